Source: an optimization exercise on an open RTL-to-GDS flow (aim: small area). Production flows keep margins and buffers that such runs may drop. At most, simulation tests tie the RTL to the original design; equivalence was not proved. The runs stand in the order in which they began. Some may have run side by side, so a run need not build on the results above it, and the first need not be the original design. Some runs may be left out. An edit can pass the tests and still lose a function that they never use. The RTL of runs 5, 7 to 9, 13 and 15 was laid out without a check of its function.

## flow/run.sh

```bash
#!/bin/bash
# synth_recipe.tcl (not shown) runs the flow's synth.tcl, then flattens the netlist and writes it again
# the make line also repeats each setting of config.mk as NAME=value (left out here)
make -C /OpenROAD-flow-scripts/flow DESIGN_CONFIG=/design/flow/config.mk WORK_HOME=/design/flow/orfs CLKGATE_MAP_FILE= SYNTH_SCRIPT=/design/flow/synth_recipe.tcl finish
```

## flow/config.mk

```make
export PLATFORM = sky130hd
export DESIGN_NAME = h_lcd
export DESIGN_NICKNAME = h_lcd
export VERILOG_FILES = /design/flow/design.v
export SDC_FILE = /design/flow/constraint.sdc
export NUM_CORES = 4
export LEC_CHECK = 0
export CAP_MARGIN = 20
export CORE_MARGIN = 2
export CORE_UTILIZATION = 40
export SLEW_MARGIN = 20
```

## flow/constraint.sdc

```tcl
create_clock -name core_clock -period 5.0 [get_ports {clk_in}]
set_input_delay 1.0000 -clock core_clock [delete_from_list [all_inputs] [get_ports {clk_in}]]
set_output_delay 1.0000 -clock core_clock [all_outputs]
set_load 0.01 [all_outputs]
```

## flow/design.v

```verilog
`timescale 1ns / 1ps
module h_gandata(
input [2:0] state,
input eval,
input success,
output reg [127:0] lcd_h0,
output reg [127:0] lcd_h1
    );
localparam IDLE = 3'b000;
localparam WAIT = 3'b001;
localparam OPEN = 3'b010;
localparam CLOSE = 3'b011;
localparam NEW = 3'b100;
localparam EXIT = 3'b101;
localparam WRONG = 3'b110;
localparam WARNING = 3'b111;
always @(*) begin
    if (state == IDLE) begin
        lcd_h0="Enter password  ";
        lcd_h1="    to open     ";
    end
    else if (state == WAIT) begin
        lcd_h0="Correct, press #";
        lcd_h1="open or 3* new  ";
    end
    else if (state == NEW) begin
        lcd_h0="Enter new pass  ";
        lcd_h1="Save press # 3s ";
    end
    else if (state == EXIT && success == 1) begin
        lcd_h0="Successfully sav";
        lcd_h1="e new pass, EXIT";
    end
    else if (state == EXIT && success == 0) begin
        lcd_h0="Fail to save new";
        lcd_h1="pass, EXIT      ";
    end
    else if (state == OPEN && eval == 0) begin
        lcd_h0="Door opening    ";
        lcd_h1="To close press #";
    end
    else if (state == OPEN && eval == 1) begin
        lcd_h0="Open over 30s   ";
        lcd_h1="Please press #,*";
    end
    else if (state == CLOSE) begin
        lcd_h0="Door close in 10";
        lcd_h1="To open press # ";
    end
    else if (state == WARNING) begin
        lcd_h0="Wrong pass!     ";
        lcd_h1="Try again       ";
    end
    else if (state == WRONG) begin
        lcd_h0="Wrong pass!     ";
        lcd_h1="Wait after:     ";
    end
    else begin
        lcd_h0="                ";
        lcd_h1="      ^.^       ";
    end
end
endmodule
`timescale 1ns / 1ps
module h_khoitao_ht(
input clk,
input rst,
input [127:0] lcd_h0,
input [127:0] lcd_h1,
output rs,
output e,
output [7:0] data
    );
     parameter [3:0] 
        LCD_INIT = 4'b0000,
        LCD_ADDR_L0 = 4'b0001,
        LCD_DATA_L0 = 4'b0010,
        LCD_ADDR_L1 = 4'b0011,
        LCD_DATA_L1 = 4'b0100,
        LCD_IDLE = 4'b1001,
        LCD_PRE = 4'b1010;
     wire[7:0] lcd_h0b[0:15];
     wire[7:0] lcd_h1b[0:15];
     reg [3:0] state;
     reg [15:0] slx;
     reg [3:0] ptr;
     reg rsr;
     reg er;
     reg [7:0] datar;
     wire [7:0] cmd [0:6];
     assign e = er;
     assign rs = rsr;
     assign data= datar;
     assign cmd[0]=8'h30;  
     assign cmd[1]=8'h38;  
     assign cmd[2]=8'h0C;  
     assign cmd[3]=8'h01;  
     assign cmd[4]=8'h06;  
     assign cmd[5]=8'h0F;  
     generate
     genvar i;
     for(i=1;i<17;i=i+1)
     begin:for_name
        assign lcd_h0b[16-i] = lcd_h0[i*8-1: i*8-8];
        assign lcd_h1b[16-i] = lcd_h1[i*8-1: i*8-8];
    end
    endgenerate
    always@(posedge clk) begin
    if (rst) begin
        state <= LCD_INIT;
        slx <= 16'd0;
        ptr <= 4'd0;
        rsr <= 1'b0;
        er <= 1'b0;
        datar <= 8'd0;
    end
    else
    case(state)
      LCD_PRE:
      begin  
        slx <= slx + 15'd1;
        if(slx == 15'd2000) begin
        slx <= 15'd0;
        state <= LCD_INIT;
        end
      end
      LCD_INIT:
        begin  
        slx <= slx + 15'd1;
        case (slx)
        15'd16: begin
            rsr <= 1'b0;  
            datar <= cmd[0];  
        end
        15'd20: er <= 1'b1;  
        15'd40: er <= 1'b0;  
        15'd46: begin
            rsr <= 1'b0;
            datar <= cmd[0];  
        end
        15'd50: er <= 1'b1;  
        15'd70: er <= 1'b0;  
        15'd96: begin
            rsr <= 1'b0;
            datar <= cmd[1];  
        end
        15'd100: er <= 1'b1;
        15'd120: er <= 1'b0;
        15'd140: begin
            rsr <= 1'b0;
            datar <= cmd[2];  
        end
        15'd145: er <= 1'b1;
        15'd165: er <= 1'b0;
        15'd185: begin
            rsr <= 1'b0;
            datar <= cmd[3];  
        end
        15'd190: er <= 1'b1;
        15'd195: er <= 1'b0;
        15'd510: begin
            rsr <= 1'b0;
            datar <= cmd[4];  
        end
        15'd515: er <= 1'b1;
        15'd535: er <= 1'b0;
        15'd600: begin
            slx <= 15'd0;
            state <= LCD_ADDR_L0;  
          end
          endcase
          end
        LCD_ADDR_L0:
        begin
            slx <= slx+15'd1;
            datar <= 8'h80;  
            rsr <= 1'b0;
            if(slx==15'd10) er <= 1'b1;  
            else if(slx==15'd11) er <= 1'b0;  
            else if(slx==15'd12) begin
                slx <= 15'd0;
                ptr <= 4'd0;
                state <= LCD_DATA_L0;
            end
        end
        LCD_DATA_L0:
        begin
            slx <= slx+15'd1;
            datar <= lcd_h0b[ptr];
            rsr <= 1'b1;
            if(slx==15'd10) er <= 1'b1;  
            else if(slx==15'd11) er <= 1'b0;  
            else if(slx==15'd12) begin
                slx <= 15'd0;
                if(ptr==4'd15) state <= LCD_ADDR_L1;
                else ptr <= ptr+4'd1;
                end
        end
        LCD_ADDR_L1:
        begin
            slx <= slx+15'd1;
            datar <= 8'hc0;  
            rsr <= 1'b0;
            if(slx==15'd10) er <= 1'b1;  
            else if(slx==15'd11) er <= 1'b0;  
            else if(slx==15'd12) begin
                slx <= 15'd0;
                ptr <= 4'd0;
                state <= LCD_DATA_L1;
            end
        end
        LCD_DATA_L1:
        begin
            slx <= slx+15'd1;
            datar <= lcd_h1b[ptr];
            rsr <= 1'b1;
            if(slx==15'd10) er <= 1'b1;  
            else if(slx==15'd11) er <= 1'b0;  
            else if(slx==15'd12) begin
                slx <= 15'd0;
                if(ptr==4'd15) state <= LCD_IDLE;
                else ptr <= ptr+4'd1;
                end
        end
        LCD_IDLE:
        begin
        slx <= slx+15'd1;
        if(slx == 15'd5) begin
            slx <= 15'd0;
            state <= LCD_ADDR_L0;
            end
        end  
        endcase
    end
endmodule
`timescale 1ns / 1ps
module h_lcd(
input [2:0] state,
input eval,
input success,
input clk_in,
input rst,
output rs,
output e,
output [7:0] data
    );
wire [127:0] lcd_h0;
wire [127:0] lcd_h1;
h_gandata IC1 (
        .state(state),
        .eval(eval),
        .success(success),
        .lcd_h0(lcd_h0),
        .lcd_h1(lcd_h1)
        );
h_khoitao_ht IC2(
        .clk(clk_in),
        .rst(rst),
        .lcd_h0(lcd_h0),
        .lcd_h1(lcd_h1),
        .rs(rs),
        .e(e),
        .data(data)
        );
endmodule
```

==> results of run 1 <==
## synth_stat cells, types with 4 or more instances
| library cell | count |
|---|---|
| or2_2 | 5 |
| and2_1 | 7 |
| o2111ai_1 | 6 |
| inv_1 | 15 |
| a21oi_1 | 74 |
| or3b_2 | 4 |
| nand2_1 | 53 |
| a31oi_1 | 12 |
| nand3_1 | 20 |
| o21ai_0 | 52 |
| o22ai_1 | 18 |
| buf_1 | 10 |
| nor2b_1 | 16 |
| o31ai_1 | 4 |
| clkbuf_1 | 48 |
| nor3_1 | 25 |
| or4_1 | 5 |
| and3b_1 | 10 |
| dfxtp_1 | 34 |
| nand2b_1 | 13 |
| a22oi_1 | 7 |
| ha_1 | 8 |
| o32ai_1 | 4 |
| a32oi_1 | 7 |
| a221oi_1 | 10 |
| xnor2_1 | 9 |
| nor3b_1 | 4 |
| a211oi_1 | 10 |
| nor4_1 | 8 |
| xor2_1 | 11 |
| o221ai_1 | 6 |
| nor2_1 | 85 |
| buf_2 | 13 |
| and3_1 | 11 |
| o211ai_1 | 10 |
| mux2i_1 | 4 |
| nand3b_1 | 13 |
| nand4_1 | 17 |
## registers in the layout, indices dropped and copies added (netlist names)
name,count
IC2.datar,8
IC2.ptr,4
IC2.slx,16
IC2.rsr,1
IC2.er,1
IC2.state,4
## per-layer routing
metal	global-route usage	vias to the layer above
li1	-	2713
met1	0.474	2982
met2	0.620	552
met3	0.0616	149
met4	0.249	0
met5	0	-
## how the worst min path moves through the flow
stage	to	slack, ns	cells past startpoint
2_1_floorplan	IC2.datar[5]	0.49	2
3_3_place_gp	IC2.datar[7]	0.48	2
3_5_place_dp	IC2.datar[7]	0.48	2
4_1_cts	IC2.datar[7]	0.50	2
5_1_grt	IC2.datar[5]	0.54	2
6_report	IC2.datar[7]	0.49	2
## through the flow
| step | hold WS (ns) | cell area, um^2 | std cells | setup WS (ns) | util |
|---|---|---|---|---|---|
| final | 0.492 | 5160 | 850 | 1.00 | 0.446 |
| after global routing | 0.541 | 5160 | 850 | 1.03 | 0.446 |
| after CTS | 0.501 | 5160 | 850 | 1.20 | 0.446 |
| after detailed placement | 0.483 | 5010 | 842 | 0.869 | 0.433 |
| after global placement | 0.478 | 5000 | 842 | 1.03 | 0.432 |
| after floorplan | 0.490 | 4780 | 731 | 2.16 | - |
## final cells by class
type / count / area, um^2
clock buffers: 6 / 139
clock inverters: 2 / 12.5
fillers: 1190 / 6410
inverters: 15 / 56.3
multi-input cells: 609 / 3760
flip-flops and latches: 34 / 681
well taps: 143 / 179
repair buffers: 41 / 333
## worst max-delay path, cell delays in order
cell and delay (ns):
clkdlybuf4s50_1 0.88, and2_1 0.43, o21ai_0 0.54, o22ai_1 0.25, or4b_1 0.56, a221oi_1 0.35
o41ai_1 0.12
## cells by family after synthesis
| kind of cell | Yosys count | share of synthesized area |
|---|---|---|
| xor gates and xnor gates | 20 | 0.0366 |
| adders and majority gates | 9 | 0.0230 |
| and+or+nand+nor | 314 | 0.355 |
| muxes | 6 | 0.0131 |
| AOI/OAI and AO/OA | 260 | 0.356 |
| DFF | 34 | 0.142 |
| buffers and inverters | 88 | 0.0743 |
==> flow_metrics.py, run 1 <==
metrics = {
    "placement": {
        "dp_hpwl_mm": 17.7,
        "gp_congestion": 1.13,
        "port_buffers": 16,
    },
    "worst_setup_path": {
        "cp-start-kind": "input pin",
        "r2r_end": "IC2.datar[3]",
        "r2r_start": "IC2.ptr[2]",
        "worstPathRequired_ns": 5.15,
        "r2r_cells": 8,
        "arrival_ns": 4.15,
        "rrSetupSlack_ns": 1.55,
        "path_class": "in -> reg",
        "cp-startpoint": "success",
        "crit_fanout": 19,
        "crit_end": "IC2.datar[3]",
        "crit_path_end_kind": "register",
    },
    "timing": {
        "finClkSkew_ns": 0.00869,
        "report.final.slew_viol_count": 0,
        "timing_hold_violations_final": 0,
        "setup_viol_count_final": 0,
        "min_period_ns": 4.00,
        "rsz0062_at_grt": "false",
        "setup_tns_ns": 0,
        "fin_crit_sh": 0.799,
        "relSlewSlack": 0.346,
        "worst_pin_slew_ns": 0.980,
        "max_freq_mhz": 250,
    },
    "detailed_routing": {
        "wl_met2_mm": 11.0,
        "drc": 0,
        "ant_nets": 0,
        "routed_via_density": 7.52,
        "drt-wirelength-per-cell_um": 29.3,
        "routed.top_layer": "met4",
        "drtIter0Drc": 1071,
        "dr_wl_met3_mm": 2.73,
        "wl_met1_mm": 9.18,
        "postRouteWirelength_mm": 24.9,
        "vias": 6396,
        "dr.pass1.iters": 6,
    },
    "cts": {
        "clock-sinks": 34,
        "clock-root-buffer": "clkbuf_16",
        "post_cts_buffers": 0,
        "clkLatencyLatePin_ns": 0.29,
        "cts_tree": "yes",
        "htree_levels": 2,
        "cts_resized": 0,
        "path_clk_slew_ns": 0.06,
        "clockBufferDepth": 2,
        "holdBufCountCts": 0,
        "numCtsBuffers": 5,
    },
    "die": {
        "boundaryPins": 17,
        "chipWidth_um": 113,
        "coreArea_um2": 11600,
        "dieArea_um2": 12800,
        "fp-row-count": 39,
        "start_util": 0.414,
        "dieHeight_um": 113,
    },
    "synthesis": {
        "synth_area_leader_cell": "dfxtp_1",
        "yosysWarnings": 2,
        "async_flop_share": 0,
        "synth_top_area_share": 0.142,
        "avgSynthCellArea_um2": 6.54,
        "syn-instance-count": 731,
        "netlist_top_cells_area": "dfxtp_1 (14%), a21oi_1 (7.7%), nor2_1 (6.7%)",
        "ys_types": 77,
        "synth-main-ff-cell": "dfxtp_1",
        "syn-num-nets": 746,
        "synth_edf_count": 0,
        "ys_ff_latch": 34,
        "synth_area_um2": 4780,
        "synth_seq_area_share": 0.142,
    },
    "status": {
        "status": "complete, no violations",
    },
    "layout": {
        "layout_common_cells": "nor2_1 (85), a21oi_1 (74), nand2_1 (53), o21ai_0 (52), dfxtp_1 (34)",
        "syn2layout_area_growth_pct": 7.85,
        "antenna_cells": 0,
        "drive_above_1_share": 0.0806,
        "fin_nets": 721,
        "layout.cells.most_common": "nor2_1",
    },
    "global_route": {
        "grt_pass1_vias": 6066,
        "grt_usage": 0.384,
        "grt_pass1_wl_mm": 37.4,
        "antenna_found_initial": 0,
        "grt_overflow": 0,
        "grt_max_degree": 40,
    },
    "min_path": {
        "hold_class": "reg -> reg",
        "min_from": "IC2.datar[7]",
    },
    "run": {
        "cap_violations": 0,
    },
}
Power of run 1 is not shown: the default activity estimate is doubtful for this run.
==> run 2: changes to the inputs <==
==> flow/design.v (replaced) <==
module h_lcd(state, eval, success, clk_in, rst, rs, e, data);
  input [2:0] state;
  wire [2:0] state;
  input eval;
  wire eval;
  input success;
  wire success;
  input clk_in;
  wire clk_in;
  input rst;
  wire rst;
  output rs;
  wire rs;
  output e;
  wire e;
  output [7:0] data;
  wire [7:0] data;
  wire _0000_;
  wire _0001_;
  wire _0002_;
  wire _0003_;
  wire _0004_;
  wire _0005_;
  wire _0006_;
  wire _0007_;
  wire _0008_;
  wire _0009_;
  wire _0010_;
  wire _0011_;
  wire _0012_;
  wire _0013_;
  wire _0014_;
  wire _0015_;
  wire _0016_;
  wire _0017_;
  wire _0018_;
  wire _0019_;
  wire _0020_;
  wire _0021_;
  wire _0022_;
  wire _0023_;
  wire _0024_;
  wire _0025_;
  wire _0026_;
  wire _0027_;
  wire _0028_;
  wire _0029_;
  wire _0030_;
  wire _0031_;
  wire _0032_;
  wire _0033_;
  wire _0034_;
  wire _0035_;
  wire _0036_;
  wire _0037_;
  wire _0038_;
  wire _0039_;
  wire _0040_;
  wire _0041_;
  wire _0042_;
  wire _0043_;
  wire _0044_;
  wire _0045_;
  wire _0046_;
  wire _0047_;
  wire _0048_;
  wire _0049_;
  wire _0050_;
  wire _0051_;
  wire _0052_;
  wire _0053_;
  wire _0054_;
  wire _0055_;
  wire _0056_;
  wire _0057_;
  wire _0058_;
  wire _0059_;
  wire _0060_;
  wire _0061_;
  wire _0062_;
  wire _0063_;
  wire _0064_;
  wire _0065_;
  wire _0066_;
  wire _0067_;
  wire _0068_;
  wire _0069_;
  wire _0070_;
  wire _0071_;
  wire _0072_;
  wire _0073_;
  wire _0074_;
  wire _0075_;
  wire _0076_;
  wire _0077_;
  wire _0078_;
  wire _0079_;
  wire _0080_;
  wire _0081_;
  wire _0082_;
  wire _0083_;
  wire _0084_;
  wire _0085_;
  wire _0086_;
  wire _0087_;
  wire _0088_;
  wire _0089_;
  wire _0090_;
  wire _0091_;
  wire _0092_;
  wire _0093_;
  wire _0094_;
  wire _0095_;
  wire _0096_;
  wire _0097_;
  wire _0098_;
  wire _0099_;
  wire _0100_;
  wire _0101_;
  wire _0102_;
  wire _0103_;
  wire _0104_;
  wire _0105_;
  wire _0106_;
  wire _0107_;
  wire _0108_;
  wire _0109_;
  wire _0110_;
  wire _0111_;
  wire _0112_;
  wire _0113_;
  wire _0114_;
  wire _0115_;
  wire _0116_;
  wire _0117_;
  wire _0118_;
  wire _0119_;
  wire _0120_;
  wire _0121_;
  wire _0122_;
  wire _0123_;
  wire _0124_;
  wire _0125_;
  wire _0126_;
  wire _0127_;
  wire _0128_;
  wire _0129_;
  wire _0130_;
  wire _0131_;
  wire _0132_;
  wire _0133_;
  wire _0134_;
  wire _0135_;
  wire _0136_;
  wire _0137_;
  wire _0138_;
  wire _0139_;
  wire _0140_;
  wire _0141_;
  wire _0142_;
  wire _0143_;
  wire _0144_;
  wire _0145_;
  wire _0146_;
  wire _0147_;
  wire _0148_;
  wire _0149_;
  wire _0150_;
  wire _0151_;
  wire _0152_;
  wire _0153_;
  wire _0154_;
  wire _0155_;
  wire _0156_;
  wire _0157_;
  wire _0158_;
  wire _0159_;
  wire _0160_;
  wire _0161_;
  wire _0162_;
  wire _0163_;
  wire _0164_;
  wire _0165_;
  wire _0166_;
  wire _0167_;
  wire _0168_;
  wire _0169_;
  wire _0170_;
  wire _0171_;
  wire _0172_;
  wire _0173_;
  wire _0174_;
  wire _0175_;
  wire _0176_;
  wire _0177_;
  wire _0178_;
  wire _0179_;
  wire _0180_;
  wire _0181_;
  wire _0182_;
  wire _0183_;
  wire _0184_;
  wire _0185_;
  wire _0186_;
  wire _0187_;
  wire _0188_;
  wire _0189_;
  wire _0190_;
  wire _0191_;
  wire _0192_;
  wire _0193_;
  wire _0194_;
  wire _0195_;
  wire _0196_;
  wire _0197_;
  wire _0198_;
  wire _0199_;
  wire _0200_;
  wire _0201_;
  wire _0202_;
  wire _0203_;
  wire _0204_;
  wire _0205_;
  wire _0206_;
  wire _0207_;
  wire _0208_;
  wire _0209_;
  wire _0210_;
  wire _0211_;
  wire _0212_;
  wire _0213_;
  wire _0214_;
  wire _0215_;
  wire _0216_;
  wire _0217_;
  wire _0218_;
  wire _0219_;
  wire _0220_;
  wire _0221_;
  wire _0222_;
  wire _0223_;
  wire _0224_;
  wire _0225_;
  wire _0226_;
  wire _0227_;
  wire _0228_;
  wire _0229_;
  wire _0230_;
  wire _0231_;
  wire _0232_;
  wire _0233_;
  wire _0234_;
  wire _0235_;
  wire _0236_;
  wire _0237_;
  wire _0238_;
  wire _0239_;
  wire _0240_;
  wire _0241_;
  wire _0242_;
  wire _0243_;
  wire _0244_;
  wire _0245_;
  wire _0246_;
  wire _0247_;
  wire _0248_;
  wire _0249_;
  wire _0250_;
  wire _0251_;
  wire _0252_;
  wire _0253_;
  wire _0254_;
  wire _0255_;
  wire _0256_;
  wire _0257_;
  wire _0258_;
  wire _0259_;
  wire _0260_;
  wire _0261_;
  wire _0262_;
  wire _0263_;
  wire _0264_;
  wire _0265_;
  wire _0266_;
  wire _0267_;
  wire _0268_;
  wire _0269_;
  wire _0270_;
  wire _0271_;
  wire _0272_;
  wire _0273_;
  wire _0274_;
  wire _0275_;
  wire _0276_;
  wire _0277_;
  wire _0278_;
  wire _0279_;
  wire _0280_;
  wire _0281_;
  wire _0282_;
  wire _0283_;
  wire _0284_;
  wire _0285_;
  wire _0286_;
  wire _0287_;
  wire _0288_;
  wire _0289_;
  wire _0290_;
  wire _0291_;
  wire _0292_;
  wire _0293_;
  wire _0294_;
  wire _0295_;
  wire _0296_;
  wire _0297_;
  wire _0298_;
  wire _0299_;
  wire _0300_;
  wire _0301_;
  wire _0302_;
  wire _0303_;
  wire _0304_;
  wire _0305_;
  wire _0306_;
  wire _0307_;
  wire _0308_;
  wire _0309_;
  wire _0310_;
  wire _0311_;
  wire _0312_;
  wire _0313_;
  wire _0314_;
  wire _0315_;
  wire _0316_;
  wire _0317_;
  wire _0318_;
  wire _0319_;
  wire _0320_;
  wire _0321_;
  wire _0322_;
  wire _0323_;
  wire _0324_;
  wire _0325_;
  wire _0326_;
  wire _0327_;
  wire _0328_;
  wire _0329_;
  wire _0330_;
  wire _0331_;
  wire _0332_;
  wire _0333_;
  wire _0334_;
  wire _0335_;
  wire _0336_;
  wire _0337_;
  wire _0338_;
  wire _0339_;
  wire _0340_;
  wire _0341_;
  wire _0342_;
  wire _0343_;
  wire _0344_;
  wire _0345_;
  wire _0346_;
  wire _0347_;
  wire _0348_;
  wire _0349_;
  wire _0350_;
  wire _0351_;
  wire _0352_;
  wire _0353_;
  wire _0354_;
  wire _0355_;
  wire _0356_;
  wire _0357_;
  wire _0358_;
  wire _0359_;
  wire _0360_;
  wire _0361_;
  wire _0362_;
  wire _0363_;
  wire _0364_;
  wire _0365_;
  wire _0366_;
  wire _0367_;
  wire _0368_;
  wire _0369_;
  wire _0370_;
  wire _0371_;
  wire _0372_;
  wire _0373_;
  wire _0374_;
  wire _0375_;
  wire _0376_;
  wire _0377_;
  wire _0378_;
  wire _0379_;
  wire _0380_;
  wire _0381_;
  wire _0382_;
  wire _0383_;
  wire _0384_;
  wire _0385_;
  wire _0386_;
  wire _0387_;
  wire _0388_;
  wire _0389_;
  wire _0390_;
  wire _0391_;
  wire _0392_;
  wire _0393_;
  wire _0394_;
  wire _0395_;
  wire _0396_;
  wire _0397_;
  wire _0398_;
  wire _0399_;
  wire _0400_;
  wire _0401_;
  wire _0402_;
  wire _0403_;
  wire _0404_;
  wire _0405_;
  wire _0406_;
  wire _0407_;
  wire _0408_;
  wire _0409_;
  wire _0410_;
  wire _0411_;
  wire _0412_;
  wire _0413_;
  wire _0414_;
  wire _0415_;
  wire _0416_;
  wire _0417_;
  wire _0418_;
  wire _0419_;
  wire _0420_;
  wire _0421_;
  wire _0422_;
  wire _0423_;
  wire _0424_;
  wire _0425_;
  wire _0426_;
  wire _0427_;
  wire _0428_;
  wire _0429_;
  wire _0430_;
  wire _0431_;
  wire _0432_;
  wire _0433_;
  wire _0434_;
  wire _0435_;
  wire _0436_;
  wire _0437_;
  wire _0438_;
  wire _0439_;
  wire _0440_;
  wire _0441_;
  wire _0442_;
  wire _0443_;
  wire _0444_;
  wire _0445_;
  wire _0446_;
  wire _0447_;
  wire _0448_;
  wire _0449_;
  wire _0450_;
  wire _0451_;
  wire _0452_;
  wire _0453_;
  wire _0454_;
  wire _0455_;
  wire _0456_;
  wire _0457_;
  wire _0458_;
  wire _0459_;
  wire _0460_;
  wire _0461_;
  wire _0462_;
  wire _0463_;
  wire _0464_;
  wire _0465_;
  wire _0466_;
  wire _0467_;
  wire _0468_;
  wire _0469_;
  wire _0470_;
  wire _0471_;
  wire _0472_;
  wire _0473_;
  wire _0474_;
  wire _0475_;
  wire _0476_;
  wire _0477_;
  wire _0478_;
  wire _0479_;
  wire _0480_;
  wire _0481_;
  wire _0482_;
  wire _0483_;
  wire _0484_;
  wire _0485_;
  wire _0486_;
  wire _0487_;
  wire _0488_;
  wire _0489_;
  wire _0490_;
  wire _0491_;
  wire _0492_;
  wire _0493_;
  wire _0494_;
  wire _0495_;
  wire _0496_;
  wire _0497_;
  wire _0498_;
  wire _0499_;
  wire _0500_;
  wire _0501_;
  wire _0502_;
  wire _0503_;
  wire _0504_;
  wire _0505_;
  wire _0506_;
  wire _0507_;
  wire _0508_;
  wire _0509_;
  wire _0510_;
  wire _0511_;
  wire _0512_;
  wire _0513_;
  wire _0514_;
  wire _0515_;
  wire _0516_;
  wire _0517_;
  wire _0518_;
  wire _0519_;
  wire _0520_;
  wire _0521_;
  wire _0522_;
  wire _0523_;
  wire _0524_;
  wire _0525_;
  wire _0526_;
  wire _0527_;
  wire _0528_;
  wire _0529_;
  wire _0530_;
  wire _0531_;
  wire _0532_;
  wire _0533_;
  wire _0534_;
  wire _0535_;
  wire _0536_;
  wire _0537_;
  wire _0538_;
  wire _0539_;
  wire _0540_;
  wire _0541_;
  wire _0542_;
  wire _0543_;
  wire _0544_;
  wire _0545_;
  wire _0546_;
  wire _0547_;
  wire _0548_;
  wire _0549_;
  wire _0550_;
  wire _0551_;
  wire _0552_;
  wire _0553_;
  wire _0554_;
  wire _0555_;
  wire _0556_;
  wire _0557_;
  wire _0558_;
  wire _0559_;
  wire _0560_;
  wire _0561_;
  wire _0562_;
  wire _0563_;
  wire _0564_;
  wire _0565_;
  wire _0566_;
  wire _0567_;
  wire _0568_;
  wire _0569_;
  wire _0570_;
  wire _0571_;
  wire _0572_;
  wire _0573_;
  wire _0574_;
  wire _0575_;
  wire _0576_;
  wire _0577_;
  wire _0578_;
  wire _0579_;
  wire _0580_;
  wire _0581_;
  wire _0582_;
  wire _0583_;
  wire _0584_;
  wire _0585_;
  wire _0586_;
  wire _0587_;
  wire _0588_;
  wire _0589_;
  wire _0590_;
  wire _0591_;
  wire _0592_;
  wire _0593_;
  wire _0594_;
  wire _0595_;
  wire _0596_;
  wire _0597_;
  wire _0598_;
  wire _0599_;
  wire _0600_;
  wire _0601_;
  wire _0602_;
  wire _0603_;
  wire _0604_;
  wire _0605_;
  wire _0606_;
  wire _0607_;
  wire _0608_;
  wire _0609_;
  wire _0610_;
  wire _0611_;
  wire _0612_;
  wire _0613_;
  wire _0614_;
  wire _0615_;
  wire _0616_;
  wire _0617_;
  wire _0618_;
  wire _0619_;
  wire _0620_;
  wire _0621_;
  wire _0622_;
  wire _0623_;
  wire _0624_;
  wire _0625_;
  wire _0626_;
  wire _0627_;
  wire _0628_;
  wire _0629_;
  wire _0630_;
  wire _0631_;
  wire _0632_;
  wire _0633_;
  wire _0634_;
  wire _0635_;
  wire _0636_;
  wire _0637_;
  wire _0638_;
  wire _0639_;
  wire _0640_;
  wire _0641_;
  wire _0642_;
  wire _0643_;
  wire _0644_;
  wire _0645_;
  wire _0646_;
  wire _0647_;
  wire _0648_;
  wire _0649_;
  wire _0650_;
  wire _0651_;
  wire _0652_;
  wire _0653_;
  wire _0654_;
  wire _0655_;
  wire _0656_;
  wire _0657_;
  wire _0658_;
  wire _0659_;
  wire _0660_;
  wire _0661_;
  wire _0662_;
  wire _0663_;
  wire _0664_;
  wire _0665_;
  wire _0666_;
  wire _0667_;
  wire _0668_;
  wire _0669_;
  wire _0670_;
  wire _0671_;
  wire _0672_;
  wire _0673_;
  wire _0674_;
  wire _0675_;
  wire _0676_;
  wire _0677_;
  wire _0678_;
  wire _0679_;
  wire _0680_;
  wire _0681_;
  wire _0682_;
  wire _0683_;
  wire _0684_;
  wire _0685_;
  wire _0686_;
  wire _0687_;
  wire _0688_;
  wire _0689_;
  wire _0690_;
  wire _0691_;
  wire _0692_;
  wire _0693_;
  wire _0694_;
  wire _0695_;
  wire _0696_;
  wire _0697_;
  wire _0698_;
  wire _0699_;
  wire _0700_;
  wire _0701_;
  wire _0702_;
  wire _0703_;
  wire _0704_;
  wire _0705_;
  wire _0706_;
  wire _0707_;
  wire _0708_;
  wire _0709_;
  wire _0710_;
  wire _0711_;
  wire _0712_;
  wire _0713_;
  wire _0714_;
  wire _0715_;
  wire _0716_;
  wire _0717_;
  wire _0718_;
  wire _0719_;
  wire _0720_;
  wire _0721_;
  wire _0722_;
  wire _0723_;
  wire _0724_;
  wire _0725_;
  wire _0726_;
  wire _0727_;
  wire _0728_;
  wire _0729_;
  wire _0730_;
  wire _0731_;
  wire _0732_;
  wire _0733_;
  wire _0734_;
  wire _0735_;
  wire _0736_;
  wire _0737_;
  wire _0738_;
  wire _0739_;
  wire _0740_;
  wire _0741_;
  wire _0742_;
  wire _0743_;
  wire _0744_;
  wire _0745_;
  wire _0746_;
  wire _0747_;
  wire _0748_;
  wire _0749_;
  wire _0750_;
  wire _0751_;
  wire _0752_;
  wire _0753_;
  wire _0754_;
  wire _0755_;
  wire _0756_;
  wire _0757_;
  wire _0758_;
  wire _0759_;
  wire _0760_;
  wire _0761_;
  wire _0762_;
  wire _0763_;
  wire _0764_;
  wire _0765_;
  wire _0766_;
  wire _0767_;
  wire _0768_;
  wire _0769_;
  wire _0770_;
  wire _0771_;
  wire _0772_;
  wire _0773_;
  wire _0774_;
  wire _0775_;
  wire _0776_;
  wire _0777_;
  wire _0778_;
  wire _0779_;
  wire _0780_;
  wire _0781_;
  wire _0782_;
  wire _0783_;
  wire _0784_;
  wire _0785_;
  wire _0786_;
  wire _0787_;
  wire _0788_;
  wire _0789_;
  wire _0790_;
  wire _0791_;
  wire _0792_;
  wire _0793_;
  wire _0794_;
  wire _0795_;
  wire _0796_;
  wire _0797_;
  wire _0798_;
  wire _0799_;
  wire _0800_;
  wire _0801_;
  wire _0802_;
  wire _0803_;
  wire _0804_;
  wire _0805_;
  wire _0806_;
  wire _0807_;
  wire _0808_;
  wire _0809_;
  wire _0810_;
  wire _0811_;
  wire _0812_;
  wire _0813_;
  wire _0814_;
  wire _0815_;
  wire _0816_;
  wire _0817_;
  wire _0818_;
  wire _0819_;
  wire _0820_;
  wire _0821_;
  wire _0822_;
  wire _0823_;
  wire _0824_;
  wire _0825_;
  wire _0826_;
  wire _0827_;
  wire _0828_;
  wire _0829_;
  wire _0830_;
  wire _0831_;
  wire _0832_;
  wire _0833_;
  wire _0834_;
  wire _0835_;
  wire _0836_;
  wire _0837_;
  wire _0838_;
  wire _0839_;
  wire _0840_;
  wire _0841_;
  wire _0842_;
  wire _0843_;
  wire _0844_;
  wire _0845_;
  wire _0846_;
  wire _0847_;
  wire _0848_;
  wire _0849_;
  wire _0850_;
  wire _0851_;
  wire _0852_;
  wire _0853_;
  wire _0854_;
  wire _0855_;
  wire _0856_;
  wire _0857_;
  wire _0858_;
  wire _0859_;
  wire _0860_;
  wire _0861_;
  wire _0862_;
  wire _0863_;
  wire _0864_;
  wire _0865_;
  wire _0866_;
  wire _0867_;
  wire _0868_;
  wire _0869_;
  wire _0870_;
  wire _0871_;
  wire _0872_;
  wire _0873_;
  wire _0874_;
  wire _0875_;
  wire _0876_;
  wire _0877_;
  wire _0878_;
  wire _0879_;
  wire _0880_;
  wire _0881_;
  wire _0882_;
  wire _0883_;
  wire _0884_;
  wire _0885_;
  wire _0886_;
  wire _0887_;
  wire _0888_;
  wire _0889_;
  wire _0890_;
  wire _0891_;
  wire _0892_;
  wire _0893_;
  wire _0894_;
  wire _0895_;
  wire _0896_;
  wire _0897_;
  wire _0898_;
  wire _0899_;
  wire _0900_;
  wire _0901_;
  wire _0902_;
  wire _0903_;
  wire _0904_;
  wire _0905_;
  wire _0906_;
  wire _0907_;
  wire _0908_;
  wire _0909_;
  wire _0910_;
  wire _0911_;
  wire _0912_;
  wire _0913_;
  wire _0914_;
  wire _0915_;
  wire _0916_;
  wire _0917_;
  wire _0918_;
  wire _0919_;
  wire _0920_;
  wire _0921_;
  wire _0922_;
  wire _0923_;
  wire _0924_;
  wire _0925_;
  wire _0926_;
  wire _0927_;
  wire _0928_;
  wire _0929_;
  wire _0930_;
  wire _0931_;
  wire _0932_;
  wire _0933_;
  wire _0934_;
  wire _0935_;
  wire _0936_;
  wire _0937_;
  wire _0938_;
  wire _0939_;
  wire _0940_;
  wire _0941_;
  wire _0942_;
  wire _0943_;
  wire _0944_;
  wire _0945_;
  wire _0946_;
  wire _0947_;
  wire _0948_;
  wire _0949_;
  wire _0950_;
  wire _0951_;
  wire _0952_;
  wire _0953_;
  wire _0954_;
  wire _0955_;
  wire _0956_;
  wire _0957_;
  wire _0958_;
  wire _0959_;
  wire _0960_;
  wire _0961_;
  wire _0962_;
  wire _0963_;
  wire _0964_;
  wire _0965_;
  wire _0966_;
  wire _0967_;
  wire _0968_;
  wire _0969_;
  wire _0970_;
  wire _0971_;
  wire _0972_;
  wire _0973_;
  wire _0974_;
  wire _0975_;
  wire _0976_;
  wire _0977_;
  wire _0978_;
  wire _0979_;
  wire _0980_;
  wire _0981_;
  wire _0982_;
  wire _0983_;
  wire _0984_;
  wire _0985_;
  wire _0986_;
  wire _0987_;
  wire _0988_;
  wire _0989_;
  wire _0990_;
  wire _0991_;
  wire _0992_;
  wire _0993_;
  wire _0994_;
  wire _0995_;
  wire _0996_;
  wire _0997_;
  wire _0998_;
  wire _0999_;
  wire _1000_;
  wire _1001_;
  wire _1002_;
  wire _1003_;
  wire _1004_;
  wire _1005_;
  wire _1006_;
  wire _1007_;
  wire _1008_;
  wire _1009_;
  wire _1010_;
  wire _1011_;
  wire _1012_;
  wire _1013_;
  wire _1014_;
  wire _1015_;
  wire _1016_;
  wire _1017_;
  wire _1018_;
  wire _1019_;
  wire _1020_;
  wire _1021_;
  wire _1022_;
  wire _1023_;
  wire _1024_;
  wire _1025_;
  wire _1026_;
  wire _1027_;
  wire _1028_;
  wire _1029_;
  wire _1030_;
  wire _1031_;
  wire _1032_;
  wire _1033_;
  wire _1034_;
  wire _1035_;
  wire _1036_;
  wire _1037_;
  wire _1038_;
  wire _1039_;
  wire _1040_;
  wire _1041_;
  wire _1042_;
  wire _1043_;
  wire _1044_;
  wire _1045_;
  wire _1046_;
  wire _1047_;
  wire _1048_;
  wire _1049_;
  wire _1050_;
  wire _1051_;
  wire _1052_;
  wire _1053_;
  wire _1054_;
  wire _1055_;
  wire _1056_;
  wire _1057_;
  wire _1058_;
  wire _1059_;
  wire _1060_;
  wire _1061_;
  wire _1062_;
  wire _1063_;
  wire _1064_;
  wire _1065_;
  wire _1066_;
  wire _1067_;
  wire _1068_;
  wire _1069_;
  wire _1070_;
  wire _1071_;
  wire _1072_;
  wire _1073_;
  wire _1074_;
  wire _1075_;
  wire _1076_;
  wire _1077_;
  wire _1078_;
  wire _1079_;
  wire _1080_;
  wire _1081_;
  wire _1082_;
  wire _1083_;
  wire _1084_;
  wire _1085_;
  wire _1086_;
  wire _1087_;
  wire _1088_;
  wire _1089_;
  wire _1090_;
  wire _1091_;
  wire _1092_;
  wire _1093_;
  wire _1094_;
  wire _1095_;
  wire _1096_;
  wire _1097_;
  wire _1098_;
  wire _1099_;
  wire _1100_;
  wire _1101_;
  wire _1102_;
  wire _1103_;
  wire _1104_;
  wire _1105_;
  wire _1106_;
  wire _1107_;
  wire _1108_;
  wire _1109_;
  wire _1110_;
  wire _1111_;
  wire _1112_;
  wire _1113_;
  wire _1114_;
  wire _1115_;
  wire _1116_;
  wire _1117_;
  reg \IC2.c ;
  wire \IC2.c_n ;
  wire \IC2.idle_n ;
  reg [3:0] \IC2.k ;
  wire [3:0] \IC2.k_n ;
  reg \IC2.line ;
  reg [3:0] \IC2.m ;
  reg \IC2.mode ;
  wire \IC2.mode_n ;
  reg [3:0] \IC2.p ;
  wire [3:0] \IC2.p_n ;
  assign _0511_ = ~\IC2.p [0];
  assign _0522_ = \IC2.p [2] & _0511_;
  assign _0533_ = ~_0522_;
  assign _0544_ = ~\IC2.p [1];
  assign _0555_ = _0544_ & \IC2.p [2];
  assign _0566_ = ~_0555_;
  assign _0577_ = ~\IC2.p [2];
  assign _0588_ = \IC2.p [1] & \IC2.p [0];
  assign _0599_ = _0588_ & _0577_;
  assign _0610_ = ~_0599_;
  assign _0621_ = _0610_ & _0566_;
  assign _0631_ = _0621_ & _0533_;
  assign _0642_ = ~_0631_;
  assign _0653_ = ~\IC2.c ;
  assign _0664_ = \IC2.mode  & _0653_;
  assign _0675_ = ~_0664_;
  assign _0004_ = _0675_ & _0642_;
  assign _0696_ = ~_0588_;
  assign _0707_ = _0544_ & _0511_;
  assign _0718_ = ~_0707_;
  assign _0729_ = _0718_ & _0696_;
  assign _0003_ = _0729_ & _0675_;
  assign _0750_ = \IC2.k [2] & \IC2.k [3];
  assign _0761_ = ~\IC2.k [1];
  assign _0772_ = ~\IC2.k [0];
  assign _0782_ = _0772_ & _0761_;
  assign _0793_ = _0782_ & _0750_;
  assign _0804_ = \IC2.p [3] & \IC2.p [2];
  assign _0815_ = _0804_ & _0588_;
  assign _0826_ = _0815_ & \IC2.line ;
  assign _0837_ = _0793_ & \IC2.c ;
  assign _0848_ = _0837_ & _0826_;
  assign _0859_ = _0848_ & \IC2.mode ;
  assign _0870_ = ~_0859_;
  assign _0881_ = _0870_ & _0793_;
  assign _0892_ = ~_0881_;
  assign _0903_ = \IC2.k [0] & \IC2.k [2];
  assign _0914_ = _0903_ & \IC2.k [1];
  assign _0925_ = ~_0914_;
  assign _0934_ = ~\IC2.k [2];
  assign _0945_ = \IC2.k [0] & \IC2.k [1];
  assign _0956_ = ~_0945_;
  assign _0967_ = _0956_ & _0934_;
  assign _0978_ = ~_0967_;
  assign _0989_ = _0978_ & _0925_;
  assign \IC2.k_n [2] = _0989_ & _0892_;
  assign data[7] = _0664_ & _0511_;
  assign _1020_ = data[7] & \IC2.line ;
  assign _1031_ = ~_1020_;
  assign _1042_ = ~\IC2.m [2];
  assign _1052_ = ~\IC2.m [1];
  assign _1063_ = ~\IC2.line ;
  assign _1074_ = _0804_ & \IC2.p [1];
  assign _1085_ = ~_1074_;
  assign _1096_ = _1085_ & _1063_;
  assign _1107_ = _0544_ & \IC2.p [0];
  assign _0007_ = ~_0804_;
  assign _0018_ = ~\IC2.p [3];
  assign _0029_ = _0018_ & _0577_;
  assign _0040_ = ~_0029_;
  assign _0051_ = _0040_ & _0007_;
  assign _0062_ = _0051_ & _1107_;
  assign _0073_ = ~_0062_;
  assign _0082_ = _0073_ & _1096_;
  assign _0091_ = _0082_ & _1052_;
  assign _0100_ = ~_0091_;
  assign _0108_ = _0533_ & _0018_;
  assign _0119_ = ~_0108_;
  assign _0130_ = _0544_ & _0577_;
  assign _0141_ = ~_0130_;
  assign _0152_ = \IC2.p [1] & \IC2.p [2];
  assign _0163_ = _0152_ & _0511_;
  assign _0174_ = ~_0163_;
  assign _0184_ = _0174_ & _0141_;
  assign _0193_ = _0184_ & _0119_;
  assign _0194_ = ~_0193_;
  assign _0195_ = _1052_ & \IC2.line ;
  assign _0196_ = _0195_ & _0194_;
  assign _0197_ = ~_0196_;
  assign _0198_ = _0197_ & _0100_;
  assign _0199_ = ~_0729_;
  assign _0200_ = _0199_ & \IC2.p [2];
  assign _0201_ = ~_0815_;
  assign _0202_ = _0201_ & _1063_;
  assign _0203_ = _0202_ & _0200_;
  assign _0204_ = ~_0203_;
  assign _0205_ = \IC2.p [3] & _0577_;
  assign _0206_ = _0205_ & _0544_;
  assign _0207_ = ~_0206_;
  assign _0208_ = _0207_ & \IC2.line ;
  assign _0209_ = \IC2.p [1] & _0018_;
  assign _0210_ = ~_0209_;
  assign _0211_ = _0210_ & _0040_;
  assign _0212_ = _0211_ & _0208_;
  assign _0213_ = ~_0212_;
  assign _0214_ = ~\IC2.m [0];
  assign _0215_ = _0214_ & \IC2.m [1];
  assign _0216_ = _0215_ & _0213_;
  assign _0217_ = _0216_ & _0204_;
  assign _0218_ = ~_0217_;
  assign _0219_ = \IC2.m [0] & \IC2.m [1];
  assign _0220_ = _1107_ & _0018_;
  assign _0221_ = ~_0220_;
  assign _0222_ = \IC2.p [1] & \IC2.p [3];
  assign _0223_ = _0222_ & _0577_;
  assign _0224_ = ~_0223_;
  assign _0225_ = _0224_ & \IC2.line ;
  assign _0226_ = _0225_ & _0221_;
  assign _0227_ = ~_0226_;
  assign _0228_ = _0804_ & _0707_;
  assign _0229_ = ~_0228_;
  assign _0230_ = _0229_ & _1063_;
  assign _0231_ = ~_0230_;
  assign _0232_ = _0231_ & _0227_;
  assign _0233_ = ~_0232_;
  assign _0234_ = _0233_ & _0219_;
  assign _0235_ = ~_0234_;
  assign _0236_ = _0235_ & _0218_;
  assign _0237_ = _0236_ & _0198_;
  assign _0238_ = ~_0237_;
  assign _0239_ = _0238_ & _1042_;
  assign _0240_ = ~_0239_;
  assign _0241_ = _0210_ & _0119_;
  assign _0242_ = _0207_ & _0195_;
  assign _0243_ = _0242_ & _0241_;
  assign _0244_ = ~_0243_;
  assign _0245_ = _0610_ & _0018_;
  assign _0246_ = ~_0245_;
  assign _0247_ = _0205_ & _0707_;
  assign _0248_ = ~_0247_;
  assign _0249_ = \IC2.m [1] & \IC2.line ;
  assign _0250_ = _0249_ & _0248_;
  assign _0251_ = _0250_ & _0246_;
  assign _0252_ = ~_0251_;
  assign _0253_ = _0207_ & _1063_;
  assign _0254_ = \IC2.p [2] & \IC2.p [0];
  assign _0255_ = _0254_ & _0544_;
  assign _0256_ = ~_0255_;
  assign _0257_ = _0256_ & _0018_;
  assign _0258_ = ~_0257_;
  assign _0259_ = _0258_ & _0253_;
  assign _0260_ = ~_0259_;
  assign _0261_ = _0260_ & _0252_;
  assign _0262_ = _0261_ & _0244_;
  assign _0263_ = _0262_ & \IC2.m [2];
  assign _0264_ = ~_0263_;
  assign _0265_ = _0264_ & \IC2.m [3];
  assign _0266_ = _0265_ & _0240_;
  assign _0267_ = ~_0266_;
  assign _0268_ = ~\IC2.m [3];
  assign _0269_ = _0200_ & _0018_;
  assign _0270_ = ~_0269_;
  assign _0271_ = _0621_ & \IC2.p [3];
  assign _0272_ = ~_0271_;
  assign _0273_ = _0272_ & _0270_;
  assign _0274_ = _0273_ & _0249_;
  assign _0275_ = ~_0274_;
  assign _0276_ = _0209_ & _0254_;
  assign _0277_ = ~_0276_;
  assign _0278_ = _0277_ & _0248_;
  assign _0279_ = ~_0278_;
  assign _0280_ = _0279_ & \IC2.m [1];
  assign _0281_ = ~_0280_;
  assign _0282_ = _0577_ & _0511_;
  assign _0283_ = ~_0282_;
  assign _0284_ = _0283_ & _1052_;
  assign _0285_ = _0696_ & _0018_;
  assign _0286_ = _0577_ & \IC2.p [0];
  assign _0287_ = ~_0286_;
  assign _0288_ = _0287_ & _0533_;
  assign _0289_ = _0288_ & _0285_;
  assign _0290_ = _0289_ & _0284_;
  assign _0291_ = ~_0290_;
  assign _0292_ = _0291_ & _1096_;
  assign _0293_ = _0292_ & _0281_;
  assign _0294_ = ~_0293_;
  assign _0295_ = _0174_ & _0007_;
  assign _0296_ = _0295_ & _0195_;
  assign _0297_ = _0040_ & _0610_;
  assign _0298_ = _0297_ & _0296_;
  assign _0299_ = ~_0298_;
  assign _0300_ = _0299_ & _1042_;
  assign _0301_ = _0300_ & _0294_;
  assign _0302_ = _0301_ & _0275_;
  assign _0303_ = ~_0302_;
  assign _0304_ = ~_0051_;
  assign _0305_ = \IC2.p [1] & _0511_;
  assign _0306_ = _0305_ & _0304_;
  assign _0307_ = ~_0306_;
  assign _0308_ = _0248_ & \IC2.line ;
  assign _0309_ = _0308_ & _1085_;
  assign _0310_ = _0309_ & _0307_;
  assign _0311_ = ~_0310_;
  assign _0312_ = _0205_ & _1063_;
  assign _0313_ = ~_0312_;
  assign _0314_ = _0313_ & _0214_;
  assign _0315_ = _0314_ & _0311_;
  assign _0316_ = ~_0315_;
  assign _0317_ = ~_0296_;
  assign _0318_ = _0544_ & \IC2.p [3];
  assign _0319_ = _0318_ & _0511_;
  assign _0320_ = _1052_ & _1063_;
  assign _0321_ = _0320_ & _0319_;
  assign _0322_ = ~_0321_;
  assign _0323_ = _0214_ & _1052_;
  assign _0324_ = ~_0323_;
  assign _0325_ = _0324_ & _0322_;
  assign _0326_ = _0325_ & _0317_;
  assign _0327_ = ~_0326_;
  assign _0328_ = _0327_ & _0316_;
  assign _0329_ = ~_0328_;
  assign _0330_ = ~_0305_;
  assign _0331_ = _0330_ & \IC2.p [3];
  assign _0332_ = \IC2.m [1] & _1063_;
  assign _0333_ = _0332_ & _0331_;
  assign _0334_ = ~_0333_;
  assign _0335_ = _0209_ & _0511_;
  assign _0336_ = _0335_ & _0577_;
  assign _0337_ = ~_0336_;
  assign _0338_ = _0337_ & _0249_;
  assign _0339_ = ~_0338_;
  assign _0340_ = _0339_ & _0334_;
  assign _0341_ = ~_0340_;
  assign _0342_ = ~_0285_;
  assign _0343_ = _0342_ & _0718_;
  assign _0344_ = _0343_ & \IC2.p [2];
  assign _0345_ = ~_0344_;
  assign _0346_ = _0345_ & _0341_;
  assign _0347_ = ~_0346_;
  assign _0348_ = ~_0241_;
  assign _0349_ = _0348_ & _1063_;
  assign _0350_ = ~_0349_;
  assign _0351_ = _0350_ & \IC2.m [2];
  assign _0352_ = _0351_ & _0347_;
  assign _0353_ = _0352_ & _0329_;
  assign _0354_ = ~_0353_;
  assign _0355_ = _0354_ & _0303_;
  assign _0356_ = ~_0355_;
  assign _0357_ = _0356_ & _0268_;
  assign _0358_ = ~_0357_;
  assign _0359_ = ~data[7];
  assign rs = _0359_ & \IC2.mode ;
  assign _0360_ = rs & _0358_;
  assign _0361_ = _0360_ & _0267_;
  assign _0362_ = ~_0361_;
  assign _0363_ = _0362_ & _1031_;
  assign data[6] = ~_0363_;
  assign _0364_ = ~\IC2.mode ;
  assign _0365_ = _0653_ & \IC2.line ;
  assign _0366_ = _0365_ & _0364_;
  assign _0367_ = _0029_ & _0696_;
  assign _0368_ = ~_0367_;
  assign _0369_ = _0368_ & _0366_;
  assign _0370_ = ~_0750_;
  assign _0371_ = _0370_ & _0707_;
  assign _0372_ = ~\IC2.k [3];
  assign _0373_ = _0925_ & _0372_;
  assign _0374_ = ~_0373_;
  assign _0375_ = ~_0903_;
  assign _0376_ = _0375_ & _0761_;
  assign _0377_ = ~_0376_;
  assign _0378_ = _0377_ & _0925_;
  assign _0379_ = ~_0378_;
  assign _0380_ = _0379_ & _0750_;
  assign _0381_ = ~_0380_;
  assign \IC2.k_n [3] = _0381_ & _0374_;
  assign _0382_ = ~\IC2.k_n [3];
  assign _0383_ = _0382_ & _0371_;
  assign _0384_ = ~_0383_;
  assign _0385_ = _0384_ & _0804_;
  assign _0386_ = ~_0385_;
  assign _0387_ = _0386_ & _0369_;
  assign _0388_ = ~_0387_;
  assign _0389_ = _0029_ & _0707_;
  assign _0390_ = ~_0389_;
  assign _0391_ = _0249_ & _1042_;
  assign _0392_ = ~_0391_;
  assign _0393_ = _0392_ & _0390_;
  assign _0394_ = ~_0393_;
  assign _0395_ = _0152_ & _0018_;
  assign _0396_ = ~_0395_;
  assign _0397_ = _0396_ & _0215_;
  assign _0398_ = _0397_ & _0207_;
  assign _0399_ = ~_0398_;
  assign _0400_ = _0219_ & _0007_;
  assign _0401_ = ~_0400_;
  assign _0402_ = _0401_ & \IC2.m [3];
  assign _0403_ = _0402_ & _0399_;
  assign _0404_ = ~_0403_;
  assign _0405_ = _1042_ & \IC2.line ;
  assign _0406_ = _0405_ & _0404_;
  assign _0407_ = ~_0406_;
  assign _0408_ = _0407_ & _0394_;
  assign _0409_ = ~_0408_;
  assign _0410_ = _0409_ & rs;
  assign _0411_ = ~_0410_;
  assign _0412_ = _0411_ & _0388_;
  assign data[5] = ~_0412_;
  assign _0413_ = ~_0331_;
  assign _0414_ = _0413_ & _0288_;
  assign _0415_ = ~_0414_;
  assign _0416_ = _0029_ & _0588_;
  assign _0417_ = ~_0416_;
  assign _0418_ = _0417_ & _1085_;
  assign _0419_ = _0205_ & \IC2.p [0];
  assign _0420_ = ~_0419_;
  assign _0421_ = _0420_ & _0418_;
  assign _0422_ = _0421_ & _0415_;
  assign _0423_ = ~_0200_;
  assign _0424_ = _0249_ & _0423_;
  assign _0425_ = _0424_ & _0422_;
  assign _0426_ = ~_0425_;
  assign _0427_ = ~_0152_;
  assign _0428_ = _0141_ & _0427_;
  assign _0429_ = _0428_ & _0511_;
  assign _0430_ = ~_0429_;
  assign _0431_ = _0522_ & _0018_;
  assign _0432_ = ~_0431_;
  assign _0433_ = _0253_ & _0432_;
  assign _0434_ = _0433_ & _0430_;
  assign _0435_ = ~_0434_;
  assign _0436_ = _0544_ & _0018_;
  assign _0437_ = _0436_ & _0522_;
  assign _0438_ = ~_0437_;
  assign _0439_ = _0438_ & _0308_;
  assign _0440_ = ~_0439_;
  assign _0441_ = _0440_ & _1052_;
  assign _0442_ = _0441_ & _0435_;
  assign _0443_ = ~_0442_;
  assign _0444_ = _0029_ & \IC2.p [0];
  assign _0445_ = ~_0444_;
  assign _0446_ = _0445_ & _0007_;
  assign _0447_ = ~_0436_;
  assign _0448_ = _0447_ & _0729_;
  assign _0449_ = ~_0448_;
  assign _0450_ = _0449_ & _0446_;
  assign _0451_ = ~_0450_;
  assign _0452_ = _0029_ & _1107_;
  assign _0453_ = ~_0452_;
  assign _0454_ = _0453_ & _1085_;
  assign _0455_ = _0454_ & _0332_;
  assign _0456_ = _0455_ & _0451_;
  assign _0457_ = ~_0456_;
  assign _0458_ = _0457_ & _0443_;
  assign _0459_ = _0458_ & _1042_;
  assign _0460_ = _0459_ & _0426_;
  assign _0461_ = ~_0460_;
  assign _0462_ = _1107_ & \IC2.p [3];
  assign _0463_ = ~_0462_;
  assign _0464_ = _0463_ & \IC2.line ;
  assign _0465_ = _0436_ & \IC2.p [2];
  assign _0466_ = ~_0465_;
  assign _0467_ = _0207_ & _0511_;
  assign _0468_ = _0467_ & _0307_;
  assign _0469_ = _0468_ & _0466_;
  assign _0470_ = ~_0469_;
  assign _0471_ = _0470_ & _0464_;
  assign _0472_ = ~_0471_;
  assign _0473_ = ~_0288_;
  assign _0474_ = _0473_ & _0209_;
  assign _0475_ = ~_0474_;
  assign _0476_ = _0475_ & _1063_;
  assign _0477_ = ~_0476_;
  assign _0478_ = _0477_ & _0214_;
  assign _0479_ = _0478_ & _0472_;
  assign _0480_ = ~_0479_;
  assign _0481_ = _0473_ & _0544_;
  assign _0482_ = ~_0481_;
  assign _0483_ = _0482_ & _0427_;
  assign _0484_ = ~_0483_;
  assign _0485_ = ~_0335_;
  assign _0486_ = _0445_ & _0485_;
  assign _0487_ = ~_0486_;
  assign _0488_ = _0487_ & _0484_;
  assign _0489_ = ~_0488_;
  assign _0490_ = \IC2.p [3] & _0511_;
  assign _0491_ = _0490_ & _0427_;
  assign _0492_ = ~_0491_;
  assign _0493_ = _0248_ & _1063_;
  assign _0494_ = _0493_ & _0224_;
  assign _0495_ = _0494_ & _0492_;
  assign _0496_ = _0495_ & _0489_;
  assign _0497_ = ~_0496_;
  assign _0498_ = _0277_ & \IC2.line ;
  assign _0499_ = ~_1107_;
  assign _0500_ = _0499_ & _0007_;
  assign _0501_ = _0500_ & _0210_;
  assign _0502_ = ~_0501_;
  assign _0503_ = _0502_ & _0498_;
  assign _0504_ = ~_0503_;
  assign _0505_ = _0504_ & \IC2.m [0];
  assign _0506_ = _0505_ & _0497_;
  assign _0507_ = ~_0506_;
  assign _0508_ = _0507_ & _0480_;
  assign _0509_ = ~_0508_;
  assign _0510_ = _0509_ & _1052_;
  assign _0512_ = ~_0510_;
  assign _0513_ = _0418_ & _0493_;
  assign _0514_ = ~_0513_;
  assign _0515_ = _0420_ & \IC2.line ;
  assign _0516_ = _0515_ & _0718_;
  assign _0517_ = ~_0516_;
  assign _0518_ = _0517_ & \IC2.m [1];
  assign _0519_ = _0518_ & _0514_;
  assign _0520_ = ~_0519_;
  assign _0521_ = _0520_ & \IC2.m [2];
  assign _0523_ = _0521_ & _0512_;
  assign _0524_ = ~_0523_;
  assign _0525_ = _0524_ & _0461_;
  assign _0526_ = ~_0525_;
  assign _0527_ = _0526_ & _0268_;
  assign _0528_ = ~_0527_;
  assign _0529_ = _0108_ & _0499_;
  assign _0530_ = ~_0529_;
  assign _0531_ = _0205_ & _1107_;
  assign _0532_ = ~_0531_;
  assign _0534_ = _0532_ & \IC2.line ;
  assign _0535_ = _0534_ & _0530_;
  assign _0536_ = ~_0535_;
  assign _0537_ = ~_0318_;
  assign _0538_ = _0210_ & _0537_;
  assign _0539_ = _0538_ & _0254_;
  assign _0540_ = ~_0539_;
  assign _0541_ = _0288_ & \IC2.p [3];
  assign _0542_ = ~_0541_;
  assign _0543_ = _0542_ & _1063_;
  assign _0545_ = ~_0543_;
  assign _0546_ = ~_0205_;
  assign _0547_ = _0546_ & _1063_;
  assign _0548_ = ~_0547_;
  assign _0549_ = _0548_ & _0545_;
  assign _0550_ = ~_0549_;
  assign _0551_ = _0550_ & _0540_;
  assign _0552_ = ~_0551_;
  assign _0553_ = _0552_ & _0536_;
  assign _0554_ = ~_0553_;
  assign _0556_ = _0554_ & _0215_;
  assign _0557_ = ~_0556_;
  assign _0558_ = _0432_ & _0208_;
  assign _0559_ = ~_0558_;
  assign _0560_ = _0205_ & _0588_;
  assign _0561_ = ~_0560_;
  assign _0562_ = _0561_ & _1063_;
  assign _0563_ = ~_0343_;
  assign _0564_ = _0430_ & _0563_;
  assign _0565_ = ~_0564_;
  assign _0567_ = _0565_ & _0562_;
  assign _0568_ = ~_0567_;
  assign _0569_ = _0568_ & _0559_;
  assign _0570_ = ~_0569_;
  assign _0571_ = _0804_ & \IC2.p [0];
  assign _0572_ = ~_0571_;
  assign _0573_ = _0572_ & _0219_;
  assign _0574_ = _0573_ & _0570_;
  assign _0575_ = ~_0574_;
  assign _0576_ = _0467_ & _0194_;
  assign _0578_ = ~_0576_;
  assign _0579_ = _0256_ & _0242_;
  assign _0580_ = _0579_ & _0578_;
  assign _0581_ = ~_0580_;
  assign _0582_ = _0318_ & _0287_;
  assign _0583_ = ~_0582_;
  assign _0584_ = _0583_ & _0320_;
  assign _0585_ = _0584_ & _0430_;
  assign _0586_ = ~_0585_;
  assign _0587_ = _0586_ & _1042_;
  assign _0589_ = _0587_ & _0581_;
  assign _0590_ = _0589_ & _0575_;
  assign _0591_ = _0590_ & _0557_;
  assign _0592_ = ~_0591_;
  assign _0593_ = ~_0184_;
  assign _0594_ = _0593_ & _0018_;
  assign _0595_ = ~_0594_;
  assign _0596_ = _0595_ & _0253_;
  assign _0597_ = ~_0596_;
  assign _0598_ = _0108_ & _0199_;
  assign _0600_ = ~_0598_;
  assign _0601_ = _0205_ & _0696_;
  assign _0602_ = _0601_ & _0718_;
  assign _0603_ = ~_0602_;
  assign _0604_ = _0603_ & _0195_;
  assign _0605_ = _0604_ & _0600_;
  assign _0606_ = ~_0605_;
  assign _0607_ = _0368_ & _0249_;
  assign _0608_ = ~_0607_;
  assign _0609_ = _0608_ & \IC2.m [2];
  assign _0611_ = _0609_ & _0606_;
  assign _0612_ = _0611_ & _0597_;
  assign _0613_ = ~_0612_;
  assign _0614_ = _0613_ & \IC2.m [3];
  assign _0615_ = _0614_ & _0592_;
  assign _0616_ = ~_0615_;
  assign _0617_ = _0616_ & rs;
  assign _0618_ = _0617_ & _0528_;
  assign _0619_ = ~_0618_;
  assign _0620_ = _0619_ & _0388_;
  assign data[4] = ~_0620_;
  assign _0622_ = _0488_ & _0320_;
  assign _0623_ = ~_0622_;
  assign _0624_ = _0312_ & _0718_;
  assign _0625_ = ~_0624_;
  assign _0626_ = _0558_ & _0448_;
  assign _0627_ = ~_0626_;
  assign _0628_ = _0627_ & _0625_;
  assign _0629_ = ~_0628_;
  assign _0630_ = _0629_ & _0219_;
  assign _0632_ = ~_0630_;
  assign _0633_ = _0632_ & _0623_;
  assign _0634_ = _0029_ & \IC2.p [1];
  assign _0635_ = ~_0634_;
  assign _0636_ = _0635_ & _1063_;
  assign _0637_ = ~_0538_;
  assign _0638_ = _0330_ & _0205_;
  assign _0639_ = ~_0638_;
  assign _0640_ = _0639_ & _1085_;
  assign _0641_ = _0640_ & _0729_;
  assign _0643_ = _0641_ & _0637_;
  assign _0644_ = ~_0643_;
  assign _0645_ = _0644_ & _0636_;
  assign _0646_ = ~_0645_;
  assign _0647_ = _0270_ & _0308_;
  assign _0648_ = ~_0647_;
  assign _0649_ = _0648_ & _0215_;
  assign _0650_ = _0649_ & _0646_;
  assign _0651_ = ~_0650_;
  assign _0652_ = _0651_ & _0633_;
  assign _0654_ = ~_0652_;
  assign _0655_ = _0654_ & _1042_;
  assign _0656_ = ~_0655_;
  assign _0657_ = _0338_ & _0278_;
  assign _0658_ = ~_0657_;
  assign _0659_ = _0305_ & _0577_;
  assign _0660_ = ~_0659_;
  assign _0661_ = _0660_ & _0195_;
  assign _0662_ = ~_0661_;
  assign _0663_ = ~_0636_;
  assign _0665_ = _0663_ & \IC2.m [2];
  assign _0666_ = _0665_ & _0662_;
  assign _0667_ = _0666_ & _0658_;
  assign _0668_ = ~_0667_;
  assign _0669_ = _0668_ & _0656_;
  assign _0670_ = ~_0669_;
  assign _0671_ = _0670_ & \IC2.m [3];
  assign _0672_ = ~_0671_;
  assign _0673_ = _0430_ & _0423_;
  assign _0674_ = _0673_ & _0454_;
  assign _0676_ = _0427_ & _0018_;
  assign _0677_ = _0676_ & _0674_;
  assign _0678_ = _0677_ & \IC2.m [0];
  assign _0679_ = ~_0678_;
  assign _0680_ = ~_0601_;
  assign _0681_ = _0676_ & _0729_;
  assign _0682_ = ~_0681_;
  assign _0683_ = _0682_ & _0680_;
  assign _0684_ = ~_0683_;
  assign _0685_ = _0684_ & _0214_;
  assign _0686_ = ~_0685_;
  assign _0687_ = _0686_ & _1063_;
  assign _0688_ = _0687_ & _0679_;
  assign _0689_ = ~_0688_;
  assign _0690_ = ~_0454_;
  assign _0691_ = _0690_ & \IC2.m [0];
  assign _0692_ = ~_0691_;
  assign _0693_ = _0436_ & _0214_;
  assign _0694_ = _0693_ & _0283_;
  assign _0695_ = ~_0694_;
  assign _0697_ = _0695_ & \IC2.line ;
  assign _0698_ = _0697_ & _0692_;
  assign _0699_ = ~_0698_;
  assign _0700_ = _0699_ & _0689_;
  assign _0701_ = ~_0700_;
  assign _0702_ = _0701_ & _1052_;
  assign _0703_ = ~_0702_;
  assign _0704_ = _0330_ & _0577_;
  assign _0705_ = ~_0704_;
  assign _0706_ = _0705_ & _0637_;
  assign _0708_ = ~_0706_;
  assign _0709_ = _0538_ & _0286_;
  assign _0710_ = ~_0709_;
  assign _0711_ = _0710_ & _0708_;
  assign _0712_ = ~_0711_;
  assign _0713_ = _0542_ & _0440_;
  assign _0714_ = _0713_ & _0712_;
  assign _0715_ = ~_0714_;
  assign _0716_ = _0466_ & _0473_;
  assign _0717_ = _0018_ & \IC2.line ;
  assign _0719_ = _0717_ & _0716_;
  assign _0720_ = ~_0719_;
  assign _0721_ = _0720_ & \IC2.m [1];
  assign _0722_ = _0721_ & _0715_;
  assign _0723_ = ~_0722_;
  assign _0724_ = _0723_ & _0703_;
  assign _0725_ = ~_0724_;
  assign _0726_ = _0725_ & \IC2.m [2];
  assign _0727_ = ~_0726_;
  assign _0728_ = ~_0677_;
  assign _0730_ = _0728_ & _0515_;
  assign _0731_ = ~_0730_;
  assign _0732_ = _0453_ & _1063_;
  assign _0733_ = _0732_ & _0277_;
  assign _0734_ = ~_0733_;
  assign _0735_ = _0734_ & \IC2.m [1];
  assign _0736_ = _0735_ & _0731_;
  assign _0737_ = ~_0736_;
  assign _0738_ = _0709_ & _0320_;
  assign _0739_ = ~_0738_;
  assign _0740_ = _0254_ & _0018_;
  assign _0741_ = ~_0740_;
  assign _0742_ = _0305_ & _0205_;
  assign _0743_ = ~_0742_;
  assign _0744_ = _0743_ & _0741_;
  assign _0745_ = ~_0744_;
  assign _0746_ = _0745_ & _0195_;
  assign _0747_ = ~_0746_;
  assign _0748_ = _0747_ & _1042_;
  assign _0749_ = _0748_ & _0739_;
  assign _0751_ = _0749_ & _0737_;
  assign _0752_ = ~_0751_;
  assign _0753_ = _0752_ & _0268_;
  assign _0754_ = _0753_ & _0727_;
  assign _0755_ = ~_0754_;
  assign _0756_ = _0755_ & _0672_;
  assign _0757_ = ~_0756_;
  assign _0758_ = _0757_ & rs;
  assign _0759_ = ~_0758_;
  assign _0760_ = _0707_ & _0577_;
  assign _0762_ = ~_0760_;
  assign _0763_ = _0762_ & \IC2.p [3];
  assign _0764_ = _0763_ & \IC2.line ;
  assign _0765_ = _0934_ & _0372_;
  assign _0766_ = _0765_ & _0761_;
  assign _0767_ = _0766_ & _0531_;
  assign _0768_ = ~_0767_;
  assign _0769_ = _0768_ & _0369_;
  assign _0770_ = _0769_ & _0764_;
  assign _0771_ = ~_0770_;
  assign _0773_ = _0771_ & _0759_;
  assign data[3] = ~_0773_;
  assign _0774_ = _0673_ & _0018_;
  assign _0775_ = _0774_ & _0453_;
  assign _0776_ = ~_0775_;
  assign _0777_ = _0776_ & _1063_;
  assign _0778_ = ~_0222_;
  assign _0779_ = _0572_ & _0778_;
  assign _0780_ = _0779_ & _0777_;
  assign _0781_ = ~_0780_;
  assign _0783_ = _0534_ & _0432_;
  assign _0784_ = ~_0783_;
  assign _0785_ = _0784_ & _0215_;
  assign _0786_ = _0785_ & _0781_;
  assign _0787_ = ~_0786_;
  assign _0788_ = ~_0273_;
  assign _0789_ = _0307_ & _0788_;
  assign _0790_ = ~_0789_;
  assign _0791_ = _0790_ & _0732_;
  assign _0792_ = ~_0791_;
  assign _0794_ = _0304_ & _0199_;
  assign _0795_ = ~_0794_;
  assign _0796_ = _0430_ & \IC2.line ;
  assign _0797_ = _0796_ & _0795_;
  assign _0798_ = ~_0797_;
  assign _0799_ = _0798_ & _0219_;
  assign _0800_ = _0799_ & _0792_;
  assign _0801_ = ~_0800_;
  assign _0802_ = ~_0763_;
  assign _0803_ = _0466_ & _0320_;
  assign _0805_ = _0803_ & _0802_;
  assign _0806_ = ~_0805_;
  assign _0807_ = _0195_ & _0533_;
  assign _0808_ = _0807_ & _0209_;
  assign _0809_ = ~_0808_;
  assign _0810_ = _0809_ & \IC2.m [3];
  assign _0811_ = _0810_ & _0806_;
  assign _0812_ = _0811_ & _0801_;
  assign _0813_ = _0812_ & _0787_;
  assign _0814_ = ~_0813_;
  assign _0816_ = _0484_ & _0018_;
  assign _0817_ = ~_0816_;
  assign _0818_ = _0817_ & _0272_;
  assign _0819_ = ~_0818_;
  assign _0820_ = _0819_ & \IC2.line ;
  assign _0821_ = ~_0820_;
  assign _0822_ = _0817_ & _0562_;
  assign _0823_ = ~_0822_;
  assign _0824_ = _0823_ & \IC2.m [1];
  assign _0825_ = _0824_ & _0821_;
  assign _0827_ = ~_0825_;
  assign _0828_ = _0762_ & _0298_;
  assign _0829_ = ~_0828_;
  assign _0830_ = _0463_ & \IC2.p [2];
  assign _0831_ = ~_0830_;
  assign _0832_ = _0320_ & _0207_;
  assign _0833_ = _0832_ & _0831_;
  assign _0834_ = ~_0833_;
  assign _0835_ = _0834_ & _0268_;
  assign _0836_ = _0835_ & _0829_;
  assign _0838_ = _0836_ & _0827_;
  assign _0839_ = ~_0838_;
  assign _0840_ = _0839_ & _0814_;
  assign _0841_ = ~_0840_;
  assign _0842_ = _0841_ & _1042_;
  assign _0843_ = ~_0842_;
  assign _0844_ = _0108_ & _0610_;
  assign _0845_ = ~_0844_;
  assign _0846_ = _0845_ & _0494_;
  assign _0847_ = ~_0846_;
  assign _0849_ = _0561_ & _0447_;
  assign _0850_ = _0849_ & _0498_;
  assign _0851_ = ~_0850_;
  assign _0852_ = _0851_ & _0847_;
  assign _0853_ = ~_0852_;
  assign _0854_ = _0853_ & _0323_;
  assign _0855_ = ~_0854_;
  assign _0856_ = ~_0774_;
  assign _0857_ = _0743_ & _0249_;
  assign _0858_ = _0857_ & _0856_;
  assign _0860_ = ~_0858_;
  assign _0861_ = _0621_ & _0018_;
  assign _0862_ = ~_0861_;
  assign _0863_ = _0473_ & _0318_;
  assign _0864_ = ~_0863_;
  assign _0865_ = _0864_ & _0332_;
  assign _0866_ = _0865_ & _0862_;
  assign _0867_ = ~_0866_;
  assign _0868_ = _0305_ & _0051_;
  assign _0869_ = ~_0868_;
  assign _0871_ = _0869_ & \IC2.line ;
  assign _0872_ = _0572_ & _0729_;
  assign _0873_ = _0872_ & _0871_;
  assign _0874_ = ~_0873_;
  assign _0875_ = _0732_ & _0348_;
  assign _0876_ = ~_0875_;
  assign _0877_ = \IC2.m [0] & _1052_;
  assign _0878_ = _0877_ & _0876_;
  assign _0879_ = _0878_ & _0874_;
  assign _0880_ = ~_0879_;
  assign _0882_ = _0880_ & _0867_;
  assign _0883_ = _0882_ & _0860_;
  assign _0884_ = _0883_ & _0855_;
  assign _0885_ = ~_0884_;
  assign _0886_ = _0885_ & _0268_;
  assign _0887_ = ~_0886_;
  assign _0888_ = ~_0284_;
  assign _0889_ = _0888_ & _0544_;
  assign _0890_ = ~_0889_;
  assign _0891_ = _0284_ & \IC2.p [1];
  assign _0893_ = ~_0891_;
  assign _0894_ = _0893_ & _0890_;
  assign _0895_ = ~_0894_;
  assign _0896_ = _0482_ & _0018_;
  assign _0897_ = _0896_ & _0895_;
  assign _0898_ = ~_0897_;
  assign _0899_ = _0898_ & _0308_;
  assign _0900_ = ~_0899_;
  assign _0901_ = _0676_ & _0499_;
  assign _0902_ = ~_0901_;
  assign _0904_ = _0902_ & _1063_;
  assign _0905_ = ~_0904_;
  assign _0906_ = _0905_ & _0900_;
  assign _0907_ = ~_0906_;
  assign _0908_ = _0907_ & \IC2.m [3];
  assign _0909_ = ~_0908_;
  assign _0910_ = _0909_ & _0887_;
  assign _0911_ = ~_0910_;
  assign _0912_ = _0911_ & \IC2.m [2];
  assign _0913_ = ~_0912_;
  assign _0915_ = _0913_ & rs;
  assign _0916_ = _0915_ & _0843_;
  assign _0917_ = ~_0916_;
  assign _0918_ = _0364_ & \IC2.c ;
  assign _0919_ = _0918_ & _0764_;
  assign _0920_ = ~_0919_;
  assign _0921_ = _0385_ & _0366_;
  assign _0922_ = ~_0921_;
  assign _0923_ = _0922_ & _0920_;
  assign _0924_ = _0923_ & _0917_;
  assign data[2] = ~_0924_;
  assign _0926_ = ~_0782_;
  assign _0927_ = _0956_ & _0926_;
  assign _0928_ = ~_0927_;
  assign _0929_ = _0928_ & _0870_;
  assign \IC2.k_n [1] = ~_0929_;
  assign _0930_ = _0777_ & _0492_;
  assign _0931_ = ~_0930_;
  assign _0932_ = _0438_ & _0225_;
  assign _0933_ = _0932_ & _0542_;
  assign _0935_ = ~_0933_;
  assign _0936_ = _0935_ & _0877_;
  assign _0937_ = _0936_ & _0931_;
  assign _0938_ = ~_0937_;
  assign _0939_ = ~_0716_;
  assign _0940_ = _0939_ & \IC2.line ;
  assign _0941_ = ~_0940_;
  assign _0942_ = _0018_ & \IC2.p [0];
  assign _0943_ = ~_0942_;
  assign _0944_ = ~_0319_;
  assign _0946_ = _0944_ & _0943_;
  assign _0947_ = _0946_ & _0636_;
  assign _0948_ = ~_0947_;
  assign _0949_ = _0948_ & \IC2.m [1];
  assign _0950_ = _0949_ & _0941_;
  assign _0951_ = ~_0950_;
  assign _0952_ = _0951_ & \IC2.m [2];
  assign _0953_ = ~_0500_;
  assign _0954_ = _0953_ & _0184_;
  assign _0955_ = ~_0954_;
  assign _0957_ = _0871_ & _0445_;
  assign _0958_ = _0957_ & _0955_;
  assign _0959_ = ~_0958_;
  assign _0960_ = _0676_ & _0718_;
  assign _0961_ = ~_0960_;
  assign _0962_ = _0961_ & _0494_;
  assign _0963_ = ~_0962_;
  assign _0964_ = _0963_ & _0323_;
  assign _0965_ = _0964_ & _0959_;
  assign _0966_ = ~_0965_;
  assign _0968_ = _0966_ & _0952_;
  assign _0969_ = _0968_ & _0938_;
  assign _0970_ = ~_0969_;
  assign _0971_ = _0413_ & _0577_;
  assign _0972_ = ~_0971_;
  assign _0973_ = _0972_ & _0955_;
  assign _0974_ = ~_0973_;
  assign _0975_ = _0974_ & _0332_;
  assign _0976_ = ~_0975_;
  assign _0977_ = _0674_ & _0249_;
  assign _0979_ = ~_0977_;
  assign _0980_ = _0482_ & _0546_;
  assign _0981_ = ~_0980_;
  assign _0982_ = _0981_ & _0320_;
  assign _0983_ = ~_0982_;
  assign _0984_ = _0983_ & _0748_;
  assign _0985_ = _0984_ & _0979_;
  assign _0986_ = _0985_ & _0976_;
  assign _0987_ = ~_0986_;
  assign _0988_ = _0987_ & _0970_;
  assign _0990_ = ~_0988_;
  assign _0991_ = _0990_ & _0268_;
  assign _0992_ = ~_0991_;
  assign _0993_ = ~_0673_;
  assign _0994_ = _0993_ & \IC2.p [3];
  assign _0995_ = ~_0994_;
  assign _0996_ = _0466_ & _0195_;
  assign _0997_ = _0996_ & _0995_;
  assign _0998_ = _0997_ & _0943_;
  assign _0999_ = ~_0998_;
  assign _1000_ = _0422_ & _0320_;
  assign _1001_ = ~_1000_;
  assign _1002_ = _1001_ & _0999_;
  assign _1003_ = _0594_ & _0511_;
  assign _1004_ = ~_1003_;
  assign _1005_ = _1004_ & _0543_;
  assign _1006_ = ~_1005_;
  assign _1007_ = _0635_ & \IC2.line ;
  assign _1008_ = ~_1007_;
  assign _1009_ = _1008_ & _0215_;
  assign _1010_ = _1009_ & _1006_;
  assign _1011_ = ~_1010_;
  assign _1012_ = ~_0490_;
  assign _1013_ = _0980_ & _1012_;
  assign _1014_ = ~_1013_;
  assign _1015_ = _1014_ & _1063_;
  assign _1016_ = ~_1015_;
  assign _1017_ = _0429_ & _0018_;
  assign _1018_ = ~_1017_;
  assign _1019_ = _1018_ & _0208_;
  assign _1021_ = ~_1019_;
  assign _1022_ = _1021_ & _0219_;
  assign _1023_ = _1022_ & _1016_;
  assign _1024_ = ~_1023_;
  assign _1025_ = _1024_ & _1011_;
  assign _1026_ = _1025_ & _1002_;
  assign _1027_ = ~_1026_;
  assign _1028_ = _1027_ & _1042_;
  assign _1029_ = ~_1028_;
  assign _1030_ = _1004_ & _0604_;
  assign _1032_ = ~_1030_;
  assign _1033_ = _0250_ & _0221_;
  assign _1034_ = ~_1033_;
  assign _1035_ = _0904_ & _0141_;
  assign _1036_ = ~_1035_;
  assign _1037_ = _1036_ & \IC2.m [2];
  assign _1038_ = _1037_ & _1034_;
  assign _1039_ = _1038_ & _1032_;
  assign _1040_ = ~_1039_;
  assign _1041_ = _1040_ & \IC2.m [3];
  assign _1043_ = _1041_ & _1029_;
  assign _1044_ = ~_1043_;
  assign _1045_ = _1044_ & rs;
  assign _1046_ = _1045_ & _0992_;
  assign _1047_ = ~_1046_;
  assign _1048_ = _1047_ & _0920_;
  assign data[1] = ~_1048_;
  assign _1049_ = ~_0764_;
  assign _1050_ = _0918_ & _1049_;
  assign _1051_ = ~_1050_;
  assign _1053_ = _0997_ & _0485_;
  assign _1054_ = ~_1053_;
  assign _1055_ = ~_0641_;
  assign _1056_ = _0572_ & _0225_;
  assign _1057_ = _1056_ & _1055_;
  assign _1058_ = ~_1057_;
  assign _1059_ = _0588_ & \IC2.p [2];
  assign _1060_ = ~_1059_;
  assign _1061_ = _1060_ & _0230_;
  assign _1062_ = _1061_ & _0603_;
  assign _1064_ = ~_1062_;
  assign _1065_ = _1064_ & _1058_;
  assign _1066_ = ~_1065_;
  assign _1067_ = _1066_ & _0219_;
  assign _1068_ = ~_1067_;
  assign _1069_ = ~_0211_;
  assign _1070_ = _1069_ & _0729_;
  assign _1071_ = ~_1070_;
  assign _1072_ = _0639_ & _1096_;
  assign _1073_ = _1072_ & _1071_;
  assign _1075_ = ~_1073_;
  assign _1076_ = _0486_ & _0308_;
  assign _1077_ = ~_1076_;
  assign _1078_ = _1077_ & _0215_;
  assign _1079_ = _1078_ & _1075_;
  assign _1080_ = ~_1079_;
  assign _1081_ = ~_0872_;
  assign _1082_ = _0803_ & _1081_;
  assign _1083_ = _1082_ & _0082_;
  assign _1084_ = ~_1083_;
  assign _1086_ = _1084_ & _1042_;
  assign _1087_ = _1086_ & _1080_;
  assign _1088_ = _1087_ & _1068_;
  assign _1089_ = _1088_ & _1054_;
  assign _1090_ = ~_1089_;
  assign _1091_ = _0610_ & _1063_;
  assign _1092_ = _1091_ & _0221_;
  assign _1093_ = _1092_ & _0295_;
  assign _1094_ = ~_1093_;
  assign _1095_ = _0704_ & \IC2.m [1];
  assign _1097_ = ~_1095_;
  assign _1098_ = _0284_ & _0499_;
  assign _1099_ = ~_1098_;
  assign _1100_ = _1099_ & _0717_;
  assign _1101_ = _1100_ & _1097_;
  assign _1102_ = ~_1101_;
  assign _1103_ = _0247_ & _0195_;
  assign _1104_ = ~_1103_;
  assign _1105_ = _1104_ & \IC2.m [2];
  assign _1106_ = _1105_ & _1102_;
  assign _1108_ = _1106_ & _1094_;
  assign _1109_ = ~_1108_;
  assign _1110_ = _1109_ & \IC2.m [3];
  assign _1111_ = _1110_ & _1090_;
  assign _1112_ = ~_1111_;
  assign _1113_ = _0415_ & _0230_;
  assign _1114_ = ~_1113_;
  assign _1115_ = _0537_ & _0428_;
  assign _1116_ = ~_1115_;
  assign _1117_ = _1116_ & _0464_;
  assign _0008_ = ~_1117_;
  assign _0009_ = _0008_ & _0877_;
  assign _0010_ = _0009_ & _1114_;
  assign _0011_ = ~_0010_;
  assign _0012_ = _0420_ & _1063_;
  assign _0013_ = _0012_ & _0741_;
  assign _0014_ = _0013_ & _0682_;
  assign _0015_ = ~_0014_;
  assign _0016_ = _0331_ & _0141_;
  assign _0017_ = ~_0016_;
  assign _0019_ = _0943_ & \IC2.line ;
  assign _0020_ = _0019_ & _0396_;
  assign _0021_ = _0020_ & _0017_;
  assign _0022_ = ~_0021_;
  assign _0023_ = _0022_ & _0323_;
  assign _0024_ = _0023_ & _0015_;
  assign _0025_ = ~_0024_;
  assign _0026_ = _0025_ & _0011_;
  assign _0027_ = _0245_ & _0499_;
  assign _0028_ = ~_0027_;
  assign _0030_ = _0572_ & \IC2.m [1];
  assign _0031_ = _0030_ & _0208_;
  assign _0032_ = _0031_ & _0028_;
  assign _0033_ = ~_0032_;
  assign _0034_ = ~_0468_;
  assign _0035_ = _0417_ & _1063_;
  assign _0036_ = _0035_ & _0030_;
  assign _0037_ = _0036_ & _0034_;
  assign _0038_ = ~_0037_;
  assign _0039_ = _0038_ & \IC2.m [2];
  assign _0041_ = _0039_ & _0033_;
  assign _0042_ = _0041_ & _0026_;
  assign _0043_ = ~_0042_;
  assign _0044_ = _0547_ & _0600_;
  assign _0045_ = ~_0044_;
  assign _0046_ = _0741_ & _0534_;
  assign _0047_ = ~_0046_;
  assign _0048_ = _0047_ & _1052_;
  assign _0049_ = _0048_ & _0045_;
  assign _0050_ = ~_0049_;
  assign _0052_ = ~_0289_;
  assign _0053_ = _0583_ & _0052_;
  assign _0054_ = ~_0053_;
  assign _0055_ = _0054_ & _0249_;
  assign _0056_ = ~_0055_;
  assign _0057_ = _0017_ & _0447_;
  assign _0058_ = ~_0057_;
  assign _0059_ = _0058_ & _0332_;
  assign _0060_ = ~_0059_;
  assign _0061_ = _0060_ & _1042_;
  assign _0063_ = _0061_ & _0056_;
  assign _0064_ = _0063_ & _0050_;
  assign _0065_ = ~_0064_;
  assign _0066_ = _0065_ & _0268_;
  assign _0067_ = _0066_ & _0043_;
  assign _0068_ = ~_0067_;
  assign _0069_ = _0068_ & _1112_;
  assign _0070_ = ~_0069_;
  assign _0071_ = _0070_ & rs;
  assign _0072_ = ~_0071_;
  assign _0074_ = _0072_ & _1051_;
  assign data[0] = ~_0074_;
  assign \IC2.k_n [0] = _0892_ & _0772_;
  assign _0075_ = ~eval;
  assign _0076_ = ~state[0];
  assign _0077_ = _0076_ & _0075_;
  assign _0078_ = ~_0077_;
  assign _0079_ = ~success;
  assign _0080_ = state[0] & _0079_;
  assign _0081_ = ~_0080_;
  assign _0006_ = _0081_ & _0078_;
  assign _0083_ = _0201_ & _0664_;
  assign _0084_ = ~_0083_;
  assign _0000_ = _0084_ & _0881_;
  assign _0085_ = ~_0000_;
  assign _0086_ = _0085_ & \IC2.p [0];
  assign _0087_ = ~_0086_;
  assign _0088_ = _0000_ & _0511_;
  assign _0089_ = ~_0088_;
  assign _0090_ = _0089_ & _0087_;
  assign \IC2.p_n [0] = ~_0090_;
  assign _0092_ = ~_0848_;
  assign _0093_ = _0092_ & _0364_;
  assign \IC2.mode_n  = ~_0093_;
  assign _0094_ = ~_0826_;
  assign _0095_ = _0201_ & \IC2.mode ;
  assign _0096_ = ~_0095_;
  assign _0097_ = _0096_ & _0094_;
  assign _0098_ = ~_0097_;
  assign _0099_ = _0098_ & _0793_;
  assign _0101_ = ~_0099_;
  assign _0102_ = _0101_ & _0653_;
  assign _0103_ = ~_0102_;
  assign _0001_ = _0096_ & _0793_;
  assign _0104_ = _0001_ & \IC2.mode_n ;
  assign _0105_ = ~_0104_;
  assign \IC2.c_n  = _0105_ & _0103_;
  assign _0106_ = ~\IC2.c_n ;
  assign _0107_ = _0106_ & \IC2.mode_n ;
  assign \IC2.idle_n  = _0107_ & \IC2.p_n [0];
  assign _0109_ = ~_0765_;
  assign _0110_ = _0761_ & _0372_;
  assign _0111_ = ~_0110_;
  assign _0112_ = _0111_ & _0109_;
  assign _0113_ = ~_0112_;
  assign _0114_ = _0113_ & _0544_;
  assign _0115_ = ~_0114_;
  assign _0116_ = _0115_ & _0602_;
  assign _0117_ = ~_0116_;
  assign _0118_ = _0109_ & _0416_;
  assign _0120_ = ~_0118_;
  assign _0121_ = _0978_ & \IC2.k [3];
  assign _0122_ = ~_0121_;
  assign _0123_ = _0122_ & _0437_;
  assign _0124_ = ~_0123_;
  assign _0125_ = _0124_ & _0120_;
  assign _0126_ = _0125_ & _0117_;
  assign _0127_ = ~_0766_;
  assign _0128_ = _1059_ & _0127_;
  assign _0129_ = ~_0128_;
  assign _0131_ = _0740_ & \IC2.k [3];
  assign _0132_ = ~_0131_;
  assign _0133_ = _0132_ & _0396_;
  assign _0134_ = ~_0133_;
  assign _0135_ = _0134_ & _0129_;
  assign _0136_ = ~_0135_;
  assign _0137_ = _0112_ & \IC2.p [1];
  assign _0138_ = ~_0137_;
  assign _0139_ = ~_0371_;
  assign _0140_ = _0804_ & _0696_;
  assign _0142_ = _0140_ & _0139_;
  assign _0143_ = _0142_ & _0138_;
  assign _0144_ = ~_0143_;
  assign _0145_ = _0144_ & _0136_;
  assign _0146_ = _0145_ & _0126_;
  assign _0147_ = ~_0146_;
  assign _0148_ = _0147_ & _0366_;
  assign _0149_ = ~_0148_;
  assign _0150_ = _0750_ & _0511_;
  assign _0151_ = ~_0150_;
  assign _0153_ = _0151_ & \IC2.line ;
  assign _0154_ = _0153_ & _0602_;
  assign _0155_ = ~_0154_;
  assign _0156_ = \IC2.k [1] & \IC2.k [3];
  assign _0157_ = ~_0156_;
  assign _0158_ = _0370_ & _1063_;
  assign _0159_ = _0158_ & _0157_;
  assign _0160_ = _0159_ & _0389_;
  assign _0161_ = ~_0160_;
  assign _0162_ = _0161_ & _0155_;
  assign _0164_ = ~_0162_;
  assign _0165_ = ~_0534_;
  assign _0166_ = _0113_ & _0375_;
  assign _0167_ = _0166_ & _0165_;
  assign _0168_ = ~_0167_;
  assign _0169_ = _0168_ & _0918_;
  assign _0170_ = _0169_ & _0164_;
  assign _0171_ = ~_0170_;
  assign _0172_ = _0653_ & \IC2.p [0];
  assign _0173_ = ~_0172_;
  assign _0175_ = _0156_ & \IC2.mode ;
  assign _0176_ = _0175_ & _0173_;
  assign _0177_ = _0176_ & _0967_;
  assign _0178_ = ~_0177_;
  assign _0179_ = _0178_ & _0171_;
  assign _0180_ = _0179_ & _0149_;
  assign e = ~_0180_;
  assign _0181_ = \IC2.mode  & \IC2.c ;
  assign _0182_ = ~_0181_;
  assign _0183_ = ~_0202_;
  assign _0185_ = _0094_ & _0364_;
  assign _0186_ = _0185_ & _0183_;
  assign _0187_ = ~_0186_;
  assign _0188_ = _0187_ & _0182_;
  assign _0002_ = ~_0188_;
  assign _0189_ = _1060_ & \IC2.p [3];
  assign _0190_ = ~_0189_;
  assign _0191_ = _0190_ & _0277_;
  assign _0192_ = ~_0191_;
  assign _0005_ = _0192_ & _0675_;
  always @(posedge clk_in)
    if (rst) \IC2.c  <= 1'h0;
    else \IC2.c  <= \IC2.c_n ;
  always @(posedge clk_in)
    if (!\IC2.idle_n ) \IC2.m [0] <= _0006_;
  always @(posedge clk_in)
    if (!\IC2.idle_n ) \IC2.m [1] <= state[0];
  always @(posedge clk_in)
    if (!\IC2.idle_n ) \IC2.m [2] <= state[1];
  always @(posedge clk_in)
    if (!\IC2.idle_n ) \IC2.m [3] <= state[2];
  always @(posedge clk_in)
    if (rst) \IC2.line  <= 1'h1;
    else if (_0001_) \IC2.line  <= _0002_;
  always @(posedge clk_in)
    if (rst) \IC2.p [0] <= 1'h1;
    else \IC2.p [0] <= \IC2.p_n [0];
  always @(posedge clk_in)
    if (rst) \IC2.p [1] <= 1'h0;
    else if (_0000_) \IC2.p [1] <= _0003_;
  always @(posedge clk_in)
    if (rst) \IC2.p [2] <= 1'h0;
    else if (_0000_) \IC2.p [2] <= _0004_;
  always @(posedge clk_in)
    if (rst) \IC2.p [3] <= 1'h0;
    else if (_0000_) \IC2.p [3] <= _0005_;
  always @(posedge clk_in)
    if (rst) \IC2.mode  <= 1'h0;
    else \IC2.mode  <= \IC2.mode_n ;
  always @(posedge clk_in)
    if (rst) \IC2.k [0] <= 1'h1;
    else \IC2.k [0] <= \IC2.k_n [0];
  always @(posedge clk_in)
    if (rst) \IC2.k [1] <= 1'h0;
    else \IC2.k [1] <= \IC2.k_n [1];
  always @(posedge clk_in)
    if (rst) \IC2.k [2] <= 1'h0;
    else \IC2.k [2] <= \IC2.k_n [2];
  always @(posedge clk_in)
    if (rst) \IC2.k [3] <= 1'h1;
    else \IC2.k [3] <= \IC2.k_n [3];
  assign \IC2.p_n [3:1] = 3'hx;
endmodule
--- a/flow/config.mk
+++ b/flow/config.mk
@@ -5,6 +5,7 @@
 export SDC_FILE = /design/flow/constraint.sdc
 export NUM_CORES = 4
 export LEC_CHECK = 0
+export ABC_AREA = 1
 export CAP_MARGIN = 20
 export CORE_MARGIN = 2
 export CORE_UTILIZATION = 40
==> flow_metrics.py, run 2 <==
metrics = {
    "detailed_routing": {
        "routed_via_density": 6.48,
        "dr.pass1.iters": 7,
        "ant_nets": 0,
        "postRouteWirelength_mm": 16.2,
        "drtIter0Drc": 956,
        "drt-wirelength-per-cell_um": 22.8,
        "vias": 4590,
        "drc": 0,
    },
    "worst_setup_path": {
        "rrSetupSlack_ns": 2.38,
        "crit_path_end_kind": "output port",
        "cp-start-kind": "register",
        "path_class": "reg -> out",
        "worstPathRequired_ns": 4.00,
        "crit_fanout": 13,
        "arrival_ns": 3.49,
    },
    "synthesis": {
        "synth_area_leader_cell": "nand2_1",
        "ys_ff_latch": 15,
        "synth_top_area_share": 0.230,
        "syn-instance-count": 596,
        "netlist_top_cells_area": "nand2_1 (23%), nand3_1 (9.6%), ha_1 (9.1%)",
        "ys_types": 35,
        "post-synth-top-count-cell": "nand2_1",
        "synth-main-ff-cell": "dfxtp_1",
        "synth_seq_area_share": 0.107,
        "synthTopCellsByCount": "nand2_1 (194), nand3_1 (61), inv_1 (57), nor2_1 (57), a21oi_1 (51)",
        "yosysWarnings": 1,
        "avgSynthCellArea_um2": 5.32,
        "async_flop_share": 0,
        "synth_edf_count": 4,
        "synth_area_um2": 3170,
        "syn-num-nets": 626,
    },
    "timing": {
        "finClkSkew_ns": 0.00170,
        "max_freq_mhz": 223,
        "worst_pin_slew_ns": 0.775,
        "relSlewSlack": 0.483,
        "min_period_ns": 4.49,
        "setup_viol_count_final": 0,
        "timing_hold_violations_final": 0,
        "rsz0062_at_grt": "false",
        "setup_tns_ns": 0,
        "fin_crit_sh": 0.898,
        "report.final.slew_viol_count": 0,
    },
    "die": {
        "chipWidth_um": 93.0,
        "fp-row-count": 32,
        "start_util": 0.413,
        "dieArea_um2": 8660,
        "boundaryPins": 17,
        "coreArea_um2": 7690,
        "dieHeight_um": 93.0,
    },
    "cts": {
        "htree_levels": 1,
        "post_cts_buffers": 0,
        "clkLatencyLatePin_ns": 0.25,
        "clock-root-buffer": "clkbuf_8",
        "clock-sinks": 15,
        "numCtsBuffers": 3,
        "cts_resized": 0,
        "path_clk_slew_ns": 0.06,
        "cts_tree": "yes",
        "clockBufferDepth": 2,
        "holdBufCountCts": 0,
    },
    "layout": {
        "antenna_cells": 0,
        "layout.cells.most_common": "nand2_1",
        "fin_nets": 637,
        "syn2layout_area_growth_pct": 8.76,
        "layout_common_cells": "nand2_1 (194), nand3_1 (61), inv_1 (57), nor2_1 (57), a21oi_1 (51)",
        "reg_top3": "IC2.k (4), IC2.m (4), IC2.p (4)",
        "drive_above_1_share": 0.0743,
    },
    "status": {
        "status": "complete, no violations",
    },
    "placement": {
        "port_buffers": 16,
        "gp_congestion": 1.15,
        "dp_hpwl_mm": 12.1,
    },
    "global_route": {
        "grt_pass1_vias": 4357,
        "grt_max_degree": 35,
        "grt_usage": 0.377,
        "antenna_found_initial": 0,
        "grt_pass1_wl_mm": 24.8,
        "grt_overflow": 0,
    },
    "min_path": {
        "hold_class": "reg -> reg",
    },
    "run": {
        "cap_violations": 0,
    },
}
==> run 2: worst max-delay path, cell delays in order, from the launching register on <==
cell             delay, ns
edfxtp_1              0.76
inv_1                 0.50
nor2_2                0.35
nand2_1               0.12
o21ai_0               0.58
nor2_1                0.14
nand3_1               0.11
a21oi_1               0.06
nand2_1               0.09
nand2_1               0.05
clkdlybuf4s50_1       0.47
==> run 2: area by class of cell <==
type | count | area, um^2
multi-input cells | 493 | 2450
fillers | 851 | 4240
clock buffers | 4 | 45.0
well taps | 102 | 128
inverters | 69 | 259
flip-flops and latches | 15 | 340
repair buffers | 25 | 228
==> run 2: layer usage <==
layer	share of wire	track usage
met2	0.42	0.583
met3	0.14	0.0878
met1	0.35	0.459
met5	0	0
met4	0.086	0.270
==> run 2: path summary, 6_finish.rpt <==
path	endpoint	cells after the start	startpoint
worst max-delay path	data[2]	10	IC2.m[1]
worst min register to register	IC2.k[0]	1	IC2.k[0]
worst min-delay path	IC2.k[0]	1	IC2.k[0]
worst max register to register	IC2.m[2]	10	IC2.p[1]
==> run 2: cells by family (layout without fill, tap and decap cells) <==
| kind of cell | count (synthesis) | in the layout | share of synthesized area |
|---|---|---|---|
| compound gates | 125 | 125 | 0.216 |
| fa+ha+maj | 23 | 23 | 0.0907 |
| mux | 1 | 1 | 0.00355 |
| flops | 15 | 15 | 0.107 |
| buf+inv | 88 | 98 | 0.120 |
| simple gates | 344 | 344 | 0.462 |
==> run 2: per-stage QoR <==
step                utilization  hold WS (ns)  area (um^2)  cells  setup WS, ns
global placement          0.443         0.501         3400    704          1.02
global route              0.449         0.582         3450    708         0.436
floorplan                     -         0.472         3170    596          2.08
finish                    0.449         0.517         3450    708         0.511
detailed placement        0.443         0.504         3400    704          1.08
CTS                       0.449         0.521         3450    708         0.797
Power of run 2 is not shown: the default activity estimate is doubtful for this run.
==> run 3: changes to the inputs <==
==> flow/flow/run.sh (new file) <==
#!/bin/bash
# Layout flow: the standard ORFS flow, except that synthesis maps the
# logic with an area-only ABC script (flow/abc_area.script) in place of
# ORFS's abc_area.script, which maps for delay and then buffers and upsizes.
# Every other script is ORFS's own, copied unchanged.
set -euo pipefail
W=$(pwd)
rm -rf "$W/scripts"
cp -r "$FLOW_HOME/scripts" "$W/scripts"
cp "$W/flow/abc_area.script" "$W/scripts/abc_area.script"
bash "$W/standard.sh" SCRIPTS_DIR="$W/scripts" finish > "$W/make.log" 2>&1
==> flow/flow/abc_area.script (new file) <==
strash
dch -f
map -a
topo
==> flow/standard.sh (new file) <==
#!/bin/bash
# synth_recipe.tcl (not shown) runs the flow's synth.tcl, then flattens the netlist and writes it again
# the make line also repeats each setting of config.mk as NAME=value (left out here)
make -C /OpenROAD-flow-scripts/flow DESIGN_CONFIG=/design/flow/config.mk WORK_HOME=/design/flow/orfs CLKGATE_MAP_FILE= SYNTH_SCRIPT=/design/flow/synth_recipe.tcl "${@:-finish}"
removed: flow/run.sh
==> flow_metrics.py, run 3 <==
metrics = {
    "cts": {
        "path_clk_slew_ns": 0.07,
        "numCtsBuffers": 3,
        "holdBufCountCts": 0,
        "htree_levels": 1,
        "clock-root-buffer": "clkbuf_8",
        "clkLatencyLatePin_ns": 0.26,
        "clock-sinks": 15,
        "cts_tree": "yes",
        "clockBufferDepth": 2,
    },
    "layout": {
        "drive_above_1_share": 0.0617,
        "antenna_cells": 0,
        "layout.cells.most_common": "nor2_1",
        "fin_nets": 550,
        "layout_common_cells": "nor2_1 (75), nand2_1 (71), clkinv_1 (69), a21oi_1 (46), o21ai_0 (40)",
        "syn2layout_area_growth_pct": 18.2,
        "reg_top3": "IC2.k (4), IC2.m (4), IC2.p (4)",
    },
    "global_route": {
        "grt_max_degree": 26,
        "grt_usage": 0.424,
        "grt_pass1_vias": 4160,
        "antenna_found_initial": 0,
        "grt_use_met2": 0.609,
        "top_usage_layer": "met2",
        "use_met3": 0.157,
        "grt_pass1_wl_mm": 23.9,
        "grtUsageMet1": 0.526,
        "grt_overflow": 0,
    },
    "die": {
        "coreArea_um2": 6720,
        "boundaryPins": 17,
        "dieHeight_um": 87.0,
        "chipWidth_um": 87.0,
        "fp-row-count": 30,
        "dieArea_um2": 7570,
        "start_util": 0.410,
    },
    "timing": {
        "max_freq_mhz": 205,
        "min_period_ns": 4.88,
        "relSlewSlack": 0.573,
        "rsz0062_at_grt": "false",
        "finClkSkew_ns": 0.00204,
        "timing_hold_violations_final": 0,
        "setup_viol_count_final": 0,
        "report.final.slew_viol_count": 0,
        "worst_pin_slew_ns": 0.641,
        "setup_tns_ns": 0,
        "fin_crit_sh": 0.976,
    },
    "detailed_routing": {
        "postRouteWirelength_mm": 15.9,
        "drt-wirelength-per-cell_um": 26.6,
        "drc": 0,
        "routed_via_density": 7.34,
        "drtIter0Drc": 1094,
        "vias": 4394,
        "ant_nets": 0,
        "dr.pass1.iters": 10,
    },
    "worst_setup_path": {
        "cp-startpoint": "IC2.p[1]",
        "rrSetupSlack_ns": 1.50,
        "crit_fanout": 6,
        "crit_path_end_kind": "output port",
        "cp-start-kind": "register",
        "r2r_cells": 12,
        "r2r_start": "IC2.p[3]",
        "arrival_ns": 3.88,
        "r2r_end": "IC2.m[1]",
        "worstPathRequired_ns": 4.00,
        "path_class": "reg -> out",
    },
    "synthesis": {
        "netlist_top_cells_area": "ha_1 (10%), nor2_1 (10%), nand2_1 (9.7%)",
        "synth_edf_count": 4,
        "yosysWarnings": 1,
        "synth-main-ff-cell": "dfxtp_1",
        "synth_area_leader_cell": "ha_1",
        "ys_ff_latch": 15,
        "avgSynthCellArea_um2": 5.82,
        "syn-num-nets": 504,
        "synth_area_um2": 2760,
        "synth_seq_area_share": 0.123,
        "synthTopCellsByCount": "nor2_1 (75), nand2_1 (71), clkinv_1 (69)",
        "syn-instance-count": 474,
        "post-synth-top-count-cell": "nor2_1",
        "synth_top_area_share": 0.104,
        "ys_types": 33,
        "async_flop_share": 0,
    },
    "placement": {
        "port_buffers": 16,
        "dp_hpwl_mm": 12.0,
        "gp_congestion": 1.29,
    },
    "run": {
        "cap_violations": 0,
    },
    "min_path": {
        "hold_class": "reg -> reg",
        "hold_end": "IC2.k[0]",
        "worstHoldPathCells": 3,
        "min_from": "IC2.k[0]",
    },
    "status": {
        "status": "complete, no violations",
    },
}
## run 3: area by class of cell
class / count / area, um^2
Clock inverter: 1 / 6.26
Clock buffer: 3 / 41.3
Inverter: 69 / 259
Tap cell: 80 / 100
Fill cell: 697 / 3460
Sequential cell: 15 / 340
Multi-Input combinational cell: 390 / 2160
Timing Repair Buffer: 41 / 348
## run 3: per-layer routing
| layer | up-vias | share of wire |
|---|---|---|
| li1 | 1801 | - |
| met1 | 1870 | 0.34 |
| met4 | 0 | 0.10 |
| met3 | 203 | 0.17 |
| met5 | - | 0 |
| met2 | 520 | 0.39 |
## run 3: timing repair
item | in CTS | in global routing
setup buffers | 0 | 0
setup endpoints to repair | 0 | 1
resized for setup | 0 | 1
## run 3: through the flow
step	cell area [um^2]	setup slack, ns	util	hold slack (ns)	instances
global placement	3210	0.399	0.477	0.496	595
global route	3260	0.0173	0.485	0.548	599
detailed placement	3210	0.513	0.477	0.501	595
floorplan	2760	1.22	-	0.468	474
CTS	3250	0.209	0.484	0.519	599
finish	3260	0.121	0.485	0.517	599
## run 3: logic make-up (layout without fill, tap and decap cells)
kind of cell             Yosys count  count (layout)  share of synthesized area
AO/OA/AOI/OAI                    154             154                      0.348
XOR/XNOR                           1               1                    0.00318
adder cells (fa/ha/maj)           23              23                      0.104
buffers and inverters             69             114                     0.0939
flip-flops                        15              15                      0.123
multiplexers                       1               1                    0.00408
AND/OR/NAND/NOR                  211             211                      0.324
## run 3: worst max path at each step
stage	end	cells past startpoint	slack [ns]
after floorplan	data[6]	9	1.22
after CTS	data[2]	12	0.21
final	data[2]	12	0.12
after global routing	data[2]	11	0.02
after detailed placement	data[2]	12	0.51
after global placement	data[2]	12	0.40
## run 3: critical path: stages, from the launching register on
cell	delay, ns
dfxtp_1	0.45
ha_1	0.35
clkinv_1	0.27
nor2_1	0.49
clkinv_1	0.22
nand4_1	0.11
nand2_1	0.10
a2111oi_2	0.54
nand2_1	0.13
nand2_1	0.09
o21ai_0	0.09
o211ai_1	0.20
clkdlybuf4s50_1	0.57
Power of run 3 is not shown: the default activity estimate is doubtful for this run.
==> run 4: changes to the inputs <==
==> flow/flow/run.sh (replaced) <==
#!/bin/bash
# Layout flow: the standard ORFS flow (standard.sh) with these changes,
# all aimed at cell area:
#  - synthesis maps the logic with an area-only ABC script
#    (flow/abc_area.script: strash; dch -f; map -a) in place of ORFS's
#    abc_area.script, which maps for delay and then buffers and upsizes;
#    Yosys's own early ABC run and the half/full-adder extraction are skipped
#    (SYNTH_ARGS=-noabc, ADDER_MAP_FILE empty), so ABC sees the design's
#    logic as written;
#  - the port buffers are sky130_fd_sc_hd__buf_1.
# Every script is ORFS's own, copied unchanged apart from abc_area.script.
# All tool output goes to make.log and to ORFS's logs under orfs/logs.
set -euo pipefail
W=$(pwd)
rm -rf "$W/scripts"
cp -r "$FLOW_HOME/scripts" "$W/scripts"
cp "$W/flow/abc_area.script" "$W/scripts/abc_area.script"
bash "$W/standard.sh" SCRIPTS_DIR="$W/scripts" SYNTH_ARGS=-noabc ADDER_MAP_FILE= \
  BUFFER_PORTS_ARGS="-buffer_cell sky130_fd_sc_hd__buf_1" finish > "$W/make.log" 2>&1
--- a/flow/config.mk
+++ b/flow/config.mk
@@ -9,4 +9,5 @@
 export CAP_MARGIN = 20
 export CORE_MARGIN = 2
 export CORE_UTILIZATION = 40
+export GPL_TIMING_DRIVEN = 0
 export SLEW_MARGIN = 20
==> flow_metrics.py, run 4 <==
metrics = {
    "status": {
        "status": "complete, but fails checks",
        "so_faults": "setup timing",
    },
    "placement": {
        "gp_congestion": 1.16,
        "dpl-instance-area_um2": 2730,
        "dp_hpwl_mm": 10.8,
        "port_buffers": 16,
    },
    "worst_setup_path": {
        "crit_path_top_delay_cell": "dfxtp_2",
        "slowest_delay_ns": 0.78,
        "crit_family": "buffers and inverters",
        "crit_fanout": 32,
        "rrSetupSlack_ns": 1.86,
        "worstPathRequired_ns": 4.00,
        "r2r_cells": 9,
        "cp-start-kind": "register",
        "r2r_end": "IC2.m[2]",
        "r2r_start": "IC2.p[0]",
        "crit_buf_inv": 3,
        "crit_chain": "clkinvlp_4 -> nor2_1 -> clkinv_1 -> nor3_1 -> a2111oi_0 -> o311ai_0 -> nand2_1 -> buf_1",
        "crit_path_end_kind": "output port",
        "arrival_ns": 4.03,
        "path_class": "reg -> out",
    },
    "die": {
        "dieHeight_um": 84.2,
        "start_util": 0.410,
        "coreArea_um2": 6280,
        "fp-row-count": 29,
        "chipWidth_um": 84.2,
        "boundaryPins": 17,
        "dieArea_um2": 7100,
    },
    "layout": {
        "reg_top3": "IC2.k (4), IC2.m (4), IC2.p (4)",
        "area.sequential_um2": 345,
        "layout_common_cells": "nor2_1 (109), nand2_1 (77), clkinv_1 (67), o21ai_0 (46), a21oi_1 (40)",
        "fin_nets": 513,
        "drive_above_1_share": 0.0436,
        "antenna_cells": 0,
        "multi_input_area_um2": 1990,
        "fill_cells": 718,
        "layout.cells.most_common": "nor2_1",
        "fin_area_um2": 2820,
        "syn2layout_area_growth_pct": 9.52,
    },
    "detailed_routing": {
        "drt-wirelength-per-cell_um": 25.1,
        "ant_nets": 0,
        "drc": 0,
        "routed_via_density": 7.21,
        "dr.pass1.iters": 7,
        "vias": 4196,
        "postRouteWirelength_mm": 14.6,
        "drtIter0Drc": 1007,
    },
    "timing": {
        "setup_viol_count_final": 1,
        "rsz0062_at_grt": "false",
        "relSlewSlack": 0.493,
        "report.final.slew_viol_count": 0,
        "setup_tns_ns": -0.0343,
        "fin_crit_sh": 1.01,
        "timing_hold_violations_final": 0,
        "worst_pin_slew_ns": 0.757,
        "max_freq_mhz": 199,
        "finClkSkew_ns": 0.00268,
        "min_period_ns": 5.03,
        "final.setup.worst_slack_ns": -0.0343,
    },
    "global_route": {
        "grt_usage": 0.401,
        "grt_overflow": 0,
        "grt_max_degree": 33,
        "grt_pass1_vias": 3757,
        "antenna_found_initial": 0,
        "grt_pass1_wl_mm": 21.8,
    },
    "cts": {
        "holdBufCountCts": 0,
        "clock-sinks": 15,
        "htree_levels": 1,
        "path_clk_slew_ns": 0.06,
        "clkLatencyLatePin_ns": 0.25,
        "numCtsBuffers": 3,
        "clock-root-buffer": "clkbuf_8",
        "clockBufferDepth": 2,
        "cts_tree": "yes",
    },
    "synthesis": {
        "async_flop_share": 0,
        "netlist_top_cells_area": "nor2_1 (17%), nand2_1 (11%), clkinv_1 (10%)",
        "ys_types": 31,
        "synth_seq_area_share": 0.132,
        "syn-instance-count": 485,
        "yosysWarnings": 1,
        "ys_ff_latch": 15,
        "synth-main-ff-cell": "dfxtp_1",
        "synth_edf_count": 4,
        "synth_top_area_share": 0.166,
        "syn-num-nets": 492,
        "synth_area_um2": 2570,
        "post-synth-top-count-cell": "nor2_1",
        "synth_area_leader_cell": "nor2_1",
        "synthTopCellsByCount": "nor2_1 (114), nand2_1 (77), clkinv_1 (72)",
        "avgSynthCellArea_um2": 5.31,
    },
    "min_path": {
        "min_from": "IC2.k[0]",
        "hold_end": "IC2.k[0]",
        "worstHoldPathCells": 1,
        "hold_class": "reg -> reg",
    },
    "run": {
        "cap_violations": 0,
    },
}
==> run 4: worst max path at each step <==
stage / from / to / slack (ns) / depth (start not counted)
after floorplan: IC2.line / data[2] / 1.25 / 8
after global placement: IC2.p[3] / data[3] / -0.58 / 12
after detailed placement: IC2.p[3] / data[3] / -0.26 / 12
after CTS: IC2.line / data[6] / 0.08 / 9
after global routing: IC2.line / data[1] / 0.007 / 8
final: IC2.line / data[1] / -0.03 / 8
==> run 4: metal layers <==
metal | up-vias | GRT usage | part of all wire
met5 | - | 0 | 0
met2 | 468 | 0.583 | 0.38
met3 | 166 | 0.102 | 0.14
met1 | 1803 | 0.513 | 0.36
li1 | 1759 | - | -
met4 | 0 | 0.286 | 0.12
==> run 4: worst register-to-register path, stage by stage (launching register included) <==
cell	delay [ns]
dfxtp_1	0.79
nand2_1	0.40
nor2_1	0.35
clkinv_1	0.18
nor2_1	0.25
nand4_1	0.17
nand2_1	0.16
a21oi_1	0.12
xor2_1	0.19
nand3b_1	0.22
==> run 4: cell families (layout without fill, tap and decap cells) <==
| kind of cell | count (synthesis) | in the layout | share of synthesized area |
|---|---|---|---|
| buffers and inverters | 72 | 92 | 0.105 |
| AND/OR/NAND/NOR | 246 | 246 | 0.395 |
| multiplexers | 1 | 1 | 0.00437 |
| AO/OA/AOI/OAI | 149 | 149 | 0.357 |
| XOR/XNOR | 2 | 2 | 0.00680 |
| flip-flops | 15 | 15 | 0.132 |
==> run 4: metrics by stage <==
step | cells | setup WS, ns | hold WS, ns | utilization
final | 582 | -0.0343 | 0.535 | 0.449
after global routing | 582 | 0.00655 | 0.561 | 0.449
after CTS | 582 | 0.0847 | 0.538 | 0.443
after detailed placement | 578 | -0.258 | 0.524 | 0.435
after global placement | 578 | -0.584 | 0.505 | 0.435
after floorplan | 485 | 1.25 | 0.471 | -
==> run 4: repair_timing <==
item / CTS / global route
setup buffers: 0 / 0
cloned: 0 / 0
resized for setup: 4 / 11
endpoints found under the setup margin: 7 / 6
==> run 4: cell type report <==
type	instances	share of cell area
multi-input cells	398	0.705
flip-flops and latches	15	0.122
inverters	72	0.101
well taps	77	0.0342
repair buffers	16	0.0213
clock buffers	4	0.0160
Power of run 4 is not shown: the default activity estimate is doubtful for this run.
--- run 5: outline of the changes from run 4 ---
flow/design.v: 2325 -> 2264 lines; modules unchanged: 0
  h_lcd: edited, 2325 -> 2264 lines, shown in part
==> module h_lcd as of run 5, first 116 of 2264 lines <==
module h_lcd(state, eval, success, clk_in, rst, rs, e, data);
  input [2:0] state;
  wire [2:0] state;
  input eval;
  wire eval;
  input success;
  wire success;
  input clk_in;
  wire clk_in;
  input rst;
  wire rst;
  output rs;
  wire rs;
  output e;
  wire e;
  output [7:0] data;
  wire [7:0] data;
  wire _0000_;
  wire [3:0] _0001_;
  wire _0002_;
  wire _0003_;
  wire _0004_;
  wire _0005_;
  wire _0006_;
  wire _0007_;
  wire _0008_;
  wire _0009_;
  wire _0010_;
  wire _0011_;
  wire _0012_;
  wire _0013_;
  wire _0014_;
  wire _0015_;
  wire _0016_;
  wire _0017_;
  wire _0018_;
  wire _0019_;
  wire _0020_;
  wire _0021_;
  wire _0022_;
  wire _0023_;
  wire _0024_;
  wire _0025_;
  wire _0026_;
  wire _0027_;
  wire _0028_;
  wire _0029_;
  wire _0030_;
  wire _0031_;
  wire _0032_;
  wire _0033_;
  wire _0034_;
  wire _0035_;
  wire _0036_;
  wire _0037_;
  wire _0038_;
  wire _0039_;
  wire _0040_;
  wire _0041_;
  wire _0042_;
  wire _0043_;
  wire _0044_;
  wire _0045_;
  wire _0046_;
  wire _0047_;
  wire _0048_;
  wire _0049_;
  wire _0050_;
  wire _0051_;
  wire _0052_;
  wire _0053_;
  wire _0054_;
  wire _0055_;
  wire _0056_;
  wire _0057_;
  wire _0058_;
  wire _0059_;
  wire _0060_;
  wire _0061_;
  wire _0062_;
  wire _0063_;
  wire _0064_;
  wire _0065_;
  wire _0066_;
  wire _0067_;
  wire _0068_;
  wire _0069_;
  wire _0070_;
  wire _0071_;
  wire _0072_;
  wire _0073_;
  wire _0074_;
  wire _0075_;
  wire _0076_;
  wire _0077_;
  wire _0078_;
  wire _0079_;
  wire _0080_;
  wire _0081_;
  wire _0082_;
  wire _0083_;
  wire _0084_;
  wire _0085_;
  wire _0086_;
  wire _0087_;
  wire _0088_;
  wire _0089_;
  wire _0090_;
  wire _0091_;
  wire _0092_;
  wire _0093_;
  wire _0094_;
  wire _0095_;
  wire _0096_;
  wire _0097_;
  wire _0098_;
--- a/flow/config.mk
+++ b/flow/config.mk
@@ -8,6 +8,8 @@
 export ABC_AREA = 1
 export CAP_MARGIN = 20
 export CORE_MARGIN = 2
-export CORE_UTILIZATION = 40
+export CORE_UTILIZATION = 30
 export GPL_TIMING_DRIVEN = 0
+export PLACE_DENSITY = 0.45
+export SETUP_SLACK_MARGIN = 0.4
 export SLEW_MARGIN = 20
==> flow_metrics.py, run 5 <==
metrics = {
    "synthesis": {
        "synth_area_um2": 2560,
        "post-synth-top-count-cell": "nor2_1",
        "synthTopCellsByCount": "nor2_1 (108), clkinv_1 (82), nand2_1 (45)",
        "netlist_top_cells_area": "nor2_1 (16%), clkinv_1 (12%), dfxtp_1 (8.6%)",
        "ys_types": 29,
        "synth-main-ff-cell": "dfxtp_1",
        "avgSynthCellArea_um2": 5.43,
        "synth_edf_count": 4,
        "ys_ff_latch": 15,
        "yosysWarnings": 1,
        "synth_top_area_share": 0.159,
        "synth_seq_area_share": 0.133,
        "synth_area_leader_cell": "nor2_1",
        "syn-num-nets": 478,
        "async_flop_share": 0,
        "syn-instance-count": 471,
    },
    "timing": {
        "timing_hold_violations_final": 0,
        "setup_viol_count_final": 0,
        "fin_crit_sh": 0.942,
        "report.final.slew_viol_count": 0,
        "max_freq_mhz": 212,
        "setup_tns_ns": 0,
        "finClkSkew_ns": 0.00222,
        "final.setup.worst_slack_ns": 0.289,
        "rsz0062_at_grt": "true",
        "relSlewSlack": 0.226,
        "min_period_ns": 4.71,
        "worst_pin_slew_ns": 1.13,
    },
    "global_route": {
        "antenna_found_initial": 0,
        "grt_pass1_wl_mm": 23.3,
        "grt_overflow": 0,
        "grt_max_degree": 23,
        "grt_pass1_vias": 3881,
        "grt_usage": 0.345,
    },
    "cts": {
        "clock-sinks": 15,
        "clock-root-buffer": "clkbuf_8",
        "numCtsBuffers": 3,
        "cts_tree": "yes",
        "htree_levels": 1,
        "clkLatencyLatePin_ns": 0.24,
        "path_clk_slew_ns": 0.06,
        "clockBufferDepth": 2,
    },
    "layout": {
        "syn2layout_area_growth_pct": 15.0,
        "fin_nets": 503,
        "reg_top3": "k (4), m (4), p (4)",
        "multi_input_area_um2": 1990,
        "fin_cells": 600,
        "layout.cells.most_common": "nor2_1",
        "drive_above_1_share": 0.0808,
        "area.sequential_um2": 352,
        "antenna_cells": 0,
        "layout_common_cells": "nor2_1 (93), clkinv_1 (75), nand2_1 (45), o21ai_0 (39), a21oi_1 (37)",
        "fin_area_um2": 2940,
        "fill_cells": 987,
    },
    "worst_setup_path": {
        "cp-start-kind": "register",
        "crit_fanout": 14,
        "r2r_end": "m[1]",
        "worstPathRequired_ns": 4.00,
        "crit_path_end_kind": "output port",
        "path_class": "reg -> out",
        "r2r_start": "p[2]",
        "arrival_ns": 3.71,
        "rrSetupSlack_ns": 2.03,
        "r2r_cells": 7,
    },
    "die": {
        "start_util": 0.310,
        "coreArea_um2": 8260,
        "chipWidth_um": 96.3,
        "dieHeight_um": 96.3,
        "fp-row-count": 33,
        "boundaryPins": 17,
        "dieArea_um2": 9280,
    },
    "placement": {
        "dpl-instance-area_um2": 2750,
        "dp_hpwl_mm": 11.8,
        "dp_slack_ns": -0.528,
        "gp_congestion": 1.08,
        "port_buffers": 16,
        "dp_cells": 592,
    },
    "detailed_routing": {
        "drt-wirelength-per-cell_um": 26.1,
        "routed_via_density": 6.88,
        "drtIter0Drc": 729,
        "ant_nets": 0,
        "postRouteWirelength_mm": 15.7,
        "vias": 4128,
        "drc": 0,
        "dr.pass1.iters": 8,
    },
    "min_path": {
        "min_from": "k[0]",
        "hold_class": "reg -> reg",
        "hold_end": "k[0]",
        "worstHoldPathCells": 1,
    },
    "run": {
        "cap_violations": 0,
    },
    "status": {
        "status": "complete, no violations",
    },
}
-- run 5: changes by cell type after synthesis, sizes merged, moves of 7 or more --
| cell | previous run | this run |
|---|---|---|
| a211oi | 1 | 8 |
| clkinv | 72 | 82 |
| nand2 | 77 | 45 |
| nand3 | 23 | 30 |
| nor3 | 15 | 25 |
| o21ai | 46 | 39 |
-- run 5: critical path: stages, from the launching register on --
cell and delay [ns]:
dfxtp_2 0.46, nor2_1 0.41, clkinv_1 0.38, nor2_2 0.48, o21ai_0 0.34, a2111oi_0 0.54, o2111ai_1 0.16, a22oi_1 0.37
o22ai_1 0.17, buf_1 0.16
-- run 5: cell families (layout without fill, tap and decap cells) --
family,Yosys count,count (layout),synth area share
mux,1,1,0.00440
buf+inv,82,106,0.120
simple gates,223,223,0.370
flops,15,15,0.133
compound gates,150,150,0.372
-- run 5: layout make-up --
class	instances	share of cell area
multi-input cells	374	0.678
flip-flops and latches	15	0.120
inverters	82	0.112
clock buffers	4	0.0153
repair buffers	20	0.0306
well taps	105	0.0447
-- run 5: worst max-delay path by stage --
stage	from	endpoint	cells after the start
floorplan	line	data[3]	10
global placement	line	data[3]	11
detailed placement	p[3]	data[0]	10
CTS	p[3]	data[1]	9
global route	p[1]	data[4]	11
finish	p[1]	data[1]	9
-- run 5: layer usage --
| metal | up-vias | part of all wire | routed length [um] | global-route usage |
|---|---|---|---|---|
| li1 | 1761 | - | - | - |
| met1 | 1822 | 0.36 | 5650 | 0.428 |
| met2 | 411 | 0.41 | 6500 | 0.521 |
| met3 | 134 | 0.13 | 2050 | 0.0838 |
| met4 | 0 | 0.094 | 1470 | 0.242 |
| met5 | - | 0 | 0 | 0 |
-- run 5: repair_timing --
item / in CTS / in global routing
pin swaps: 0 / 1
buffers inserted: 1 / 3
resized for setup: 24 / 18
endpoints found under the setup margin: 7 / 6
hold buffers: 0 / 0
-- run 5: stage by stage --
step                      hold WS (ns)  utilization
final                            0.508        0.356
after global routing             0.552        0.356
after CTS                        0.512        0.346
after detailed placement         0.504        0.333
after global placement           0.499        0.333
after floorplan                  0.468            -
Power of run 5 is not shown: the default activity estimate is doubtful for this run.
==> run 6: changes to the inputs <==
==> flow/design.v: back to that of run 2 <==
--- a/flow/config.mk
+++ b/flow/config.mk
@@ -8,8 +8,7 @@
 export ABC_AREA = 1
 export CAP_MARGIN = 20
 export CORE_MARGIN = 2
-export CORE_UTILIZATION = 30
+export CORE_UTILIZATION = 40
 export GPL_TIMING_DRIVEN = 0
-export PLACE_DENSITY = 0.45
 export SETUP_SLACK_MARGIN = 0.4
 export SLEW_MARGIN = 20
==> flow_metrics.py, run 6 <==
metrics = {
    "timing": {
        "timing_hold_violations_final": 0,
        "relSlewSlack": 0.534,
        "max_freq_mhz": 214,
        "finClkSkew_ns": 0.00319,
        "fin_crit_sh": 0.933,
        "report.final.slew_viol_count": 0,
        "rsz0062_at_grt": "false",
        "setup_viol_count_final": 0,
        "worst_pin_slew_ns": 0.699,
        "min_period_ns": 4.67,
    },
    "layout": {
        "fin_util": 0.450,
        "drive_above_1_share": 0.0554,
        "fill_cells": 717,
        "layout_common_cells": "nor2_1 (105), nand2_1 (77), clkinv_1 (66), o21ai_0 (46), a21oi_1 (40)",
        "fin_nets": 513,
        "area.sequential_um2": 347,
        "antenna_cells": 0,
        "reg_top3": "IC2.k (4), IC2.m (4), IC2.p (4)",
        "fin_area_um2": 2820,
        "layout.cells.most_common": "nor2_1",
        "syn2layout_area_growth_pct": 9.67,
        "multi_input_area_um2": 2000,
    },
    "detailed_routing": {
        "drt-wirelength-per-cell_um": 25.1,
        "dr.pass1.iters": 8,
        "vias": 4208,
        "ant_nets": 0,
        "drc": 0,
        "routed_via_density": 7.23,
        "drtIter0Drc": 1073,
        "postRouteWirelength_mm": 14.6,
    },
    "synthesis": {
        "ys_types": 31,
        "synth_area_leader_cell": "nor2_1",
        "synth_seq_area_share": 0.132,
        "async_flop_share": 0,
        "synthTopCellsByCount": "nor2_1 (114), nand2_1 (77), clkinv_1 (72)",
        "netlist_top_cells_area": "nor2_1 (17%), nand2_1 (11%), clkinv_1 (10%)",
        "syn-instance-count": 485,
        "synth_top_area_share": 0.166,
        "yosysWarnings": 1,
        "syn-num-nets": 492,
        "avgSynthCellArea_um2": 5.31,
        "synth_area_um2": 2570,
        "synth-main-ff-cell": "dfxtp_1",
        "ys_ff_latch": 15,
        "synth_edf_count": 4,
        "post-synth-top-count-cell": "nor2_1",
    },
    "die": {
        "chipWidth_um": 84.2,
        "boundaryPins": 17,
        "dieHeight_um": 84.2,
        "start_util": 0.410,
        "coreArea_um2": 6280,
        "fp-row-count": 29,
        "dieArea_um2": 7100,
    },
    "cts": {
        "clkLatencyLatePin_ns": 0.25,
        "path_clk_slew_ns": 0.06,
        "clock-root-buffer": "clkbuf_8",
        "numCtsBuffers": 3,
        "htree_levels": 1,
        "holdBufCountCts": 0,
        "cts_tree": "yes",
        "clockBufferDepth": 2,
        "clock-sinks": 15,
    },
    "placement": {
        "gp_congestion": 1.16,
        "dp_hpwl_mm": 10.8,
        "port_buffers": 16,
        "dpl-instance-area_um2": 2730,
    },
    "worst_setup_path": {
        "cp-start-kind": "register",
        "crit_chain": "clkinv_2 -> nor2_1 -> nor2_1 -> nor2_2 -> nor2_1 -> clkinv_1 -> nor3_1 -> nand2_1 -> o21ai_0 -> a21oi_1 -> o21ai_0 -> a21oi_1 -> o32ai_1 -> buf_1",
        "crit_path_top_delay_cell": "dfxtp_2",
        "worstPathRequired_ns": 4.00,
        "crit_fanout": 14,
        "cpMostUsedCell": "nor2_1",
        "rrSetupSlack_ns": 2.08,
        "crit_buf_inv": 3,
        "arrival_ns": 3.67,
        "crit_family": "simple AND/OR/NAND/NOR gates",
        "crit_path_end_kind": "output port",
        "slowest_delay_ns": 0.58,
        "path_class": "reg -> out",
    },
    "run": {
        "cap_violations": 0,
    },
    "global_route": {
        "grt_pass1_vias": 3773,
        "grt_usage": 0.401,
        "grt_overflow": 0,
        "grt_max_degree": 33,
        "grt_pass1_wl_mm": 21.9,
        "antenna_found_initial": 0,
    },
    "min_path": {
        "hold_class": "reg -> reg",
    },
    "status": {
        "status": "complete, no violations",
    },
}
## run 6: changes by cell type after synthesis, moves of 6 or more
| cell | delta |
|---|---|
| a211oi_1 | -7 |
| clkinv_1 | -10 |
| nand2_1 | +32 |
| nand3_1 | -7 |
| nor2_1 | +6 |
| nor3_1 | -10 |
| o21ai_0 | +7 |
| o31ai_1 | +6 |
## run 6: routing by layer
layer,vias to the layer above,global-route usage,wire [um]
li1,1758,-,-
met1,1852,0.504,5120
met5,-,0,0
met4,0,0.274,1510
met3,141,0.114,2180
met2,457,0.589,5810
## run 6: path summary, 6_finish.rpt
check,from,cells past startpoint,end
worst max-delay path,IC2.p[0],14,data[3]
worst min-delay path,IC2.k[0],1,IC2.k[0]
worst max register to register,IC2.p[2],9,IC2.m[2]
worst min register to register,IC2.k[0],1,IC2.k[0]
## run 6: final cells by class
cell class                      instances  area share
Sequential cell                        15       0.123
Tap cell                               77      0.0341
Inverter                               72      0.0979
Clock buffer                            4      0.0160
Multi-Input combinational cell        398       0.708
Timing Repair Buffer                   16      0.0213
## run 6: worst reg2reg max path, cell delays in order, from the launching register on
cell and delay (ns):
dfxtp_2 0.61, nand2_1 0.35, nor2_1 0.36, clkinv_1 0.18
nor2_1 0.25, nand4_1 0.18, nand2_1 0.16, a21oi_1 0.12
xor2_1 0.19, nand3b_1 0.21
## run 6: cells by family (layout without fill, tap and decap cells)
logic type / count (synthesis) / after routing / share of synthesized area
buf+inv: 72 / 92 / 0.105
xor+xnor: 2 / 2 / 0.00680
compound gates: 149 / 149 / 0.357
flops: 15 / 15 / 0.132
simple gates: 246 / 246 / 0.395
mux: 1 / 1 / 0.00437
## run 6: repair_timing
item | in CTS | in global routing
setup endpoints to repair | 7 | 6
buffers inserted | 0 | 0
gates resized for setup | 13 | 8
## run 6: per-stage QoR
step	setup slack, ns	TNS (ns)	std cells	hold WS [ns]
2_1_floorplan	1.25	0	485	0.471
3_3_place_gp	-0.584	-2.73	578	0.505
3_5_place_dp	-0.258	-0.520	578	0.524
4_1_cts	0.455	0	582	0.538
5_1_grt	0.410	0	582	0.561
6_report	0.334	0	582	0.535
Power of run 6 is not shown: the default activity estimate is doubtful for this run.
## Run 7: large edit since run 6, in outline
flow/design.v: 2325 -> 2235 lines; modules unchanged: 0
  h_lcd: edited, 2325 -> 2235 lines, shown in part
==> module h_lcd as of run 7, first 116 of 2235 lines <==
module h_lcd(state, eval, success, clk_in, rst, rs, e, data);
  input [2:0] state;
  wire [2:0] state;
  input eval;
  wire eval;
  input success;
  wire success;
  input clk_in;
  wire clk_in;
  input rst;
  wire rst;
  output rs;
  wire rs;
  output e;
  wire e;
  output [7:0] data;
  wire [7:0] data;
  wire _0000_;
  wire [3:0] _0001_;
  wire _0002_;
  wire _0003_;
  wire _0004_;
  wire _0005_;
  wire _0006_;
  wire _0007_;
  wire _0008_;
  wire _0009_;
  wire _0010_;
  wire _0011_;
  wire _0012_;
  wire _0013_;
  wire _0014_;
  wire _0015_;
  wire _0016_;
  wire _0017_;
  wire _0018_;
  wire _0019_;
  wire _0020_;
  wire _0021_;
  wire _0022_;
  wire _0023_;
  wire _0024_;
  wire _0025_;
  wire _0026_;
  wire _0027_;
  wire _0028_;
  wire _0029_;
  wire _0030_;
  wire _0031_;
  wire _0032_;
  wire _0033_;
  wire _0034_;
  wire _0035_;
  wire _0036_;
  wire _0037_;
  wire _0038_;
  wire _0039_;
  wire _0040_;
  wire _0041_;
  wire _0042_;
  wire _0043_;
  wire _0044_;
  wire _0045_;
  wire _0046_;
  wire _0047_;
  wire _0048_;
  wire _0049_;
  wire _0050_;
  wire _0051_;
  wire _0052_;
  wire _0053_;
  wire _0054_;
  wire _0055_;
  wire _0056_;
  wire _0057_;
  wire _0058_;
  wire _0059_;
  wire _0060_;
  wire _0061_;
  wire _0062_;
  wire _0063_;
  wire _0064_;
  wire _0065_;
  wire _0066_;
  wire _0067_;
  wire _0068_;
  wire _0069_;
  wire _0070_;
  wire _0071_;
  wire _0072_;
  wire _0073_;
  wire _0074_;
  wire _0075_;
  wire _0076_;
  wire _0077_;
  wire _0078_;
  wire _0079_;
  wire _0080_;
  wire _0081_;
  wire _0082_;
  wire _0083_;
  wire _0084_;
  wire _0085_;
  wire _0086_;
  wire _0087_;
  wire _0088_;
  wire _0089_;
  wire _0090_;
  wire _0091_;
  wire _0092_;
  wire _0093_;
  wire _0094_;
  wire _0095_;
  wire _0096_;
  wire _0097_;
  wire _0098_;
--- a/flow/config.mk
+++ b/flow/config.mk
@@ -9,6 +9,9 @@
 export CAP_MARGIN = 20
 export CORE_MARGIN = 2
 export CORE_UTILIZATION = 40
+export CTS_BUF_LIST = sky130_fd_sc_hd__clkbuf_4
+export CTS_CLUSTER_DIAMETER = 200
+export CTS_CLUSTER_SIZE = 30
 export GPL_TIMING_DRIVEN = 0
 export SETUP_SLACK_MARGIN = 0.4
 export SLEW_MARGIN = 20
==> flow_metrics.py, run 7 <==
metrics = {
    "status": {
        "status": "complete, no violations",
    },
    "die": {
        "start_util": 0.420,
        "boundaryPins": 17,
        "coreArea_um2": 5990,
        "fp-row-count": 28,
        "dieArea_um2": 6950,
        "chipWidth_um": 83.4,
        "dieHeight_um": 83.4,
    },
    "layout": {
        "fill_cells": 672,
        "drive_above_1_share": 0.0704,
        "fin_nets": 491,
        "layout.cells.most_common": "nor2_1",
        "antenna_cells": 0,
        "reg_top3": "k (4), m (4), p (4)",
        "layout_common_cells": "nor2_1 (110), clkinv_1 (64), nand2_1 (57), o21ai_0 (34), a21oi_1 (33)",
        "fin_util": 0.470,
        "syn2layout_area_growth_pct": 11.8,
    },
    "global_route": {
        "antenna_found_initial": 0,
        "grt_pass1_wl_mm": 20.7,
        "use_met3": 0.127,
        "grt_usage": 0.380,
        "grt_use_met2": 0.552,
        "grt_max_degree": 19,
        "top_usage_layer": "met2",
        "grtUsageMet1": 0.471,
        "grt_pass1_vias": 3762,
        "grt_overflow": 0,
    },
    "synthesis": {
        "ys_ff_latch": 15,
        "synthTopCellsByCount": "nor2_1 (120), clkinv_1 (71), nand2_1 (57)",
        "synth-main-ff-cell": "dfxtp_1",
        "ys_types": 36,
        "synth_seq_area_share": 0.135,
        "synth_top_area_share": 0.179,
        "post-synth-top-count-cell": "nor2_1",
        "netlist_top_cells_area": "nor2_1 (18%), clkinv_1 (11%), dfxtp_1 (8.7%)",
        "synth_edf_count": 4,
        "synth_area_leader_cell": "nor2_1",
        "avgSynthCellArea_um2": 5.48,
        "syn-num-nets": 467,
        "synth_area_um2": 2520,
        "yosysWarnings": 1,
        "async_flop_share": 0,
        "syn-instance-count": 460,
    },
    "timing": {
        "timing_hold_violations_final": 0,
        "setup_viol_count_final": 0,
        "max_freq_mhz": 219,
        "rsz0062_at_grt": "false",
        "min_period_ns": 4.56,
        "report.final.slew_viol_count": 0,
        "worst_pin_slew_ns": 0.966,
        "finClkSkew_ns": 0.0107,
        "hold_ws_ns": 0.506,
        "relSlewSlack": 0.353,
        "fin_crit_sh": 0.913,
    },
    "detailed_routing": {
        "drtIter0Drc": 881,
        "dr.pass1.iters": 9,
        "vias": 4038,
        "drc": 0,
        "ant_nets": 0,
        "routed_via_density": 7.24,
        "drt-wirelength-per-cell_um": 24.3,
        "postRouteWirelength_mm": 13.6,
    },
    "cts": {
        "clock-sinks": 15,
        "cts_tree": "yes",
        "clock-root-buffer": "clkbuf_4",
        "path_clk_slew_ns": 0.10,
        "clkLatencyLatePin_ns": 0.30,
        "numCtsBuffers": 3,
        "htree_levels": 1,
        "clockBufferDepth": 2,
    },
    "worst_setup_path": {
        "crit_buf_inv": 4,
        "crit_fanout": 18,
        "slowest_delay_ns": 0.55,
        "crit_path_top_delay_cell": "a2111oi_2",
        "worstPathRequired_ns": 4.00,
        "cp-start-kind": "register",
        "path_class": "reg -> out",
        "arrival_ns": 3.56,
        "crit_chain": "clkinv_2 -> nor2_1 -> clkinv_1 -> nand2_1 -> nand2_1 -> clkinv_1 -> a21oi_1 -> nor2_1 -> a2111oi_1 -> a2111oi_2 -> a22o_2 -> buf_1",
        "crit_family": "compound AO/OA/AOI/OAI gates",
        "crit_path_end_kind": "output port",
    },
    "placement": {
        "port_buffers": 16,
        "gp_congestion": 1.18,
        "dp_hpwl_mm": 10.1,
    },
    "run": {
        "cap_violations": 0,
    },
    "min_path": {
        "hold_class": "reg -> reg",
    },
}
[run 7: cell count changes after synthesis, sizes merged, moves of 4 or more]
| cell | delta |
|---|---|
| a2111oi | +4 |
| a211oi | +7 |
| a21oi | -7 |
| a31oi | -4 |
| nand2 | -20 |
| nand3 | -7 |
| nor2 | +6 |
| nor3 | +4 |
| o2111ai | +6 |
| o21ai | -12 |
| o22ai | +4 |
| o311ai | -5 |
| o31ai | -5 |
[run 7: cell type report]
cell class / count / area, um^2 / share of cell area
clock buffer: 3 / 22.5 / 0.00800
clock inverter: 1 / 6.26 / 0.00222
inverter: 71 / 284 / 0.101
tap: 75 / 93.8 / 0.0333
sequential: 15 / 354 / 0.126
timing repair buffer: 19 / 82.6 / 0.0293
multi-input combinational: 374 / 1970 / 0.700
[run 7: per-stage QoR]
step,instances,setup TNS [ns],cell area [um^2],worst slack [ns]
2_1_floorplan,460,0,2520,1.31
3_3_place_gp,551,-2.27,2670,-0.906
3_5_place_dp,551,-0.879,2670,-0.584
4_1_cts,555,0,2740,0.278
5_1_grt,558,0,2820,0.433
6_report,558,0,2820,0.435
[run 7: what timing repair did]
item,in CTS,in global routing
resized for setup,19,19
buffers inserted,0,3
hold buffers,0,0
endpoints found under the setup margin,7,5
pin swaps,1,1
[run 7: cell families after synthesis]
logic type             share of synthesized area
AND/OR/NAND/NOR                            0.372
multiplexers                             0.00447
flip-flops                                 0.135
AO/OA/AOI/OAI                              0.373
XOR/XNOR                                  0.0104
buffers and inverters                      0.106
[run 7: worst paths after layout]
kind / start / endpoint / slack [ns] / cells after the start
max: p[3] / data[3] / 0.44 / 12
min reg2reg: k[0] / k[0] / 0.51 / 1
max reg2reg: p[3] / m[0] / 1.25 / 8
min: k[0] / k[0] / 0.51 / 1
[run 7: layer usage]
metal	vias to the layer above	part of all wire
met5	-	0
met4	0	0.095
met3	143	0.17
met2	414	0.39
met1	1769	0.35
li1	1712	-
Power of run 7 is not shown: the default activity estimate is doubtful for this run.
==> run 8: changes to the inputs <==
==> flow/design.v (replaced) <==
module h_lcd(state, eval, success, clk_in, rst, rs, e, data);
  input [2:0] state;
  wire [2:0] state;
  input eval;
  wire eval;
  input success;
  wire success;
  input clk_in;
  wire clk_in;
  input rst;
  wire rst;
  output rs;
  wire rs;
  output e;
  wire e;
  output [7:0] data;
  wire [7:0] data;
  wire _0000_;
  wire [3:0] _0001_;
  wire _0002_;
  wire _0003_;
  wire _0004_;
  wire _0005_;
  wire _0006_;
  wire _0007_;
  wire _0008_;
  wire _0009_;
  wire _0010_;
  wire _0011_;
  wire _0012_;
  wire _0013_;
  wire _0014_;
  wire _0015_;
  wire _0016_;
  wire _0017_;
  wire _0018_;
  wire _0019_;
  wire _0020_;
  wire _0021_;
  wire _0022_;
  wire _0023_;
  wire _0024_;
  wire _0025_;
  wire _0026_;
  wire _0027_;
  wire _0028_;
  wire _0029_;
  wire _0030_;
  wire _0031_;
  wire _0032_;
  wire _0033_;
  wire _0034_;
  wire _0035_;
  wire _0036_;
  wire _0037_;
  wire _0038_;
  wire _0039_;
  wire _0040_;
  wire _0041_;
  wire _0042_;
  wire _0043_;
  wire _0044_;
  wire _0045_;
  wire _0046_;
  wire _0047_;
  wire _0048_;
  wire _0049_;
  wire _0050_;
  wire _0051_;
  wire _0052_;
  wire _0053_;
  wire _0054_;
  wire _0055_;
  wire _0056_;
  wire _0057_;
  wire _0058_;
  wire _0059_;
  wire _0060_;
  wire _0061_;
  wire _0062_;
  wire _0063_;
  wire _0064_;
  wire _0065_;
  wire _0066_;
  wire _0067_;
  wire _0068_;
  wire _0069_;
  wire _0070_;
  wire _0071_;
  wire _0072_;
  wire _0073_;
  wire _0074_;
  wire _0075_;
  wire _0076_;
  wire _0077_;
  wire _0078_;
  wire _0079_;
  wire _0080_;
  wire _0081_;
  wire _0082_;
  wire _0083_;
  wire _0084_;
  wire _0085_;
  wire _0086_;
  wire _0087_;
  wire _0088_;
  wire _0089_;
  wire _0090_;
  wire _0091_;
  wire _0092_;
  wire _0093_;
  wire _0094_;
  wire _0095_;
  wire _0096_;
  wire _0097_;
  wire _0098_;
  wire _0099_;
  wire _0100_;
  wire _0101_;
  wire _0102_;
  wire _0103_;
  wire _0104_;
  wire _0105_;
  wire _0106_;
  wire _0107_;
  wire _0108_;
  wire _0109_;
  wire _0110_;
  wire _0111_;
  wire _0112_;
  wire _0113_;
  wire _0114_;
  wire _0115_;
  wire _0116_;
  wire _0117_;
  wire _0118_;
  wire _0119_;
  wire _0120_;
  wire _0121_;
  wire _0122_;
  wire _0123_;
  wire _0124_;
  wire _0125_;
  wire _0126_;
  wire _0127_;
  wire _0128_;
  wire _0129_;
  wire _0130_;
  wire _0131_;
  wire _0132_;
  wire _0133_;
  wire _0134_;
  wire _0135_;
  wire _0136_;
  wire _0137_;
  wire _0138_;
  wire _0139_;
  wire _0140_;
  wire _0141_;
  wire _0142_;
  wire _0143_;
  wire _0144_;
  wire _0145_;
  wire _0146_;
  wire _0147_;
  wire _0148_;
  wire _0149_;
  wire _0150_;
  wire _0151_;
  wire _0152_;
  wire _0153_;
  wire _0154_;
  wire _0155_;
  wire _0156_;
  wire _0157_;
  wire _0158_;
  wire _0159_;
  wire _0160_;
  wire _0161_;
  wire _0162_;
  wire _0163_;
  wire _0164_;
  wire _0165_;
  wire _0166_;
  wire _0167_;
  wire _0168_;
  wire _0169_;
  wire _0170_;
  wire _0171_;
  wire _0172_;
  wire _0173_;
  wire _0174_;
  wire _0175_;
  wire _0176_;
  wire _0177_;
  wire _0178_;
  wire _0179_;
  wire _0180_;
  wire _0181_;
  wire _0182_;
  wire _0183_;
  wire _0184_;
  wire _0185_;
  wire _0186_;
  wire _0187_;
  wire _0188_;
  wire _0189_;
  wire _0190_;
  wire _0191_;
  wire _0192_;
  wire _0193_;
  wire _0194_;
  wire _0195_;
  wire _0196_;
  wire _0197_;
  wire _0198_;
  wire _0199_;
  wire _0200_;
  wire _0201_;
  wire _0202_;
  wire _0203_;
  wire _0204_;
  wire _0205_;
  wire _0206_;
  wire _0207_;
  wire _0208_;
  wire _0209_;
  wire _0210_;
  wire _0211_;
  wire _0212_;
  wire _0213_;
  wire _0214_;
  wire _0215_;
  wire _0216_;
  wire _0217_;
  wire _0218_;
  wire _0219_;
  wire _0220_;
  wire _0221_;
  wire _0222_;
  wire _0223_;
  wire _0224_;
  wire _0225_;
  wire _0226_;
  wire _0227_;
  wire _0228_;
  wire _0229_;
  wire _0230_;
  wire _0231_;
  wire _0232_;
  wire _0233_;
  wire _0234_;
  wire _0235_;
  wire _0236_;
  wire _0237_;
  wire _0238_;
  wire _0239_;
  wire _0240_;
  wire _0241_;
  wire _0242_;
  wire _0243_;
  wire _0244_;
  wire _0245_;
  wire _0246_;
  wire _0247_;
  wire _0248_;
  wire _0249_;
  wire _0250_;
  wire _0251_;
  wire _0252_;
  wire _0253_;
  wire _0254_;
  wire _0255_;
  wire _0256_;
  wire _0257_;
  wire _0258_;
  wire _0259_;
  wire _0260_;
  wire _0261_;
  wire _0262_;
  wire _0263_;
  wire _0264_;
  wire _0265_;
  wire _0266_;
  wire _0267_;
  wire _0268_;
  wire _0269_;
  wire _0270_;
  wire _0271_;
  wire _0272_;
  wire _0273_;
  wire _0274_;
  wire _0275_;
  wire _0276_;
  wire _0277_;
  wire _0278_;
  wire _0279_;
  wire _0280_;
  wire _0281_;
  wire _0282_;
  wire _0283_;
  wire _0284_;
  wire _0285_;
  wire _0286_;
  wire _0287_;
  wire _0288_;
  wire _0289_;
  wire _0290_;
  wire _0291_;
  wire _0292_;
  wire _0293_;
  wire _0294_;
  wire _0295_;
  wire _0296_;
  wire _0297_;
  wire _0298_;
  wire _0299_;
  wire _0300_;
  wire _0301_;
  wire _0302_;
  wire _0303_;
  wire _0304_;
  wire _0305_;
  wire _0306_;
  wire _0307_;
  wire _0308_;
  wire _0309_;
  wire _0310_;
  wire _0311_;
  wire _0312_;
  wire _0313_;
  wire _0314_;
  wire _0315_;
  wire _0316_;
  wire _0317_;
  wire _0318_;
  wire _0319_;
  wire _0320_;
  wire _0321_;
  wire _0322_;
  wire _0323_;
  wire _0324_;
  wire _0325_;
  wire _0326_;
  wire _0327_;
  wire _0328_;
  wire _0329_;
  wire _0330_;
  wire _0331_;
  wire _0332_;
  wire _0333_;
  wire _0334_;
  wire _0335_;
  wire _0336_;
  wire _0337_;
  wire _0338_;
  wire _0339_;
  wire _0340_;
  wire _0341_;
  wire _0342_;
  wire _0343_;
  wire _0344_;
  wire _0345_;
  wire _0346_;
  wire _0347_;
  wire _0348_;
  wire _0349_;
  wire _0350_;
  wire _0351_;
  wire _0352_;
  wire _0353_;
  wire _0354_;
  wire _0355_;
  wire _0356_;
  wire _0357_;
  wire _0358_;
  wire _0359_;
  wire _0360_;
  wire _0361_;
  wire _0362_;
  wire _0363_;
  wire _0364_;
  wire _0365_;
  wire _0366_;
  wire _0367_;
  wire _0368_;
  wire _0369_;
  wire _0370_;
  wire _0371_;
  wire _0372_;
  wire _0373_;
  wire _0374_;
  wire _0375_;
  wire _0376_;
  wire _0377_;
  wire _0378_;
  wire _0379_;
  wire _0380_;
  wire _0381_;
  wire _0382_;
  wire _0383_;
  wire _0384_;
  wire _0385_;
  wire _0386_;
  wire _0387_;
  wire _0388_;
  wire _0389_;
  wire _0390_;
  wire _0391_;
  wire _0392_;
  wire _0393_;
  wire _0394_;
  wire _0395_;
  wire _0396_;
  wire _0397_;
  wire _0398_;
  wire _0399_;
  wire _0400_;
  wire _0401_;
  wire _0402_;
  wire _0403_;
  wire _0404_;
  wire _0405_;
  wire _0406_;
  wire _0407_;
  wire _0408_;
  wire _0409_;
  wire _0410_;
  wire _0411_;
  wire _0412_;
  wire _0413_;
  wire _0414_;
  wire _0415_;
  wire _0416_;
  wire _0417_;
  wire _0418_;
  wire _0419_;
  wire _0420_;
  wire _0421_;
  wire _0422_;
  wire _0423_;
  wire _0424_;
  wire _0425_;
  wire _0426_;
  wire _0427_;
  wire _0428_;
  wire _0429_;
  wire _0430_;
  wire _0431_;
  wire _0432_;
  wire _0433_;
  wire _0434_;
  wire _0435_;
  wire _0436_;
  wire _0437_;
  wire _0438_;
  wire _0439_;
  wire _0440_;
  wire _0441_;
  wire _0442_;
  wire _0443_;
  wire _0444_;
  wire _0445_;
  wire _0446_;
  wire _0447_;
  wire _0448_;
  wire _0449_;
  wire _0450_;
  wire _0451_;
  wire _0452_;
  wire _0453_;
  wire _0454_;
  wire _0455_;
  wire _0456_;
  wire _0457_;
  wire _0458_;
  wire _0459_;
  wire _0460_;
  wire _0461_;
  wire _0462_;
  wire _0463_;
  wire _0464_;
  wire _0465_;
  wire _0466_;
  wire _0467_;
  wire _0468_;
  wire _0469_;
  wire _0470_;
  wire _0471_;
  wire _0472_;
  wire _0473_;
  wire _0474_;
  wire _0475_;
  wire _0476_;
  wire _0477_;
  wire _0478_;
  wire _0479_;
  wire _0480_;
  wire _0481_;
  wire _0482_;
  wire _0483_;
  wire _0484_;
  wire _0485_;
  wire _0486_;
  wire _0487_;
  wire _0488_;
  wire _0489_;
  wire _0490_;
  wire _0491_;
  wire _0492_;
  wire _0493_;
  wire _0494_;
  wire _0495_;
  wire _0496_;
  wire _0497_;
  wire _0498_;
  wire _0499_;
  wire _0500_;
  wire _0501_;
  wire _0502_;
  wire _0503_;
  wire _0504_;
  wire _0505_;
  wire _0506_;
  wire _0507_;
  wire _0508_;
  wire _0509_;
  wire _0510_;
  wire _0511_;
  wire _0512_;
  wire _0513_;
  wire _0514_;
  wire _0515_;
  wire _0516_;
  wire _0517_;
  wire _0518_;
  wire _0519_;
  wire _0520_;
  wire _0521_;
  wire _0522_;
  wire _0523_;
  wire _0524_;
  wire _0525_;
  wire _0526_;
  wire _0527_;
  wire _0528_;
  wire _0529_;
  wire _0530_;
  wire _0531_;
  wire _0532_;
  wire _0533_;
  wire _0534_;
  wire _0535_;
  wire _0536_;
  wire _0537_;
  wire _0538_;
  wire _0539_;
  wire _0540_;
  wire _0541_;
  wire _0542_;
  wire _0543_;
  wire _0544_;
  wire _0545_;
  wire _0546_;
  wire _0547_;
  wire _0548_;
  wire _0549_;
  wire _0550_;
  wire _0551_;
  wire _0552_;
  wire _0553_;
  wire _0554_;
  wire _0555_;
  wire _0556_;
  wire _0557_;
  wire _0558_;
  wire _0559_;
  wire _0560_;
  wire _0561_;
  wire _0562_;
  wire _0563_;
  wire _0564_;
  wire _0565_;
  wire _0566_;
  wire _0567_;
  wire _0568_;
  wire _0569_;
  wire _0570_;
  wire _0571_;
  wire _0572_;
  wire _0573_;
  wire _0574_;
  wire _0575_;
  wire _0576_;
  wire _0577_;
  wire _0578_;
  wire _0579_;
  wire _0580_;
  wire _0581_;
  wire _0582_;
  wire _0583_;
  wire _0584_;
  wire _0585_;
  wire _0586_;
  wire _0587_;
  wire _0588_;
  wire _0589_;
  wire _0590_;
  wire _0591_;
  wire _0592_;
  wire _0593_;
  wire _0594_;
  wire _0595_;
  wire _0596_;
  wire _0597_;
  wire _0598_;
  wire _0599_;
  wire _0600_;
  wire _0601_;
  wire _0602_;
  wire _0603_;
  wire _0604_;
  wire _0605_;
  wire _0606_;
  wire _0607_;
  wire _0608_;
  wire _0609_;
  wire _0610_;
  wire _0611_;
  wire _0612_;
  wire _0613_;
  wire _0614_;
  wire _0615_;
  wire _0616_;
  wire _0617_;
  wire _0618_;
  wire _0619_;
  wire _0620_;
  wire _0621_;
  wire _0622_;
  wire _0623_;
  wire _0624_;
  wire _0625_;
  wire _0626_;
  wire _0627_;
  wire _0628_;
  wire _0629_;
  wire _0630_;
  wire _0631_;
  wire _0632_;
  wire _0633_;
  wire _0634_;
  wire _0635_;
  wire _0636_;
  wire _0637_;
  wire _0638_;
  wire _0639_;
  wire _0640_;
  wire _0641_;
  wire _0642_;
  wire _0643_;
  wire _0644_;
  wire _0645_;
  wire _0646_;
  wire _0647_;
  wire _0648_;
  wire _0649_;
  wire _0650_;
  wire _0651_;
  wire _0652_;
  wire _0653_;
  wire _0654_;
  wire _0655_;
  wire _0656_;
  wire _0657_;
  wire _0658_;
  wire _0659_;
  wire _0660_;
  wire _0661_;
  wire _0662_;
  wire _0663_;
  wire _0664_;
  wire _0665_;
  wire _0666_;
  wire _0667_;
  wire _0668_;
  wire _0669_;
  wire _0670_;
  wire _0671_;
  wire _0672_;
  wire _0673_;
  wire _0674_;
  wire _0675_;
  wire _0676_;
  wire _0677_;
  wire _0678_;
  wire _0679_;
  wire _0680_;
  wire _0681_;
  wire _0682_;
  wire _0683_;
  wire _0684_;
  wire _0685_;
  wire _0686_;
  wire _0687_;
  wire _0688_;
  wire _0689_;
  wire _0690_;
  wire _0691_;
  wire _0692_;
  wire _0693_;
  wire _0694_;
  wire _0695_;
  wire _0696_;
  wire _0697_;
  wire _0698_;
  wire _0699_;
  wire _0700_;
  wire _0701_;
  wire _0702_;
  wire _0703_;
  wire _0704_;
  wire _0705_;
  wire _0706_;
  wire _0707_;
  wire _0708_;
  wire _0709_;
  wire _0710_;
  wire _0711_;
  wire _0712_;
  wire _0713_;
  wire _0714_;
  wire _0715_;
  wire _0716_;
  wire _0717_;
  wire _0718_;
  wire _0719_;
  wire _0720_;
  wire _0721_;
  wire _0722_;
  wire _0723_;
  wire _0724_;
  wire _0725_;
  wire _0726_;
  wire _0727_;
  wire _0728_;
  wire _0729_;
  wire _0730_;
  wire _0731_;
  wire _0732_;
  wire _0733_;
  wire _0734_;
  wire _0735_;
  wire _0736_;
  wire _0737_;
  wire _0738_;
  wire _0739_;
  wire _0740_;
  wire _0741_;
  wire _0742_;
  wire _0743_;
  wire _0744_;
  wire _0745_;
  wire _0746_;
  wire _0747_;
  wire _0748_;
  wire _0749_;
  wire _0750_;
  wire _0751_;
  wire _0752_;
  wire _0753_;
  wire _0754_;
  wire _0755_;
  wire _0756_;
  wire _0757_;
  wire _0758_;
  wire _0759_;
  wire _0760_;
  wire _0761_;
  wire _0762_;
  wire _0763_;
  wire _0764_;
  wire _0765_;
  wire _0766_;
  wire _0767_;
  wire _0768_;
  wire _0769_;
  wire _0770_;
  wire _0771_;
  wire _0772_;
  wire _0773_;
  wire _0774_;
  wire _0775_;
  wire _0776_;
  wire _0777_;
  wire _0778_;
  wire _0779_;
  wire _0780_;
  wire _0781_;
  wire _0782_;
  wire _0783_;
  wire _0784_;
  wire _0785_;
  wire _0786_;
  wire _0787_;
  wire _0788_;
  wire _0789_;
  wire _0790_;
  wire _0791_;
  wire _0792_;
  wire _0793_;
  wire _0794_;
  wire _0795_;
  wire _0796_;
  wire _0797_;
  wire _0798_;
  wire _0799_;
  wire _0800_;
  wire _0801_;
  wire _0802_;
  wire _0803_;
  wire _0804_;
  wire _0805_;
  wire _0806_;
  wire _0807_;
  wire _0808_;
  wire _0809_;
  wire _0810_;
  wire _0811_;
  wire _0812_;
  wire _0813_;
  wire _0814_;
  wire _0815_;
  wire _0816_;
  wire _0817_;
  wire _0818_;
  wire _0819_;
  wire _0820_;
  wire _0821_;
  wire _0822_;
  wire _0823_;
  wire _0824_;
  wire _0825_;
  wire _0826_;
  wire _0827_;
  wire _0828_;
  wire _0829_;
  wire _0830_;
  wire _0831_;
  wire _0832_;
  wire _0833_;
  wire _0834_;
  wire _0835_;
  wire _0836_;
  wire _0837_;
  wire _0838_;
  wire _0839_;
  wire _0840_;
  wire _0841_;
  wire _0842_;
  wire _0843_;
  wire _0844_;
  wire _0845_;
  wire _0846_;
  wire _0847_;
  wire _0848_;
  wire _0849_;
  wire _0850_;
  wire _0851_;
  wire _0852_;
  wire _0853_;
  wire _0854_;
  wire _0855_;
  wire _0856_;
  wire _0857_;
  wire _0858_;
  wire _0859_;
  wire _0860_;
  wire _0861_;
  wire _0862_;
  wire _0863_;
  wire _0864_;
  wire _0865_;
  wire _0866_;
  wire _0867_;
  wire _0868_;
  wire _0869_;
  wire _0870_;
  wire _0871_;
  wire _0872_;
  wire _0873_;
  wire _0874_;
  wire _0875_;
  wire _0876_;
  wire _0877_;
  wire _0878_;
  wire _0879_;
  wire _0880_;
  wire _0881_;
  wire _0882_;
  wire _0883_;
  wire _0884_;
  wire _0885_;
  wire _0886_;
  wire _0887_;
  wire _0888_;
  wire _0889_;
  wire _0890_;
  wire _0891_;
  wire _0892_;
  wire _0893_;
  wire _0894_;
  wire _0895_;
  wire _0896_;
  wire _0897_;
  wire _0898_;
  wire _0899_;
  wire _0900_;
  wire _0901_;
  wire _0902_;
  wire _0903_;
  wire _0904_;
  wire _0905_;
  wire _0906_;
  wire _0907_;
  wire _0908_;
  wire _0909_;
  wire _0910_;
  wire _0911_;
  wire _0912_;
  wire _0913_;
  wire _0914_;
  wire _0915_;
  wire _0916_;
  wire _0917_;
  wire _0918_;
  wire _0919_;
  wire _0920_;
  wire _0921_;
  wire _0922_;
  wire _0923_;
  wire _0924_;
  wire _0925_;
  wire _0926_;
  wire _0927_;
  wire _0928_;
  wire _0929_;
  wire _0930_;
  wire _0931_;
  wire _0932_;
  wire _0933_;
  wire _0934_;
  wire _0935_;
  wire _0936_;
  wire _0937_;
  wire _0938_;
  wire _0939_;
  wire _0940_;
  wire _0941_;
  wire _0942_;
  wire _0943_;
  wire _0944_;
  wire _0945_;
  wire _0946_;
  wire _0947_;
  wire _0948_;
  wire _0949_;
  wire _0950_;
  wire _0951_;
  wire _0952_;
  wire _0953_;
  wire _0954_;
  wire _0955_;
  wire _0956_;
  wire _0957_;
  wire _0958_;
  wire _0959_;
  wire _0960_;
  wire _0961_;
  wire _0962_;
  wire _0963_;
  wire _0964_;
  wire _0965_;
  wire _0966_;
  wire _0967_;
  wire _0968_;
  wire _0969_;
  wire _0970_;
  wire _0971_;
  wire _0972_;
  wire _0973_;
  wire _0974_;
  wire _0975_;
  wire _0976_;
  wire _0977_;
  wire _0978_;
  wire _0979_;
  wire _0980_;
  wire _0981_;
  wire _0982_;
  wire _0983_;
  wire _0984_;
  wire _0985_;
  wire _0986_;
  wire _0987_;
  wire _0988_;
  wire _0989_;
  wire _0990_;
  wire _0991_;
  wire _0992_;
  wire _0993_;
  wire _0994_;
  wire _0995_;
  wire _0996_;
  wire _0997_;
  wire _0998_;
  wire _0999_;
  wire _1000_;
  wire _1001_;
  wire _1002_;
  wire _1003_;
  wire _1004_;
  wire _1005_;
  wire _1006_;
  wire _1007_;
  wire _1008_;
  wire _1009_;
  wire _1010_;
  wire _1011_;
  wire _1012_;
  wire _1013_;
  wire _1014_;
  wire _1015_;
  wire _1016_;
  wire _1017_;
  wire _1018_;
  wire _1019_;
  wire _1020_;
  wire _1021_;
  wire _1022_;
  wire _1023_;
  wire _1024_;
  wire _1025_;
  wire _1026_;
  wire _1027_;
  wire _1028_;
  wire _1029_;
  wire _1030_;
  wire _1031_;
  wire _1032_;
  wire _1033_;
  wire _1034_;
  wire _1035_;
  wire _1036_;
  wire _1037_;
  wire _1038_;
  wire [3:0] _1039_;
  reg c;
  wire c_n;
  wire idle_n;
  reg [3:0] k;
  wire [3:0] k_n;
  reg line;
  reg [3:0] m;
  reg mode;
  wire mode_n;
  reg [3:0] p;
  wire p_n;
  assign _0495_ = ~p[2];
  assign _0505_ = ~p[1];
  assign _0516_ = _0505_ & _0495_;
  assign _0527_ = ~p[3];
  assign _0538_ = ~line;
  assign _0549_ = p[0] & _0538_;
  assign _0560_ = _0549_ & _0527_;
  assign _0571_ = _0560_ & _0516_;
  assign _0582_ = ~_0571_;
  assign _0593_ = p[1] & _0495_;
  assign _0604_ = ~p[0];
  assign _0615_ = p[3] & _0604_;
  assign _0625_ = ~_0615_;
  assign _0636_ = _0625_ & line;
  assign _0647_ = ~_0636_;
  assign _0658_ = _0647_ & _0593_;
  assign _0669_ = _0658_ & line;
  assign _0680_ = ~_0669_;
  assign _0691_ = ~m[2];
  assign _0702_ = p[2] & line;
  assign _0713_ = _0527_ & p[0];
  assign _0724_ = _0713_ & _0702_;
  assign _0735_ = ~_0724_;
  assign _0746_ = _0735_ & _0691_;
  assign _0756_ = ~m[1];
  assign _0767_ = _0495_ & _0538_;
  assign _0778_ = p[3] & p[0];
  assign _0789_ = _0778_ & p[1];
  assign _0800_ = _0789_ & _0767_;
  assign _0811_ = ~_0800_;
  assign _0822_ = _0811_ & _0756_;
  assign _0833_ = _0822_ & _0746_;
  assign _0844_ = _0833_ & _0680_;
  assign _0855_ = ~_0844_;
  assign _0866_ = _0691_ & m[1];
  assign _0877_ = p[2] & _0538_;
  assign _0887_ = _0604_ & p[1];
  assign _0898_ = _0887_ & _0527_;
  assign _0909_ = _0898_ & _0877_;
  assign _0920_ = ~_0909_;
  assign _0931_ = _0920_ & _0866_;
  assign _0942_ = ~_0931_;
  assign _0953_ = _0713_ & p[2];
  assign _0964_ = p[1] & p[2];
  assign _0975_ = _0964_ & _0549_;
  assign _0986_ = ~_0975_;
  assign _0995_ = _0713_ & line;
  assign _1005_ = _0995_ & _0505_;
  assign _1014_ = ~_1005_;
  assign _1025_ = _1014_ & _0986_;
  assign _0005_ = ~_1025_;
  assign _0016_ = _0005_ & _0953_;
  assign _0027_ = ~_0016_;
  assign _0038_ = _0527_ & _0505_;
  assign _0049_ = ~_0038_;
  assign _0059_ = _0495_ & line;
  assign _0069_ = _0059_ & p[0];
  assign _0078_ = _0069_ & _0049_;
  assign _0087_ = ~_0078_;
  assign _0097_ = m[2] & _0756_;
  assign _0106_ = _0527_ & _0604_;
  assign _0113_ = _0106_ & _0059_;
  assign _0114_ = m[2] & p[1];
  assign _0115_ = ~_0114_;
  assign _0116_ = _0115_ & _0113_;
  assign _0117_ = ~_0116_;
  assign _0118_ = _0117_ & _0097_;
  assign _0119_ = _0118_ & _0087_;
  assign _0120_ = _0119_ & _0027_;
  assign _0121_ = ~_0120_;
  assign _0122_ = _0121_ & _0942_;
  assign _0123_ = _0122_ & _0855_;
  assign _0124_ = ~_0123_;
  assign _0125_ = _0124_ & _0582_;
  assign _0126_ = ~_0125_;
  assign _0127_ = _0995_ & _0964_;
  assign _0128_ = ~_0127_;
  assign _0129_ = _0615_ & _0516_;
  assign _0130_ = _0129_ & line;
  assign _0131_ = ~_0130_;
  assign _0132_ = _0131_ & _0128_;
  assign _0133_ = _0505_ & p[2];
  assign _0134_ = _0133_ & _0106_;
  assign _0135_ = _0134_ & line;
  assign _0136_ = ~_0135_;
  assign _0137_ = ~m[0];
  assign _0138_ = m[2] & m[1];
  assign _0139_ = _0138_ & _0137_;
  assign _0140_ = _0527_ & p[1];
  assign _0141_ = _0140_ & _0767_;
  assign _0142_ = ~_0141_;
  assign _0143_ = _0142_ & _0139_;
  assign _0144_ = _0143_ & _0136_;
  assign _0145_ = _0898_ & _0538_;
  assign _0146_ = ~_0145_;
  assign _0147_ = p[3] & p[2];
  assign _0148_ = _0549_ & _0505_;
  assign _0149_ = _0148_ & _0147_;
  assign _0150_ = ~_0149_;
  assign _0151_ = _0150_ & _0146_;
  assign _0152_ = _0151_ & _0144_;
  assign _0153_ = _0152_ & _0132_;
  assign _0154_ = ~_0153_;
  assign _0155_ = ~m[3];
  assign _0156_ = ~c;
  assign _0157_ = mode & _0156_;
  assign data[7] = _0157_ & _0604_;
  assign _0158_ = ~data[7];
  assign rs = _0158_ & mode;
  assign _0159_ = rs & _0155_;
  assign _0160_ = _0138_ & m[0];
  assign _0161_ = _0964_ & p[0];
  assign _0162_ = ~_0161_;
  assign _0163_ = ~_0877_;
  assign _0164_ = _0604_ & _0505_;
  assign _0165_ = ~_0164_;
  assign _0166_ = _0165_ & _0163_;
  assign _0167_ = _0166_ & _0162_;
  assign _0168_ = ~_0069_;
  assign _0169_ = ~_0059_;
  assign _0170_ = _0169_ & _0527_;
  assign _0171_ = ~_0170_;
  assign _0172_ = _0171_ & _0168_;
  assign _0173_ = _0172_ & _0167_;
  assign _0174_ = ~_0173_;
  assign _0175_ = _0174_ & _0160_;
  assign _0176_ = ~_0175_;
  assign _0177_ = _0176_ & _0159_;
  assign _0178_ = _0177_ & _0154_;
  assign _0179_ = _0178_ & _0126_;
  assign _0180_ = ~_0179_;
  assign _0181_ = _0669_ & m[2];
  assign _0182_ = ~_0181_;
  assign _0183_ = ~_0132_;
  assign _0184_ = _0183_ & _0691_;
  assign _0185_ = ~_0184_;
  assign _0186_ = _0106_ & _0593_;
  assign _0187_ = ~_0186_;
  assign _0188_ = _0187_ & _0756_;
  assign _0189_ = _0188_ & _0142_;
  assign _0190_ = _0189_ & _0185_;
  assign _0191_ = _0190_ & _0182_;
  assign _0192_ = ~_0191_;
  assign _0193_ = rs & m[3];
  assign _0194_ = ~_0593_;
  assign _0195_ = ~_0133_;
  assign _0196_ = _0195_ & _0194_;
  assign _0197_ = ~_0196_;
  assign _0198_ = _0197_ & _0549_;
  assign _0199_ = ~_0198_;
  assign _0200_ = _0604_ & _0538_;
  assign _0201_ = _0516_ & _0527_;
  assign _0202_ = _0201_ & _0200_;
  assign _0203_ = ~_0202_;
  assign _0204_ = _0203_ & _0199_;
  assign _0205_ = ~_0204_;
  assign _0206_ = _0205_ & _0527_;
  assign _0207_ = ~_0206_;
  assign _0208_ = p[3] & p[1];
  assign _0209_ = _0208_ & _0702_;
  assign _0210_ = ~_0209_;
  assign _0211_ = _0069_ & _0038_;
  assign _0212_ = ~_0211_;
  assign _0213_ = _0212_ & _0210_;
  assign _0214_ = _0213_ & _0160_;
  assign _0215_ = _0214_ & _0207_;
  assign _0216_ = ~_0215_;
  assign _0217_ = _0216_ & _0193_;
  assign _0218_ = _0767_ & p[3];
  assign _0219_ = _0218_ & _0505_;
  assign _0220_ = ~_0219_;
  assign _0221_ = _0049_ & p[2];
  assign _0222_ = ~_0221_;
  assign _0223_ = _0222_ & _0200_;
  assign _0224_ = ~_0223_;
  assign _0225_ = _0224_ & _0220_;
  assign _0226_ = ~_0225_;
  assign _0227_ = _0226_ & _0049_;
  assign _0228_ = ~_0227_;
  assign _0229_ = _0038_ & p[0];
  assign _0230_ = ~_0229_;
  assign _0231_ = _0230_ & _0139_;
  assign _0232_ = _0038_ & _0702_;
  assign _0233_ = ~_0232_;
  assign _0234_ = _0233_ & _0231_;
  assign _0235_ = _0234_ & _0228_;
  assign _0236_ = ~_0235_;
  assign _0237_ = ~_0887_;
  assign _0238_ = _0986_ & _0237_;
  assign _0239_ = ~_0238_;
  assign _0240_ = _0239_ & _0170_;
  assign _0241_ = ~_0240_;
  assign _0242_ = _0200_ & _0133_;
  assign _0243_ = _0242_ & p[3];
  assign _0244_ = ~_0243_;
  assign _0245_ = _0244_ & _0866_;
  assign _0246_ = _0245_ & _0241_;
  assign _0247_ = ~_0516_;
  assign _0248_ = _0168_ & _0247_;
  assign _0249_ = ~_0248_;
  assign _0250_ = _0249_ & _0713_;
  assign _0251_ = ~_0250_;
  assign _0252_ = _0251_ & _0811_;
  assign _0253_ = _0252_ & _0246_;
  assign _0254_ = ~_0253_;
  assign _0255_ = _0254_ & _0236_;
  assign _0256_ = _0255_ & _0217_;
  assign _0257_ = _0256_ & _0192_;
  assign _0258_ = ~_0257_;
  assign _0259_ = ~k[2];
  assign _0260_ = ~k[1];
  assign _0261_ = _0260_ & _0259_;
  assign _0262_ = ~k[3];
  assign _0263_ = _0516_ & _0262_;
  assign _0264_ = _0263_ & _0261_;
  assign _0265_ = ~_0264_;
  assign _0266_ = ~_0129_;
  assign _0267_ = ~mode;
  assign _0268_ = _0267_ & line;
  assign _0269_ = _0268_ & p[3];
  assign _0270_ = _0269_ & _0266_;
  assign _0271_ = _0270_ & _0156_;
  assign _0272_ = _0271_ & _0265_;
  assign _0273_ = ~_0272_;
  assign _0274_ = _0273_ & _0258_;
  assign _0275_ = _0274_ & _0180_;
  assign data[3] = ~_0275_;
  assign _0276_ = ~k[0];
  assign _0277_ = k[3] & k[2];
  assign _0278_ = ~_0277_;
  assign k_n[0] = _0278_ & _0276_;
  assign _0279_ = ~_0157_;
  assign _0280_ = p[0] & p[1];
  assign _0281_ = ~_0280_;
  assign _0282_ = _0281_ & p[2];
  assign _0283_ = ~_0282_;
  assign _0284_ = _0280_ & _0495_;
  assign _0285_ = ~_0284_;
  assign _0286_ = _0285_ & _0283_;
  assign _0287_ = ~_0286_;
  assign _0001_[2] = _0287_ & _0279_;
  assign _0288_ = _0281_ & _0165_;
  assign _0001_[1] = _0288_ & _0279_;
  assign _0289_ = _0778_ & _0593_;
  assign _0290_ = ~_0289_;
  assign _0291_ = _0290_ & _0582_;
  assign _0292_ = _0160_ & _0128_;
  assign _0293_ = ~_0702_;
  assign _0294_ = ~_0964_;
  assign _0295_ = _0294_ & _0293_;
  assign _0296_ = _0295_ & _0615_;
  assign _0297_ = ~_0296_;
  assign _0298_ = _0297_ & _0136_;
  assign _0299_ = _0298_ & _0292_;
  assign _0300_ = _0299_ & _0291_;
  assign _0301_ = ~_0300_;
  assign _0302_ = _0059_ & _0778_;
  assign _0303_ = _0302_ & _0505_;
  assign _0304_ = ~_0303_;
  assign _0305_ = _0304_ & _0139_;
  assign _0306_ = _0593_ & _0560_;
  assign _0307_ = ~_0306_;
  assign _0308_ = _0898_ & p[2];
  assign _0309_ = ~_0308_;
  assign _0310_ = _0505_ & line;
  assign _0311_ = _0310_ & _0147_;
  assign _0312_ = ~_0311_;
  assign _0313_ = _0312_ & _0309_;
  assign _0314_ = _0313_ & _0307_;
  assign _0315_ = _0314_ & _0305_;
  assign _0316_ = ~_0315_;
  assign _0317_ = ~_0713_;
  assign _0318_ = _0317_ & _0625_;
  assign _0319_ = _0318_ & m[2];
  assign _0320_ = ~_0319_;
  assign _0321_ = _0320_ & line;
  assign _0322_ = ~_0321_;
  assign _0323_ = _0322_ & _0516_;
  assign _0324_ = ~_0323_;
  assign _0325_ = _0201_ & _0691_;
  assign _0326_ = ~_0325_;
  assign _0327_ = _0114_ & _0995_;
  assign _0328_ = ~_0327_;
  assign _0329_ = _0328_ & _0756_;
  assign _0330_ = _0329_ & _0326_;
  assign _0331_ = _0330_ & _0324_;
  assign _0332_ = ~_0331_;
  assign _0333_ = _0332_ & _0316_;
  assign _0334_ = _0333_ & _0301_;
  assign _0335_ = ~_0334_;
  assign _0336_ = _0117_ & _0920_;
  assign _0337_ = _0336_ & _0182_;
  assign _0338_ = _0337_ & _0335_;
  assign _0339_ = ~_0338_;
  assign _0340_ = _0164_ & line;
  assign _0341_ = ~_0340_;
  assign _0342_ = _0341_ & m[1];
  assign _0343_ = _0342_ & _0307_;
  assign _0344_ = ~_0302_;
  assign _0345_ = _0344_ & _0266_;
  assign _0346_ = _0208_ & _0877_;
  assign _0347_ = ~_0346_;
  assign _0348_ = _0347_ & _0691_;
  assign _0349_ = _0348_ & _0345_;
  assign _0350_ = _0349_ & _0343_;
  assign _0351_ = ~_0350_;
  assign _0352_ = _0351_ & _0193_;
  assign _0353_ = _0352_ & _0339_;
  assign _0354_ = ~_0353_;
  assign _0355_ = ~_0789_;
  assign _0356_ = _0049_ & _0355_;
  assign _0357_ = _0165_ & _0767_;
  assign _0358_ = _0357_ & _0356_;
  assign _0359_ = ~_0358_;
  assign _0360_ = ~_0318_;
  assign _0361_ = _0516_ & line;
  assign _0362_ = _0361_ & _0360_;
  assign _0363_ = ~_0362_;
  assign _0364_ = _0309_ & _0097_;
  assign _0365_ = _0364_ & _0363_;
  assign _0366_ = _0365_ & _0359_;
  assign _0367_ = ~_0366_;
  assign _0368_ = _0140_ & line;
  assign _0369_ = _0368_ & p[0];
  assign _0370_ = ~_0369_;
  assign _0371_ = ~_0113_;
  assign _0372_ = _0371_ & _0137_;
  assign _0373_ = _0372_ & _0370_;
  assign _0374_ = ~_0373_;
  assign _0375_ = ~_0295_;
  assign _0376_ = _0375_ & _0106_;
  assign _0377_ = ~_0376_;
  assign _0378_ = _0266_ & m[0];
  assign _0379_ = _0378_ & _0377_;
  assign _0380_ = ~_0379_;
  assign _0381_ = _0380_ & _0374_;
  assign _0382_ = ~_0381_;
  assign _0383_ = _0304_ & _0138_;
  assign _0384_ = m[0] & _0538_;
  assign _0385_ = _0384_ & _0201_;
  assign _0386_ = ~_0385_;
  assign _0387_ = _0133_ & _0560_;
  assign _0388_ = ~_0387_;
  assign _0389_ = _0388_ & _0386_;
  assign _0390_ = _0877_ & _0789_;
  assign _0391_ = ~_0390_;
  assign _0392_ = _0767_ & _0137_;
  assign _0393_ = _0392_ & _0615_;
  assign _0394_ = ~_0393_;
  assign _0395_ = _0394_ & _0391_;
  assign _0396_ = _0395_ & _0389_;
  assign _0397_ = _0396_ & _0383_;
  assign _0398_ = _0397_ & _0382_;
  assign _0399_ = ~_0398_;
  assign _0400_ = _0399_ & _0367_;
  assign _0401_ = ~_0400_;
  assign _0402_ = _0615_ & _0505_;
  assign _0403_ = ~_0402_;
  assign _0404_ = _0887_ & line;
  assign _0405_ = ~_0404_;
  assign _0406_ = _0405_ & _0403_;
  assign _0407_ = ~_0406_;
  assign _0408_ = _0407_ & _0702_;
  assign _0409_ = ~_0408_;
  assign _0410_ = _0409_ & _0756_;
  assign _0411_ = ~_0410_;
  assign _0412_ = _0778_ & _0767_;
  assign _0413_ = _0412_ & _0505_;
  assign _0414_ = ~_0413_;
  assign _0415_ = _0164_ & _0702_;
  assign _0416_ = ~_0415_;
  assign _0417_ = _0416_ & m[1];
  assign _0418_ = _0417_ & _0414_;
  assign _0419_ = ~_0418_;
  assign _0420_ = _0419_ & _0411_;
  assign _0421_ = ~_0420_;
  assign _0422_ = _0133_ & _0756_;
  assign _0423_ = ~_0422_;
  assign _0424_ = m[0] & p[0];
  assign _0425_ = _0169_ & m[1];
  assign _0426_ = _0425_ & _0424_;
  assign _0427_ = ~_0426_;
  assign _0428_ = _0427_ & _0423_;
  assign _0429_ = ~_0428_;
  assign _0430_ = _0429_ & p[3];
  assign _0431_ = _0430_ & _0421_;
  assign _0432_ = ~_0431_;
  assign _0433_ = _0432_ & _0401_;
  assign _0434_ = ~_0433_;
  assign _0435_ = ~_0134_;
  assign _0436_ = _0220_ & _0435_;
  assign _0437_ = _0436_ & _0146_;
  assign _0438_ = ~_0437_;
  assign _0439_ = _0438_ & _0756_;
  assign _0440_ = ~_0439_;
  assign _0441_ = _0304_ & _0150_;
  assign _0442_ = _0288_ & _0702_;
  assign _0443_ = ~_0442_;
  assign _0444_ = _0443_ & _0371_;
  assign _0445_ = _0444_ & _0441_;
  assign _0446_ = ~_0445_;
  assign _0447_ = _0446_ & m[1];
  assign _0448_ = ~_0447_;
  assign _0449_ = _0200_ & _0197_;
  assign _0450_ = ~_0449_;
  assign _0451_ = _0266_ & _0691_;
  assign _0452_ = _0451_ & _0450_;
  assign _0453_ = _0452_ & _0448_;
  assign _0454_ = _0453_ & _0440_;
  assign _0455_ = ~_0454_;
  assign _0456_ = _0455_ & _0159_;
  assign _0457_ = _0456_ & _0434_;
  assign _0458_ = ~_0457_;
  assign _0459_ = k[1] & k[2];
  assign _0460_ = _0459_ & k[0];
  assign _0461_ = ~_0460_;
  assign _0462_ = _0461_ & _0262_;
  assign _0463_ = _0462_ & _0402_;
  assign _0464_ = ~_0463_;
  assign _0465_ = ~_0147_;
  assign _0466_ = _0527_ & _0495_;
  assign _0467_ = ~_0466_;
  assign _0468_ = _0467_ & _0465_;
  assign _0469_ = ~_0468_;
  assign _0470_ = _0469_ & _0285_;
  assign _0471_ = _0470_ & _0464_;
  assign _0472_ = ~_0471_;
  assign _0473_ = _0472_ & _0156_;
  assign _0474_ = _0473_ & _0268_;
  assign _0475_ = ~_0474_;
  assign _0476_ = _0475_ & _0458_;
  assign _0477_ = _0476_ & _0354_;
  assign data[4] = ~_0477_;
  assign _0478_ = _0468_ & _0196_;
  assign _0479_ = ~_0478_;
  assign _0480_ = _0479_ & _0137_;
  assign _0481_ = ~_0480_;
  assign _0482_ = _0465_ & m[0];
  assign _0483_ = ~_0482_;
  assign _0484_ = _0155_ & line;
  assign _0485_ = _0484_ & _0138_;
  assign _0486_ = _0485_ & _0483_;
  assign _0487_ = _0486_ & _0481_;
  assign _0488_ = ~_0487_;
  assign _0489_ = ~_0866_;
  assign _0490_ = _0484_ & _0489_;
  assign _0491_ = ~_0490_;
  assign _0492_ = _0106_ & _0516_;
  assign _0493_ = _0492_ & _0491_;
  assign _0494_ = ~_0493_;
  assign _0496_ = _0494_ & rs;
  assign _0497_ = _0496_ & _0488_;
  assign _0498_ = ~_0497_;
  assign _0499_ = _0498_ & _0475_;
  assign data[5] = ~_0499_;
  assign _0500_ = ~_0767_;
  assign _0501_ = m[1] & p[3];
  assign _0502_ = _0501_ & _0500_;
  assign _0503_ = _0502_ & _0593_;
  assign _0504_ = ~_0503_;
  assign _0506_ = _0527_ & line;
  assign _0507_ = _0756_ & _0495_;
  assign _0508_ = _0507_ & _0506_;
  assign _0509_ = ~_0508_;
  assign _0510_ = _0509_ & _0388_;
  assign _0511_ = _0247_ & line;
  assign _0512_ = _0511_ & _0778_;
  assign _0513_ = ~_0512_;
  assign _0514_ = _0513_ & _0348_;
  assign _0515_ = _0514_ & _0510_;
  assign _0517_ = _0515_ & _0421_;
  assign _0518_ = ~_0517_;
  assign _0519_ = _0964_ & _0560_;
  assign _0520_ = ~_0519_;
  assign _0521_ = ~_0140_;
  assign _0522_ = _0521_ & _0702_;
  assign _0523_ = ~_0522_;
  assign _0524_ = ~_0242_;
  assign _0525_ = _0524_ & _0139_;
  assign _0526_ = _0525_ & _0523_;
  assign _0528_ = _0526_ & _0520_;
  assign _0529_ = ~_0528_;
  assign _0530_ = _0244_ & _0160_;
  assign _0531_ = _0530_ & _1014_;
  assign _0532_ = ~_0531_;
  assign _0533_ = _0532_ & _0529_;
  assign _0534_ = _0533_ & _0518_;
  assign _0535_ = ~_0534_;
  assign _0536_ = _0535_ & _0504_;
  assign _0537_ = ~_0536_;
  assign _0539_ = _0361_ & p[3];
  assign _0540_ = ~_0539_;
  assign _0541_ = _0540_ & _0136_;
  assign _0542_ = ~_0106_;
  assign _0543_ = _0542_ & _0964_;
  assign _0544_ = ~_0543_;
  assign _0545_ = _0266_ & _0097_;
  assign _0546_ = _0545_ & _0544_;
  assign _0547_ = _0546_ & _0680_;
  assign _0548_ = _0547_ & _0541_;
  assign _0550_ = ~_0548_;
  assign _0551_ = _0550_ & _0537_;
  assign _0552_ = ~_0551_;
  assign _0553_ = _0552_ & _0159_;
  assign _0554_ = ~_0553_;
  assign _0555_ = data[7] & line;
  assign _0556_ = ~_0555_;
  assign _0557_ = ~_0200_;
  assign _0558_ = _0557_ & _0049_;
  assign _0559_ = ~_0558_;
  assign _0561_ = _0559_ & _0163_;
  assign _0562_ = ~_0561_;
  assign _0563_ = _0470_ & _0312_;
  assign _0564_ = _0563_ & _0562_;
  assign _0565_ = ~_0564_;
  assign _0566_ = _0524_ & _0131_;
  assign _0567_ = _0566_ & _0565_;
  assign _0568_ = ~_0567_;
  assign _0569_ = _0568_ & _0139_;
  assign _0570_ = ~_0569_;
  assign _0572_ = _0570_ & _0193_;
  assign _0573_ = _0078_ & _0691_;
  assign _0574_ = ~_0573_;
  assign _0575_ = _0415_ & m[2];
  assign _0576_ = ~_0575_;
  assign _0577_ = ~_0208_;
  assign _0578_ = _0577_ & _0465_;
  assign _0579_ = _0578_ & _0388_;
  assign _0580_ = _0579_ & _0576_;
  assign _0581_ = _0580_ & _0574_;
  assign _0583_ = ~_0581_;
  assign _0584_ = _0583_ & _0756_;
  assign _0585_ = ~_0584_;
  assign _0586_ = _0557_ & _0187_;
  assign _0587_ = _0778_ & p[2];
  assign _0588_ = ~_0587_;
  assign _0589_ = _0588_ & _0544_;
  assign _0590_ = _0589_ & _0586_;
  assign _0591_ = ~_0590_;
  assign _0592_ = _0591_ & _0866_;
  assign _0594_ = ~_0592_;
  assign _0595_ = _0506_ & _0237_;
  assign _0596_ = ~_0595_;
  assign _0597_ = _0160_ & _0169_;
  assign _0598_ = _0597_ & _0596_;
  assign _0599_ = ~_0598_;
  assign _0600_ = _0599_ & _0594_;
  assign _0601_ = ~_0600_;
  assign _0602_ = ~_0778_;
  assign _0603_ = _0577_ & _0538_;
  assign _0605_ = _0603_ & _0602_;
  assign _0606_ = _0605_ & _0435_;
  assign _0607_ = ~_0606_;
  assign _0608_ = _0607_ & _0601_;
  assign _0609_ = ~_0608_;
  assign _0610_ = _0609_ & _0585_;
  assign _0611_ = _0610_ & _0572_;
  assign _0612_ = ~_0611_;
  assign _0613_ = _0612_ & _0556_;
  assign _0614_ = _0613_ & _0554_;
  assign data[6] = ~_0614_;
  assign _0616_ = ~_0412_;
  assign _0617_ = _0402_ & _0169_;
  assign _0618_ = ~_0617_;
  assign _0619_ = _0618_ & _0521_;
  assign _0620_ = _0619_ & _0604_;
  assign _0621_ = ~_0620_;
  assign _0622_ = _0621_ & _0702_;
  assign _0623_ = ~_0622_;
  assign _0624_ = _0623_ & _0231_;
  assign _0626_ = ~_0624_;
  assign _0627_ = _0375_ & _0615_;
  assign _0628_ = ~_0627_;
  assign _0629_ = _0059_ & _0887_;
  assign _0630_ = ~_0629_;
  assign _0631_ = _0630_ & _0628_;
  assign _0632_ = ~_0631_;
  assign _0633_ = _0632_ & _0615_;
  assign _0634_ = ~_0633_;
  assign _0635_ = _0230_ & _0866_;
  assign _0637_ = _0635_ & _0220_;
  assign _0638_ = _0637_ & _0634_;
  assign _0639_ = ~_0638_;
  assign _0640_ = _0639_ & _0626_;
  assign _0641_ = ~_0640_;
  assign _0642_ = _0641_ & _0616_;
  assign _0643_ = ~_0642_;
  assign _0644_ = _0296_ & _0247_;
  assign _0645_ = ~_0644_;
  assign _0646_ = _0187_ & m[0];
  assign _0648_ = _0233_ & _0138_;
  assign _0649_ = _0310_ & _0778_;
  assign _0650_ = ~_0649_;
  assign _0651_ = _0106_ & _0767_;
  assign _0652_ = ~_0651_;
  assign _0653_ = _0652_ & _0650_;
  assign _0654_ = _0653_ & _0648_;
  assign _0655_ = _0654_ & _0646_;
  assign _0656_ = _0655_ & _0645_;
  assign _0657_ = ~_0656_;
  assign _0659_ = _0657_ & _0643_;
  assign _0660_ = ~_0659_;
  assign _0661_ = ~_0560_;
  assign _0662_ = _0142_ & _0168_;
  assign _0663_ = _0662_ & _0661_;
  assign _0664_ = ~_0663_;
  assign _0665_ = _0307_ & _0247_;
  assign _0666_ = _0665_ & _0664_;
  assign _0667_ = ~_0666_;
  assign _0668_ = _0667_ & _0660_;
  assign _0670_ = ~_0668_;
  assign _0671_ = _0778_ & _0505_;
  assign _0672_ = ~_0671_;
  assign _0673_ = _0672_ & _0171_;
  assign _0674_ = _0516_ & m[2];
  assign _0675_ = _0674_ & _0673_;
  assign _0676_ = ~_0675_;
  assign _0677_ = _0691_ & _0527_;
  assign _0678_ = _0677_ & _0702_;
  assign _0679_ = ~_0678_;
  assign _0681_ = _0679_ & _0188_;
  assign _0682_ = _0681_ & _0225_;
  assign _0683_ = _0682_ & _0676_;
  assign _0684_ = _0683_ & _0027_;
  assign _0685_ = ~_0684_;
  assign _0686_ = _0685_ & _0193_;
  assign _0687_ = _0686_ & _0670_;
  assign _0688_ = ~_0687_;
  assign _0689_ = ~_0453_;
  assign _0690_ = ~_0502_;
  assign _0692_ = _0690_ & _0691_;
  assign _0693_ = ~_0692_;
  assign _0694_ = _0693_ & _0689_;
  assign _0695_ = ~_0694_;
  assign _0696_ = ~_0218_;
  assign _0697_ = _0696_ & _0735_;
  assign _0698_ = ~_0697_;
  assign _0699_ = _0698_ & _0489_;
  assign _0700_ = ~_0699_;
  assign _0701_ = _0700_ & _0695_;
  assign _0703_ = _0673_ & _0756_;
  assign _0704_ = ~_0703_;
  assign _0705_ = ~_0148_;
  assign _0706_ = _0195_ & _0237_;
  assign _0707_ = _0706_ & _0465_;
  assign _0708_ = _0707_ & _0705_;
  assign _0709_ = _0708_ & _0704_;
  assign _0710_ = ~_0709_;
  assign _0711_ = _0710_ & _0701_;
  assign _0712_ = ~_0711_;
  assign _0714_ = _0898_ & line;
  assign _0715_ = ~_0714_;
  assign _0716_ = _0513_ & _0414_;
  assign _0717_ = _0716_ & _0715_;
  assign _0718_ = _0645_ & _1025_;
  assign _0719_ = _0718_ & _0717_;
  assign _0720_ = ~_0719_;
  assign _0721_ = _0720_ & _0160_;
  assign _0722_ = ~_0721_;
  assign _0723_ = _0341_ & _0195_;
  assign _0725_ = ~_0723_;
  assign _0726_ = _0725_ & _0542_;
  assign _0727_ = ~_0726_;
  assign _0728_ = ~_0356_;
  assign _0729_ = _0728_ & _0538_;
  assign _0730_ = ~_0729_;
  assign _0731_ = _0371_ & _0097_;
  assign _0732_ = _0731_ & _0730_;
  assign _0733_ = _0732_ & _0727_;
  assign _0734_ = ~_0733_;
  assign _0736_ = _0360_ & _0249_;
  assign _0737_ = ~_0736_;
  assign _0738_ = ~_0898_;
  assign _0739_ = _0139_ & _0738_;
  assign _0740_ = _0616_ & _0347_;
  assign _0741_ = _0740_ & _0739_;
  assign _0742_ = _0741_ & _0737_;
  assign _0743_ = ~_0742_;
  assign _0744_ = _0743_ & _0159_;
  assign _0745_ = _0744_ & _0734_;
  assign _0747_ = _0745_ & _0722_;
  assign _0748_ = _0747_ & _0712_;
  assign _0749_ = ~_0748_;
  assign _0750_ = ~_0270_;
  assign _0751_ = _0267_ & c;
  assign _0752_ = _0751_ & _0750_;
  assign _0753_ = ~_0752_;
  assign _0754_ = _0753_ & _0749_;
  assign _0755_ = _0754_ & _0688_;
  assign data[0] = ~_0755_;
  assign _0757_ = _0887_ & _0702_;
  assign _0758_ = ~_0757_;
  assign _0759_ = _0758_ & _0371_;
  assign _0760_ = _0759_ & _0345_;
  assign _0761_ = ~_0760_;
  assign _0762_ = _0761_ & m[1];
  assign _0763_ = ~_0762_;
  assign _0764_ = _0763_ & _0524_;
  assign _0765_ = _0764_ & _0125_;
  assign _0766_ = _0765_ & _0701_;
  assign _0768_ = ~_0766_;
  assign _0769_ = _0616_ & _0213_;
  assign _0770_ = ~_0167_;
  assign _0771_ = _0770_ & _0140_;
  assign _0772_ = ~_0771_;
  assign _0773_ = _0631_ & _0436_;
  assign _0774_ = _0773_ & _0772_;
  assign _0775_ = _0774_ & _0769_;
  assign _0776_ = ~_0775_;
  assign _0777_ = _0776_ & _0097_;
  assign _0779_ = ~_0777_;
  assign _0780_ = _0087_ & _0293_;
  assign _0781_ = _0140_ & m[0];
  assign _0782_ = _0781_ & _0780_;
  assign _0783_ = ~_0782_;
  assign _0784_ = _0203_ & _0138_;
  assign _0785_ = _0784_ & _0783_;
  assign _0786_ = _0480_ & _0368_;
  assign _0787_ = ~_0786_;
  assign _0788_ = ~_0541_;
  assign _0790_ = _0788_ & m[0];
  assign _0791_ = ~_0790_;
  assign _0792_ = ~_0424_;
  assign _0793_ = _0792_ & _0602_;
  assign _0794_ = ~_0793_;
  assign _0795_ = _0794_ & _0877_;
  assign _0796_ = ~_0795_;
  assign _0797_ = _0394_ & _0920_;
  assign _0798_ = _0797_ & _0796_;
  assign _0799_ = _0798_ & _0791_;
  assign _0801_ = _0799_ & _0787_;
  assign _0802_ = _0801_ & _0785_;
  assign _0803_ = ~_0802_;
  assign _0804_ = _0803_ & _0159_;
  assign _0805_ = _0804_ & _0779_;
  assign _0806_ = _0805_ & _0768_;
  assign _0807_ = ~_0806_;
  assign _0808_ = _0270_ & c;
  assign _0809_ = ~_0808_;
  assign _0810_ = _0266_ & _1014_;
  assign _0812_ = ~_0810_;
  assign _0813_ = _0812_ & _0691_;
  assign _0814_ = ~_0813_;
  assign _0815_ = _0468_ & _0114_;
  assign _0816_ = _0815_ & _0407_;
  assign _0817_ = ~_0816_;
  assign _0818_ = ~_0995_;
  assign _0819_ = _0705_ & _0818_;
  assign _0820_ = _0295_ & _0170_;
  assign _0821_ = _0820_ & _0819_;
  assign _0823_ = ~_0821_;
  assign _0824_ = _0823_ & _0817_;
  assign _0825_ = _0824_ & _0814_;
  assign _0826_ = _0825_ & _0324_;
  assign _0827_ = ~_0826_;
  assign _0828_ = _0827_ & _0756_;
  assign _0829_ = ~_0828_;
  assign _0830_ = _0407_ & _0169_;
  assign _0831_ = ~_0830_;
  assign _0832_ = _0831_ & _0663_;
  assign _0834_ = ~_0832_;
  assign _0835_ = _0834_ & _0866_;
  assign _0836_ = ~_0835_;
  assign _0837_ = _0344_ & _0137_;
  assign _0838_ = _0837_ & _0540_;
  assign _0839_ = ~_0838_;
  assign _0840_ = _0646_ & _0818_;
  assign _0841_ = _0840_ & _0409_;
  assign _0842_ = ~_0841_;
  assign _0843_ = _0842_ & _0839_;
  assign _0845_ = ~_0843_;
  assign _0846_ = m[0] & _0604_;
  assign _0847_ = ~_0846_;
  assign _0848_ = _0847_ & _0317_;
  assign _0849_ = ~_0848_;
  assign _0850_ = _0849_ & _0435_;
  assign _0851_ = ~_0850_;
  assign _0852_ = _0851_ & _0877_;
  assign _0853_ = ~_0852_;
  assign _0854_ = _0360_ & _0964_;
  assign _0856_ = ~_0854_;
  assign _0857_ = _0138_ & _0371_;
  assign _0858_ = _0857_ & _0856_;
  assign _0859_ = _0794_ & _0516_;
  assign _0860_ = ~_0859_;
  assign _0861_ = ~_0384_;
  assign _0862_ = _0861_ & _0049_;
  assign _0863_ = ~_0862_;
  assign _0864_ = _0863_ & _0848_;
  assign _0865_ = ~_0864_;
  assign _0867_ = _0865_ & _0860_;
  assign _0868_ = _0867_ & _0858_;
  assign _0869_ = _0868_ & _0853_;
  assign _0870_ = _0869_ & _0845_;
  assign _0871_ = ~_0870_;
  assign _0872_ = _0871_ & _0836_;
  assign _0873_ = _0872_ & _0829_;
  assign _0874_ = ~_0873_;
  assign _0875_ = _0874_ & _0193_;
  assign _0876_ = ~_0875_;
  assign _0878_ = _0876_ & _0809_;
  assign _0879_ = _0878_ & _0807_;
  assign data[1] = ~_0879_;
  assign _0880_ = ~_0825_;
  assign _0881_ = _0165_ & _0169_;
  assign _0882_ = _0881_ & _0880_;
  assign _0883_ = ~_0882_;
  assign _0884_ = _0340_ & _0495_;
  assign _0885_ = ~_0884_;
  assign _0886_ = _0885_ & _0329_;
  assign _0888_ = _0886_ & _0823_;
  assign _0889_ = _0888_ & _0883_;
  assign _0890_ = ~_0889_;
  assign _0891_ = ~_0819_;
  assign _0892_ = _0891_ & _0167_;
  assign _0893_ = ~_0892_;
  assign _0894_ = ~_0201_;
  assign _0895_ = _0894_ & _0680_;
  assign _0896_ = _0895_ & _0893_;
  assign _0897_ = _0896_ & _0246_;
  assign _0899_ = ~_0897_;
  assign _0900_ = _0953_ & _0505_;
  assign _0901_ = ~_0900_;
  assign _0902_ = _0901_ & m[0];
  assign _0903_ = ~_0902_;
  assign _0904_ = ~_0953_;
  assign _0905_ = _0290_ & _0904_;
  assign _0906_ = _0905_ & _0562_;
  assign _0907_ = ~_0906_;
  assign _0908_ = _0907_ & _0903_;
  assign _0910_ = ~_0908_;
  assign _0911_ = _0846_ & _0209_;
  assign _0912_ = ~_0911_;
  assign _0913_ = _0424_ & _0361_;
  assign _0914_ = ~_0913_;
  assign _0915_ = _0914_ & _0912_;
  assign _0916_ = _0915_ & _0910_;
  assign _0917_ = _0916_ & _0785_;
  assign _0918_ = ~_0917_;
  assign _0919_ = _0918_ & _0193_;
  assign _0921_ = _0919_ & _0899_;
  assign _0922_ = _0921_ & _0890_;
  assign _0923_ = ~_0922_;
  assign _0924_ = ~_0473_;
  assign _0925_ = _0924_ & _0270_;
  assign _0926_ = ~_0925_;
  assign _0927_ = ~_0288_;
  assign _0928_ = _0927_ & _0132_;
  assign _0929_ = ~_0928_;
  assign _0930_ = ~_0310_;
  assign _0932_ = _0930_ & _0294_;
  assign _0933_ = ~_0932_;
  assign _0934_ = _0933_ & _0929_;
  assign _0935_ = ~_0934_;
  assign _0936_ = _0652_ & _0290_;
  assign _0937_ = _0936_ & _0204_;
  assign _0938_ = _0937_ & _0935_;
  assign _0939_ = ~_0938_;
  assign _0940_ = _0939_ & _0160_;
  assign _0941_ = ~_0940_;
  assign _0943_ = ~_0658_;
  assign _0944_ = _0233_ & _0943_;
  assign _0945_ = _0944_ & _0746_;
  assign _0946_ = _0945_ & _0441_;
  assign _0947_ = ~_0946_;
  assign _0948_ = _0947_ & _0489_;
  assign _0949_ = ~_0948_;
  assign _0950_ = _0767_ & _0527_;
  assign _0951_ = ~_0950_;
  assign _0952_ = ~_0619_;
  assign _0954_ = _0409_ & m[1];
  assign _0955_ = _0954_ & _0952_;
  assign _0956_ = ~_0955_;
  assign _0957_ = _0956_ & _0951_;
  assign _0958_ = _0957_ & _0949_;
  assign _0959_ = ~_0958_;
  assign _0960_ = _0208_ & _0538_;
  assign _0961_ = ~_0960_;
  assign _0962_ = _0961_ & _0377_;
  assign _0963_ = _0962_ & _0204_;
  assign _0965_ = _0963_ & _0305_;
  assign _0966_ = ~_0965_;
  assign _0967_ = _0106_ & line;
  assign _0968_ = ~_0967_;
  assign _0969_ = _0930_ & _0542_;
  assign _0970_ = ~_0969_;
  assign _0971_ = _0970_ & p[2];
  assign _0972_ = _0971_ & _0968_;
  assign _0973_ = ~_0972_;
  assign _0974_ = _0500_ & _0293_;
  assign _0976_ = _0974_ & _0140_;
  assign _0977_ = ~_0976_;
  assign _0978_ = _0977_ & _0731_;
  assign _0979_ = _0978_ & _0291_;
  assign _0980_ = _0979_ & _0973_;
  assign _0981_ = ~_0980_;
  assign _0982_ = _0244_ & _0159_;
  assign _0983_ = _0982_ & _0981_;
  assign _0984_ = _0983_ & _0966_;
  assign _0985_ = _0984_ & _0959_;
  assign _0987_ = _0985_ & _0941_;
  assign _0988_ = ~_0987_;
  assign _0989_ = _0988_ & _0926_;
  assign _0990_ = _0989_ & _0923_;
  assign data[2] = ~_0990_;
  assign _0991_ = k[1] & k[0];
  assign _0992_ = ~_0991_;
  assign _0993_ = _0992_ & _0259_;
  assign _0994_ = ~_0993_;
  assign _1039_[2] = _0994_ & _0461_;
  assign _0996_ = _0260_ & _0276_;
  assign _0997_ = ~_0996_;
  assign _1039_[1] = _0997_ & _0992_;
  assign _0998_ = mode & c;
  assign _0999_ = ~_0998_;
  assign _1000_ = _0964_ & _0778_;
  assign _1001_ = ~_1000_;
  assign _1002_ = _1001_ & _0538_;
  assign _1003_ = ~_1002_;
  assign _1004_ = _0209_ & p[0];
  assign _1006_ = ~_1004_;
  assign _1007_ = _1006_ & _0267_;
  assign _1008_ = _1007_ & _1003_;
  assign _1009_ = ~_1008_;
  assign _1010_ = _1009_ & _0999_;
  assign _0000_ = ~_1010_;
  assign _1011_ = _0162_ & _0527_;
  assign _1012_ = ~_1011_;
  assign _1013_ = _1001_ & _0279_;
  assign _0001_[3] = _1013_ & _1012_;
  assign _1015_ = ~k_n[0];
  assign _1016_ = _0294_ & k[3];
  assign _1017_ = _1016_ & _0106_;
  assign _1018_ = _1017_ & _1015_;
  assign _1019_ = ~_1018_;
  assign _1020_ = _1019_ & _0544_;
  assign _1021_ = ~_1020_;
  assign _1022_ = ~_0261_;
  assign _1023_ = ~_0459_;
  assign _1024_ = _1023_ & p[3];
  assign _1026_ = ~_1024_;
  assign _1027_ = _1026_ & _1022_;
  assign _1028_ = _1027_ & _1021_;
  assign _1029_ = ~_1028_;
  assign _1030_ = _0360_ & _0505_;
  assign _1031_ = ~_1030_;
  assign _1032_ = _0260_ & _0505_;
  assign _1033_ = ~_1032_;
  assign _1034_ = _1033_ & k[2];
  assign _1035_ = ~_1034_;
  assign _0006_ = _1035_ & _0495_;
  assign _0007_ = ~_0006_;
  assign _0008_ = _0007_ & _1031_;
  assign _0009_ = ~_0008_;
  assign _0010_ = _0009_ & _0262_;
  assign _0011_ = ~_0010_;
  assign _0012_ = _0615_ & _0259_;
  assign _0013_ = ~_0012_;
  assign _0014_ = _0013_ & _0544_;
  assign _0015_ = ~_0014_;
  assign _0017_ = _0015_ & k[3];
  assign _0018_ = ~_0017_;
  assign _0019_ = ~_0780_;
  assign _0020_ = _0355_ & _0156_;
  assign _0021_ = _0020_ & _0019_;
  assign _0022_ = _0021_ & _0018_;
  assign _0023_ = _0022_ & _0011_;
  assign _0024_ = _0023_ & _1029_;
  assign _0025_ = ~_0024_;
  assign _0026_ = _0277_ & c;
  assign _0028_ = ~_0026_;
  assign _0029_ = _0028_ & _0669_;
  assign _0030_ = ~_0029_;
  assign _0031_ = _1022_ & k[3];
  assign _0032_ = ~_0031_;
  assign _0033_ = _0032_ & _0202_;
  assign _0034_ = ~_0033_;
  assign _0035_ = _0034_ & _0304_;
  assign _0036_ = ~_0035_;
  assign _0037_ = _0997_ & k[2];
  assign _0039_ = ~_0037_;
  assign _0040_ = _0039_ & _0262_;
  assign _0041_ = ~_0040_;
  assign _0042_ = _0041_ & c;
  assign _0043_ = _0042_ & _0036_;
  assign _0044_ = ~_0043_;
  assign _0045_ = _0044_ & _0030_;
  assign _0046_ = _0045_ & _0025_;
  assign _0047_ = ~_0046_;
  assign _0048_ = _0047_ & _0267_;
  assign _0050_ = ~_0048_;
  assign _0051_ = k_n[0] & mode;
  assign _0052_ = _0051_ & _0031_;
  assign _0053_ = ~_0052_;
  assign _0054_ = _0053_ & _0050_;
  assign e = ~_0054_;
  assign _0055_ = _1004_ & _0998_;
  assign _0056_ = ~_0055_;
  assign _0057_ = _0157_ & p[0];
  assign _0058_ = ~_0057_;
  assign _0060_ = _0058_ & _0278_;
  assign _0061_ = ~_0060_;
  assign _0062_ = _1015_ & k[2];
  assign _0063_ = _0062_ & _0061_;
  assign _0064_ = _0063_ & _0056_;
  assign _0002_ = _0064_ & _0158_;
  assign _0065_ = _0999_ & _0158_;
  assign _0066_ = ~_0065_;
  assign _0067_ = _0066_ & _1001_;
  assign _0068_ = ~_0067_;
  assign _0003_ = _0068_ & _0063_;
  assign _0070_ = _0026_ & _1004_;
  assign _0071_ = ~_0070_;
  assign _0072_ = _0071_ & _0267_;
  assign mode_n = ~_0072_;
  assign _0073_ = ~_0064_;
  assign _0074_ = _0073_ & p[0];
  assign _0075_ = ~_0074_;
  assign _0076_ = _0002_ & _0604_;
  assign _0077_ = ~_0076_;
  assign _0079_ = _0077_ & _0075_;
  assign p_n = ~_0079_;
  assign _0080_ = ~state[0];
  assign _0081_ = _0080_ & state[1];
  assign _0082_ = ~_0081_;
  assign _0083_ = ~state[1];
  assign _0084_ = state[0] & _0083_;
  assign _0085_ = ~_0084_;
  assign _0086_ = _0085_ & _0082_;
  assign _1038_ = ~_0086_;
  assign _0088_ = ~state[2];
  assign _0089_ = _0088_ & state[1];
  assign _0090_ = ~_0089_;
  assign _0091_ = state[2] & _0083_;
  assign _0092_ = ~_0091_;
  assign _0093_ = _0092_ & _0090_;
  assign _1037_ = ~_0093_;
  assign _0094_ = ~success;
  assign _0095_ = _0094_ & state[0];
  assign _0096_ = ~_0095_;
  assign _0098_ = ~eval;
  assign _0099_ = _0098_ & _0080_;
  assign _0100_ = ~_0099_;
  assign _1036_ = _0100_ & _0096_;
  assign idle_n = _0073_ & _0061_;
  assign _0101_ = mode_n & _0003_;
  assign _0102_ = ~_0101_;
  assign _0103_ = ~_1007_;
  assign _0104_ = _0103_ & _0277_;
  assign _0105_ = ~_0104_;
  assign _0107_ = _0105_ & _0156_;
  assign _0108_ = ~_0107_;
  assign c_n = _0108_ & _0102_;
  assign _0109_ = ~_0462_;
  assign _0110_ = ~_0063_;
  assign k_n[3] = _0110_ & _0109_;
  assign _0111_ = ~rst;
  assign _0112_ = _0110_ & _0111_;
  assign _0004_ = ~_0112_;
  always @(posedge clk_in)
    if (rst) c <= 1'h0;
    else c <= c_n;
  always @(posedge clk_in)
    if (rst) mode <= 1'h0;
    else mode <= mode_n;
  always @(posedge clk_in)
    if (rst) line <= 1'h1;
    else if (_0003_) line <= _0000_;
  always @(posedge clk_in)
    if (rst) p[0] <= 1'h1;
    else p[0] <= p_n;
  always @(posedge clk_in)
    if (rst) p[1] <= 1'h0;
    else if (_0002_) p[1] <= _0001_[1];
  always @(posedge clk_in)
    if (rst) p[2] <= 1'h0;
    else if (_0002_) p[2] <= _0001_[2];
  always @(posedge clk_in)
    if (rst) p[3] <= 1'h0;
    else if (_0002_) p[3] <= _0001_[3];
  always @(posedge clk_in)
    if (_0004_) k[1] <= 1'h0;
    else k[1] <= _1039_[1];
  always @(posedge clk_in)
    if (_0004_) k[2] <= 1'h0;
    else k[2] <= _1039_[2];
  always @(posedge clk_in)
    if (rst) k[0] <= 1'h1;
    else k[0] <= k_n[0];
  always @(posedge clk_in)
    if (rst) k[3] <= 1'h1;
    else k[3] <= k_n[3];
  always @(posedge clk_in)
    if (!idle_n) m[0] <= _1036_;
  always @(posedge clk_in)
    if (!idle_n) m[1] <= _1037_;
  always @(posedge clk_in)
    if (!idle_n) m[2] <= _1038_;
  always @(posedge clk_in)
    if (!idle_n) m[3] <= state[1];
endmodule
==> flow_metrics.py, run 8 <==
metrics = {
    "placement": {
        "dp_cells": 554,
        "port_buffers": 16,
        "dp_slack_ns": -0.323,
        "gp_congestion": 1.22,
        "dp_hpwl_mm": 10.2,
    },
    "layout": {
        "syn2layout_area_growth_pct": 13.5,
        "multi_input_area_um2": 1920,
        "reg_top3": "k (4), m (4), p (4)",
        "area.sequential_um2": 352,
        "fill_cells": 665,
        "fin_nets": 497,
        "drive_above_1_share": 0.0859,
        "fin_cells": 564,
        "antenna_cells": 0,
        "layout.cells.most_common": "nor2_1",
        "layout_common_cells": "nor2_1 (117), clkinv_1 (73), a21oi_1 (39), nand2_1 (39), o21ai_0 (34)",
    },
    "detailed_routing": {
        "routed_via_density": 7.34,
        "wl_met1_mm": 4.68,
        "routed.top_layer": "met4",
        "drt-wirelength-per-cell_um": 25.3,
        "vias": 4137,
        "dr_wl_met3_mm": 2.38,
        "postRouteWirelength_mm": 14.3,
        "wl_met2_mm": 5.69,
        "ant_nets": 0,
        "drc": 0,
        "dr.pass1.iters": 12,
        "drtIter0Drc": 1010,
    },
    "die": {
        "boundaryPins": 17,
        "start_util": 0.418,
        "fp-row-count": 28,
        "dieArea_um2": 6900,
        "chipWidth_um": 83.1,
        "coreArea_um2": 5990,
        "dieHeight_um": 83.1,
    },
    "timing": {
        "final.setup.worst_slack_ns": 0.409,
        "timing_hold_violations_final": 0,
        "max_freq_mhz": 218,
        "setup_viol_count_final": 0,
        "relSlewSlack": 0.474,
        "report.final.slew_viol_count": 0,
        "min_period_ns": 4.59,
        "rsz0062_at_grt": "false",
        "worst_pin_slew_ns": 0.783,
        "finClkSkew_ns": 0.00455,
        "fin_crit_sh": 0.918,
    },
    "cts": {
        "numCtsBuffers": 3,
        "clkLatencyLatePin_ns": 0.29,
        "clock-root-buffer": "clkbuf_4",
        "clock-sinks": 15,
        "htree_levels": 1,
        "clockBufferDepth": 2,
        "cts_tree": "yes",
        "path_clk_slew_ns": 0.08,
        "holdBufCountCts": 0,
    },
    "global_route": {
        "grt_pass1_wl_mm": 21.3,
        "grt_usage": 0.398,
        "grt_max_degree": 18,
        "grt_overflow": 0,
        "grt_pass1_vias": 3659,
        "antenna_found_initial": 0,
    },
    "worst_setup_path": {
        "crit_chain": "clkinv_1 -> nor2_1 -> clkinv_1 -> nor2_1 -> clkinv_1 -> o311ai_2 -> a32oi_1 -> o21ai_1 -> buf_1",
        "cp-startpoint": "m[1]",
        "crit_path_top_delay_cell": "edfxtp_1",
        "path_class": "reg -> out",
        "crit_buf_inv": 4,
        "crit_family": "buffers and inverters",
        "r2r_end": "m[0]",
        "r2r_start": "p[3]",
        "crit_fanout": 11,
        "crit_path_end_kind": "output port",
        "rrSetupSlack_ns": 2.16,
        "cpMostUsedCell": "clkinv_1",
        "slowest_delay_ns": 0.60,
        "worstPathRequired_ns": 4.00,
        "arrival_ns": 3.59,
        "r2r_cells": 10,
        "cp-start-kind": "register",
    },
    "min_path": {
        "worstHoldPathCells": 1,
        "hold_end": "k[0]",
        "min_from": "k[0]",
        "hold_class": "reg -> reg",
    },
    "synthesis": {
        "synth_top_area_share": 0.194,
        "syn-instance-count": 463,
        "synth_area_leader_cell": "nor2_1",
        "avgSynthCellArea_um2": 5.40,
        "syn-num-nets": 470,
        "async_flop_share": 0,
        "yosysWarnings": 1,
        "post-synth-top-count-cell": "nor2_1",
        "synth_edf_count": 4,
        "synth-main-ff-cell": "dfxtp_1",
        "ys_types": 32,
        "synth_area_um2": 2500,
        "synth_seq_area_share": 0.136,
        "synthTopCellsByCount": "nor2_1 (129), clkinv_1 (83), a21oi_1 (39), nand2_1 (39), o21ai_0 (35)",
        "netlist_top_cells_area": "nor2_1 (19%), clkinv_1 (12%), dfxtp_1 (8.8%)",
        "ys_ff_latch": 15,
    },
    "run": {
        "cap_violations": 0,
    },
    "status": {
        "status": "complete, no violations",
    },
}
-- run 8: cell type report --
class	count	share of cell area
multi-input cells	365	0.676
clock buffers	4	0.0106
flip-flops and latches	15	0.124
inverters	83	0.119
well taps	75	0.0330
repair buffers	22	0.0370
-- run 8: per-stage QoR --
stage	setup TNS (ns)	util	area (um^2)	hold WS (ns)
floorplan	0	-	2500	0.474
global placement	-2.70	0.443	2660	0.515
detailed placement	-1.19	0.443	2660	0.510
CTS	0	0.454	2720	0.532
global route	0	0.474	2840	0.566
finish	0	0.474	2840	0.537
-- run 8: cells by family (layout without fill, tap and decap cells) --
logic type | after synthesis | in the layout | synth area share
AO/OA/AOI/OAI | 142 | 142 | 0.366
XOR/XNOR | 2 | 2 | 0.00700
buffers and inverters | 83 | 109 | 0.125
flip-flops | 15 | 15 | 0.136
multiplexers | 1 | 1 | 0.00450
AND/OR/NAND/NOR | 220 | 220 | 0.362
-- run 8: worst max path at each step --
stage | cells past startpoint | end
after global placement | 10 | data[6]
final | 9 | data[6]
after global routing | 9 | data[6]
after floorplan | 10 | data[3]
after CTS | 9 | data[6]
after detailed placement | 10 | data[6]
-- run 8: what timing repair did --
action	CTS	global route
buffers inserted	0	6
resized for setup	13	27
endpoints found under the setup margin	7	6
endpoints found under the hold margin	0	0
-- run 8: per-layer routing --
metal / vias up / global-route usage
li1: 1715 / -
met4: 0 / 0.243
met2: 442 / 0.593
met5: - / 0
met3: 197 / 0.160
met1: 1783 / 0.475
Power of run 8 is not shown: the default activity estimate is doubtful for this run.
==> run 9: changes to the inputs <==
--- a/flow/config.mk
+++ b/flow/config.mk
@@ -13,5 +13,5 @@
 export CTS_CLUSTER_DIAMETER = 200
 export CTS_CLUSTER_SIZE = 30
 export GPL_TIMING_DRIVEN = 0
-export SETUP_SLACK_MARGIN = 0.4
+export SETUP_SLACK_MARGIN = 0.3
 export SLEW_MARGIN = 20
==> flow_metrics.py, run 9 <==
metrics = {
    "placement": {
        "gp_congestion": 1.22,
        "dp_hpwl_mm": 10.2,
        "dp_slack_ns": -0.323,
        "port_buffers": 16,
    },
    "die": {
        "coreArea_um2": 5990,
        "fp-row-count": 28,
        "boundaryPins": 17,
        "dieArea_um2": 6900,
        "chipWidth_um": 83.1,
        "dieHeight_um": 83.1,
        "start_util": 0.418,
    },
    "cts": {
        "cts_tree": "yes",
        "clock-root-buffer": "clkbuf_4",
        "numCtsBuffers": 3,
        "clock-sinks": 15,
        "clkLatencyLatePin_ns": 0.28,
        "clockBufferDepth": 2,
        "path_clk_slew_ns": 0.08,
        "htree_levels": 1,
    },
    "synthesis": {
        "synth_area_um2": 2500,
        "yosysWarnings": 1,
        "ys_ff_latch": 15,
        "syn-instance-count": 463,
        "synthTopCellsByCount": "nor2_1 (129), clkinv_1 (83), a21oi_1 (39), nand2_1 (39), o21ai_0 (35)",
        "synth_edf_count": 4,
        "ys_types": 32,
        "netlist_top_cells_area": "nor2_1 (19%), clkinv_1 (12%), dfxtp_1 (8.8%)",
        "syn-num-nets": 470,
        "synth_area_leader_cell": "nor2_1",
        "avgSynthCellArea_um2": 5.40,
        "synth-main-ff-cell": "dfxtp_1",
        "post-synth-top-count-cell": "nor2_1",
        "async_flop_share": 0,
        "synth_top_area_share": 0.194,
        "synth_seq_area_share": 0.136,
    },
    "worst_setup_path": {
        "rrSetupSlack_ns": 1.95,
        "arrival_ns": 3.80,
        "crit_fanout": 13,
        "crit_path_end_kind": "output port",
        "cp-start-kind": "register",
        "path_class": "reg -> out",
        "worstPathRequired_ns": 4.00,
        "r2r_cells": 6,
    },
    "timing": {
        "fin_crit_sh": 0.961,
        "worst_pin_slew_ns": 0.787,
        "setup_viol_count_final": 0,
        "min_period_ns": 4.80,
        "max_freq_mhz": 208,
        "rsz0062_at_grt": "true",
        "relSlewSlack": 0.471,
        "report.final.slew_viol_count": 0,
        "timing_hold_violations_final": 0,
        "final.setup.worst_slack_ns": 0.196,
        "finClkSkew_ns": 0.000937,
    },
    "run": {
        "cap_violations": 0,
    },
    "detailed_routing": {
        "ant_nets": 0,
        "routed_via_density": 7.27,
        "drt-wirelength-per-cell_um": 25.1,
        "drc": 0,
        "vias": 4079,
        "drtIter0Drc": 1013,
        "postRouteWirelength_mm": 14.1,
        "dr.pass1.iters": 9,
    },
    "layout": {
        "syn2layout_area_growth_pct": 11.9,
        "antenna_cells": 0,
        "fin_nets": 494,
        "layout_common_cells": "nor2_1 (118), clkinv_1 (74), a21oi_1 (39), nand2_1 (39), o21ai_0 (34)",
        "drive_above_1_share": 0.0720,
        "layout.cells.most_common": "nor2_1",
        "reg_top3": "k (4), m (4), p (4)",
    },
    "global_route": {
        "grt_usage": 0.395,
        "top_usage_layer": "met2",
        "use_met3": 0.162,
        "grt_pass1_vias": 3670,
        "grt_overflow": 0,
        "grt_pass1_wl_mm": 21.1,
        "grt_use_met2": 0.588,
        "antenna_found_initial": 0,
        "grt_max_degree": 18,
        "grtUsageMet1": 0.468,
    },
    "status": {
        "status": "complete, no violations",
    },
    "min_path": {
        "worstHoldPathCells": 1,
        "hold_class": "reg -> reg",
    },
}
-- run 9: layout make-up --
cell class / instances / area [um^2]
clock buffers: 4 / 30.0
fillers: 653 / 3190
inverters: 83 / 335
multi-input cells: 365 / 1910
flip-flops and latches: 15 / 347
well taps: 75 / 93.8
repair buffers: 19 / 82.6
-- run 9: final timing paths --
| kind | start | end |
|---|---|---|
| setup / recovery | m[2] | data[6] |
| setup reg to reg | p[2] | m[0] |
| hold / removal | k[0] | k[0] |
| hold reg to reg | k[0] | k[0] |
-- run 9: through the flow --
step / cells / hold slack [ns] / setup TNS, ns / util / instance area, um^2
4_1_cts: 558 / 0.532 / 0 / 0.453 / 2720
3_5_place_dp: 554 / 0.510 / -1.19 / 0.443 / 2660
2_1_floorplan: 463 / 0.474 / 0 / - / 2500
3_3_place_gp: 554 / 0.515 / -2.70 / 0.443 / 2660
5_1_grt: 561 / 0.566 / 0 / 0.467 / 2800
6_report: 561 / 0.538 / 0 / 0.467 / 2800
-- run 9: critical path, stage by stage, from the launching register on --
cell	delay (ns)
edfxtp_1	0.78
clkinv_1	0.51
nor2_1	0.21
clkinv_1	0.31
nor2_1	0.23
clkinv_1	0.24
o311ai_2	0.51
a32oi_1	0.13
o21ai_1	0.38
buf_1	0.20
-- run 9: cell families after synthesis --
logic type / after synthesis / share of synthesized area
buf+inv: 83 / 0.125
mux: 1 / 0.00450
flops: 15 / 0.136
xor+xnor: 2 / 0.00700
simple gates: 220 / 0.362
compound gates: 142 / 0.366
-- run 9: layer usage --
metal | up-vias | part of all wire
li1 | 1703 | -
met1 | 1747 | 0.33
met2 | 457 | 0.39
met3 | 172 | 0.17
met4 | 0 | 0.11
met5 | - | 0
-- run 9: what timing repair did --
item | 4_1_cts | 5_1_grt
setup buffers | 0 | 3
gates resized for setup | 12 | 21
setup endpoints to repair | 7 | 5
hold buffers | 0 | 0
Power of run 9 is not shown: the default activity estimate is doubtful for this run.
==> run 10: too many edits to list; what changed since run 9 <==
flow/design.v: 2169 -> 2206 lines; modules unchanged: 0
  h_lcd: edited, 2169 -> 2206 lines, shown in part
==> module h_lcd, changes in run 10, first 84 of 2161 lines <==
@@ -16,7 +16,7 @@
   output [7:0] data;
   wire [7:0] data;
   wire _0000_;
-  wire [3:0] _0001_;
+  wire _0001_;
   wire _0002_;
   wire _0003_;
   wire _0004_;
@@ -1054,1116 +1054,1153 @@
   wire _1036_;
   wire _1037_;
   wire _1038_;
-  wire [3:0] _1039_;
+  wire _1039_;
+  wire _1040_;
+  wire _1041_;
+  wire _1042_;
+  wire _1043_;
+  wire _1044_;
+  wire _1045_;
+  wire _1046_;
+  wire _1047_;
+  wire _1048_;
+  wire _1049_;
+  wire _1050_;
+  wire _1051_;
+  wire _1052_;
+  wire _1053_;
+  wire _1054_;
+  wire _1055_;
+  wire _1056_;
+  wire _1057_;
+  wire _1058_;
+  wire _1059_;
+  wire _1060_;
+  wire _1061_;
+  wire _1062_;
+  wire _1063_;
+  wire _1064_;
+  wire _1065_;
+  wire _1066_;
+  wire _1067_;
+  wire _1068_;
+  wire _1069_;
+  wire _1070_;
   reg c;
-  wire c_n;
-  wire idle_n;
   reg [3:0] k;
-  wire [3:0] k_n;
   reg line;
   reg [3:0] m;
   reg mode;
-  wire mode_n;
   reg [3:0] p;
-  wire p_n;
-  assign _0495_ = ~p[2];
-  assign _0505_ = ~p[1];
-  assign _0516_ = _0505_ & _0495_;
-  assign _0527_ = ~p[3];
-  assign _0538_ = ~line;
-  assign _0549_ = p[0] & _0538_;
-  assign _0560_ = _0549_ & _0527_;
-  assign _0571_ = _0560_ & _0516_;
-  assign _0582_ = ~_0571_;
-  assign _0593_ = p[1] & _0495_;
-  assign _0604_ = ~p[0];
-  assign _0615_ = p[3] & _0604_;
-  assign _0625_ = ~_0615_;
-  assign _0636_ = _0625_ & line;
-  assign _0647_ = ~_0636_;
-  assign _0658_ = _0647_ & _0593_;
-  assign _0669_ = _0658_ & line;
-  assign _0680_ = ~_0669_;
-  assign _0691_ = ~m[2];
-  assign _0702_ = p[2] & line;
-  assign _0713_ = _0527_ & p[0];
-  assign _0724_ = _0713_ & _0702_;
-  assign _0735_ = ~_0724_;
-  assign _0746_ = _0735_ & _0691_;
-  assign _0756_ = ~m[1];
-  assign _0767_ = _0495_ & _0538_;
-  assign _0778_ = p[3] & p[0];
==> flow_metrics.py, run 10 <==
metrics = {
    "synthesis": {
        "synth_top_area_share": 0.195,
        "netlist_top_cells_area": "nor2_1 (19%), clkinv_1 (11%), dfxtp_1 (9.1%)",
        "synthTopCellsByCount": "nor2_1 (126), clkinv_1 (73), nand2_1 (44)",
        "synth_area_um2": 2430,
        "ys_types": 34,
        "yosysWarnings": 1,
        "synth-main-ff-cell": "dfxtp_1",
        "synth_top_family_by_area": "simple AND/OR/NAND/NOR gates",
        "synth_seq_area_share": 0.140,
        "synth_edf_count": 4,
        "syn-num-nets": 455,
        "async_flop_share": 0,
        "synth_xor_area_frac": 0.00722,
        "synth_area_leader_cell": "nor2_1",
        "avgSynthCellArea_um2": 5.42,
        "yosys.area_share.simple": 0.386,
        "syn-instance-count": 448,
        "synth_fa_ha_area_frac": 0,
        "ys_ff_latch": 15,
        "synth_compound_area_frac": 0.349,
        "post-synth-top-count-cell": "nor2_1",
        "muxShareOfSynthArea": 0.00464,
    },
    "worst_setup_path": {
        "cp-start-kind": "register",
        "crit_chain": "clkinv_2 -> nor2_1 -> clkinv_1 -> nor2_1 -> a211oi_1 -> a21oi_1 -> o22ai_1 -> nand2_1 -> o22ai_1 -> a22o_2 -> buf_1",
        "slowest_delay_ns": 0.71,
        "crit_path_top_delay_cell": "nor2_1",
        "r2r_cells": 10,
        "crit_family": "simple AND/OR/NAND/NOR gates",
        "arrival_ns": 3.64,
        "cp.depth": 11,
        "worstPathRequired_ns": 4.00,
        "crit_fanout": 11,
        "crit_buf_inv": 3,
        "path_class": "reg -> out",
        "crit_path_end_kind": "output port",
    },
    "run": {
        "cap_violations": 0,
    },
    "layout": {
        "layout_common_cells": "nor2_1 (118), clkinv_1 (64), nand2_1 (44), a21oi_1 (38), o21ai_0 (32)",
        "syn2layout_area_growth_pct": 11.7,
        "layout.cells.most_common": "nor2_1",
        "fin_cells": 546,
        "fin_nets": 479,
        "drive_above_1_share": 0.0743,
        "reg_top3": "k (4), m (4), p (4)",
        "antenna_cells": 0,
    },
    "global_route": {
        "grt_pass1_vias": 3535,
        "grtUsageMet1": 0.510,
        "antenna_found_initial": 0,
        "grt_overflow": 0,
        "use_met3": 0.0824,
        "grt_usage": 0.402,
        "grt_pass1_wl_mm": 20.0,
        "grt_max_degree": 21,
        "grt_use_met2": 0.620,
        "top_usage_layer": "met2",
    },
    "timing": {
        "report.final.slew_viol_count": 0,
        "worst_pin_slew_ns": 0.990,
        "finClkSkew_ns": 0.0109,
        "final.setup.worst_slack_ns": 0.356,
        "fin_crit_sh": 0.929,
        "timing_hold_violations_final": 0,
        "rsz0062_at_grt": "true",
        "setup_viol_count_final": 0,
        "relSlewSlack": 0.334,
        "max_freq_mhz": 215,
        "min_period_ns": 4.64,
    },
    "cts": {
        "path_clk_slew_ns": 0.10,
        "htree_levels": 1,
        "clock-sinks": 15,
        "clkLatencyLatePin_ns": 0.29,
        "clockBufferDepth": 2,
        "cts_tree": "yes",
        "holdBufCountCts": 0,
        "clock-root-buffer": "clkbuf_4",
        "numCtsBuffers": 3,
    },
    "placement": {
        "dp_cells": 539,
        "dp_hpwl_mm": 9.75,
        "port_buffers": 16,
        "dp_slack_ns": -0.642,
        "gp_congestion": 1.11,
    },
    "detailed_routing": {
        "dr.pass1.iters": 7,
        "routed_via_density": 7.14,
        "ant_nets": 0,
        "drc": 0,
        "drt-wirelength-per-cell_um": 23.8,
        "postRouteWirelength_mm": 13.0,
        "drtIter0Drc": 682,
        "vias": 3896,
    },
    "status": {
        "status": "complete, no violations",
    },
    "die": {
        "boundaryPins": 17,
        "chipWidth_um": 81.9,
        "start_util": 0.412,
        "dieArea_um2": 6710,
        "dieHeight_um": 81.9,
        "fp-row-count": 28,
        "coreArea_um2": 5890,
    },
    "min_path": {
        "hold_class": "reg -> reg",
        "worstHoldPathCells": 1,
    },
}
## run 10: changes by cell type after synthesis, moves of 3 or more
cell / change
clkinv_1: -10
a221oi_1: +3
o211ai_1: -3
nand2_1: +5
nand4_1: +7
a41oi_1: -3
nor2_1: -3
o311ai_0: -5
o2111ai_1: +4
nor3_1: -5
## run 10: cells by family after synthesis
family          Yosys count
compound gates          133
mux                       1
flops                    15
simple gates            224
xor+xnor                  2
buf+inv                  73
## run 10: path summary, 6_finish.rpt
check | startpoint | endpoint | slack [ns]
setup / recovery | p[2] | data[1] | 0.36
hold reg to reg | k[0] | k[0] | 0.50
hold / removal | k[0] | k[0] | 0.50
setup reg to reg | p[2] | c | 2.07
## run 10: cell type report
cell class / instances / area (um^2)
fill: 658 / 3170
multi-input combinational: 360 / 1860
sequential: 15 / 352
inverter: 73 / 299
tap: 75 / 93.8
timing repair buffer: 19 / 82.6
clock buffer: 3 / 22.5
clock inverter: 1 / 6.26
## run 10: per-stage QoR
step	hold slack, ns	setup TNS (ns)	cell area [um^2]	util
final	0.495	0	2710	0.461
after global routing	0.553	0	2710	0.461
after CTS	0.497	0	2640	0.449
after detailed placement	0.478	-2.11	2580	0.439
after global placement	0.484	-2.85	2580	0.439
after floorplan	0.457	0	2430	-
## run 10: metal layers
metal | vias to the layer above | share of wire
li1 | 1647 | -
met1 | 1730 | 0.35
met2 | 420 | 0.41
met3 | 99 | 0.16
met4 | 0 | 0.085
met5 | - | 0
## run 10: what timing repair did
| item | 4_1_cts | 5_1_grt |
|---|---|---|
| pin swaps | 0 | 0 |
| endpoints found under the setup margin | 7 | 5 |
| setup buffers | 0 | 3 |
| resized for setup | 16 | 17 |
Power of run 10 is not shown: the default activity estimate is doubtful for this run.
==> run 11: changes to the inputs <==
--- a/flow/config.mk
+++ b/flow/config.mk
@@ -13,5 +13,5 @@
 export CTS_CLUSTER_DIAMETER = 200
 export CTS_CLUSTER_SIZE = 30
 export GPL_TIMING_DRIVEN = 0
-export SETUP_SLACK_MARGIN = 0.3
+export SETUP_SLACK_MARGIN = 0.2
 export SLEW_MARGIN = 20
==> flow_metrics.py, run 11 <==
metrics = {
    "cts": {
        "clock-root-buffer": "clkbuf_4",
        "clock-sinks": 15,
        "numCtsBuffers": 3,
        "cts_tree": "yes",
        "clkLatencyLatePin_ns": 0.30,
        "path_clk_slew_ns": 0.10,
        "htree_levels": 1,
        "clockBufferDepth": 2,
    },
    "die": {
        "fp-row-count": 28,
        "dieHeight_um": 81.9,
        "chipWidth_um": 81.9,
        "start_util": 0.412,
        "dieArea_um2": 6710,
        "coreArea_um2": 5890,
        "boundaryPins": 17,
    },
    "synthesis": {
        "synth-main-ff-cell": "dfxtp_1",
        "synth_area_um2": 2430,
        "ys_types": 34,
        "syn-num-nets": 455,
        "async_flop_share": 0,
        "synth_seq_area_share": 0.140,
        "syn-instance-count": 448,
        "synth_area_leader_cell": "nor2_1",
        "synth_top_area_share": 0.195,
        "synthTopCellsByCount": "nor2_1 (126), clkinv_1 (73), nand2_1 (44)",
        "yosysWarnings": 1,
        "post-synth-top-count-cell": "nor2_1",
        "netlist_top_cells_area": "nor2_1 (19%), clkinv_1 (11%), dfxtp_1 (9.1%)",
        "ys_ff_latch": 15,
        "synth_edf_count": 4,
        "avgSynthCellArea_um2": 5.42,
    },
    "timing": {
        "min_period_ns": 4.66,
        "worst_pin_slew_ns": 1.02,
        "finClkSkew_ns": 0.0147,
        "fin_crit_sh": 0.932,
        "setup_viol_count_final": 0,
        "relSlewSlack": 0.316,
        "timing_hold_violations_final": 0,
        "report.final.slew_viol_count": 0,
        "rsz0062_at_grt": "false",
        "max_freq_mhz": 215,
    },
    "global_route": {
        "grt_pass1_wl_mm": 19.9,
        "grt_max_degree": 21,
        "grt_overflow": 0,
        "grt_usage": 0.401,
        "antenna_found_initial": 0,
        "grt_pass1_vias": 3550,
    },
    "run": {
        "cap_violations": 0,
    },
    "layout": {
        "fin_util": 0.460,
        "fin_nets": 480,
        "reg_top3": "k (4), m (4), p (4)",
        "layout.cells.most_common": "nor2_1",
        "syn2layout_area_growth_pct": 11.6,
        "layout_common_cells": "nor2_1 (118), clkinv_1 (65), nand2_1 (44), a21oi_1 (38), o21ai_0 (32)",
        "drive_above_1_share": 0.0720,
        "antenna_cells": 0,
    },
    "worst_setup_path": {
        "slowest_delay_ns": 0.72,
        "r2r_end": "c",
        "crit_fanout": 11,
        "rrSetupSlack_ns": 2.05,
        "crit_path_top_delay_cell": "nor2_1",
        "worstPathRequired_ns": 4.00,
        "path_class": "reg -> out",
        "crit_path_end_kind": "output port",
        "crit_family": "simple AND/OR/NAND/NOR gates",
        "cp-start-kind": "register",
        "crit_buf_inv": 3,
        "r2r_cells": 10,
        "r2r_start": "p[2]",
        "crit_chain": "clkinv_2 -> nor2_1 -> clkinv_1 -> nor2_1 -> a211oi_1 -> a21oi_1 -> o22ai_1 -> nand2_1 -> o22ai_1 -> a22o_2 -> buf_1",
        "arrival_ns": 3.66,
    },
    "detailed_routing": {
        "vias": 3902,
        "postRouteWirelength_mm": 13.0,
        "dr.pass1.iters": 6,
        "drt-wirelength-per-cell_um": 23.8,
        "drtIter0Drc": 670,
        "ant_nets": 0,
        "drc": 0,
        "routed_via_density": 7.13,
    },
    "min_path": {
        "min_from": "k[0]",
        "worstHoldPathCells": 1,
        "hold_class": "reg -> reg",
        "hold_end": "k[0]",
    },
    "placement": {
        "port_buffers": 16,
        "dp_hpwl_mm": 9.75,
        "gp_congestion": 1.11,
    },
    "status": {
        "status": "complete, no violations",
    },
}
==> run 11: cell counts after synthesis <==
Identical to the previous run, type by type.
==> run 11: through the flow <==
stage               std cells  TNS (ns)  cell area, um^2  hold slack [ns]  worst slack [ns]
finish                    547         0             2710            0.497             0.340
global route              547         0             2710            0.553             0.214
CTS                       543         0             2630            0.497             0.157
detailed placement        539     -2.11             2580            0.478            -0.642
global placement          539     -2.85             2580            0.484            -0.796
floorplan                 448         0             2430            0.457             0.921
==> run 11: logic make-up (layout without fill, tap and decap cells) <==
logic type | Yosys count | in the layout | synth area share
buffers and inverters | 73 | 97 | 0.113
muxes | 1 | 1 | 0.00464
DFF | 15 | 15 | 0.140
and+or+nand+nor | 224 | 224 | 0.386
AOI/OAI and AO/OA | 133 | 133 | 0.349
xor gates and xnor gates | 2 | 2 | 0.00722
==> run 11: cell type report <==
class | instances | area [um^2]
Fill cell | 658 | 3180
Multi-Input combinational cell | 360 | 1850
Sequential cell | 15 | 352
Inverter | 73 | 295
Tap cell | 75 | 93.8
Timing Repair Buffer | 20 | 90.1
Clock buffer | 3 | 22.5
Clock inverter | 1 | 6.26
==> run 11: how the worst max path moves through the flow <==
stage / slack, ns / startpoint / endpoint / cells past startpoint
after floorplan: 0.92 / line / data[4] / 12
after global placement: -0.80 / line / data[1] / 12
after detailed placement: -0.64 / line / data[1] / 12
after CTS: 0.16 / line / data[1] / 12
after global routing: 0.21 / p[2] / data[1] / 12
final: 0.34 / p[2] / data[1] / 11
==> run 11: per-layer routing <==
layer | share of wire | GRT usage | vias up | routed length (um)
met1 | 0.35 | 0.509 | 1702 | 4560
met5 | 0 | 0 | - | 0
li1 | - | - | 1654 | -
met3 | 0.15 | 0.0791 | 129 | 1970
met4 | 0.095 | 0.252 | 0 | 1240
met2 | 0.40 | 0.620 | 417 | 5250
==> run 11: timing repair <==
item	CTS	global route
gates resized for setup	11	19
endpoints found under the setup margin	6	5
hold buffers	0	0
buffers inserted	0	4
Power of run 11 is not shown: the default activity estimate is doubtful for this run.
==> run 12: changes to the inputs <==
--- a/flow/flow/run.sh
+++ b/flow/flow/run.sh
@@ -7,13 +7,19 @@
 #    Yosys's own early ABC run and the half/full-adder extraction are skipped
 #    (SYNTH_ARGS=-noabc, ADDER_MAP_FILE empty), so ABC sees the design's
 #    logic as written;
-#  - the port buffers are sky130_fd_sc_hd__buf_1.
+#  - the port buffers are sky130_fd_sc_hd__buf_1;
+#  - the larger flip-flop sizes (dfxtp_2, dfxtp_4) are added to the
+#    platform's don't-use list, so that timing repair buffers the loads of a
+#    flip-flop instead of upsizing it.
 # Every script is ORFS's own, copied unchanged apart from abc_area.script.
 # All tool output goes to make.log and to ORFS's logs under orfs/logs.
 set -euo pipefail
 W=$(pwd)
+# the platform's don't-use cells (platforms/sky130hd/config.mk) and two more
+DONT_USE="sky130_fd_sc_hd__probe_p_8 sky130_fd_sc_hd__probec_p_8 sky130_fd_sc_hd__lpflow_bleeder_1 sky130_fd_sc_hd__lpflow_clkbufkapwr_1 sky130_fd_sc_hd__lpflow_clkbufkapwr_16 sky130_fd_sc_hd__lpflow_clkbufkapwr_2 sky130_fd_sc_hd__lpflow_clkbufkapwr_4 sky130_fd_sc_hd__lpflow_clkbufkapwr_8 sky130_fd_sc_hd__lpflow_clkinvkapwr_1 sky130_fd_sc_hd__lpflow_clkinvkapwr_16 sky130_fd_sc_hd__lpflow_clkinvkapwr_2 sky130_fd_sc_hd__lpflow_clkinvkapwr_4 sky130_fd_sc_hd__lpflow_clkinvkapwr_8 sky130_fd_sc_hd__lpflow_decapkapwr_12 sky130_fd_sc_hd__lpflow_decapkapwr_3 sky130_fd_sc_hd__lpflow_decapkapwr_4 sky130_fd_sc_hd__lpflow_decapkapwr_6 sky130_fd_sc_hd__lpflow_decapkapwr_8 sky130_fd_sc_hd__lpflow_inputiso0n_1 sky130_fd_sc_hd__lpflow_inputiso0p_1 sky130_fd_sc_hd__lpflow_inputiso1n_1 sky130_fd_sc_hd__lpflow_inputiso1p_1 sky130_fd_sc_hd__lpflow_inputisolatch_1 sky130_fd_sc_hd__lpflow_isobufsrc_1 sky130_fd_sc_hd__lpflow_isobufsrc_16 sky130_fd_sc_hd__lpflow_isobufsrc_2 sky130_fd_sc_hd__lpflow_isobufsrc_4 sky130_fd_sc_hd__lpflow_isobufsrc_8 sky130_fd_sc_hd__lpflow_isobufsrckapwr_16 sky130_fd_sc_hd__lpflow_lsbuf_lh_hl_isowell_tap_1 sky130_fd_sc_hd__lpflow_lsbuf_lh_hl_isowell_tap_2 sky130_fd_sc_hd__lpflow_lsbuf_lh_hl_isowell_tap_4 sky130_fd_sc_hd__lpflow_lsbuf_lh_isowell_4 sky130_fd_sc_hd__lpflow_lsbuf_lh_isowell_tap_1 sky130_fd_sc_hd__lpflow_lsbuf_lh_isowell_tap_2 sky130_fd_sc_hd__lpflow_lsbuf_lh_isowell_tap_4 sky130_fd_sc_hd__dfxtp_2 sky130_fd_sc_hd__dfxtp_4"
 rm -rf "$W/scripts"
 cp -r "$FLOW_HOME/scripts" "$W/scripts"
 cp "$W/flow/abc_area.script" "$W/scripts/abc_area.script"
 bash "$W/standard.sh" SCRIPTS_DIR="$W/scripts" SYNTH_ARGS=-noabc ADDER_MAP_FILE= \
-  BUFFER_PORTS_ARGS="-buffer_cell sky130_fd_sc_hd__buf_1" finish > "$W/make.log" 2>&1
+  BUFFER_PORTS_ARGS="-buffer_cell sky130_fd_sc_hd__buf_1" \
+  DONT_USE_CELLS="$DONT_USE" finish > "$W/make.log" 2>&1
--- a/flow/config.mk
+++ b/flow/config.mk
@@ -13,5 +13,5 @@
 export CTS_CLUSTER_DIAMETER = 200
 export CTS_CLUSTER_SIZE = 30
 export GPL_TIMING_DRIVEN = 0
-export SETUP_SLACK_MARGIN = 0.2
+export SETUP_SLACK_MARGIN = 0.3
 export SLEW_MARGIN = 20
==> flow_metrics.py, run 12 <==
metrics = {
    "status": {
        "status": "complete, no violations",
    },
    "cts": {
        "path_clk_slew_ns": 0.10,
        "htree_levels": 1,
        "clockBufferDepth": 2,
        "clock-root-buffer": "clkbuf_4",
        "clock-sinks": 15,
        "clkLatencyLatePin_ns": 0.30,
        "cts_tree": "yes",
        "holdBufCountCts": 0,
        "numCtsBuffers": 3,
    },
    "synthesis": {
        "synth_area_leader_cell": "nor2_1",
        "synth_area_um2": 2430,
        "synth-main-ff-cell": "dfxtp_1",
        "syn-instance-count": 448,
        "synth_seq_area_share": 0.140,
        "ys_ff_latch": 15,
        "post-synth-top-count-cell": "nor2_1",
        "async_flop_share": 0,
        "synthTopCellsByCount": "nor2_1 (126), clkinv_1 (73), nand2_1 (44)",
        "syn-num-nets": 455,
        "synth_edf_count": 4,
        "synth_top_area_share": 0.195,
        "netlist_top_cells_area": "nor2_1 (19%), clkinv_1 (11%), dfxtp_1 (9.1%)",
        "avgSynthCellArea_um2": 5.42,
        "yosysWarnings": 1,
        "ys_types": 34,
    },
    "layout": {
        "syn2layout_area_growth_pct": 13.5,
        "fin_nets": 489,
        "reg_top3": "k (4), m (4), p (4)",
        "antenna_cells": 0,
        "layout.cells.most_common": "nor2_1",
        "layout_common_cells": "nor2_1 (119), clkinv_1 (66), nand2_1 (44), a21oi_1 (38), o21ai_0 (32)",
        "drive_above_1_share": 0.0769,
        "fill_cells": 658,
    },
    "timing": {
        "fin_crit_sh": 0.928,
        "min_period_ns": 4.64,
        "max_freq_mhz": 215,
        "report.final.slew_viol_count": 0,
        "setup_tns_ns": 0,
        "relSlewSlack": 0.297,
        "worst_pin_slew_ns": 1.05,
        "rsz0062_at_grt": "false",
        "final.setup.worst_slack_ns": 0.359,
        "timing_hold_violations_final": 0,
        "setup_viol_count_final": 0,
        "hold_ws_ns": 0.493,
        "finClkSkew_ns": 0.0126,
    },
    "detailed_routing": {
        "routed_via_density": 7.20,
        "vias": 4004,
        "postRouteWirelength_mm": 13.2,
        "ant_nets": 0,
        "drtIter0Drc": 739,
        "drt-wirelength-per-cell_um": 23.8,
        "dr.pass1.iters": 7,
        "drc": 0,
    },
    "worst_setup_path": {
        "cp-startpoint": "line",
        "crit_family": "simple AND/OR/NAND/NOR gates",
        "crit_chain": "buf_4 -> nor2_2 -> clkinv_1 -> nor2_1 -> a32oi_1 -> nand2_1 -> nor2_1 -> clkinv_1 -> nand2_1 -> a21oi_1 -> a211o_2 -> a221oi_1 -> o221ai_1 -> buf_1",
        "slowest_delay_ns": 0.51,
        "path_class": "reg -> out",
        "worstPathRequired_ns": 4.00,
        "crit_path_top_delay_cell": "nor2_1",
        "r2r_start": "p[2]",
        "crit_buf_inv": 4,
        "arrival_ns": 3.64,
        "cp-start-kind": "register",
        "crit_path_end_kind": "output port",
        "crit_fanout": 10,
    },
    "min_path": {
        "min_from": "k[0]",
        "hold_class": "reg -> reg",
    },
    "global_route": {
        "grt_pass1_wl_mm": 20.1,
        "antenna_found_initial": 0,
        "grt_pass1_vias": 3561,
        "grt_usage": 0.407,
        "grt_overflow": 0,
        "grt_max_degree": 20,
    },
    "placement": {
        "dp_slack_ns": -0.642,
        "dp_hpwl_mm": 9.75,
        "port_buffers": 16,
        "gp_congestion": 1.11,
    },
    "die": {
        "fp-row-count": 28,
        "dieHeight_um": 81.9,
        "dieArea_um2": 6710,
        "chipWidth_um": 81.9,
        "start_util": 0.412,
        "boundaryPins": 17,
        "coreArea_um2": 5890,
    },
    "run": {
        "cap_violations": 0,
    },
}
-- run 12: cell counts after synthesis --
No cell type changed its count.
-- run 12: cells by family after synthesis --
kind of cell,Yosys count,share of synthesized area
AO/OA/AOI/OAI,133,0.349
AND/OR/NAND/NOR,224,0.386
buffers and inverters,73,0.113
multiplexers,1,0.00464
XOR/XNOR,2,0.00722
flip-flops,15,0.140
-- run 12: timing repair --
item / 4_1_cts / 5_1_grt
endpoints found under the setup margin: 7 / 5
gates resized for setup: 10 / 10
buffers inserted: 5 / 8
-- run 12: layer usage --
layer  track usage  up-vias  share of wire
met4         0.268        0           0.10
met3        0.0912      145           0.15
met2         0.622      448           0.40
met5             0        -              0
met1         0.510     1741           0.35
li1              -     1670              -
-- run 12: final cells by class --
| type | instances | area (um^2) | share of cell area |
|---|---|---|---|
| multi-input cells | 360 | 1850 | 0.671 |
| flip-flops and latches | 15 | 340 | 0.124 |
| well taps | 75 | 93.8 | 0.0341 |
| inverters | 73 | 287 | 0.104 |
| clock buffers | 3 | 22.5 | 0.00817 |
| clock inverters | 1 | 6.26 | 0.00227 |
| repair buffers | 29 | 158 | 0.0572 |
-- run 12: path summary, 6_finish.rpt --
| kind | end | slack, ns | cells past startpoint |
|---|---|---|---|
| hold / removal | k[0] | 0.49 | 1 |
| setup reg to reg | c | 2.18 | 10 |
| hold reg to reg | k[0] | 0.49 | 1 |
| setup / recovery | data[4] | 0.36 | 14 |
-- run 12: per-stage QoR --
| step | util | area (um^2) | instances |
|---|---|---|---|
| 6_report | 0.468 | 2760 | 556 |
| 2_1_floorplan | - | 2430 | 448 |
| 3_5_place_dp | 0.439 | 2580 | 539 |
| 5_1_grt | 0.468 | 2760 | 556 |
| 4_1_cts | 0.453 | 2670 | 548 |
| 3_3_place_gp | 0.439 | 2580 | 539 |
Power of run 12 is not shown: the default activity estimate is doubtful for this run.
==> run 13: too many edits to list; what changed since run 12 <==
flow/design.v: 2206 -> 2190 lines; modules unchanged: 0
  h_lcd: edited, 2206 -> 2190 lines, shown in part
==> module h_lcd as of run 13, first 116 of 2190 lines <==
module h_lcd(state, eval, success, clk_in, rst, rs, e, data);
  input [2:0] state;
  wire [2:0] state;
  input eval;
  wire eval;
  input success;
  wire success;
  input clk_in;
  wire clk_in;
  input rst;
  wire rst;
  output rs;
  wire rs;
  output e;
  wire e;
  output [7:0] data;
  wire [7:0] data;
  wire _0000_;
  wire _0001_;
  wire _0002_;
  wire _0003_;
  wire _0004_;
  wire _0005_;
  wire _0006_;
  wire _0007_;
  wire _0008_;
  wire _0009_;
  wire _0010_;
  wire _0011_;
  wire _0012_;
  wire _0013_;
  wire _0014_;
  wire _0015_;
  wire _0016_;
  wire _0017_;
  wire _0018_;
  wire _0019_;
  wire _0020_;
  wire _0021_;
  wire _0022_;
  wire _0023_;
  wire _0024_;
  wire _0025_;
  wire _0026_;
  wire _0027_;
  wire _0028_;
  wire _0029_;
  wire _0030_;
  wire _0031_;
  wire _0032_;
  wire _0033_;
  wire _0034_;
  wire _0035_;
  wire _0036_;
  wire _0037_;
  wire _0038_;
  wire _0039_;
  wire _0040_;
  wire _0041_;
  wire _0042_;
  wire _0043_;
  wire _0044_;
  wire _0045_;
  wire _0046_;
  wire _0047_;
  wire _0048_;
  wire _0049_;
  wire _0050_;
  wire _0051_;
  wire _0052_;
  wire _0053_;
  wire _0054_;
  wire _0055_;
  wire _0056_;
  wire _0057_;
  wire _0058_;
  wire _0059_;
  wire _0060_;
  wire _0061_;
  wire _0062_;
  wire _0063_;
  wire _0064_;
  wire _0065_;
  wire _0066_;
  wire _0067_;
  wire _0068_;
  wire _0069_;
  wire _0070_;
  wire _0071_;
  wire _0072_;
  wire _0073_;
  wire _0074_;
  wire _0075_;
  wire _0076_;
  wire _0077_;
  wire _0078_;
  wire _0079_;
  wire _0080_;
  wire _0081_;
  wire _0082_;
  wire _0083_;
  wire _0084_;
  wire _0085_;
  wire _0086_;
  wire _0087_;
  wire _0088_;
  wire _0089_;
  wire _0090_;
  wire _0091_;
  wire _0092_;
  wire _0093_;
  wire _0094_;
  wire _0095_;
  wire _0096_;
  wire _0097_;
  wire _0098_;
==> flow/flow/run.sh (replaced) <==
#!/bin/bash
# Layout flow: the standard ORFS flow (standard.sh) with these changes,
# all aimed at cell area:
#  - synthesis maps the logic with an area-only ABC script
#    (flow/abc_area.script: strash; dch -f; map -a) in place of ORFS's
#    abc_area.script, which maps for delay and then buffers and upsizes;
#    Yosys's own early ABC run and the half/full-adder extraction are skipped
#    (SYNTH_ARGS=-noabc, ADDER_MAP_FILE empty), so ABC sees the design's
#    logic as written;
#  - the port buffers are sky130_fd_sc_hd__buf_1.
# Every script is ORFS's own, copied unchanged apart from abc_area.script.
# All tool output goes to make.log and to ORFS's logs under orfs/logs.
set -euo pipefail
W=$(pwd)
rm -rf "$W/scripts"
cp -r "$FLOW_HOME/scripts" "$W/scripts"
cp "$W/flow/abc_area.script" "$W/scripts/abc_area.script"
bash "$W/standard.sh" SCRIPTS_DIR="$W/scripts" SYNTH_ARGS=-noabc ADDER_MAP_FILE= \
  BUFFER_PORTS_ARGS="-buffer_cell sky130_fd_sc_hd__buf_1" finish > "$W/make.log" 2>&1
==> flow_metrics.py, run 13 <==
metrics = {
    "status": {
        "status": "complete, no violations",
    },
    "die": {
        "boundaryPins": 17,
        "fp-row-count": 28,
        "chipWidth_um": 81.8,
        "dieArea_um2": 6700,
        "dieHeight_um": 81.8,
        "coreArea_um2": 5890,
        "start_util": 0.412,
    },
    "cts": {
        "htree_levels": 1,
        "clkLatencyLatePin_ns": 0.30,
        "clock-root-buffer": "clkbuf_4",
        "clock-sinks": 15,
        "numCtsBuffers": 3,
        "path_clk_slew_ns": 0.10,
        "cts_tree": "yes",
        "clockBufferDepth": 2,
    },
    "synthesis": {
        "synth_area_leader_cell": "nor2_1",
        "async_flop_share": 0,
        "netlist_top_cells_area": "nor2_1 (17%), clkinv_1 (12%), dfxtp_1 (9.1%)",
        "synth_edf_count": 4,
        "yosysWarnings": 1,
        "ys_ff_latch": 15,
        "syn-instance-count": 448,
        "syn-num-nets": 455,
        "ys_types": 33,
        "synth_seq_area_share": 0.140,
        "synth_top_area_share": 0.169,
        "synth_area_um2": 2420,
        "synthTopCellsByCount": "nor2_1 (109), clkinv_1 (76), nand2_1 (54)",
        "post-synth-top-count-cell": "nor2_1",
        "synth-main-ff-cell": "dfxtp_1",
        "avgSynthCellArea_um2": 5.41,
    },
    "placement": {
        "dp_hpwl_mm": 9.55,
        "gp_congestion": 1.11,
        "port_buffers": 16,
    },
    "timing": {
        "max_freq_mhz": 214,
        "relSlewSlack": 0.528,
        "finClkSkew_ns": 0.00189,
        "timing_hold_violations_final": 0,
        "report.final.slew_viol_count": 0,
        "min_period_ns": 4.68,
        "rsz0062_at_grt": "true",
        "setup_tns_ns": 0,
        "worst_pin_slew_ns": 0.690,
        "fin_crit_sh": 0.937,
        "setup_viol_count_final": 0,
    },
    "global_route": {
        "grt_max_degree": 24,
        "grtUsageMet1": 0.500,
        "antenna_found_initial": 0,
        "grt_pass1_wl_mm": 20.3,
        "use_met3": 0.126,
        "grt_overflow": 0,
        "grt_pass1_vias": 3507,
        "top_usage_layer": "met2",
        "grt_usage": 0.412,
        "grt_use_met2": 0.607,
    },
    "worst_setup_path": {
        "path_class": "reg -> out",
        "slowest_delay_ns": 0.56,
        "crit_fanout": 15,
        "crit_path_end_kind": "output port",
        "crit_path_top_delay_cell": "dfxtp_2",
        "arrival_ns": 3.68,
        "worstPathRequired_ns": 4.00,
        "rrSetupSlack_ns": 2.28,
        "crit_chain": "clkinv_2 -> nor2_4 -> clkinvlp_4 -> nor2_1 -> clkinv_1 -> o21ai_0 -> clkinv_1 -> a31oi_1 -> o21ai_0 -> nand3_1 -> a31oi_1 -> o22ai_1 -> buf_1",
        "cp-start-kind": "register",
    },
    "detailed_routing": {
        "drtIter0Drc": 951,
        "vias": 3957,
        "postRouteWirelength_mm": 13.4,
        "ant_nets": 0,
        "dr.pass1.iters": 12,
        "drc": 0,
        "drt-wirelength-per-cell_um": 24.3,
        "routed_via_density": 7.17,
    },
    "layout": {
        "reg_top3": "k (4), m (4), p (4)",
        "antenna_cells": 0,
        "fin_nets": 485,
        "syn2layout_area_growth_pct": 14.1,
        "drive_above_1_share": 0.0839,
        "layout.cells.most_common": "nor2_1",
        "layout_common_cells": "nor2_1 (100), clkinv_1 (67), nand2_1 (54), o21ai_0 (40), a21oi_1 (39)",
    },
    "min_path": {
        "hold_class": "reg -> reg",
    },
    "run": {
        "cap_violations": 0,
    },
}
-- run 13: changes by cell type after synthesis, sizes merged, moves of 3 or more --
cell    change
clkinv      +3
o21ai       +7
nor2       -17
nand2      +10
a31oi       +6
a22oi       +3
o32ai       +3
nand4       -8
nor4        -3
-- run 13: metrics by stage --
stage               hold WS (ns)  area (um^2)  instances  setup WS [ns]  utilization
floorplan                  0.458         2420        448           1.03            -
global placement           0.487         2580        539         -0.809        0.438
detailed placement         0.489         2580        539         -0.596        0.438
CTS                        0.507         2640        543          0.307        0.448
global route               0.548         2770        552          0.268        0.470
finish                     0.506         2770        552          0.316        0.470
-- run 13: cells by family (layout without fill, tap and decap cells) --
logic type | after synthesis | after routing | synth area share
simple gates | 205 | 205 | 0.344
xor+xnor | 2 | 2 | 0.00723
compound gates | 149 | 149 | 0.386
mux | 1 | 1 | 0.00465
buf+inv | 76 | 105 | 0.118
flops | 15 | 15 | 0.140
-- run 13: worst paths after layout --
check | cells after the start | startpoint | endpoint
max reg2reg | 11 | p[2] | c
min reg2reg | 1 | k[0] | k[0]
max | 13 | p[2] | data[1]
min | 1 | k[0] | k[0]
-- run 13: area by class of cell --
cell class	instances	area [um^2]
fillers	632	3120
multi-input cells	357	1850
flip-flops and latches	15	352
inverters	76	313
repair buffers	25	131
well taps	75	93.8
clock buffers	3	22.5
clock inverters	1	5.00
-- run 13: what timing repair did --
item                       4_1_cts  5_1_grt
hold buffers                     0        0
pin swaps                        0        1
buffers inserted                 0        9
setup endpoints to repair        8        4
gates resized for setup         16       16
-- run 13: critical path: cells and delay by family (launching register included) --
family                 cells  cell delay, ns
AND/OR/NAND/NOR            3            0.78
flip-flops                 1            0.56
AO/OA/AOI/OAI              5            0.95
buffers and inverters      5            1.09
-- run 13: metal layers --
layer | wire length (um) | vias to the layer above
li1 | - | 1669
met1 | 4500 | 1694
met2 | 5450 | 460
met3 | 2040 | 134
met4 | 1420 | 0
met5 | 0 | -
Power of run 13 is not shown: the default activity estimate is doubtful for this run.
==> run 14: changes to the inputs <==
==> flow/design.v: back to that of run 10 <==
--- a/flow/config.mk
+++ b/flow/config.mk
@@ -6,7 +6,7 @@
 export NUM_CORES = 4
 export LEC_CHECK = 0
 export ABC_AREA = 1
-export CAP_MARGIN = 20
+export CAP_MARGIN = 0
 export CORE_MARGIN = 2
 export CORE_UTILIZATION = 40
 export CTS_BUF_LIST = sky130_fd_sc_hd__clkbuf_4
@@ -14,4 +14,4 @@
 export CTS_CLUSTER_SIZE = 30
 export GPL_TIMING_DRIVEN = 0
 export SETUP_SLACK_MARGIN = 0.3
-export SLEW_MARGIN = 20
+export SLEW_MARGIN = 0
==> flow_metrics.py, run 14 <==
metrics = {
    "status": {
        "status": "complete, no violations",
    },
    "synthesis": {
        "synth_area_leader_cell": "nor2_1",
        "synthTopCellsByCount": "nor2_1 (126), clkinv_1 (73), nand2_1 (44)",
        "synth-main-ff-cell": "dfxtp_1",
        "post-synth-top-count-cell": "nor2_1",
        "synth_seq_area_share": 0.140,
        "syn-instance-count": 448,
        "async_flop_share": 0,
        "synth_top_area_share": 0.195,
        "avgSynthCellArea_um2": 5.42,
        "yosysWarnings": 1,
        "netlist_top_cells_area": "nor2_1 (19%), clkinv_1 (11%), dfxtp_1 (9.1%)",
        "ys_ff_latch": 15,
        "synth_area_um2": 2430,
        "synth_edf_count": 4,
        "ys_types": 34,
        "syn-num-nets": 455,
    },
    "global_route": {
        "grt_overflow": 0,
        "grt_pass1_wl_mm": 20.0,
        "grt_max_degree": 21,
        "grt_pass1_vias": 3535,
        "antenna_found_initial": 0,
        "grt_usage": 0.402,
    },
    "cts": {
        "htree_levels": 1,
        "clkLatencyLatePin_ns": 0.29,
        "holdBufCountCts": 0,
        "path_clk_slew_ns": 0.10,
        "numCtsBuffers": 3,
        "cts_tree": "yes",
        "clockBufferDepth": 2,
        "clock-sinks": 15,
        "clock-root-buffer": "clkbuf_4",
    },
    "detailed_routing": {
        "postRouteWirelength_mm": 13.0,
        "ant_nets": 0,
        "drc": 0,
        "routed_via_density": 7.14,
        "drtIter0Drc": 682,
        "vias": 3896,
        "drt-wirelength-per-cell_um": 23.8,
        "dr.pass1.iters": 7,
    },
    "timing": {
        "timing_hold_violations_final": 0,
        "min_period_ns": 4.64,
        "relSlewSlack": 0.334,
        "final.setup.worst_slack_ns": 0.356,
        "worst_pin_slew_ns": 0.990,
        "max_freq_mhz": 215,
        "setup_viol_count_final": 0,
        "fin_crit_sh": 0.929,
        "setup_tns_ns": 0,
        "report.final.slew_viol_count": 0,
        "rsz0062_at_grt": "true",
        "hold_ws_ns": 0.495,
        "finClkSkew_ns": 0.0109,
    },
    "layout": {
        "drive_above_1_share": 0.0743,
        "layout.cells.most_common": "nor2_1",
        "reg_top3": "k (4), m (4), p (4)",
        "fin_nets": 479,
        "layout_common_cells": "nor2_1 (118), clkinv_1 (64), nand2_1 (44), a21oi_1 (38), o21ai_0 (32)",
        "fill_cells": 658,
        "syn2layout_area_growth_pct": 11.7,
        "antenna_cells": 0,
        "fin_util": 0.461,
    },
    "placement": {
        "dp_hpwl_mm": 9.75,
        "dp_slack_ns": -0.642,
        "port_buffers": 16,
        "gp_congestion": 1.11,
    },
    "die": {
        "chipWidth_um": 81.9,
        "dieHeight_um": 81.9,
        "fp-row-count": 28,
        "boundaryPins": 17,
        "dieArea_um2": 6710,
        "coreArea_um2": 5890,
        "start_util": 0.412,
    },
    "run": {
        "cap_violations": 0,
    },
    "worst_setup_path": {
        "crit_fanout": 11,
        "worstPathRequired_ns": 4.00,
        "path_class": "reg -> out",
        "arrival_ns": 3.64,
        "crit_path_end_kind": "output port",
        "cp-start-kind": "register",
    },
    "min_path": {
        "hold_class": "reg -> reg",
    },
}
-- run 14: logic make-up after synthesis --
| kind of cell | count (synthesis) | synth area share |
|---|---|---|
| and+or+nand+nor | 224 | 0.386 |
| AOI/OAI and AO/OA | 133 | 0.349 |
| buffers and inverters | 73 | 0.113 |
| DFF | 15 | 0.140 |
| xor gates and xnor gates | 2 | 0.00722 |
| muxes | 1 | 0.00464 |
-- run 14: final cells by class --
| type | count | area (um^2) | share of cell area |
|---|---|---|---|
| multi-input cells | 360 | 1860 | 0.684 |
| flip-flops and latches | 15 | 352 | 0.130 |
| inverters | 73 | 299 | 0.110 |
| well taps | 75 | 93.8 | 0.0346 |
| repair buffers | 19 | 82.6 | 0.0305 |
| clock buffers | 3 | 22.5 | 0.00831 |
| clock inverters | 1 | 6.26 | 0.00231 |
-- run 14: worst paths after layout --
| check | start | to | slack, ns | cells after the start |
|---|---|---|---|---|
| hold / removal | k[0] | k[0] | 0.50 | 1 |
| setup / recovery | p[2] | data[1] | 0.36 | 11 |
| hold reg to reg | k[0] | k[0] | 0.50 | 1 |
| setup reg to reg | p[2] | c | 2.07 | 10 |
-- run 14: layer usage --
layer | track usage | share of wire | up-vias
li1 | - | - | 1647
met1 | 0.510 | 0.35 | 1730
met2 | 0.620 | 0.41 | 420
met3 | 0.0824 | 0.16 | 99
met4 | 0.252 | 0.085 | 0
met5 | 0 | 0 | -
-- run 14: critical path, cell delays in order, from the launching register on --
cell and delay [ns]:
dfxtp_2 0.52, clkinv_2 0.30, nor2_1 0.71, clkinv_1 0.38, nor2_1 0.44, a211oi_1 0.11
a21oi_1 0.17, o22ai_1 0.08, nand2_1 0.07, o22ai_1 0.15, a22o_2 0.28, buf_1 0.13
-- run 14: stage by stage --
stage                     area, um^2  std cells
final                           2710        546
after global routing            2710        546
after CTS                       2640        543
after detailed placement        2580        539
after global placement          2580        539
after floorplan                 2430        448
-- run 14: repair_timing --
item | in CTS | in global routing
setup endpoints to repair | 7 | 5
buffers inserted | 0 | 3
gates resized for setup | 16 | 17
Power of run 14 is not shown: the default activity estimate is doubtful for this run.
==> run 15: changes to the inputs <==
==> flow/design.v (replaced) <==
module h_lcd(state, eval, success, clk_in, rst, rs, e, data);
  input [2:0] state;
  wire [2:0] state;
  input eval;
  wire eval;
  input success;
  wire success;
  input clk_in;
  wire clk_in;
  input rst;
  wire rst;
  output rs;
  wire rs;
  output e;
  wire e;
  output [7:0] data;
  wire [7:0] data;
  wire _0000_;
  wire _0001_;
  wire _0002_;
  wire _0003_;
  wire _0004_;
  wire _0005_;
  wire _0006_;
  wire _0007_;
  wire _0008_;
  wire _0009_;
  wire _0010_;
  wire _0011_;
  wire _0012_;
  wire _0013_;
  wire _0014_;
  wire _0015_;
  wire _0016_;
  wire _0017_;
  wire _0018_;
  wire _0019_;
  wire _0020_;
  wire _0021_;
  wire _0022_;
  wire _0023_;
  wire _0024_;
  wire _0025_;
  wire _0026_;
  wire _0027_;
  wire _0028_;
  wire _0029_;
  wire _0030_;
  wire _0031_;
  wire _0032_;
  wire _0033_;
  wire _0034_;
  wire _0035_;
  wire _0036_;
  wire _0037_;
  wire _0038_;
  wire _0039_;
  wire _0040_;
  wire _0041_;
  wire _0042_;
  wire _0043_;
  wire _0044_;
  wire _0045_;
  wire _0046_;
  wire _0047_;
  wire _0048_;
  wire _0049_;
  wire _0050_;
  wire _0051_;
  wire _0052_;
  wire _0053_;
  wire _0054_;
  wire _0055_;
  wire _0056_;
  wire _0057_;
  wire _0058_;
  wire _0059_;
  wire _0060_;
  wire _0061_;
  wire _0062_;
  wire _0063_;
  wire _0064_;
  wire _0065_;
  wire _0066_;
  wire _0067_;
  wire _0068_;
  wire _0069_;
  wire _0070_;
  wire _0071_;
  wire _0072_;
  wire _0073_;
  wire _0074_;
  wire _0075_;
  wire _0076_;
  wire _0077_;
  wire _0078_;
  wire _0079_;
  wire _0080_;
  wire _0081_;
  wire _0082_;
  wire _0083_;
  wire _0084_;
  wire _0085_;
  wire _0086_;
  wire _0087_;
  wire _0088_;
  wire _0089_;
  wire _0090_;
  wire _0091_;
  wire _0092_;
  wire _0093_;
  wire _0094_;
  wire _0095_;
  wire _0096_;
  wire _0097_;
  wire _0098_;
  wire _0099_;
  wire _0100_;
  wire _0101_;
  wire _0102_;
  wire _0103_;
  wire _0104_;
  wire _0105_;
  wire _0106_;
  wire _0107_;
  wire _0108_;
  wire _0109_;
  wire _0110_;
  wire _0111_;
  wire _0112_;
  wire _0113_;
  wire _0114_;
  wire _0115_;
  wire _0116_;
  wire _0117_;
  wire _0118_;
  wire _0119_;
  wire _0120_;
  wire _0121_;
  wire _0122_;
  wire _0123_;
  wire _0124_;
  wire _0125_;
  wire _0126_;
  wire _0127_;
  wire _0128_;
  wire _0129_;
  wire _0130_;
  wire _0131_;
  wire _0132_;
  wire _0133_;
  wire _0134_;
  wire _0135_;
  wire _0136_;
  wire _0137_;
  wire _0138_;
  wire _0139_;
  wire _0140_;
  wire _0141_;
  wire _0142_;
  wire _0143_;
  wire _0144_;
  wire _0145_;
  wire _0146_;
  wire _0147_;
  wire _0148_;
  wire _0149_;
  wire _0150_;
  wire _0151_;
  wire _0152_;
  wire _0153_;
  wire _0154_;
  wire _0155_;
  wire _0156_;
  wire _0157_;
  wire _0158_;
  wire _0159_;
  wire _0160_;
  wire _0161_;
  wire _0162_;
  wire _0163_;
  wire _0164_;
  wire _0165_;
  wire _0166_;
  wire _0167_;
  wire _0168_;
  wire _0169_;
  wire _0170_;
  wire _0171_;
  wire _0172_;
  wire _0173_;
  wire _0174_;
  wire _0175_;
  wire _0176_;
  wire _0177_;
  wire _0178_;
  wire _0179_;
  wire _0180_;
  wire _0181_;
  wire _0182_;
  wire _0183_;
  wire _0184_;
  wire _0185_;
  wire _0186_;
  wire _0187_;
  wire _0188_;
  wire _0189_;
  wire _0190_;
  wire _0191_;
  wire _0192_;
  wire _0193_;
  wire _0194_;
  wire _0195_;
  wire _0196_;
  wire _0197_;
  wire _0198_;
  wire _0199_;
  wire _0200_;
  wire _0201_;
  wire _0202_;
  wire _0203_;
  wire _0204_;
  wire _0205_;
  wire _0206_;
  wire _0207_;
  wire _0208_;
  wire _0209_;
  wire _0210_;
  wire _0211_;
  wire _0212_;
  wire _0213_;
  wire _0214_;
  wire _0215_;
  wire _0216_;
  wire _0217_;
  wire _0218_;
  wire _0219_;
  wire _0220_;
  wire _0221_;
  wire _0222_;
  wire _0223_;
  wire _0224_;
  wire _0225_;
  wire _0226_;
  wire _0227_;
  wire _0228_;
  wire _0229_;
  wire _0230_;
  wire _0231_;
  wire _0232_;
  wire _0233_;
  wire _0234_;
  wire _0235_;
  wire _0236_;
  wire _0237_;
  wire _0238_;
  wire _0239_;
  wire _0240_;
  wire _0241_;
  wire _0242_;
  wire _0243_;
  wire _0244_;
  wire _0245_;
  wire _0246_;
  wire _0247_;
  wire _0248_;
  wire _0249_;
  wire _0250_;
  wire _0251_;
  wire _0252_;
  wire _0253_;
  wire _0254_;
  wire _0255_;
  wire _0256_;
  wire _0257_;
  wire _0258_;
  wire _0259_;
  wire _0260_;
  wire _0261_;
  wire _0262_;
  wire _0263_;
  wire _0264_;
  wire _0265_;
  wire _0266_;
  wire _0267_;
  wire _0268_;
  wire _0269_;
  wire _0270_;
  wire _0271_;
  wire _0272_;
  wire _0273_;
  wire _0274_;
  wire _0275_;
  wire _0276_;
  wire _0277_;
  wire _0278_;
  wire _0279_;
  wire _0280_;
  wire _0281_;
  wire _0282_;
  wire _0283_;
  wire _0284_;
  wire _0285_;
  wire _0286_;
  wire _0287_;
  wire _0288_;
  wire _0289_;
  wire _0290_;
  wire _0291_;
  wire _0292_;
  wire _0293_;
  wire _0294_;
  wire _0295_;
  wire _0296_;
  wire _0297_;
  wire _0298_;
  wire _0299_;
  wire _0300_;
  wire _0301_;
  wire _0302_;
  wire _0303_;
  wire _0304_;
  wire _0305_;
  wire _0306_;
  wire _0307_;
  wire _0308_;
  wire _0309_;
  wire _0310_;
  wire _0311_;
  wire _0312_;
  wire _0313_;
  wire _0314_;
  wire _0315_;
  wire _0316_;
  wire _0317_;
  wire _0318_;
  wire _0319_;
  wire _0320_;
  wire _0321_;
  wire _0322_;
  wire _0323_;
  wire _0324_;
  wire _0325_;
  wire _0326_;
  wire _0327_;
  wire _0328_;
  wire _0329_;
  wire _0330_;
  wire _0331_;
  wire _0332_;
  wire _0333_;
  wire _0334_;
  wire _0335_;
  wire _0336_;
  wire _0337_;
  wire _0338_;
  wire _0339_;
  wire _0340_;
  wire _0341_;
  wire _0342_;
  wire _0343_;
  wire _0344_;
  wire _0345_;
  wire _0346_;
  wire _0347_;
  wire _0348_;
  wire _0349_;
  wire _0350_;
  wire _0351_;
  wire _0352_;
  wire _0353_;
  wire _0354_;
  wire _0355_;
  wire _0356_;
  wire _0357_;
  wire _0358_;
  wire _0359_;
  wire _0360_;
  wire _0361_;
  wire _0362_;
  wire _0363_;
  wire _0364_;
  wire _0365_;
  wire _0366_;
  wire _0367_;
  wire _0368_;
  wire _0369_;
  wire _0370_;
  wire _0371_;
  wire _0372_;
  wire _0373_;
  wire _0374_;
  wire _0375_;
  wire _0376_;
  wire _0377_;
  wire _0378_;
  wire _0379_;
  wire _0380_;
  wire _0381_;
  wire _0382_;
  wire _0383_;
  wire _0384_;
  wire _0385_;
  wire _0386_;
  wire _0387_;
  wire _0388_;
  wire _0389_;
  wire _0390_;
  wire _0391_;
  wire _0392_;
  wire _0393_;
  wire _0394_;
  wire _0395_;
  wire _0396_;
  wire _0397_;
  wire _0398_;
  wire _0399_;
  wire _0400_;
  wire _0401_;
  wire _0402_;
  wire _0403_;
  wire _0404_;
  wire _0405_;
  wire _0406_;
  wire _0407_;
  wire _0408_;
  wire _0409_;
  wire _0410_;
  wire _0411_;
  wire _0412_;
  wire _0413_;
  wire _0414_;
  wire _0415_;
  wire _0416_;
  wire _0417_;
  wire _0418_;
  wire _0419_;
  wire _0420_;
  wire _0421_;
  wire _0422_;
  wire _0423_;
  wire _0424_;
  wire _0425_;
  wire _0426_;
  wire _0427_;
  wire _0428_;
  wire _0429_;
  wire _0430_;
  wire _0431_;
  wire _0432_;
  wire _0433_;
  wire _0434_;
  wire _0435_;
  wire _0436_;
  wire _0437_;
  wire _0438_;
  wire _0439_;
  wire _0440_;
  wire _0441_;
  wire _0442_;
  wire _0443_;
  wire _0444_;
  wire _0445_;
  wire _0446_;
  wire _0447_;
  wire _0448_;
  wire _0449_;
  wire _0450_;
  wire _0451_;
  wire _0452_;
  wire _0453_;
  wire _0454_;
  wire _0455_;
  wire _0456_;
  wire _0457_;
  wire _0458_;
  wire _0459_;
  wire _0460_;
  wire _0461_;
  wire _0462_;
  wire _0463_;
  wire _0464_;
  wire _0465_;
  wire _0466_;
  wire _0467_;
  wire _0468_;
  wire _0469_;
  wire _0470_;
  wire _0471_;
  wire _0472_;
  wire _0473_;
  wire _0474_;
  wire _0475_;
  wire _0476_;
  wire _0477_;
  wire _0478_;
  wire _0479_;
  wire _0480_;
  wire _0481_;
  wire _0482_;
  wire _0483_;
  wire _0484_;
  wire _0485_;
  wire _0486_;
  wire _0487_;
  wire _0488_;
  wire _0489_;
  wire _0490_;
  wire _0491_;
  wire _0492_;
  wire _0493_;
  wire _0494_;
  wire _0495_;
  wire _0496_;
  wire _0497_;
  wire _0498_;
  wire _0499_;
  wire _0500_;
  wire _0501_;
  wire _0502_;
  wire _0503_;
  wire _0504_;
  wire _0505_;
  wire _0506_;
  wire _0507_;
  wire _0508_;
  wire _0509_;
  wire _0510_;
  wire _0511_;
  wire _0512_;
  wire _0513_;
  wire _0514_;
  wire _0515_;
  wire _0516_;
  wire _0517_;
  wire _0518_;
  wire _0519_;
  wire _0520_;
  wire _0521_;
  wire _0522_;
  wire _0523_;
  wire _0524_;
  wire _0525_;
  wire _0526_;
  wire _0527_;
  wire _0528_;
  wire _0529_;
  wire _0530_;
  wire _0531_;
  wire _0532_;
  wire _0533_;
  wire _0534_;
  wire _0535_;
  wire _0536_;
  wire _0537_;
  wire _0538_;
  wire _0539_;
  wire _0540_;
  wire _0541_;
  wire _0542_;
  wire _0543_;
  wire _0544_;
  wire _0545_;
  wire _0546_;
  wire _0547_;
  wire _0548_;
  wire _0549_;
  wire _0550_;
  wire _0551_;
  wire _0552_;
  wire _0553_;
  wire _0554_;
  wire _0555_;
  wire _0556_;
  wire _0557_;
  wire _0558_;
  wire _0559_;
  wire _0560_;
  wire _0561_;
  wire _0562_;
  wire _0563_;
  wire _0564_;
  wire _0565_;
  wire _0566_;
  wire _0567_;
  wire _0568_;
  wire _0569_;
  wire _0570_;
  wire _0571_;
  wire _0572_;
  wire _0573_;
  wire _0574_;
  wire _0575_;
  wire _0576_;
  wire _0577_;
  wire _0578_;
  wire _0579_;
  wire _0580_;
  wire _0581_;
  wire _0582_;
  wire _0583_;
  wire _0584_;
  wire _0585_;
  wire _0586_;
  wire _0587_;
  wire _0588_;
  wire _0589_;
  wire _0590_;
  wire _0591_;
  wire _0592_;
  wire _0593_;
  wire _0594_;
  wire _0595_;
  wire _0596_;
  wire _0597_;
  wire _0598_;
  wire _0599_;
  wire _0600_;
  wire _0601_;
  wire _0602_;
  wire _0603_;
  wire _0604_;
  wire _0605_;
  wire _0606_;
  wire _0607_;
  wire _0608_;
  wire _0609_;
  wire _0610_;
  wire _0611_;
  wire _0612_;
  wire _0613_;
  wire _0614_;
  wire _0615_;
  wire _0616_;
  wire _0617_;
  wire _0618_;
  wire _0619_;
  wire _0620_;
  wire _0621_;
  wire _0622_;
  wire _0623_;
  wire _0624_;
  wire _0625_;
  wire _0626_;
  wire _0627_;
  wire _0628_;
  wire _0629_;
  wire _0630_;
  wire _0631_;
  wire _0632_;
  wire _0633_;
  wire _0634_;
  wire _0635_;
  wire _0636_;
  wire _0637_;
  wire _0638_;
  wire _0639_;
  wire _0640_;
  wire _0641_;
  wire _0642_;
  wire _0643_;
  wire _0644_;
  wire _0645_;
  wire _0646_;
  wire _0647_;
  wire _0648_;
  wire _0649_;
  wire _0650_;
  wire _0651_;
  wire _0652_;
  wire _0653_;
  wire _0654_;
  wire _0655_;
  wire _0656_;
  wire _0657_;
  wire _0658_;
  wire _0659_;
  wire _0660_;
  wire _0661_;
  wire _0662_;
  wire _0663_;
  wire _0664_;
  wire _0665_;
  wire _0666_;
  wire _0667_;
  wire _0668_;
  wire _0669_;
  wire _0670_;
  wire _0671_;
  wire _0672_;
  wire _0673_;
  wire _0674_;
  wire _0675_;
  wire _0676_;
  wire _0677_;
  wire _0678_;
  wire _0679_;
  wire _0680_;
  wire _0681_;
  wire _0682_;
  wire _0683_;
  wire _0684_;
  wire _0685_;
  wire _0686_;
  wire _0687_;
  wire _0688_;
  wire _0689_;
  wire _0690_;
  wire _0691_;
  wire _0692_;
  wire _0693_;
  wire _0694_;
  wire _0695_;
  wire _0696_;
  wire _0697_;
  wire _0698_;
  wire _0699_;
  wire _0700_;
  wire _0701_;
  wire _0702_;
  wire _0703_;
  wire _0704_;
  wire _0705_;
  wire _0706_;
  wire _0707_;
  wire _0708_;
  wire _0709_;
  wire _0710_;
  wire _0711_;
  wire _0712_;
  wire _0713_;
  wire _0714_;
  wire _0715_;
  wire _0716_;
  wire _0717_;
  wire _0718_;
  wire _0719_;
  wire _0720_;
  wire _0721_;
  wire _0722_;
  wire _0723_;
  wire _0724_;
  wire _0725_;
  wire _0726_;
  wire _0727_;
  wire _0728_;
  wire _0729_;
  wire _0730_;
  wire _0731_;
  wire _0732_;
  wire _0733_;
  wire _0734_;
  wire _0735_;
  wire _0736_;
  wire _0737_;
  wire _0738_;
  wire _0739_;
  wire _0740_;
  wire _0741_;
  wire _0742_;
  wire _0743_;
  wire _0744_;
  wire _0745_;
  wire _0746_;
  wire _0747_;
  wire _0748_;
  wire _0749_;
  wire _0750_;
  wire _0751_;
  wire _0752_;
  wire _0753_;
  wire _0754_;
  wire _0755_;
  wire _0756_;
  wire _0757_;
  wire _0758_;
  wire _0759_;
  wire _0760_;
  wire _0761_;
  wire _0762_;
  wire _0763_;
  wire _0764_;
  wire _0765_;
  wire _0766_;
  wire _0767_;
  wire _0768_;
  wire _0769_;
  wire _0770_;
  wire _0771_;
  wire _0772_;
  wire _0773_;
  wire _0774_;
  wire _0775_;
  wire _0776_;
  wire _0777_;
  wire _0778_;
  wire _0779_;
  wire _0780_;
  wire _0781_;
  wire _0782_;
  wire _0783_;
  wire _0784_;
  wire _0785_;
  wire _0786_;
  wire _0787_;
  wire _0788_;
  wire _0789_;
  wire _0790_;
  wire _0791_;
  wire _0792_;
  wire _0793_;
  wire _0794_;
  wire _0795_;
  wire _0796_;
  wire _0797_;
  wire _0798_;
  wire _0799_;
  wire _0800_;
  wire _0801_;
  wire _0802_;
  wire _0803_;
  wire _0804_;
  wire _0805_;
  wire _0806_;
  wire _0807_;
  wire _0808_;
  wire _0809_;
  wire _0810_;
  wire _0811_;
  wire _0812_;
  wire _0813_;
  wire _0814_;
  wire _0815_;
  wire _0816_;
  wire _0817_;
  wire _0818_;
  wire _0819_;
  wire _0820_;
  wire _0821_;
  wire _0822_;
  wire _0823_;
  wire _0824_;
  wire _0825_;
  wire _0826_;
  wire _0827_;
  wire _0828_;
  wire _0829_;
  wire _0830_;
  wire _0831_;
  wire _0832_;
  wire _0833_;
  wire _0834_;
  wire _0835_;
  wire _0836_;
  wire _0837_;
  wire _0838_;
  wire _0839_;
  wire _0840_;
  wire _0841_;
  wire _0842_;
  wire _0843_;
  wire _0844_;
  wire _0845_;
  wire _0846_;
  wire _0847_;
  wire _0848_;
  wire _0849_;
  wire _0850_;
  wire _0851_;
  wire _0852_;
  wire _0853_;
  wire _0854_;
  wire _0855_;
  wire _0856_;
  wire _0857_;
  wire _0858_;
  wire _0859_;
  wire _0860_;
  wire _0861_;
  wire _0862_;
  wire _0863_;
  wire _0864_;
  wire _0865_;
  wire _0866_;
  wire _0867_;
  wire _0868_;
  wire _0869_;
  wire _0870_;
  wire _0871_;
  wire _0872_;
  wire _0873_;
  wire _0874_;
  wire _0875_;
  wire _0876_;
  wire _0877_;
  wire _0878_;
  wire _0879_;
  wire _0880_;
  wire _0881_;
  wire _0882_;
  wire _0883_;
  wire _0884_;
  wire _0885_;
  wire _0886_;
  wire _0887_;
  wire _0888_;
  wire _0889_;
  wire _0890_;
  wire _0891_;
  wire _0892_;
  wire _0893_;
  wire _0894_;
  wire _0895_;
  wire _0896_;
  wire _0897_;
  wire _0898_;
  wire _0899_;
  wire _0900_;
  wire _0901_;
  wire _0902_;
  wire _0903_;
  wire _0904_;
  wire _0905_;
  wire _0906_;
  wire _0907_;
  wire _0908_;
  wire _0909_;
  wire _0910_;
  wire _0911_;
  wire _0912_;
  wire _0913_;
  wire _0914_;
  wire _0915_;
  wire _0916_;
  wire _0917_;
  wire _0918_;
  wire _0919_;
  wire _0920_;
  wire _0921_;
  wire _0922_;
  wire _0923_;
  wire _0924_;
  wire _0925_;
  wire _0926_;
  wire _0927_;
  wire _0928_;
  wire _0929_;
  wire _0930_;
  wire _0931_;
  wire _0932_;
  wire _0933_;
  wire _0934_;
  wire _0935_;
  wire _0936_;
  wire _0937_;
  wire _0938_;
  wire _0939_;
  wire _0940_;
  wire _0941_;
  wire _0942_;
  wire _0943_;
  wire _0944_;
  wire _0945_;
  wire _0946_;
  wire _0947_;
  wire _0948_;
  wire _0949_;
  wire _0950_;
  wire _0951_;
  wire _0952_;
  wire _0953_;
  wire _0954_;
  wire _0955_;
  wire _0956_;
  wire _0957_;
  wire _0958_;
  wire _0959_;
  wire _0960_;
  wire _0961_;
  wire _0962_;
  wire _0963_;
  wire _0964_;
  wire _0965_;
  wire _0966_;
  wire _0967_;
  wire _0968_;
  wire _0969_;
  wire _0970_;
  wire _0971_;
  wire _0972_;
  wire _0973_;
  wire _0974_;
  wire _0975_;
  wire _0976_;
  wire _0977_;
  wire _0978_;
  wire _0979_;
  wire _0980_;
  wire _0981_;
  wire _0982_;
  wire _0983_;
  wire _0984_;
  wire _0985_;
  wire _0986_;
  wire _0987_;
  wire _0988_;
  wire _0989_;
  wire _0990_;
  wire _0991_;
  wire _0992_;
  wire _0993_;
  wire _0994_;
  wire _0995_;
  wire _0996_;
  wire _0997_;
  wire _0998_;
  wire _0999_;
  wire _1000_;
  wire _1001_;
  wire _1002_;
  wire _1003_;
  wire _1004_;
  wire _1005_;
  wire _1006_;
  wire _1007_;
  wire _1008_;
  wire _1009_;
  wire _1010_;
  wire _1011_;
  wire _1012_;
  wire _1013_;
  wire _1014_;
  wire _1015_;
  wire _1016_;
  wire _1017_;
  wire _1018_;
  wire _1019_;
  wire _1020_;
  wire _1021_;
  wire _1022_;
  wire _1023_;
  wire _1024_;
  wire _1025_;
  wire _1026_;
  wire _1027_;
  wire _1028_;
  wire _1029_;
  wire _1030_;
  wire _1031_;
  wire _1032_;
  wire _1033_;
  wire _1034_;
  wire _1035_;
  wire _1036_;
  wire _1037_;
  wire _1038_;
  wire _1039_;
  wire _1040_;
  wire _1041_;
  wire _1042_;
  wire _1043_;
  wire _1044_;
  wire _1045_;
  wire _1046_;
  wire _1047_;
  wire _1048_;
  wire _1049_;
  wire _1050_;
  wire _1051_;
  wire _1052_;
  wire _1053_;
  wire _1054_;
  wire _1055_;
  wire _1056_;
  wire _1057_;
  reg c;
  reg [3:0] k;
  reg line;
  reg [3:0] m;
  reg mode;
  reg [3:0] p;
  assign _0512_ = m[2] & m[1];
  assign _0523_ = ~line;
  assign _0534_ = ~m[0];
  assign _0545_ = _0534_ & _0523_;
  assign _0556_ = ~p[0];
  assign _0566_ = ~p[2];
  assign _0577_ = _0566_ & p[3];
  assign _0587_ = _0577_ & _0556_;
  assign _0598_ = _0587_ & _0545_;
  assign _0609_ = ~_0598_;
  assign _0620_ = _0609_ & _0512_;
  assign _0631_ = p[2] & _0523_;
  assign _0642_ = ~_0631_;
  assign _0653_ = m[0] & _0556_;
  assign _0664_ = _0653_ & _0642_;
  assign _0675_ = _0556_ & p[1];
  assign _0686_ = ~_0675_;
  assign _0697_ = ~p[1];
  assign _0707_ = p[0] & _0697_;
  assign _0718_ = ~_0707_;
  assign _0729_ = _0718_ & _0686_;
  assign _0740_ = m[0] & _0523_;
  assign _0751_ = _0740_ & _0729_;
  assign _0762_ = ~_0751_;
  assign _0773_ = _0556_ & _0697_;
  assign _0784_ = ~_0577_;
  assign _0795_ = ~p[3];
  assign _0806_ = line & _0795_;
  assign _0817_ = _0806_ & p[2];
  assign _0828_ = ~_0817_;
  assign _0838_ = _0828_ & _0784_;
  assign _0849_ = ~_0838_;
  assign _0860_ = _0849_ & _0773_;
  assign _0871_ = ~_0860_;
  assign _0882_ = _0871_ & _0762_;
  assign _0893_ = ~_0882_;
  assign _0904_ = _0893_ & _0664_;
  assign _0915_ = ~_0904_;
  assign _0926_ = _0915_ & _0620_;
  assign _0937_ = _0773_ & _0577_;
  assign _0947_ = _0937_ & _0926_;
  assign _0958_ = ~_0947_;
  assign _0969_ = p[2] & line;
  assign _0980_ = _0534_ & _0795_;
  assign _0991_ = _0980_ & _0729_;
  assign _1002_ = ~_0991_;
  assign _1013_ = _0697_ & p[3];
  assign _1024_ = _1013_ & p[0];
  assign _1035_ = _1024_ & m[0];
  assign _1045_ = ~_1035_;
  assign _0015_ = _1045_ & _1002_;
  assign _0024_ = ~_0015_;
  assign _0035_ = _0024_ & _0969_;
  assign _0046_ = ~_0035_;
  assign _0057_ = ~_0773_;
  assign _0068_ = _0057_ & p[3];
  assign _0079_ = _0068_ & _0664_;
  assign _0090_ = ~_0079_;
  assign _0099_ = p[1] & _0795_;
  assign _0108_ = _0545_ & _0566_;
  assign _0118_ = _0108_ & _0099_;
  assign _0128_ = ~_0118_;
  assign _0132_ = p[0] & p[3];
  assign _0133_ = _0132_ & _0523_;
  assign _0134_ = m[0] & _0566_;
  assign _0135_ = _0134_ & _0133_;
  assign _0136_ = ~_0135_;
  assign _0137_ = _0136_ & _0128_;
  assign _0138_ = _0137_ & _0090_;
  assign _0139_ = ~_0729_;
  assign _0140_ = ~_1013_;
  assign _0141_ = ~_0099_;
  assign _0142_ = _0141_ & _0140_;
  assign _0143_ = ~_0142_;
  assign _0144_ = _0143_ & _0139_;
  assign _0145_ = _0631_ & _0534_;
  assign _0146_ = _0145_ & _0144_;
  assign _0147_ = ~_0146_;
  assign _0148_ = _0566_ & line;
  assign _0149_ = _0148_ & _0675_;
  assign _0150_ = _0149_ & m[0];
  assign _0151_ = ~_0150_;
  assign _0152_ = _0151_ & _0512_;
  assign _0153_ = _0152_ & _0147_;
  assign _0154_ = _0153_ & _0138_;
  assign _0155_ = _0154_ & _0046_;
  assign _0156_ = _0155_ & _0958_;
  assign _0157_ = ~_0156_;
  assign _0158_ = ~m[2];
  assign _0159_ = ~m[1];
  assign _0160_ = p[0] & p[2];
  assign _0161_ = _0806_ & _0158_;
  assign _0162_ = _0161_ & _0160_;
  assign _0163_ = _0162_ & _0159_;
  assign _0164_ = ~_0163_;
  assign _0165_ = _0164_ & _0158_;
  assign _0166_ = p[0] & p[1];
  assign _0167_ = _0166_ & _0577_;
  assign _0168_ = _0167_ & _0523_;
  assign _0169_ = ~_0168_;
  assign _0170_ = _0149_ & p[3];
  assign _0171_ = ~_0170_;
  assign _0172_ = _0171_ & _0169_;
  assign _0173_ = ~_0172_;
  assign _0174_ = _0173_ & _0159_;
  assign _0175_ = ~_0174_;
  assign _0176_ = _0556_ & _0795_;
  assign _0177_ = _0176_ & _0631_;
  assign _0178_ = _0177_ & p[1];
  assign _0179_ = _0178_ & m[1];
  assign _0180_ = ~_0179_;
  assign _0181_ = _0566_ & _0523_;
  assign _0182_ = _0181_ & _0707_;
  assign _0183_ = _0182_ & _0795_;
  assign _0184_ = ~_0183_;
  assign _0185_ = _0184_ & _0180_;
  assign _0186_ = _0185_ & _0175_;
  assign _0187_ = _0186_ & _0165_;
  assign _0188_ = ~_0187_;
  assign _0189_ = m[2] & _0159_;
  assign _0190_ = _0189_ & _0184_;
  assign _0191_ = _0697_ & _0795_;
  assign _0192_ = ~_0160_;
  assign _0193_ = _0556_ & _0566_;
  assign _0194_ = ~_0193_;
  assign _0195_ = _0194_ & _0192_;
  assign _0196_ = ~_0195_;
  assign _0197_ = _0196_ & line;
  assign _0198_ = _0197_ & _0191_;
  assign _0199_ = ~_0198_;
  assign _0200_ = ~_0191_;
  assign _0201_ = _0148_ & p[0];
  assign _0202_ = _0201_ & _0200_;
  assign _0203_ = ~_0202_;
  assign _0204_ = _0099_ & p[0];
  assign _0205_ = _0204_ & _0631_;
  assign _0206_ = ~_0205_;
  assign _0207_ = _0206_ & _0203_;
  assign _0208_ = _0207_ & _0199_;
  assign _0209_ = _0208_ & _0190_;
  assign _0210_ = ~_0209_;
  assign _0211_ = _0210_ & _0188_;
  assign _0212_ = ~m[3];
  assign _0213_ = ~c;
  assign _0214_ = mode & _0213_;
  assign data[7] = _0214_ & _0556_;
  assign _0215_ = ~data[7];
  assign rs = _0215_ & mode;
  assign _0216_ = rs & _0212_;
  assign _0217_ = _0216_ & _0211_;
  assign _0218_ = _0217_ & _0157_;
  assign _0219_ = ~_0218_;
  assign _0220_ = ~_0162_;
  assign _0221_ = _0176_ & _0148_;
  assign _0222_ = ~_0221_;
  assign _0223_ = _0222_ & _0220_;
  assign _0224_ = ~_0223_;
  assign _0225_ = _0224_ & p[1];
  assign _0226_ = ~_0225_;
  assign _0227_ = _0170_ & m[2];
  assign _0228_ = ~_0227_;
  assign _0229_ = _0099_ & _0523_;
  assign _0230_ = _0229_ & _0566_;
  assign _0231_ = ~_0230_;
  assign _0232_ = _0231_ & _0159_;
  assign _0233_ = _0577_ & line;
  assign _0234_ = _0233_ & _0773_;
  assign _0235_ = _0234_ & _0158_;
  assign _0236_ = ~_0235_;
  assign _0237_ = _0236_ & _0232_;
  assign _0238_ = _0237_ & _0228_;
  assign _0239_ = _0238_ & _0226_;
  assign _0240_ = ~_0239_;
  assign _0241_ = _0566_ & _0697_;
  assign _0242_ = _0241_ & line;
  assign _0243_ = _0242_ & _0556_;
  assign _0244_ = ~_0243_;
  assign _0245_ = ~_0176_;
  assign _0246_ = p[2] & _0697_;
  assign _0247_ = _0246_ & _0245_;
  assign _0248_ = ~_0247_;
  assign _0249_ = _0248_ & _0222_;
  assign _0250_ = _0249_ & _0244_;
  assign _0251_ = _0139_ & _0795_;
  assign _0252_ = _0251_ & _0250_;
  assign _0253_ = ~_0252_;
  assign _0254_ = _0773_ & _0631_;
  assign _0255_ = _0254_ & p[3];
  assign _0256_ = ~_0255_;
  assign _0257_ = _0201_ & _0795_;
  assign _0258_ = ~_0257_;
  assign _0259_ = _0099_ & _0631_;
  assign _0260_ = ~_0259_;
  assign _0261_ = _0158_ & m[1];
  assign _0262_ = _0261_ & _0260_;
  assign _0263_ = _0262_ & _0258_;
  assign _0264_ = _0263_ & _0256_;
  assign _0265_ = _0264_ & _0169_;
  assign _0266_ = _0265_ & _0253_;
  assign _0267_ = ~_0266_;
  assign _0268_ = _0806_ & m[0];
  assign _0269_ = ~_0268_;
  assign _0270_ = p[2] & p[1];
  assign _0271_ = m[0] & line;
  assign _0272_ = _0271_ & _0270_;
  assign _0273_ = ~_0272_;
  assign _0274_ = _0191_ & _0969_;
  assign _0275_ = ~_0274_;
  assign _0276_ = _0275_ & _0273_;
  assign _0277_ = ~_0276_;
  assign _0278_ = _0277_ & _0269_;
  assign _0279_ = ~_0278_;
  assign _0280_ = p[0] & _0795_;
  assign _0281_ = _0280_ & _0697_;
  assign _0282_ = ~_0969_;
  assign _0283_ = ~_0181_;
  assign _0284_ = _0283_ & _0282_;
  assign _0285_ = _0284_ & _0281_;
  assign _0286_ = ~_0285_;
  assign _0287_ = _0108_ & _0139_;
  assign _0288_ = ~_0287_;
  assign _0289_ = _0288_ & _0286_;
  assign _0290_ = _0289_ & _0279_;
  assign _0291_ = _0642_ & _0784_;
  assign _0292_ = _0291_ & _0751_;
  assign _0293_ = ~_0292_;
  assign _0294_ = _0293_ & _0620_;
  assign _0295_ = _0294_ & _0290_;
  assign _0296_ = ~_0295_;
  assign _0297_ = rs & m[3];
  assign _0298_ = _0297_ & _0296_;
  assign _0299_ = _0298_ & _0267_;
  assign _0300_ = _0299_ & _0240_;
  assign _0301_ = ~_0300_;
  assign _0302_ = ~mode;
  assign _0303_ = line & p[3];
  assign _0304_ = _0303_ & _0244_;
  assign _0305_ = _0304_ & _0302_;
  assign _0306_ = ~k[1];
  assign _0307_ = ~k[2];
  assign _0308_ = ~k[3];
  assign _0309_ = _0308_ & _0307_;
  assign _0310_ = _0309_ & _0306_;
  assign _0311_ = _0310_ & _0241_;
  assign _0312_ = ~_0311_;
  assign _0313_ = _0312_ & _0213_;
  assign _0314_ = _0313_ & _0305_;
  assign _0315_ = ~_0314_;
  assign _0316_ = _0315_ & _0301_;
  assign _0317_ = _0316_ & _0219_;
  assign data[3] = ~_0317_;
  assign _0318_ = ~_0214_;
  assign _0319_ = k[3] & k[2];
  assign _0320_ = _0319_ & p[0];
  assign _0321_ = ~_0320_;
  assign _0322_ = _0321_ & _0318_;
  assign _0323_ = ~_0322_;
  assign _0324_ = ~k[0];
  assign _0325_ = ~_0319_;
  assign _0326_ = _0325_ & _0324_;
  assign _0327_ = ~_0326_;
  assign _0328_ = _0327_ & k[2];
  assign _0329_ = _0328_ & _0214_;
  assign _0330_ = ~_0329_;
  assign _0331_ = _0270_ & p[3];
  assign _0332_ = mode & line;
  assign _0333_ = _0332_ & _0331_;
  assign _0334_ = ~_0333_;
  assign _0335_ = _0334_ & _0320_;
  assign _0336_ = ~_0335_;
  assign _0337_ = _0325_ & _0556_;
  assign _0338_ = ~_0337_;
  assign _0339_ = _0338_ & _0336_;
  assign _0340_ = _0339_ & _0330_;
  assign _0341_ = _0340_ & _0323_;
  assign _0000_ = ~_0341_;
  assign _0342_ = ~rst;
  assign _0343_ = _0327_ & _0342_;
  assign _0004_ = ~_0343_;
  assign _0344_ = _0329_ & p[0];
  assign _0345_ = ~_0344_;
  assign _0346_ = _0345_ & _0342_;
  assign _0347_ = _0346_ & _0325_;
  assign _0348_ = k[1] & k[0];
  assign _0349_ = ~_0348_;
  assign _0350_ = _0306_ & _0324_;
  assign _0351_ = ~_0350_;
  assign _0352_ = _0351_ & _0349_;
  assign _0005_ = _0352_ & _0347_;
  assign _0353_ = _0335_ & p[1];
  assign _0354_ = _0353_ & p[2];
  assign _0355_ = ~_0354_;
  assign _0356_ = ~_0353_;
  assign _0357_ = _0356_ & _0566_;
  assign _0358_ = ~_0357_;
  assign _0359_ = _0358_ & _0346_;
  assign _0006_ = _0359_ & _0355_;
  assign _0360_ = _0321_ & _0697_;
  assign _0361_ = ~_0360_;
  assign _0362_ = _0361_ & _0356_;
  assign _0007_ = _0362_ & _0346_;
  assign _0363_ = _0534_ & p[2];
  assign _0364_ = ~_0280_;
  assign _0365_ = _0364_ & line;
  assign _0366_ = _0365_ & _0363_;
  assign _0367_ = ~_0366_;
  assign _0368_ = _0653_ & _0631_;
  assign _0369_ = ~_0368_;
  assign _0370_ = _0369_ & _0367_;
  assign _0371_ = ~_0370_;
  assign _0372_ = _0371_ & _0143_;
  assign _0373_ = ~_0372_;
  assign _0374_ = _0373_ & _0512_;
  assign _0375_ = ~_0363_;
  assign _0376_ = _0176_ & _0697_;
  assign _0377_ = _0376_ & line;
  assign _0378_ = ~_0377_;
  assign _0379_ = ~_0740_;
  assign _0380_ = ~_0148_;
  assign _0381_ = _0380_ & _0379_;
  assign _0382_ = _0381_ & _0204_;
  assign _0383_ = ~_0382_;
  assign _0384_ = _0383_ & _0378_;
  assign _0385_ = ~_0384_;
  assign _0386_ = _0385_ & _0375_;
  assign _0387_ = ~_0386_;
  assign _0388_ = ~_0182_;
  assign _0389_ = _0201_ & _1013_;
  assign _0390_ = ~_0389_;
  assign _0391_ = _0390_ & _0388_;
  assign _0392_ = ~_0391_;
  assign _0393_ = ~_0545_;
  assign _0394_ = ~_0271_;
  assign _0395_ = _0394_ & _0393_;
  assign _0396_ = _0395_ & _0392_;
  assign _0397_ = ~_0396_;
  assign _0398_ = _0718_ & p[3];
  assign _0399_ = _0398_ & _0134_;
  assign _0400_ = ~_0399_;
  assign _0401_ = _0400_ & _0397_;
  assign _0402_ = _0401_ & _0387_;
  assign _0403_ = _0402_ & _0374_;
  assign _0404_ = ~_0403_;
  assign _0405_ = ~_0211_;
  assign _0406_ = _0405_ & line;
  assign _0407_ = ~_0406_;
  assign _0408_ = _0407_ & _0241_;
  assign _0409_ = ~_0408_;
  assign _0410_ = ~_0166_;
  assign _0411_ = _0410_ & _0566_;
  assign _0412_ = _0411_ & _0161_;
  assign _0413_ = ~_0412_;
  assign _0414_ = m[2] & line;
  assign _0415_ = _0414_ & _0204_;
  assign _0416_ = ~_0415_;
  assign _0417_ = _0416_ & _0159_;
  assign _0418_ = _0417_ & _0413_;
  assign _0419_ = _0418_ & _0409_;
  assign _0420_ = ~_0419_;
  assign _0421_ = _0420_ & _0404_;
  assign _0422_ = ~_0421_;
  assign _0423_ = ~_0178_;
  assign _0424_ = _0228_ & _0423_;
  assign _0425_ = _0424_ & _0422_;
  assign _0426_ = ~_0425_;
  assign _0427_ = ~_0204_;
  assign _0428_ = ~_0254_;
  assign _0429_ = _0969_ & _0675_;
  assign _0430_ = ~_0429_;
  assign _0431_ = _0430_ & _0222_;
  assign _0432_ = ~_0431_;
  assign _0433_ = _0432_ & m[1];
  assign _0434_ = ~_0433_;
  assign _0435_ = _0434_ & _0428_;
  assign _0436_ = _0196_ & _0697_;
  assign _0437_ = ~_0436_;
  assign _0438_ = _0437_ & m[1];
  assign _0439_ = _0438_ & _0435_;
  assign _0440_ = ~_0439_;
  assign _0441_ = _0440_ & p[3];
  assign _0442_ = ~_0441_;
  assign _0443_ = _0442_ & _0427_;
  assign _0444_ = ~_0443_;
  assign _0445_ = _0444_ & _0181_;
  assign _0446_ = ~_0445_;
  assign _0447_ = _0192_ & _0686_;
  assign _0448_ = _0447_ & _0365_;
  assign _0449_ = ~_0448_;
  assign _0450_ = _0331_ & _0523_;
  assign _0451_ = ~_0450_;
  assign _0452_ = ~_0261_;
  assign _0453_ = _0577_ & _0697_;
  assign _0454_ = ~_0453_;
  assign _0455_ = _0454_ & _0452_;
  assign _0456_ = ~_0455_;
  assign _0457_ = _0456_ & _0451_;
  assign _0458_ = _0457_ & _0449_;
  assign _0459_ = _0458_ & _0446_;
  assign _0460_ = ~_0459_;
  assign _0461_ = _0460_ & _0297_;
  assign _0462_ = _0461_ & _0426_;
  assign _0463_ = ~_0462_;
  assign _0464_ = _0181_ & _0675_;
  assign _0465_ = ~_0464_;
  assign _0466_ = m[1] & p[0];
  assign _0467_ = _0284_ & _1024_;
  assign _0468_ = ~_0467_;
  assign _0469_ = _0247_ & line;
  assign _0470_ = ~_0469_;
  assign _0471_ = _0470_ & _0468_;
  assign _0472_ = ~_0471_;
  assign _0473_ = _0472_ & _0466_;
  assign _0474_ = ~_0473_;
  assign _0475_ = ~_0177_;
  assign _0476_ = _0181_ & _1013_;
  assign _0477_ = ~_0476_;
  assign _0478_ = _0376_ & p[2];
  assign _0479_ = ~_0478_;
  assign _0480_ = _0479_ & _0477_;
  assign _0481_ = _0480_ & _0475_;
  assign _0482_ = ~_0481_;
  assign _0483_ = _0482_ & _0159_;
  assign _0484_ = ~_0483_;
  assign _0485_ = ~_0937_;
  assign _0486_ = _0485_ & _0158_;
  assign _0487_ = _0486_ & _0435_;
  assign _0488_ = _0487_ & _0484_;
  assign _0489_ = _0488_ & _0474_;
  assign _0490_ = ~_0489_;
  assign _0491_ = ~_0234_;
  assign _0492_ = _0256_ & m[2];
  assign _0493_ = _0492_ & _0491_;
  assign _0494_ = _0380_ & _0144_;
  assign _0495_ = ~_0494_;
  assign _0496_ = _0257_ & _0697_;
  assign _0497_ = ~_0496_;
  assign _0498_ = _0497_ & _0232_;
  assign _0499_ = _0498_ & _0495_;
  assign _0500_ = _0499_ & _0493_;
  assign _0501_ = ~_0500_;
  assign _0502_ = _0501_ & _0490_;
  assign _0503_ = ~_0502_;
  assign _0504_ = _0503_ & _0465_;
  assign _0505_ = ~_0504_;
  assign _0506_ = _0270_ & _0176_;
  assign _0507_ = ~_0506_;
  assign _0508_ = p[2] & p[3];
  assign _0509_ = ~_0508_;
  assign _0510_ = _0509_ & _0507_;
  assign _0511_ = _0142_ & _0523_;
  assign _0513_ = ~_0511_;
  assign _0514_ = _0513_ & m[0];
  assign _0515_ = _0514_ & _0510_;
  assign _0516_ = ~_0515_;
  assign _0517_ = _0507_ & _0653_;
  assign _0518_ = ~_0517_;
  assign _0519_ = _0511_ & _0160_;
  assign _0520_ = ~_0519_;
  assign _0521_ = _0166_ & _0806_;
  assign _0522_ = ~_0521_;
  assign _0524_ = _0222_ & _0534_;
  assign _0525_ = _0524_ & _0522_;
  assign _0526_ = _0525_ & _0520_;
  assign _0527_ = ~_0526_;
  assign _0528_ = _0527_ & _0518_;
  assign _0529_ = _0528_ & _0516_;
  assign _0530_ = ~_0529_;
  assign _0531_ = _0390_ & _0926_;
  assign _0532_ = _0531_ & _0530_;
  assign _0533_ = ~_0532_;
  assign _0535_ = _0533_ & _0216_;
  assign _0536_ = _0535_ & _0505_;
  assign _0537_ = ~_0536_;
  assign _0538_ = _0191_ & _0566_;
  assign _0539_ = ~_0538_;
  assign _0540_ = _0539_ & _0509_;
  assign _0541_ = ~_0540_;
  assign _0542_ = _0348_ & k[2];
  assign _0543_ = ~_0542_;
  assign _0544_ = _0543_ & _0308_;
  assign _0546_ = _0544_ & _0773_;
  assign _0547_ = ~_0546_;
  assign _0548_ = _0547_ & _0541_;
  assign _0549_ = ~_0548_;
  assign _0550_ = _0213_ & line;
  assign _0551_ = _0550_ & _0549_;
  assign _0552_ = _0222_ & _0302_;
  assign _0553_ = _0552_ & _0551_;
  assign _0554_ = ~_0553_;
  assign _0555_ = _0554_ & _0537_;
  assign _0557_ = _0555_ & _0463_;
  assign data[4] = ~_0557_;
  assign _0558_ = _0363_ & _0099_;
  assign _0559_ = ~_0558_;
  assign _0560_ = ~_0241_;
  assign _0561_ = m[0] & p[2];
  assign _0562_ = ~_0561_;
  assign _0563_ = _0562_ & _0560_;
  assign _0564_ = ~_0563_;
  assign _0565_ = ~_0134_;
  assign _0567_ = _0565_ & p[3];
  assign _0568_ = _0567_ & _0564_;
  assign _0569_ = ~_0568_;
  assign _0570_ = _0569_ & _0559_;
  assign _0571_ = ~_0570_;
  assign _0572_ = _0212_ & line;
  assign _0573_ = _0572_ & _0512_;
  assign _0574_ = _0573_ & _0571_;
  assign _0575_ = ~_0574_;
  assign _0576_ = _0572_ & _0452_;
  assign _0578_ = ~_0576_;
  assign _0579_ = _0241_ & _0176_;
  assign _0580_ = _0579_ & _0578_;
  assign _0581_ = ~_0580_;
  assign _0582_ = _0581_ & rs;
  assign _0583_ = _0582_ & _0575_;
  assign _0584_ = ~_0583_;
  assign _0585_ = _0584_ & _0554_;
  assign data[5] = ~_0585_;
  assign _0586_ = ~_0488_;
  assign _0588_ = _0586_ & _0241_;
  assign _0589_ = ~_0588_;
  assign _0590_ = _0589_ & p[3];
  assign _0591_ = ~_0590_;
  assign _0592_ = ~_0414_;
  assign _0593_ = _0592_ & _0773_;
  assign _0594_ = ~_0593_;
  assign _0595_ = _0969_ & _0773_;
  assign _0596_ = ~_0595_;
  assign _0597_ = _0596_ & _0642_;
  assign _0599_ = ~_0597_;
  assign _0600_ = _0599_ & _0594_;
  assign _0601_ = ~_0600_;
  assign _0602_ = _0158_ & _0566_;
  assign _0603_ = _0602_ & _0166_;
  assign _0604_ = ~_0603_;
  assign _0605_ = _0604_ & _0159_;
  assign _0606_ = _0605_ & _0601_;
  assign _0607_ = _0606_ & _0591_;
  assign _0608_ = ~_0607_;
  assign _0610_ = ~_0395_;
  assign _0611_ = ~_0510_;
  assign _0612_ = _0611_ & _0610_;
  assign _0613_ = ~_0612_;
  assign _0614_ = _0068_ & _0740_;
  assign _0615_ = ~_0614_;
  assign _0616_ = _0615_ & _0512_;
  assign _0617_ = _0616_ & _0613_;
  assign _0618_ = _0617_ & _0958_;
  assign _0619_ = ~_0618_;
  assign _0621_ = ~_0229_;
  assign _0622_ = _0233_ & _0410_;
  assign _0623_ = ~_0622_;
  assign _0624_ = _0623_ & _0871_;
  assign _0625_ = _0196_ & _0200_;
  assign _0626_ = _0625_ & _0624_;
  assign _0627_ = ~_0626_;
  assign _0628_ = _0627_ & _0261_;
  assign _0629_ = ~_0628_;
  assign _0630_ = _0629_ & _0621_;
  assign _0632_ = _0630_ & _0619_;
  assign _0633_ = ~_0632_;
  assign _0634_ = _0376_ & _0631_;
  assign _0635_ = ~_0634_;
  assign _0636_ = _0149_ & _0980_;
  assign _0637_ = ~_0636_;
  assign _0638_ = _0637_ & _0635_;
  assign _0639_ = _0638_ & _0633_;
  assign _0640_ = ~_0639_;
  assign _0641_ = _0640_ & _0608_;
  assign _0643_ = ~_0641_;
  assign _0644_ = ~_0331_;
  assign _0645_ = _0644_ & _0297_;
  assign _0646_ = _0645_ & _0643_;
  assign _0647_ = ~_0646_;
  assign _0648_ = data[7] & line;
  assign _0649_ = ~_0648_;
  assign _0650_ = _0466_ & _0806_;
  assign _0651_ = ~_0650_;
  assign _0652_ = _0651_ & _0621_;
  assign _0654_ = _0181_ & _0140_;
  assign _0655_ = ~_0654_;
  assign _0656_ = _0655_ & _0468_;
  assign _0657_ = _0656_ & _0652_;
  assign _0658_ = _0657_ & _0187_;
  assign _0659_ = _0658_ & _0488_;
  assign _0660_ = ~_0659_;
  assign _0661_ = _0270_ & _0245_;
  assign _0662_ = ~_0661_;
  assign _0663_ = _0662_ & _0624_;
  assign _0665_ = ~_0663_;
  assign _0666_ = _0665_ & _0189_;
  assign _0667_ = ~_0666_;
  assign _0668_ = ~_0411_;
  assign _0669_ = _0394_ & _0057_;
  assign _0670_ = ~_0669_;
  assign _0671_ = _0670_ & _0668_;
  assign _0672_ = ~_0671_;
  assign _0673_ = _0672_ & _0206_;
  assign _0674_ = ~_0673_;
  assign _0676_ = _0674_ & _0534_;
  assign _0677_ = ~_0676_;
  assign _0678_ = _0141_ & line;
  assign _0679_ = _0678_ & _0563_;
  assign _0680_ = ~_0679_;
  assign _0681_ = p[0] & line;
  assign _0682_ = _0681_ & _0191_;
  assign _0683_ = _0682_ & m[0];
  assign _0684_ = ~_0683_;
  assign _0685_ = _0684_ & _0256_;
  assign _0687_ = _0685_ & _0680_;
  assign _0688_ = _0687_ & _0677_;
  assign _0689_ = ~_0688_;
  assign _0690_ = _0689_ & _0512_;
  assign _0691_ = ~_0690_;
  assign _0692_ = _0691_ & _0216_;
  assign _0693_ = _0692_ & _0667_;
  assign _0694_ = _0693_ & _0660_;
  assign _0695_ = ~_0694_;
  assign _0696_ = _0695_ & _0649_;
  assign _0698_ = _0696_ & _0647_;
  assign data[6] = ~_0698_;
  assign _0699_ = ~_0602_;
  assign _0700_ = ~_0161_;
  assign _0701_ = ~_0682_;
  assign _0702_ = _0701_ & _0700_;
  assign _0703_ = ~_0702_;
  assign _0704_ = _0703_ & _0699_;
  assign _0705_ = ~_0704_;
  assign _0706_ = ~_0149_;
  assign _0708_ = _0193_ & _0706_;
  assign _0709_ = ~_0708_;
  assign _0710_ = _0176_ & _0282_;
  assign _0711_ = ~_0710_;
  assign _0712_ = _0711_ & _0159_;
  assign _0713_ = _0712_ & _0709_;
  assign _0714_ = _0713_ & _0705_;
  assign _0715_ = ~_0714_;
  assign _0716_ = ~_0242_;
  assign _0717_ = ~_0270_;
  assign _0719_ = _0556_ & _0523_;
  assign _0720_ = _0719_ & _0717_;
  assign _0721_ = ~_0720_;
  assign _0722_ = _0245_ & _0192_;
  assign _0723_ = _0722_ & _0721_;
  assign _0724_ = ~_0723_;
  assign _0725_ = _0724_ & m[1];
  assign _0726_ = ~_0725_;
  assign _0727_ = _0726_ & _0716_;
  assign _0728_ = ~_0727_;
  assign _0730_ = ~_0281_;
  assign _0731_ = _0730_ & _0158_;
  assign _0732_ = _0731_ & _0728_;
  assign _0733_ = ~_0732_;
  assign _0734_ = _0733_ & _0715_;
  assign _0735_ = ~_0734_;
  assign _0736_ = _0735_ & _0477_;
  assign _0737_ = ~_0736_;
  assign _0738_ = _0397_ & _0642_;
  assign _0739_ = ~_0738_;
  assign _0741_ = _0739_ & _0364_;
  assign _0742_ = ~_0741_;
  assign _0743_ = _0140_ & _0653_;
  assign _0744_ = ~_0743_;
  assign _0745_ = _0565_ & p[0];
  assign _0746_ = ~_0745_;
  assign _0747_ = _0746_ & _0744_;
  assign _0748_ = _0747_ & _0203_;
  assign _0749_ = ~_0748_;
  assign _0750_ = _0273_ & _0244_;
  assign _0752_ = _0750_ & _0749_;
  assign _0753_ = _0752_ & _0742_;
  assign _0754_ = ~_0753_;
  assign _0755_ = _0754_ & _0374_;
  assign _0756_ = ~_0755_;
  assign _0757_ = _0756_ & _0737_;
  assign _0758_ = ~_0757_;
  assign _0759_ = _0758_ & _0621_;
  assign _0760_ = ~_0759_;
  assign _0761_ = _0229_ & _0195_;
  assign _0763_ = ~_0761_;
  assign _0764_ = _0763_ & _0297_;
  assign _0765_ = _0764_ & _0760_;
  assign _0766_ = ~_0765_;
  assign _0767_ = _0283_ & _0159_;
  assign _0768_ = ~_0767_;
  assign _0769_ = _0768_ & _0441_;
  assign _0770_ = ~_0769_;
  assign _0771_ = ~_0652_;
  assign _0772_ = _0771_ & _0204_;
  assign _0774_ = ~_0772_;
  assign _0775_ = ~_0681_;
  assign _0776_ = _0775_ & _0139_;
  assign _0777_ = ~_0776_;
  assign _0778_ = m[1] & _0566_;
  assign _0779_ = _0778_ & _0777_;
  assign _0780_ = ~_0779_;
  assign _0781_ = _0719_ & _0241_;
  assign _0782_ = ~_0781_;
  assign _0783_ = _0782_ & _0390_;
  assign _0785_ = _0783_ & _0780_;
  assign _0786_ = _0785_ & _0774_;
  assign _0787_ = _0786_ & _0165_;
  assign _0788_ = _0787_ & _0770_;
  assign _0789_ = ~_0788_;
  assign _0790_ = ~_0246_;
  assign _0791_ = ~_0304_;
  assign _0792_ = _0791_ & _0790_;
  assign _0793_ = ~_0792_;
  assign _0794_ = _0793_ & _0534_;
  assign _0796_ = ~_0794_;
  assign _0797_ = _0283_ & m[0];
  assign _0798_ = _0797_ & _0166_;
  assign _0799_ = ~_0798_;
  assign _0800_ = _0269_ & _0256_;
  assign _0801_ = _0800_ & _0799_;
  assign _0802_ = _0801_ & _0384_;
  assign _0803_ = ~_0291_;
  assign _0804_ = _0803_ & _0675_;
  assign _0805_ = ~_0804_;
  assign _0807_ = _0805_ & _0192_;
  assign _0808_ = ~_0807_;
  assign _0809_ = _0808_ & _0642_;
  assign _0810_ = ~_0809_;
  assign _0811_ = _0181_ & _0024_;
  assign _0812_ = ~_0811_;
  assign _0813_ = _0812_ & _0810_;
  assign _0814_ = _0813_ & _0802_;
  assign _0815_ = _0814_ & _0796_;
  assign _0816_ = ~_0815_;
  assign _0818_ = _0268_ & _0729_;
  assign _0819_ = ~_0818_;
  assign _0820_ = _0819_ & _0512_;
  assign _0821_ = _0820_ & _0816_;
  assign _0822_ = ~_0821_;
  assign _0823_ = _0511_ & _0686_;
  assign _0824_ = ~_0823_;
  assign _0825_ = _0250_ & _0189_;
  assign _0826_ = _0825_ & _0824_;
  assign _0827_ = ~_0826_;
  assign _0829_ = _0827_ & _0216_;
  assign _0830_ = _0829_ & _0822_;
  assign _0831_ = _0830_ & _0789_;
  assign _0832_ = ~_0831_;
  assign _0833_ = _0302_ & c;
  assign _0834_ = _0833_ & _0791_;
  assign _0835_ = ~_0834_;
  assign _0836_ = _0835_ & _0832_;
  assign _0837_ = _0836_ & _0766_;
  assign data[0] = ~_0837_;
  assign _0839_ = _0305_ & c;
  assign _0840_ = ~_0839_;
  assign _0841_ = _0682_ & _0158_;
  assign _0842_ = ~_0841_;
  assign _0843_ = _0376_ & _0523_;
  assign _0844_ = ~_0843_;
  assign _0845_ = _0506_ & _0414_;
  assign _0846_ = ~_0845_;
  assign _0847_ = _0846_ & _0844_;
  assign _0848_ = _0847_ & _0842_;
  assign _0850_ = _0848_ & _0238_;
  assign _0851_ = _0850_ & _0409_;
  assign _0852_ = ~_0851_;
  assign _0853_ = ~_0197_;
  assign _0854_ = ~_0133_;
  assign _0855_ = ~_0376_;
  assign _0856_ = _0855_ & _0854_;
  assign _0857_ = _0856_ & _0853_;
  assign _0858_ = _0857_ & _0805_;
  assign _0859_ = ~_0858_;
  assign _0861_ = _0859_ & _0261_;
  assign _0862_ = ~_0861_;
  assign _0863_ = _0862_ & _0297_;
  assign _0864_ = _0863_ & _0852_;
  assign _0865_ = ~_0864_;
  assign _0866_ = _0260_ & _0706_;
  assign _0867_ = _0662_ & _0854_;
  assign _0868_ = _0867_ & _0596_;
  assign _0869_ = _0868_ & _0866_;
  assign _0870_ = _0869_ & _0480_;
  assign _0872_ = ~_0870_;
  assign _0873_ = _0872_ & _0189_;
  assign _0874_ = ~_0873_;
  assign _0875_ = _0716_ & p[3];
  assign _0876_ = ~_0875_;
  assign _0877_ = _0876_ & m[0];
  assign _0878_ = ~_0877_;
  assign _0879_ = _0878_ & _0620_;
  assign _0880_ = ~_0879_;
  assign _0881_ = _0880_ & _0258_;
  assign _0883_ = ~_0881_;
  assign _0884_ = _0148_ & _0099_;
  assign _0885_ = ~_0884_;
  assign _0886_ = _0885_ & _0475_;
  assign _0887_ = _0886_ & _0844_;
  assign _0888_ = _0887_ & _0883_;
  assign _0889_ = ~_0888_;
  assign _0890_ = _0889_ & _0874_;
  assign _0891_ = ~_0890_;
  assign _0892_ = _0132_ & _0631_;
  assign _0894_ = ~_0892_;
  assign _0895_ = _0894_ & _0891_;
  assign _0896_ = ~_0895_;
  assign _0897_ = _0466_ & _0233_;
  assign _0898_ = ~_0897_;
  assign _0899_ = _0898_ & _0435_;
  assign _0900_ = _0899_ & _0187_;
  assign _0901_ = _0900_ & _0770_;
  assign _0902_ = ~_0901_;
  assign _0903_ = _0902_ & _0216_;
  assign _0905_ = _0903_ & _0896_;
  assign _0906_ = ~_0905_;
  assign _0907_ = _0906_ & _0865_;
  assign _0908_ = ~_0907_;
  assign _0909_ = _0809_ & p[3];
  assign _0910_ = ~_0909_;
  assign _0911_ = _0280_ & _0717_;
  assign _0912_ = ~_0911_;
  assign _0913_ = _0912_ & m[3];
  assign _0914_ = ~_0913_;
  assign _0916_ = _0538_ & m[0];
  assign _0917_ = ~_0916_;
  assign _0918_ = _0917_ & _0672_;
  assign _0919_ = _0918_ & _0914_;
  assign _0920_ = ~_0919_;
  assign _0921_ = ~_0108_;
  assign _0922_ = _0271_ & _0132_;
  assign _0923_ = ~_0922_;
  assign _0924_ = _0923_ & _0921_;
  assign _0925_ = ~_0924_;
  assign _0927_ = _0925_ & p[1];
  assign _0928_ = ~_0927_;
  assign _0929_ = _0928_ & _0373_;
  assign _0930_ = _0929_ & _0920_;
  assign _0931_ = _0930_ & _0910_;
  assign _0932_ = _0931_ & _0926_;
  assign _0933_ = ~_0932_;
  assign _0934_ = _0933_ & _0908_;
  assign _0935_ = ~_0934_;
  assign _0936_ = _0935_ & _0840_;
  assign data[1] = ~_0936_;
  assign _0938_ = _0166_ & _0838_;
  assign _0939_ = ~_0938_;
  assign _0940_ = _0596_ & _0855_;
  assign _0941_ = _0940_ & _0939_;
  assign _0942_ = ~_0941_;
  assign _0943_ = _0942_ & _0797_;
  assign _0944_ = ~_0943_;
  assign _0945_ = _0740_ & _0587_;
  assign _0946_ = ~_0945_;
  assign _0948_ = _0946_ & _0152_;
  assign _0949_ = _0366_ & _0795_;
  assign _0950_ = ~_0949_;
  assign _0951_ = _0507_ & _0099_;
  assign _0952_ = ~_0951_;
  assign _0953_ = _0192_ & _0697_;
  assign _0954_ = ~_0953_;
  assign _0955_ = _0954_ & _0545_;
  assign _0956_ = _0955_ & _0952_;
  assign _0957_ = ~_0956_;
  assign _0959_ = _0957_ & _0950_;
  assign _0960_ = _0959_ & _0948_;
  assign _0961_ = _0812_ & _0397_;
  assign _0962_ = _0961_ & _0960_;
  assign _0963_ = _0962_ & _0944_;
  assign _0964_ = ~_0963_;
  assign _0965_ = _0275_ & _0159_;
  assign _0966_ = _0965_ & _0656_;
  assign _0967_ = ~_0966_;
  assign _0968_ = _0782_ & m[1];
  assign _0970_ = _0968_ & _0952_;
  assign _0971_ = ~_0970_;
  assign _0972_ = _0971_ & _0967_;
  assign _0973_ = ~_0972_;
  assign _0974_ = _0973_ & _0187_;
  assign _0975_ = ~_0974_;
  assign _0976_ = ~_0167_;
  assign _0977_ = _0260_ & _0976_;
  assign _0978_ = _0977_ & _0222_;
  assign _0979_ = _0886_ & _0470_;
  assign _0981_ = _0979_ & _0978_;
  assign _0982_ = _0981_ & _0190_;
  assign _0983_ = ~_0982_;
  assign _0984_ = _0983_ & _0216_;
  assign _0985_ = _0984_ & _0975_;
  assign _0986_ = _0985_ & _0964_;
  assign _0987_ = ~_0986_;
  assign _0988_ = ~_0551_;
  assign _0989_ = _0988_ & _0305_;
  assign _0990_ = ~_0989_;
  assign _0992_ = _0291_ & _0675_;
  assign _0993_ = _0992_ & _0828_;
  assign _0994_ = ~_0993_;
  assign _0995_ = _0621_ & m[0];
  assign _0996_ = _0995_ & _0390_;
  assign _0997_ = _0996_ & _0994_;
  assign _0998_ = ~_0997_;
  assign _0999_ = ~_0719_;
  assign _1000_ = _0999_ & _0191_;
  assign _1001_ = ~_1000_;
  assign _1003_ = _0976_ & _0534_;
  assign _1004_ = _1003_ & _1001_;
  assign _1005_ = ~_1004_;
  assign _1006_ = _1005_ & _0998_;
  assign _1007_ = ~_1006_;
  assign _1008_ = _0375_ & _0790_;
  assign _1009_ = ~_1008_;
  assign _1010_ = _1009_ & _0280_;
  assign _1011_ = ~_1010_;
  assign _1012_ = _1011_ & _0620_;
  assign _1014_ = _1012_ & _1007_;
  assign _1015_ = ~_1014_;
  assign _1016_ = _0507_ & _0388_;
  assign _1017_ = _1016_ & _0539_;
  assign _1018_ = _1017_ & _0171_;
  assign _1019_ = _1018_ & _0264_;
  assign _1020_ = ~_1019_;
  assign _1021_ = _1020_ & _1015_;
  assign _1022_ = ~_1021_;
  assign _1023_ = _0181_ & _0176_;
  assign _1025_ = ~_1023_;
  assign _1026_ = _1025_ & _0701_;
  assign _1027_ = _1026_ & _1022_;
  assign _1028_ = ~_1027_;
  assign _1029_ = ~_0848_;
  assign _1030_ = _1029_ & _0380_;
  assign _1031_ = ~_1030_;
  assign _1032_ = _0416_ & _0244_;
  assign _1033_ = _1032_ & _0232_;
  assign _1034_ = _1033_ & _1031_;
  assign _1036_ = ~_1034_;
  assign _1037_ = _1036_ & _0297_;
  assign _1038_ = _1037_ & _1028_;
  assign _1039_ = ~_1038_;
  assign _1040_ = _1039_ & _0990_;
  assign _1041_ = _1040_ & _0987_;
  assign data[2] = ~_1041_;
  assign _1042_ = ~_0544_;
  assign _1043_ = _1042_ & _0347_;
  assign _1044_ = ~_1043_;
  assign _1046_ = _1044_ & _0342_;
  assign _0008_ = ~_1046_;
  assign _1047_ = _0331_ & _0320_;
  assign _1048_ = _1047_ & line;
  assign _1049_ = _1048_ & c;
  assign _1050_ = ~_1049_;
  assign _1051_ = _1050_ & _0302_;
  assign _1052_ = ~_1051_;
  assign _1053_ = _1052_ & _1047_;
  assign _1054_ = ~_1053_;
  assign _0016_ = ~_1048_;
  assign _0017_ = _0319_ & data[7];
  assign _0018_ = ~_0017_;
  assign _0019_ = _0018_ & _0213_;
  assign _0020_ = _0019_ & _0016_;
  assign _0021_ = ~_0020_;
  assign _0022_ = _0021_ & _0342_;
  assign _0009_ = _0022_ & _1054_;
  assign _0010_ = _1052_ & _0342_;
  assign _0023_ = _0556_ & c;
  assign _0025_ = _0023_ & _0319_;
  assign _0026_ = ~_0025_;
  assign _0027_ = _0026_ & _0302_;
  assign _0028_ = ~_0027_;
  assign _0029_ = k[1] & _0307_;
  assign _0030_ = k[3] & _0324_;
  assign _0031_ = _0030_ & _0029_;
  assign _0032_ = ~_0031_;
  assign _0033_ = _0032_ & _0028_;
  assign _0034_ = ~_0033_;
  assign _0036_ = _0508_ & _0338_;
  assign _0037_ = ~_0036_;
  assign _0038_ = _0160_ & k[3];
  assign _0039_ = ~_0038_;
  assign _0040_ = _0039_ & _0037_;
  assign _0041_ = ~_0040_;
  assign _0042_ = _0041_ & _0697_;
  assign _0043_ = ~_0042_;
  assign _0044_ = ~_0310_;
  assign _0045_ = _0044_ & _0160_;
  assign _0047_ = ~_0045_;
  assign _0048_ = _0047_ & _0099_;
  assign _0049_ = ~_0048_;
  assign _0050_ = k[1] & k[2];
  assign _0051_ = ~_0050_;
  assign _0052_ = _0051_ & _0308_;
  assign _0053_ = _0052_ & _0675_;
  assign _0054_ = ~_0053_;
  assign _0055_ = _0349_ & _0307_;
  assign _0056_ = ~_0055_;
  assign _0058_ = _0056_ & k[3];
  assign _0059_ = ~_0058_;
  assign _0060_ = _0059_ & _0176_;
  assign _0061_ = ~_0060_;
  assign _0062_ = _0061_ & _0054_;
  assign _0063_ = _0062_ & _0049_;
  assign _0064_ = _0063_ & _0043_;
  assign _0065_ = ~_0064_;
  assign _0066_ = ~_0309_;
  assign _0067_ = _0681_ & _0066_;
  assign _0069_ = ~_0067_;
  assign _0070_ = _0069_ & _0282_;
  assign _0071_ = ~_0070_;
  assign _0072_ = _0071_ & _0213_;
  assign _0073_ = _0072_ & _0065_;
  assign _0074_ = ~_0073_;
  assign _0075_ = _0328_ & c;
  assign _0076_ = ~_0075_;
  assign _0077_ = _0076_ & _0052_;
  assign _0078_ = ~_0077_;
  assign _0080_ = ~_0029_;
  assign _0081_ = _0719_ & c;
  assign _0082_ = _0081_ & _0080_;
  assign _0083_ = _0082_ & _0538_;
  assign _0084_ = ~_0083_;
  assign _0085_ = _0390_ & _0302_;
  assign _0086_ = _0085_ & _0084_;
  assign _0087_ = ~_0086_;
  assign _0088_ = _0087_ & _0078_;
  assign _0089_ = ~_0088_;
  assign _0091_ = _0089_ & _0171_;
  assign _0092_ = _0091_ & _0074_;
  assign _0093_ = ~_0092_;
  assign e = _0093_ & _0034_;
  assign _0094_ = ~_0340_;
  assign _0095_ = _0094_ & _0342_;
  assign _0011_ = ~_0095_;
  assign _0096_ = ~state[1];
  assign _0097_ = ~state[0];
  assign _0098_ = _0097_ & _0096_;
  assign _0100_ = ~_0098_;
  assign _0101_ = state[0] & state[1];
  assign _0102_ = ~_0101_;
  assign _1057_ = _0102_ & _0100_;
  assign _0103_ = ~state[2];
  assign _0104_ = _0103_ & _0096_;
  assign _0105_ = ~_0104_;
  assign _0106_ = state[2] & state[1];
  assign _0107_ = ~_0106_;
  assign _1056_ = _0107_ & _0105_;
  assign _0109_ = ~success;
  assign _0110_ = _0109_ & state[0];
  assign _0111_ = ~_0110_;
  assign _0112_ = ~eval;
  assign _0113_ = _0112_ & _0097_;
  assign _0114_ = ~_0113_;
  assign _1055_ = _0114_ & _0111_;
  assign _0115_ = _1048_ & _0302_;
  assign _0116_ = ~_0115_;
  assign _0117_ = ~_1047_;
  assign _0119_ = _0117_ & _0523_;
  assign _0120_ = ~_0119_;
  assign _0121_ = _0120_ & _0345_;
  assign _0122_ = _0121_ & _0116_;
  assign _0123_ = ~_0122_;
  assign _0124_ = _0123_ & _0342_;
  assign _0012_ = ~_0124_;
  assign _0125_ = _0354_ & p[3];
  assign _0126_ = ~_0125_;
  assign _0127_ = _0355_ & _0795_;
  assign _0129_ = ~_0127_;
  assign _0130_ = _0129_ & _0346_;
  assign _0013_ = _0130_ & _0126_;
  assign _0131_ = _0056_ & _0543_;
  assign _0014_ = _0131_ & _0347_;
  assign _0001_ = ~_0341_;
  assign _0002_ = ~_0341_;
  assign _0003_ = ~_0341_;
  always @(posedge clk_in)
    c <= _0009_;
  always @(posedge clk_in)
    mode <= _0010_;
  always @(posedge clk_in)
    line <= _0012_;
  always @(posedge clk_in)
    p[0] <= _0011_;
  always @(posedge clk_in)
    p[1] <= _0007_;
  always @(posedge clk_in)
    p[2] <= _0006_;
  always @(posedge clk_in)
    p[3] <= _0013_;
  always @(posedge clk_in)
    k[1] <= _0005_;
  always @(posedge clk_in)
    k[2] <= _0014_;
  always @(posedge clk_in)
    k[0] <= _0004_;
  always @(posedge clk_in)
    k[3] <= _0008_;
  always @(posedge clk_in)
    if (_0002_) m[0] <= _1055_;
  always @(posedge clk_in)
    if (_0001_) m[1] <= _1056_;
  always @(posedge clk_in)
    if (_0000_) m[2] <= _1057_;
  always @(posedge clk_in)
    if (_0003_) m[3] <= state[1];
endmodule
--- a/flow/config.mk
+++ b/flow/config.mk
@@ -6,7 +6,7 @@
 export NUM_CORES = 4
 export LEC_CHECK = 0
 export ABC_AREA = 1
-export CAP_MARGIN = 0
+export CAP_MARGIN = 20
 export CORE_MARGIN = 2
 export CORE_UTILIZATION = 40
 export CTS_BUF_LIST = sky130_fd_sc_hd__clkbuf_4
@@ -14,4 +14,4 @@
 export CTS_CLUSTER_SIZE = 30
 export GPL_TIMING_DRIVEN = 0
 export SETUP_SLACK_MARGIN = 0.3
-export SLEW_MARGIN = 0
+export SLEW_MARGIN = 20
==> flow_metrics.py, run 15 <==
metrics = {
    "status": {
        "status": "complete, no violations",
    },
    "synthesis": {
        "avgSynthCellArea_um2": 5.44,
        "synth_edf_count": 4,
        "synth_seq_area_share": 0.141,
        "syn-instance-count": 444,
        "netlist_top_cells_area": "nor2_1 (18%), clkinv_1 (11%), dfxtp_1 (9.1%)",
        "synth_area_um2": 2420,
        "yosysWarnings": 1,
        "ys_ff_latch": 15,
        "async_flop_share": 0,
        "synth-main-ff-cell": "dfxtp_1",
        "synth_top_area_share": 0.180,
        "post-synth-top-count-cell": "nor2_1",
        "synth_area_leader_cell": "nor2_1",
        "synthTopCellsByCount": "nor2_1 (116), clkinv_1 (74), nand2_1 (49)",
        "ys_types": 35,
        "syn-num-nets": 451,
    },
    "global_route": {
        "grt_overflow": 0,
        "antenna_found_initial": 0,
        "grt_pass1_wl_mm": 19.8,
        "grt_pass1_vias": 3538,
        "grt_usage": 0.401,
        "grt_max_degree": 22,
    },
    "die": {
        "chipWidth_um": 81.7,
        "coreArea_um2": 5890,
        "boundaryPins": 17,
        "fp-row-count": 28,
        "dieArea_um2": 6680,
        "dieHeight_um": 81.7,
        "start_util": 0.411,
    },
    "timing": {
        "finClkSkew_ns": 0.00117,
        "rsz0062_at_grt": "false",
        "report.final.slew_viol_count": 0,
        "setup_viol_count_final": 0,
        "relSlewSlack": 0.475,
        "min_period_ns": 4.62,
        "fin_crit_sh": 0.924,
        "max_freq_mhz": 216,
        "timing_hold_violations_final": 0,
        "hold_ws_ns": 0.512,
        "worst_pin_slew_ns": 0.785,
    },
    "layout": {
        "reg_top3": "k (4), m (4), p (4)",
        "layout.cells.most_common": "nor2_1",
        "fin_util": 0.463,
        "fill_cells": 661,
        "fin_nets": 480,
        "syn2layout_area_growth_pct": 12.7,
        "antenna_cells": 0,
        "drive_above_1_share": 0.0678,
        "layout_common_cells": "nor2_1 (110), clkinv_1 (68), nand2_1 (49), o21ai_0 (39), a21oi_1 (37)",
    },
    "worst_setup_path": {
        "slowest_delay_ns": 0.50,
        "cp-start-kind": "register",
        "cpMostUsedCell": "clkinv_1",
        "worstPathRequired_ns": 4.00,
        "crit_buf_inv": 6,
        "crit_family": "buffers and inverters",
        "rrSetupSlack_ns": 2.48,
        "crit_path_end_kind": "output port",
        "crit_path_top_delay_cell": "dfxtp_4",
        "r2r_start": "p[2]",
        "r2r_end": "m[3]",
        "path_class": "reg -> out",
        "r2r_cells": 8,
        "crit_chain": "clkinv_2 -> nor2_4 -> clkinv_1 -> nor2_1 -> clkinv_1 -> nor2_1 -> a211oi_1 -> a21oi_1 -> clkinv_1 -> a21oi_1 -> clkinv_1 -> nand3_1 -> nand3_1 -> o21ai_0 -> a22o_2 -> buf_1",
        "crit_fanout": 14,
        "arrival_ns": 3.62,
    },
    "placement": {
        "dp_hpwl_mm": 9.75,
        "port_buffers": 16,
        "gp_congestion": 1.19,
    },
    "cts": {
        "holdBufCountCts": 0,
        "clock-root-buffer": "clkbuf_4",
        "clkLatencyLatePin_ns": 0.27,
        "path_clk_slew_ns": 0.08,
        "clockBufferDepth": 2,
        "clock-sinks": 15,
        "numCtsBuffers": 3,
        "htree_levels": 1,
        "cts_tree": "yes",
    },
    "detailed_routing": {
        "ant_nets": 0,
        "routed_via_density": 7.13,
        "dr.pass1.iters": 9,
        "drc": 0,
        "drtIter0Drc": 686,
        "postRouteWirelength_mm": 13.1,
        "drt-wirelength-per-cell_um": 24.0,
        "vias": 3900,
    },
    "min_path": {
        "hold_end": "k[0]",
        "min_from": "k[0]",
        "worstHoldPathCells": 1,
        "hold_class": "reg -> reg",
    },
    "run": {
        "cap_violations": 0,
    },
}
run 15: cell families (layout without fill, tap and decap cells):
logic type      count (synthesis)  after routing  synth area share
compound gates                145            145             0.383
xor+xnor                        2              2           0.00725
buf+inv                        74            102             0.115
flops                          15             15             0.141
mux                             1              1           0.00466
simple gates                  207            207             0.350
run 15: metrics by stage:
| stage | instances | setup WS, ns | TNS [ns] | area (um^2) |
|---|---|---|---|---|
| finish | 547 | 0.378 | 0 | 2720 |
| global placement | 535 | -0.624 | -1.62 | 2570 |
| detailed placement | 535 | -0.405 | -0.847 | 2570 |
| global route | 547 | 0.308 | 0 | 2720 |
| floorplan | 444 | 1.11 | 0 | 2420 |
| CTS | 539 | 0.450 | 0 | 2640 |
run 15: area by class of cell:
type | count | area [um^2] | area share
Sequential cell | 15 | 354 | 0.130
Inverter | 74 | 292 | 0.107
Timing Repair Buffer | 24 | 120 | 0.0441
Multi-Input combinational cell | 355 | 1830 | 0.673
Tap cell | 75 | 93.8 | 0.0345
Clock buffer | 4 | 30.0 | 0.0110
run 15: worst reg2reg max path, cell delays in order (launching register included):
cell,delay (ns)
dfxtp_2,0.55
inv_4,0.19
nor2_1,0.30
clkinv_1,0.11
nor2_1,0.15
clkinv_1,0.15
o31ai_1,0.36
nand3_1,0.16
o21bai_1,0.28
run 15: per-layer routing:
layer,GRT usage,wire length (um)
met1,0.511,4510
met3,0.0890,2060
met2,0.607,5380
met5,0,0
met4,0.255,1180
run 15: timing repair:
| item | 4_1_cts | 5_1_grt |
|---|---|---|
| endpoints found under the hold margin | 0 | 0 |
| endpoints found under the setup margin | 7 | 4 |
| buffers inserted | 0 | 8 |
| resized for setup | 19 | 9 |
run 15: worst max path at each step:
stage	start	to	slack [ns]	cells past startpoint
2_1_floorplan	line	data[4]	1.11	15
3_3_place_gp	line	data[1]	-0.62	17
3_5_place_dp	line	data[1]	-0.40	17
4_1_cts	p[0]	data[1]	0.45	15
5_1_grt	p[1]	data[1]	0.31	16
6_report	p[1]	data[1]	0.38	16
Power of run 15 is not shown: the default activity estimate is doubtful for this run.
==> run 16: changes to the inputs <==
==> flow/design.v: back to that of run 10 <==
--- a/flow/config.mk
+++ b/flow/config.mk
@@ -12,6 +12,5 @@
 export CTS_BUF_LIST = sky130_fd_sc_hd__clkbuf_4
 export CTS_CLUSTER_DIAMETER = 200
 export CTS_CLUSTER_SIZE = 30
-export GPL_TIMING_DRIVEN = 0
 export SETUP_SLACK_MARGIN = 0.3
 export SLEW_MARGIN = 20
==> flow_metrics.py, run 16 <==
metrics = {
    "status": {
        "status": "complete, no violations",
    },
    "min_path": {
        "worstHoldPathCells": 1,
        "hold_class": "reg -> reg",
    },
    "placement": {
        "dp_hpwl_mm": 10.0,
        "gp_congestion": 1.12,
        "dpl-instance-area_um2": 2750,
        "port_buffers": 16,
    },
    "synthesis": {
        "synth_edf_count": 4,
        "avgSynthCellArea_um2": 5.42,
        "synth_seq_area_share": 0.140,
        "ys_types": 34,
        "post-synth-top-count-cell": "nor2_1",
        "syn-instance-count": 448,
        "synth-main-ff-cell": "dfxtp_1",
        "ys_ff_latch": 15,
        "netlist_top_cells_area": "nor2_1 (19%), clkinv_1 (11%), dfxtp_1 (9.1%)",
        "synth_area_leader_cell": "nor2_1",
        "synth_area_um2": 2430,
        "async_flop_share": 0,
        "synthTopCellsByCount": "nor2_1 (126), clkinv_1 (73), nand2_1 (44)",
        "synth_top_area_share": 0.195,
        "yosysWarnings": 1,
        "syn-num-nets": 455,
    },
    "detailed_routing": {
        "routed_via_density": 7.02,
        "drc": 0,
        "drt-wirelength-per-cell_um": 23.2,
        "vias": 3972,
        "ant_nets": 0,
        "dr.pass1.iters": 9,
        "drtIter0Drc": 991,
        "postRouteWirelength_mm": 13.1,
    },
    "cts": {
        "clkLatencyLatePin_ns": 0.30,
        "numCtsBuffers": 3,
        "clock-root-buffer": "clkbuf_4",
        "cts_resized": 1,
        "post_cts_buffers": 0,
        "path_clk_slew_ns": 0.11,
        "cts_tree": "yes",
        "holdBufCountCts": 0,
        "clockBufferDepth": 2,
        "htree_levels": 1,
        "clock-sinks": 15,
    },
    "layout": {
        "area.sequential_um2": 343,
        "fin_area_um2": 2790,
        "reg_top3": "k (4), m (4), p (4)",
        "layout.cells.most_common": "nor2_1",
        "layout_common_cells": "nor2_1 (124), clkinv_1 (70), nand2_1 (44), a21oi_1 (38), o21ai_0 (33)",
        "antenna_cells": 0,
        "multi_input_area_um2": 1820,
        "fill_cells": 671,
        "syn2layout_area_growth_pct": 15.0,
        "fin_nets": 499,
        "drive_above_1_share": 0.0794,
    },
    "timing": {
        "rsz0062_at_grt": "false",
        "setup_viol_count_final": 0,
        "max_freq_mhz": 221,
        "setup_tns_ns": 0,
        "timing_hold_violations_final": 0,
        "report.final.slew_viol_count": 0,
        "fin_crit_sh": 0.903,
        "min_period_ns": 4.52,
        "finClkSkew_ns": 0.00880,
        "worst_pin_slew_ns": 0.735,
        "relSlewSlack": 0.497,
    },
    "worst_setup_path": {
        "r2r_end": "c",
        "crit_end": "data[2]",
        "cp-startpoint": "p[1]",
        "worstPathRequired_ns": 4.00,
        "path_class": "reg -> out",
        "cp-start-kind": "register",
        "crit_fanout": 11,
        "r2r_start": "p[1]",
        "arrival_ns": 3.52,
        "r2r_cells": 10,
        "rrSetupSlack_ns": 2.20,
        "crit_path_end_kind": "output port",
    },
    "die": {
        "boundaryPins": 17,
        "dieArea_um2": 6710,
        "chipWidth_um": 81.9,
        "dieHeight_um": 81.9,
        "fp-row-count": 28,
        "coreArea_um2": 5890,
        "start_util": 0.412,
    },
    "global_route": {
        "grt_overflow": 0,
        "grt_usage": 0.411,
        "grt_pass1_wl_mm": 20.4,
        "grt_pass1_vias": 3694,
        "antenna_found_initial": 0,
        "grt_max_degree": 20,
    },
    "run": {
        "cap_violations": 0,
    },
}
## run 16: per-stage QoR
step                      cells  hold WS [ns]  setup WS, ns  utilization
after floorplan             448         0.457         0.921            -
after global placement      562         0.479         0.453        0.468
after detailed placement    562         0.483         0.529        0.468
after CTS                   566         0.504         0.362        0.473
after global routing        566         0.549         0.316        0.474
final                       566         0.504         0.484        0.474
## run 16: cell families (layout without fill, tap and decap cells)
group,Yosys count,in the layout,synth area share
AOI/OAI and AO/OA,133,133,0.349
and+or+nand+nor,224,224,0.386
muxes,1,1,0.00464
buffers and inverters,73,116,0.113
xor gates and xnor gates,2,2,0.00722
DFF,15,15,0.140
## run 16: cell type report
class	instances	share of cell area
Multi-Input combinational cell	360	0.651
Sequential cell	15	0.123
Inverter	73	0.0986
Timing Repair Buffer	39	0.0834
Tap cell	75	0.0336
Clock buffer	3	0.00807
Clock inverter	1	0.00224
## run 16: routing by layer
metal | routed length [um] | GRT usage | part of all wire | vias to the layer above
met5 | 0 | 0 | 0 | -
met1 | 4530 | 0.512 | 0.35 | 1716
li1 | - | - | - | 1696
met4 | 1020 | 0.225 | 0.078 | 0
met3 | 2240 | 0.149 | 0.17 | 119
met2 | 5320 | 0.612 | 0.41 | 441
## run 16: worst min path at each step
stage	startpoint	endpoint	slack, ns
3_3_place_gp	k[0]	k[0]	0.48
2_1_floorplan	k[0]	k[0]	0.46
6_report	k[0]	k[0]	0.50
5_1_grt	k[0]	k[1]	0.55
3_5_place_dp	k[0]	k[0]	0.48
4_1_cts	k[0]	k[0]	0.50
## run 16: worst max-delay path: stages, from the launching register on
cell and delay (ns):
dfxtp_1 0.48, buf_4 0.27, nor2_1 0.15, clkinv_1 0.25, nor2_1 0.23, clkinv_1 0.11
nor2_1 0.44, clkinv_1 0.20, nand4_1 0.11, o31ai_1 0.09, a32oi_1 0.44, o221ai_1 0.16
nand3_1 0.11, buf_1 0.15
Power of run 16 is not shown: the default activity estimate is doubtful for this run.
==> run 17: changes to the inputs <==
--- a/flow/config.mk
+++ b/flow/config.mk
@@ -8,9 +8,11 @@
 export ABC_AREA = 1
 export CAP_MARGIN = 20
 export CORE_MARGIN = 2
-export CORE_UTILIZATION = 40
+export CORE_UTILIZATION = 55
 export CTS_BUF_LIST = sky130_fd_sc_hd__clkbuf_4
 export CTS_CLUSTER_DIAMETER = 200
 export CTS_CLUSTER_SIZE = 30
+export GPL_TIMING_DRIVEN = 0
+export PLACE_DENSITY = 0.75
 export SETUP_SLACK_MARGIN = 0.3
 export SLEW_MARGIN = 20
==> flow_metrics.py, run 17 <==
metrics = {
    "status": {
        "status": "complete, no violations",
    },
    "die": {
        "boundaryPins": 17,
        "coreArea_um2": 4290,
        "chipWidth_um": 70.4,
        "dieArea_um2": 4960,
        "start_util": 0.565,
        "dieHeight_um": 70.4,
        "fp-row-count": 24,
    },
    "synthesis": {
        "synth_seq_area_share": 0.140,
        "synthTopCellsByCount": "nor2_1 (126), clkinv_1 (73), nand2_1 (44)",
        "synth_xor_area_frac": 0.00722,
        "synth-main-ff-cell": "dfxtp_1",
        "ys_ff_latch": 15,
        "syn-num-nets": 455,
        "synth_top_family_by_area": "simple AND/OR/NAND/NOR gates",
        "yosysWarnings": 1,
        "synth_area_um2": 2430,
        "synth_top_area_share": 0.195,
        "ys_types": 34,
        "synth_area_leader_cell": "nor2_1",
        "async_flop_share": 0,
        "syn-instance-count": 448,
        "netlist_top_cells_area": "nor2_1 (19%), clkinv_1 (11%), dfxtp_1 (9.1%)",
        "avgSynthCellArea_um2": 5.42,
        "post-synth-top-count-cell": "nor2_1",
        "yosys.area_share.simple": 0.386,
        "synth_compound_area_frac": 0.349,
        "synth_fa_ha_area_frac": 0,
        "synth_edf_count": 4,
        "muxShareOfSynthArea": 0.00464,
    },
    "cts": {
        "clock-root-buffer": "clkbuf_4",
        "htree_levels": 1,
        "clock-sinks": 15,
        "numCtsBuffers": 3,
        "clockBufferDepth": 2,
        "cts_tree": "yes",
        "path_clk_slew_ns": 0.08,
        "clkLatencyLatePin_ns": 0.28,
        "holdBufCountCts": 0,
    },
    "global_route": {
        "grt_pass1_vias": 3666,
        "grt_pass1_wl_mm": 19.1,
        "grt_usage": 0.495,
        "grt_max_degree": 21,
        "antenna_found_initial": 0,
        "grt_overflow": 0,
    },
    "detailed_routing": {
        "wl_met2_mm": 4.88,
        "vias": 3923,
        "drt-wirelength-per-cell_um": 23.5,
        "drtIter0Drc": 1148,
        "wl_met1_mm": 3.91,
        "routed.top_layer": "met4",
        "ant_nets": 0,
        "drc": 0,
        "dr_wl_met3_mm": 2.14,
        "routed_via_density": 7.50,
        "postRouteWirelength_mm": 12.3,
        "dr.pass1.iters": 9,
    },
    "layout": {
        "fin_util": 0.623,
        "drive_above_1_share": 0.0701,
        "fill_cells": 418,
        "reg_top3": "k (4), m (4), p (4)",
        "layout_common_cells": "nor2_1 (118), clkinv_1 (65), nand2_1 (44), a21oi_1 (38), o21ai_0 (32)",
        "fin_nets": 479,
        "syn2layout_area_growth_pct": 10.2,
        "layout.cells.most_common": "nor2_1",
        "antenna_cells": 0,
    },
    "placement": {
        "dp_hpwl_mm": 8.69,
        "gp_congestion": 1.21,
        "port_buffers": 16,
    },
    "worst_setup_path": {
        "cpMostUsedCell": "clkinv_1",
        "crit_fanout": 17,
        "worstPathRequired_ns": 4.00,
        "cp-start-kind": "register",
        "arrival_ns": 3.68,
        "path_class": "reg -> out",
        "crit_path_top_delay_cell": "dfxtp_2",
        "crit_chain": "inv_4 -> nor2_2 -> clkinv_1 -> nor2_1 -> clkinv_1 -> nand3_1 -> o2111ai_1 -> nand2_1 -> a21oi_1 -> a211o_2 -> a221oi_1 -> o221ai_1 -> buf_1",
        "slowest_delay_ns": 0.55,
        "crit_path_end_kind": "output port",
    },
    "timing": {
        "min_period_ns": 4.68,
        "worst_pin_slew_ns": 0.829,
        "setup_viol_count_final": 0,
        "fin_crit_sh": 0.937,
        "max_freq_mhz": 213,
        "relSlewSlack": 0.442,
        "timing_hold_violations_final": 0,
        "rsz0062_at_grt": "true",
        "report.final.slew_viol_count": 0,
        "finClkSkew_ns": 0.00149,
    },
    "min_path": {
        "hold_class": "reg -> reg",
    },
    "run": {
        "cap_violations": 0,
    },
}
-- run 17: cell counts after synthesis --
Identical to the previous run, type by type.
-- run 17: cell families after synthesis --
| kind of cell | after synthesis |
|---|---|
| AND/OR/NAND/NOR | 224 |
| AO/OA/AOI/OAI | 133 |
| buffers and inverters | 73 |
| flip-flops | 15 |
| XOR/XNOR | 2 |
| multiplexers | 1 |
-- run 17: final cells by class --
cell class              instances  area [um^2]  area share
clock buffers                   4         30.0      0.0112
inverters                      73          297       0.111
multi-input cells             360         1850       0.691
flip-flops and latches         15          352       0.131
well taps                      52         65.1      0.0243
repair buffers                 19         82.6      0.0309
-- run 17: repair_timing --
| item | in CTS | in global routing |
|---|---|---|
| cloned | 0 | 0 |
| setup buffers | 0 | 3 |
| endpoints found under the hold margin | 0 | 0 |
| gates resized for setup | 12 | 17 |
| setup endpoints to repair | 6 | 5 |
-- run 17: metrics by stage --
step           area, um^2  setup TNS [ns]  worst slack, ns  hold slack, ns  instances
3_5_place_dp         2550           -1.68           -0.525           0.492        516
2_1_floorplan        2430               0            0.921           0.457        448
6_report             2670               0            0.316           0.504        523
4_1_cts              2600               0            0.261           0.509        520
3_3_place_gp         2550           -1.97           -0.593           0.482        516
5_1_grt              2670               0            0.289           0.539        523
-- run 17: layer usage --
layer	global-route usage	vias to the layer above
met1	0.580	1639
met2	0.743	462
li1	-	1649
met3	0.186	173
met5	0	-
met4	0.335	0
-- run 17: final timing paths --
check / endpoint / cells past startpoint / slack (ns) / startpoint
max: data[4] / 13 / 0.32 / p[0]
min: k[0] / 1 / 0.50 / k[0]
max reg2reg: c / 10 / 2.43 / p[2]
min reg2reg: k[0] / 1 / 0.50 / k[0]
-- run 17: critical path, delay by kind of cell, from the launching register on --
| family | cells | cell delay, ns |
|---|---|---|
| AO/OA/AOI/OAI | 5 | 1.19 |
| buffers and inverters | 4 | 0.77 |
| flip-flops | 1 | 0.55 |
| AND/OR/NAND/NOR | 4 | 0.87 |
Power of run 17 is not shown: the default activity estimate is doubtful for this run.

[what the ideal ports hide]
Ports are ideal in the flow. The routed layouts listed here were re-timed in OpenROAD.
Step 1 assumes that a clkbuf_16 drives the clock port and a buf_2 every other input.
Step 2 adds t to the input delays and takes it off the output delays; t is the mean of the earliest and latest rising clock arrival at the registers after step 1. Input paths then give back, and output paths get back, about the clock's delay inside the block.
Slacks: no drivers / after step 1 / after step 2; pairs: no drivers / after step 1.
run	t, ns	slack for setup (ns)	clock arrival spread, ns	worst register clock-pin slew, ns
run 1	0.325	1.004 / 1.012 / 0.688	0.009 / 0.009	0.06 / 0.06
run 2	0.267	0.511 / 0.489 / 0.756	0.002 / 0.001	0.06 / 0.06
run 3	0.287	0.121 / 0.095 / 0.382	0.002 / 0.002	0.07 / 0.07
run 4	0.276	-0.034 / -0.057 / 0.218	0.003 / 0.003	0.06 / 0.06
run 5	0.266	0.289 / 0.265 / 0.531	0.002 / 0.002	0.06 / 0.06
run 6	0.274	0.334 / 0.312 / 0.585	0.003 / 0.003	0.06 / 0.06
run 7	0.315	0.435 / 0.413 / 0.728	0.011 / 0.011	0.10 / 0.10
run 8	0.306	0.409 / 0.389 / 0.695	0.004 / 0.005	0.09 / 0.09
run 9	0.303	0.196 / 0.176 / 0.480	0.001 / 0.001	0.08 / 0.08
run 10	0.307	0.356 / 0.336 / 0.644	0.011 / 0.011	0.10 / 0.10
run 11	0.310	0.340 / 0.320 / 0.630	0.014 / 0.015	0.10 / 0.10
run 12	0.308	0.359 / 0.339 / 0.648	0.012 / 0.013	0.10 / 0.10
run 13	0.321	0.316 / 0.290 / 0.611	0.002 / 0.002	0.10 / 0.10
run 14	0.307	0.356 / 0.336 / 0.644	0.011 / 0.011	0.10 / 0.10
run 15	0.287	0.378 / 0.357 / 0.644	0.001 / 0.002	0.08 / 0.08
run 16	0.315	0.484 / 0.466 / 0.781	0.009 / 0.009	0.11 / 0.11
run 17	0.300	0.316 / 0.296 / 0.596	0.001 / 0.001	0.08 / 0.08
For run 1, which loses most, drivers alone change the setup slack by +0.008 ns; drivers and shift together by -0.316 ns.
